This design comes from an exercise in tuning for small area on the open sky130 flow, not from production work. Where RTL was checked, it was by simulation tests only, not by an equivalence proof against the original. The runs stand in the order in which they began. Some may have run side by side, so a run need not build on the results above it, and the first need not be the original design. The series may have gaps, and a smaller design here may also do less where the tests do not look. The RTL of run 1 was laid out without a check of its function. Power figures rest on the tool's default switching activity, not on a simulated workload.

### config.mk
export PLATFORM = sky130hd
export DESIGN_NAME = snitch
export DESIGN_NICKNAME = snitch
export VERILOG_FILES = /design/flow/design.v
export SDC_FILE = /design/flow/constraint.sdc
export NUM_CORES = 4
export LEC_CHECK = 0
export CAP_MARGIN = 20
export CORE_MARGIN = 2
export CORE_UTILIZATION = 40
export GPL_TIMING_DRIVEN = 0
export SETUP_SLACK_MARGIN = 0.2
export SLEW_MARGIN = 20
export SYNTH_HIERARCHICAL = 1
### constraint.sdc
create_clock -name core_clock -period 16.0 [get_ports {clk_i}]
set_input_delay 3.2000 -clock core_clock [delete_from_list [all_inputs] [get_ports {clk_i}]]
set_output_delay 3.2000 -clock core_clock [all_outputs]
set_load 0.01 [all_outputs]
### design.v
package riscv_instr;
  localparam [31:0] BEQ                = 32'b?????????????????000?????1100011;
  localparam [31:0] BEQ_MASK = 32'b00000000000000000111000001111111;
  localparam [31:0] BEQ_MATCH = 32'b00000000000000000000000001100011;
  localparam [31:0] BNE                = 32'b?????????????????001?????1100011;
  localparam [31:0] BNE_MASK = 32'b00000000000000000111000001111111;
  localparam [31:0] BNE_MATCH = 32'b00000000000000000001000001100011;
  localparam [31:0] BLT                = 32'b?????????????????100?????1100011;
  localparam [31:0] BLT_MASK = 32'b00000000000000000111000001111111;
  localparam [31:0] BLT_MATCH = 32'b00000000000000000100000001100011;
  localparam [31:0] BGE                = 32'b?????????????????101?????1100011;
  localparam [31:0] BGE_MASK = 32'b00000000000000000111000001111111;
  localparam [31:0] BGE_MATCH = 32'b00000000000000000101000001100011;
  localparam [31:0] BLTU               = 32'b?????????????????110?????1100011;
  localparam [31:0] BLTU_MASK = 32'b00000000000000000111000001111111;
  localparam [31:0] BLTU_MATCH = 32'b00000000000000000110000001100011;
  localparam [31:0] BGEU               = 32'b?????????????????111?????1100011;
  localparam [31:0] BGEU_MASK = 32'b00000000000000000111000001111111;
  localparam [31:0] BGEU_MATCH = 32'b00000000000000000111000001100011;
  localparam [31:0] JALR               = 32'b?????????????????000?????1100111;
  localparam [31:0] JALR_MASK = 32'b00000000000000000111000001111111;
  localparam [31:0] JALR_MATCH = 32'b00000000000000000000000001100111;
  localparam [31:0] JAL                = 32'b?????????????????????????1101111;
  localparam [31:0] JAL_MASK = 32'b00000000000000000000000001111111;
  localparam [31:0] JAL_MATCH = 32'b00000000000000000000000001101111;
  localparam [31:0] LUI                = 32'b?????????????????????????0110111;
  localparam [31:0] LUI_MASK = 32'b00000000000000000000000001111111;
  localparam [31:0] LUI_MATCH = 32'b00000000000000000000000000110111;
  localparam [31:0] AUIPC              = 32'b?????????????????????????0010111;
  localparam [31:0] AUIPC_MASK = 32'b00000000000000000000000001111111;
  localparam [31:0] AUIPC_MATCH = 32'b00000000000000000000000000010111;
  localparam [31:0] ADDI               = 32'b?????????????????000?????0010011;
  localparam [31:0] ADDI_MASK = 32'b00000000000000000111000001111111;
  localparam [31:0] ADDI_MATCH = 32'b00000000000000000000000000010011;
  localparam [31:0] SLLI               = 32'b000000???????????001?????0010011;
  localparam [31:0] SLLI_MASK = 32'b11111100000000000111000001111111;
  localparam [31:0] SLLI_MATCH = 32'b00000000000000000001000000010011;
  localparam [31:0] SLTI               = 32'b?????????????????010?????0010011;
  localparam [31:0] SLTI_MASK = 32'b00000000000000000111000001111111;
  localparam [31:0] SLTI_MATCH = 32'b00000000000000000010000000010011;
  localparam [31:0] SLTIU              = 32'b?????????????????011?????0010011;
  localparam [31:0] SLTIU_MASK = 32'b00000000000000000111000001111111;
  localparam [31:0] SLTIU_MATCH = 32'b00000000000000000011000000010011;
  localparam [31:0] XORI               = 32'b?????????????????100?????0010011;
  localparam [31:0] XORI_MASK = 32'b00000000000000000111000001111111;
  localparam [31:0] XORI_MATCH = 32'b00000000000000000100000000010011;
  localparam [31:0] SRLI               = 32'b000000???????????101?????0010011;
  localparam [31:0] SRLI_MASK = 32'b11111100000000000111000001111111;
  localparam [31:0] SRLI_MATCH = 32'b00000000000000000101000000010011;
  localparam [31:0] SRAI               = 32'b010000???????????101?????0010011;
  localparam [31:0] SRAI_MASK = 32'b11111100000000000111000001111111;
  localparam [31:0] SRAI_MATCH = 32'b01000000000000000101000000010011;
  localparam [31:0] ORI                = 32'b?????????????????110?????0010011;
  localparam [31:0] ORI_MASK = 32'b00000000000000000111000001111111;
  localparam [31:0] ORI_MATCH = 32'b00000000000000000110000000010011;
  localparam [31:0] ANDI               = 32'b?????????????????111?????0010011;
  localparam [31:0] ANDI_MASK = 32'b00000000000000000111000001111111;
  localparam [31:0] ANDI_MATCH = 32'b00000000000000000111000000010011;
  localparam [31:0] ADD                = 32'b0000000??????????000?????0110011;
  localparam [31:0] ADD_MASK = 32'b11111110000000000111000001111111;
  localparam [31:0] ADD_MATCH = 32'b00000000000000000000000000110011;
  localparam [31:0] SUB                = 32'b0100000??????????000?????0110011;
  localparam [31:0] SUB_MASK = 32'b11111110000000000111000001111111;
  localparam [31:0] SUB_MATCH = 32'b01000000000000000000000000110011;
  localparam [31:0] SLL                = 32'b0000000??????????001?????0110011;
  localparam [31:0] SLL_MASK = 32'b11111110000000000111000001111111;
  localparam [31:0] SLL_MATCH = 32'b00000000000000000001000000110011;
  localparam [31:0] SLT                = 32'b0000000??????????010?????0110011;
  localparam [31:0] SLT_MASK = 32'b11111110000000000111000001111111;
  localparam [31:0] SLT_MATCH = 32'b00000000000000000010000000110011;
  localparam [31:0] SLTU               = 32'b0000000??????????011?????0110011;
  localparam [31:0] SLTU_MASK = 32'b11111110000000000111000001111111;
  localparam [31:0] SLTU_MATCH = 32'b00000000000000000011000000110011;
  localparam [31:0] XOR                = 32'b0000000??????????100?????0110011;
  localparam [31:0] XOR_MASK = 32'b11111110000000000111000001111111;
  localparam [31:0] XOR_MATCH = 32'b00000000000000000100000000110011;
  localparam [31:0] SRL                = 32'b0000000??????????101?????0110011;
  localparam [31:0] SRL_MASK = 32'b11111110000000000111000001111111;
  localparam [31:0] SRL_MATCH = 32'b00000000000000000101000000110011;
  localparam [31:0] SRA                = 32'b0100000??????????101?????0110011;
  localparam [31:0] SRA_MASK = 32'b11111110000000000111000001111111;
  localparam [31:0] SRA_MATCH = 32'b01000000000000000101000000110011;
  localparam [31:0] OR                 = 32'b0000000??????????110?????0110011;
  localparam [31:0] OR_MASK = 32'b11111110000000000111000001111111;
  localparam [31:0] OR_MATCH = 32'b00000000000000000110000000110011;
  localparam [31:0] AND                = 32'b0000000??????????111?????0110011;
  localparam [31:0] AND_MASK = 32'b11111110000000000111000001111111;
  localparam [31:0] AND_MATCH = 32'b00000000000000000111000000110011;
  localparam [31:0] ADDIW              = 32'b?????????????????000?????0011011;
  localparam [31:0] ADDIW_MASK = 32'b00000000000000000111000001111111;
  localparam [31:0] ADDIW_MATCH = 32'b00000000000000000000000000011011;
  localparam [31:0] SLLIW              = 32'b0000000??????????001?????0011011;
  localparam [31:0] SLLIW_MASK = 32'b11111110000000000111000001111111;
  localparam [31:0] SLLIW_MATCH = 32'b00000000000000000001000000011011;
  localparam [31:0] SRLIW              = 32'b0000000??????????101?????0011011;
  localparam [31:0] SRLIW_MASK = 32'b11111110000000000111000001111111;
  localparam [31:0] SRLIW_MATCH = 32'b00000000000000000101000000011011;
  localparam [31:0] SRAIW              = 32'b0100000??????????101?????0011011;
  localparam [31:0] SRAIW_MASK = 32'b11111110000000000111000001111111;
  localparam [31:0] SRAIW_MATCH = 32'b01000000000000000101000000011011;
  localparam [31:0] ADDW               = 32'b0000000??????????000?????0111011;
  localparam [31:0] ADDW_MASK = 32'b11111110000000000111000001111111;
  localparam [31:0] ADDW_MATCH = 32'b00000000000000000000000000111011;
  localparam [31:0] SUBW               = 32'b0100000??????????000?????0111011;
  localparam [31:0] SUBW_MASK = 32'b11111110000000000111000001111111;
  localparam [31:0] SUBW_MATCH = 32'b01000000000000000000000000111011;
  localparam [31:0] SLLW               = 32'b0000000??????????001?????0111011;
  localparam [31:0] SLLW_MASK = 32'b11111110000000000111000001111111;
  localparam [31:0] SLLW_MATCH = 32'b00000000000000000001000000111011;
  localparam [31:0] SRLW               = 32'b0000000??????????101?????0111011;
  localparam [31:0] SRLW_MASK = 32'b11111110000000000111000001111111;
  localparam [31:0] SRLW_MATCH = 32'b00000000000000000101000000111011;
  localparam [31:0] SRAW               = 32'b0100000??????????101?????0111011;
  localparam [31:0] SRAW_MASK = 32'b11111110000000000111000001111111;
  localparam [31:0] SRAW_MATCH = 32'b01000000000000000101000000111011;
  localparam [31:0] LB                 = 32'b?????????????????000?????0000011;
  localparam [31:0] LB_MASK = 32'b00000000000000000111000001111111;
  localparam [31:0] LB_MATCH = 32'b00000000000000000000000000000011;
  localparam [31:0] LH                 = 32'b?????????????????001?????0000011;
  localparam [31:0] LH_MASK = 32'b00000000000000000111000001111111;
  localparam [31:0] LH_MATCH = 32'b00000000000000000001000000000011;
  localparam [31:0] LW                 = 32'b?????????????????010?????0000011;
  localparam [31:0] LW_MASK = 32'b00000000000000000111000001111111;
  localparam [31:0] LW_MATCH = 32'b00000000000000000010000000000011;
  localparam [31:0] LD                 = 32'b?????????????????011?????0000011;
  localparam [31:0] LD_MASK = 32'b00000000000000000111000001111111;
  localparam [31:0] LD_MATCH = 32'b00000000000000000011000000000011;
  localparam [31:0] LBU                = 32'b?????????????????100?????0000011;
  localparam [31:0] LBU_MASK = 32'b00000000000000000111000001111111;
  localparam [31:0] LBU_MATCH = 32'b00000000000000000100000000000011;
  localparam [31:0] LHU                = 32'b?????????????????101?????0000011;
  localparam [31:0] LHU_MASK = 32'b00000000000000000111000001111111;
  localparam [31:0] LHU_MATCH = 32'b00000000000000000101000000000011;
  localparam [31:0] LWU                = 32'b?????????????????110?????0000011;
  localparam [31:0] LWU_MASK = 32'b00000000000000000111000001111111;
  localparam [31:0] LWU_MATCH = 32'b00000000000000000110000000000011;
  localparam [31:0] SB                 = 32'b?????????????????000?????0100011;
  localparam [31:0] SB_MASK = 32'b00000000000000000111000001111111;
  localparam [31:0] SB_MATCH = 32'b00000000000000000000000000100011;
  localparam [31:0] SH                 = 32'b?????????????????001?????0100011;
  localparam [31:0] SH_MASK = 32'b00000000000000000111000001111111;
  localparam [31:0] SH_MATCH = 32'b00000000000000000001000000100011;
  localparam [31:0] SW                 = 32'b?????????????????010?????0100011;
  localparam [31:0] SW_MASK = 32'b00000000000000000111000001111111;
  localparam [31:0] SW_MATCH = 32'b00000000000000000010000000100011;
  localparam [31:0] SD                 = 32'b?????????????????011?????0100011;
  localparam [31:0] SD_MASK = 32'b00000000000000000111000001111111;
  localparam [31:0] SD_MATCH = 32'b00000000000000000011000000100011;
  localparam [31:0] FENCE              = 32'b?????????????????000?????0001111;
  localparam [31:0] FENCE_MASK = 32'b00000000000000000111000001111111;
  localparam [31:0] FENCE_MATCH = 32'b00000000000000000000000000001111;
  localparam [31:0] FENCE_I            = 32'b?????????????????001?????0001111;
  localparam [31:0] FENCE_I_MASK = 32'b00000000000000000111000001111111;
  localparam [31:0] FENCE_I_MATCH = 32'b00000000000000000001000000001111;
  localparam [31:0] MUL                = 32'b0000001??????????000?????0110011;
  localparam [31:0] MUL_MASK = 32'b11111110000000000111000001111111;
  localparam [31:0] MUL_MATCH = 32'b00000010000000000000000000110011;
  localparam [31:0] MULH               = 32'b0000001??????????001?????0110011;
  localparam [31:0] MULH_MASK = 32'b11111110000000000111000001111111;
  localparam [31:0] MULH_MATCH = 32'b00000010000000000001000000110011;
  localparam [31:0] MULHSU             = 32'b0000001??????????010?????0110011;
  localparam [31:0] MULHSU_MASK = 32'b11111110000000000111000001111111;
  localparam [31:0] MULHSU_MATCH = 32'b00000010000000000010000000110011;
  localparam [31:0] MULHU              = 32'b0000001??????????011?????0110011;
  localparam [31:0] MULHU_MASK = 32'b11111110000000000111000001111111;
  localparam [31:0] MULHU_MATCH = 32'b00000010000000000011000000110011;
  localparam [31:0] DIV                = 32'b0000001??????????100?????0110011;
  localparam [31:0] DIV_MASK = 32'b11111110000000000111000001111111;
  localparam [31:0] DIV_MATCH = 32'b00000010000000000100000000110011;
  localparam [31:0] DIVU               = 32'b0000001??????????101?????0110011;
  localparam [31:0] DIVU_MASK = 32'b11111110000000000111000001111111;
  localparam [31:0] DIVU_MATCH = 32'b00000010000000000101000000110011;
  localparam [31:0] REM                = 32'b0000001??????????110?????0110011;
  localparam [31:0] REM_MASK = 32'b11111110000000000111000001111111;
  localparam [31:0] REM_MATCH = 32'b00000010000000000110000000110011;
  localparam [31:0] REMU               = 32'b0000001??????????111?????0110011;
  localparam [31:0] REMU_MASK = 32'b11111110000000000111000001111111;
  localparam [31:0] REMU_MATCH = 32'b00000010000000000111000000110011;
  localparam [31:0] MULW               = 32'b0000001??????????000?????0111011;
  localparam [31:0] MULW_MASK = 32'b11111110000000000111000001111111;
  localparam [31:0] MULW_MATCH = 32'b00000010000000000000000000111011;
  localparam [31:0] DIVW               = 32'b0000001??????????100?????0111011;
  localparam [31:0] DIVW_MASK = 32'b11111110000000000111000001111111;
  localparam [31:0] DIVW_MATCH = 32'b00000010000000000100000000111011;
  localparam [31:0] DIVUW              = 32'b0000001??????????101?????0111011;
  localparam [31:0] DIVUW_MASK = 32'b11111110000000000111000001111111;
  localparam [31:0] DIVUW_MATCH = 32'b00000010000000000101000000111011;
  localparam [31:0] REMW               = 32'b0000001??????????110?????0111011;
  localparam [31:0] REMW_MASK = 32'b11111110000000000111000001111111;
  localparam [31:0] REMW_MATCH = 32'b00000010000000000110000000111011;
  localparam [31:0] REMUW              = 32'b0000001??????????111?????0111011;
  localparam [31:0] REMUW_MASK = 32'b11111110000000000111000001111111;
  localparam [31:0] REMUW_MATCH = 32'b00000010000000000111000000111011;
  localparam [31:0] ANDN               = 32'b0100000??????????111?????0110011;
  localparam [31:0] ANDN_MASK = 32'b11111110000000000111000001111111;
  localparam [31:0] ANDN_MATCH = 32'b01000000000000000111000000110011;
  localparam [31:0] ORN                = 32'b0100000??????????110?????0110011;
  localparam [31:0] ORN_MASK = 32'b11111110000000000111000001111111;
  localparam [31:0] ORN_MATCH = 32'b01000000000000000110000000110011;
  localparam [31:0] XNOR               = 32'b0100000??????????100?????0110011;
  localparam [31:0] XNOR_MASK = 32'b11111110000000000111000001111111;
  localparam [31:0] XNOR_MATCH = 32'b01000000000000000100000000110011;
  localparam [31:0] GREV               = 32'b0100000??????????001?????0110011;
  localparam [31:0] GREV_MASK = 32'b11111110000000000111000001111111;
  localparam [31:0] GREV_MATCH = 32'b01000000000000000001000000110011;
  localparam [31:0] SLO                = 32'b0010000??????????001?????0110011;
  localparam [31:0] SLO_MASK = 32'b11111110000000000111000001111111;
  localparam [31:0] SLO_MATCH = 32'b00100000000000000001000000110011;
  localparam [31:0] SRO                = 32'b0010000??????????101?????0110011;
  localparam [31:0] SRO_MASK = 32'b11111110000000000111000001111111;
  localparam [31:0] SRO_MATCH = 32'b00100000000000000101000000110011;
  localparam [31:0] ROL                = 32'b0110000??????????001?????0110011;
  localparam [31:0] ROL_MASK = 32'b11111110000000000111000001111111;
  localparam [31:0] ROL_MATCH = 32'b01100000000000000001000000110011;
  localparam [31:0] ROR                = 32'b0110000??????????101?????0110011;
  localparam [31:0] ROR_MASK = 32'b11111110000000000111000001111111;
  localparam [31:0] ROR_MATCH = 32'b01100000000000000101000000110011;
  localparam [31:0] SBSET              = 32'b0010100??????????001?????0110011;
  localparam [31:0] SBSET_MASK = 32'b11111110000000000111000001111111;
  localparam [31:0] SBSET_MATCH = 32'b00101000000000000001000000110011;
  localparam [31:0] SBCLR              = 32'b0100100??????????001?????0110011;
  localparam [31:0] SBCLR_MASK = 32'b11111110000000000111000001111111;
  localparam [31:0] SBCLR_MATCH = 32'b01001000000000000001000000110011;
  localparam [31:0] SBINV              = 32'b0110100??????????001?????0110011;
  localparam [31:0] SBINV_MASK = 32'b11111110000000000111000001111111;
  localparam [31:0] SBINV_MATCH = 32'b01101000000000000001000000110011;
  localparam [31:0] SBEXT              = 32'b0100100??????????101?????0110011;
  localparam [31:0] SBEXT_MASK = 32'b11111110000000000111000001111111;
  localparam [31:0] SBEXT_MATCH = 32'b01001000000000000101000000110011;
  localparam [31:0] GREVI              = 32'b010000???????????001?????0010011;
  localparam [31:0] GREVI_MASK = 32'b11111100000000000111000001111111;
  localparam [31:0] GREVI_MATCH = 32'b01000000000000000001000000010011;
  localparam [31:0] SLOI               = 32'b001000???????????001?????0010011;
  localparam [31:0] SLOI_MASK = 32'b11111100000000000111000001111111;
  localparam [31:0] SLOI_MATCH = 32'b00100000000000000001000000010011;
  localparam [31:0] SROI               = 32'b001000???????????101?????0010011;
  localparam [31:0] SROI_MASK = 32'b11111100000000000111000001111111;
  localparam [31:0] SROI_MATCH = 32'b00100000000000000101000000010011;
  localparam [31:0] RORI               = 32'b011000???????????101?????0010011;
  localparam [31:0] RORI_MASK = 32'b11111100000000000111000001111111;
  localparam [31:0] RORI_MATCH = 32'b01100000000000000101000000010011;
  localparam [31:0] SBSETI             = 32'b001010???????????001?????0010011;
  localparam [31:0] SBSETI_MASK = 32'b11111100000000000111000001111111;
  localparam [31:0] SBSETI_MATCH = 32'b00101000000000000001000000010011;
  localparam [31:0] SBCLRI             = 32'b010010???????????001?????0010011;
  localparam [31:0] SBCLRI_MASK = 32'b11111100000000000111000001111111;
  localparam [31:0] SBCLRI_MATCH = 32'b01001000000000000001000000010011;
  localparam [31:0] SBINVI             = 32'b011010???????????001?????0010011;
  localparam [31:0] SBINVI_MASK = 32'b11111100000000000111000001111111;
  localparam [31:0] SBINVI_MATCH = 32'b01101000000000000001000000010011;
  localparam [31:0] SBEXTI             = 32'b010010???????????101?????0010011;
  localparam [31:0] SBEXTI_MASK = 32'b11111100000000000111000001111111;
  localparam [31:0] SBEXTI_MATCH = 32'b01001000000000000101000000010011;
  localparam [31:0] CMIX               = 32'b?????11??????????001?????0110011;
  localparam [31:0] CMIX_MASK = 32'b00000110000000000111000001111111;
  localparam [31:0] CMIX_MATCH = 32'b00000110000000000001000000110011;
  localparam [31:0] CMOV               = 32'b?????11??????????101?????0110011;
  localparam [31:0] CMOV_MASK = 32'b00000110000000000111000001111111;
  localparam [31:0] CMOV_MATCH = 32'b00000110000000000101000000110011;
  localparam [31:0] FSL                = 32'b?????10??????????001?????0110011;
  localparam [31:0] FSL_MASK = 32'b00000110000000000111000001111111;
  localparam [31:0] FSL_MATCH = 32'b00000100000000000001000000110011;
  localparam [31:0] FSR                = 32'b?????10??????????101?????0110011;
  localparam [31:0] FSR_MASK = 32'b00000110000000000111000001111111;
  localparam [31:0] FSR_MATCH = 32'b00000100000000000101000000110011;
  localparam [31:0] FSRI               = 32'b?????1???????????101?????0010011;
  localparam [31:0] FSRI_MASK = 32'b00000100000000000111000001111111;
  localparam [31:0] FSRI_MATCH = 32'b00000100000000000101000000010011;
  localparam [31:0] CLZ                = 32'b011000000000?????001?????0010011;
  localparam [31:0] CLZ_MASK = 32'b11111111111100000111000001111111;
  localparam [31:0] CLZ_MATCH = 32'b01100000000000000001000000010011;
  localparam [31:0] CTZ                = 32'b011000000001?????001?????0010011;
  localparam [31:0] CTZ_MASK = 32'b11111111111100000111000001111111;
  localparam [31:0] CTZ_MATCH = 32'b01100000000100000001000000010011;
  localparam [31:0] PCNT               = 32'b011000000010?????001?????0010011;
  localparam [31:0] PCNT_MASK = 32'b11111111111100000111000001111111;
  localparam [31:0] PCNT_MATCH = 32'b01100000001000000001000000010011;
  localparam [31:0] CRC32_B            = 32'b011000010000?????001?????0010011;
  localparam [31:0] CRC32_B_MASK = 32'b11111111111100000111000001111111;
  localparam [31:0] CRC32_B_MATCH = 32'b01100001000000000001000000010011;
  localparam [31:0] CRC32_H            = 32'b011000010001?????001?????0010011;
  localparam [31:0] CRC32_H_MASK = 32'b11111111111100000111000001111111;
  localparam [31:0] CRC32_H_MATCH = 32'b01100001000100000001000000010011;
  localparam [31:0] CRC32_W            = 32'b011000010010?????001?????0010011;
  localparam [31:0] CRC32_W_MASK = 32'b11111111111100000111000001111111;
  localparam [31:0] CRC32_W_MATCH = 32'b01100001001000000001000000010011;
  localparam [31:0] CRC32C_B           = 32'b011000011000?????001?????0010011;
  localparam [31:0] CRC32C_B_MASK = 32'b11111111111100000111000001111111;
  localparam [31:0] CRC32C_B_MATCH = 32'b01100001100000000001000000010011;
  localparam [31:0] CRC32C_H           = 32'b011000011001?????001?????0010011;
  localparam [31:0] CRC32C_H_MASK = 32'b11111111111100000111000001111111;
  localparam [31:0] CRC32C_H_MATCH = 32'b01100001100100000001000000010011;
  localparam [31:0] CRC32C_W           = 32'b011000011010?????001?????0010011;
  localparam [31:0] CRC32C_W_MASK = 32'b11111111111100000111000001111111;
  localparam [31:0] CRC32C_W_MATCH = 32'b01100001101000000001000000010011;
  localparam [31:0] CLMUL              = 32'b0000101??????????001?????0110011;
  localparam [31:0] CLMUL_MASK = 32'b11111110000000000111000001111111;
  localparam [31:0] CLMUL_MATCH = 32'b00001010000000000001000000110011;
  localparam [31:0] CLMULR             = 32'b0000101??????????010?????0110011;
  localparam [31:0] CLMULR_MASK = 32'b11111110000000000111000001111111;
  localparam [31:0] CLMULR_MATCH = 32'b00001010000000000010000000110011;
  localparam [31:0] CLMULH             = 32'b0000101??????????011?????0110011;
  localparam [31:0] CLMULH_MASK = 32'b11111110000000000111000001111111;
  localparam [31:0] CLMULH_MATCH = 32'b00001010000000000011000000110011;
  localparam [31:0] MIN                = 32'b0000101??????????100?????0110011;
  localparam [31:0] MIN_MASK = 32'b11111110000000000111000001111111;
  localparam [31:0] MIN_MATCH = 32'b00001010000000000100000000110011;
  localparam [31:0] MAX                = 32'b0000101??????????101?????0110011;
  localparam [31:0] MAX_MASK = 32'b11111110000000000111000001111111;
  localparam [31:0] MAX_MATCH = 32'b00001010000000000101000000110011;
  localparam [31:0] MINU               = 32'b0000101??????????110?????0110011;
  localparam [31:0] MINU_MASK = 32'b11111110000000000111000001111111;
  localparam [31:0] MINU_MATCH = 32'b00001010000000000110000000110011;
  localparam [31:0] MAXU               = 32'b0000101??????????111?????0110011;
  localparam [31:0] MAXU_MASK = 32'b11111110000000000111000001111111;
  localparam [31:0] MAXU_MATCH = 32'b00001010000000000111000000110011;
  localparam [31:0] SHFL               = 32'b0000100??????????001?????0110011;
  localparam [31:0] SHFL_MASK = 32'b11111110000000000111000001111111;
  localparam [31:0] SHFL_MATCH = 32'b00001000000000000001000000110011;
  localparam [31:0] UNSHFL             = 32'b0000100??????????101?????0110011;
  localparam [31:0] UNSHFL_MASK = 32'b11111110000000000111000001111111;
  localparam [31:0] UNSHFL_MATCH = 32'b00001000000000000101000000110011;
  localparam [31:0] BDEP               = 32'b0000100??????????010?????0110011;
  localparam [31:0] BDEP_MASK = 32'b11111110000000000111000001111111;
  localparam [31:0] BDEP_MATCH = 32'b00001000000000000010000000110011;
  localparam [31:0] BEXT               = 32'b0000100??????????110?????0110011;
  localparam [31:0] BEXT_MASK = 32'b11111110000000000111000001111111;
  localparam [31:0] BEXT_MATCH = 32'b00001000000000000110000000110011;
  localparam [31:0] PACK               = 32'b0000100??????????100?????0110011;
  localparam [31:0] PACK_MASK = 32'b11111110000000000111000001111111;
  localparam [31:0] PACK_MATCH = 32'b00001000000000000100000000110011;
  localparam [31:0] SHFLI              = 32'b000010???????????001?????0010011;
  localparam [31:0] SHFLI_MASK = 32'b11111100000000000111000001111111;
  localparam [31:0] SHFLI_MATCH = 32'b00001000000000000001000000010011;
  localparam [31:0] UNSHFLI            = 32'b000010???????????101?????0010011;
  localparam [31:0] UNSHFLI_MASK = 32'b11111100000000000111000001111111;
  localparam [31:0] UNSHFLI_MATCH = 32'b00001000000000000101000000010011;
  localparam [31:0] BMATFLIP           = 32'b011000000011?????001?????0010011;
  localparam [31:0] BMATFLIP_MASK = 32'b11111111111100000111000001111111;
  localparam [31:0] BMATFLIP_MATCH = 32'b01100000001100000001000000010011;
  localparam [31:0] CRC32_D            = 32'b011000010011?????001?????0010011;
  localparam [31:0] CRC32_D_MASK = 32'b11111111111100000111000001111111;
  localparam [31:0] CRC32_D_MATCH = 32'b01100001001100000001000000010011;
  localparam [31:0] CRC32C_D           = 32'b011000011011?????001?????0010011;
  localparam [31:0] CRC32C_D_MASK = 32'b11111111111100000111000001111111;
  localparam [31:0] CRC32C_D_MATCH = 32'b01100001101100000001000000010011;
  localparam [31:0] BMATOR             = 32'b0000100??????????011?????0110011;
  localparam [31:0] BMATOR_MASK = 32'b11111110000000000111000001111111;
  localparam [31:0] BMATOR_MATCH = 32'b00001000000000000011000000110011;
  localparam [31:0] BMATXOR            = 32'b0000100??????????111?????0110011;
  localparam [31:0] BMATXOR_MASK = 32'b11111110000000000111000001111111;
  localparam [31:0] BMATXOR_MATCH = 32'b00001000000000000111000000110011;
  localparam [31:0] ADDIWU             = 32'b?????????????????100?????0011011;
  localparam [31:0] ADDIWU_MASK = 32'b00000000000000000111000001111111;
  localparam [31:0] ADDIWU_MATCH = 32'b00000000000000000100000000011011;
  localparam [31:0] SLLIU_W            = 32'b000010???????????001?????0011011;
  localparam [31:0] SLLIU_W_MASK = 32'b11111100000000000111000001111111;
  localparam [31:0] SLLIU_W_MATCH = 32'b00001000000000000001000000011011;
  localparam [31:0] ADDWU              = 32'b0000101??????????000?????0111011;
  localparam [31:0] ADDWU_MASK = 32'b11111110000000000111000001111111;
  localparam [31:0] ADDWU_MATCH = 32'b00001010000000000000000000111011;
  localparam [31:0] SUBWU              = 32'b0100101??????????000?????0111011;
  localparam [31:0] SUBWU_MASK = 32'b11111110000000000111000001111111;
  localparam [31:0] SUBWU_MATCH = 32'b01001010000000000000000000111011;
  localparam [31:0] ADDU_W             = 32'b0000100??????????000?????0111011;
  localparam [31:0] ADDU_W_MASK = 32'b11111110000000000111000001111111;
  localparam [31:0] ADDU_W_MATCH = 32'b00001000000000000000000000111011;
  localparam [31:0] SUBU_W             = 32'b0100100??????????000?????0111011;
  localparam [31:0] SUBU_W_MASK = 32'b11111110000000000111000001111111;
  localparam [31:0] SUBU_W_MATCH = 32'b01001000000000000000000000111011;
  localparam [31:0] GREVW              = 32'b0100000??????????001?????0111011;
  localparam [31:0] GREVW_MASK = 32'b11111110000000000111000001111111;
  localparam [31:0] GREVW_MATCH = 32'b01000000000000000001000000111011;
  localparam [31:0] SLOW               = 32'b0010000??????????001?????0111011;
  localparam [31:0] SLOW_MASK = 32'b11111110000000000111000001111111;
  localparam [31:0] SLOW_MATCH = 32'b00100000000000000001000000111011;
  localparam [31:0] SROW               = 32'b0010000??????????101?????0111011;
  localparam [31:0] SROW_MASK = 32'b11111110000000000111000001111111;
  localparam [31:0] SROW_MATCH = 32'b00100000000000000101000000111011;
  localparam [31:0] ROLW               = 32'b0110000??????????001?????0111011;
  localparam [31:0] ROLW_MASK = 32'b11111110000000000111000001111111;
  localparam [31:0] ROLW_MATCH = 32'b01100000000000000001000000111011;
  localparam [31:0] RORW               = 32'b0110000??????????101?????0111011;
  localparam [31:0] RORW_MASK = 32'b11111110000000000111000001111111;
  localparam [31:0] RORW_MATCH = 32'b01100000000000000101000000111011;
  localparam [31:0] SBSETW             = 32'b0010100??????????001?????0111011;
  localparam [31:0] SBSETW_MASK = 32'b11111110000000000111000001111111;
  localparam [31:0] SBSETW_MATCH = 32'b00101000000000000001000000111011;
  localparam [31:0] SBCLRW             = 32'b0100100??????????001?????0111011;
  localparam [31:0] SBCLRW_MASK = 32'b11111110000000000111000001111111;
  localparam [31:0] SBCLRW_MATCH = 32'b01001000000000000001000000111011;
  localparam [31:0] SBINVW             = 32'b0110100??????????001?????0111011;
  localparam [31:0] SBINVW_MASK = 32'b11111110000000000111000001111111;
  localparam [31:0] SBINVW_MATCH = 32'b01101000000000000001000000111011;
  localparam [31:0] SBEXTW             = 32'b0100100??????????101?????0111011;
  localparam [31:0] SBEXTW_MASK = 32'b11111110000000000111000001111111;
  localparam [31:0] SBEXTW_MATCH = 32'b01001000000000000101000000111011;
  localparam [31:0] GREVIW             = 32'b0100000??????????001?????0011011;
  localparam [31:0] GREVIW_MASK = 32'b11111110000000000111000001111111;
  localparam [31:0] GREVIW_MATCH = 32'b01000000000000000001000000011011;
  localparam [31:0] SLOIW              = 32'b0010000??????????001?????0011011;
  localparam [31:0] SLOIW_MASK = 32'b11111110000000000111000001111111;
  localparam [31:0] SLOIW_MATCH = 32'b00100000000000000001000000011011;
  localparam [31:0] SROIW              = 32'b0010000??????????101?????0011011;
  localparam [31:0] SROIW_MASK = 32'b11111110000000000111000001111111;
  localparam [31:0] SROIW_MATCH = 32'b00100000000000000101000000011011;
  localparam [31:0] RORIW              = 32'b0110000??????????101?????0011011;
  localparam [31:0] RORIW_MASK = 32'b11111110000000000111000001111111;
  localparam [31:0] RORIW_MATCH = 32'b01100000000000000101000000011011;
  localparam [31:0] SBSETIW            = 32'b0010100??????????001?????0011011;
  localparam [31:0] SBSETIW_MASK = 32'b11111110000000000111000001111111;
  localparam [31:0] SBSETIW_MATCH = 32'b00101000000000000001000000011011;
  localparam [31:0] SBCLRIW            = 32'b0100100??????????001?????0011011;
  localparam [31:0] SBCLRIW_MASK = 32'b11111110000000000111000001111111;
  localparam [31:0] SBCLRIW_MATCH = 32'b01001000000000000001000000011011;
  localparam [31:0] SBINVIW            = 32'b0110100??????????001?????0011011;
  localparam [31:0] SBINVIW_MASK = 32'b11111110000000000111000001111111;
  localparam [31:0] SBINVIW_MATCH = 32'b01101000000000000001000000011011;
  localparam [31:0] FSLW               = 32'b?????10??????????001?????0111011;
  localparam [31:0] FSLW_MASK = 32'b00000110000000000111000001111111;
  localparam [31:0] FSLW_MATCH = 32'b00000100000000000001000000111011;
  localparam [31:0] FSRW               = 32'b?????10??????????101?????0111011;
  localparam [31:0] FSRW_MASK = 32'b00000110000000000111000001111111;
  localparam [31:0] FSRW_MATCH = 32'b00000100000000000101000000111011;
  localparam [31:0] FSRIW              = 32'b?????10??????????101?????0011011;
  localparam [31:0] FSRIW_MASK = 32'b00000110000000000111000001111111;
  localparam [31:0] FSRIW_MATCH = 32'b00000100000000000101000000011011;
  localparam [31:0] CLZW               = 32'b011000000000?????001?????0011011;
  localparam [31:0] CLZW_MASK = 32'b11111111111100000111000001111111;
  localparam [31:0] CLZW_MATCH = 32'b01100000000000000001000000011011;
  localparam [31:0] CTZW               = 32'b011000000001?????001?????0011011;
  localparam [31:0] CTZW_MASK = 32'b11111111111100000111000001111111;
  localparam [31:0] CTZW_MATCH = 32'b01100000000100000001000000011011;
  localparam [31:0] PCNTW              = 32'b011000000010?????001?????0011011;
  localparam [31:0] PCNTW_MASK = 32'b11111111111100000111000001111111;
  localparam [31:0] PCNTW_MATCH = 32'b01100000001000000001000000011011;
  localparam [31:0] CLMULW             = 32'b0000101??????????001?????0111011;
  localparam [31:0] CLMULW_MASK = 32'b11111110000000000111000001111111;
  localparam [31:0] CLMULW_MATCH = 32'b00001010000000000001000000111011;
  localparam [31:0] CLMULRW            = 32'b0000101??????????010?????0111011;
  localparam [31:0] CLMULRW_MASK = 32'b11111110000000000111000001111111;
  localparam [31:0] CLMULRW_MATCH = 32'b00001010000000000010000000111011;
  localparam [31:0] CLMULHW            = 32'b0000101??????????011?????0111011;
  localparam [31:0] CLMULHW_MASK = 32'b11111110000000000111000001111111;
  localparam [31:0] CLMULHW_MATCH = 32'b00001010000000000011000000111011;
  localparam [31:0] SHFLW              = 32'b0000100??????????001?????0111011;
  localparam [31:0] SHFLW_MASK = 32'b11111110000000000111000001111111;
  localparam [31:0] SHFLW_MATCH = 32'b00001000000000000001000000111011;
  localparam [31:0] UNSHFLW            = 32'b0000100??????????101?????0111011;
  localparam [31:0] UNSHFLW_MASK = 32'b11111110000000000111000001111111;
  localparam [31:0] UNSHFLW_MATCH = 32'b00001000000000000101000000111011;
  localparam [31:0] BDEPW              = 32'b0000100??????????010?????0111011;
  localparam [31:0] BDEPW_MASK = 32'b11111110000000000111000001111111;
  localparam [31:0] BDEPW_MATCH = 32'b00001000000000000010000000111011;
  localparam [31:0] BEXTW              = 32'b0000100??????????110?????0111011;
  localparam [31:0] BEXTW_MASK = 32'b11111110000000000111000001111111;
  localparam [31:0] BEXTW_MATCH = 32'b00001000000000000110000000111011;
  localparam [31:0] PACKW              = 32'b0000100??????????100?????0111011;
  localparam [31:0] PACKW_MASK = 32'b11111110000000000111000001111111;
  localparam [31:0] PACKW_MATCH = 32'b00001000000000000100000000111011;
  localparam [31:0] AMOADD_W           = 32'b00000????????????010?????0101111;
  localparam [31:0] AMOADD_W_MASK = 32'b11111000000000000111000001111111;
  localparam [31:0] AMOADD_W_MATCH = 32'b00000000000000000010000000101111;
  localparam [31:0] AMOXOR_W           = 32'b00100????????????010?????0101111;
  localparam [31:0] AMOXOR_W_MASK = 32'b11111000000000000111000001111111;
  localparam [31:0] AMOXOR_W_MATCH = 32'b00100000000000000010000000101111;
  localparam [31:0] AMOOR_W            = 32'b01000????????????010?????0101111;
  localparam [31:0] AMOOR_W_MASK = 32'b11111000000000000111000001111111;
  localparam [31:0] AMOOR_W_MATCH = 32'b01000000000000000010000000101111;
  localparam [31:0] AMOAND_W           = 32'b01100????????????010?????0101111;
  localparam [31:0] AMOAND_W_MASK = 32'b11111000000000000111000001111111;
  localparam [31:0] AMOAND_W_MATCH = 32'b01100000000000000010000000101111;
  localparam [31:0] AMOMIN_W           = 32'b10000????????????010?????0101111;
  localparam [31:0] AMOMIN_W_MASK = 32'b11111000000000000111000001111111;
  localparam [31:0] AMOMIN_W_MATCH = 32'b10000000000000000010000000101111;
  localparam [31:0] AMOMAX_W           = 32'b10100????????????010?????0101111;
  localparam [31:0] AMOMAX_W_MASK = 32'b11111000000000000111000001111111;
  localparam [31:0] AMOMAX_W_MATCH = 32'b10100000000000000010000000101111;
  localparam [31:0] AMOMINU_W          = 32'b11000????????????010?????0101111;
  localparam [31:0] AMOMINU_W_MASK = 32'b11111000000000000111000001111111;
  localparam [31:0] AMOMINU_W_MATCH = 32'b11000000000000000010000000101111;
  localparam [31:0] AMOMAXU_W          = 32'b11100????????????010?????0101111;
  localparam [31:0] AMOMAXU_W_MASK = 32'b11111000000000000111000001111111;
  localparam [31:0] AMOMAXU_W_MATCH = 32'b11100000000000000010000000101111;
  localparam [31:0] AMOSWAP_W          = 32'b00001????????????010?????0101111;
  localparam [31:0] AMOSWAP_W_MASK = 32'b11111000000000000111000001111111;
  localparam [31:0] AMOSWAP_W_MATCH = 32'b00001000000000000010000000101111;
  localparam [31:0] LR_W               = 32'b00010??00000?????010?????0101111;
  localparam [31:0] LR_W_MASK = 32'b11111001111100000111000001111111;
  localparam [31:0] LR_W_MATCH = 32'b00010000000000000010000000101111;
  localparam [31:0] SC_W               = 32'b00011????????????010?????0101111;
  localparam [31:0] SC_W_MASK = 32'b11111000000000000111000001111111;
  localparam [31:0] SC_W_MATCH = 32'b00011000000000000010000000101111;
  localparam [31:0] AMOADD_D           = 32'b00000????????????011?????0101111;
  localparam [31:0] AMOADD_D_MASK = 32'b11111000000000000111000001111111;
  localparam [31:0] AMOADD_D_MATCH = 32'b00000000000000000011000000101111;
  localparam [31:0] AMOXOR_D           = 32'b00100????????????011?????0101111;
  localparam [31:0] AMOXOR_D_MASK = 32'b11111000000000000111000001111111;
  localparam [31:0] AMOXOR_D_MATCH = 32'b00100000000000000011000000101111;
  localparam [31:0] AMOOR_D            = 32'b01000????????????011?????0101111;
  localparam [31:0] AMOOR_D_MASK = 32'b11111000000000000111000001111111;
  localparam [31:0] AMOOR_D_MATCH = 32'b01000000000000000011000000101111;
  localparam [31:0] AMOAND_D           = 32'b01100????????????011?????0101111;
  localparam [31:0] AMOAND_D_MASK = 32'b11111000000000000111000001111111;
  localparam [31:0] AMOAND_D_MATCH = 32'b01100000000000000011000000101111;
  localparam [31:0] AMOMIN_D           = 32'b10000????????????011?????0101111;
  localparam [31:0] AMOMIN_D_MASK = 32'b11111000000000000111000001111111;
  localparam [31:0] AMOMIN_D_MATCH = 32'b10000000000000000011000000101111;
  localparam [31:0] AMOMAX_D           = 32'b10100????????????011?????0101111;
  localparam [31:0] AMOMAX_D_MASK = 32'b11111000000000000111000001111111;
  localparam [31:0] AMOMAX_D_MATCH = 32'b10100000000000000011000000101111;
  localparam [31:0] AMOMINU_D          = 32'b11000????????????011?????0101111;
  localparam [31:0] AMOMINU_D_MASK = 32'b11111000000000000111000001111111;
  localparam [31:0] AMOMINU_D_MATCH = 32'b11000000000000000011000000101111;
  localparam [31:0] AMOMAXU_D          = 32'b11100????????????011?????0101111;
  localparam [31:0] AMOMAXU_D_MASK = 32'b11111000000000000111000001111111;
  localparam [31:0] AMOMAXU_D_MATCH = 32'b11100000000000000011000000101111;
  localparam [31:0] AMOSWAP_D          = 32'b00001????????????011?????0101111;
  localparam [31:0] AMOSWAP_D_MASK = 32'b11111000000000000111000001111111;
  localparam [31:0] AMOSWAP_D_MATCH = 32'b00001000000000000011000000101111;
  localparam [31:0] LR_D               = 32'b00010??00000?????011?????0101111;
  localparam [31:0] LR_D_MASK = 32'b11111001111100000111000001111111;
  localparam [31:0] LR_D_MATCH = 32'b00010000000000000011000000101111;
  localparam [31:0] SC_D               = 32'b00011????????????011?????0101111;
  localparam [31:0] SC_D_MASK = 32'b11111000000000000111000001111111;
  localparam [31:0] SC_D_MATCH = 32'b00011000000000000011000000101111;
  localparam [31:0] ECALL              = 32'b00000000000000000000000001110011;
  localparam [31:0] EBREAK             = 32'b00000000000100000000000001110011;
  localparam [31:0] URET               = 32'b00000000001000000000000001110011;
  localparam [31:0] SRET               = 32'b00010000001000000000000001110011;
  localparam [31:0] MRET               = 32'b00110000001000000000000001110011;
  localparam [31:0] DRET               = 32'b01111011001000000000000001110011;
  localparam [31:0] SFENCE_VMA         = 32'b0001001??????????000000001110011;
  localparam [31:0] SFENCE_VMA_MASK = 32'b11111110000000000111111111111111;
  localparam [31:0] SFENCE_VMA_MATCH = 32'b00010010000000000000000001110011;
  localparam [31:0] WFI                = 32'b00010000010100000000000001110011;
  localparam [31:0] CSRRW              = 32'b?????????????????001?????1110011;
  localparam [31:0] CSRRW_MASK = 32'b00000000000000000111000001111111;
  localparam [31:0] CSRRW_MATCH = 32'b00000000000000000001000001110011;
  localparam [31:0] CSRRS              = 32'b?????????????????010?????1110011;
  localparam [31:0] CSRRS_MASK = 32'b00000000000000000111000001111111;
  localparam [31:0] CSRRS_MATCH = 32'b00000000000000000010000001110011;
  localparam [31:0] CSRRC              = 32'b?????????????????011?????1110011;
  localparam [31:0] CSRRC_MASK = 32'b00000000000000000111000001111111;
  localparam [31:0] CSRRC_MATCH = 32'b00000000000000000011000001110011;
  localparam [31:0] CSRRWI             = 32'b?????????????????101?????1110011;
  localparam [31:0] CSRRWI_MASK = 32'b00000000000000000111000001111111;
  localparam [31:0] CSRRWI_MATCH = 32'b00000000000000000101000001110011;
  localparam [31:0] CSRRSI             = 32'b?????????????????110?????1110011;
  localparam [31:0] CSRRSI_MASK = 32'b00000000000000000111000001111111;
  localparam [31:0] CSRRSI_MATCH = 32'b00000000000000000110000001110011;
  localparam [31:0] CSRRCI             = 32'b?????????????????111?????1110011;
  localparam [31:0] CSRRCI_MASK = 32'b00000000000000000111000001111111;
  localparam [31:0] CSRRCI_MATCH = 32'b00000000000000000111000001110011;
  localparam [31:0] HFENCE_BVMA        = 32'b0010001??????????000000001110011;
  localparam [31:0] HFENCE_BVMA_MASK = 32'b11111110000000000111111111111111;
  localparam [31:0] HFENCE_BVMA_MATCH = 32'b00100010000000000000000001110011;
  localparam [31:0] HFENCE_GVMA        = 32'b1010001??????????000000001110011;
  localparam [31:0] HFENCE_GVMA_MASK = 32'b11111110000000000111111111111111;
  localparam [31:0] HFENCE_GVMA_MATCH = 32'b10100010000000000000000001110011;
  localparam [31:0] FADD_S             = 32'b0000000??????????????????1010011;
  localparam [31:0] FADD_S_MASK = 32'b11111110000000000000000001111111;
  localparam [31:0] FADD_S_MATCH = 32'b00000000000000000000000001010011;
  localparam [31:0] FSUB_S             = 32'b0000100??????????????????1010011;
  localparam [31:0] FSUB_S_MASK = 32'b11111110000000000000000001111111;
  localparam [31:0] FSUB_S_MATCH = 32'b00001000000000000000000001010011;
  localparam [31:0] FMUL_S             = 32'b0001000??????????????????1010011;
  localparam [31:0] FMUL_S_MASK = 32'b11111110000000000000000001111111;
  localparam [31:0] FMUL_S_MATCH = 32'b00010000000000000000000001010011;
  localparam [31:0] FDIV_S             = 32'b0001100??????????????????1010011;
  localparam [31:0] FDIV_S_MASK = 32'b11111110000000000000000001111111;
  localparam [31:0] FDIV_S_MATCH = 32'b00011000000000000000000001010011;
  localparam [31:0] FSGNJ_S            = 32'b0010000??????????000?????1010011;
  localparam [31:0] FSGNJ_S_MASK = 32'b11111110000000000111000001111111;
  localparam [31:0] FSGNJ_S_MATCH = 32'b00100000000000000000000001010011;
  localparam [31:0] FSGNJN_S           = 32'b0010000??????????001?????1010011;
  localparam [31:0] FSGNJN_S_MASK = 32'b11111110000000000111000001111111;
  localparam [31:0] FSGNJN_S_MATCH = 32'b00100000000000000001000001010011;
  localparam [31:0] FSGNJX_S           = 32'b0010000??????????010?????1010011;
  localparam [31:0] FSGNJX_S_MASK = 32'b11111110000000000111000001111111;
  localparam [31:0] FSGNJX_S_MATCH = 32'b00100000000000000010000001010011;
  localparam [31:0] FMIN_S             = 32'b0010100??????????000?????1010011;
  localparam [31:0] FMIN_S_MASK = 32'b11111110000000000111000001111111;
  localparam [31:0] FMIN_S_MATCH = 32'b00101000000000000000000001010011;
  localparam [31:0] FMAX_S             = 32'b0010100??????????001?????1010011;
  localparam [31:0] FMAX_S_MASK = 32'b11111110000000000111000001111111;
  localparam [31:0] FMAX_S_MATCH = 32'b00101000000000000001000001010011;
  localparam [31:0] FSQRT_S            = 32'b010110000000?????????????1010011;
  localparam [31:0] FSQRT_S_MASK = 32'b11111111111100000000000001111111;
  localparam [31:0] FSQRT_S_MATCH = 32'b01011000000000000000000001010011;
  localparam [31:0] FADD_D             = 32'b0000001??????????????????1010011;
  localparam [31:0] FADD_D_MASK = 32'b11111110000000000000000001111111;
  localparam [31:0] FADD_D_MATCH = 32'b00000010000000000000000001010011;
  localparam [31:0] FSUB_D             = 32'b0000101??????????????????1010011;
  localparam [31:0] FSUB_D_MASK = 32'b11111110000000000000000001111111;
  localparam [31:0] FSUB_D_MATCH = 32'b00001010000000000000000001010011;
  localparam [31:0] FMUL_D             = 32'b0001001??????????????????1010011;
  localparam [31:0] FMUL_D_MASK = 32'b11111110000000000000000001111111;
  localparam [31:0] FMUL_D_MATCH = 32'b00010010000000000000000001010011;
  localparam [31:0] FDIV_D             = 32'b0001101??????????????????1010011;
  localparam [31:0] FDIV_D_MASK = 32'b11111110000000000000000001111111;
  localparam [31:0] FDIV_D_MATCH = 32'b00011010000000000000000001010011;
  localparam [31:0] FSGNJ_D            = 32'b0010001??????????000?????1010011;
  localparam [31:0] FSGNJ_D_MASK = 32'b11111110000000000111000001111111;
  localparam [31:0] FSGNJ_D_MATCH = 32'b00100010000000000000000001010011;
  localparam [31:0] FSGNJN_D           = 32'b0010001??????????001?????1010011;
  localparam [31:0] FSGNJN_D_MASK = 32'b11111110000000000111000001111111;
  localparam [31:0] FSGNJN_D_MATCH = 32'b00100010000000000001000001010011;
  localparam [31:0] FSGNJX_D           = 32'b0010001??????????010?????1010011;
  localparam [31:0] FSGNJX_D_MASK = 32'b11111110000000000111000001111111;
  localparam [31:0] FSGNJX_D_MATCH = 32'b00100010000000000010000001010011;
  localparam [31:0] FMIN_D             = 32'b0010101??????????000?????1010011;
  localparam [31:0] FMIN_D_MASK = 32'b11111110000000000111000001111111;
  localparam [31:0] FMIN_D_MATCH = 32'b00101010000000000000000001010011;
  localparam [31:0] FMAX_D             = 32'b0010101??????????001?????1010011;
  localparam [31:0] FMAX_D_MASK = 32'b11111110000000000111000001111111;
  localparam [31:0] FMAX_D_MATCH = 32'b00101010000000000001000001010011;
  localparam [31:0] FCVT_S_D           = 32'b010000000001?????????????1010011;
  localparam [31:0] FCVT_S_D_MASK = 32'b11111111111100000000000001111111;
  localparam [31:0] FCVT_S_D_MATCH = 32'b01000000000100000000000001010011;
  localparam [31:0] FCVT_D_S           = 32'b010000100000?????????????1010011;
  localparam [31:0] FCVT_D_S_MASK = 32'b11111111111100000000000001111111;
  localparam [31:0] FCVT_D_S_MATCH = 32'b01000010000000000000000001010011;
  localparam [31:0] FSQRT_D            = 32'b010110100000?????????????1010011;
  localparam [31:0] FSQRT_D_MASK = 32'b11111111111100000000000001111111;
  localparam [31:0] FSQRT_D_MATCH = 32'b01011010000000000000000001010011;
  localparam [31:0] FADD_Q             = 32'b0000011??????????????????1010011;
  localparam [31:0] FADD_Q_MASK = 32'b11111110000000000000000001111111;
  localparam [31:0] FADD_Q_MATCH = 32'b00000110000000000000000001010011;
  localparam [31:0] FSUB_Q             = 32'b0000111??????????????????1010011;
  localparam [31:0] FSUB_Q_MASK = 32'b11111110000000000000000001111111;
  localparam [31:0] FSUB_Q_MATCH = 32'b00001110000000000000000001010011;
  localparam [31:0] FMUL_Q             = 32'b0001011??????????????????1010011;
  localparam [31:0] FMUL_Q_MASK = 32'b11111110000000000000000001111111;
  localparam [31:0] FMUL_Q_MATCH = 32'b00010110000000000000000001010011;
  localparam [31:0] FDIV_Q             = 32'b0001111??????????????????1010011;
  localparam [31:0] FDIV_Q_MASK = 32'b11111110000000000000000001111111;
  localparam [31:0] FDIV_Q_MATCH = 32'b00011110000000000000000001010011;
  localparam [31:0] FSGNJ_Q            = 32'b0010011??????????000?????1010011;
  localparam [31:0] FSGNJ_Q_MASK = 32'b11111110000000000111000001111111;
  localparam [31:0] FSGNJ_Q_MATCH = 32'b00100110000000000000000001010011;
  localparam [31:0] FSGNJN_Q           = 32'b0010011??????????001?????1010011;
  localparam [31:0] FSGNJN_Q_MASK = 32'b11111110000000000111000001111111;
  localparam [31:0] FSGNJN_Q_MATCH = 32'b00100110000000000001000001010011;
  localparam [31:0] FSGNJX_Q           = 32'b0010011??????????010?????1010011;
  localparam [31:0] FSGNJX_Q_MASK = 32'b11111110000000000111000001111111;
  localparam [31:0] FSGNJX_Q_MATCH = 32'b00100110000000000010000001010011;
  localparam [31:0] FMIN_Q             = 32'b0010111??????????000?????1010011;
  localparam [31:0] FMIN_Q_MASK = 32'b11111110000000000111000001111111;
  localparam [31:0] FMIN_Q_MATCH = 32'b00101110000000000000000001010011;
  localparam [31:0] FMAX_Q             = 32'b0010111??????????001?????1010011;
  localparam [31:0] FMAX_Q_MASK = 32'b11111110000000000111000001111111;
  localparam [31:0] FMAX_Q_MATCH = 32'b00101110000000000001000001010011;
  localparam [31:0] FCVT_S_Q           = 32'b010000000011?????????????1010011;
  localparam [31:0] FCVT_S_Q_MASK = 32'b11111111111100000000000001111111;
  localparam [31:0] FCVT_S_Q_MATCH = 32'b01000000001100000000000001010011;
  localparam [31:0] FCVT_Q_S           = 32'b010001100000?????????????1010011;
  localparam [31:0] FCVT_Q_S_MASK = 32'b11111111111100000000000001111111;
  localparam [31:0] FCVT_Q_S_MATCH = 32'b01000110000000000000000001010011;
  localparam [31:0] FCVT_D_Q           = 32'b010000100011?????????????1010011;
  localparam [31:0] FCVT_D_Q_MASK = 32'b11111111111100000000000001111111;
  localparam [31:0] FCVT_D_Q_MATCH = 32'b01000010001100000000000001010011;
  localparam [31:0] FCVT_Q_D           = 32'b010001100001?????????????1010011;
  localparam [31:0] FCVT_Q_D_MASK = 32'b11111111111100000000000001111111;
  localparam [31:0] FCVT_Q_D_MATCH = 32'b01000110000100000000000001010011;
  localparam [31:0] FSQRT_Q            = 32'b010111100000?????????????1010011;
  localparam [31:0] FSQRT_Q_MASK = 32'b11111111111100000000000001111111;
  localparam [31:0] FSQRT_Q_MATCH = 32'b01011110000000000000000001010011;
  localparam [31:0] FLE_S              = 32'b1010000??????????000?????1010011;
  localparam [31:0] FLE_S_MASK = 32'b11111110000000000111000001111111;
  localparam [31:0] FLE_S_MATCH = 32'b10100000000000000000000001010011;
  localparam [31:0] FLT_S              = 32'b1010000??????????001?????1010011;
  localparam [31:0] FLT_S_MASK = 32'b11111110000000000111000001111111;
  localparam [31:0] FLT_S_MATCH = 32'b10100000000000000001000001010011;
  localparam [31:0] FEQ_S              = 32'b1010000??????????010?????1010011;
  localparam [31:0] FEQ_S_MASK = 32'b11111110000000000111000001111111;
  localparam [31:0] FEQ_S_MATCH = 32'b10100000000000000010000001010011;
  localparam [31:0] FLE_D              = 32'b1010001??????????000?????1010011;
  localparam [31:0] FLE_D_MASK = 32'b11111110000000000111000001111111;
  localparam [31:0] FLE_D_MATCH = 32'b10100010000000000000000001010011;
  localparam [31:0] FLT_D              = 32'b1010001??????????001?????1010011;
  localparam [31:0] FLT_D_MASK = 32'b11111110000000000111000001111111;
  localparam [31:0] FLT_D_MATCH = 32'b10100010000000000001000001010011;
  localparam [31:0] FEQ_D              = 32'b1010001??????????010?????1010011;
  localparam [31:0] FEQ_D_MASK = 32'b11111110000000000111000001111111;
  localparam [31:0] FEQ_D_MATCH = 32'b10100010000000000010000001010011;
  localparam [31:0] FLE_Q              = 32'b1010011??????????000?????1010011;
  localparam [31:0] FLE_Q_MASK = 32'b11111110000000000111000001111111;
  localparam [31:0] FLE_Q_MATCH = 32'b10100110000000000000000001010011;
  localparam [31:0] FLT_Q              = 32'b1010011??????????001?????1010011;
  localparam [31:0] FLT_Q_MASK = 32'b11111110000000000111000001111111;
  localparam [31:0] FLT_Q_MATCH = 32'b10100110000000000001000001010011;
  localparam [31:0] FEQ_Q              = 32'b1010011??????????010?????1010011;
  localparam [31:0] FEQ_Q_MASK = 32'b11111110000000000111000001111111;
  localparam [31:0] FEQ_Q_MATCH = 32'b10100110000000000010000001010011;
  localparam [31:0] FCVT_W_S           = 32'b110000000000?????????????1010011;
  localparam [31:0] FCVT_W_S_MASK = 32'b11111111111100000000000001111111;
  localparam [31:0] FCVT_W_S_MATCH = 32'b11000000000000000000000001010011;
  localparam [31:0] FCVT_WU_S          = 32'b110000000001?????????????1010011;
  localparam [31:0] FCVT_WU_S_MASK = 32'b11111111111100000000000001111111;
  localparam [31:0] FCVT_WU_S_MATCH = 32'b11000000000100000000000001010011;
  localparam [31:0] FCVT_L_S           = 32'b110000000010?????????????1010011;
  localparam [31:0] FCVT_L_S_MASK = 32'b11111111111100000000000001111111;
  localparam [31:0] FCVT_L_S_MATCH = 32'b11000000001000000000000001010011;
  localparam [31:0] FCVT_LU_S          = 32'b110000000011?????????????1010011;
  localparam [31:0] FCVT_LU_S_MASK = 32'b11111111111100000000000001111111;
  localparam [31:0] FCVT_LU_S_MATCH = 32'b11000000001100000000000001010011;
  localparam [31:0] FMV_X_W            = 32'b111000000000?????000?????1010011;
  localparam [31:0] FMV_X_W_MASK = 32'b11111111111100000111000001111111;
  localparam [31:0] FMV_X_W_MATCH = 32'b11100000000000000000000001010011;
  localparam [31:0] FCLASS_S           = 32'b111000000000?????001?????1010011;
  localparam [31:0] FCLASS_S_MASK = 32'b11111111111100000111000001111111;
  localparam [31:0] FCLASS_S_MATCH = 32'b11100000000000000001000001010011;
  localparam [31:0] FCVT_W_D           = 32'b110000100000?????????????1010011;
  localparam [31:0] FCVT_W_D_MASK = 32'b11111111111100000000000001111111;
  localparam [31:0] FCVT_W_D_MATCH = 32'b11000010000000000000000001010011;
  localparam [31:0] FCVT_WU_D          = 32'b110000100001?????????????1010011;
  localparam [31:0] FCVT_WU_D_MASK = 32'b11111111111100000000000001111111;
  localparam [31:0] FCVT_WU_D_MATCH = 32'b11000010000100000000000001010011;
  localparam [31:0] FCVT_L_D           = 32'b110000100010?????????????1010011;
  localparam [31:0] FCVT_L_D_MASK = 32'b11111111111100000000000001111111;
  localparam [31:0] FCVT_L_D_MATCH = 32'b11000010001000000000000001010011;
  localparam [31:0] FCVT_LU_D          = 32'b110000100011?????????????1010011;
  localparam [31:0] FCVT_LU_D_MASK = 32'b11111111111100000000000001111111;
  localparam [31:0] FCVT_LU_D_MATCH = 32'b11000010001100000000000001010011;
  localparam [31:0] FMV_X_D            = 32'b111000100000?????000?????1010011;
  localparam [31:0] FMV_X_D_MASK = 32'b11111111111100000111000001111111;
  localparam [31:0] FMV_X_D_MATCH = 32'b11100010000000000000000001010011;
  localparam [31:0] FCLASS_D           = 32'b111000100000?????001?????1010011;
  localparam [31:0] FCLASS_D_MASK = 32'b11111111111100000111000001111111;
  localparam [31:0] FCLASS_D_MATCH = 32'b11100010000000000001000001010011;
  localparam [31:0] FCVT_W_Q           = 32'b110001100000?????????????1010011;
  localparam [31:0] FCVT_W_Q_MASK = 32'b11111111111100000000000001111111;
  localparam [31:0] FCVT_W_Q_MATCH = 32'b11000110000000000000000001010011;
  localparam [31:0] FCVT_WU_Q          = 32'b110001100001?????????????1010011;
  localparam [31:0] FCVT_WU_Q_MASK = 32'b11111111111100000000000001111111;
  localparam [31:0] FCVT_WU_Q_MATCH = 32'b11000110000100000000000001010011;
  localparam [31:0] FCVT_L_Q           = 32'b110001100010?????????????1010011;
  localparam [31:0] FCVT_L_Q_MASK = 32'b11111111111100000000000001111111;
  localparam [31:0] FCVT_L_Q_MATCH = 32'b11000110001000000000000001010011;
  localparam [31:0] FCVT_LU_Q          = 32'b110001100011?????????????1010011;
  localparam [31:0] FCVT_LU_Q_MASK = 32'b11111111111100000000000001111111;
  localparam [31:0] FCVT_LU_Q_MATCH = 32'b11000110001100000000000001010011;
  localparam [31:0] FMV_X_Q            = 32'b111001100000?????000?????1010011;
  localparam [31:0] FMV_X_Q_MASK = 32'b11111111111100000111000001111111;
  localparam [31:0] FMV_X_Q_MATCH = 32'b11100110000000000000000001010011;
  localparam [31:0] FCLASS_Q           = 32'b111001100000?????001?????1010011;
  localparam [31:0] FCLASS_Q_MASK = 32'b11111111111100000111000001111111;
  localparam [31:0] FCLASS_Q_MATCH = 32'b11100110000000000001000001010011;
  localparam [31:0] FCVT_S_W           = 32'b110100000000?????????????1010011;
  localparam [31:0] FCVT_S_W_MASK = 32'b11111111111100000000000001111111;
  localparam [31:0] FCVT_S_W_MATCH = 32'b11010000000000000000000001010011;
  localparam [31:0] FCVT_S_WU          = 32'b110100000001?????????????1010011;
  localparam [31:0] FCVT_S_WU_MASK = 32'b11111111111100000000000001111111;
  localparam [31:0] FCVT_S_WU_MATCH = 32'b11010000000100000000000001010011;
  localparam [31:0] FCVT_S_L           = 32'b110100000010?????????????1010011;
  localparam [31:0] FCVT_S_L_MASK = 32'b11111111111100000000000001111111;
  localparam [31:0] FCVT_S_L_MATCH = 32'b11010000001000000000000001010011;
  localparam [31:0] FCVT_S_LU          = 32'b110100000011?????????????1010011;
  localparam [31:0] FCVT_S_LU_MASK = 32'b11111111111100000000000001111111;
  localparam [31:0] FCVT_S_LU_MATCH = 32'b11010000001100000000000001010011;
  localparam [31:0] FMV_W_X            = 32'b111100000000?????000?????1010011;
  localparam [31:0] FMV_W_X_MASK = 32'b11111111111100000111000001111111;
  localparam [31:0] FMV_W_X_MATCH = 32'b11110000000000000000000001010011;
  localparam [31:0] FCVT_D_W           = 32'b110100100000?????????????1010011;
  localparam [31:0] FCVT_D_W_MASK = 32'b11111111111100000000000001111111;
  localparam [31:0] FCVT_D_W_MATCH = 32'b11010010000000000000000001010011;
  localparam [31:0] FCVT_D_WU          = 32'b110100100001?????????????1010011;
  localparam [31:0] FCVT_D_WU_MASK = 32'b11111111111100000000000001111111;
  localparam [31:0] FCVT_D_WU_MATCH = 32'b11010010000100000000000001010011;
  localparam [31:0] FCVT_D_L           = 32'b110100100010?????????????1010011;
  localparam [31:0] FCVT_D_L_MASK = 32'b11111111111100000000000001111111;
  localparam [31:0] FCVT_D_L_MATCH = 32'b11010010001000000000000001010011;
  localparam [31:0] FCVT_D_LU          = 32'b110100100011?????????????1010011;
  localparam [31:0] FCVT_D_LU_MASK = 32'b11111111111100000000000001111111;
  localparam [31:0] FCVT_D_LU_MATCH = 32'b11010010001100000000000001010011;
  localparam [31:0] FMV_D_X            = 32'b111100100000?????000?????1010011;
  localparam [31:0] FMV_D_X_MASK = 32'b11111111111100000111000001111111;
  localparam [31:0] FMV_D_X_MATCH = 32'b11110010000000000000000001010011;
  localparam [31:0] FCVT_Q_W           = 32'b110101100000?????????????1010011;
  localparam [31:0] FCVT_Q_W_MASK = 32'b11111111111100000000000001111111;
  localparam [31:0] FCVT_Q_W_MATCH = 32'b11010110000000000000000001010011;
  localparam [31:0] FCVT_Q_WU          = 32'b110101100001?????????????1010011;
  localparam [31:0] FCVT_Q_WU_MASK = 32'b11111111111100000000000001111111;
  localparam [31:0] FCVT_Q_WU_MATCH = 32'b11010110000100000000000001010011;
  localparam [31:0] FCVT_Q_L           = 32'b110101100010?????????????1010011;
  localparam [31:0] FCVT_Q_L_MASK = 32'b11111111111100000000000001111111;
  localparam [31:0] FCVT_Q_L_MATCH = 32'b11010110001000000000000001010011;
  localparam [31:0] FCVT_Q_LU          = 32'b110101100011?????????????1010011;
  localparam [31:0] FCVT_Q_LU_MASK = 32'b11111111111100000000000001111111;
  localparam [31:0] FCVT_Q_LU_MATCH = 32'b11010110001100000000000001010011;
  localparam [31:0] FMV_Q_X            = 32'b111101100000?????000?????1010011;
  localparam [31:0] FMV_Q_X_MASK = 32'b11111111111100000111000001111111;
  localparam [31:0] FMV_Q_X_MATCH = 32'b11110110000000000000000001010011;
  localparam [31:0] FLW                = 32'b?????????????????010?????0000111;
  localparam [31:0] FLW_MASK = 32'b00000000000000000111000001111111;
  localparam [31:0] FLW_MATCH = 32'b00000000000000000010000000000111;
  localparam [31:0] FLD                = 32'b?????????????????011?????0000111;
  localparam [31:0] FLD_MASK = 32'b00000000000000000111000001111111;
  localparam [31:0] FLD_MATCH = 32'b00000000000000000011000000000111;
  localparam [31:0] FLQ                = 32'b?????????????????100?????0000111;
  localparam [31:0] FLQ_MASK = 32'b00000000000000000111000001111111;
  localparam [31:0] FLQ_MATCH = 32'b00000000000000000100000000000111;
  localparam [31:0] FSW                = 32'b?????????????????010?????0100111;
  localparam [31:0] FSW_MASK = 32'b00000000000000000111000001111111;
  localparam [31:0] FSW_MATCH = 32'b00000000000000000010000000100111;
  localparam [31:0] FSD                = 32'b?????????????????011?????0100111;
  localparam [31:0] FSD_MASK = 32'b00000000000000000111000001111111;
  localparam [31:0] FSD_MATCH = 32'b00000000000000000011000000100111;
  localparam [31:0] FSQ                = 32'b?????????????????100?????0100111;
  localparam [31:0] FSQ_MASK = 32'b00000000000000000111000001111111;
  localparam [31:0] FSQ_MATCH = 32'b00000000000000000100000000100111;
  localparam [31:0] FMADD_S            = 32'b?????00??????????????????1000011;
  localparam [31:0] FMADD_S_MASK = 32'b00000110000000000000000001111111;
  localparam [31:0] FMADD_S_MATCH = 32'b00000000000000000000000001000011;
  localparam [31:0] FMSUB_S            = 32'b?????00??????????????????1000111;
  localparam [31:0] FMSUB_S_MASK = 32'b00000110000000000000000001111111;
  localparam [31:0] FMSUB_S_MATCH = 32'b00000000000000000000000001000111;
  localparam [31:0] FNMSUB_S           = 32'b?????00??????????????????1001011;
  localparam [31:0] FNMSUB_S_MASK = 32'b00000110000000000000000001111111;
  localparam [31:0] FNMSUB_S_MATCH = 32'b00000000000000000000000001001011;
  localparam [31:0] FNMADD_S           = 32'b?????00??????????????????1001111;
  localparam [31:0] FNMADD_S_MASK = 32'b00000110000000000000000001111111;
  localparam [31:0] FNMADD_S_MATCH = 32'b00000000000000000000000001001111;
  localparam [31:0] FMADD_D            = 32'b?????01??????????????????1000011;
  localparam [31:0] FMADD_D_MASK = 32'b00000110000000000000000001111111;
  localparam [31:0] FMADD_D_MATCH = 32'b00000010000000000000000001000011;
  localparam [31:0] FMSUB_D            = 32'b?????01??????????????????1000111;
  localparam [31:0] FMSUB_D_MASK = 32'b00000110000000000000000001111111;
  localparam [31:0] FMSUB_D_MATCH = 32'b00000010000000000000000001000111;
  localparam [31:0] FNMSUB_D           = 32'b?????01??????????????????1001011;
  localparam [31:0] FNMSUB_D_MASK = 32'b00000110000000000000000001111111;
  localparam [31:0] FNMSUB_D_MATCH = 32'b00000010000000000000000001001011;
  localparam [31:0] FNMADD_D           = 32'b?????01??????????????????1001111;
  localparam [31:0] FNMADD_D_MASK = 32'b00000110000000000000000001111111;
  localparam [31:0] FNMADD_D_MATCH = 32'b00000010000000000000000001001111;
  localparam [31:0] FMADD_Q            = 32'b?????11??????????????????1000011;
  localparam [31:0] FMADD_Q_MASK = 32'b00000110000000000000000001111111;
  localparam [31:0] FMADD_Q_MATCH = 32'b00000110000000000000000001000011;
  localparam [31:0] FMSUB_Q            = 32'b?????11??????????????????1000111;
  localparam [31:0] FMSUB_Q_MASK = 32'b00000110000000000000000001111111;
  localparam [31:0] FMSUB_Q_MATCH = 32'b00000110000000000000000001000111;
  localparam [31:0] FNMSUB_Q           = 32'b?????11??????????????????1001011;
  localparam [31:0] FNMSUB_Q_MASK = 32'b00000110000000000000000001111111;
  localparam [31:0] FNMSUB_Q_MATCH = 32'b00000110000000000000000001001011;
  localparam [31:0] FNMADD_Q           = 32'b?????11??????????????????1001111;
  localparam [31:0] FNMADD_Q_MASK = 32'b00000110000000000000000001111111;
  localparam [31:0] FNMADD_Q_MATCH = 32'b00000110000000000000000001001111;
  localparam [31:0] C_ADDI4SPN         = 32'b????????????????000???????????00;
  localparam [31:0] C_ADDI4SPN_MASK = 32'b00000000000000001110000000000011;
  localparam [31:0] C_ADDI4SPN_MATCH = 32'b00000000000000000000000000000000;
  localparam [31:0] C_FLD              = 32'b????????????????001???????????00;
  localparam [31:0] C_FLD_MASK = 32'b00000000000000001110000000000011;
  localparam [31:0] C_FLD_MATCH = 32'b00000000000000000010000000000000;
  localparam [31:0] C_LW               = 32'b????????????????010???????????00;
  localparam [31:0] C_LW_MASK = 32'b00000000000000001110000000000011;
  localparam [31:0] C_LW_MATCH = 32'b00000000000000000100000000000000;
  localparam [31:0] C_FLW              = 32'b????????????????011???????????00;
  localparam [31:0] C_FLW_MASK = 32'b00000000000000001110000000000011;
  localparam [31:0] C_FLW_MATCH = 32'b00000000000000000110000000000000;
  localparam [31:0] C_FSD              = 32'b????????????????101???????????00;
  localparam [31:0] C_FSD_MASK = 32'b00000000000000001110000000000011;
  localparam [31:0] C_FSD_MATCH = 32'b00000000000000001010000000000000;
  localparam [31:0] C_SW               = 32'b????????????????110???????????00;
  localparam [31:0] C_SW_MASK = 32'b00000000000000001110000000000011;
  localparam [31:0] C_SW_MATCH = 32'b00000000000000001100000000000000;
  localparam [31:0] C_FSW              = 32'b????????????????111???????????00;
  localparam [31:0] C_FSW_MASK = 32'b00000000000000001110000000000011;
  localparam [31:0] C_FSW_MATCH = 32'b00000000000000001110000000000000;
  localparam [31:0] C_ADDI             = 32'b????????????????000???????????01;
  localparam [31:0] C_ADDI_MASK = 32'b00000000000000001110000000000011;
  localparam [31:0] C_ADDI_MATCH = 32'b00000000000000000000000000000001;
  localparam [31:0] C_JAL              = 32'b????????????????001???????????01;
  localparam [31:0] C_JAL_MASK = 32'b00000000000000001110000000000011;
  localparam [31:0] C_JAL_MATCH = 32'b00000000000000000010000000000001;
  localparam [31:0] C_LI               = 32'b????????????????010???????????01;
  localparam [31:0] C_LI_MASK = 32'b00000000000000001110000000000011;
  localparam [31:0] C_LI_MATCH = 32'b00000000000000000100000000000001;
  localparam [31:0] C_LUI              = 32'b????????????????011???????????01;
  localparam [31:0] C_LUI_MASK = 32'b00000000000000001110000000000011;
  localparam [31:0] C_LUI_MATCH = 32'b00000000000000000110000000000001;
  localparam [31:0] C_SRLI             = 32'b????????????????100?00????????01;
  localparam [31:0] C_SRLI_MASK = 32'b00000000000000001110110000000011;
  localparam [31:0] C_SRLI_MATCH = 32'b00000000000000001000000000000001;
  localparam [31:0] C_SRAI             = 32'b????????????????100?01????????01;
  localparam [31:0] C_SRAI_MASK = 32'b00000000000000001110110000000011;
  localparam [31:0] C_SRAI_MATCH = 32'b00000000000000001000010000000001;
  localparam [31:0] C_ANDI             = 32'b????????????????100?10????????01;
  localparam [31:0] C_ANDI_MASK = 32'b00000000000000001110110000000011;
  localparam [31:0] C_ANDI_MATCH = 32'b00000000000000001000100000000001;
  localparam [31:0] C_SUB              = 32'b????????????????100011???00???01;
  localparam [31:0] C_SUB_MASK = 32'b00000000000000001111110001100011;
  localparam [31:0] C_SUB_MATCH = 32'b00000000000000001000110000000001;
  localparam [31:0] C_XOR              = 32'b????????????????100011???01???01;
  localparam [31:0] C_XOR_MASK = 32'b00000000000000001111110001100011;
  localparam [31:0] C_XOR_MATCH = 32'b00000000000000001000110000100001;
  localparam [31:0] C_OR               = 32'b????????????????100011???10???01;
  localparam [31:0] C_OR_MASK = 32'b00000000000000001111110001100011;
  localparam [31:0] C_OR_MATCH = 32'b00000000000000001000110001000001;
  localparam [31:0] C_AND              = 32'b????????????????100011???11???01;
  localparam [31:0] C_AND_MASK = 32'b00000000000000001111110001100011;
  localparam [31:0] C_AND_MATCH = 32'b00000000000000001000110001100001;
  localparam [31:0] C_SUBW             = 32'b????????????????100111???00???01;
  localparam [31:0] C_SUBW_MASK = 32'b00000000000000001111110001100011;
  localparam [31:0] C_SUBW_MATCH = 32'b00000000000000001001110000000001;
  localparam [31:0] C_ADDW             = 32'b????????????????100111???01???01;
  localparam [31:0] C_ADDW_MASK = 32'b00000000000000001111110001100011;
  localparam [31:0] C_ADDW_MATCH = 32'b00000000000000001001110000100001;
  localparam [31:0] C_J                = 32'b????????????????101???????????01;
  localparam [31:0] C_J_MASK = 32'b00000000000000001110000000000011;
  localparam [31:0] C_J_MATCH = 32'b00000000000000001010000000000001;
  localparam [31:0] C_BEQZ             = 32'b????????????????110???????????01;
  localparam [31:0] C_BEQZ_MASK = 32'b00000000000000001110000000000011;
  localparam [31:0] C_BEQZ_MATCH = 32'b00000000000000001100000000000001;
  localparam [31:0] C_BNEZ             = 32'b????????????????111???????????01;
  localparam [31:0] C_BNEZ_MASK = 32'b00000000000000001110000000000011;
  localparam [31:0] C_BNEZ_MATCH = 32'b00000000000000001110000000000001;
  localparam [31:0] C_SLLI             = 32'b????????????????000???????????10;
  localparam [31:0] C_SLLI_MASK = 32'b00000000000000001110000000000011;
  localparam [31:0] C_SLLI_MATCH = 32'b00000000000000000000000000000010;
  localparam [31:0] C_FLDSP            = 32'b????????????????001???????????10;
  localparam [31:0] C_FLDSP_MASK = 32'b00000000000000001110000000000011;
  localparam [31:0] C_FLDSP_MATCH = 32'b00000000000000000010000000000010;
  localparam [31:0] C_LWSP             = 32'b????????????????010???????????10;
  localparam [31:0] C_LWSP_MASK = 32'b00000000000000001110000000000011;
  localparam [31:0] C_LWSP_MATCH = 32'b00000000000000000100000000000010;
  localparam [31:0] C_FLWSP            = 32'b????????????????011???????????10;
  localparam [31:0] C_FLWSP_MASK = 32'b00000000000000001110000000000011;
  localparam [31:0] C_FLWSP_MATCH = 32'b00000000000000000110000000000010;
  localparam [31:0] C_MV               = 32'b????????????????1000??????????10;
  localparam [31:0] C_MV_MASK = 32'b00000000000000001111000000000011;
  localparam [31:0] C_MV_MATCH = 32'b00000000000000001000000000000010;
  localparam [31:0] C_ADD              = 32'b????????????????1001??????????10;
  localparam [31:0] C_ADD_MASK = 32'b00000000000000001111000000000011;
  localparam [31:0] C_ADD_MATCH = 32'b00000000000000001001000000000010;
  localparam [31:0] C_FSDSP            = 32'b????????????????101???????????10;
  localparam [31:0] C_FSDSP_MASK = 32'b00000000000000001110000000000011;
  localparam [31:0] C_FSDSP_MATCH = 32'b00000000000000001010000000000010;
  localparam [31:0] C_SWSP             = 32'b????????????????110???????????10;
  localparam [31:0] C_SWSP_MASK = 32'b00000000000000001110000000000011;
  localparam [31:0] C_SWSP_MATCH = 32'b00000000000000001100000000000010;
  localparam [31:0] C_FSWSP            = 32'b????????????????111???????????10;
  localparam [31:0] C_FSWSP_MASK = 32'b00000000000000001110000000000011;
  localparam [31:0] C_FSWSP_MATCH = 32'b00000000000000001110000000000010;
  localparam [31:0] C_NOP              = 32'b????????????????0000000000000001;
  localparam [31:0] C_NOP_MASK = 32'b00000000000000001111111111111111;
  localparam [31:0] C_NOP_MATCH = 32'b00000000000000000000000000000001;
  localparam [31:0] C_ADDI16SP         = 32'b????????????????011?00010?????01;
  localparam [31:0] C_ADDI16SP_MASK = 32'b00000000000000001110111110000011;
  localparam [31:0] C_ADDI16SP_MATCH = 32'b00000000000000000110000100000001;
  localparam [31:0] C_JR               = 32'b????????????????1000?????0000010;
  localparam [31:0] C_JR_MASK = 32'b00000000000000001111000001111111;
  localparam [31:0] C_JR_MATCH = 32'b00000000000000001000000000000010;
  localparam [31:0] C_JALR             = 32'b????????????????1001?????0000010;
  localparam [31:0] C_JALR_MASK = 32'b00000000000000001111000001111111;
  localparam [31:0] C_JALR_MATCH = 32'b00000000000000001001000000000010;
  localparam [31:0] C_EBREAK           = 32'b????????????????1001000000000010;
  localparam [31:0] C_EBREAK_MASK = 32'b00000000000000001111111111111111;
  localparam [31:0] C_EBREAK_MATCH = 32'b00000000000000001001000000000010;
  localparam [31:0] C_LD               = 32'b????????????????011???????????00;
  localparam [31:0] C_LD_MASK = 32'b00000000000000001110000000000011;
  localparam [31:0] C_LD_MATCH = 32'b00000000000000000110000000000000;
  localparam [31:0] C_SD               = 32'b????????????????111???????????00;
  localparam [31:0] C_SD_MASK = 32'b00000000000000001110000000000011;
  localparam [31:0] C_SD_MATCH = 32'b00000000000000001110000000000000;
  localparam [31:0] C_ADDIW            = 32'b????????????????001???????????01;
  localparam [31:0] C_ADDIW_MASK = 32'b00000000000000001110000000000011;
  localparam [31:0] C_ADDIW_MATCH = 32'b00000000000000000010000000000001;
  localparam [31:0] C_LDSP             = 32'b????????????????011???????????10;
  localparam [31:0] C_LDSP_MASK = 32'b00000000000000001110000000000011;
  localparam [31:0] C_LDSP_MATCH = 32'b00000000000000000110000000000010;
  localparam [31:0] C_SDSP             = 32'b????????????????111???????????10;
  localparam [31:0] C_SDSP_MASK = 32'b00000000000000001110000000000011;
  localparam [31:0] C_SDSP_MATCH = 32'b00000000000000001110000000000010;
  localparam [31:0] FREP               = 32'b?????????????????????????0001011;
  localparam [31:0] FREP_MASK = 32'b00000000000000000000000001111111;
  localparam [31:0] FREP_MATCH = 32'b00000000000000000000000000001011;
  localparam [31:0] SLLI_RV32          = 32'b0000000??????????001?????0010011;
  localparam [31:0] SLLI_RV32_MASK = 32'b11111110000000000111000001111111;
  localparam [31:0] SLLI_RV32_MATCH = 32'b00000000000000000001000000010011;
  localparam [31:0] SRLI_RV32          = 32'b0000000??????????101?????0010011;
  localparam [31:0] SRLI_RV32_MASK = 32'b11111110000000000111000001111111;
  localparam [31:0] SRLI_RV32_MATCH = 32'b00000000000000000101000000010011;
  localparam [31:0] SRAI_RV32          = 32'b0100000??????????101?????0010011;
  localparam [31:0] SRAI_RV32_MASK = 32'b11111110000000000111000001111111;
  localparam [31:0] SRAI_RV32_MATCH = 32'b01000000000000000101000000010011;
  localparam [31:0] FRFLAGS            = 32'b00000000000100000010?????1110011;
  localparam [31:0] FRFLAGS_MASK = 32'b11111111111111111111000001111111;
  localparam [31:0] FRFLAGS_MATCH = 32'b00000000000100000010000001110011;
  localparam [31:0] FSFLAGS            = 32'b000000000001?????001?????1110011;
  localparam [31:0] FSFLAGS_MASK = 32'b11111111111100000111000001111111;
  localparam [31:0] FSFLAGS_MATCH = 32'b00000000000100000001000001110011;
  localparam [31:0] FSFLAGSI           = 32'b000000000001?????101?????1110011;
  localparam [31:0] FSFLAGSI_MASK = 32'b11111111111100000111000001111111;
  localparam [31:0] FSFLAGSI_MATCH = 32'b00000000000100000101000001110011;
  localparam [31:0] FRRM               = 32'b00000000001000000010?????1110011;
  localparam [31:0] FRRM_MASK = 32'b11111111111111111111000001111111;
  localparam [31:0] FRRM_MATCH = 32'b00000000001000000010000001110011;
  localparam [31:0] FSRM               = 32'b000000000010?????001?????1110011;
  localparam [31:0] FSRM_MASK = 32'b11111111111100000111000001111111;
  localparam [31:0] FSRM_MATCH = 32'b00000000001000000001000001110011;
  localparam [31:0] FSRMI              = 32'b000000000010?????101?????1110011;
  localparam [31:0] FSRMI_MASK = 32'b11111111111100000111000001111111;
  localparam [31:0] FSRMI_MATCH = 32'b00000000001000000101000001110011;
  localparam [31:0] FSCSR              = 32'b000000000011?????001?????1110011;
  localparam [31:0] FSCSR_MASK = 32'b11111111111100000111000001111111;
  localparam [31:0] FSCSR_MATCH = 32'b00000000001100000001000001110011;
  localparam [31:0] FRCSR              = 32'b00000000001100000010?????1110011;
  localparam [31:0] FRCSR_MASK = 32'b11111111111111111111000001111111;
  localparam [31:0] FRCSR_MATCH = 32'b00000000001100000010000001110011;
  localparam [31:0] RDCYCLE            = 32'b11000000000000000010?????1110011;
  localparam [31:0] RDCYCLE_MASK = 32'b11111111111111111111000001111111;
  localparam [31:0] RDCYCLE_MATCH = 32'b11000000000000000010000001110011;
  localparam [31:0] RDTIME             = 32'b11000000000100000010?????1110011;
  localparam [31:0] RDTIME_MASK = 32'b11111111111111111111000001111111;
  localparam [31:0] RDTIME_MATCH = 32'b11000000000100000010000001110011;
  localparam [31:0] RDINSTRET          = 32'b11000000001000000010?????1110011;
  localparam [31:0] RDINSTRET_MASK = 32'b11111111111111111111000001111111;
  localparam [31:0] RDINSTRET_MATCH = 32'b11000000001000000010000001110011;
  localparam [31:0] RDCYCLEH           = 32'b11001000000000000010?????1110011;
  localparam [31:0] RDCYCLEH_MASK = 32'b11111111111111111111000001111111;
  localparam [31:0] RDCYCLEH_MATCH = 32'b11001000000000000010000001110011;
  localparam [31:0] RDTIMEH            = 32'b11001000000100000010?????1110011;
  localparam [31:0] RDTIMEH_MASK = 32'b11111111111111111111000001111111;
  localparam [31:0] RDTIMEH_MATCH = 32'b11001000000100000010000001110011;
  localparam [31:0] RDINSTRETH         = 32'b11001000001000000010?????1110011;
  localparam [31:0] RDINSTRETH_MASK = 32'b11111111111111111111000001111111;
  localparam [31:0] RDINSTRETH_MATCH = 32'b11001000001000000010000001110011;
  localparam [31:0] SCALL              = 32'b00000000000000000000000001110011;
  localparam [31:0] SBREAK             = 32'b00000000000100000000000001110011;
  localparam [31:0] FMV_X_S            = 32'b111000000000?????000?????1010011;
  localparam [31:0] FMV_X_S_MASK = 32'b11111111111100000111000001111111;
  localparam [31:0] FMV_X_S_MATCH = 32'b11100000000000000000000001010011;
  localparam [31:0] FMV_S_X            = 32'b111100000000?????000?????1010011;
  localparam [31:0] FMV_S_X_MASK = 32'b11111111111100000111000001111111;
  localparam [31:0] FMV_S_X_MATCH = 32'b11110000000000000000000001010011;
  localparam [31:0] FENCE_TSO          = 32'b100000110011?????000?????0001111;
  localparam [31:0] FENCE_TSO_MASK = 32'b11111111111100000111000001111111;
  localparam [31:0] FENCE_TSO_MATCH = 32'b10000011001100000000000000001111;
  localparam [31:0] FLH                = 32'b?????????????????001?????0000111;
  localparam [31:0] FLH_MASK = 32'b00000000000000000111000001111111;
  localparam [31:0] FLH_MATCH = 32'b00000000000000000001000000000111;
  localparam [31:0] FSH                = 32'b?????????????????001?????0100111;
  localparam [31:0] FSH_MASK = 32'b00000000000000000111000001111111;
  localparam [31:0] FSH_MATCH = 32'b00000000000000000001000000100111;
  localparam [31:0] FMADD_H            = 32'b?????10??????????????????1000011;
  localparam [31:0] FMADD_H_MASK = 32'b00000110000000000000000001111111;
  localparam [31:0] FMADD_H_MATCH = 32'b00000100000000000000000001000011;
  localparam [31:0] FMSUB_H            = 32'b?????10??????????????????1000111;
  localparam [31:0] FMSUB_H_MASK = 32'b00000110000000000000000001111111;
  localparam [31:0] FMSUB_H_MATCH = 32'b00000100000000000000000001000111;
  localparam [31:0] FNMSUB_H           = 32'b?????10??????????????????1001011;
  localparam [31:0] FNMSUB_H_MASK = 32'b00000110000000000000000001111111;
  localparam [31:0] FNMSUB_H_MATCH = 32'b00000100000000000000000001001011;
  localparam [31:0] FNMADD_H           = 32'b?????10??????????????????1001111;
  localparam [31:0] FNMADD_H_MASK = 32'b00000110000000000000000001111111;
  localparam [31:0] FNMADD_H_MATCH = 32'b00000100000000000000000001001111;
  localparam [31:0] FADD_H             = 32'b0000010??????????????????1010011;
  localparam [31:0] FADD_H_MASK = 32'b11111110000000000000000001111111;
  localparam [31:0] FADD_H_MATCH = 32'b00000100000000000000000001010011;
  localparam [31:0] FSUB_H             = 32'b0000110??????????????????1010011;
  localparam [31:0] FSUB_H_MASK = 32'b11111110000000000000000001111111;
  localparam [31:0] FSUB_H_MATCH = 32'b00001100000000000000000001010011;
  localparam [31:0] FMUL_H             = 32'b0001010??????????????????1010011;
  localparam [31:0] FMUL_H_MASK = 32'b11111110000000000000000001111111;
  localparam [31:0] FMUL_H_MATCH = 32'b00010100000000000000000001010011;
  localparam [31:0] FDIV_H             = 32'b0001110??????????????????1010011;
  localparam [31:0] FDIV_H_MASK = 32'b11111110000000000000000001111111;
  localparam [31:0] FDIV_H_MATCH = 32'b00011100000000000000000001010011;
  localparam [31:0] FSQRT_H            = 32'b010111000000?????????????1010011;
  localparam [31:0] FSQRT_H_MASK = 32'b11111111111100000000000001111111;
  localparam [31:0] FSQRT_H_MATCH = 32'b01011100000000000000000001010011;
  localparam [31:0] FSGNJ_H            = 32'b0010010??????????000?????1010011;
  localparam [31:0] FSGNJ_H_MASK = 32'b11111110000000000111000001111111;
  localparam [31:0] FSGNJ_H_MATCH = 32'b00100100000000000000000001010011;
  localparam [31:0] FSGNJN_H           = 32'b0010010??????????001?????1010011;
  localparam [31:0] FSGNJN_H_MASK = 32'b11111110000000000111000001111111;
  localparam [31:0] FSGNJN_H_MATCH = 32'b00100100000000000001000001010011;
  localparam [31:0] FSGNJX_H           = 32'b0010010??????????010?????1010011;
  localparam [31:0] FSGNJX_H_MASK = 32'b11111110000000000111000001111111;
  localparam [31:0] FSGNJX_H_MATCH = 32'b00100100000000000010000001010011;
  localparam [31:0] FMIN_H             = 32'b0010110??????????000?????1010011;
  localparam [31:0] FMIN_H_MASK = 32'b11111110000000000111000001111111;
  localparam [31:0] FMIN_H_MATCH = 32'b00101100000000000000000001010011;
  localparam [31:0] FMAX_H             = 32'b0010110??????????001?????1010011;
  localparam [31:0] FMAX_H_MASK = 32'b11111110000000000111000001111111;
  localparam [31:0] FMAX_H_MATCH = 32'b00101100000000000001000001010011;
  localparam [31:0] FEQ_H              = 32'b1010010??????????010?????1010011;
  localparam [31:0] FEQ_H_MASK = 32'b11111110000000000111000001111111;
  localparam [31:0] FEQ_H_MATCH = 32'b10100100000000000010000001010011;
  localparam [31:0] FLT_H              = 32'b1010010??????????001?????1010011;
  localparam [31:0] FLT_H_MASK = 32'b11111110000000000111000001111111;
  localparam [31:0] FLT_H_MATCH = 32'b10100100000000000001000001010011;
  localparam [31:0] FLE_H              = 32'b1010010??????????000?????1010011;
  localparam [31:0] FLE_H_MASK = 32'b11111110000000000111000001111111;
  localparam [31:0] FLE_H_MATCH = 32'b10100100000000000000000001010011;
  localparam [31:0] FCVT_W_H           = 32'b110001000000?????????????1010011;
  localparam [31:0] FCVT_W_H_MASK = 32'b11111111111100000000000001111111;
  localparam [31:0] FCVT_W_H_MATCH = 32'b11000100000000000000000001010011;
  localparam [31:0] FCVT_WU_H          = 32'b110001000001?????????????1010011;
  localparam [31:0] FCVT_WU_H_MASK = 32'b11111111111100000000000001111111;
  localparam [31:0] FCVT_WU_H_MATCH = 32'b11000100000100000000000001010011;
  localparam [31:0] FCVT_H_W           = 32'b110101000000?????????????1010011;
  localparam [31:0] FCVT_H_W_MASK = 32'b11111111111100000000000001111111;
  localparam [31:0] FCVT_H_W_MATCH = 32'b11010100000000000000000001010011;
  localparam [31:0] FCVT_H_WU          = 32'b110101000001?????????????1010011;
  localparam [31:0] FCVT_H_WU_MASK = 32'b11111111111100000000000001111111;
  localparam [31:0] FCVT_H_WU_MATCH = 32'b11010100000100000000000001010011;
  localparam [31:0] FMV_X_H            = 32'b111001000000?????000?????1010011;
  localparam [31:0] FMV_X_H_MASK = 32'b11111111111100000111000001111111;
  localparam [31:0] FMV_X_H_MATCH = 32'b11100100000000000000000001010011;
  localparam [31:0] FCLASS_H           = 32'b111001000000?????001?????1010011;
  localparam [31:0] FCLASS_H_MASK = 32'b11111111111100000111000001111111;
  localparam [31:0] FCLASS_H_MATCH = 32'b11100100000000000001000001010011;
  localparam [31:0] FMV_H_X            = 32'b111101000000?????000?????1010011;
  localparam [31:0] FMV_H_X_MASK = 32'b11111111111100000111000001111111;
  localparam [31:0] FMV_H_X_MATCH = 32'b11110100000000000000000001010011;
  localparam [31:0] FCVT_L_H           = 32'b110001000010?????????????1010011;
  localparam [31:0] FCVT_L_H_MASK = 32'b11111111111100000000000001111111;
  localparam [31:0] FCVT_L_H_MATCH = 32'b11000100001000000000000001010011;
  localparam [31:0] FCVT_LU_H          = 32'b110001000011?????????????1010011;
  localparam [31:0] FCVT_LU_H_MASK = 32'b11111111111100000000000001111111;
  localparam [31:0] FCVT_LU_H_MATCH = 32'b11000100001100000000000001010011;
  localparam [31:0] FCVT_H_L           = 32'b110101000010?????????????1010011;
  localparam [31:0] FCVT_H_L_MASK = 32'b11111111111100000000000001111111;
  localparam [31:0] FCVT_H_L_MATCH = 32'b11010100001000000000000001010011;
  localparam [31:0] FCVT_H_LU          = 32'b110101000011?????????????1010011;
  localparam [31:0] FCVT_H_LU_MASK = 32'b11111111111100000000000001111111;
  localparam [31:0] FCVT_H_LU_MATCH = 32'b11010100001100000000000001010011;
  localparam [31:0] FCVT_S_H           = 32'b010000000010?????000?????1010011;
  localparam [31:0] FCVT_S_H_MASK = 32'b11111111111100000111000001111111;
  localparam [31:0] FCVT_S_H_MATCH = 32'b01000000001000000000000001010011;
  localparam [31:0] FCVT_H_S           = 32'b010001000000?????????????1010011;
  localparam [31:0] FCVT_H_S_MASK = 32'b11111111111100000000000001111111;
  localparam [31:0] FCVT_H_S_MATCH = 32'b01000100000000000000000001010011;
  localparam [31:0] FCVT_D_H           = 32'b010000100010?????000?????1010011;
  localparam [31:0] FCVT_D_H_MASK = 32'b11111111111100000111000001111111;
  localparam [31:0] FCVT_D_H_MATCH = 32'b01000010001000000000000001010011;
  localparam [31:0] FCVT_H_D           = 32'b010001000001?????????????1010011;
  localparam [31:0] FCVT_H_D_MASK = 32'b11111111111100000000000001111111;
  localparam [31:0] FCVT_H_D_MATCH = 32'b01000100000100000000000001010011;
  localparam [31:0] FLAH               = 32'b?????????????????001?????0000111;
  localparam [31:0] FLAH_MASK = 32'b00000000000000000111000001111111;
  localparam [31:0] FLAH_MATCH = 32'b00000000000000000001000000000111;
  localparam [31:0] FSAH               = 32'b?????????????????001?????0100111;
  localparam [31:0] FSAH_MASK = 32'b00000000000000000111000001111111;
  localparam [31:0] FSAH_MATCH = 32'b00000000000000000001000000100111;
  localparam [31:0] FMADD_AH           = 32'b?????10??????????101?????1000011;
  localparam [31:0] FMADD_AH_MASK = 32'b00000110000000000111000001111111;
  localparam [31:0] FMADD_AH_MATCH = 32'b00000100000000000101000001000011;
  localparam [31:0] FMSUB_AH           = 32'b?????10??????????101?????1000111;
  localparam [31:0] FMSUB_AH_MASK = 32'b00000110000000000111000001111111;
  localparam [31:0] FMSUB_AH_MATCH = 32'b00000100000000000101000001000111;
  localparam [31:0] FNMSUB_AH          = 32'b?????10??????????101?????1001011;
  localparam [31:0] FNMSUB_AH_MASK = 32'b00000110000000000111000001111111;
  localparam [31:0] FNMSUB_AH_MATCH = 32'b00000100000000000101000001001011;
  localparam [31:0] FNMADD_AH          = 32'b?????10??????????101?????1001111;
  localparam [31:0] FNMADD_AH_MASK = 32'b00000110000000000111000001111111;
  localparam [31:0] FNMADD_AH_MATCH = 32'b00000100000000000101000001001111;
  localparam [31:0] FADD_AH            = 32'b0000010??????????101?????1010011;
  localparam [31:0] FADD_AH_MASK = 32'b11111110000000000111000001111111;
  localparam [31:0] FADD_AH_MATCH = 32'b00000100000000000101000001010011;
  localparam [31:0] FSUB_AH            = 32'b0000110??????????101?????1010011;
  localparam [31:0] FSUB_AH_MASK = 32'b11111110000000000111000001111111;
  localparam [31:0] FSUB_AH_MATCH = 32'b00001100000000000101000001010011;
  localparam [31:0] FMUL_AH            = 32'b0001010??????????101?????1010011;
  localparam [31:0] FMUL_AH_MASK = 32'b11111110000000000111000001111111;
  localparam [31:0] FMUL_AH_MATCH = 32'b00010100000000000101000001010011;
  localparam [31:0] FDIV_AH            = 32'b0001110??????????101?????1010011;
  localparam [31:0] FDIV_AH_MASK = 32'b11111110000000000111000001111111;
  localparam [31:0] FDIV_AH_MATCH = 32'b00011100000000000101000001010011;
  localparam [31:0] FSQRT_AH           = 32'b010111000000?????101?????1010011;
  localparam [31:0] FSQRT_AH_MASK = 32'b11111111111100000111000001111111;
  localparam [31:0] FSQRT_AH_MATCH = 32'b01011100000000000101000001010011;
  localparam [31:0] FSGNJ_AH           = 32'b0010010??????????100?????1010011;
  localparam [31:0] FSGNJ_AH_MASK = 32'b11111110000000000111000001111111;
  localparam [31:0] FSGNJ_AH_MATCH = 32'b00100100000000000100000001010011;
  localparam [31:0] FSGNJN_AH          = 32'b0010010??????????101?????1010011;
  localparam [31:0] FSGNJN_AH_MASK = 32'b11111110000000000111000001111111;
  localparam [31:0] FSGNJN_AH_MATCH = 32'b00100100000000000101000001010011;
  localparam [31:0] FSGNJX_AH          = 32'b0010010??????????110?????1010011;
  localparam [31:0] FSGNJX_AH_MASK = 32'b11111110000000000111000001111111;
  localparam [31:0] FSGNJX_AH_MATCH = 32'b00100100000000000110000001010011;
  localparam [31:0] FMIN_AH            = 32'b0010110??????????100?????1010011;
  localparam [31:0] FMIN_AH_MASK = 32'b11111110000000000111000001111111;
  localparam [31:0] FMIN_AH_MATCH = 32'b00101100000000000100000001010011;
  localparam [31:0] FMAX_AH            = 32'b0010110??????????101?????1010011;
  localparam [31:0] FMAX_AH_MASK = 32'b11111110000000000111000001111111;
  localparam [31:0] FMAX_AH_MATCH = 32'b00101100000000000101000001010011;
  localparam [31:0] FEQ_AH             = 32'b1010010??????????110?????1010011;
  localparam [31:0] FEQ_AH_MASK = 32'b11111110000000000111000001111111;
  localparam [31:0] FEQ_AH_MATCH = 32'b10100100000000000110000001010011;
  localparam [31:0] FLT_AH             = 32'b1010010??????????101?????1010011;
  localparam [31:0] FLT_AH_MASK = 32'b11111110000000000111000001111111;
  localparam [31:0] FLT_AH_MATCH = 32'b10100100000000000101000001010011;
  localparam [31:0] FLE_AH             = 32'b1010010??????????100?????1010011;
  localparam [31:0] FLE_AH_MASK = 32'b11111110000000000111000001111111;
  localparam [31:0] FLE_AH_MATCH = 32'b10100100000000000100000001010011;
  localparam [31:0] FCVT_W_AH          = 32'b110001000000?????101?????1010011;
  localparam [31:0] FCVT_W_AH_MASK = 32'b11111111111100000111000001111111;
  localparam [31:0] FCVT_W_AH_MATCH = 32'b11000100000000000101000001010011;
  localparam [31:0] FCVT_WU_AH         = 32'b110001000001?????101?????1010011;
  localparam [31:0] FCVT_WU_AH_MASK = 32'b11111111111100000111000001111111;
  localparam [31:0] FCVT_WU_AH_MATCH = 32'b11000100000100000101000001010011;
  localparam [31:0] FCVT_AH_W          = 32'b110101000000?????101?????1010011;
  localparam [31:0] FCVT_AH_W_MASK = 32'b11111111111100000111000001111111;
  localparam [31:0] FCVT_AH_W_MATCH = 32'b11010100000000000101000001010011;
  localparam [31:0] FCVT_AH_WU         = 32'b110101000001?????101?????1010011;
  localparam [31:0] FCVT_AH_WU_MASK = 32'b11111111111100000111000001111111;
  localparam [31:0] FCVT_AH_WU_MATCH = 32'b11010100000100000101000001010011;
  localparam [31:0] FMV_X_AH           = 32'b111001000000?????100?????1010011;
  localparam [31:0] FMV_X_AH_MASK = 32'b11111111111100000111000001111111;
  localparam [31:0] FMV_X_AH_MATCH = 32'b11100100000000000100000001010011;
  localparam [31:0] FCLASS_AH          = 32'b111001000000?????101?????1010011;
  localparam [31:0] FCLASS_AH_MASK = 32'b11111111111100000111000001111111;
  localparam [31:0] FCLASS_AH_MATCH = 32'b11100100000000000101000001010011;
  localparam [31:0] FMV_AH_X           = 32'b111101000000?????100?????1010011;
  localparam [31:0] FMV_AH_X_MASK = 32'b11111111111100000111000001111111;
  localparam [31:0] FMV_AH_X_MATCH = 32'b11110100000000000100000001010011;
  localparam [31:0] FCVT_L_AH          = 32'b110001000010?????101?????1010011;
  localparam [31:0] FCVT_L_AH_MASK = 32'b11111111111100000111000001111111;
  localparam [31:0] FCVT_L_AH_MATCH = 32'b11000100001000000101000001010011;
  localparam [31:0] FCVT_LU_AH         = 32'b110001000011?????101?????1010011;
  localparam [31:0] FCVT_LU_AH_MASK = 32'b11111111111100000111000001111111;
  localparam [31:0] FCVT_LU_AH_MATCH = 32'b11000100001100000101000001010011;
  localparam [31:0] FCVT_AH_L          = 32'b110101000010?????101?????1010011;
  localparam [31:0] FCVT_AH_L_MASK = 32'b11111111111100000111000001111111;
  localparam [31:0] FCVT_AH_L_MATCH = 32'b11010100001000000101000001010011;
  localparam [31:0] FCVT_AH_LU         = 32'b110101000011?????101?????1010011;
  localparam [31:0] FCVT_AH_LU_MASK = 32'b11111111111100000111000001111111;
  localparam [31:0] FCVT_AH_LU_MATCH = 32'b11010100001100000101000001010011;
  localparam [31:0] FCVT_S_AH          = 32'b010000000110?????000?????1010011;
  localparam [31:0] FCVT_S_AH_MASK = 32'b11111111111100000111000001111111;
  localparam [31:0] FCVT_S_AH_MATCH = 32'b01000000011000000000000001010011;
  localparam [31:0] FCVT_AH_S          = 32'b010001000000?????101?????1010011;
  localparam [31:0] FCVT_AH_S_MASK = 32'b11111111111100000111000001111111;
  localparam [31:0] FCVT_AH_S_MATCH = 32'b01000100000000000101000001010011;
  localparam [31:0] FCVT_D_AH          = 32'b010000100110?????000?????1010011;
  localparam [31:0] FCVT_D_AH_MASK = 32'b11111111111100000111000001111111;
  localparam [31:0] FCVT_D_AH_MATCH = 32'b01000010011000000000000001010011;
  localparam [31:0] FCVT_AH_D          = 32'b010001000001?????101?????1010011;
  localparam [31:0] FCVT_AH_D_MASK = 32'b11111111111100000111000001111111;
  localparam [31:0] FCVT_AH_D_MATCH = 32'b01000100000100000101000001010011;
  localparam [31:0] FCVT_H_AH          = 32'b010001000110?????????????1010011;
  localparam [31:0] FCVT_H_AH_MASK = 32'b11111111111100000000000001111111;
  localparam [31:0] FCVT_H_AH_MATCH = 32'b01000100011000000000000001010011;
  localparam [31:0] FCVT_AH_H          = 32'b010001000010?????101?????1010011;
  localparam [31:0] FCVT_AH_H_MASK = 32'b11111111111100000111000001111111;
  localparam [31:0] FCVT_AH_H_MATCH = 32'b01000100001000000101000001010011;
  localparam [31:0] FLB                = 32'b?????????????????000?????0000111;
  localparam [31:0] FLB_MASK = 32'b00000000000000000111000001111111;
  localparam [31:0] FLB_MATCH = 32'b00000000000000000000000000000111;
  localparam [31:0] FSB                = 32'b?????????????????000?????0100111;
  localparam [31:0] FSB_MASK = 32'b00000000000000000111000001111111;
  localparam [31:0] FSB_MATCH = 32'b00000000000000000000000000100111;
  localparam [31:0] FMADD_B            = 32'b?????11??????????????????1000011;
  localparam [31:0] FMADD_B_MASK = 32'b00000110000000000000000001111111;
  localparam [31:0] FMADD_B_MATCH = 32'b00000110000000000000000001000011;
  localparam [31:0] FMSUB_B            = 32'b?????11??????????????????1000111;
  localparam [31:0] FMSUB_B_MASK = 32'b00000110000000000000000001111111;
  localparam [31:0] FMSUB_B_MATCH = 32'b00000110000000000000000001000111;
  localparam [31:0] FNMSUB_B           = 32'b?????11??????????????????1001011;
  localparam [31:0] FNMSUB_B_MASK = 32'b00000110000000000000000001111111;
  localparam [31:0] FNMSUB_B_MATCH = 32'b00000110000000000000000001001011;
  localparam [31:0] FNMADD_B           = 32'b?????11??????????????????1001111;
  localparam [31:0] FNMADD_B_MASK = 32'b00000110000000000000000001111111;
  localparam [31:0] FNMADD_B_MATCH = 32'b00000110000000000000000001001111;
  localparam [31:0] FADD_B             = 32'b0000011??????????????????1010011;
  localparam [31:0] FADD_B_MASK = 32'b11111110000000000000000001111111;
  localparam [31:0] FADD_B_MATCH = 32'b00000110000000000000000001010011;
  localparam [31:0] FSUB_B             = 32'b0000111??????????????????1010011;
  localparam [31:0] FSUB_B_MASK = 32'b11111110000000000000000001111111;
  localparam [31:0] FSUB_B_MATCH = 32'b00001110000000000000000001010011;
  localparam [31:0] FMUL_B             = 32'b0001011??????????????????1010011;
  localparam [31:0] FMUL_B_MASK = 32'b11111110000000000000000001111111;
  localparam [31:0] FMUL_B_MATCH = 32'b00010110000000000000000001010011;
  localparam [31:0] FDIV_B             = 32'b0001111??????????????????1010011;
  localparam [31:0] FDIV_B_MASK = 32'b11111110000000000000000001111111;
  localparam [31:0] FDIV_B_MATCH = 32'b00011110000000000000000001010011;
  localparam [31:0] FSQRT_B            = 32'b010111100000?????????????1010011;
  localparam [31:0] FSQRT_B_MASK = 32'b11111111111100000000000001111111;
  localparam [31:0] FSQRT_B_MATCH = 32'b01011110000000000000000001010011;
  localparam [31:0] FSGNJ_B            = 32'b0010011??????????000?????1010011;
  localparam [31:0] FSGNJ_B_MASK = 32'b11111110000000000111000001111111;
  localparam [31:0] FSGNJ_B_MATCH = 32'b00100110000000000000000001010011;
  localparam [31:0] FSGNJN_B           = 32'b0010011??????????001?????1010011;
  localparam [31:0] FSGNJN_B_MASK = 32'b11111110000000000111000001111111;
  localparam [31:0] FSGNJN_B_MATCH = 32'b00100110000000000001000001010011;
  localparam [31:0] FSGNJX_B           = 32'b0010011??????????010?????1010011;
  localparam [31:0] FSGNJX_B_MASK = 32'b11111110000000000111000001111111;
  localparam [31:0] FSGNJX_B_MATCH = 32'b00100110000000000010000001010011;
  localparam [31:0] FMIN_B             = 32'b0010111??????????000?????1010011;
  localparam [31:0] FMIN_B_MASK = 32'b11111110000000000111000001111111;
  localparam [31:0] FMIN_B_MATCH = 32'b00101110000000000000000001010011;
  localparam [31:0] FMAX_B             = 32'b0010111??????????001?????1010011;
  localparam [31:0] FMAX_B_MASK = 32'b11111110000000000111000001111111;
  localparam [31:0] FMAX_B_MATCH = 32'b00101110000000000001000001010011;
  localparam [31:0] FEQ_B              = 32'b1010011??????????010?????1010011;
  localparam [31:0] FEQ_B_MASK = 32'b11111110000000000111000001111111;
  localparam [31:0] FEQ_B_MATCH = 32'b10100110000000000010000001010011;
  localparam [31:0] FLT_B              = 32'b1010011??????????001?????1010011;
  localparam [31:0] FLT_B_MASK = 32'b11111110000000000111000001111111;
  localparam [31:0] FLT_B_MATCH = 32'b10100110000000000001000001010011;
  localparam [31:0] FLE_B              = 32'b1010011??????????000?????1010011;
  localparam [31:0] FLE_B_MASK = 32'b11111110000000000111000001111111;
  localparam [31:0] FLE_B_MATCH = 32'b10100110000000000000000001010011;
  localparam [31:0] FCVT_W_B           = 32'b110001100000?????????????1010011;
  localparam [31:0] FCVT_W_B_MASK = 32'b11111111111100000000000001111111;
  localparam [31:0] FCVT_W_B_MATCH = 32'b11000110000000000000000001010011;
  localparam [31:0] FCVT_WU_B          = 32'b110001100001?????????????1010011;
  localparam [31:0] FCVT_WU_B_MASK = 32'b11111111111100000000000001111111;
  localparam [31:0] FCVT_WU_B_MATCH = 32'b11000110000100000000000001010011;
  localparam [31:0] FCVT_B_W           = 32'b110101100000?????????????1010011;
  localparam [31:0] FCVT_B_W_MASK = 32'b11111111111100000000000001111111;
  localparam [31:0] FCVT_B_W_MATCH = 32'b11010110000000000000000001010011;
  localparam [31:0] FCVT_B_WU          = 32'b110101100001?????????????1010011;
  localparam [31:0] FCVT_B_WU_MASK = 32'b11111111111100000000000001111111;
  localparam [31:0] FCVT_B_WU_MATCH = 32'b11010110000100000000000001010011;
  localparam [31:0] FMV_X_B            = 32'b111001100000?????000?????1010011;
  localparam [31:0] FMV_X_B_MASK = 32'b11111111111100000111000001111111;
  localparam [31:0] FMV_X_B_MATCH = 32'b11100110000000000000000001010011;
  localparam [31:0] FCLASS_B           = 32'b111001100000?????001?????1010011;
  localparam [31:0] FCLASS_B_MASK = 32'b11111111111100000111000001111111;
  localparam [31:0] FCLASS_B_MATCH = 32'b11100110000000000001000001010011;
  localparam [31:0] FMV_B_X            = 32'b111101100000?????000?????1010011;
  localparam [31:0] FMV_B_X_MASK = 32'b11111111111100000111000001111111;
  localparam [31:0] FMV_B_X_MATCH = 32'b11110110000000000000000001010011;
  localparam [31:0] FCVT_L_B           = 32'b110001100010?????????????1010011;
  localparam [31:0] FCVT_L_B_MASK = 32'b11111111111100000000000001111111;
  localparam [31:0] FCVT_L_B_MATCH = 32'b11000110001000000000000001010011;
  localparam [31:0] FCVT_LU_B          = 32'b110001100011?????????????1010011;
  localparam [31:0] FCVT_LU_B_MASK = 32'b11111111111100000000000001111111;
  localparam [31:0] FCVT_LU_B_MATCH = 32'b11000110001100000000000001010011;
  localparam [31:0] FCVT_B_L           = 32'b110101100010?????????????1010011;
  localparam [31:0] FCVT_B_L_MASK = 32'b11111111111100000000000001111111;
  localparam [31:0] FCVT_B_L_MATCH = 32'b11010110001000000000000001010011;
  localparam [31:0] FCVT_B_LU          = 32'b110101100011?????????????1010011;
  localparam [31:0] FCVT_B_LU_MASK = 32'b11111111111100000000000001111111;
  localparam [31:0] FCVT_B_LU_MATCH = 32'b11010110001100000000000001010011;
  localparam [31:0] FCVT_S_B           = 32'b010000000011?????000?????1010011;
  localparam [31:0] FCVT_S_B_MASK = 32'b11111111111100000111000001111111;
  localparam [31:0] FCVT_S_B_MATCH = 32'b01000000001100000000000001010011;
  localparam [31:0] FCVT_B_S           = 32'b010001100000?????????????1010011;
  localparam [31:0] FCVT_B_S_MASK = 32'b11111111111100000000000001111111;
  localparam [31:0] FCVT_B_S_MATCH = 32'b01000110000000000000000001010011;
  localparam [31:0] FCVT_D_B           = 32'b010000100011?????000?????1010011;
  localparam [31:0] FCVT_D_B_MASK = 32'b11111111111100000111000001111111;
  localparam [31:0] FCVT_D_B_MATCH = 32'b01000010001100000000000001010011;
  localparam [31:0] FCVT_B_D           = 32'b010001100001?????????????1010011;
  localparam [31:0] FCVT_B_D_MASK = 32'b11111111111100000000000001111111;
  localparam [31:0] FCVT_B_D_MATCH = 32'b01000110000100000000000001010011;
  localparam [31:0] FCVT_H_B           = 32'b010001000011?????000?????1010011;
  localparam [31:0] FCVT_H_B_MASK = 32'b11111111111100000111000001111111;
  localparam [31:0] FCVT_H_B_MATCH = 32'b01000100001100000000000001010011;
  localparam [31:0] FCVT_B_H           = 32'b010001100010?????????????1010011;
  localparam [31:0] FCVT_B_H_MASK = 32'b11111111111100000000000001111111;
  localparam [31:0] FCVT_B_H_MATCH = 32'b01000110001000000000000001010011;
  localparam [31:0] FCVT_AH_B          = 32'b010001000011?????101?????1010011;
  localparam [31:0] FCVT_AH_B_MASK = 32'b11111111111100000111000001111111;
  localparam [31:0] FCVT_AH_B_MATCH = 32'b01000100001100000101000001010011;
  localparam [31:0] FCVT_B_AH          = 32'b010001100110?????????????1010011;
  localparam [31:0] FCVT_B_AH_MASK = 32'b11111111111100000000000001111111;
  localparam [31:0] FCVT_B_AH_MATCH = 32'b01000110011000000000000001010011;
  localparam [31:0] VFADD_S            = 32'b1000001??????????000?????0110011;
  localparam [31:0] VFADD_S_MASK = 32'b11111110000000000111000001111111;
  localparam [31:0] VFADD_S_MATCH = 32'b10000010000000000000000000110011;
  localparam [31:0] VFADD_R_S          = 32'b1000001??????????100?????0110011;
  localparam [31:0] VFADD_R_S_MASK = 32'b11111110000000000111000001111111;
  localparam [31:0] VFADD_R_S_MATCH = 32'b10000010000000000100000000110011;
  localparam [31:0] VFSUB_S            = 32'b1000010??????????000?????0110011;
  localparam [31:0] VFSUB_S_MASK = 32'b11111110000000000111000001111111;
  localparam [31:0] VFSUB_S_MATCH = 32'b10000100000000000000000000110011;
  localparam [31:0] VFSUB_R_S          = 32'b1000010??????????100?????0110011;
  localparam [31:0] VFSUB_R_S_MASK = 32'b11111110000000000111000001111111;
  localparam [31:0] VFSUB_R_S_MATCH = 32'b10000100000000000100000000110011;
  localparam [31:0] VFMUL_S            = 32'b1000011??????????000?????0110011;
  localparam [31:0] VFMUL_S_MASK = 32'b11111110000000000111000001111111;
  localparam [31:0] VFMUL_S_MATCH = 32'b10000110000000000000000000110011;
  localparam [31:0] VFMUL_R_S          = 32'b1000011??????????100?????0110011;
  localparam [31:0] VFMUL_R_S_MASK = 32'b11111110000000000111000001111111;
  localparam [31:0] VFMUL_R_S_MATCH = 32'b10000110000000000100000000110011;
  localparam [31:0] VFDIV_S            = 32'b1000100??????????000?????0110011;
  localparam [31:0] VFDIV_S_MASK = 32'b11111110000000000111000001111111;
  localparam [31:0] VFDIV_S_MATCH = 32'b10001000000000000000000000110011;
  localparam [31:0] VFDIV_R_S          = 32'b1000100??????????100?????0110011;
  localparam [31:0] VFDIV_R_S_MASK = 32'b11111110000000000111000001111111;
  localparam [31:0] VFDIV_R_S_MATCH = 32'b10001000000000000100000000110011;
  localparam [31:0] VFMIN_S            = 32'b1000101??????????000?????0110011;
  localparam [31:0] VFMIN_S_MASK = 32'b11111110000000000111000001111111;
  localparam [31:0] VFMIN_S_MATCH = 32'b10001010000000000000000000110011;
  localparam [31:0] VFMIN_R_S          = 32'b1000101??????????100?????0110011;
  localparam [31:0] VFMIN_R_S_MASK = 32'b11111110000000000111000001111111;
  localparam [31:0] VFMIN_R_S_MATCH = 32'b10001010000000000100000000110011;
  localparam [31:0] VFMAX_S            = 32'b1000110??????????000?????0110011;
  localparam [31:0] VFMAX_S_MASK = 32'b11111110000000000111000001111111;
  localparam [31:0] VFMAX_S_MATCH = 32'b10001100000000000000000000110011;
  localparam [31:0] VFMAX_R_S          = 32'b1000110??????????100?????0110011;
  localparam [31:0] VFMAX_R_S_MASK = 32'b11111110000000000111000001111111;
  localparam [31:0] VFMAX_R_S_MATCH = 32'b10001100000000000100000000110011;
  localparam [31:0] VFSQRT_S           = 32'b100011100000?????000?????0110011;
  localparam [31:0] VFSQRT_S_MASK = 32'b11111111111100000111000001111111;
  localparam [31:0] VFSQRT_S_MATCH = 32'b10001110000000000000000000110011;
  localparam [31:0] VFMAC_S            = 32'b1001000??????????000?????0110011;
  localparam [31:0] VFMAC_S_MASK = 32'b11111110000000000111000001111111;
  localparam [31:0] VFMAC_S_MATCH = 32'b10010000000000000000000000110011;
  localparam [31:0] VFMAC_R_S          = 32'b1001000??????????100?????0110011;
  localparam [31:0] VFMAC_R_S_MASK = 32'b11111110000000000111000001111111;
  localparam [31:0] VFMAC_R_S_MATCH = 32'b10010000000000000100000000110011;
  localparam [31:0] VFMRE_S            = 32'b1001001??????????000?????0110011;
  localparam [31:0] VFMRE_S_MASK = 32'b11111110000000000111000001111111;
  localparam [31:0] VFMRE_S_MATCH = 32'b10010010000000000000000000110011;
  localparam [31:0] VFMRE_R_S          = 32'b1001001??????????100?????0110011;
  localparam [31:0] VFMRE_R_S_MASK = 32'b11111110000000000111000001111111;
  localparam [31:0] VFMRE_R_S_MATCH = 32'b10010010000000000100000000110011;
  localparam [31:0] VFCLASS_S          = 32'b100110000001?????000?????0110011;
  localparam [31:0] VFCLASS_S_MASK = 32'b11111111111100000111000001111111;
  localparam [31:0] VFCLASS_S_MATCH = 32'b10011000000100000000000000110011;
  localparam [31:0] VFSGNJ_S           = 32'b1001101??????????000?????0110011;
  localparam [31:0] VFSGNJ_S_MASK = 32'b11111110000000000111000001111111;
  localparam [31:0] VFSGNJ_S_MATCH = 32'b10011010000000000000000000110011;
  localparam [31:0] VFSGNJ_R_S         = 32'b1001101??????????100?????0110011;
  localparam [31:0] VFSGNJ_R_S_MASK = 32'b11111110000000000111000001111111;
  localparam [31:0] VFSGNJ_R_S_MATCH = 32'b10011010000000000100000000110011;
  localparam [31:0] VFSGNJN_S          = 32'b1001110??????????000?????0110011;
  localparam [31:0] VFSGNJN_S_MASK = 32'b11111110000000000111000001111111;
  localparam [31:0] VFSGNJN_S_MATCH = 32'b10011100000000000000000000110011;
  localparam [31:0] VFSGNJN_R_S        = 32'b1001110??????????100?????0110011;
  localparam [31:0] VFSGNJN_R_S_MASK = 32'b11111110000000000111000001111111;
  localparam [31:0] VFSGNJN_R_S_MATCH = 32'b10011100000000000100000000110011;
  localparam [31:0] VFSGNJX_S          = 32'b1001111??????????000?????0110011;
  localparam [31:0] VFSGNJX_S_MASK = 32'b11111110000000000111000001111111;
  localparam [31:0] VFSGNJX_S_MATCH = 32'b10011110000000000000000000110011;
  localparam [31:0] VFSGNJX_R_S        = 32'b1001111??????????100?????0110011;
  localparam [31:0] VFSGNJX_R_S_MASK = 32'b11111110000000000111000001111111;
  localparam [31:0] VFSGNJX_R_S_MATCH = 32'b10011110000000000100000000110011;
  localparam [31:0] VFEQ_S             = 32'b1010000??????????000?????0110011;
  localparam [31:0] VFEQ_S_MASK = 32'b11111110000000000111000001111111;
  localparam [31:0] VFEQ_S_MATCH = 32'b10100000000000000000000000110011;
  localparam [31:0] VFEQ_R_S           = 32'b1010000??????????100?????0110011;
  localparam [31:0] VFEQ_R_S_MASK = 32'b11111110000000000111000001111111;
  localparam [31:0] VFEQ_R_S_MATCH = 32'b10100000000000000100000000110011;
  localparam [31:0] VFNE_S             = 32'b1010001??????????000?????0110011;
  localparam [31:0] VFNE_S_MASK = 32'b11111110000000000111000001111111;
  localparam [31:0] VFNE_S_MATCH = 32'b10100010000000000000000000110011;
  localparam [31:0] VFNE_R_S           = 32'b1010001??????????100?????0110011;
  localparam [31:0] VFNE_R_S_MASK = 32'b11111110000000000111000001111111;
  localparam [31:0] VFNE_R_S_MATCH = 32'b10100010000000000100000000110011;
  localparam [31:0] VFLT_S             = 32'b1010010??????????000?????0110011;
  localparam [31:0] VFLT_S_MASK = 32'b11111110000000000111000001111111;
  localparam [31:0] VFLT_S_MATCH = 32'b10100100000000000000000000110011;
  localparam [31:0] VFLT_R_S           = 32'b1010010??????????100?????0110011;
  localparam [31:0] VFLT_R_S_MASK = 32'b11111110000000000111000001111111;
  localparam [31:0] VFLT_R_S_MATCH = 32'b10100100000000000100000000110011;
  localparam [31:0] VFGE_S             = 32'b1010011??????????000?????0110011;
  localparam [31:0] VFGE_S_MASK = 32'b11111110000000000111000001111111;
  localparam [31:0] VFGE_S_MATCH = 32'b10100110000000000000000000110011;
  localparam [31:0] VFGE_R_S           = 32'b1010011??????????100?????0110011;
  localparam [31:0] VFGE_R_S_MASK = 32'b11111110000000000111000001111111;
  localparam [31:0] VFGE_R_S_MATCH = 32'b10100110000000000100000000110011;
  localparam [31:0] VFLE_S             = 32'b1010100??????????000?????0110011;
  localparam [31:0] VFLE_S_MASK = 32'b11111110000000000111000001111111;
  localparam [31:0] VFLE_S_MATCH = 32'b10101000000000000000000000110011;
  localparam [31:0] VFLE_R_S           = 32'b1010100??????????100?????0110011;
  localparam [31:0] VFLE_R_S_MASK = 32'b11111110000000000111000001111111;
  localparam [31:0] VFLE_R_S_MATCH = 32'b10101000000000000100000000110011;
  localparam [31:0] VFGT_S             = 32'b1010101??????????000?????0110011;
  localparam [31:0] VFGT_S_MASK = 32'b11111110000000000111000001111111;
  localparam [31:0] VFGT_S_MATCH = 32'b10101010000000000000000000110011;
  localparam [31:0] VFGT_R_S           = 32'b1010101??????????100?????0110011;
  localparam [31:0] VFGT_R_S_MASK = 32'b11111110000000000111000001111111;
  localparam [31:0] VFGT_R_S_MATCH = 32'b10101010000000000100000000110011;
  localparam [31:0] VFMV_X_S           = 32'b100110000000?????000?????0110011;
  localparam [31:0] VFMV_X_S_MASK = 32'b11111111111100000111000001111111;
  localparam [31:0] VFMV_X_S_MATCH = 32'b10011000000000000000000000110011;
  localparam [31:0] VFMV_S_X           = 32'b100110000000?????100?????0110011;
  localparam [31:0] VFMV_S_X_MASK = 32'b11111111111100000111000001111111;
  localparam [31:0] VFMV_S_X_MATCH = 32'b10011000000000000100000000110011;
  localparam [31:0] VFCVT_X_S          = 32'b100110000010?????000?????0110011;
  localparam [31:0] VFCVT_X_S_MASK = 32'b11111111111100000111000001111111;
  localparam [31:0] VFCVT_X_S_MATCH = 32'b10011000001000000000000000110011;
  localparam [31:0] VFCVT_XU_S         = 32'b100110000010?????100?????0110011;
  localparam [31:0] VFCVT_XU_S_MASK = 32'b11111111111100000111000001111111;
  localparam [31:0] VFCVT_XU_S_MATCH = 32'b10011000001000000100000000110011;
  localparam [31:0] VFCVT_S_X          = 32'b100110000011?????000?????0110011;
  localparam [31:0] VFCVT_S_X_MASK = 32'b11111111111100000111000001111111;
  localparam [31:0] VFCVT_S_X_MATCH = 32'b10011000001100000000000000110011;
  localparam [31:0] VFCVT_S_XU         = 32'b100110000011?????100?????0110011;
  localparam [31:0] VFCVT_S_XU_MASK = 32'b11111111111100000111000001111111;
  localparam [31:0] VFCVT_S_XU_MATCH = 32'b10011000001100000100000000110011;
  localparam [31:0] VFCPKA_S_S         = 32'b1011000??????????000?????0110011;
  localparam [31:0] VFCPKA_S_S_MASK = 32'b11111110000000000111000001111111;
  localparam [31:0] VFCPKA_S_S_MATCH = 32'b10110000000000000000000000110011;
  localparam [31:0] VFCPKB_S_S         = 32'b1011000??????????100?????0110011;
  localparam [31:0] VFCPKB_S_S_MASK = 32'b11111110000000000111000001111111;
  localparam [31:0] VFCPKB_S_S_MATCH = 32'b10110000000000000100000000110011;
  localparam [31:0] VFCPKC_S_S         = 32'b1011001??????????000?????0110011;
  localparam [31:0] VFCPKC_S_S_MASK = 32'b11111110000000000111000001111111;
  localparam [31:0] VFCPKC_S_S_MATCH = 32'b10110010000000000000000000110011;
  localparam [31:0] VFCPKD_S_S         = 32'b1011001??????????100?????0110011;
  localparam [31:0] VFCPKD_S_S_MASK = 32'b11111110000000000111000001111111;
  localparam [31:0] VFCPKD_S_S_MATCH = 32'b10110010000000000100000000110011;
  localparam [31:0] VFCPKA_S_D         = 32'b1011010??????????000?????0110011;
  localparam [31:0] VFCPKA_S_D_MASK = 32'b11111110000000000111000001111111;
  localparam [31:0] VFCPKA_S_D_MATCH = 32'b10110100000000000000000000110011;
  localparam [31:0] VFCPKB_S_D         = 32'b1011010??????????100?????0110011;
  localparam [31:0] VFCPKB_S_D_MASK = 32'b11111110000000000111000001111111;
  localparam [31:0] VFCPKB_S_D_MATCH = 32'b10110100000000000100000000110011;
  localparam [31:0] VFCPKC_S_D         = 32'b1011011??????????000?????0110011;
  localparam [31:0] VFCPKC_S_D_MASK = 32'b11111110000000000111000001111111;
  localparam [31:0] VFCPKC_S_D_MATCH = 32'b10110110000000000000000000110011;
  localparam [31:0] VFCPKD_S_D         = 32'b1011011??????????100?????0110011;
  localparam [31:0] VFCPKD_S_D_MASK = 32'b11111110000000000111000001111111;
  localparam [31:0] VFCPKD_S_D_MATCH = 32'b10110110000000000100000000110011;
  localparam [31:0] VFADD_H            = 32'b1000001??????????010?????0110011;
  localparam [31:0] VFADD_H_MASK = 32'b11111110000000000111000001111111;
  localparam [31:0] VFADD_H_MATCH = 32'b10000010000000000010000000110011;
  localparam [31:0] VFADD_R_H          = 32'b1000001??????????110?????0110011;
  localparam [31:0] VFADD_R_H_MASK = 32'b11111110000000000111000001111111;
  localparam [31:0] VFADD_R_H_MATCH = 32'b10000010000000000110000000110011;
  localparam [31:0] VFSUB_H            = 32'b1000010??????????010?????0110011;
  localparam [31:0] VFSUB_H_MASK = 32'b11111110000000000111000001111111;
  localparam [31:0] VFSUB_H_MATCH = 32'b10000100000000000010000000110011;
  localparam [31:0] VFSUB_R_H          = 32'b1000010??????????110?????0110011;
  localparam [31:0] VFSUB_R_H_MASK = 32'b11111110000000000111000001111111;
  localparam [31:0] VFSUB_R_H_MATCH = 32'b10000100000000000110000000110011;
  localparam [31:0] VFMUL_H            = 32'b1000011??????????010?????0110011;
  localparam [31:0] VFMUL_H_MASK = 32'b11111110000000000111000001111111;
  localparam [31:0] VFMUL_H_MATCH = 32'b10000110000000000010000000110011;
  localparam [31:0] VFMUL_R_H          = 32'b1000011??????????110?????0110011;
  localparam [31:0] VFMUL_R_H_MASK = 32'b11111110000000000111000001111111;
  localparam [31:0] VFMUL_R_H_MATCH = 32'b10000110000000000110000000110011;
  localparam [31:0] VFDIV_H            = 32'b1000100??????????010?????0110011;
  localparam [31:0] VFDIV_H_MASK = 32'b11111110000000000111000001111111;
  localparam [31:0] VFDIV_H_MATCH = 32'b10001000000000000010000000110011;
  localparam [31:0] VFDIV_R_H          = 32'b1000100??????????110?????0110011;
  localparam [31:0] VFDIV_R_H_MASK = 32'b11111110000000000111000001111111;
  localparam [31:0] VFDIV_R_H_MATCH = 32'b10001000000000000110000000110011;
  localparam [31:0] VFMIN_H            = 32'b1000101??????????010?????0110011;
  localparam [31:0] VFMIN_H_MASK = 32'b11111110000000000111000001111111;
  localparam [31:0] VFMIN_H_MATCH = 32'b10001010000000000010000000110011;
  localparam [31:0] VFMIN_R_H          = 32'b1000101??????????110?????0110011;
  localparam [31:0] VFMIN_R_H_MASK = 32'b11111110000000000111000001111111;
  localparam [31:0] VFMIN_R_H_MATCH = 32'b10001010000000000110000000110011;
  localparam [31:0] VFMAX_H            = 32'b1000110??????????010?????0110011;
  localparam [31:0] VFMAX_H_MASK = 32'b11111110000000000111000001111111;
  localparam [31:0] VFMAX_H_MATCH = 32'b10001100000000000010000000110011;
  localparam [31:0] VFMAX_R_H          = 32'b1000110??????????110?????0110011;
  localparam [31:0] VFMAX_R_H_MASK = 32'b11111110000000000111000001111111;
  localparam [31:0] VFMAX_R_H_MATCH = 32'b10001100000000000110000000110011;
  localparam [31:0] VFSQRT_H           = 32'b100011100000?????010?????0110011;
  localparam [31:0] VFSQRT_H_MASK = 32'b11111111111100000111000001111111;
  localparam [31:0] VFSQRT_H_MATCH = 32'b10001110000000000010000000110011;
  localparam [31:0] VFMAC_H            = 32'b1001000??????????010?????0110011;
  localparam [31:0] VFMAC_H_MASK = 32'b11111110000000000111000001111111;
  localparam [31:0] VFMAC_H_MATCH = 32'b10010000000000000010000000110011;
  localparam [31:0] VFMAC_R_H          = 32'b1001000??????????110?????0110011;
  localparam [31:0] VFMAC_R_H_MASK = 32'b11111110000000000111000001111111;
  localparam [31:0] VFMAC_R_H_MATCH = 32'b10010000000000000110000000110011;
  localparam [31:0] VFMRE_H            = 32'b1001001??????????010?????0110011;
  localparam [31:0] VFMRE_H_MASK = 32'b11111110000000000111000001111111;
  localparam [31:0] VFMRE_H_MATCH = 32'b10010010000000000010000000110011;
  localparam [31:0] VFMRE_R_H          = 32'b1001001??????????110?????0110011;
  localparam [31:0] VFMRE_R_H_MASK = 32'b11111110000000000111000001111111;
  localparam [31:0] VFMRE_R_H_MATCH = 32'b10010010000000000110000000110011;
  localparam [31:0] VFCLASS_H          = 32'b100110000001?????010?????0110011;
  localparam [31:0] VFCLASS_H_MASK = 32'b11111111111100000111000001111111;
  localparam [31:0] VFCLASS_H_MATCH = 32'b10011000000100000010000000110011;
  localparam [31:0] VFSGNJ_H           = 32'b1001101??????????010?????0110011;
  localparam [31:0] VFSGNJ_H_MASK = 32'b11111110000000000111000001111111;
  localparam [31:0] VFSGNJ_H_MATCH = 32'b10011010000000000010000000110011;
  localparam [31:0] VFSGNJ_R_H         = 32'b1001101??????????110?????0110011;
  localparam [31:0] VFSGNJ_R_H_MASK = 32'b11111110000000000111000001111111;
  localparam [31:0] VFSGNJ_R_H_MATCH = 32'b10011010000000000110000000110011;
  localparam [31:0] VFSGNJN_H          = 32'b1001110??????????010?????0110011;
  localparam [31:0] VFSGNJN_H_MASK = 32'b11111110000000000111000001111111;
  localparam [31:0] VFSGNJN_H_MATCH = 32'b10011100000000000010000000110011;
  localparam [31:0] VFSGNJN_R_H        = 32'b1001110??????????110?????0110011;
  localparam [31:0] VFSGNJN_R_H_MASK = 32'b11111110000000000111000001111111;
  localparam [31:0] VFSGNJN_R_H_MATCH = 32'b10011100000000000110000000110011;
  localparam [31:0] VFSGNJX_H          = 32'b1001111??????????010?????0110011;
  localparam [31:0] VFSGNJX_H_MASK = 32'b11111110000000000111000001111111;
  localparam [31:0] VFSGNJX_H_MATCH = 32'b10011110000000000010000000110011;
  localparam [31:0] VFSGNJX_R_H        = 32'b1001111??????????110?????0110011;
  localparam [31:0] VFSGNJX_R_H_MASK = 32'b11111110000000000111000001111111;
  localparam [31:0] VFSGNJX_R_H_MATCH = 32'b10011110000000000110000000110011;
  localparam [31:0] VFEQ_H             = 32'b1010000??????????010?????0110011;
  localparam [31:0] VFEQ_H_MASK = 32'b11111110000000000111000001111111;
  localparam [31:0] VFEQ_H_MATCH = 32'b10100000000000000010000000110011;
  localparam [31:0] VFEQ_R_H           = 32'b1010000??????????110?????0110011;
  localparam [31:0] VFEQ_R_H_MASK = 32'b11111110000000000111000001111111;
  localparam [31:0] VFEQ_R_H_MATCH = 32'b10100000000000000110000000110011;
  localparam [31:0] VFNE_H             = 32'b1010001??????????010?????0110011;
  localparam [31:0] VFNE_H_MASK = 32'b11111110000000000111000001111111;
  localparam [31:0] VFNE_H_MATCH = 32'b10100010000000000010000000110011;
  localparam [31:0] VFNE_R_H           = 32'b1010001??????????110?????0110011;
  localparam [31:0] VFNE_R_H_MASK = 32'b11111110000000000111000001111111;
  localparam [31:0] VFNE_R_H_MATCH = 32'b10100010000000000110000000110011;
  localparam [31:0] VFLT_H             = 32'b1010010??????????010?????0110011;
  localparam [31:0] VFLT_H_MASK = 32'b11111110000000000111000001111111;
  localparam [31:0] VFLT_H_MATCH = 32'b10100100000000000010000000110011;
  localparam [31:0] VFLT_R_H           = 32'b1010010??????????110?????0110011;
  localparam [31:0] VFLT_R_H_MASK = 32'b11111110000000000111000001111111;
  localparam [31:0] VFLT_R_H_MATCH = 32'b10100100000000000110000000110011;
  localparam [31:0] VFGE_H             = 32'b1010011??????????010?????0110011;
  localparam [31:0] VFGE_H_MASK = 32'b11111110000000000111000001111111;
  localparam [31:0] VFGE_H_MATCH = 32'b10100110000000000010000000110011;
  localparam [31:0] VFGE_R_H           = 32'b1010011??????????110?????0110011;
  localparam [31:0] VFGE_R_H_MASK = 32'b11111110000000000111000001111111;
  localparam [31:0] VFGE_R_H_MATCH = 32'b10100110000000000110000000110011;
  localparam [31:0] VFLE_H             = 32'b1010100??????????010?????0110011;
  localparam [31:0] VFLE_H_MASK = 32'b11111110000000000111000001111111;
  localparam [31:0] VFLE_H_MATCH = 32'b10101000000000000010000000110011;
  localparam [31:0] VFLE_R_H           = 32'b1010100??????????110?????0110011;
  localparam [31:0] VFLE_R_H_MASK = 32'b11111110000000000111000001111111;
  localparam [31:0] VFLE_R_H_MATCH = 32'b10101000000000000110000000110011;
  localparam [31:0] VFGT_H             = 32'b1010101??????????010?????0110011;
  localparam [31:0] VFGT_H_MASK = 32'b11111110000000000111000001111111;
  localparam [31:0] VFGT_H_MATCH = 32'b10101010000000000010000000110011;
  localparam [31:0] VFGT_R_H           = 32'b1010101??????????110?????0110011;
  localparam [31:0] VFGT_R_H_MASK = 32'b11111110000000000111000001111111;
  localparam [31:0] VFGT_R_H_MATCH = 32'b10101010000000000110000000110011;
  localparam [31:0] VFMV_X_H           = 32'b100110000000?????010?????0110011;
  localparam [31:0] VFMV_X_H_MASK = 32'b11111111111100000111000001111111;
  localparam [31:0] VFMV_X_H_MATCH = 32'b10011000000000000010000000110011;
  localparam [31:0] VFMV_H_X           = 32'b100110000000?????110?????0110011;
  localparam [31:0] VFMV_H_X_MASK = 32'b11111111111100000111000001111111;
  localparam [31:0] VFMV_H_X_MATCH = 32'b10011000000000000110000000110011;
  localparam [31:0] VFCVT_X_H          = 32'b100110000010?????010?????0110011;
  localparam [31:0] VFCVT_X_H_MASK = 32'b11111111111100000111000001111111;
  localparam [31:0] VFCVT_X_H_MATCH = 32'b10011000001000000010000000110011;
  localparam [31:0] VFCVT_XU_H         = 32'b100110000010?????110?????0110011;
  localparam [31:0] VFCVT_XU_H_MASK = 32'b11111111111100000111000001111111;
  localparam [31:0] VFCVT_XU_H_MATCH = 32'b10011000001000000110000000110011;
  localparam [31:0] VFCVT_H_X          = 32'b100110000011?????010?????0110011;
  localparam [31:0] VFCVT_H_X_MASK = 32'b11111111111100000111000001111111;
  localparam [31:0] VFCVT_H_X_MATCH = 32'b10011000001100000010000000110011;
  localparam [31:0] VFCVT_H_XU         = 32'b100110000011?????110?????0110011;
  localparam [31:0] VFCVT_H_XU_MASK = 32'b11111111111100000111000001111111;
  localparam [31:0] VFCVT_H_XU_MATCH = 32'b10011000001100000110000000110011;
  localparam [31:0] VFCPKA_H_S         = 32'b1011000??????????010?????0110011;
  localparam [31:0] VFCPKA_H_S_MASK = 32'b11111110000000000111000001111111;
  localparam [31:0] VFCPKA_H_S_MATCH = 32'b10110000000000000010000000110011;
  localparam [31:0] VFCPKB_H_S         = 32'b1011000??????????110?????0110011;
  localparam [31:0] VFCPKB_H_S_MASK = 32'b11111110000000000111000001111111;
  localparam [31:0] VFCPKB_H_S_MATCH = 32'b10110000000000000110000000110011;
  localparam [31:0] VFCPKC_H_S         = 32'b1011001??????????010?????0110011;
  localparam [31:0] VFCPKC_H_S_MASK = 32'b11111110000000000111000001111111;
  localparam [31:0] VFCPKC_H_S_MATCH = 32'b10110010000000000010000000110011;
  localparam [31:0] VFCPKD_H_S         = 32'b1011001??????????110?????0110011;
  localparam [31:0] VFCPKD_H_S_MASK = 32'b11111110000000000111000001111111;
  localparam [31:0] VFCPKD_H_S_MATCH = 32'b10110010000000000110000000110011;
  localparam [31:0] VFCPKA_H_D         = 32'b1011010??????????010?????0110011;
  localparam [31:0] VFCPKA_H_D_MASK = 32'b11111110000000000111000001111111;
  localparam [31:0] VFCPKA_H_D_MATCH = 32'b10110100000000000010000000110011;
  localparam [31:0] VFCPKB_H_D         = 32'b1011010??????????110?????0110011;
  localparam [31:0] VFCPKB_H_D_MASK = 32'b11111110000000000111000001111111;
  localparam [31:0] VFCPKB_H_D_MATCH = 32'b10110100000000000110000000110011;
  localparam [31:0] VFCPKC_H_D         = 32'b1011011??????????010?????0110011;
  localparam [31:0] VFCPKC_H_D_MASK = 32'b11111110000000000111000001111111;
  localparam [31:0] VFCPKC_H_D_MATCH = 32'b10110110000000000010000000110011;
  localparam [31:0] VFCPKD_H_D         = 32'b1011011??????????110?????0110011;
  localparam [31:0] VFCPKD_H_D_MASK = 32'b11111110000000000111000001111111;
  localparam [31:0] VFCPKD_H_D_MATCH = 32'b10110110000000000110000000110011;
  localparam [31:0] VFCVT_S_H          = 32'b100110000110?????000?????0110011;
  localparam [31:0] VFCVT_S_H_MASK = 32'b11111111111100000111000001111111;
  localparam [31:0] VFCVT_S_H_MATCH = 32'b10011000011000000000000000110011;
  localparam [31:0] VFCVTU_S_H         = 32'b100110000110?????100?????0110011;
  localparam [31:0] VFCVTU_S_H_MASK = 32'b11111111111100000111000001111111;
  localparam [31:0] VFCVTU_S_H_MATCH = 32'b10011000011000000100000000110011;
  localparam [31:0] VFCVT_H_S          = 32'b100110000100?????010?????0110011;
  localparam [31:0] VFCVT_H_S_MASK = 32'b11111111111100000111000001111111;
  localparam [31:0] VFCVT_H_S_MATCH = 32'b10011000010000000010000000110011;
  localparam [31:0] VFCVTU_H_S         = 32'b100110000100?????110?????0110011;
  localparam [31:0] VFCVTU_H_S_MASK = 32'b11111111111100000111000001111111;
  localparam [31:0] VFCVTU_H_S_MATCH = 32'b10011000010000000110000000110011;
  localparam [31:0] VFADD_AH           = 32'b1000001??????????001?????0110011;
  localparam [31:0] VFADD_AH_MASK = 32'b11111110000000000111000001111111;
  localparam [31:0] VFADD_AH_MATCH = 32'b10000010000000000001000000110011;
  localparam [31:0] VFADD_R_AH         = 32'b1000001??????????101?????0110011;
  localparam [31:0] VFADD_R_AH_MASK = 32'b11111110000000000111000001111111;
  localparam [31:0] VFADD_R_AH_MATCH = 32'b10000010000000000101000000110011;
  localparam [31:0] VFSUB_AH           = 32'b1000010??????????001?????0110011;
  localparam [31:0] VFSUB_AH_MASK = 32'b11111110000000000111000001111111;
  localparam [31:0] VFSUB_AH_MATCH = 32'b10000100000000000001000000110011;
  localparam [31:0] VFSUB_R_AH         = 32'b1000010??????????101?????0110011;
  localparam [31:0] VFSUB_R_AH_MASK = 32'b11111110000000000111000001111111;
  localparam [31:0] VFSUB_R_AH_MATCH = 32'b10000100000000000101000000110011;
  localparam [31:0] VFMUL_AH           = 32'b1000011??????????001?????0110011;
  localparam [31:0] VFMUL_AH_MASK = 32'b11111110000000000111000001111111;
  localparam [31:0] VFMUL_AH_MATCH = 32'b10000110000000000001000000110011;
  localparam [31:0] VFMUL_R_AH         = 32'b1000011??????????101?????0110011;
  localparam [31:0] VFMUL_R_AH_MASK = 32'b11111110000000000111000001111111;
  localparam [31:0] VFMUL_R_AH_MATCH = 32'b10000110000000000101000000110011;
  localparam [31:0] VFDIV_AH           = 32'b1000100??????????001?????0110011;
  localparam [31:0] VFDIV_AH_MASK = 32'b11111110000000000111000001111111;
  localparam [31:0] VFDIV_AH_MATCH = 32'b10001000000000000001000000110011;
  localparam [31:0] VFDIV_R_AH         = 32'b1000100??????????101?????0110011;
  localparam [31:0] VFDIV_R_AH_MASK = 32'b11111110000000000111000001111111;
  localparam [31:0] VFDIV_R_AH_MATCH = 32'b10001000000000000101000000110011;
  localparam [31:0] VFMIN_AH           = 32'b1000101??????????001?????0110011;
  localparam [31:0] VFMIN_AH_MASK = 32'b11111110000000000111000001111111;
  localparam [31:0] VFMIN_AH_MATCH = 32'b10001010000000000001000000110011;
  localparam [31:0] VFMIN_R_AH         = 32'b1000101??????????101?????0110011;
  localparam [31:0] VFMIN_R_AH_MASK = 32'b11111110000000000111000001111111;
  localparam [31:0] VFMIN_R_AH_MATCH = 32'b10001010000000000101000000110011;
  localparam [31:0] VFMAX_AH           = 32'b1000110??????????001?????0110011;
  localparam [31:0] VFMAX_AH_MASK = 32'b11111110000000000111000001111111;
  localparam [31:0] VFMAX_AH_MATCH = 32'b10001100000000000001000000110011;
  localparam [31:0] VFMAX_R_AH         = 32'b1000110??????????101?????0110011;
  localparam [31:0] VFMAX_R_AH_MASK = 32'b11111110000000000111000001111111;
  localparam [31:0] VFMAX_R_AH_MATCH = 32'b10001100000000000101000000110011;
  localparam [31:0] VFSQRT_AH          = 32'b100011100000?????001?????0110011;
  localparam [31:0] VFSQRT_AH_MASK = 32'b11111111111100000111000001111111;
  localparam [31:0] VFSQRT_AH_MATCH = 32'b10001110000000000001000000110011;
  localparam [31:0] VFMAC_AH           = 32'b1001000??????????001?????0110011;
  localparam [31:0] VFMAC_AH_MASK = 32'b11111110000000000111000001111111;
  localparam [31:0] VFMAC_AH_MATCH = 32'b10010000000000000001000000110011;
  localparam [31:0] VFMAC_R_AH         = 32'b1001000??????????101?????0110011;
  localparam [31:0] VFMAC_R_AH_MASK = 32'b11111110000000000111000001111111;
  localparam [31:0] VFMAC_R_AH_MATCH = 32'b10010000000000000101000000110011;
  localparam [31:0] VFMRE_AH           = 32'b1001001??????????001?????0110011;
  localparam [31:0] VFMRE_AH_MASK = 32'b11111110000000000111000001111111;
  localparam [31:0] VFMRE_AH_MATCH = 32'b10010010000000000001000000110011;
  localparam [31:0] VFMRE_R_AH         = 32'b1001001??????????101?????0110011;
  localparam [31:0] VFMRE_R_AH_MASK = 32'b11111110000000000111000001111111;
  localparam [31:0] VFMRE_R_AH_MATCH = 32'b10010010000000000101000000110011;
  localparam [31:0] VFCLASS_AH         = 32'b100110000001?????001?????0110011;
  localparam [31:0] VFCLASS_AH_MASK = 32'b11111111111100000111000001111111;
  localparam [31:0] VFCLASS_AH_MATCH = 32'b10011000000100000001000000110011;
  localparam [31:0] VFSGNJ_AH          = 32'b1001101??????????001?????0110011;
  localparam [31:0] VFSGNJ_AH_MASK = 32'b11111110000000000111000001111111;
  localparam [31:0] VFSGNJ_AH_MATCH = 32'b10011010000000000001000000110011;
  localparam [31:0] VFSGNJ_R_AH        = 32'b1001101??????????101?????0110011;
  localparam [31:0] VFSGNJ_R_AH_MASK = 32'b11111110000000000111000001111111;
  localparam [31:0] VFSGNJ_R_AH_MATCH = 32'b10011010000000000101000000110011;
  localparam [31:0] VFSGNJN_AH         = 32'b1001110??????????001?????0110011;
  localparam [31:0] VFSGNJN_AH_MASK = 32'b11111110000000000111000001111111;
  localparam [31:0] VFSGNJN_AH_MATCH = 32'b10011100000000000001000000110011;
  localparam [31:0] VFSGNJN_R_AH       = 32'b1001110??????????101?????0110011;
  localparam [31:0] VFSGNJN_R_AH_MASK = 32'b11111110000000000111000001111111;
  localparam [31:0] VFSGNJN_R_AH_MATCH = 32'b10011100000000000101000000110011;
  localparam [31:0] VFSGNJX_AH         = 32'b1001111??????????001?????0110011;
  localparam [31:0] VFSGNJX_AH_MASK = 32'b11111110000000000111000001111111;
  localparam [31:0] VFSGNJX_AH_MATCH = 32'b10011110000000000001000000110011;
  localparam [31:0] VFSGNJX_R_AH       = 32'b1001111??????????101?????0110011;
  localparam [31:0] VFSGNJX_R_AH_MASK = 32'b11111110000000000111000001111111;
  localparam [31:0] VFSGNJX_R_AH_MATCH = 32'b10011110000000000101000000110011;
  localparam [31:0] VFEQ_AH            = 32'b1010000??????????001?????0110011;
  localparam [31:0] VFEQ_AH_MASK = 32'b11111110000000000111000001111111;
  localparam [31:0] VFEQ_AH_MATCH = 32'b10100000000000000001000000110011;
  localparam [31:0] VFEQ_R_AH          = 32'b1010000??????????101?????0110011;
  localparam [31:0] VFEQ_R_AH_MASK = 32'b11111110000000000111000001111111;
  localparam [31:0] VFEQ_R_AH_MATCH = 32'b10100000000000000101000000110011;
  localparam [31:0] VFNE_AH            = 32'b1010001??????????001?????0110011;
  localparam [31:0] VFNE_AH_MASK = 32'b11111110000000000111000001111111;
  localparam [31:0] VFNE_AH_MATCH = 32'b10100010000000000001000000110011;
  localparam [31:0] VFNE_R_AH          = 32'b1010001??????????101?????0110011;
  localparam [31:0] VFNE_R_AH_MASK = 32'b11111110000000000111000001111111;
  localparam [31:0] VFNE_R_AH_MATCH = 32'b10100010000000000101000000110011;
  localparam [31:0] VFLT_AH            = 32'b1010010??????????001?????0110011;
  localparam [31:0] VFLT_AH_MASK = 32'b11111110000000000111000001111111;
  localparam [31:0] VFLT_AH_MATCH = 32'b10100100000000000001000000110011;
  localparam [31:0] VFLT_R_AH          = 32'b1010010??????????101?????0110011;
  localparam [31:0] VFLT_R_AH_MASK = 32'b11111110000000000111000001111111;
  localparam [31:0] VFLT_R_AH_MATCH = 32'b10100100000000000101000000110011;
  localparam [31:0] VFGE_AH            = 32'b1010011??????????001?????0110011;
  localparam [31:0] VFGE_AH_MASK = 32'b11111110000000000111000001111111;
  localparam [31:0] VFGE_AH_MATCH = 32'b10100110000000000001000000110011;
  localparam [31:0] VFGE_R_AH          = 32'b1010011??????????101?????0110011;
  localparam [31:0] VFGE_R_AH_MASK = 32'b11111110000000000111000001111111;
  localparam [31:0] VFGE_R_AH_MATCH = 32'b10100110000000000101000000110011;
  localparam [31:0] VFLE_AH            = 32'b1010100??????????001?????0110011;
  localparam [31:0] VFLE_AH_MASK = 32'b11111110000000000111000001111111;
  localparam [31:0] VFLE_AH_MATCH = 32'b10101000000000000001000000110011;
  localparam [31:0] VFLE_R_AH          = 32'b1010100??????????101?????0110011;
  localparam [31:0] VFLE_R_AH_MASK = 32'b11111110000000000111000001111111;
  localparam [31:0] VFLE_R_AH_MATCH = 32'b10101000000000000101000000110011;
  localparam [31:0] VFGT_AH            = 32'b1010101??????????001?????0110011;
  localparam [31:0] VFGT_AH_MASK = 32'b11111110000000000111000001111111;
  localparam [31:0] VFGT_AH_MATCH = 32'b10101010000000000001000000110011;
  localparam [31:0] VFGT_R_AH          = 32'b1010101??????????101?????0110011;
  localparam [31:0] VFGT_R_AH_MASK = 32'b11111110000000000111000001111111;
  localparam [31:0] VFGT_R_AH_MATCH = 32'b10101010000000000101000000110011;
  localparam [31:0] VFMV_X_AH          = 32'b100110000000?????001?????0110011;
  localparam [31:0] VFMV_X_AH_MASK = 32'b11111111111100000111000001111111;
  localparam [31:0] VFMV_X_AH_MATCH = 32'b10011000000000000001000000110011;
  localparam [31:0] VFMV_AH_X          = 32'b100110000000?????101?????0110011;
  localparam [31:0] VFMV_AH_X_MASK = 32'b11111111111100000111000001111111;
  localparam [31:0] VFMV_AH_X_MATCH = 32'b10011000000000000101000000110011;
  localparam [31:0] VFCVT_X_AH         = 32'b100110000010?????001?????0110011;
  localparam [31:0] VFCVT_X_AH_MASK = 32'b11111111111100000111000001111111;
  localparam [31:0] VFCVT_X_AH_MATCH = 32'b10011000001000000001000000110011;
  localparam [31:0] VFCVT_XU_AH        = 32'b100110000010?????101?????0110011;
  localparam [31:0] VFCVT_XU_AH_MASK = 32'b11111111111100000111000001111111;
  localparam [31:0] VFCVT_XU_AH_MATCH = 32'b10011000001000000101000000110011;
  localparam [31:0] VFCVT_AH_X         = 32'b100110000011?????001?????0110011;
  localparam [31:0] VFCVT_AH_X_MASK = 32'b11111111111100000111000001111111;
  localparam [31:0] VFCVT_AH_X_MATCH = 32'b10011000001100000001000000110011;
  localparam [31:0] VFCVT_AH_XU        = 32'b100110000011?????101?????0110011;
  localparam [31:0] VFCVT_AH_XU_MASK = 32'b11111111111100000111000001111111;
  localparam [31:0] VFCVT_AH_XU_MATCH = 32'b10011000001100000101000000110011;
  localparam [31:0] VFCPKA_AH_S        = 32'b1011000??????????001?????0110011;
  localparam [31:0] VFCPKA_AH_S_MASK = 32'b11111110000000000111000001111111;
  localparam [31:0] VFCPKA_AH_S_MATCH = 32'b10110000000000000001000000110011;
  localparam [31:0] VFCPKB_AH_S        = 32'b1011000??????????101?????0110011;
  localparam [31:0] VFCPKB_AH_S_MASK = 32'b11111110000000000111000001111111;
  localparam [31:0] VFCPKB_AH_S_MATCH = 32'b10110000000000000101000000110011;
  localparam [31:0] VFCPKC_AH_S        = 32'b1011001??????????001?????0110011;
  localparam [31:0] VFCPKC_AH_S_MASK = 32'b11111110000000000111000001111111;
  localparam [31:0] VFCPKC_AH_S_MATCH = 32'b10110010000000000001000000110011;
  localparam [31:0] VFCPKD_AH_S        = 32'b1011001??????????101?????0110011;
  localparam [31:0] VFCPKD_AH_S_MASK = 32'b11111110000000000111000001111111;
  localparam [31:0] VFCPKD_AH_S_MATCH = 32'b10110010000000000101000000110011;
  localparam [31:0] VFCPKA_AH_D        = 32'b1011010??????????001?????0110011;
  localparam [31:0] VFCPKA_AH_D_MASK = 32'b11111110000000000111000001111111;
  localparam [31:0] VFCPKA_AH_D_MATCH = 32'b10110100000000000001000000110011;
  localparam [31:0] VFCPKB_AH_D        = 32'b1011010??????????101?????0110011;
  localparam [31:0] VFCPKB_AH_D_MASK = 32'b11111110000000000111000001111111;
  localparam [31:0] VFCPKB_AH_D_MATCH = 32'b10110100000000000101000000110011;
  localparam [31:0] VFCPKC_AH_D        = 32'b1011011??????????001?????0110011;
  localparam [31:0] VFCPKC_AH_D_MASK = 32'b11111110000000000111000001111111;
  localparam [31:0] VFCPKC_AH_D_MATCH = 32'b10110110000000000001000000110011;
  localparam [31:0] VFCPKD_AH_D        = 32'b1011011??????????101?????0110011;
  localparam [31:0] VFCPKD_AH_D_MASK = 32'b11111110000000000111000001111111;
  localparam [31:0] VFCPKD_AH_D_MATCH = 32'b10110110000000000101000000110011;
  localparam [31:0] VFCVT_S_AH         = 32'b100110000101?????000?????0110011;
  localparam [31:0] VFCVT_S_AH_MASK = 32'b11111111111100000111000001111111;
  localparam [31:0] VFCVT_S_AH_MATCH = 32'b10011000010100000000000000110011;
  localparam [31:0] VFCVTU_S_AH        = 32'b100110000101?????100?????0110011;
  localparam [31:0] VFCVTU_S_AH_MASK = 32'b11111111111100000111000001111111;
  localparam [31:0] VFCVTU_S_AH_MATCH = 32'b10011000010100000100000000110011;
  localparam [31:0] VFCVT_AH_S         = 32'b100110000100?????001?????0110011;
  localparam [31:0] VFCVT_AH_S_MASK = 32'b11111111111100000111000001111111;
  localparam [31:0] VFCVT_AH_S_MATCH = 32'b10011000010000000001000000110011;
  localparam [31:0] VFCVTU_AH_S        = 32'b100110000100?????101?????0110011;
  localparam [31:0] VFCVTU_AH_S_MASK = 32'b11111111111100000111000001111111;
  localparam [31:0] VFCVTU_AH_S_MATCH = 32'b10011000010000000101000000110011;
  localparam [31:0] VFCVT_H_AH         = 32'b100110000101?????010?????0110011;
  localparam [31:0] VFCVT_H_AH_MASK = 32'b11111111111100000111000001111111;
  localparam [31:0] VFCVT_H_AH_MATCH = 32'b10011000010100000010000000110011;
  localparam [31:0] VFCVTU_H_AH        = 32'b100110000101?????110?????0110011;
  localparam [31:0] VFCVTU_H_AH_MASK = 32'b11111111111100000111000001111111;
  localparam [31:0] VFCVTU_H_AH_MATCH = 32'b10011000010100000110000000110011;
  localparam [31:0] VFCVT_AH_H         = 32'b100110000110?????001?????0110011;
  localparam [31:0] VFCVT_AH_H_MASK = 32'b11111111111100000111000001111111;
  localparam [31:0] VFCVT_AH_H_MATCH = 32'b10011000011000000001000000110011;
  localparam [31:0] VFCVTU_AH_H        = 32'b100110000110?????101?????0110011;
  localparam [31:0] VFCVTU_AH_H_MASK = 32'b11111111111100000111000001111111;
  localparam [31:0] VFCVTU_AH_H_MATCH = 32'b10011000011000000101000000110011;
  localparam [31:0] VFADD_B            = 32'b1000001??????????011?????0110011;
  localparam [31:0] VFADD_B_MASK = 32'b11111110000000000111000001111111;
  localparam [31:0] VFADD_B_MATCH = 32'b10000010000000000011000000110011;
  localparam [31:0] VFADD_R_B          = 32'b1000001??????????111?????0110011;
  localparam [31:0] VFADD_R_B_MASK = 32'b11111110000000000111000001111111;
  localparam [31:0] VFADD_R_B_MATCH = 32'b10000010000000000111000000110011;
  localparam [31:0] VFSUB_B            = 32'b1000010??????????011?????0110011;
  localparam [31:0] VFSUB_B_MASK = 32'b11111110000000000111000001111111;
  localparam [31:0] VFSUB_B_MATCH = 32'b10000100000000000011000000110011;
  localparam [31:0] VFSUB_R_B          = 32'b1000010??????????111?????0110011;
  localparam [31:0] VFSUB_R_B_MASK = 32'b11111110000000000111000001111111;
  localparam [31:0] VFSUB_R_B_MATCH = 32'b10000100000000000111000000110011;
  localparam [31:0] VFMUL_B            = 32'b1000011??????????011?????0110011;
  localparam [31:0] VFMUL_B_MASK = 32'b11111110000000000111000001111111;
  localparam [31:0] VFMUL_B_MATCH = 32'b10000110000000000011000000110011;
  localparam [31:0] VFMUL_R_B          = 32'b1000011??????????111?????0110011;
  localparam [31:0] VFMUL_R_B_MASK = 32'b11111110000000000111000001111111;
  localparam [31:0] VFMUL_R_B_MATCH = 32'b10000110000000000111000000110011;
  localparam [31:0] VFDIV_B            = 32'b1000100??????????011?????0110011;
  localparam [31:0] VFDIV_B_MASK = 32'b11111110000000000111000001111111;
  localparam [31:0] VFDIV_B_MATCH = 32'b10001000000000000011000000110011;
  localparam [31:0] VFDIV_R_B          = 32'b1000100??????????111?????0110011;
  localparam [31:0] VFDIV_R_B_MASK = 32'b11111110000000000111000001111111;
  localparam [31:0] VFDIV_R_B_MATCH = 32'b10001000000000000111000000110011;
  localparam [31:0] VFMIN_B            = 32'b1000101??????????011?????0110011;
  localparam [31:0] VFMIN_B_MASK = 32'b11111110000000000111000001111111;
  localparam [31:0] VFMIN_B_MATCH = 32'b10001010000000000011000000110011;
  localparam [31:0] VFMIN_R_B          = 32'b1000101??????????111?????0110011;
  localparam [31:0] VFMIN_R_B_MASK = 32'b11111110000000000111000001111111;
  localparam [31:0] VFMIN_R_B_MATCH = 32'b10001010000000000111000000110011;
  localparam [31:0] VFMAX_B            = 32'b1000110??????????011?????0110011;
  localparam [31:0] VFMAX_B_MASK = 32'b11111110000000000111000001111111;
  localparam [31:0] VFMAX_B_MATCH = 32'b10001100000000000011000000110011;
  localparam [31:0] VFMAX_R_B          = 32'b1000110??????????111?????0110011;
  localparam [31:0] VFMAX_R_B_MASK = 32'b11111110000000000111000001111111;
  localparam [31:0] VFMAX_R_B_MATCH = 32'b10001100000000000111000000110011;
  localparam [31:0] VFSQRT_B           = 32'b100011100000?????011?????0110011;
  localparam [31:0] VFSQRT_B_MASK = 32'b11111111111100000111000001111111;
  localparam [31:0] VFSQRT_B_MATCH = 32'b10001110000000000011000000110011;
  localparam [31:0] VFMAC_B            = 32'b1001000??????????011?????0110011;
  localparam [31:0] VFMAC_B_MASK = 32'b11111110000000000111000001111111;
  localparam [31:0] VFMAC_B_MATCH = 32'b10010000000000000011000000110011;
  localparam [31:0] VFMAC_R_B          = 32'b1001000??????????111?????0110011;
  localparam [31:0] VFMAC_R_B_MASK = 32'b11111110000000000111000001111111;
  localparam [31:0] VFMAC_R_B_MATCH = 32'b10010000000000000111000000110011;
  localparam [31:0] VFMRE_B            = 32'b1001001??????????011?????0110011;
  localparam [31:0] VFMRE_B_MASK = 32'b11111110000000000111000001111111;
  localparam [31:0] VFMRE_B_MATCH = 32'b10010010000000000011000000110011;
  localparam [31:0] VFMRE_R_B          = 32'b1001001??????????111?????0110011;
  localparam [31:0] VFMRE_R_B_MASK = 32'b11111110000000000111000001111111;
  localparam [31:0] VFMRE_R_B_MATCH = 32'b10010010000000000111000000110011;
  localparam [31:0] VFSGNJ_B           = 32'b1001101??????????011?????0110011;
  localparam [31:0] VFSGNJ_B_MASK = 32'b11111110000000000111000001111111;
  localparam [31:0] VFSGNJ_B_MATCH = 32'b10011010000000000011000000110011;
  localparam [31:0] VFSGNJ_R_B         = 32'b1001101??????????111?????0110011;
  localparam [31:0] VFSGNJ_R_B_MASK = 32'b11111110000000000111000001111111;
  localparam [31:0] VFSGNJ_R_B_MATCH = 32'b10011010000000000111000000110011;
  localparam [31:0] VFSGNJN_B          = 32'b1001110??????????011?????0110011;
  localparam [31:0] VFSGNJN_B_MASK = 32'b11111110000000000111000001111111;
  localparam [31:0] VFSGNJN_B_MATCH = 32'b10011100000000000011000000110011;
  localparam [31:0] VFSGNJN_R_B        = 32'b1001110??????????111?????0110011;
  localparam [31:0] VFSGNJN_R_B_MASK = 32'b11111110000000000111000001111111;
  localparam [31:0] VFSGNJN_R_B_MATCH = 32'b10011100000000000111000000110011;
  localparam [31:0] VFSGNJX_B          = 32'b1001111??????????011?????0110011;
  localparam [31:0] VFSGNJX_B_MASK = 32'b11111110000000000111000001111111;
  localparam [31:0] VFSGNJX_B_MATCH = 32'b10011110000000000011000000110011;
  localparam [31:0] VFSGNJX_R_B        = 32'b1001111??????????111?????0110011;
  localparam [31:0] VFSGNJX_R_B_MASK = 32'b11111110000000000111000001111111;
  localparam [31:0] VFSGNJX_R_B_MATCH = 32'b10011110000000000111000000110011;
  localparam [31:0] VFEQ_B             = 32'b1010000??????????011?????0110011;
  localparam [31:0] VFEQ_B_MASK = 32'b11111110000000000111000001111111;
  localparam [31:0] VFEQ_B_MATCH = 32'b10100000000000000011000000110011;
  localparam [31:0] VFEQ_R_B           = 32'b1010000??????????111?????0110011;
  localparam [31:0] VFEQ_R_B_MASK = 32'b11111110000000000111000001111111;
  localparam [31:0] VFEQ_R_B_MATCH = 32'b10100000000000000111000000110011;
  localparam [31:0] VFNE_B             = 32'b1010001??????????011?????0110011;
  localparam [31:0] VFNE_B_MASK = 32'b11111110000000000111000001111111;
  localparam [31:0] VFNE_B_MATCH = 32'b10100010000000000011000000110011;
  localparam [31:0] VFNE_R_B           = 32'b1010001??????????111?????0110011;
  localparam [31:0] VFNE_R_B_MASK = 32'b11111110000000000111000001111111;
  localparam [31:0] VFNE_R_B_MATCH = 32'b10100010000000000111000000110011;
  localparam [31:0] VFLT_B             = 32'b1010010??????????011?????0110011;
  localparam [31:0] VFLT_B_MASK = 32'b11111110000000000111000001111111;
  localparam [31:0] VFLT_B_MATCH = 32'b10100100000000000011000000110011;
  localparam [31:0] VFLT_R_B           = 32'b1010010??????????111?????0110011;
  localparam [31:0] VFLT_R_B_MASK = 32'b11111110000000000111000001111111;
  localparam [31:0] VFLT_R_B_MATCH = 32'b10100100000000000111000000110011;
  localparam [31:0] VFGE_B             = 32'b1010011??????????011?????0110011;
  localparam [31:0] VFGE_B_MASK = 32'b11111110000000000111000001111111;
  localparam [31:0] VFGE_B_MATCH = 32'b10100110000000000011000000110011;
  localparam [31:0] VFGE_R_B           = 32'b1010011??????????111?????0110011;
  localparam [31:0] VFGE_R_B_MASK = 32'b11111110000000000111000001111111;
  localparam [31:0] VFGE_R_B_MATCH = 32'b10100110000000000111000000110011;
  localparam [31:0] VFLE_B             = 32'b1010100??????????011?????0110011;
  localparam [31:0] VFLE_B_MASK = 32'b11111110000000000111000001111111;
  localparam [31:0] VFLE_B_MATCH = 32'b10101000000000000011000000110011;
  localparam [31:0] VFLE_R_B           = 32'b1010100??????????111?????0110011;
  localparam [31:0] VFLE_R_B_MASK = 32'b11111110000000000111000001111111;
  localparam [31:0] VFLE_R_B_MATCH = 32'b10101000000000000111000000110011;
  localparam [31:0] VFGT_B             = 32'b1010101??????????011?????0110011;
  localparam [31:0] VFGT_B_MASK = 32'b11111110000000000111000001111111;
  localparam [31:0] VFGT_B_MATCH = 32'b10101010000000000011000000110011;
  localparam [31:0] VFGT_R_B           = 32'b1010101??????????111?????0110011;
  localparam [31:0] VFGT_R_B_MASK = 32'b11111110000000000111000001111111;
  localparam [31:0] VFGT_R_B_MATCH = 32'b10101010000000000111000000110011;
  localparam [31:0] VFMV_X_B           = 32'b100110000000?????011?????0110011;
  localparam [31:0] VFMV_X_B_MASK = 32'b11111111111100000111000001111111;
  localparam [31:0] VFMV_X_B_MATCH = 32'b10011000000000000011000000110011;
  localparam [31:0] VFMV_B_X           = 32'b100110000000?????111?????0110011;
  localparam [31:0] VFMV_B_X_MASK = 32'b11111111111100000111000001111111;
  localparam [31:0] VFMV_B_X_MATCH = 32'b10011000000000000111000000110011;
  localparam [31:0] VFCLASS_B          = 32'b100110000001?????011?????0110011;
  localparam [31:0] VFCLASS_B_MASK = 32'b11111111111100000111000001111111;
  localparam [31:0] VFCLASS_B_MATCH = 32'b10011000000100000011000000110011;
  localparam [31:0] VFCVT_X_B          = 32'b100110000010?????011?????0110011;
  localparam [31:0] VFCVT_X_B_MASK = 32'b11111111111100000111000001111111;
  localparam [31:0] VFCVT_X_B_MATCH = 32'b10011000001000000011000000110011;
  localparam [31:0] VFCVT_XU_B         = 32'b100110000010?????111?????0110011;
  localparam [31:0] VFCVT_XU_B_MASK = 32'b11111111111100000111000001111111;
  localparam [31:0] VFCVT_XU_B_MATCH = 32'b10011000001000000111000000110011;
  localparam [31:0] VFCVT_B_X          = 32'b100110000011?????011?????0110011;
  localparam [31:0] VFCVT_B_X_MASK = 32'b11111111111100000111000001111111;
  localparam [31:0] VFCVT_B_X_MATCH = 32'b10011000001100000011000000110011;
  localparam [31:0] VFCVT_B_XU         = 32'b100110000011?????111?????0110011;
  localparam [31:0] VFCVT_B_XU_MASK = 32'b11111111111100000111000001111111;
  localparam [31:0] VFCVT_B_XU_MATCH = 32'b10011000001100000111000000110011;
  localparam [31:0] VFCPKA_B_S         = 32'b1011000??????????011?????0110011;
  localparam [31:0] VFCPKA_B_S_MASK = 32'b11111110000000000111000001111111;
  localparam [31:0] VFCPKA_B_S_MATCH = 32'b10110000000000000011000000110011;
  localparam [31:0] VFCPKB_B_S         = 32'b1011000??????????111?????0110011;
  localparam [31:0] VFCPKB_B_S_MASK = 32'b11111110000000000111000001111111;
  localparam [31:0] VFCPKB_B_S_MATCH = 32'b10110000000000000111000000110011;
  localparam [31:0] VFCPKC_B_S         = 32'b1011001??????????011?????0110011;
  localparam [31:0] VFCPKC_B_S_MASK = 32'b11111110000000000111000001111111;
  localparam [31:0] VFCPKC_B_S_MATCH = 32'b10110010000000000011000000110011;
  localparam [31:0] VFCPKD_B_S         = 32'b1011001??????????111?????0110011;
  localparam [31:0] VFCPKD_B_S_MASK = 32'b11111110000000000111000001111111;
  localparam [31:0] VFCPKD_B_S_MATCH = 32'b10110010000000000111000000110011;
  localparam [31:0] VFCPKA_B_D         = 32'b1011010??????????011?????0110011;
  localparam [31:0] VFCPKA_B_D_MASK = 32'b11111110000000000111000001111111;
  localparam [31:0] VFCPKA_B_D_MATCH = 32'b10110100000000000011000000110011;
  localparam [31:0] VFCPKB_B_D         = 32'b1011010??????????111?????0110011;
  localparam [31:0] VFCPKB_B_D_MASK = 32'b11111110000000000111000001111111;
  localparam [31:0] VFCPKB_B_D_MATCH = 32'b10110100000000000111000000110011;
  localparam [31:0] VFCPKC_B_D         = 32'b1011011??????????011?????0110011;
  localparam [31:0] VFCPKC_B_D_MASK = 32'b11111110000000000111000001111111;
  localparam [31:0] VFCPKC_B_D_MATCH = 32'b10110110000000000011000000110011;
  localparam [31:0] VFCPKD_B_D         = 32'b1011011??????????111?????0110011;
  localparam [31:0] VFCPKD_B_D_MASK = 32'b11111110000000000111000001111111;
  localparam [31:0] VFCPKD_B_D_MATCH = 32'b10110110000000000111000000110011;
  localparam [31:0] VFCVT_S_B          = 32'b100110000111?????000?????0110011;
  localparam [31:0] VFCVT_S_B_MASK = 32'b11111111111100000111000001111111;
  localparam [31:0] VFCVT_S_B_MATCH = 32'b10011000011100000000000000110011;
  localparam [31:0] VFCVTU_S_B         = 32'b100110000111?????100?????0110011;
  localparam [31:0] VFCVTU_S_B_MASK = 32'b11111111111100000111000001111111;
  localparam [31:0] VFCVTU_S_B_MATCH = 32'b10011000011100000100000000110011;
  localparam [31:0] VFCVT_B_S          = 32'b100110000100?????011?????0110011;
  localparam [31:0] VFCVT_B_S_MASK = 32'b11111111111100000111000001111111;
  localparam [31:0] VFCVT_B_S_MATCH = 32'b10011000010000000011000000110011;
  localparam [31:0] VFCVTU_B_S         = 32'b100110000100?????111?????0110011;
  localparam [31:0] VFCVTU_B_S_MASK = 32'b11111111111100000111000001111111;
  localparam [31:0] VFCVTU_B_S_MATCH = 32'b10011000010000000111000000110011;
  localparam [31:0] VFCVT_H_B          = 32'b100110000111?????010?????0110011;
  localparam [31:0] VFCVT_H_B_MASK = 32'b11111111111100000111000001111111;
  localparam [31:0] VFCVT_H_B_MATCH = 32'b10011000011100000010000000110011;
  localparam [31:0] VFCVTU_H_B         = 32'b100110000111?????110?????0110011;
  localparam [31:0] VFCVTU_H_B_MASK = 32'b11111111111100000111000001111111;
  localparam [31:0] VFCVTU_H_B_MATCH = 32'b10011000011100000110000000110011;
  localparam [31:0] VFCVT_B_H          = 32'b100110000110?????011?????0110011;
  localparam [31:0] VFCVT_B_H_MASK = 32'b11111111111100000111000001111111;
  localparam [31:0] VFCVT_B_H_MATCH = 32'b10011000011000000011000000110011;
  localparam [31:0] VFCVTU_B_H         = 32'b100110000110?????111?????0110011;
  localparam [31:0] VFCVTU_B_H_MASK = 32'b11111111111100000111000001111111;
  localparam [31:0] VFCVTU_B_H_MATCH = 32'b10011000011000000111000000110011;
  localparam [31:0] VFCVT_AH_B         = 32'b100110000111?????001?????0110011;
  localparam [31:0] VFCVT_AH_B_MASK = 32'b11111111111100000111000001111111;
  localparam [31:0] VFCVT_AH_B_MATCH = 32'b10011000011100000001000000110011;
  localparam [31:0] VFCVTU_AH_B        = 32'b100110000111?????101?????0110011;
  localparam [31:0] VFCVTU_AH_B_MASK = 32'b11111111111100000111000001111111;
  localparam [31:0] VFCVTU_AH_B_MATCH = 32'b10011000011100000101000000110011;
  localparam [31:0] VFCVT_B_AH         = 32'b100110000101?????011?????0110011;
  localparam [31:0] VFCVT_B_AH_MASK = 32'b11111111111100000111000001111111;
  localparam [31:0] VFCVT_B_AH_MATCH = 32'b10011000010100000011000000110011;
  localparam [31:0] VFCVTU_B_AH        = 32'b100110000101?????111?????0110011;
  localparam [31:0] VFCVTU_B_AH_MASK = 32'b11111111111100000111000001111111;
  localparam [31:0] VFCVTU_B_AH_MATCH = 32'b10011000010100000111000000110011;
  localparam [31:0] VFDOTP_S           = 32'b1001010??????????000?????0110011;
  localparam [31:0] VFDOTP_S_MASK = 32'b11111110000000000111000001111111;
  localparam [31:0] VFDOTP_S_MATCH = 32'b10010100000000000000000000110011;
  localparam [31:0] VFDOTP_R_S         = 32'b1001010??????????100?????0110011;
  localparam [31:0] VFDOTP_R_S_MASK = 32'b11111110000000000111000001111111;
  localparam [31:0] VFDOTP_R_S_MATCH = 32'b10010100000000000100000000110011;
  localparam [31:0] VFAVG_S            = 32'b1010110??????????000?????0110011;
  localparam [31:0] VFAVG_S_MASK = 32'b11111110000000000111000001111111;
  localparam [31:0] VFAVG_S_MATCH = 32'b10101100000000000000000000110011;
  localparam [31:0] VFAVG_R_S          = 32'b1010110??????????100?????0110011;
  localparam [31:0] VFAVG_R_S_MASK = 32'b11111110000000000111000001111111;
  localparam [31:0] VFAVG_R_S_MATCH = 32'b10101100000000000100000000110011;
  localparam [31:0] FMULEX_S_H         = 32'b0100110??????????????????1010011;
  localparam [31:0] FMULEX_S_H_MASK = 32'b11111110000000000000000001111111;
  localparam [31:0] FMULEX_S_H_MATCH = 32'b01001100000000000000000001010011;
  localparam [31:0] FMACEX_S_H         = 32'b0101010??????????????????1010011;
  localparam [31:0] FMACEX_S_H_MASK = 32'b11111110000000000000000001111111;
  localparam [31:0] FMACEX_S_H_MATCH = 32'b01010100000000000000000001010011;
  localparam [31:0] VFDOTP_H           = 32'b1001010??????????010?????0110011;
  localparam [31:0] VFDOTP_H_MASK = 32'b11111110000000000111000001111111;
  localparam [31:0] VFDOTP_H_MATCH = 32'b10010100000000000010000000110011;
  localparam [31:0] VFDOTP_R_H         = 32'b1001010??????????110?????0110011;
  localparam [31:0] VFDOTP_R_H_MASK = 32'b11111110000000000111000001111111;
  localparam [31:0] VFDOTP_R_H_MATCH = 32'b10010100000000000110000000110011;
  localparam [31:0] VFDOTPEX_S_H       = 32'b1001011??????????010?????0110011;
  localparam [31:0] VFDOTPEX_S_H_MASK = 32'b11111110000000000111000001111111;
  localparam [31:0] VFDOTPEX_S_H_MATCH = 32'b10010110000000000010000000110011;
  localparam [31:0] VFDOTPEX_S_R_H     = 32'b1001011??????????110?????0110011;
  localparam [31:0] VFDOTPEX_S_R_H_MASK = 32'b11111110000000000111000001111111;
  localparam [31:0] VFDOTPEX_S_R_H_MATCH = 32'b10010110000000000110000000110011;
  localparam [31:0] VFAVG_H            = 32'b1010110??????????010?????0110011;
  localparam [31:0] VFAVG_H_MASK = 32'b11111110000000000111000001111111;
  localparam [31:0] VFAVG_H_MATCH = 32'b10101100000000000010000000110011;
  localparam [31:0] VFAVG_R_H          = 32'b1010110??????????110?????0110011;
  localparam [31:0] VFAVG_R_H_MASK = 32'b11111110000000000111000001111111;
  localparam [31:0] VFAVG_R_H_MATCH = 32'b10101100000000000110000000110011;
  localparam [31:0] FMULEX_S_AH        = 32'b0100110??????????101?????1010011;
  localparam [31:0] FMULEX_S_AH_MASK = 32'b11111110000000000111000001111111;
  localparam [31:0] FMULEX_S_AH_MATCH = 32'b01001100000000000101000001010011;
  localparam [31:0] FMACEX_S_AH        = 32'b0101010??????????101?????1010011;
  localparam [31:0] FMACEX_S_AH_MASK = 32'b11111110000000000111000001111111;
  localparam [31:0] FMACEX_S_AH_MATCH = 32'b01010100000000000101000001010011;
  localparam [31:0] VFDOTP_AH          = 32'b1001010??????????001?????0110011;
  localparam [31:0] VFDOTP_AH_MASK = 32'b11111110000000000111000001111111;
  localparam [31:0] VFDOTP_AH_MATCH = 32'b10010100000000000001000000110011;
  localparam [31:0] VFDOTP_R_AH        = 32'b1001010??????????101?????0110011;
  localparam [31:0] VFDOTP_R_AH_MASK = 32'b11111110000000000111000001111111;
  localparam [31:0] VFDOTP_R_AH_MATCH = 32'b10010100000000000101000000110011;
  localparam [31:0] VFDOTPEX_S_AH      = 32'b1001011??????????001?????0110011;
  localparam [31:0] VFDOTPEX_S_AH_MASK = 32'b11111110000000000111000001111111;
  localparam [31:0] VFDOTPEX_S_AH_MATCH = 32'b10010110000000000001000000110011;
  localparam [31:0] VFDOTPEX_S_R_AH    = 32'b1001011??????????101?????0110011;
  localparam [31:0] VFDOTPEX_S_R_AH_MASK = 32'b11111110000000000111000001111111;
  localparam [31:0] VFDOTPEX_S_R_AH_MATCH = 32'b10010110000000000101000000110011;
  localparam [31:0] VFAVG_AH           = 32'b1010110??????????001?????0110011;
  localparam [31:0] VFAVG_AH_MASK = 32'b11111110000000000111000001111111;
  localparam [31:0] VFAVG_AH_MATCH = 32'b10101100000000000001000000110011;
  localparam [31:0] VFAVG_R_AH         = 32'b1010110??????????101?????0110011;
  localparam [31:0] VFAVG_R_AH_MASK = 32'b11111110000000000111000001111111;
  localparam [31:0] VFAVG_R_AH_MATCH = 32'b10101100000000000101000000110011;
  localparam [31:0] FMULEX_S_B         = 32'b0100111??????????????????1010011;
  localparam [31:0] FMULEX_S_B_MASK = 32'b11111110000000000000000001111111;
  localparam [31:0] FMULEX_S_B_MATCH = 32'b01001110000000000000000001010011;
  localparam [31:0] FMACEX_S_B         = 32'b0101011??????????????????1010011;
  localparam [31:0] FMACEX_S_B_MASK = 32'b11111110000000000000000001111111;
  localparam [31:0] FMACEX_S_B_MATCH = 32'b01010110000000000000000001010011;
  localparam [31:0] VFDOTP_B           = 32'b1001010??????????011?????0110011;
  localparam [31:0] VFDOTP_B_MASK = 32'b11111110000000000111000001111111;
  localparam [31:0] VFDOTP_B_MATCH = 32'b10010100000000000011000000110011;
  localparam [31:0] VFDOTP_R_B         = 32'b1001010??????????111?????0110011;
  localparam [31:0] VFDOTP_R_B_MASK = 32'b11111110000000000111000001111111;
  localparam [31:0] VFDOTP_R_B_MATCH = 32'b10010100000000000111000000110011;
  localparam [31:0] VFDOTPEX_S_B       = 32'b1001011??????????011?????0110011;
  localparam [31:0] VFDOTPEX_S_B_MASK = 32'b11111110000000000111000001111111;
  localparam [31:0] VFDOTPEX_S_B_MATCH = 32'b10010110000000000011000000110011;
  localparam [31:0] VFDOTPEX_S_R_B     = 32'b1001011??????????111?????0110011;
  localparam [31:0] VFDOTPEX_S_R_B_MASK = 32'b11111110000000000111000001111111;
  localparam [31:0] VFDOTPEX_S_R_B_MATCH = 32'b10010110000000000111000000110011;
  localparam [31:0] VFAVG_B            = 32'b1010110??????????011?????0110011;
  localparam [31:0] VFAVG_B_MASK = 32'b11111110000000000111000001111111;
  localparam [31:0] VFAVG_B_MATCH = 32'b10101100000000000011000000110011;
  localparam [31:0] VFAVG_R_B          = 32'b1010110??????????111?????0110011;
  localparam [31:0] VFAVG_R_B_MASK = 32'b11111110000000000111000001111111;
  localparam [31:0] VFAVG_R_B_MATCH = 32'b10101100000000000111000000110011;
  localparam logic [11:0] CSR_FFLAGS = 12'h1;
  localparam logic [11:0] CSR_FRM = 12'h2;
  localparam logic [11:0] CSR_FCSR = 12'h3;
  localparam logic [11:0] CSR_CYCLE = 12'hc00;
  localparam logic [11:0] CSR_TIME = 12'hc01;
  localparam logic [11:0] CSR_INSTRET = 12'hc02;
  localparam logic [11:0] CSR_HPMCOUNTER3 = 12'hc03;
  localparam logic [11:0] CSR_HPMCOUNTER4 = 12'hc04;
  localparam logic [11:0] CSR_HPMCOUNTER5 = 12'hc05;
  localparam logic [11:0] CSR_HPMCOUNTER6 = 12'hc06;
  localparam logic [11:0] CSR_HPMCOUNTER7 = 12'hc07;
  localparam logic [11:0] CSR_HPMCOUNTER8 = 12'hc08;
  localparam logic [11:0] CSR_HPMCOUNTER9 = 12'hc09;
  localparam logic [11:0] CSR_HPMCOUNTER10 = 12'hc0a;
  localparam logic [11:0] CSR_HPMCOUNTER11 = 12'hc0b;
  localparam logic [11:0] CSR_HPMCOUNTER12 = 12'hc0c;
  localparam logic [11:0] CSR_HPMCOUNTER13 = 12'hc0d;
  localparam logic [11:0] CSR_HPMCOUNTER14 = 12'hc0e;
  localparam logic [11:0] CSR_HPMCOUNTER15 = 12'hc0f;
  localparam logic [11:0] CSR_HPMCOUNTER16 = 12'hc10;
  localparam logic [11:0] CSR_HPMCOUNTER17 = 12'hc11;
  localparam logic [11:0] CSR_HPMCOUNTER18 = 12'hc12;
  localparam logic [11:0] CSR_HPMCOUNTER19 = 12'hc13;
  localparam logic [11:0] CSR_HPMCOUNTER20 = 12'hc14;
  localparam logic [11:0] CSR_HPMCOUNTER21 = 12'hc15;
  localparam logic [11:0] CSR_HPMCOUNTER22 = 12'hc16;
  localparam logic [11:0] CSR_HPMCOUNTER23 = 12'hc17;
  localparam logic [11:0] CSR_HPMCOUNTER24 = 12'hc18;
  localparam logic [11:0] CSR_HPMCOUNTER25 = 12'hc19;
  localparam logic [11:0] CSR_HPMCOUNTER26 = 12'hc1a;
  localparam logic [11:0] CSR_HPMCOUNTER27 = 12'hc1b;
  localparam logic [11:0] CSR_HPMCOUNTER28 = 12'hc1c;
  localparam logic [11:0] CSR_HPMCOUNTER29 = 12'hc1d;
  localparam logic [11:0] CSR_HPMCOUNTER30 = 12'hc1e;
  localparam logic [11:0] CSR_HPMCOUNTER31 = 12'hc1f;
  localparam logic [11:0] CSR_SSTATUS = 12'h100;
  localparam logic [11:0] CSR_SIE = 12'h104;
  localparam logic [11:0] CSR_STVEC = 12'h105;
  localparam logic [11:0] CSR_SCOUNTEREN = 12'h106;
  localparam logic [11:0] CSR_SSCRATCH = 12'h140;
  localparam logic [11:0] CSR_SEPC = 12'h141;
  localparam logic [11:0] CSR_SCAUSE = 12'h142;
  localparam logic [11:0] CSR_STVAL = 12'h143;
  localparam logic [11:0] CSR_SIP = 12'h144;
  localparam logic [11:0] CSR_SATP = 12'h180;
  localparam logic [11:0] CSR_BSSTATUS = 12'h200;
  localparam logic [11:0] CSR_BSIE = 12'h204;
  localparam logic [11:0] CSR_BSTVEC = 12'h205;
  localparam logic [11:0] CSR_BSSCRATCH = 12'h240;
  localparam logic [11:0] CSR_BSEPC = 12'h241;
  localparam logic [11:0] CSR_BSCAUSE = 12'h242;
  localparam logic [11:0] CSR_BSTVAL = 12'h243;
  localparam logic [11:0] CSR_BSIP = 12'h244;
  localparam logic [11:0] CSR_BSATP = 12'h280;
  localparam logic [11:0] CSR_HSTATUS = 12'ha00;
  localparam logic [11:0] CSR_HEDELEG = 12'ha02;
  localparam logic [11:0] CSR_HIDELEG = 12'ha03;
  localparam logic [11:0] CSR_HGATP = 12'ha80;
  localparam logic [11:0] CSR_UTVT = 12'h7;
  localparam logic [11:0] CSR_UNXTI = 12'h45;
  localparam logic [11:0] CSR_UINTSTATUS = 12'h46;
  localparam logic [11:0] CSR_USCRATCHCSW = 12'h48;
  localparam logic [11:0] CSR_USCRATCHCSWL = 12'h49;
  localparam logic [11:0] CSR_STVT = 12'h107;
  localparam logic [11:0] CSR_SNXTI = 12'h145;
  localparam logic [11:0] CSR_SINTSTATUS = 12'h146;
  localparam logic [11:0] CSR_SSCRATCHCSW = 12'h148;
  localparam logic [11:0] CSR_SSCRATCHCSWL = 12'h149;
  localparam logic [11:0] CSR_MTVT = 12'h307;
  localparam logic [11:0] CSR_MNXTI = 12'h345;
  localparam logic [11:0] CSR_MINTSTATUS = 12'h346;
  localparam logic [11:0] CSR_MSCRATCHCSW = 12'h348;
  localparam logic [11:0] CSR_MSCRATCHCSWL = 12'h349;
  localparam logic [11:0] CSR_MSTATUS = 12'h300;
  localparam logic [11:0] CSR_MISA = 12'h301;
  localparam logic [11:0] CSR_MEDELEG = 12'h302;
  localparam logic [11:0] CSR_MIDELEG = 12'h303;
  localparam logic [11:0] CSR_MIE = 12'h304;
  localparam logic [11:0] CSR_MTVEC = 12'h305;
  localparam logic [11:0] CSR_MCOUNTEREN = 12'h306;
  localparam logic [11:0] CSR_MSCRATCH = 12'h340;
  localparam logic [11:0] CSR_MEPC = 12'h341;
  localparam logic [11:0] CSR_MCAUSE = 12'h342;
  localparam logic [11:0] CSR_MTVAL = 12'h343;
  localparam logic [11:0] CSR_MIP = 12'h344;
  localparam logic [11:0] CSR_PMPCFG0 = 12'h3a0;
  localparam logic [11:0] CSR_PMPCFG1 = 12'h3a1;
  localparam logic [11:0] CSR_PMPCFG2 = 12'h3a2;
  localparam logic [11:0] CSR_PMPCFG3 = 12'h3a3;
  localparam logic [11:0] CSR_PMPADDR0 = 12'h3b0;
  localparam logic [11:0] CSR_PMPADDR1 = 12'h3b1;
  localparam logic [11:0] CSR_PMPADDR2 = 12'h3b2;
  localparam logic [11:0] CSR_PMPADDR3 = 12'h3b3;
  localparam logic [11:0] CSR_PMPADDR4 = 12'h3b4;
  localparam logic [11:0] CSR_PMPADDR5 = 12'h3b5;
  localparam logic [11:0] CSR_PMPADDR6 = 12'h3b6;
  localparam logic [11:0] CSR_PMPADDR7 = 12'h3b7;
  localparam logic [11:0] CSR_PMPADDR8 = 12'h3b8;
  localparam logic [11:0] CSR_PMPADDR9 = 12'h3b9;
  localparam logic [11:0] CSR_PMPADDR10 = 12'h3ba;
  localparam logic [11:0] CSR_PMPADDR11 = 12'h3bb;
  localparam logic [11:0] CSR_PMPADDR12 = 12'h3bc;
  localparam logic [11:0] CSR_PMPADDR13 = 12'h3bd;
  localparam logic [11:0] CSR_PMPADDR14 = 12'h3be;
  localparam logic [11:0] CSR_PMPADDR15 = 12'h3bf;
  localparam logic [11:0] CSR_TSELECT = 12'h7a0;
  localparam logic [11:0] CSR_TDATA1 = 12'h7a1;
  localparam logic [11:0] CSR_TDATA2 = 12'h7a2;
  localparam logic [11:0] CSR_TDATA3 = 12'h7a3;
  localparam logic [11:0] CSR_DCSR = 12'h7b0;
  localparam logic [11:0] CSR_DPC = 12'h7b1;
  localparam logic [11:0] CSR_DSCRATCH = 12'h7b2;
  localparam logic [11:0] CSR_MCYCLE = 12'hb00;
  localparam logic [11:0] CSR_MINSTRET = 12'hb02;
  localparam logic [11:0] CSR_MHPMCOUNTER3 = 12'hb03;
  localparam logic [11:0] CSR_MHPMCOUNTER4 = 12'hb04;
  localparam logic [11:0] CSR_MHPMCOUNTER5 = 12'hb05;
  localparam logic [11:0] CSR_MHPMCOUNTER6 = 12'hb06;
  localparam logic [11:0] CSR_MHPMCOUNTER7 = 12'hb07;
  localparam logic [11:0] CSR_MHPMCOUNTER8 = 12'hb08;
  localparam logic [11:0] CSR_MHPMCOUNTER9 = 12'hb09;
  localparam logic [11:0] CSR_MHPMCOUNTER10 = 12'hb0a;
  localparam logic [11:0] CSR_MHPMCOUNTER11 = 12'hb0b;
  localparam logic [11:0] CSR_MHPMCOUNTER12 = 12'hb0c;
  localparam logic [11:0] CSR_MHPMCOUNTER13 = 12'hb0d;
  localparam logic [11:0] CSR_MHPMCOUNTER14 = 12'hb0e;
  localparam logic [11:0] CSR_MHPMCOUNTER15 = 12'hb0f;
  localparam logic [11:0] CSR_MHPMCOUNTER16 = 12'hb10;
  localparam logic [11:0] CSR_MHPMCOUNTER17 = 12'hb11;
  localparam logic [11:0] CSR_MHPMCOUNTER18 = 12'hb12;
  localparam logic [11:0] CSR_MHPMCOUNTER19 = 12'hb13;
  localparam logic [11:0] CSR_MHPMCOUNTER20 = 12'hb14;
  localparam logic [11:0] CSR_MHPMCOUNTER21 = 12'hb15;
  localparam logic [11:0] CSR_MHPMCOUNTER22 = 12'hb16;
  localparam logic [11:0] CSR_MHPMCOUNTER23 = 12'hb17;
  localparam logic [11:0] CSR_MHPMCOUNTER24 = 12'hb18;
  localparam logic [11:0] CSR_MHPMCOUNTER25 = 12'hb19;
  localparam logic [11:0] CSR_MHPMCOUNTER26 = 12'hb1a;
  localparam logic [11:0] CSR_MHPMCOUNTER27 = 12'hb1b;
  localparam logic [11:0] CSR_MHPMCOUNTER28 = 12'hb1c;
  localparam logic [11:0] CSR_MHPMCOUNTER29 = 12'hb1d;
  localparam logic [11:0] CSR_MHPMCOUNTER30 = 12'hb1e;
  localparam logic [11:0] CSR_MHPMCOUNTER31 = 12'hb1f;
  localparam logic [11:0] CSR_MHPMEVENT3 = 12'h323;
  localparam logic [11:0] CSR_MHPMEVENT4 = 12'h324;
  localparam logic [11:0] CSR_MHPMEVENT5 = 12'h325;
  localparam logic [11:0] CSR_MHPMEVENT6 = 12'h326;
  localparam logic [11:0] CSR_MHPMEVENT7 = 12'h327;
  localparam logic [11:0] CSR_MHPMEVENT8 = 12'h328;
  localparam logic [11:0] CSR_MHPMEVENT9 = 12'h329;
  localparam logic [11:0] CSR_MHPMEVENT10 = 12'h32a;
  localparam logic [11:0] CSR_MHPMEVENT11 = 12'h32b;
  localparam logic [11:0] CSR_MHPMEVENT12 = 12'h32c;
  localparam logic [11:0] CSR_MHPMEVENT13 = 12'h32d;
  localparam logic [11:0] CSR_MHPMEVENT14 = 12'h32e;
  localparam logic [11:0] CSR_MHPMEVENT15 = 12'h32f;
  localparam logic [11:0] CSR_MHPMEVENT16 = 12'h330;
  localparam logic [11:0] CSR_MHPMEVENT17 = 12'h331;
  localparam logic [11:0] CSR_MHPMEVENT18 = 12'h332;
  localparam logic [11:0] CSR_MHPMEVENT19 = 12'h333;
  localparam logic [11:0] CSR_MHPMEVENT20 = 12'h334;
  localparam logic [11:0] CSR_MHPMEVENT21 = 12'h335;
  localparam logic [11:0] CSR_MHPMEVENT22 = 12'h336;
  localparam logic [11:0] CSR_MHPMEVENT23 = 12'h337;
  localparam logic [11:0] CSR_MHPMEVENT24 = 12'h338;
  localparam logic [11:0] CSR_MHPMEVENT25 = 12'h339;
  localparam logic [11:0] CSR_MHPMEVENT26 = 12'h33a;
  localparam logic [11:0] CSR_MHPMEVENT27 = 12'h33b;
  localparam logic [11:0] CSR_MHPMEVENT28 = 12'h33c;
  localparam logic [11:0] CSR_MHPMEVENT29 = 12'h33d;
  localparam logic [11:0] CSR_MHPMEVENT30 = 12'h33e;
  localparam logic [11:0] CSR_MHPMEVENT31 = 12'h33f;
  localparam logic [11:0] CSR_MVENDORID = 12'hf11;
  localparam logic [11:0] CSR_MARCHID = 12'hf12;
  localparam logic [11:0] CSR_MIMPID = 12'hf13;
  localparam logic [11:0] CSR_MHARTID = 12'hf14;
  localparam logic [11:0] CSR_CYCLEH = 12'hc80;
  localparam logic [11:0] CSR_TIMEH = 12'hc81;
  localparam logic [11:0] CSR_INSTRETH = 12'hc82;
  localparam logic [11:0] CSR_HPMCOUNTER3H = 12'hc83;
  localparam logic [11:0] CSR_HPMCOUNTER4H = 12'hc84;
  localparam logic [11:0] CSR_HPMCOUNTER5H = 12'hc85;
  localparam logic [11:0] CSR_HPMCOUNTER6H = 12'hc86;
  localparam logic [11:0] CSR_HPMCOUNTER7H = 12'hc87;
  localparam logic [11:0] CSR_HPMCOUNTER8H = 12'hc88;
  localparam logic [11:0] CSR_HPMCOUNTER9H = 12'hc89;
  localparam logic [11:0] CSR_HPMCOUNTER10H = 12'hc8a;
  localparam logic [11:0] CSR_HPMCOUNTER11H = 12'hc8b;
  localparam logic [11:0] CSR_HPMCOUNTER12H = 12'hc8c;
  localparam logic [11:0] CSR_HPMCOUNTER13H = 12'hc8d;
  localparam logic [11:0] CSR_HPMCOUNTER14H = 12'hc8e;
  localparam logic [11:0] CSR_HPMCOUNTER15H = 12'hc8f;
  localparam logic [11:0] CSR_HPMCOUNTER16H = 12'hc90;
  localparam logic [11:0] CSR_HPMCOUNTER17H = 12'hc91;
  localparam logic [11:0] CSR_HPMCOUNTER18H = 12'hc92;
  localparam logic [11:0] CSR_HPMCOUNTER19H = 12'hc93;
  localparam logic [11:0] CSR_HPMCOUNTER20H = 12'hc94;
  localparam logic [11:0] CSR_HPMCOUNTER21H = 12'hc95;
  localparam logic [11:0] CSR_HPMCOUNTER22H = 12'hc96;
  localparam logic [11:0] CSR_HPMCOUNTER23H = 12'hc97;
  localparam logic [11:0] CSR_HPMCOUNTER24H = 12'hc98;
  localparam logic [11:0] CSR_HPMCOUNTER25H = 12'hc99;
  localparam logic [11:0] CSR_HPMCOUNTER26H = 12'hc9a;
  localparam logic [11:0] CSR_HPMCOUNTER27H = 12'hc9b;
  localparam logic [11:0] CSR_HPMCOUNTER28H = 12'hc9c;
  localparam logic [11:0] CSR_HPMCOUNTER29H = 12'hc9d;
  localparam logic [11:0] CSR_HPMCOUNTER30H = 12'hc9e;
  localparam logic [11:0] CSR_HPMCOUNTER31H = 12'hc9f;
  localparam logic [11:0] CSR_MCYCLEH = 12'hb80;
  localparam logic [11:0] CSR_MINSTRETH = 12'hb82;
  localparam logic [11:0] CSR_MHPMCOUNTER3H = 12'hb83;
  localparam logic [11:0] CSR_MHPMCOUNTER4H = 12'hb84;
  localparam logic [11:0] CSR_MHPMCOUNTER5H = 12'hb85;
  localparam logic [11:0] CSR_MHPMCOUNTER6H = 12'hb86;
  localparam logic [11:0] CSR_MHPMCOUNTER7H = 12'hb87;
  localparam logic [11:0] CSR_MHPMCOUNTER8H = 12'hb88;
  localparam logic [11:0] CSR_MHPMCOUNTER9H = 12'hb89;
  localparam logic [11:0] CSR_MHPMCOUNTER10H = 12'hb8a;
  localparam logic [11:0] CSR_MHPMCOUNTER11H = 12'hb8b;
  localparam logic [11:0] CSR_MHPMCOUNTER12H = 12'hb8c;
  localparam logic [11:0] CSR_MHPMCOUNTER13H = 12'hb8d;
  localparam logic [11:0] CSR_MHPMCOUNTER14H = 12'hb8e;
  localparam logic [11:0] CSR_MHPMCOUNTER15H = 12'hb8f;
  localparam logic [11:0] CSR_MHPMCOUNTER16H = 12'hb90;
  localparam logic [11:0] CSR_MHPMCOUNTER17H = 12'hb91;
  localparam logic [11:0] CSR_MHPMCOUNTER18H = 12'hb92;
  localparam logic [11:0] CSR_MHPMCOUNTER19H = 12'hb93;
  localparam logic [11:0] CSR_MHPMCOUNTER20H = 12'hb94;
  localparam logic [11:0] CSR_MHPMCOUNTER21H = 12'hb95;
  localparam logic [11:0] CSR_MHPMCOUNTER22H = 12'hb96;
  localparam logic [11:0] CSR_MHPMCOUNTER23H = 12'hb97;
  localparam logic [11:0] CSR_MHPMCOUNTER24H = 12'hb98;
  localparam logic [11:0] CSR_MHPMCOUNTER25H = 12'hb99;
  localparam logic [11:0] CSR_MHPMCOUNTER26H = 12'hb9a;
  localparam logic [11:0] CSR_MHPMCOUNTER27H = 12'hb9b;
  localparam logic [11:0] CSR_MHPMCOUNTER28H = 12'hb9c;
  localparam logic [11:0] CSR_MHPMCOUNTER29H = 12'hb9d;
  localparam logic [11:0] CSR_MHPMCOUNTER30H = 12'hb9e;
  localparam logic [11:0] CSR_MHPMCOUNTER31H = 12'hb9f;
endpackage
package fpnew_pkg;
  typedef enum logic [2:0] {
    RNE = 3'b000,
    RTZ = 3'b001,
    RDN = 3'b010,
    RUP = 3'b011,
    RMM = 3'b100,
    DYN = 3'b111
  } roundmode_e;
  typedef struct packed {
    logic NV;  
    logic DZ;  
    logic OF;  
    logic UF;  
    logic NX;  
  } status_t;
endpackage
package snitch_pkg;
  localparam int NumIntOutstandingLoads = 1;
  localparam logic [11:0] CSR_SSR = 12'h7C0;
  localparam bit RVF = 1'b1;  
  localparam bit RVD = 1'b1;  
  localparam bit XF16    = 1'b0;  
  localparam bit XF16ALT = 1'b0;  
  localparam bit XF8     = 1'b0;  
  localparam bit XFVEC   = 1'b1;  
  localparam bit FP_PRESENT = RVF | RVD | XF16 | XF16ALT | XF8;
  localparam FLEN = RVD     ? 64 :  
                    RVF     ? 32 :  
                    XF16    ? 16 :  
                    XF16ALT ? 16 :  
                    XF8     ? 8 :   
                    0;              
  typedef struct packed {
    logic issue_fpu;           
    logic issue_fpu_seq;       
    logic issue_core_to_fpu;   
    logic retired_insts;       
  } core_events_t;
endpackage
module snitch #(
  parameter logic [31:0] BootAddr  = 32'h0000_1000,
  parameter logic [31:0] MTVEC     = BootAddr,  
  parameter bit          RVE       = 0,    
  parameter bit          RVFD      = 0     
) (
  input  logic          clk_i,
  input  logic          rst_i,
  input  logic [31:0]   hart_id_i,
  output logic [31:0]   inst_addr_o,
  input  logic [31:0]   inst_data_i,
  output logic          inst_valid_o,
  input  logic          inst_ready_i,
  output logic [31:0]   acc_qaddr_o,
  output logic [4:0]    acc_qid_o,
  output logic [31:0]   acc_qdata_op_o,
  output logic [63:0]   acc_qdata_arga_o,
  output logic [63:0]   acc_qdata_argb_o,
  output logic [63:0]   acc_qdata_argc_o,
  output logic          acc_qvalid_o,
  input  logic          acc_qready_i,
  input  logic [63:0]   acc_pdata_i,
  input  logic [4:0]    acc_pid_i,
  input  logic          acc_perror_i,
  input  logic          acc_pvalid_i,
  output logic          acc_pready_o,
  output logic [31:0]   data_qaddr_o,
  output logic          data_qwrite_o,
  output logic [3:0]    data_qamo_o,
  output logic [63:0]   data_qdata_o,
  output logic [7:0]    data_qstrb_o,
  output logic          data_qvalid_o,
  input  logic          data_qready_i,
  input  logic [63:0]   data_pdata_i,
  input  logic          data_perror_i,
  input  logic          data_pvalid_i,
  output logic          data_pready_o,
  input  logic          wake_up_sync_i,  
  output logic [2:0]    fpu_rnd_mode_o,
  input  logic [4:0]    fpu_status_i,
  output logic [3:0]    core_events_o
);
  localparam logic [3:0] Add = 4'd0, Sub = 4'd1, Slt = 4'd2, Sltu = 4'd3, Sll = 4'd4,
                         Srl = 4'd5, Sra = 4'd6, LXor = 4'd7, LOr = 4'd8, LAnd = 4'd9,
                         LNAnd = 4'd10, Eq = 4'd11, Neq = 4'd12, Ge = 4'd13, Geu = 4'd14,
                         BypassA = 4'd15;
  localparam logic [3:0] None = 4'd0, Reg = 4'd1, IImmediate = 4'd2, UImmediate = 4'd3,
                         JImmediate = 4'd4, SImmediate = 4'd5, SFImmediate = 4'd6, PC = 4'd7,
                         CSR = 4'd8, CSRImmmediate = 4'd9;
  localparam logic [1:0] Consec = 2'd0, Alu = 2'd1, Exception = 2'd2;
  localparam logic [1:0] RdAlu = 2'd0, RdConsecPC = 2'd1, RdBypass = 2'd2;
  localparam logic [1:0] Byte = 2'b00, HalfWord = 2'b01, Word = 2'b10;
  localparam logic [3:0] AMONone = 4'h0, AMOSwap = 4'h1, AMOAdd = 4'h2, AMOAnd = 4'h3,
                         AMOOr = 4'h4, AMOXor = 4'h5, AMOMax = 4'h6, AMOMaxu = 4'h7,
                         AMOMin = 4'h8, AMOMinu = 4'h9, AMOLR = 4'hA, AMOSC = 4'hB;
  logic [31:0] pc_q, pc_d;
  logic        wfi_q, wfi_d;
  logic [31:1] sb_q, sb_d;
  logic [2:0]  frm_q, frm_d;
  logic [4:0]  fflags_q, fflags_d;
  logic        laq_full_q, laq_full_d;
  logic [4:0]  laq_tag_q;
  logic        laq_sext_q;
  logic [2:0]  laq_off_q;
  logic [1:0]  laq_size_q;
  logic [31:0] mem_q [1:31];
  logic illegal_inst;
  logic [3:0] alu_op, opa_select, opb_select;
  logic [1:0] next_pc, rd_select, ls_size;
  logic [3:0] ls_amo;
  logic write_rd, uses_rd, zero_lsb, is_branch, is_load, is_store, is_signed;
  logic acc_off, acc_register_rd, csr_en, is_wfi, byp_lui;
  always_comb begin
    illegal_inst = 1'b0;
    alu_op = Add;
    opa_select = None;
    opb_select = None;
    next_pc = Consec;
    rd_select = RdAlu;
    write_rd = 1'b1;
    uses_rd = write_rd;
    byp_lui = 1'b0;
    zero_lsb = 1'b0;
    is_branch = 1'b0;
    is_load = 1'b0;
    is_store = 1'b0;
    is_signed = 1'b0;
    ls_size = Byte;
    ls_amo = AMONone;
    acc_off = 1'b0;
    acc_register_rd = 1'b0;
    csr_en = 1'b0;
    is_wfi = 1'b0;
    unique case (1'b1)
      ((inst_data_i & riscv_instr::ADD_MASK) == riscv_instr::ADD_MATCH): begin
        opa_select = Reg;
        opb_select = Reg;
      end
      ((inst_data_i & riscv_instr::ADDI_MASK) == riscv_instr::ADDI_MATCH): begin
        opa_select = Reg;
        opb_select = IImmediate;
      end
      ((inst_data_i & riscv_instr::SUB_MASK) == riscv_instr::SUB_MATCH): begin
        alu_op = Sub;
        opa_select = Reg;
        opb_select = Reg;
      end
      ((inst_data_i & riscv_instr::XOR_MASK) == riscv_instr::XOR_MATCH): begin
        opa_select = Reg;
        opb_select = Reg;
        alu_op = LXor;
      end
      ((inst_data_i & riscv_instr::XORI_MASK) == riscv_instr::XORI_MATCH): begin
        alu_op = LXor;
        opa_select = Reg;
        opb_select = IImmediate;
      end
      ((inst_data_i & riscv_instr::OR_MASK) == riscv_instr::OR_MATCH): begin
        opa_select = Reg;
        opb_select = Reg;
        alu_op = LOr;
      end
      ((inst_data_i & riscv_instr::ORI_MASK) == riscv_instr::ORI_MATCH): begin
        alu_op = LOr;
        opa_select = Reg;
        opb_select = IImmediate;
      end
      ((inst_data_i & riscv_instr::AND_MASK) == riscv_instr::AND_MATCH): begin
        alu_op = LAnd;
        opa_select = Reg;
        opb_select = Reg;
      end
      ((inst_data_i & riscv_instr::ANDI_MASK) == riscv_instr::ANDI_MATCH): begin
        alu_op = LAnd;
        opa_select = Reg;
        opb_select = IImmediate;
      end
      ((inst_data_i & riscv_instr::SLT_MASK) == riscv_instr::SLT_MATCH): begin
        alu_op = Slt;
        opa_select = Reg;
        opb_select = Reg;
      end
      ((inst_data_i & riscv_instr::SLTI_MASK) == riscv_instr::SLTI_MATCH): begin
        alu_op = Slt;
        opa_select = Reg;
        opb_select = IImmediate;
      end
      ((inst_data_i & riscv_instr::SLTU_MASK) == riscv_instr::SLTU_MATCH): begin
        alu_op = Sltu;
        opa_select = Reg;
        opb_select = Reg;
      end
      ((inst_data_i & riscv_instr::SLTIU_MASK) == riscv_instr::SLTIU_MATCH): begin
        alu_op = Sltu;
        opa_select = Reg;
        opb_select = IImmediate;
      end
      ((inst_data_i & riscv_instr::SLL_MASK) == riscv_instr::SLL_MATCH): begin
        alu_op = Sll;
        opa_select = Reg;
        opb_select = Reg;
      end
      ((inst_data_i & riscv_instr::SRL_MASK) == riscv_instr::SRL_MATCH): begin
        alu_op = Srl;
        opa_select = Reg;
        opb_select = Reg;
      end
      ((inst_data_i & riscv_instr::SRA_MASK) == riscv_instr::SRA_MATCH): begin
        alu_op = Sra;
        opa_select = Reg;
        opb_select = Reg;
      end
      ((inst_data_i & riscv_instr::SLLI_MASK) == riscv_instr::SLLI_MATCH): begin
        alu_op = Sll;
        opa_select = Reg;
        opb_select = IImmediate;
      end
      ((inst_data_i & riscv_instr::SRLI_MASK) == riscv_instr::SRLI_MATCH): begin
        alu_op = Srl;
        opa_select = Reg;
        opb_select = IImmediate;
      end
      ((inst_data_i & riscv_instr::SRAI_MASK) == riscv_instr::SRAI_MATCH): begin
        alu_op = Sra;
        opa_select = Reg;
        opb_select = IImmediate;
      end
      ((inst_data_i & riscv_instr::LUI_MASK) == riscv_instr::LUI_MATCH): begin
        opa_select = None;
        opb_select = None;
        rd_select = RdBypass;
        byp_lui = 1'b1;
      end
      ((inst_data_i & riscv_instr::AUIPC_MASK) == riscv_instr::AUIPC_MATCH): begin
        opa_select = UImmediate;
        opb_select = PC;
      end
      ((inst_data_i & riscv_instr::JAL_MASK) == riscv_instr::JAL_MATCH): begin
        rd_select = RdConsecPC;
        opa_select = JImmediate;
        opb_select = PC;
        next_pc = Alu;
      end
      ((inst_data_i & riscv_instr::JALR_MASK) == riscv_instr::JALR_MATCH): begin
        rd_select = RdConsecPC;
        opa_select = Reg;
        opb_select = IImmediate;
        next_pc = Alu;
        zero_lsb = 1'b1;
      end
      ((inst_data_i & riscv_instr::BEQ_MASK) == riscv_instr::BEQ_MATCH): begin
        is_branch = 1'b1;
        write_rd = 1'b0;
        alu_op = Eq;
        opa_select = Reg;
        opb_select = Reg;
      end
      ((inst_data_i & riscv_instr::BNE_MASK) == riscv_instr::BNE_MATCH): begin
        is_branch = 1'b1;
        write_rd = 1'b0;
        alu_op = Neq;
        opa_select = Reg;
        opb_select = Reg;
      end
      ((inst_data_i & riscv_instr::BLT_MASK) == riscv_instr::BLT_MATCH): begin
        is_branch = 1'b1;
        write_rd = 1'b0;
        alu_op = Slt;
        opa_select = Reg;
        opb_select = Reg;
      end
      ((inst_data_i & riscv_instr::BLTU_MASK) == riscv_instr::BLTU_MATCH): begin
        is_branch = 1'b1;
        write_rd = 1'b0;
        alu_op = Sltu;
        opa_select = Reg;
        opb_select = Reg;
      end
      ((inst_data_i & riscv_instr::BGE_MASK) == riscv_instr::BGE_MATCH): begin
        is_branch = 1'b1;
        write_rd = 1'b0;
        alu_op = Ge;
        opa_select = Reg;
        opb_select = Reg;
      end
      ((inst_data_i & riscv_instr::BGEU_MASK) == riscv_instr::BGEU_MATCH): begin
        is_branch = 1'b1;
        write_rd = 1'b0;
        alu_op = Geu;
        opa_select = Reg;
        opb_select = Reg;
      end
      ((inst_data_i & riscv_instr::SB_MASK) == riscv_instr::SB_MATCH): begin
        write_rd = 1'b0;
        is_store = 1'b1;
        opa_select = Reg;
        opb_select = SImmediate;
      end
      ((inst_data_i & riscv_instr::SH_MASK) == riscv_instr::SH_MATCH): begin
        write_rd = 1'b0;
        is_store = 1'b1;
        ls_size = HalfWord;
        opa_select = Reg;
        opb_select = SImmediate;
      end
      ((inst_data_i & riscv_instr::SW_MASK) == riscv_instr::SW_MATCH): begin
        write_rd = 1'b0;
        is_store = 1'b1;
        ls_size = Word;
        opa_select = Reg;
        opb_select = SImmediate;
      end
      ((inst_data_i & riscv_instr::LB_MASK) == riscv_instr::LB_MATCH): begin
        write_rd = 1'b0;
        uses_rd = 1'b1;
        is_load = 1'b1;
        is_signed = 1'b1;
        opa_select = Reg;
        opb_select = IImmediate;
      end
      ((inst_data_i & riscv_instr::LH_MASK) == riscv_instr::LH_MATCH): begin
        write_rd = 1'b0;
        uses_rd = 1'b1;
        is_load = 1'b1;
        is_signed = 1'b1;
        ls_size = HalfWord;
        opa_select = Reg;
        opb_select = IImmediate;
      end
      ((inst_data_i & riscv_instr::LW_MASK) == riscv_instr::LW_MATCH): begin
        write_rd = 1'b0;
        uses_rd = 1'b1;
        is_load = 1'b1;
        is_signed = 1'b1;
        ls_size = Word;
        opa_select = Reg;
        opb_select = IImmediate;
      end
      ((inst_data_i & riscv_instr::LBU_MASK) == riscv_instr::LBU_MATCH): begin
        write_rd = 1'b0;
        uses_rd = 1'b1;
        is_load = 1'b1;
        opa_select = Reg;
        opb_select = IImmediate;
      end
      ((inst_data_i & riscv_instr::LHU_MASK) == riscv_instr::LHU_MATCH): begin
        write_rd = 1'b0;
        uses_rd = 1'b1;
        is_load = 1'b1;
        ls_size = HalfWord;
        opa_select = Reg;
        opb_select = IImmediate;
      end
      ((inst_data_i & riscv_instr::CSRRW_MASK) == riscv_instr::CSRRW_MATCH): begin  
        opa_select = Reg;
        opb_select = None;
        rd_select = RdBypass;
        csr_en = 1'b1;
      end
      ((inst_data_i & riscv_instr::CSRRWI_MASK) == riscv_instr::CSRRWI_MATCH): begin
        opa_select = CSRImmmediate;
        opb_select = None;
        rd_select = RdBypass;
        csr_en = 1'b1;
      end
      ((inst_data_i & riscv_instr::CSRRS_MASK) == riscv_instr::CSRRS_MATCH): begin   
          alu_op = LOr;
          opa_select = Reg;
          opb_select = CSR;
          rd_select = RdBypass;
          csr_en = 1'b1;
      end
      ((inst_data_i & riscv_instr::CSRRSI_MASK) == riscv_instr::CSRRSI_MATCH): begin
        if (inst_data_i[31:20] != snitch_pkg::CSR_SSR) begin
          alu_op = LOr;
          opa_select = CSRImmmediate;
          opb_select = CSR;
          rd_select = RdBypass;
          csr_en = 1'b1;
        end else begin
          write_rd = 1'b0;
          acc_off = 1'b1;
        end
      end
      ((inst_data_i & riscv_instr::CSRRC_MASK) == riscv_instr::CSRRC_MATCH): begin  
        alu_op = LNAnd;
        opa_select = Reg;
        opb_select = CSR;
        rd_select = RdBypass;
        csr_en = 1'b1;
      end
      ((inst_data_i & riscv_instr::CSRRCI_MASK) == riscv_instr::CSRRCI_MATCH): begin
        if (inst_data_i[31:20] != snitch_pkg::CSR_SSR) begin
          alu_op = LNAnd;
          opa_select = CSRImmmediate;
          opb_select = CSR;
          rd_select = RdBypass;
          csr_en = 1'b1;
        end else begin
          write_rd = 1'b0;
          acc_off = 1'b1;
        end
      end
      (inst_data_i == riscv_instr::ECALL),
      (inst_data_i == riscv_instr::EBREAK): begin
        write_rd = 1'b0;
      end
      ((inst_data_i & riscv_instr::FENCE_MASK) == riscv_instr::FENCE_MATCH): begin
        write_rd = 1'b0;
      end
      (inst_data_i == riscv_instr::WFI): begin
        is_wfi = 1'b1;
      end
      ((inst_data_i & riscv_instr::AMOADD_W_MASK) == riscv_instr::AMOADD_W_MATCH): begin
        alu_op = BypassA;
        write_rd = 1'b0;
        uses_rd = 1'b1;
        is_load = 1'b1;
        is_signed = 1'b1;
        ls_size = Word;
        ls_amo = AMOAdd;
        opa_select = Reg;
        opb_select = Reg;
      end
      ((inst_data_i & riscv_instr::AMOXOR_W_MASK) == riscv_instr::AMOXOR_W_MATCH): begin
        alu_op = BypassA;
        write_rd = 1'b0;
        uses_rd = 1'b1;
        is_load = 1'b1;
        is_signed = 1'b1;
        ls_size = Word;
        ls_amo = AMOXor;
        opa_select = Reg;
        opb_select = Reg;
      end
      ((inst_data_i & riscv_instr::AMOOR_W_MASK) == riscv_instr::AMOOR_W_MATCH): begin
        alu_op = BypassA;
        write_rd = 1'b0;
        uses_rd = 1'b1;
        is_load = 1'b1;
        is_signed = 1'b1;
        ls_size = Word;
        ls_amo = AMOOr;
        opa_select = Reg;
        opb_select = Reg;
      end
      ((inst_data_i & riscv_instr::AMOAND_W_MASK) == riscv_instr::AMOAND_W_MATCH): begin
        alu_op = BypassA;
        write_rd = 1'b0;
        uses_rd = 1'b1;
        is_load = 1'b1;
        is_signed = 1'b1;
        ls_size = Word;
        ls_amo = AMOAnd;
        opa_select = Reg;
        opb_select = Reg;
      end
      ((inst_data_i & riscv_instr::AMOMIN_W_MASK) == riscv_instr::AMOMIN_W_MATCH): begin
        alu_op = BypassA;
        write_rd = 1'b0;
        uses_rd = 1'b1;
        is_load = 1'b1;
        is_signed = 1'b1;
        ls_size = Word;
        ls_amo = AMOMinu;
        opa_select = Reg;
        opb_select = Reg;
      end
      ((inst_data_i & riscv_instr::AMOMAX_W_MASK) == riscv_instr::AMOMAX_W_MATCH): begin
        alu_op = BypassA;
        write_rd = 1'b0;
        uses_rd = 1'b1;
        is_load = 1'b1;
        is_signed = 1'b1;
        ls_size = Word;
        ls_amo = AMOMax;
        opa_select = Reg;
        opb_select = Reg;
      end
      ((inst_data_i & riscv_instr::AMOMINU_W_MASK) == riscv_instr::AMOMINU_W_MATCH): begin
        alu_op = BypassA;
        write_rd = 1'b0;
        uses_rd = 1'b1;
        is_load = 1'b1;
        is_signed = 1'b1;
        ls_size = Word;
        ls_amo = AMOMinu;
        opa_select = Reg;
        opb_select = Reg;
      end
      ((inst_data_i & riscv_instr::AMOMAXU_W_MASK) == riscv_instr::AMOMAXU_W_MATCH): begin
        alu_op = BypassA;
        write_rd = 1'b0;
        uses_rd = 1'b1;
        is_load = 1'b1;
        is_signed = 1'b1;
        ls_size = Word;
        ls_amo = AMOMaxu;
        opa_select = Reg;
        opb_select = Reg;
      end
      ((inst_data_i & riscv_instr::AMOSWAP_W_MASK) == riscv_instr::AMOSWAP_W_MATCH): begin
        alu_op = BypassA;
        write_rd = 1'b0;
        uses_rd = 1'b1;
        is_load = 1'b1;
        is_signed = 1'b1;
        ls_size = Word;
        ls_amo = AMOSwap;
        opa_select = Reg;
        opb_select = Reg;
      end
      ((inst_data_i & riscv_instr::LR_W_MASK) == riscv_instr::LR_W_MATCH): begin
        alu_op = BypassA;
        write_rd = 1'b0;
        uses_rd = 1'b1;
        is_load = 1'b1;
        is_signed = 1'b1;
        ls_size = Word;
        ls_amo = AMOLR;
        opa_select = Reg;
        opb_select = Reg;
      end
      ((inst_data_i & riscv_instr::SC_W_MASK) == riscv_instr::SC_W_MATCH): begin
        alu_op = BypassA;
        write_rd = 1'b0;
        uses_rd = 1'b1;
        is_load = 1'b1;
        is_signed = 1'b1;
        ls_size = Word;
        ls_amo = AMOSC;
        opa_select = Reg;
        opb_select = Reg;
      end
      ((inst_data_i & riscv_instr::MUL_MASK) == riscv_instr::MUL_MATCH),
      ((inst_data_i & riscv_instr::MULH_MASK) == riscv_instr::MULH_MATCH),
      ((inst_data_i & riscv_instr::MULHSU_MASK) == riscv_instr::MULHSU_MATCH),
      ((inst_data_i & riscv_instr::MULHU_MASK) == riscv_instr::MULHU_MATCH),
      ((inst_data_i & riscv_instr::DIV_MASK) == riscv_instr::DIV_MATCH),
      ((inst_data_i & riscv_instr::DIVU_MASK) == riscv_instr::DIVU_MATCH),
      ((inst_data_i & riscv_instr::REM_MASK) == riscv_instr::REM_MATCH),
      ((inst_data_i & riscv_instr::REMU_MASK) == riscv_instr::REMU_MATCH),
      ((inst_data_i & riscv_instr::MULW_MASK) == riscv_instr::MULW_MATCH),
      ((inst_data_i & riscv_instr::DIVW_MASK) == riscv_instr::DIVW_MATCH),
      ((inst_data_i & riscv_instr::DIVUW_MASK) == riscv_instr::DIVUW_MATCH),
      ((inst_data_i & riscv_instr::REMW_MASK) == riscv_instr::REMW_MATCH),
      ((inst_data_i & riscv_instr::REMUW_MASK) == riscv_instr::REMUW_MATCH): begin
        write_rd = 1'b0;
        uses_rd = 1'b1;
        acc_off = 1'b1;
        opa_select = Reg;
        opb_select = Reg;
        acc_register_rd = 1'b1;
      end
      ((inst_data_i & riscv_instr::FADD_S_MASK) == riscv_instr::FADD_S_MATCH),
      ((inst_data_i & riscv_instr::FSUB_S_MASK) == riscv_instr::FSUB_S_MATCH),
      ((inst_data_i & riscv_instr::FMUL_S_MASK) == riscv_instr::FMUL_S_MATCH),
      ((inst_data_i & riscv_instr::FDIV_S_MASK) == riscv_instr::FDIV_S_MATCH),
      ((inst_data_i & riscv_instr::FSGNJ_S_MASK) == riscv_instr::FSGNJ_S_MATCH),
      ((inst_data_i & riscv_instr::FSGNJN_S_MASK) == riscv_instr::FSGNJN_S_MATCH),
      ((inst_data_i & riscv_instr::FSGNJX_S_MASK) == riscv_instr::FSGNJX_S_MATCH),
      ((inst_data_i & riscv_instr::FMIN_S_MASK) == riscv_instr::FMIN_S_MATCH),
      ((inst_data_i & riscv_instr::FMAX_S_MASK) == riscv_instr::FMAX_S_MATCH),
      ((inst_data_i & riscv_instr::FSQRT_S_MASK) == riscv_instr::FSQRT_S_MATCH),
      ((inst_data_i & riscv_instr::FMADD_S_MASK) == riscv_instr::FMADD_S_MATCH),
      ((inst_data_i & riscv_instr::FMSUB_S_MASK) == riscv_instr::FMSUB_S_MATCH),
      ((inst_data_i & riscv_instr::FNMSUB_S_MASK) == riscv_instr::FNMSUB_S_MATCH),
      ((inst_data_i & riscv_instr::FNMADD_S_MASK) == riscv_instr::FNMADD_S_MATCH): begin
        if (snitch_pkg::RVF) begin
          write_rd = 1'b0;
          acc_off = 1'b1;
        end else begin
          illegal_inst = 1'b1;
        end
      end
      ((inst_data_i & riscv_instr::VFADD_S_MASK) == riscv_instr::VFADD_S_MATCH),
      ((inst_data_i & riscv_instr::VFADD_R_S_MASK) == riscv_instr::VFADD_R_S_MATCH),
      ((inst_data_i & riscv_instr::VFSUB_S_MASK) == riscv_instr::VFSUB_S_MATCH),
      ((inst_data_i & riscv_instr::VFSUB_R_S_MASK) == riscv_instr::VFSUB_R_S_MATCH),
      ((inst_data_i & riscv_instr::VFMUL_S_MASK) == riscv_instr::VFMUL_S_MATCH),
      ((inst_data_i & riscv_instr::VFMUL_R_S_MASK) == riscv_instr::VFMUL_R_S_MATCH),
      ((inst_data_i & riscv_instr::VFDIV_S_MASK) == riscv_instr::VFDIV_S_MATCH),
      ((inst_data_i & riscv_instr::VFDIV_R_S_MASK) == riscv_instr::VFDIV_R_S_MATCH),
      ((inst_data_i & riscv_instr::VFMIN_S_MASK) == riscv_instr::VFMIN_S_MATCH),
      ((inst_data_i & riscv_instr::VFMIN_R_S_MASK) == riscv_instr::VFMIN_R_S_MATCH),
      ((inst_data_i & riscv_instr::VFMAX_S_MASK) == riscv_instr::VFMAX_S_MATCH),
      ((inst_data_i & riscv_instr::VFMAX_R_S_MASK) == riscv_instr::VFMAX_R_S_MATCH),
      ((inst_data_i & riscv_instr::VFSQRT_S_MASK) == riscv_instr::VFSQRT_S_MATCH),
      ((inst_data_i & riscv_instr::VFMAC_S_MASK) == riscv_instr::VFMAC_S_MATCH),
      ((inst_data_i & riscv_instr::VFMAC_R_S_MASK) == riscv_instr::VFMAC_R_S_MATCH),
      ((inst_data_i & riscv_instr::VFMRE_S_MASK) == riscv_instr::VFMRE_S_MATCH),
      ((inst_data_i & riscv_instr::VFMRE_R_S_MASK) == riscv_instr::VFMRE_R_S_MATCH),
      ((inst_data_i & riscv_instr::VFSGNJ_S_MASK) == riscv_instr::VFSGNJ_S_MATCH),
      ((inst_data_i & riscv_instr::VFSGNJ_R_S_MASK) == riscv_instr::VFSGNJ_R_S_MATCH),
      ((inst_data_i & riscv_instr::VFSGNJN_S_MASK) == riscv_instr::VFSGNJN_S_MATCH),
      ((inst_data_i & riscv_instr::VFSGNJN_R_S_MASK) == riscv_instr::VFSGNJN_R_S_MATCH),
      ((inst_data_i & riscv_instr::VFSGNJX_S_MASK) == riscv_instr::VFSGNJX_S_MATCH),
      ((inst_data_i & riscv_instr::VFSGNJX_R_S_MASK) == riscv_instr::VFSGNJX_R_S_MATCH),
      ((inst_data_i & riscv_instr::VFCPKA_S_S_MASK) == riscv_instr::VFCPKA_S_S_MATCH),
      ((inst_data_i & riscv_instr::VFCPKA_S_D_MASK) == riscv_instr::VFCPKA_S_D_MATCH): begin
        if (snitch_pkg::XFVEC && snitch_pkg::RVF && snitch_pkg::RVD) begin
          write_rd = 1'b0;
          acc_off = 1'b1;
        end else begin
          illegal_inst = 1'b1;
        end
      end
      ((inst_data_i & riscv_instr::FADD_D_MASK) == riscv_instr::FADD_D_MATCH),
      ((inst_data_i & riscv_instr::FSUB_D_MASK) == riscv_instr::FSUB_D_MATCH),
      ((inst_data_i & riscv_instr::FMUL_D_MASK) == riscv_instr::FMUL_D_MATCH),
      ((inst_data_i & riscv_instr::FDIV_D_MASK) == riscv_instr::FDIV_D_MATCH),
      ((inst_data_i & riscv_instr::FSGNJ_D_MASK) == riscv_instr::FSGNJ_D_MATCH),
      ((inst_data_i & riscv_instr::FSGNJN_D_MASK) == riscv_instr::FSGNJN_D_MATCH),
      ((inst_data_i & riscv_instr::FSGNJX_D_MASK) == riscv_instr::FSGNJX_D_MATCH),
      ((inst_data_i & riscv_instr::FMIN_D_MASK) == riscv_instr::FMIN_D_MATCH),
      ((inst_data_i & riscv_instr::FMAX_D_MASK) == riscv_instr::FMAX_D_MATCH),
      ((inst_data_i & riscv_instr::FSQRT_D_MASK) == riscv_instr::FSQRT_D_MATCH),
      ((inst_data_i & riscv_instr::FMADD_D_MASK) == riscv_instr::FMADD_D_MATCH),
      ((inst_data_i & riscv_instr::FMSUB_D_MASK) == riscv_instr::FMSUB_D_MATCH),
      ((inst_data_i & riscv_instr::FNMSUB_D_MASK) == riscv_instr::FNMSUB_D_MATCH),
      ((inst_data_i & riscv_instr::FNMADD_D_MASK) == riscv_instr::FNMADD_D_MATCH): begin
        if (snitch_pkg::RVD) begin
          write_rd = 1'b0;
          acc_off = 1'b1;
        end else begin
          illegal_inst = 1'b1;
        end
      end
      ((inst_data_i & riscv_instr::FCVT_S_D_MASK) == riscv_instr::FCVT_S_D_MATCH),
      ((inst_data_i & riscv_instr::FCVT_D_S_MASK) == riscv_instr::FCVT_D_S_MATCH): begin
        if (snitch_pkg::RVF && snitch_pkg::RVD) begin
          write_rd = 1'b0;
          acc_off = 1'b1;
        end else begin
          illegal_inst = 1'b1;
        end
      end
      ((inst_data_i & riscv_instr::FADD_H_MASK) == riscv_instr::FADD_H_MATCH),
      ((inst_data_i & riscv_instr::FSUB_H_MASK) == riscv_instr::FSUB_H_MATCH),
      ((inst_data_i & riscv_instr::FMUL_H_MASK) == riscv_instr::FMUL_H_MATCH),
      ((inst_data_i & riscv_instr::FDIV_H_MASK) == riscv_instr::FDIV_H_MATCH),
      ((inst_data_i & riscv_instr::FSQRT_H_MASK) == riscv_instr::FSQRT_H_MATCH),
      ((inst_data_i & riscv_instr::FMADD_H_MASK) == riscv_instr::FMADD_H_MATCH),
      ((inst_data_i & riscv_instr::FMSUB_H_MASK) == riscv_instr::FMSUB_H_MATCH),
      ((inst_data_i & riscv_instr::FNMSUB_H_MASK) == riscv_instr::FNMSUB_H_MATCH),
      ((inst_data_i & riscv_instr::FNMADD_H_MASK) == riscv_instr::FNMADD_H_MATCH): begin
        if ((snitch_pkg::XF16 && (inst_data_i[14:12] <= 3'b100 || inst_data_i[14:12] == 3'b111)) ||
            (snitch_pkg::XF16ALT && inst_data_i[14:12] == 3'b101)) begin
          write_rd = 1'b0;
          acc_off = 1'b1;
        end else begin
          illegal_inst = 1'b1;
        end
      end
      ((inst_data_i & riscv_instr::FSGNJ_H_MASK) == riscv_instr::FSGNJ_H_MATCH),
      ((inst_data_i & riscv_instr::FSGNJN_H_MASK) == riscv_instr::FSGNJN_H_MATCH),
      ((inst_data_i & riscv_instr::FSGNJX_H_MASK) == riscv_instr::FSGNJX_H_MATCH),
      ((inst_data_i & riscv_instr::FMIN_H_MASK) == riscv_instr::FMIN_H_MATCH),
      ((inst_data_i & riscv_instr::FMAX_H_MASK) == riscv_instr::FMAX_H_MATCH): begin
        if (snitch_pkg::XF16) begin
          write_rd = 1'b0;
          acc_off = 1'b1;
        end else begin
          illegal_inst = 1'b1;
        end
      end
      ((inst_data_i & riscv_instr::FCVT_S_H_MASK) == riscv_instr::FCVT_S_H_MATCH),
      ((inst_data_i & riscv_instr::FCVT_H_S_MASK) == riscv_instr::FCVT_H_S_MATCH): begin
        if (snitch_pkg::RVF) begin
          if ((snitch_pkg::XF16 && (inst_data_i[14:12] <= 3'b100 || inst_data_i[14:12] == 3'b111)) ||
              (snitch_pkg::XF16ALT && inst_data_i[14:12] == 3'b101)) begin
            write_rd = 1'b0;
            acc_off = 1'b1;
          end else begin
            illegal_inst = 1'b1;
          end
        end else begin
          illegal_inst = 1'b1;
        end
      end
      ((inst_data_i & riscv_instr::FCVT_D_H_MASK) == riscv_instr::FCVT_D_H_MATCH),
      ((inst_data_i & riscv_instr::FCVT_H_D_MASK) == riscv_instr::FCVT_H_D_MATCH): begin
        if (snitch_pkg::RVD) begin
          if ((snitch_pkg::XF16 && (inst_data_i[14:12] <= 3'b100 || inst_data_i[14:12] == 3'b111)) ||
              (snitch_pkg::XF16ALT && inst_data_i[14:12] == 3'b101)) begin
            write_rd = 1'b0;
            acc_off = 1'b1;
          end else begin
            illegal_inst = 1'b1;
          end
        end else begin
          illegal_inst = 1'b1;
        end
      end
      ((inst_data_i & riscv_instr::VFADD_H_MASK) == riscv_instr::VFADD_H_MATCH),
      ((inst_data_i & riscv_instr::VFADD_R_H_MASK) == riscv_instr::VFADD_R_H_MATCH),
      ((inst_data_i & riscv_instr::VFSUB_H_MASK) == riscv_instr::VFSUB_H_MATCH),
      ((inst_data_i & riscv_instr::VFSUB_R_H_MASK) == riscv_instr::VFSUB_R_H_MATCH),
      ((inst_data_i & riscv_instr::VFMUL_H_MASK) == riscv_instr::VFMUL_H_MATCH),
      ((inst_data_i & riscv_instr::VFMUL_R_H_MASK) == riscv_instr::VFMUL_R_H_MATCH),
      ((inst_data_i & riscv_instr::VFDIV_H_MASK) == riscv_instr::VFDIV_H_MATCH),
      ((inst_data_i & riscv_instr::VFDIV_R_H_MASK) == riscv_instr::VFDIV_R_H_MATCH),
      ((inst_data_i & riscv_instr::VFMIN_H_MASK) == riscv_instr::VFMIN_H_MATCH),
      ((inst_data_i & riscv_instr::VFMIN_R_H_MASK) == riscv_instr::VFMIN_R_H_MATCH),
      ((inst_data_i & riscv_instr::VFMAX_H_MASK) == riscv_instr::VFMAX_H_MATCH),
      ((inst_data_i & riscv_instr::VFMAX_R_H_MASK) == riscv_instr::VFMAX_R_H_MATCH),
      ((inst_data_i & riscv_instr::VFSQRT_H_MASK) == riscv_instr::VFSQRT_H_MATCH),
      ((inst_data_i & riscv_instr::VFMAC_H_MASK) == riscv_instr::VFMAC_H_MATCH),
      ((inst_data_i & riscv_instr::VFMAC_R_H_MASK) == riscv_instr::VFMAC_R_H_MATCH),
      ((inst_data_i & riscv_instr::VFMRE_H_MASK) == riscv_instr::VFMRE_H_MATCH),
      ((inst_data_i & riscv_instr::VFMRE_R_H_MASK) == riscv_instr::VFMRE_R_H_MATCH),
      ((inst_data_i & riscv_instr::VFSGNJ_H_MASK) == riscv_instr::VFSGNJ_H_MATCH),
      ((inst_data_i & riscv_instr::VFSGNJ_R_H_MASK) == riscv_instr::VFSGNJ_R_H_MATCH),
      ((inst_data_i & riscv_instr::VFSGNJN_H_MASK) == riscv_instr::VFSGNJN_H_MATCH),
      ((inst_data_i & riscv_instr::VFSGNJN_R_H_MASK) == riscv_instr::VFSGNJN_R_H_MATCH),
      ((inst_data_i & riscv_instr::VFSGNJX_H_MASK) == riscv_instr::VFSGNJX_H_MATCH),
      ((inst_data_i & riscv_instr::VFSGNJX_R_H_MASK) == riscv_instr::VFSGNJX_R_H_MATCH),
      ((inst_data_i & riscv_instr::VFCPKA_H_S_MASK) == riscv_instr::VFCPKA_H_S_MATCH): begin
        if (snitch_pkg::XFVEC && snitch_pkg::XF16 && snitch_pkg::RVF) begin
          write_rd = 1'b0;
          acc_off = 1'b1;
        end else begin
          illegal_inst = 1'b1;
        end
      end
      ((inst_data_i & riscv_instr::VFCVT_S_H_MASK) == riscv_instr::VFCVT_S_H_MATCH),
      ((inst_data_i & riscv_instr::VFCVTU_S_H_MASK) == riscv_instr::VFCVTU_S_H_MATCH),
      ((inst_data_i & riscv_instr::VFCVT_H_S_MASK) == riscv_instr::VFCVT_H_S_MATCH),
      ((inst_data_i & riscv_instr::VFCVTU_H_S_MASK) == riscv_instr::VFCVTU_H_S_MATCH),
      ((inst_data_i & riscv_instr::VFCPKB_H_S_MASK) == riscv_instr::VFCPKB_H_S_MATCH),
      ((inst_data_i & riscv_instr::VFCPKA_H_D_MASK) == riscv_instr::VFCPKA_H_D_MATCH),
      ((inst_data_i & riscv_instr::VFCPKB_H_D_MASK) == riscv_instr::VFCPKB_H_D_MATCH): begin
        if (snitch_pkg::XFVEC && snitch_pkg::XF16 && snitch_pkg::RVF && snitch_pkg::RVD) begin
          write_rd = 1'b0;
          acc_off = 1'b1;
        end else begin
          illegal_inst = 1'b1;
        end
      end
      ((inst_data_i & riscv_instr::FSGNJ_AH_MASK) == riscv_instr::FSGNJ_AH_MATCH),
      ((inst_data_i & riscv_instr::FSGNJN_AH_MASK) == riscv_instr::FSGNJN_AH_MATCH),
      ((inst_data_i & riscv_instr::FSGNJX_AH_MASK) == riscv_instr::FSGNJX_AH_MATCH),
      ((inst_data_i & riscv_instr::FMIN_AH_MASK) == riscv_instr::FMIN_AH_MATCH),
      ((inst_data_i & riscv_instr::FMAX_AH_MASK) == riscv_instr::FMAX_AH_MATCH): begin
        if (snitch_pkg::XF16ALT) begin
          write_rd = 1'b0;
          acc_off = 1'b1;
        end else begin
          illegal_inst = 1'b1;
        end
      end
      ((inst_data_i & riscv_instr::FCVT_S_AH_MASK) == riscv_instr::FCVT_S_AH_MATCH): begin
        if (snitch_pkg::RVF && snitch_pkg::XF16ALT) begin
          write_rd = 1'b0;
          acc_off = 1'b1;
        end else begin
          illegal_inst = 1'b1;
        end
      end
      ((inst_data_i & riscv_instr::FCVT_D_AH_MASK) == riscv_instr::FCVT_D_AH_MATCH): begin
        if (snitch_pkg::RVD && snitch_pkg::XF16ALT) begin
          write_rd = 1'b0;
          acc_off = 1'b1;
        end else begin
          illegal_inst = 1'b1;
        end
      end
      ((inst_data_i & riscv_instr::FCVT_H_AH_MASK) == riscv_instr::FCVT_H_AH_MATCH),
      ((inst_data_i & riscv_instr::FCVT_AH_H_MASK) == riscv_instr::FCVT_AH_H_MATCH): begin
        if (snitch_pkg::XF16 && snitch_pkg::XF16ALT) begin
          write_rd = 1'b0;
          acc_off = 1'b1;
        end else begin
          illegal_inst = 1'b1;
        end
      end
      ((inst_data_i & riscv_instr::VFADD_AH_MASK) == riscv_instr::VFADD_AH_MATCH),
      ((inst_data_i & riscv_instr::VFADD_R_AH_MASK) == riscv_instr::VFADD_R_AH_MATCH),
      ((inst_data_i & riscv_instr::VFSUB_AH_MASK) == riscv_instr::VFSUB_AH_MATCH),
      ((inst_data_i & riscv_instr::VFSUB_R_AH_MASK) == riscv_instr::VFSUB_R_AH_MATCH),
      ((inst_data_i & riscv_instr::VFMUL_AH_MASK) == riscv_instr::VFMUL_AH_MATCH),
      ((inst_data_i & riscv_instr::VFMUL_R_AH_MASK) == riscv_instr::VFMUL_R_AH_MATCH),
      ((inst_data_i & riscv_instr::VFDIV_AH_MASK) == riscv_instr::VFDIV_AH_MATCH),
      ((inst_data_i & riscv_instr::VFDIV_R_AH_MASK) == riscv_instr::VFDIV_R_AH_MATCH),
      ((inst_data_i & riscv_instr::VFMIN_AH_MASK) == riscv_instr::VFMIN_AH_MATCH),
      ((inst_data_i & riscv_instr::VFMIN_R_AH_MASK) == riscv_instr::VFMIN_R_AH_MATCH),
      ((inst_data_i & riscv_instr::VFMAX_AH_MASK) == riscv_instr::VFMAX_AH_MATCH),
      ((inst_data_i & riscv_instr::VFMAX_R_AH_MASK) == riscv_instr::VFMAX_R_AH_MATCH),
      ((inst_data_i & riscv_instr::VFSQRT_AH_MASK) == riscv_instr::VFSQRT_AH_MATCH),
      ((inst_data_i & riscv_instr::VFMAC_AH_MASK) == riscv_instr::VFMAC_AH_MATCH),
      ((inst_data_i & riscv_instr::VFMAC_R_AH_MASK) == riscv_instr::VFMAC_R_AH_MATCH),
      ((inst_data_i & riscv_instr::VFMRE_AH_MASK) == riscv_instr::VFMRE_AH_MATCH),
      ((inst_data_i & riscv_instr::VFMRE_R_AH_MASK) == riscv_instr::VFMRE_R_AH_MATCH),
      ((inst_data_i & riscv_instr::VFSGNJ_AH_MASK) == riscv_instr::VFSGNJ_AH_MATCH),
      ((inst_data_i & riscv_instr::VFSGNJ_R_AH_MASK) == riscv_instr::VFSGNJ_R_AH_MATCH),
      ((inst_data_i & riscv_instr::VFSGNJN_AH_MASK) == riscv_instr::VFSGNJN_AH_MATCH),
      ((inst_data_i & riscv_instr::VFSGNJN_R_AH_MASK) == riscv_instr::VFSGNJN_R_AH_MATCH),
      ((inst_data_i & riscv_instr::VFSGNJX_AH_MASK) == riscv_instr::VFSGNJX_AH_MATCH),
      ((inst_data_i & riscv_instr::VFSGNJX_R_AH_MASK) == riscv_instr::VFSGNJX_R_AH_MATCH),
      ((inst_data_i & riscv_instr::VFCPKA_AH_S_MASK) == riscv_instr::VFCPKA_AH_S_MATCH): begin
        if (snitch_pkg::XFVEC && snitch_pkg::XF16ALT && snitch_pkg::RVF) begin
          write_rd = 1'b0;
          acc_off = 1'b1;
        end else begin
          illegal_inst = 1'b1;
        end
      end
      ((inst_data_i & riscv_instr::VFCVT_S_AH_MASK) == riscv_instr::VFCVT_S_AH_MATCH),
      ((inst_data_i & riscv_instr::VFCVTU_S_AH_MASK) == riscv_instr::VFCVTU_S_AH_MATCH),
      ((inst_data_i & riscv_instr::VFCVT_AH_S_MASK) == riscv_instr::VFCVT_AH_S_MATCH),
      ((inst_data_i & riscv_instr::VFCVTU_AH_S_MASK) == riscv_instr::VFCVTU_AH_S_MATCH),
      ((inst_data_i & riscv_instr::VFCPKB_AH_S_MASK) == riscv_instr::VFCPKB_AH_S_MATCH),
      ((inst_data_i & riscv_instr::VFCPKA_AH_D_MASK) == riscv_instr::VFCPKA_AH_D_MATCH),
      ((inst_data_i & riscv_instr::VFCPKB_AH_D_MASK) == riscv_instr::VFCPKB_AH_D_MATCH): begin
        if (snitch_pkg::XFVEC && snitch_pkg::XF16ALT && snitch_pkg::RVF && snitch_pkg::RVD) begin
          write_rd = 1'b0;
          acc_off = 1'b1;
        end else begin
          illegal_inst = 1'b1;
        end
      end
      ((inst_data_i & riscv_instr::VFCVT_H_AH_MASK) == riscv_instr::VFCVT_H_AH_MATCH),
      ((inst_data_i & riscv_instr::VFCVTU_H_AH_MASK) == riscv_instr::VFCVTU_H_AH_MATCH),
      ((inst_data_i & riscv_instr::VFCVT_AH_H_MASK) == riscv_instr::VFCVT_AH_H_MATCH),
      ((inst_data_i & riscv_instr::VFCVTU_AH_H_MASK) == riscv_instr::VFCVTU_AH_H_MATCH): begin
        if (snitch_pkg::XFVEC && snitch_pkg::XF16ALT && snitch_pkg::XF16 && snitch_pkg::RVF) begin
          write_rd = 1'b0;
          acc_off = 1'b1;
        end else begin
          illegal_inst = 1'b1;
        end
      end
      ((inst_data_i & riscv_instr::FADD_B_MASK) == riscv_instr::FADD_B_MATCH),
      ((inst_data_i & riscv_instr::FSUB_B_MASK) == riscv_instr::FSUB_B_MATCH),
      ((inst_data_i & riscv_instr::FMUL_B_MASK) == riscv_instr::FMUL_B_MATCH),
      ((inst_data_i & riscv_instr::FDIV_B_MASK) == riscv_instr::FDIV_B_MATCH),
      ((inst_data_i & riscv_instr::FSGNJ_B_MASK) == riscv_instr::FSGNJ_B_MATCH),
      ((inst_data_i & riscv_instr::FSGNJN_B_MASK) == riscv_instr::FSGNJN_B_MATCH),
      ((inst_data_i & riscv_instr::FSGNJX_B_MASK) == riscv_instr::FSGNJX_B_MATCH),
      ((inst_data_i & riscv_instr::FMIN_B_MASK) == riscv_instr::FMIN_B_MATCH),
      ((inst_data_i & riscv_instr::FMAX_B_MASK) == riscv_instr::FMAX_B_MATCH),
      ((inst_data_i & riscv_instr::FSQRT_B_MASK) == riscv_instr::FSQRT_B_MATCH),
      ((inst_data_i & riscv_instr::FMADD_B_MASK) == riscv_instr::FMADD_B_MATCH),
      ((inst_data_i & riscv_instr::FMSUB_B_MASK) == riscv_instr::FMSUB_B_MATCH),
      ((inst_data_i & riscv_instr::FNMSUB_B_MASK) == riscv_instr::FNMSUB_B_MATCH),
      ((inst_data_i & riscv_instr::FNMADD_B_MASK) == riscv_instr::FNMADD_B_MATCH): begin
        if (snitch_pkg::XF8) begin
          write_rd = 1'b0;
          acc_off = 1'b1;
        end else begin
          illegal_inst = 1'b1;
        end
      end
      ((inst_data_i & riscv_instr::FCVT_S_B_MASK) == riscv_instr::FCVT_S_B_MATCH),
      ((inst_data_i & riscv_instr::FCVT_B_S_MASK) == riscv_instr::FCVT_B_S_MATCH): begin
        if (snitch_pkg::RVF && snitch_pkg::XF8) begin
          write_rd = 1'b0;
          acc_off = 1'b1;
        end else begin
          illegal_inst = 1'b1;
        end
      end
      ((inst_data_i & riscv_instr::FCVT_D_B_MASK) == riscv_instr::FCVT_D_B_MATCH),
      ((inst_data_i & riscv_instr::FCVT_B_D_MASK) == riscv_instr::FCVT_B_D_MATCH): begin
        if (snitch_pkg::RVD && snitch_pkg::XF8) begin
          write_rd = 1'b0;
          acc_off = 1'b1;
        end else begin
          illegal_inst = 1'b1;
        end
      end
      ((inst_data_i & riscv_instr::FCVT_H_B_MASK) == riscv_instr::FCVT_H_B_MATCH),
      ((inst_data_i & riscv_instr::FCVT_B_H_MASK) == riscv_instr::FCVT_B_H_MATCH): begin
        if (snitch_pkg::XF16 && snitch_pkg::XF8) begin
          write_rd = 1'b0;
          acc_off = 1'b1;
        end else begin
          illegal_inst = 1'b1;
        end
      end
      ((inst_data_i & riscv_instr::FCVT_AH_B_MASK) == riscv_instr::FCVT_AH_B_MATCH),
      ((inst_data_i & riscv_instr::FCVT_B_AH_MASK) == riscv_instr::FCVT_B_AH_MATCH): begin
        if (snitch_pkg::RVF && snitch_pkg::RVD) begin
          write_rd = 1'b0;
          acc_off = 1'b1;
        end else begin
          illegal_inst = 1'b1;
        end
      end
      ((inst_data_i & riscv_instr::VFADD_B_MASK) == riscv_instr::VFADD_B_MATCH),
      ((inst_data_i & riscv_instr::VFADD_R_B_MASK) == riscv_instr::VFADD_R_B_MATCH),
      ((inst_data_i & riscv_instr::VFSUB_B_MASK) == riscv_instr::VFSUB_B_MATCH),
      ((inst_data_i & riscv_instr::VFSUB_R_B_MASK) == riscv_instr::VFSUB_R_B_MATCH),
      ((inst_data_i & riscv_instr::VFMUL_B_MASK) == riscv_instr::VFMUL_B_MATCH),
      ((inst_data_i & riscv_instr::VFMUL_R_B_MASK) == riscv_instr::VFMUL_R_B_MATCH),
      ((inst_data_i & riscv_instr::VFDIV_B_MASK) == riscv_instr::VFDIV_B_MATCH),
      ((inst_data_i & riscv_instr::VFDIV_R_B_MASK) == riscv_instr::VFDIV_R_B_MATCH),
      ((inst_data_i & riscv_instr::VFMIN_B_MASK) == riscv_instr::VFMIN_B_MATCH),
      ((inst_data_i & riscv_instr::VFMIN_R_B_MASK) == riscv_instr::VFMIN_R_B_MATCH),
      ((inst_data_i & riscv_instr::VFMAX_B_MASK) == riscv_instr::VFMAX_B_MATCH),
      ((inst_data_i & riscv_instr::VFMAX_R_B_MASK) == riscv_instr::VFMAX_R_B_MATCH),
      ((inst_data_i & riscv_instr::VFSQRT_B_MASK) == riscv_instr::VFSQRT_B_MATCH),
      ((inst_data_i & riscv_instr::VFMAC_B_MASK) == riscv_instr::VFMAC_B_MATCH),
      ((inst_data_i & riscv_instr::VFMAC_R_B_MASK) == riscv_instr::VFMAC_R_B_MATCH),
      ((inst_data_i & riscv_instr::VFMRE_B_MASK) == riscv_instr::VFMRE_B_MATCH),
      ((inst_data_i & riscv_instr::VFMRE_R_B_MASK) == riscv_instr::VFMRE_R_B_MATCH),
      ((inst_data_i & riscv_instr::VFSGNJ_B_MASK) == riscv_instr::VFSGNJ_B_MATCH),
      ((inst_data_i & riscv_instr::VFSGNJ_R_B_MASK) == riscv_instr::VFSGNJ_R_B_MATCH),
      ((inst_data_i & riscv_instr::VFSGNJN_B_MASK) == riscv_instr::VFSGNJN_B_MATCH),
      ((inst_data_i & riscv_instr::VFSGNJN_R_B_MASK) == riscv_instr::VFSGNJN_R_B_MATCH),
      ((inst_data_i & riscv_instr::VFSGNJX_B_MASK) == riscv_instr::VFSGNJX_B_MATCH),
      ((inst_data_i & riscv_instr::VFSGNJX_R_B_MASK) == riscv_instr::VFSGNJX_R_B_MATCH): begin
        if (snitch_pkg::XFVEC && snitch_pkg::XF8 && snitch_pkg::FLEN >= 16) begin
          write_rd = 1'b0;
          acc_off = 1'b1;
        end else begin
          illegal_inst = 1'b1;
        end
      end
      ((inst_data_i & riscv_instr::VFCPKA_B_S_MASK) == riscv_instr::VFCPKA_B_S_MATCH),
      ((inst_data_i & riscv_instr::VFCPKB_B_S_MASK) == riscv_instr::VFCPKB_B_S_MATCH): begin
        if (snitch_pkg::XFVEC && snitch_pkg::XF8 && snitch_pkg::RVF) begin
          write_rd = 1'b0;
          acc_off = 1'b1;
        end else begin
          illegal_inst = 1'b1;
        end
      end
      ((inst_data_i & riscv_instr::VFCVT_S_B_MASK) == riscv_instr::VFCVT_S_B_MATCH),
      ((inst_data_i & riscv_instr::VFCVTU_S_B_MASK) == riscv_instr::VFCVTU_S_B_MATCH),
      ((inst_data_i & riscv_instr::VFCVT_B_S_MASK) == riscv_instr::VFCVT_B_S_MATCH),
      ((inst_data_i & riscv_instr::VFCVTU_B_S_MASK) == riscv_instr::VFCVTU_B_S_MATCH): begin
        if (snitch_pkg::XFVEC && snitch_pkg::XF8 && snitch_pkg::RVF && snitch_pkg::FLEN >= 64) begin
          write_rd = 1'b0;
          acc_off = 1'b1;
        end else begin
          illegal_inst = 1'b1;
        end
      end
      ((inst_data_i & riscv_instr::VFCPKC_B_S_MASK) == riscv_instr::VFCPKC_B_S_MATCH),
      ((inst_data_i & riscv_instr::VFCPKD_B_S_MASK) == riscv_instr::VFCPKD_B_S_MATCH),
      ((inst_data_i & riscv_instr::VFCPKA_B_D_MASK) == riscv_instr::VFCPKA_B_D_MATCH),
      ((inst_data_i & riscv_instr::VFCPKB_B_D_MASK) == riscv_instr::VFCPKB_B_D_MATCH),
      ((inst_data_i & riscv_instr::VFCPKC_B_D_MASK) == riscv_instr::VFCPKC_B_D_MATCH),
      ((inst_data_i & riscv_instr::VFCPKD_B_D_MASK) == riscv_instr::VFCPKD_B_D_MATCH): begin
        if (snitch_pkg::XFVEC && snitch_pkg::XF8 && snitch_pkg::RVD) begin
          write_rd = 1'b0;
          acc_off = 1'b1;
        end else begin
          illegal_inst = 1'b1;
        end
      end
      ((inst_data_i & riscv_instr::VFCVT_H_B_MASK) == riscv_instr::VFCVT_H_B_MATCH),
      ((inst_data_i & riscv_instr::VFCVTU_H_B_MASK) == riscv_instr::VFCVTU_H_B_MATCH),
      ((inst_data_i & riscv_instr::VFCVT_B_H_MASK) == riscv_instr::VFCVT_B_H_MATCH),
      ((inst_data_i & riscv_instr::VFCVTU_B_H_MASK) == riscv_instr::VFCVTU_B_H_MATCH): begin
        if (snitch_pkg::XFVEC && snitch_pkg::XF8 && snitch_pkg::XF16 && snitch_pkg::FLEN >= 32) begin
          write_rd = 1'b0;
          acc_off = 1'b1;
        end else begin
          illegal_inst = 1'b1;
        end
      end
      ((inst_data_i & riscv_instr::VFCVT_AH_B_MASK) == riscv_instr::VFCVT_AH_B_MATCH),
      ((inst_data_i & riscv_instr::VFCVTU_AH_B_MASK) == riscv_instr::VFCVTU_AH_B_MATCH),
      ((inst_data_i & riscv_instr::VFCVT_B_AH_MASK) == riscv_instr::VFCVT_B_AH_MATCH),
      ((inst_data_i & riscv_instr::VFCVTU_B_AH_MASK) == riscv_instr::VFCVTU_B_AH_MATCH): begin
        if (snitch_pkg::XFVEC && snitch_pkg::XF8 && snitch_pkg::XF16ALT && snitch_pkg::FLEN >= 32) begin
          write_rd = 1'b0;
          acc_off = 1'b1;
        end else begin
          illegal_inst = 1'b1;
        end
      end
      ((inst_data_i & riscv_instr::FLE_S_MASK) == riscv_instr::FLE_S_MATCH),
      ((inst_data_i & riscv_instr::FLT_S_MASK) == riscv_instr::FLT_S_MATCH),
      ((inst_data_i & riscv_instr::FEQ_S_MASK) == riscv_instr::FEQ_S_MATCH),
      ((inst_data_i & riscv_instr::FCLASS_S_MASK) == riscv_instr::FCLASS_S_MATCH),
      ((inst_data_i & riscv_instr::FCVT_W_S_MASK) == riscv_instr::FCVT_W_S_MATCH),
      ((inst_data_i & riscv_instr::FCVT_WU_S_MASK) == riscv_instr::FCVT_WU_S_MATCH),
      ((inst_data_i & riscv_instr::FMV_X_W_MASK) == riscv_instr::FMV_X_W_MATCH): begin
        if (snitch_pkg::RVF) begin
          write_rd = 1'b0;
          uses_rd = 1'b1;
          acc_off = 1'b1;
          acc_register_rd = 1'b1;  
        end else begin
          illegal_inst = 1'b1;
        end
      end
      ((inst_data_i & riscv_instr::VFEQ_S_MASK) == riscv_instr::VFEQ_S_MATCH),
      ((inst_data_i & riscv_instr::VFEQ_R_S_MASK) == riscv_instr::VFEQ_R_S_MATCH),
      ((inst_data_i & riscv_instr::VFNE_S_MASK) == riscv_instr::VFNE_S_MATCH),
      ((inst_data_i & riscv_instr::VFNE_R_S_MASK) == riscv_instr::VFNE_R_S_MATCH),
      ((inst_data_i & riscv_instr::VFLT_S_MASK) == riscv_instr::VFLT_S_MATCH),
      ((inst_data_i & riscv_instr::VFLT_R_S_MASK) == riscv_instr::VFLT_R_S_MATCH),
      ((inst_data_i & riscv_instr::VFGE_S_MASK) == riscv_instr::VFGE_S_MATCH),
      ((inst_data_i & riscv_instr::VFGE_R_S_MASK) == riscv_instr::VFGE_R_S_MATCH),
      ((inst_data_i & riscv_instr::VFLE_S_MASK) == riscv_instr::VFLE_S_MATCH),
      ((inst_data_i & riscv_instr::VFLE_R_S_MASK) == riscv_instr::VFLE_R_S_MATCH),
      ((inst_data_i & riscv_instr::VFGT_S_MASK) == riscv_instr::VFGT_S_MATCH),
      ((inst_data_i & riscv_instr::VFGT_R_S_MASK) == riscv_instr::VFGT_R_S_MATCH),
      ((inst_data_i & riscv_instr::VFCLASS_S_MASK) == riscv_instr::VFCLASS_S_MATCH): begin
        if (snitch_pkg::XFVEC && snitch_pkg::RVF && snitch_pkg::FLEN >= 64) begin
          write_rd = 1'b0;
          acc_off = 1'b1;
        end else begin
          illegal_inst = 1'b1;
        end
      end
      ((inst_data_i & riscv_instr::FLE_D_MASK) == riscv_instr::FLE_D_MATCH),
      ((inst_data_i & riscv_instr::FLT_D_MASK) == riscv_instr::FLT_D_MATCH),
      ((inst_data_i & riscv_instr::FEQ_D_MASK) == riscv_instr::FEQ_D_MATCH),
      ((inst_data_i & riscv_instr::FCLASS_D_MASK) == riscv_instr::FCLASS_D_MATCH),
      ((inst_data_i & riscv_instr::FCVT_W_D_MASK) == riscv_instr::FCVT_W_D_MATCH),
      ((inst_data_i & riscv_instr::FCVT_WU_D_MASK) == riscv_instr::FCVT_WU_D_MATCH): begin
        if (snitch_pkg::RVD) begin
          write_rd = 1'b0;
          uses_rd = 1'b1;
          acc_off = 1'b1;
          acc_register_rd = 1'b1;  
        end else begin
          illegal_inst = 1'b1;
        end
      end
      ((inst_data_i & riscv_instr::FLE_H_MASK) == riscv_instr::FLE_H_MATCH),
      ((inst_data_i & riscv_instr::FLT_H_MASK) == riscv_instr::FLT_H_MATCH),
      ((inst_data_i & riscv_instr::FEQ_H_MASK) == riscv_instr::FEQ_H_MATCH),
      ((inst_data_i & riscv_instr::FCLASS_H_MASK) == riscv_instr::FCLASS_H_MATCH),
      ((inst_data_i & riscv_instr::FCVT_W_H_MASK) == riscv_instr::FCVT_W_H_MATCH),
      ((inst_data_i & riscv_instr::FCVT_WU_H_MASK) == riscv_instr::FCVT_WU_H_MATCH),
      ((inst_data_i & riscv_instr::FMV_X_H_MASK) == riscv_instr::FMV_X_H_MATCH): begin
        if ((snitch_pkg::XF16 && (inst_data_i[14:12] <= 3'b100 || inst_data_i[14:12] == 3'b111)) ||
              (snitch_pkg::XF16ALT && inst_data_i[14:12] == 3'b101)) begin
          write_rd = 1'b0;
          uses_rd = 1'b1;
          acc_off = 1'b1;
          acc_register_rd = 1'b1;  
        end else begin
          illegal_inst = 1'b1;
        end
      end
      ((inst_data_i & riscv_instr::VFEQ_H_MASK) == riscv_instr::VFEQ_H_MATCH),
      ((inst_data_i & riscv_instr::VFEQ_R_H_MASK) == riscv_instr::VFEQ_R_H_MATCH),
      ((inst_data_i & riscv_instr::VFNE_H_MASK) == riscv_instr::VFNE_H_MATCH),
      ((inst_data_i & riscv_instr::VFNE_R_H_MASK) == riscv_instr::VFNE_R_H_MATCH),
      ((inst_data_i & riscv_instr::VFLT_H_MASK) == riscv_instr::VFLT_H_MATCH),
      ((inst_data_i & riscv_instr::VFLT_R_H_MASK) == riscv_instr::VFLT_R_H_MATCH),
      ((inst_data_i & riscv_instr::VFGE_H_MASK) == riscv_instr::VFGE_H_MATCH),
      ((inst_data_i & riscv_instr::VFGE_R_H_MASK) == riscv_instr::VFGE_R_H_MATCH),
      ((inst_data_i & riscv_instr::VFLE_H_MASK) == riscv_instr::VFLE_H_MATCH),
      ((inst_data_i & riscv_instr::VFLE_R_H_MASK) == riscv_instr::VFLE_R_H_MATCH),
      ((inst_data_i & riscv_instr::VFGT_H_MASK) == riscv_instr::VFGT_H_MATCH),
      ((inst_data_i & riscv_instr::VFGT_R_H_MASK) == riscv_instr::VFGT_R_H_MATCH),
      ((inst_data_i & riscv_instr::VFCLASS_H_MASK) == riscv_instr::VFCLASS_H_MATCH): begin
        if (snitch_pkg::XFVEC && snitch_pkg::XF16 && snitch_pkg::FLEN >= 32) begin
          write_rd = 1'b0;
          acc_off = 1'b1;
        end else begin
          illegal_inst = 1'b1;
        end
      end
      ((inst_data_i & riscv_instr::VFMV_X_H_MASK) == riscv_instr::VFMV_X_H_MATCH),
      ((inst_data_i & riscv_instr::VFCVT_X_H_MASK) == riscv_instr::VFCVT_X_H_MATCH),
      ((inst_data_i & riscv_instr::VFCVT_XU_H_MASK) == riscv_instr::VFCVT_XU_H_MATCH): begin
        if (snitch_pkg::XFVEC && snitch_pkg::XF16 && snitch_pkg::FLEN >= 32 && ~snitch_pkg::RVD) begin
          write_rd = 1'b0;
          acc_off = 1'b1;
        end else begin
          illegal_inst = 1'b1;
        end
      end
      ((inst_data_i & riscv_instr::FLE_AH_MASK) == riscv_instr::FLE_AH_MATCH),
      ((inst_data_i & riscv_instr::FLT_AH_MASK) == riscv_instr::FLT_AH_MATCH),
      ((inst_data_i & riscv_instr::FEQ_AH_MASK) == riscv_instr::FEQ_AH_MATCH),
      ((inst_data_i & riscv_instr::FCLASS_AH_MASK) == riscv_instr::FCLASS_AH_MATCH),
      ((inst_data_i & riscv_instr::FMV_X_AH_MASK) == riscv_instr::FMV_X_AH_MATCH): begin
        if (snitch_pkg::XF16ALT) begin
          write_rd = 1'b0;
          uses_rd = 1'b1;
          acc_off = 1'b1;
          acc_register_rd = 1'b1;  
        end else begin
          illegal_inst = 1'b1;
        end
      end
      ((inst_data_i & riscv_instr::VFEQ_AH_MASK) == riscv_instr::VFEQ_AH_MATCH),
      ((inst_data_i & riscv_instr::VFEQ_R_AH_MASK) == riscv_instr::VFEQ_R_AH_MATCH),
      ((inst_data_i & riscv_instr::VFNE_AH_MASK) == riscv_instr::VFNE_AH_MATCH),
      ((inst_data_i & riscv_instr::VFNE_R_AH_MASK) == riscv_instr::VFNE_R_AH_MATCH),
      ((inst_data_i & riscv_instr::VFLT_AH_MASK) == riscv_instr::VFLT_AH_MATCH),
      ((inst_data_i & riscv_instr::VFLT_R_AH_MASK) == riscv_instr::VFLT_R_AH_MATCH),
      ((inst_data_i & riscv_instr::VFGE_AH_MASK) == riscv_instr::VFGE_AH_MATCH),
      ((inst_data_i & riscv_instr::VFGE_R_AH_MASK) == riscv_instr::VFGE_R_AH_MATCH),
      ((inst_data_i & riscv_instr::VFLE_AH_MASK) == riscv_instr::VFLE_AH_MATCH),
      ((inst_data_i & riscv_instr::VFLE_R_AH_MASK) == riscv_instr::VFLE_R_AH_MATCH),
      ((inst_data_i & riscv_instr::VFGT_AH_MASK) == riscv_instr::VFGT_AH_MATCH),
      ((inst_data_i & riscv_instr::VFGT_R_AH_MASK) == riscv_instr::VFGT_R_AH_MATCH),
      ((inst_data_i & riscv_instr::VFCLASS_AH_MASK) == riscv_instr::VFCLASS_AH_MATCH): begin
        if (snitch_pkg::XFVEC && snitch_pkg::XF16ALT && snitch_pkg::FLEN >= 32) begin
          write_rd = 1'b0;
          acc_off = 1'b1;
        end else begin
          illegal_inst = 1'b1;
        end
      end
      ((inst_data_i & riscv_instr::VFMV_X_AH_MASK) == riscv_instr::VFMV_X_AH_MATCH),
      ((inst_data_i & riscv_instr::VFCVT_X_AH_MASK) == riscv_instr::VFCVT_X_AH_MATCH),
      ((inst_data_i & riscv_instr::VFCVT_XU_AH_MASK) == riscv_instr::VFCVT_XU_AH_MATCH): begin
        if (snitch_pkg::XFVEC && snitch_pkg::XF16ALT && snitch_pkg::FLEN >= 32 && ~snitch_pkg::RVD) begin
          write_rd = 1'b0;
          acc_off = 1'b1;
        end else begin
          illegal_inst = 1'b1;
        end
      end
      ((inst_data_i & riscv_instr::FLE_B_MASK) == riscv_instr::FLE_B_MATCH),
      ((inst_data_i & riscv_instr::FLT_B_MASK) == riscv_instr::FLT_B_MATCH),
      ((inst_data_i & riscv_instr::FEQ_B_MASK) == riscv_instr::FEQ_B_MATCH),
      ((inst_data_i & riscv_instr::FCLASS_B_MASK) == riscv_instr::FCLASS_B_MATCH),
      ((inst_data_i & riscv_instr::FCVT_W_B_MASK) == riscv_instr::FCVT_W_B_MATCH),
      ((inst_data_i & riscv_instr::FCVT_WU_B_MASK) == riscv_instr::FCVT_WU_B_MATCH),
      ((inst_data_i & riscv_instr::FMV_X_B_MASK) == riscv_instr::FMV_X_B_MATCH): begin
        if (snitch_pkg::XF8) begin
          write_rd = 1'b0;
          uses_rd = 1'b1;
          acc_off = 1'b1;
          acc_register_rd = 1'b1;  
        end else begin
          illegal_inst = 1'b1;
        end
      end
      ((inst_data_i & riscv_instr::VFEQ_B_MASK) == riscv_instr::VFEQ_B_MATCH),
      ((inst_data_i & riscv_instr::VFEQ_R_B_MASK) == riscv_instr::VFEQ_R_B_MATCH),
      ((inst_data_i & riscv_instr::VFNE_B_MASK) == riscv_instr::VFNE_B_MATCH),
      ((inst_data_i & riscv_instr::VFNE_R_B_MASK) == riscv_instr::VFNE_R_B_MATCH),
      ((inst_data_i & riscv_instr::VFLT_B_MASK) == riscv_instr::VFLT_B_MATCH),
      ((inst_data_i & riscv_instr::VFLT_R_B_MASK) == riscv_instr::VFLT_R_B_MATCH),
      ((inst_data_i & riscv_instr::VFGE_B_MASK) == riscv_instr::VFGE_B_MATCH),
      ((inst_data_i & riscv_instr::VFGE_R_B_MASK) == riscv_instr::VFGE_R_B_MATCH),
      ((inst_data_i & riscv_instr::VFLE_B_MASK) == riscv_instr::VFLE_B_MATCH),
      ((inst_data_i & riscv_instr::VFLE_R_B_MASK) == riscv_instr::VFLE_R_B_MATCH),
      ((inst_data_i & riscv_instr::VFGT_B_MASK) == riscv_instr::VFGT_B_MATCH),
      ((inst_data_i & riscv_instr::VFGT_R_B_MASK) == riscv_instr::VFGT_R_B_MATCH): begin
        if (snitch_pkg::XFVEC && snitch_pkg::XF8 && snitch_pkg::FLEN >= 16) begin
          write_rd = 1'b0;
          acc_off = 1'b1;
        end else begin
          illegal_inst = 1'b1;
        end
      end
      ((inst_data_i & riscv_instr::VFMV_X_B_MASK) == riscv_instr::VFMV_X_B_MATCH),
      ((inst_data_i & riscv_instr::VFCLASS_B_MASK) == riscv_instr::VFCLASS_B_MATCH),
      ((inst_data_i & riscv_instr::VFCVT_X_B_MASK) == riscv_instr::VFCVT_X_B_MATCH),
      ((inst_data_i & riscv_instr::VFCVT_XU_B_MASK) == riscv_instr::VFCVT_XU_B_MATCH): begin
        if (snitch_pkg::XFVEC && snitch_pkg::XF8 && snitch_pkg::FLEN >= 16 && ~snitch_pkg::RVD) begin
          write_rd = 1'b0;
          acc_off = 1'b1;
        end else begin
          illegal_inst = 1'b1;
        end
      end
      ((inst_data_i & riscv_instr::FMV_W_X_MASK) == riscv_instr::FMV_W_X_MATCH),
      ((inst_data_i & riscv_instr::FCVT_S_W_MASK) == riscv_instr::FCVT_S_W_MATCH),
      ((inst_data_i & riscv_instr::FCVT_S_WU_MASK) == riscv_instr::FCVT_S_WU_MATCH): begin
        if (snitch_pkg::RVF) begin
          opa_select = Reg;
          write_rd = 1'b0;
          acc_off = 1'b1;
        end else begin
          illegal_inst = 1'b1;
        end
      end
      ((inst_data_i & riscv_instr::FCVT_D_W_MASK) == riscv_instr::FCVT_D_W_MATCH),
      ((inst_data_i & riscv_instr::FCVT_D_WU_MASK) == riscv_instr::FCVT_D_WU_MATCH): begin
        if (snitch_pkg::RVD) begin
          opa_select = Reg;
          write_rd = 1'b0;
          acc_off = 1'b1;
        end else begin
          illegal_inst = 1'b1;
        end
      end
      ((inst_data_i & riscv_instr::FMV_H_X_MASK) == riscv_instr::FMV_H_X_MATCH),
      ((inst_data_i & riscv_instr::FCVT_H_W_MASK) == riscv_instr::FCVT_H_W_MATCH),
      ((inst_data_i & riscv_instr::FCVT_H_WU_MASK) == riscv_instr::FCVT_H_WU_MATCH): begin
        if (snitch_pkg::XF16) begin
          opa_select = Reg;
          write_rd = 1'b0;
          acc_off = 1'b1;
        end else begin
          illegal_inst = 1'b1;
        end
      end
      ((inst_data_i & riscv_instr::VFMV_H_X_MASK) == riscv_instr::VFMV_H_X_MATCH),
      ((inst_data_i & riscv_instr::VFCVT_H_X_MASK) == riscv_instr::VFCVT_H_X_MATCH),
      ((inst_data_i & riscv_instr::VFCVT_H_XU_MASK) == riscv_instr::VFCVT_H_XU_MATCH): begin
        if (snitch_pkg::XFVEC && snitch_pkg::XF16 && snitch_pkg::FLEN >= 32 && ~snitch_pkg::RVD) begin
          write_rd = 1'b0;
          acc_off = 1'b1;
        end else begin
          illegal_inst = 1'b1;
        end
      end
      ((inst_data_i & riscv_instr::FMV_AH_X_MASK) == riscv_instr::FMV_AH_X_MATCH): begin
        if (snitch_pkg::XF16ALT) begin
          opa_select = Reg;
          write_rd = 1'b0;
          acc_off = 1'b1;
        end else begin
          illegal_inst = 1'b1;
        end
      end
      ((inst_data_i & riscv_instr::VFMV_AH_X_MASK) == riscv_instr::VFMV_AH_X_MATCH),
      ((inst_data_i & riscv_instr::VFCVT_AH_X_MASK) == riscv_instr::VFCVT_AH_X_MATCH),
      ((inst_data_i & riscv_instr::VFCVT_AH_XU_MASK) == riscv_instr::VFCVT_AH_XU_MATCH): begin
        if (snitch_pkg::XFVEC && snitch_pkg::XF16ALT && snitch_pkg::FLEN >= 32 && ~snitch_pkg::RVD) begin
          write_rd = 1'b0;
          acc_off = 1'b1;
        end else begin
          illegal_inst = 1'b1;
        end
      end
      ((inst_data_i & riscv_instr::FMV_B_X_MASK) == riscv_instr::FMV_B_X_MATCH),
      ((inst_data_i & riscv_instr::FCVT_B_W_MASK) == riscv_instr::FCVT_B_W_MATCH),
      ((inst_data_i & riscv_instr::FCVT_B_WU_MASK) == riscv_instr::FCVT_B_WU_MATCH): begin
        if (snitch_pkg::XF8) begin
          opa_select = Reg;
          write_rd = 1'b0;
          acc_off = 1'b1;
        end else begin
          illegal_inst = 1'b1;
        end
      end
      ((inst_data_i & riscv_instr::VFMV_B_X_MASK) == riscv_instr::VFMV_B_X_MATCH),
      ((inst_data_i & riscv_instr::VFCVT_B_X_MASK) == riscv_instr::VFCVT_B_X_MATCH),
      ((inst_data_i & riscv_instr::VFCVT_B_XU_MASK) == riscv_instr::VFCVT_B_XU_MATCH): begin
        if (snitch_pkg::XFVEC && snitch_pkg::XF8 && snitch_pkg::FLEN >= 16 && ~snitch_pkg::RVD) begin
          write_rd = 1'b0;
          acc_off = 1'b1;
        end else begin
          illegal_inst = 1'b1;
        end
      end
      ((inst_data_i & riscv_instr::FREP_MASK) == riscv_instr::FREP_MATCH): begin
        if (snitch_pkg::FP_PRESENT)
          opa_select = Reg;
          write_rd = 1'b0;
          acc_off = 1'b1;
      end
      ((inst_data_i & riscv_instr::FLW_MASK) == riscv_instr::FLW_MATCH): begin
        if (snitch_pkg::RVF) begin
          opa_select = Reg;
          opb_select = IImmediate;
          write_rd = 1'b0;
          acc_off = 1'b1;
        end else begin
          illegal_inst = 1'b1;
        end
      end
      ((inst_data_i & riscv_instr::FSW_MASK) == riscv_instr::FSW_MATCH): begin
        if (snitch_pkg::RVF) begin
          opa_select = Reg;
          opb_select = SFImmediate;
          write_rd = 1'b0;
          acc_off = 1'b1;
        end else begin
          illegal_inst = 1'b1;
        end
      end
      ((inst_data_i & riscv_instr::FLD_MASK) == riscv_instr::FLD_MATCH): begin
        if (snitch_pkg::RVD || snitch_pkg::XFVEC) begin
          opa_select = Reg;
          opb_select = IImmediate;
          write_rd = 1'b0;
          acc_off = 1'b1;
        end else begin
          illegal_inst = 1'b1;
        end
      end
      ((inst_data_i & riscv_instr::FSD_MASK) == riscv_instr::FSD_MATCH): begin
        if (snitch_pkg::RVD || snitch_pkg::XFVEC) begin
          opa_select = Reg;
          opb_select = SFImmediate;
          write_rd = 1'b0;
          acc_off = 1'b1;
        end else begin
          illegal_inst = 1'b1;
        end
      end
      ((inst_data_i & riscv_instr::FLH_MASK) == riscv_instr::FLH_MATCH): begin
        if (snitch_pkg::XF16 || snitch_pkg::XF16ALT) begin
          opa_select = Reg;
          opb_select = IImmediate;
          write_rd = 1'b0;
          acc_off = 1'b1;
        end else begin
          illegal_inst = 1'b1;
        end
      end
      ((inst_data_i & riscv_instr::FSH_MASK) == riscv_instr::FSH_MATCH): begin
        if (snitch_pkg::XF16 || snitch_pkg::XF16ALT) begin
          opa_select = Reg;
          opb_select = SFImmediate;
          write_rd = 1'b0;
          acc_off = 1'b1;
        end else begin
          illegal_inst = 1'b1;
        end
      end
      ((inst_data_i & riscv_instr::FLB_MASK) == riscv_instr::FLB_MATCH): begin
        if (snitch_pkg::XF8) begin
          opa_select = Reg;
          opb_select = IImmediate;
          write_rd = 1'b0;
          acc_off = 1'b1;
        end else begin
          illegal_inst = 1'b1;
        end
      end
      ((inst_data_i & riscv_instr::FSB_MASK) == riscv_instr::FSB_MATCH): begin
        if (snitch_pkg::XF8) begin
          opa_select = Reg;
          opb_select = SFImmediate;
          write_rd = 1'b0;
          acc_off = 1'b1;
        end else begin
          illegal_inst = 1'b1;
        end
      end
      default: begin
        illegal_inst = 1'b1;
      end
    endcase
    if (illegal_inst) begin
      write_rd = 1'b0;
      uses_rd = 1'b0;
      next_pc = Exception;
    end
  end
  logic [4:0] rd, rs1, rs2;
  assign rd  = inst_data_i[11:7];
  assign rs1 = inst_data_i[19:15];
  assign rs2 = inst_data_i[24:20];
  logic [31:1] rsel_a, rsel_b;
  logic [31:0] rdata_a, rdata_b;
  always_comb begin
    for (int unsigned k = 1; k < 32; k++) begin
      rsel_a[k] = (rs1 == k);
      rsel_b[k] = (rs2 == k);
    end
  end
  for (genvar b = 0; b < 32; b++) begin : gen_rf_rd
    logic [31:1] col;
    for (genvar k = 1; k < 32; k++) begin : gen_col
      assign col[k] = mem_q[k][b];
    end
    snitch_rf_bit i_rd_a (.d_i(col), .sel_i(rsel_a), .q_o(rdata_a[b]));
    snitch_rf_bit i_rd_b (.d_i(col), .sel_i(rsel_b), .q_o(rdata_b[b]));
  end
  logic valid_instr, stall, lsu_stall, acc_stall;
  logic opa_ready, opb_ready, dst_ready;
  logic lsu_qvalid, lsu_qready;
  logic [31:0] alu_result;
  logic [32:0] adder_result;
  logic [31:0] csr_rvalue;
  assign opa_ready = (opa_select != Reg) | ~sb_q[rs1];
  assign opb_ready = (opb_select != Reg & opb_select != SImmediate) | ~sb_q[rs2];
  assign dst_ready = uses_rd & ~sb_q[rd];
  assign valid_instr = inst_ready_i & ~wfi_q & opa_ready & opb_ready & dst_ready;
  assign acc_qvalid_o = acc_off & valid_instr;
  assign acc_stall = acc_qvalid_o & ~acc_qready_i;
  assign lsu_stall = lsu_qvalid & ~lsu_qready;
  assign stall = ~valid_instr | lsu_stall | acc_stall;
  assign core_events_o = {3'b000, ~stall};
  assign inst_addr_o = pc_q;
  assign inst_valid_o = ~wfi_q;
  assign fpu_rnd_mode_o = frm_q;
  logic [31:0] iimm, uimm, jimm, bimm, simm;
  assign iimm = {{20{inst_data_i[31]}}, inst_data_i[31:20]};
  assign uimm = {inst_data_i[31:12], 12'b0};
  assign jimm = {{12{inst_data_i[31]}}, inst_data_i[19:12], inst_data_i[20], inst_data_i[30:21], 1'b0};
  assign bimm = {{20{inst_data_i[31]}}, inst_data_i[7], inst_data_i[30:25], inst_data_i[11:8], 1'b0};
  assign simm = {{21{inst_data_i[31]}}, inst_data_i[30:25], inst_data_i[11:7]};
  logic [31:0] opa, opb;
  always_comb begin
    unique case (opa_select)
      Reg: opa = rdata_a;
      UImmediate: opa = uimm;
      JImmediate: opa = jimm;
      CSRImmmediate: opa = {27'b0, rs1};
      default: opa = '0;
    endcase
  end
  always_comb begin
    unique case (opb_select)
      Reg: opb = rdata_b;
      IImmediate: opb = iimm;
      SFImmediate, SImmediate: opb = simm;
      PC: opb = pc_q;
      CSR: opb = csr_rvalue;
      default: opb = '0;
    endcase
  end
  logic alu_sub, alu_sext;
  assign alu_sub = (alu_op == Sub) | (alu_op == Slt) | (alu_op == Ge) | (alu_op == Sltu) |
                   (alu_op == Geu) | (alu_op == Eq) | (alu_op == Neq);
  assign alu_sext = ~((alu_op == Sltu) | (alu_op == Geu));
  logic [32:0] alu_opa, alu_opb;
  assign alu_opa = {alu_sext & opa[31], opa};
  assign alu_opb = {alu_sext & opb[31], opb} ^ {33{alu_sub}};
  assign adder_result = alu_opa + alu_opb + {32'b0, alu_sub};
  logic shift_left, shift_arith;
  logic [31:0] shift_opa, shift_rres, shift_lres;
  assign shift_left = (alu_op == Sll);
  assign shift_arith = (alu_op == Sra);
  for (genvar i = 0; i < 32; i++) begin : gen_rev
    assign shift_opa[i] = shift_left ? opa[31-i] : opa[i];
    assign shift_lres[i] = shift_rres[31-i];
  end
  logic [32:0] shift_ext;
  assign shift_ext = $unsigned($signed({shift_opa[31] & shift_arith, shift_opa}) >>> opb[4:0]);
  assign shift_rres = shift_ext[31:0];
  always_comb begin
    unique case (alu_op)
      Slt, Sltu: alu_result = {31'b0, adder_result[32]};
      Ge, Geu:   alu_result = {31'b0, ~adder_result[32]};
      Sll:       alu_result = shift_lres;
      Srl, Sra:  alu_result = shift_rres;
      LXor:      alu_result = opa ^ opb;
      LAnd:      alu_result = opa & opb;
      LNAnd:     alu_result = (~opa) & opb;
      LOr:       alu_result = opa | opb;
      Eq:        alu_result = {31'b0, ~|adder_result[31:0]};
      Neq:       alu_result = {31'b0, |adder_result[31:0]};
      BypassA:   alu_result = opa;
      default:   alu_result = adder_result[31:0];
    endcase
  end
  logic csr_hartid, csr_fflags, csr_frm, csr_fcsr;
  assign csr_hartid = csr_en & (inst_data_i[31:20] == 12'hf14);
  assign csr_fflags = csr_en & (inst_data_i[31:20] == 12'h001);
  assign csr_frm    = csr_en & (inst_data_i[31:20] == 12'h002);
  assign csr_fcsr   = csr_en & (inst_data_i[31:20] == 12'h003);
  always_comb begin
    csr_rvalue = '0;
    if (csr_hartid) csr_rvalue = hart_id_i;
    if (csr_fflags) csr_rvalue = {27'b0, fflags_q};
    if (csr_frm)    csr_rvalue = {29'b0, frm_q};
    if (csr_fcsr)   csr_rvalue = {24'b0, frm_q, fflags_q};
  end
  always_comb begin
    frm_d = frm_q;
    fflags_d = fflags_q | fpu_status_i;
    if (valid_instr) begin
      if (csr_fflags) fflags_d = alu_result[4:0];
      if (csr_frm) frm_d = alu_result[2:0];
      if (csr_fcsr) {frm_d, fflags_d} = alu_result[7:0];
    end
  end
  logic [31:0] consec_pc;
  assign consec_pc = pc_q + ((is_branch & alu_result[0]) ? bimm : 32'd4);
  always_comb begin
    pc_d = pc_q;
    if (!stall) begin
      unique case (next_pc)
        Consec: pc_d = consec_pc;
        Alu: pc_d = {alu_result[31:1], alu_result[0] & ~zero_lsb};
        default: pc_d = MTVEC;
      endcase
    end
  end
  always_comb begin
    wfi_d = wake_up_sync_i ? 1'b0 : wfi_q;
    if (is_wfi & valid_instr) wfi_d = 1'b1;
  end
  assign lsu_qvalid = valid_instr & (is_load | is_store);
  assign data_qvalid_o = lsu_qvalid & (is_store | ~laq_full_q);
  assign data_qwrite_o = is_store;
  assign data_qaddr_o = {alu_result[31:3], 3'b0};
  assign data_qamo_o = ls_amo;
  always_comb begin
    unique case (ls_size)
      2'b00: data_qstrb_o = (8'b1 << alu_result[2:0]);
      2'b01: data_qstrb_o = (8'b11 << alu_result[2:0]);
      2'b10: data_qstrb_o = (8'b1111 << alu_result[2:0]);
      default: data_qstrb_o = '1;
    endcase
  end
  logic [31:0] st_rot;
  always_comb begin
    unique case (alu_result[1:0])
      2'b00: st_rot = rdata_b;
      2'b01: st_rot = {rdata_b[23:0], rdata_b[31:24]};
      2'b10: st_rot = {rdata_b[15:0], rdata_b[31:16]};
      default: st_rot = {rdata_b[7:0], rdata_b[31:8]};
    endcase
  end
  assign data_qdata_o = {st_rot, st_rot};
  assign lsu_qready = ~(data_qvalid_o & ~data_qready_i) & (is_store | ~laq_full_q);
  logic laq_push, laq_pop;
  assign laq_push = ~is_store & data_qready_i & data_qvalid_o & ~laq_full_q;
  assign laq_pop = data_pvalid_i & data_pready_o;
  always_comb begin
    laq_full_d = laq_full_q;
    if (laq_push) laq_full_d = 1'b1;
    else if (laq_pop) laq_full_d = 1'b0;
  end
  logic [55:0] ld_s1;
  logic [39:0] ld_s2;
  logic [31:0] ld_s3, ld_result;
  assign ld_s1 = laq_off_q[2] ? {24'b0, data_pdata_i[63:32]} : data_pdata_i[55:0];
  assign ld_s2 = laq_off_q[1] ? ld_s1[55:16] : ld_s1[39:0];
  assign ld_s3 = laq_off_q[0] ? ld_s2[39:8] : ld_s2[31:0];
  always_comb begin
    unique case (laq_size_q)
      2'b00: ld_result = {{24{ld_s3[7] & laq_sext_q}}, ld_s3[7:0]};
      2'b01: ld_result = {{16{ld_s3[15] & laq_sext_q}}, ld_s3[15:0]};
      default: ld_result = ld_s3;
    endcase
  end
  assign acc_qaddr_o = hart_id_i;
  assign acc_qid_o = rd;
  assign acc_qdata_op_o = inst_data_i;
  assign acc_qdata_arga_o = {{32{rdata_a[31]}}, rdata_a};
  assign acc_qdata_argb_o = {{32{rdata_b[31]}}, rdata_b};
  assign acc_qdata_argc_o = {32'b0, alu_result};
  logic retire_i, retire_load, retire_acc;
  assign retire_i = write_rd & valid_instr & (rd != 5'd0);
  assign retire_load = ~retire_i & data_pvalid_i;
  assign retire_acc = ~retire_i & ~data_pvalid_i & acc_pvalid_i;
  assign data_pready_o = retire_load;
  assign acc_pready_o = retire_acc;
  logic [31:0] alu_writeback;
  always_comb begin
    unique case (rd_select)
      RdConsecPC: alu_writeback = consec_pc;
      RdBypass: alu_writeback = byp_lui ? uimm : csr_rvalue;
      default: alu_writeback = alu_result;
    endcase
  end
  logic gpr_we;
  logic [4:0] gpr_waddr;
  logic [31:0] gpr_wdata;
  assign gpr_we = retire_i | data_pvalid_i | acc_pvalid_i;
  always_comb begin
    if (retire_i) begin
      gpr_waddr = rd;
      gpr_wdata = alu_writeback;
    end else if (data_pvalid_i) begin
      gpr_waddr = laq_tag_q;
      gpr_wdata = ld_result;
    end else begin
      gpr_waddr = acc_pid_i;
      gpr_wdata = acc_pdata_i[31:0];
    end
  end
  always_comb begin
    sb_d = sb_q;
    for (int unsigned k = 1; k < 32; k++) begin
      if (retire_load && laq_tag_q == k) sb_d[k] = 1'b0;
      if ((is_load | acc_register_rd) && !stall && rd == k) sb_d[k] = 1'b1;
      if (retire_acc && acc_pid_i == k) sb_d[k] = 1'b0;
    end
  end
  always_ff @(posedge clk_i) begin
    if (rst_i) begin
      pc_q <= BootAddr;
      wfi_q <= 1'b0;
      sb_q <= '0;
      frm_q <= '0;
      fflags_q <= '0;
      laq_full_q <= 1'b0;
    end else begin
      pc_q <= pc_d;
      wfi_q <= wfi_d;
      sb_q <= sb_d;
      frm_q <= frm_d;
      fflags_q <= fflags_d;
      laq_full_q <= laq_full_d;
    end
  end
  always_ff @(posedge clk_i) begin
    if (laq_push) begin
      laq_tag_q <= rd;
      laq_sext_q <= is_signed;
      laq_off_q <= alu_result[2:0];
      laq_size_q <= ls_size;
    end
  end
  for (genvar k = 1; k < 32; k++) begin : gen_rf
    always_ff @(posedge clk_i) begin
      if (gpr_we && gpr_waddr == k) mem_q[k] <= gpr_wdata;
    end
  end
endmodule
module snitch_rf_bit (
  input  logic [31:1] d_i,
  input  logic [31:1] sel_i,
  output logic        q_o
);
  assign q_o = |(d_i & sel_i);
endmodule
### run.sh
#!/bin/bash
# synth_recipe.tcl (not shown) runs the flow's synth.tcl, then flattens the netlist and writes it again
# the make line also repeats each setting of config.mk as NAME=value (left out here)
make -C /OpenROAD-flow-scripts/flow DESIGN_CONFIG=/design/flow/config.mk WORK_HOME=/design/flow/orfs CLKGATE_MAP_FILE= SYNTH_SCRIPT=/design/flow/synth_recipe.tcl finish
==> impl_metrics.yaml, run 1 <==
placement:
  gp_routability_congestion: 1.08
  placed_area_um2: 75500
  dp_cells: 8293
  io_buffers: 547
  dp_slack_ns: -5.77
  hpwl_um: 260000
logic_synthesis:
  synth_edf_count: 1003
  synthArstFlopShare_pct: 0
  yosys_warnings: 711
  synth_area_um2: 61900
  yosysTopAreaCell: "edfxtp_1"
  yosys_register_bits: 1076
  yosysTopAreaCellShare_pct: 48.6
  synth_area_leaders: "edfxtp_1, a22oi_1, mux2i_1"
  avgSynthCellArea_um2: 11.3
  synth-main-ff-cell: "edfxtp_1"
  syn_inst: 5476
  ys_seq_area_share_pct: 51.0
  synth.distinct_cells: 101
route:
  drc: 0
  drtIter0Drc: 9576
  dr_wl_met3_um: 48100
  via_per_inst: 7.06
  highest_layer: "met5"
  dr_total_vias: 60500
  totalWireLength_um: 346000
  drtAntennaViolNets: 0
  met2WireLength_um: 146000
  drtPass1Iterations: 12
  wl_met1_um: 118000
  wl_per_cell_um: 40.3
cts:
  holdBufCountCts: 0
  insertion_delay_ns: 0.80
  root_buffer: "clkbuf_16"
  cts.path.max_buffers: 3
  numCtsBuffers: 113
  cts.sinks: 1076
  cts_htree_levels: 3
  clkSlewWorstSetupHoldPaths_ns: 0.06
  tritoncts: "yes"
critical_path:
  cp.required_ns: 12.80
  slowest_delay_ns: 0.72
  cp_max_fo: 16
  crit_family: "compound AO/OA/AOI/OAI gates"
  r2r_end: "mem_q[17][31]$_DFFE_PP_"
  cp-end-kind: "primary output"
  cp-start-kind: "input pin"
  worstRegToRegCells: 50
  critPathBufInv: 11
  r2r_setup_slack_ns: 3.89
  r2r_start: "mem_q[14][0]$_DFFE_PP_"
  path_class: "input pin to primary output"
  critPathArrivalTime_ns: 12.51
  cp_num_cells: 35
  crit_slowest_cell: "nor2_4"
floorplanning:
  io_pins: 626
  die_w_um: 398
  die_area_um2: 158000
  start_util_pct: 40.3
  coreArea_um2: 154000
  row_count: 144
  die_h_um: 398
sta:
  slew_violations: 0
  rsz0062_at_grt: "false"
  fmax_mhz: 63.6
  clock_skew_ns: 0.0857
  tightest_slew_ns: 1.25
  hold_viol: 0
  finalCritPeriodShare_pct: 98.2
  finalCriticalPeriod_ns: 15.71
  setup_viol: 0
  slew_headroom_pct: 16.2
  setup_ws_ns: 0.285
grt:
  grt_usage_pct: 42.2
  antenna_found_initial: 45
  grt_pass1_wl_um: 463000
  grt_pass1_vias: 56600
  grt_overflow: 0
  grt_max_degree: 35
min_path:
  holdPathEnd: "sb_q[11]$_SDFFE_PP0P_"
  hp-start: "sb_q[11]$_SDFFE_PP0P_"
  hold_depth: 2
  min_path_type: "flop to flop"
pwr:
  cellLeakagePower_uw: 0.0270
  power_uw: 7210
  powerDensity_nw_per_um2: 89.3
  peakVddDrop_mv: 0.132
final_layout:
  drive_gt1_share_pct: 17.3
  area_delta_synth_final_pct: 30.3
  nFillCells: 13300
  finalNonFillerCells: 8572
  fin_area_um2: 80700
  fin_nets: 6744
  final_util_pct: 52.4
outcome:
  status: "timing/DRC/antenna clean"
job:
  max_cap_viol_count: 0
-- modules after synthesis (local to each module, per instance) --
module         area (µm²)  times used  cells inside
snitch              52100           1          4196
snitch_rf_bit         154          64            20
-- cell usage after synthesis, drive strengths merged (10+ instances only) --
master     n
a221o     30
mux2      36
xor2      24
nor4      19
a31oi     35
a222oi    66
nor3b     14
nor3      84
o21ai    228
nand2b    38
ha       113
nand2    252
o22ai     32
o221ai    17
inv      119
mux4      31
o31ai     37
a21o      52
nor2b     31
a221oi   138
and2      26
nand4    150
o211ai    58
a22o     120
or2       14
a211oi    68
or4       71
a21boi    10
a21oi    265
dfxtp     73
buf      301
xnor2     70
nor2     322
nand3    175
o21a      11
clkbuf   173
mux2i    190
a22oi    809
and3      26
edfxtp  1003
or3       12
-- repair_timing --
action | CTS | global route
pin swaps | 22 | 20
setup endpoints to repair | 1159 | 640
buffers inserted | 41 | 12
resized for setup | 210 | 88
-- through the flow --
step           hold WS (ns)   TNS, ns
2_1_floorplan         0.487         0
3_3_place_gp          0.506  -8648.68
3_5_place_dp          0.518  -4742.06
4_1_cts               0.530         0
5_1_grt               0.565         0
6_report              0.535         0
-- how the worst max path moves through the flow --
stage                          startpoint                       to
after floorplan           inst_data_i[20]  mem_q[10][18]$_DFFE_PP_
after global placement    inst_data_i[20]  mem_q[17][18]$_DFFE_PP_
after detailed placement  inst_data_i[20]  mem_q[15][27]$_DFFE_PP_
after CTS                 inst_data_i[20]         data_qdata_o[44]
after global routing      inst_data_i[21]         data_qdata_o[44]
final                     inst_data_i[23]         data_qdata_o[37]
-- metal layers --
metal | track usage (%) | vias up
li1 | - | 24200
met1 | 50.1 | 29600
met2 | 62.7 | 5185
met3 | 14.7 | 1480
met4 | 32.6 | 43
met5 | 0.0908 | -
-- worst register-to-register path: cells and delay by family (launching register included) --
family / cells / cell delay [ns]
AOI/OAI and AO/OA: 25 / 5.66
xor gates and xnor gates: 1 / 0.17
adders and majority gates: 3 / 1.03
buffers and inverters: 9 / 1.80
DFF: 1 / 0.42
muxes: 1 / 0.38
and+or+nand+nor: 11 / 2.46
-- logic make-up after synthesis --
family | after synthesis | share of synthesized area (%)
DFF | 1076 | 51.0
AOI/OAI and AO/OA | 2067 | 24.8
muxes | 257 | 4.85
other | 1 | 0.00605
buffers and inverters | 593 | 5.13
and+or+nand+nor | 1273 | 10.5
xor gates and xnor gates | 94 | 1.33
adders and majority gates | 115 | 2.35
-- cells in the final DEF (no fill, tap or decap), drive strengths merged, types with 17 or more instances in the layout --
master,n
a211oi,68
a21o,52
a21oi,265
a221o,30
a221oi,138
a222oi,66
a22o,120
a22oi,809
a31oi,35
and2,26
and3,26
buf,547
clkbuf,312
clkdlybuf4s50,527
clkinv,48
conb,38
dfxtp,73
diode,19
edfxtp,1003
ha,113
inv,123
mux2,36
mux2i,190
mux4,31
nand2,252
nand2b,38
nand3,175
nand4,150
nor2,322
nor2b,31
nor3,84
nor4,19
o211ai,58
o21ai,228
o221ai,17
o22ai,32
o31ai,37
or4,71
xnor2,70
xor2,24
-- cell type report --
type | count | area, µm² | share of cell area, %
buffer | 473 | 3010 | 3.73
antenna | 19 | 47.5 | 0.0589
multi-input combinational | 3844 | 29100 | 36.1
clock buffer | 138 | 2920 | 3.62
inverter | 119 | 459 | 0.569
clock inverter | 69 | 743 | 0.921
timing repair buffer | 790 | 10300 | 12.7
sequential | 1076 | 31600 | 39.1
tap | 2044 | 2560 | 3.17
-- sequential cells by signal (all words and copies together), names as in the netlist, 2 cells and up --
| name | flops |
|---|---|
| frm_q | 3 |
| mem_q | 992 |
| sb_q | 31 |
| laq_size_q | 2 |
| laq_tag_q | 5 |
| pc_q | 32 |
| laq_off_q | 3 |
| fflags_q | 5 |
-- where the power goes --
group | internal [µW] | switching [µW] | total [µW]
logic | 531 | 858 | 1390
registers | 3140 | 25.9 | 3170
clock network | 1480 | 1170 | 2650
==> run 2, diff against run 1 <==
==> design.v (replaced) <==
module snitch #(
  parameter logic [31:0] BootAddr  = 32'h0000_1000,
  parameter logic [31:0] MTVEC     = BootAddr,  
  parameter bit          RVE       = 0,    
  parameter bit          RVFD      = 0     
) (
  input  logic          clk_i,
  input  logic          rst_i,
  input  logic [31:0]   hart_id_i,
  output logic [31:0]   inst_addr_o,
  input  logic [31:0]   inst_data_i,
  output logic          inst_valid_o,
  input  logic          inst_ready_i,
  output logic [31:0]   acc_qaddr_o,
  output logic [4:0]    acc_qid_o,
  output logic [31:0]   acc_qdata_op_o,
  output logic [63:0]   acc_qdata_arga_o,
  output logic [63:0]   acc_qdata_argb_o,
  output logic [63:0]   acc_qdata_argc_o,
  output logic          acc_qvalid_o,
  input  logic          acc_qready_i,
  input  logic [63:0]   acc_pdata_i,
  input  logic [4:0]    acc_pid_i,
  input  logic          acc_perror_i,
  input  logic          acc_pvalid_i,
  output logic          acc_pready_o,
  output logic [31:0]   data_qaddr_o,
  output logic          data_qwrite_o,
  output logic [3:0]    data_qamo_o,
  output logic [63:0]   data_qdata_o,
  output logic [7:0]    data_qstrb_o,
  output logic          data_qvalid_o,
  input  logic          data_qready_i,
  input  logic [63:0]   data_pdata_i,
  input  logic          data_perror_i,
  input  logic          data_pvalid_i,
  output logic          data_pready_o,
  input  logic          wake_up_sync_i,  
  output logic [2:0]    fpu_rnd_mode_o,
  input  logic [4:0]    fpu_status_i,
  output logic [3:0]    core_events_o
);
  localparam logic [3:0] Add = 4'd0, Sub = 4'd1, Slt = 4'd2, Sltu = 4'd3, Sll = 4'd4,
                         Srl = 4'd5, Sra = 4'd6, LXor = 4'd7, LOr = 4'd8, LAnd = 4'd9,
                         LNAnd = 4'd10, Eq = 4'd11, Neq = 4'd12, Ge = 4'd13, Geu = 4'd14,
                         BypassA = 4'd15;
  localparam logic [3:0] None = 4'd0, Reg = 4'd1, IImmediate = 4'd2, UImmediate = 4'd3,
                         JImmediate = 4'd4, SImmediate = 4'd5, SFImmediate = 4'd6, PC = 4'd7,
                         CSR = 4'd8, CSRImmmediate = 4'd9;
  localparam logic [1:0] Consec = 2'd0, Alu = 2'd1, Exception = 2'd2;
  localparam logic [1:0] RdAlu = 2'd0, RdConsecPC = 2'd1, RdBypass = 2'd2;
  localparam logic [1:0] Byte = 2'b00, HalfWord = 2'b01, Word = 2'b10;
  localparam logic [3:0] AMONone = 4'h0, AMOSwap = 4'h1, AMOAdd = 4'h2, AMOAnd = 4'h3,
                         AMOOr = 4'h4, AMOXor = 4'h5, AMOMax = 4'h6, AMOMaxu = 4'h7,
                         AMOMin = 4'h8, AMOMinu = 4'h9, AMOLR = 4'hA, AMOSC = 4'hB;
  logic [31:0] pc_q, pc_d;
  logic [31:1] pc_hi_q;
  assign pc_q = {pc_hi_q, 1'b0};
  logic        wfi_q, wfi_d;
  logic [31:1] sb_q, sb_d;
  logic [2:0]  frm_q, frm_d;
  logic [4:0]  fflags_q, fflags_d;
  logic        laq_full_q, laq_full_d;
  logic [4:0]  laq_tag_q;
  logic        laq_sext_q;
  logic [2:0]  laq_off_q;
  logic [1:0]  laq_size_q;
  logic [31:0] mem_q [1:31];
  logic legal;
  logic d_opa_reg, d_opa_csri, d_opa_pc, d_opb_rdy, d_opb_reg, d_opb_csr, d_imm_i, d_imm_s, d_imm_u, d_imm_j, d_alu_sub, d_alu_uns, d_shift_left, d_shift_arith, d_cmp_ge, d_cmp_eq, d_cmp_inv, d_lu_tt0, d_lu_tt1, d_lu_tt2, d_lu_tt3, d_wb_pc, d_wb_csr, d_wb_add, d_wb_shr, d_wb_shl, d_wb_lu, d_wb_cmp, d_next_pc_alu, d_zero_lsb, d_is_branch, d_write_rd, d_is_load, d_is_store, d_is_signed, d_ls_size0, d_ls_size1, d_ls_amo0, d_ls_amo1, d_ls_amo2, d_ls_amo3, d_acc_off, d_acc_register_rd, d_csr_en, d_is_wfi;
  assign legal = ((inst_data_i & 32'h0000005f) == 32'h00000017) |
      ((inst_data_i & 32'h0000007f) == 32'h0000000b) |
      ((inst_data_i & 32'h0000007f) == 32'h0000006f) |
      ((inst_data_i & 32'h0000107f) == 32'h00000013) |
      ((inst_data_i & 32'h0000207f) == 32'h00000003) |
      ((inst_data_i & 32'h0000207f) == 32'h00000063) |
      ((inst_data_i & 32'h0000207f) == 32'h00002013) |
      ((inst_data_i & 32'h0000207f) == 32'h00002073) |
      ((inst_data_i & 32'h0000306f) == 32'h00000003) |
      ((inst_data_i & 32'h0000306f) == 32'h00001063) |
      ((inst_data_i & 32'h0000407f) == 32'h00004063) |
      ((inst_data_i & 32'h0000505f) == 32'h00000003) |
      ((inst_data_i & 32'h0000506f) == 32'h00000003) |
      ((inst_data_i & 32'h0000507f) == 32'h00001073) |
      ((inst_data_i & 32'h0000603f) == 32'h00000023) |
      ((inst_data_i & 32'h0000605f) == 32'h00000003) |
      ((inst_data_i & 32'h0000605f) == 32'h00002007) |
      ((inst_data_i & 32'h0000705b) == 32'h00002003) |
      ((inst_data_i & 32'h0000707b) == 32'h00000063) |
      ((inst_data_i & 32'h0000707f) == 32'h0000000f) |
      ((inst_data_i & 32'h04000073) == 32'h00000043) |
      ((inst_data_i & 32'h1800707f) == 32'h0000202f) |
      ((inst_data_i & 32'h7c00507f) == 32'h20000053) |
      ((inst_data_i & 32'h7c00607f) == 32'h20000053) |
      ((inst_data_i & 32'h7e00307f) == 32'h02000033) |
      ((inst_data_i & 32'h7ff0007f) == 32'h40100053) |
      ((inst_data_i & 32'h7ff0007f) == 32'h42000053) |
      ((inst_data_i & 32'hbc00707f) == 32'h00005013) |
      ((inst_data_i & 32'hbe00707f) == 32'h00000033) |
      ((inst_data_i & 32'hbe00707f) == 32'h00005033) |
      ((inst_data_i & 32'hd600307f) == 32'h82000033) |
      ((inst_data_i & 32'hda00307f) == 32'h82000033) |
      ((inst_data_i & 32'hdc00307f) == 32'h84000033) |
      ((inst_data_i & 32'hdc00307f) == 32'h88000033) |
      ((inst_data_i & 32'hde00707f) == 32'h90000033) |
      ((inst_data_i & 32'he400007f) == 32'h00000053) |
      ((inst_data_i & 32'he600307f) == 32'h82000033) |
      ((inst_data_i & 32'he800707f) == 32'h0800202f) |
      ((inst_data_i & 32'hea00707f) == 32'ha0000033) |
      ((inst_data_i & 32'hede0007f) == 32'hc0000053) |
      ((inst_data_i & 32'hee00307f) == 32'h8c000033) |
      ((inst_data_i & 32'heff0707f) == 32'he0000053) |
      ((inst_data_i & 32'hf000707f) == 32'h0000202f) |
      ((inst_data_i & 32'hf400307f) == 32'ha0000033) |
      ((inst_data_i & 32'hf400607f) == 32'h20000053) |
      ((inst_data_i & 32'hf600307f) == 32'h84000033) |
      ((inst_data_i & 32'hf800307f) == 32'ha0000033) |
      ((inst_data_i & 32'hf9f0707f) == 32'h1000202f) |
      ((inst_data_i & 32'hfa00307f) == 32'h88000033) |
      ((inst_data_i & 32'hfa00307f) == 32'h9a000033) |
      ((inst_data_i & 32'hfc00007f) == 32'h00000033) |
      ((inst_data_i & 32'hfc00305f) == 32'h00001013) |
      ((inst_data_i & 32'hfc00307f) == 32'h90000033) |
      ((inst_data_i & 32'hfc00307f) == 32'h9c000033) |
      ((inst_data_i & 32'hfdf0007f) == 32'h58000053) |
      ((inst_data_i & 32'hfdf0707f) == 32'he0001053) |
      ((inst_data_i & 32'hfe003077) == 32'h02000033) |
      ((inst_data_i & 32'hfe004077) == 32'h02004033) |
      ((inst_data_i & 32'hffefffff) == 32'h00000073) |
      ((inst_data_i & 32'hfff0007f) == 32'h46600053) |
      ((inst_data_i & 32'hfff0607f) == 32'he0000053) |
      ((inst_data_i & 32'hfff0707f) == 32'h44305053) |
      ((inst_data_i & 32'hfff0707f) == 32'h8e000033) |
      ((inst_data_i & 32'hfff0707f) == 32'h98100033) |
      ((inst_data_i & 32'hffffffff) == 32'h10500073);
  assign d_opa_reg = ((inst_data_i & 32'h00000038) == 32'h00000020) |
      ((inst_data_i & 32'h00000058) == 32'h00000000) |
      ((inst_data_i & 32'h00000064) == 32'h00000000) |
      ((inst_data_i & 32'h00002044) == 32'h00002000) |
      ((inst_data_i & 32'h00002050) == 32'h00002000) |
      ((inst_data_i & 32'h00005068) == 32'h00001060) |
      ((inst_data_i & 32'h00005070) == 32'h00001070) |
      ((inst_data_i & 32'h00006070) == 32'h00002070) |
      ((inst_data_i & 32'h80000044) == 32'h00000000) |
      ((inst_data_i & 32'h90000070) == 32'h90000050) |
      ((inst_data_i & 32'h90004050) == 32'h90000050);
  assign d_opa_csri = ((inst_data_i & 32'h00006070) == 32'h00004070) |
      ((inst_data_i & 32'h00104070) == 32'h00104070) |
      ((inst_data_i & 32'h00204070) == 32'h00204070) |
      ((inst_data_i & 32'h00404070) == 32'h00404070) |
      ((inst_data_i & 32'h00804070) == 32'h00804070) |
      ((inst_data_i & 32'h01004070) == 32'h01004070) |
      ((inst_data_i & 32'h02004070) == 32'h02004070) |
      ((inst_data_i & 32'h04004070) == 32'h00004070) |
      ((inst_data_i & 32'h0c204050) == 32'h04004050) |
      ((inst_data_i & 32'h1c004050) == 32'h0c004050) |
      ((inst_data_i & 32'h34004050) == 32'h14004050) |
      ((inst_data_i & 32'h60004050) == 32'h20004050) |
      ((inst_data_i & 32'ha0004050) == 32'ha0004050);
  assign d_opa_pc = ((inst_data_i & 32'h00000034) == 32'h00000014) |
      ((inst_data_i & 32'h00000068) == 32'h00000068);
  assign d_opb_rdy = ((inst_data_i & 32'h00000034) == 32'h00000020) |
      ((inst_data_i & 32'h00000068) == 32'h00000028) |
      ((inst_data_i & 32'h00004038) == 32'h00004020) |
      ((inst_data_i & 32'h80000064) == 32'h00000020) |
      ((inst_data_i & 32'h82003024) == 32'h02000020);
  assign d_opb_reg = ((inst_data_i & 32'h00000074) == 32'h00000060) |
      ((inst_data_i & 32'h00004038) == 32'h00004020) |
      ((inst_data_i & 32'h80000074) == 32'h00000030) |
      ((inst_data_i & 32'h80004064) == 32'h00004020) |
      ((inst_data_i & 32'h82003034) == 32'h02000030);
  assign d_opb_csr = ((inst_data_i & 32'h00006070) == 32'h00002070) |
      ((inst_data_i & 32'h00102070) == 32'h00102070) |
      ((inst_data_i & 32'h00202070) == 32'h00202070) |
      ((inst_data_i & 32'h00402070) == 32'h00402070) |
      ((inst_data_i & 32'h00802070) == 32'h00802070) |
      ((inst_data_i & 32'h01002070) == 32'h01002070) |
      ((inst_data_i & 32'h02002070) == 32'h02002070) |
      ((inst_data_i & 32'h04002070) == 32'h00002070) |
      ((inst_data_i & 32'h0e002050) == 32'h04002050) |
      ((inst_data_i & 32'h1c002050) == 32'h0c002050) |
      ((inst_data_i & 32'h34002050) == 32'h14002050) |
      ((inst_data_i & 32'h70002050) == 32'h30002050) |
      ((inst_data_i & 32'he0002050) == 32'he0002050);
  assign d_imm_i = ((inst_data_i & 32'h0000006c) == 32'h00000000) |
      ((inst_data_i & 32'h0000006c) == 32'h00000064) |
      ((inst_data_i & 32'h00000074) == 32'h00000010) |
      ((inst_data_i & 32'h00000078) == 32'h00000000);
  assign d_imm_s = ((inst_data_i & 32'h00000078) == 32'h00000020) |
      ((inst_data_i & 32'h00002070) == 32'h00000020) |
      ((inst_data_i & 32'h00006038) == 32'h00002020);
  assign d_imm_u = ((inst_data_i & 32'h00000014) == 32'h00000014);
  assign d_imm_j = ((inst_data_i & 32'h00000068) == 32'h00000068);
  assign d_alu_sub = ((inst_data_i & 32'h00000074) == 32'h00000060) |
      ((inst_data_i & 32'h00004038) == 32'h00004020) |
      ((inst_data_i & 32'h00006074) == 32'h00002010) |
      ((inst_data_i & 32'h02006054) == 32'h00002010) |
      ((inst_data_i & 32'h40003034) == 32'h40000030);
  assign d_alu_uns = ((inst_data_i & 32'h00006038) == 32'h00006020) |
      ((inst_data_i & 32'h00007074) == 32'h00003010) |
      ((inst_data_i & 32'h02007064) == 32'h00003020);
  assign d_shift_left = ((inst_data_i & 32'h00007074) == 32'h00001010) |
      ((inst_data_i & 32'h02007054) == 32'h00001010);
  assign d_shift_arith = ((inst_data_i & 32'h40003054) == 32'h40001010) |
      ((inst_data_i & 32'h40004064) == 32'h40004020);
  assign d_cmp_ge = ((inst_data_i & 32'h00005038) == 32'h00005020);
  assign d_cmp_eq = ((inst_data_i & 32'h00004074) == 32'h00000060);
  assign d_cmp_inv = ((inst_data_i & 32'h00005038) == 32'h00005020) |
      ((inst_data_i & 32'h00005074) == 32'h00000060);
  assign d_lu_tt0 = 1'b0;
  assign d_lu_tt1 = ((inst_data_i & 32'h00005074) == 32'h00004010) |
      ((inst_data_i & 32'h00006070) == 32'h00002070) |
      ((inst_data_i & 32'h00102070) == 32'h00102070) |
      ((inst_data_i & 32'h00202070) == 32'h00202070) |
      ((inst_data_i & 32'h00402070) == 32'h00402070) |
      ((inst_data_i & 32'h00802070) == 32'h00802070) |
      ((inst_data_i & 32'h01002070) == 32'h01002070) |
      ((inst_data_i & 32'h02002070) == 32'h02002070) |
      ((inst_data_i & 32'h04002070) == 32'h00002070) |
      ((inst_data_i & 32'h0e002050) == 32'h04002050) |
      ((inst_data_i & 32'h1c002050) == 32'h0c002050) |
      ((inst_data_i & 32'h34002050) == 32'h14002050) |
      ((inst_data_i & 32'h70002050) == 32'h30002050) |
      ((inst_data_i & 32'h82005064) == 32'h00004020) |
      ((inst_data_i & 32'he0002050) == 32'he0002050);
  assign d_lu_tt2 = ((inst_data_i & 32'h00000004) == 32'h00000004) |
      ((inst_data_i & 32'h00000010) == 32'h00000000) |
      ((inst_data_i & 32'h00000060) == 32'h00000040) |
      ((inst_data_i & 32'h00001000) == 32'h00000000) |
      ((inst_data_i & 32'h00002000) == 32'h00000000) |
      ((inst_data_i & 32'h00004040) == 32'h00000000) |
      ((inst_data_i & 32'h02000060) == 32'h02000020) |
      ((inst_data_i & 32'hfff04040) == 32'h7c004040);
  assign d_lu_tt3 = ((inst_data_i & 32'h00000004) == 32'h00000004) |
      ((inst_data_i & 32'h00000010) == 32'h00000000) |
      ((inst_data_i & 32'h00000060) == 32'h00000040) |
      ((inst_data_i & 32'h00001040) == 32'h00001000) |
      ((inst_data_i & 32'h00002040) == 32'h00000040) |
      ((inst_data_i & 32'h00002040) == 32'h00002000) |
      ((inst_data_i & 32'h00003000) == 32'h00001000) |
      ((inst_data_i & 32'h00003000) == 32'h00002000) |
      ((inst_data_i & 32'h00004040) == 32'h00000000) |
      ((inst_data_i & 32'h00005000) == 32'h00000000) |
      ((inst_data_i & 32'h00006000) == 32'h00000000) |
      ((inst_data_i & 32'h02000060) == 32'h02000020) |
      ((inst_data_i & 32'h02002020) == 32'h02000020) |
      ((inst_data_i & 32'h80002020) == 32'h80000020) |
      ((inst_data_i & 32'hfff06000) == 32'h7c006000);
  assign d_wb_pc = ((inst_data_i & 32'h00000064) == 32'h00000064) |
      ((inst_data_i & 32'h00000068) == 32'h00000068);
  assign d_wb_csr = ((inst_data_i & 32'h00003070) == 32'h00001070) |
      ((inst_data_i & 32'h00005070) == 32'h00001070) |
      ((inst_data_i & 32'h00006070) == 32'h00002070) |
      ((inst_data_i & 32'h00104070) == 32'h00104070) |
      ((inst_data_i & 32'h00200070) == 32'h00200070) |
      ((inst_data_i & 32'h00500070) == 32'h00400070) |
      ((inst_data_i & 32'h00800070) == 32'h00800070) |
      ((inst_data_i & 32'h01000070) == 32'h01000070) |
      ((inst_data_i & 32'h02000070) == 32'h02000070) |
      ((inst_data_i & 32'h04004070) == 32'h00004070) |
      ((inst_data_i & 32'h0c200050) == 32'h04000050) |
      ((inst_data_i & 32'h1c000050) == 32'h0c000050) |
      ((inst_data_i & 32'h34000050) == 32'h14000050) |
      ((inst_data_i & 32'h70000050) == 32'h30000050) |
      ((inst_data_i & 32'h88000050) == 32'h88000050);
  assign d_wb_add = ((inst_data_i & 32'h00000014) == 32'h00000014) |
      ((inst_data_i & 32'h00000030) == 32'h00000000) |
      ((inst_data_i & 32'h00000058) == 32'h00000000) |
      ((inst_data_i & 32'h00000060) == 32'h00000040) |
      ((inst_data_i & 32'h00002050) == 32'h00000000) |
      ((inst_data_i & 32'h00006018) == 32'h00002000) |
      ((inst_data_i & 32'h00007010) == 32'h00000010) |
      ((inst_data_i & 32'h00007040) == 32'h00000000) |
      ((inst_data_i & 32'h02000070) == 32'h02000030) |
      ((inst_data_i & 32'h02002060) == 32'h02000020) |
      ((inst_data_i & 32'h02004060) == 32'h02004020) |
      ((inst_data_i & 32'h04003020) == 32'h04001000) |
      ((inst_data_i & 32'h20006020) == 32'h20000000) |
      ((inst_data_i & 32'h80002060) == 32'h80000020) |
      ((inst_data_i & 32'h80006020) == 32'h80000000) |
      ((inst_data_i & 32'h80006040) == 32'h80000000) |
      ((inst_data_i & 32'h88000060) == 32'h88000020) |
      ((inst_data_i & 32'h90000060) == 32'h90000020) |
      ((inst_data_i & 32'hfff06050) == 32'h7c006050);
  assign d_wb_shr = ((inst_data_i & 32'h00007074) == 32'h00005010) |
      ((inst_data_i & 32'h02007064) == 32'h00005020);
  assign d_wb_shl = ((inst_data_i & 32'h00007074) == 32'h00001010) |
      ((inst_data_i & 32'h02007054) == 32'h00001010);
  assign d_wb_lu = ((inst_data_i & 32'h00005074) == 32'h00004010) |
      ((inst_data_i & 32'h00006068) == 32'h00002028) |
      ((inst_data_i & 32'h00006074) == 32'h00006010) |
      ((inst_data_i & 32'h02006064) == 32'h00006020) |
      ((inst_data_i & 32'h08000068) == 32'h08000028) |
      ((inst_data_i & 32'h10000068) == 32'h10000028) |
      ((inst_data_i & 32'h82005064) == 32'h00004020);
  assign d_wb_cmp = ((inst_data_i & 32'h00000074) == 32'h00000060) |
      ((inst_data_i & 32'h00004038) == 32'h00004020) |
      ((inst_data_i & 32'h00006074) == 32'h00002010) |
      ((inst_data_i & 32'h02006054) == 32'h00002010);
  assign d_next_pc_alu = ((inst_data_i & 32'h00000064) == 32'h00000064) |
      ((inst_data_i & 32'h00000068) == 32'h00000068);
  assign d_zero_lsb = ((inst_data_i & 32'h0000006c) == 32'h00000064);
  assign d_is_branch = ((inst_data_i & 32'h00000074) == 32'h00000060) |
      ((inst_data_i & 32'h00004038) == 32'h00004020);
  assign d_write_rd = ((inst_data_i & 32'h00000014) == 32'h00000014) |
      ((inst_data_i & 32'h00000068) == 32'h00000068) |
      ((inst_data_i & 32'h00000070) == 32'h00000010) |
      ((inst_data_i & 32'h00002024) == 32'h00000024) |
      ((inst_data_i & 32'h00003070) == 32'h00001070) |
      ((inst_data_i & 32'h00005070) == 32'h00001070) |
      ((inst_data_i & 32'h00006060) == 32'h00002060) |
      ((inst_data_i & 32'h00104070) == 32'h00104070) |
      ((inst_data_i & 32'h00200070) == 32'h00200070) |
      ((inst_data_i & 32'h00400070) == 32'h00400070) |
      ((inst_data_i & 32'h00800070) == 32'h00800070) |
      ((inst_data_i & 32'h01000070) == 32'h01000070) |
      ((inst_data_i & 32'h02000070) == 32'h02000070) |
      ((inst_data_i & 32'h06002030) == 32'h00002030) |
      ((inst_data_i & 32'h0e002010) == 32'h04002010) |
      ((inst_data_i & 32'h1c002010) == 32'h0c002010) |
      ((inst_data_i & 32'h34002010) == 32'h14002010) |
      ((inst_data_i & 32'h78000010) == 32'h38000010) |
      ((inst_data_i & 32'h82000050) == 32'h00000010) |
      ((inst_data_i & 32'h82004060) == 32'h00004020) |
      ((inst_data_i & 32'hc8000010) == 32'hc8000010) |
      ((inst_data_i & 32'hd0000030) == 32'h10000030);
  assign d_is_load = ((inst_data_i & 32'h0000007c) == 32'h00000000) |
      ((inst_data_i & 32'h00002078) == 32'h00000000) |
      ((inst_data_i & 32'h00006068) == 32'h00002028) |
      ((inst_data_i & 32'h08000068) == 32'h08000028) |
      ((inst_data_i & 32'h10000068) == 32'h10000028);
  assign d_is_store = ((inst_data_i & 32'h00000074) == 32'h00000020) |
      ((inst_data_i & 32'h00002070) == 32'h00000020);
  assign d_is_signed = ((inst_data_i & 32'h0000407c) == 32'h00000000) |
      ((inst_data_i & 32'h00006068) == 32'h00002028) |
      ((inst_data_i & 32'h00006078) == 32'h00000000) |
      ((inst_data_i & 32'h08000068) == 32'h08000028) |
      ((inst_data_i & 32'h10000068) == 32'h10000028);
  assign d_ls_size0 = ((inst_data_i & 32'h00003058) == 32'h00001000);
  assign d_ls_size1 = ((inst_data_i & 32'h0000205c) == 32'h00002000) |
      ((inst_data_i & 32'h00006068) == 32'h00002028) |
      ((inst_data_i & 32'h08000068) == 32'h08000028) |
      ((inst_data_i & 32'h10000068) == 32'h10000028);
  assign d_ls_amo0 = ((inst_data_i & 32'h08000068) == 32'h08000028) |
      ((inst_data_i & 32'h60000068) == 32'h60000028) |
      ((inst_data_i & 32'ha0000068) == 32'h20000028) |
      ((inst_data_i & 32'ha0000068) == 32'h80000028) |
      ((inst_data_i & 32'hc0000068) == 32'hc0000028);
  assign d_ls_amo1 = ((inst_data_i & 32'h10000068) == 32'h10000028) |
      ((inst_data_i & 32'h60000068) == 32'h60000028) |
      ((inst_data_i & 32'ha0000068) == 32'ha0000028) |
      ((inst_data_i & 32'he8006068) == 32'h00002028);
  assign d_ls_amo2 = ((inst_data_i & 32'h60000068) == 32'h20000028) |
      ((inst_data_i & 32'ha0000068) == 32'ha0000028) |
      ((inst_data_i & 32'he0000068) == 32'h40000028);
  assign d_ls_amo3 = ((inst_data_i & 32'h10000068) == 32'h10000028) |
      ((inst_data_i & 32'ha0000068) == 32'h80000028);
  assign d_acc_off = ((inst_data_i & 32'h0000000c) == 32'h00000008) |
      ((inst_data_i & 32'h00000060) == 32'h00000040) |
      ((inst_data_i & 32'h0000201c) == 32'h00002004) |
      ((inst_data_i & 32'h02000074) == 32'h02000030) |
      ((inst_data_i & 32'h02003034) == 32'h02000030) |
      ((inst_data_i & 32'h02004064) == 32'h02004020) |
      ((inst_data_i & 32'h80003034) == 32'h80000030) |
      ((inst_data_i & 32'hfff06050) == 32'h7c006050);
  assign d_acc_register_rd = ((inst_data_i & 32'h82000074) == 32'h02000030) |
      ((inst_data_i & 32'h82003034) == 32'h02000030) |
      ((inst_data_i & 32'h82004064) == 32'h02004020) |
      ((inst_data_i & 32'h90000070) == 32'h80000050) |
      ((inst_data_i & 32'hc0000070) == 32'h80000050);
  assign d_csr_en = ((inst_data_i & 32'h00003070) == 32'h00001070) |
      ((inst_data_i & 32'h00005070) == 32'h00001070) |
      ((inst_data_i & 32'h00006070) == 32'h00002070) |
      ((inst_data_i & 32'h00104070) == 32'h00104070) |
      ((inst_data_i & 32'h00200070) == 32'h00200070) |
      ((inst_data_i & 32'h00500070) == 32'h00400070) |
      ((inst_data_i & 32'h00800070) == 32'h00800070) |
      ((inst_data_i & 32'h01000070) == 32'h01000070) |
      ((inst_data_i & 32'h02000070) == 32'h02000070) |
      ((inst_data_i & 32'h04004070) == 32'h00004070) |
      ((inst_data_i & 32'h0c200050) == 32'h04000050) |
      ((inst_data_i & 32'h1c000050) == 32'h0c000050) |
      ((inst_data_i & 32'h34000050) == 32'h14000050) |
      ((inst_data_i & 32'h70000050) == 32'h30000050) |
      ((inst_data_i & 32'h88000050) == 32'h88000050);
  assign d_is_wfi = ((inst_data_i & 32'h10003070) == 32'h10000070);
  logic uses_rd, write_rd, is_load, is_store, is_signed, acc_off, acc_register_rd, csr_en, is_wfi;
  logic is_branch, zero_lsb;
  logic [1:0] ls_size;
  logic [3:0] ls_amo;
  assign uses_rd = legal;
  assign write_rd = d_write_rd;
  assign is_load = d_is_load;
  assign is_store = d_is_store;
  assign is_signed = d_is_signed;
  assign acc_off = d_acc_off;
  assign acc_register_rd = d_acc_register_rd;
  assign csr_en = d_csr_en;
  assign is_wfi = d_is_wfi;
  assign is_branch = d_is_branch;
  assign zero_lsb = d_zero_lsb;
  assign ls_size = {d_ls_size1, d_ls_size0};
  assign ls_amo = {d_ls_amo3, d_ls_amo2, d_ls_amo1, d_ls_amo0};
  logic [4:0] rd, rs1, rs2;
  assign rd  = inst_data_i[11:7];
  assign rs1 = inst_data_i[19:15];
  assign rs2 = inst_data_i[24:20];
  logic [31:1] rsel_a, rsel_b;
  logic [31:0] rdata_a, rdata_b;
  always_comb begin
    for (int unsigned k = 1; k < 32; k++) begin
      rsel_a[k] = (rs1 == k);
      rsel_b[k] = (rs2 == k);
    end
  end
  for (genvar b = 0; b < 32; b++) begin : gen_rf_rd
    logic [31:1] col;
    for (genvar k = 1; k < 32; k++) begin : gen_col
      assign col[k] = mem_q[k][b];
    end
    snitch_rf_bit i_rd_a (.d_i(col), .sel_i(rsel_a), .q_o(rdata_a[b]));
    snitch_rf_bit i_rd_b (.d_i(col), .sel_i(rsel_b), .q_o(rdata_b[b]));
  end
  logic [31:1] rdsel;
  always_comb begin
    for (int unsigned k = 1; k < 32; k++) rdsel[k] = (rd == k);
  end
  logic valid_instr, stall, lsu_stall, acc_stall;
  logic opa_ready, opb_ready, dst_ready;
  logic lsu_qvalid, lsu_qready;
  logic [32:0] adder_result;
  logic [31:0] csr_rvalue;
  assign opa_ready = ~d_opa_reg | ~|(sb_q & rsel_a);
  assign opb_ready = ~d_opb_rdy | ~|(sb_q & rsel_b);
  assign dst_ready = uses_rd & ~|(sb_q & rdsel);
  assign valid_instr = inst_ready_i & ~wfi_q & opa_ready & opb_ready & dst_ready;
  assign acc_qvalid_o = acc_off & valid_instr;
  assign acc_stall = acc_qvalid_o & ~acc_qready_i;
  assign lsu_stall = lsu_qvalid & ~lsu_qready;
  assign stall = ~valid_instr | lsu_stall | acc_stall;
  assign core_events_o = {3'b000, ~stall};
  assign inst_addr_o = pc_q;
  assign inst_valid_o = ~wfi_q;
  assign fpu_rnd_mode_o = frm_q;
  logic opa_is_reg, opa_is_pc, opa_is_csri;
  logic opb_is_reg, opb_is_imm, opb_is_csr;
  logic imm_i, imm_s, imm_u, imm_j;
  assign opa_is_reg  = d_opa_reg;
  assign opa_is_pc   = d_opa_pc;
  assign opa_is_csri = d_opa_csri;
  assign opb_is_reg  = d_opb_reg;
  assign opb_is_csr  = d_opb_csr;
  assign imm_i = d_imm_i;
  assign imm_s = d_imm_s;
  assign imm_u = d_imm_u;
  assign imm_j = d_imm_j;
  assign opb_is_imm = imm_i | imm_s | imm_u | imm_j;
  logic [31:0] bimm;
  assign bimm = {{20{inst_data_i[31]}}, inst_data_i[7], inst_data_i[30:25], inst_data_i[11:8], 1'b0};
  logic [31:0] imm;
  always_comb begin
    imm[31:20] = imm_u ? inst_data_i[31:20] : {12{inst_data_i[31]}};
    imm[19:12] = (imm_u | imm_j) ? inst_data_i[19:12] : {8{inst_data_i[31]}};
    imm[11] = imm_j ? inst_data_i[20] : (imm_u ? 1'b0 : inst_data_i[31]);
    imm[10:5] = imm_u ? 6'b0 : inst_data_i[30:25];
    imm[4:1] = imm_s ? inst_data_i[11:8] : (imm_u ? 4'b0 : inst_data_i[24:21]);
    imm[0] = imm_s ? inst_data_i[7] : (imm_i ? inst_data_i[20] : 1'b0);
  end
  logic [31:0] opa, opb;
  assign opa = ({32{opa_is_reg}} & rdata_a) | ({32{opa_is_pc}} & pc_q) |
               ({32{opa_is_csri}} & {27'b0, rs1});
  assign opb = ({32{opb_is_reg}} & rdata_b) | ({32{opb_is_imm}} & imm) |
               ({32{opb_is_csr}} & csr_rvalue);
  logic alu_sub, alu_sext;
  assign alu_sub = d_alu_sub;
  assign alu_sext = ~d_alu_uns;
  logic [32:0] alu_opa, alu_opb;
  assign alu_opa = {alu_sext & opa[31], opa};
  assign alu_opb = {alu_sext & opb[31], opb} ^ {33{alu_sub}};
  assign adder_result = alu_opa + alu_opb + {32'b0, alu_sub};
  logic shift_left, shift_arith;
  logic [31:0] shift_opa, shift_rres, shift_lres;
  assign shift_left = d_shift_left;
  assign shift_arith = d_shift_arith;
  for (genvar i = 0; i < 32; i++) begin : gen_rev
    assign shift_opa[i] = shift_left ? opa[31-i] : opa[i];
    assign shift_lres[i] = shift_rres[31-i];
  end
  logic [32:0] shift_ext;
  assign shift_ext = $unsigned($signed({shift_opa[31] & shift_arith, shift_opa}) >>> opb[4:0]);
  assign shift_rres = shift_ext[31:0];
  logic [3:0] lu_tt;
  assign lu_tt = {d_lu_tt3, d_lu_tt2, d_lu_tt1, d_lu_tt0};
  logic [31:0] lu;
  for (genvar i = 0; i < 32; i++) begin : gen_lu
    assign lu[i] = lu_tt[{opa[i], opb[i]}];
  end
  logic cmp_res;
  assign cmp_res = (d_cmp_eq ? |adder_result[31:0] : adder_result[32]) ^ d_cmp_inv;
  logic csr_hartid, csr_fflags, csr_frm, csr_fcsr;
  assign csr_hartid = csr_en & (inst_data_i[31:20] == 12'hf14);
  assign csr_fflags = csr_en & (inst_data_i[31:20] == 12'h001);
  assign csr_frm    = csr_en & (inst_data_i[31:20] == 12'h002);
  assign csr_fcsr   = csr_en & (inst_data_i[31:20] == 12'h003);
  assign csr_rvalue = ({32{csr_hartid}} & hart_id_i) |
                      ({32{csr_fflags}} & {27'b0, fflags_q}) |
                      ({32{csr_frm}} & {29'b0, frm_q}) |
                      ({32{csr_fcsr}} & {24'b0, frm_q, fflags_q});
  logic [7:0] csr_wdata;
  assign csr_wdata = lu[7:0];
  always_comb begin
    frm_d = frm_q;
    fflags_d = fflags_q | fpu_status_i;
    if (valid_instr) begin
      if (csr_fflags) fflags_d = csr_wdata[4:0];
      if (csr_frm) frm_d = csr_wdata[2:0];
      if (csr_fcsr) {frm_d, fflags_d} = csr_wdata[7:0];
    end
  end
  logic [31:0] consec_pc;
  assign consec_pc = pc_q + ((is_branch & cmp_res) ? bimm : 32'd4);
  always_comb begin
    pc_d = pc_q;
    if (!stall) begin
      if (d_next_pc_alu) pc_d = {adder_result[31:1], adder_result[0] & ~zero_lsb};
      else pc_d = consec_pc;
    end
  end
  always_comb begin
    wfi_d = wake_up_sync_i ? 1'b0 : wfi_q;
    if (is_wfi & valid_instr) wfi_d = 1'b1;
  end
  logic [31:0] lsu_addr;
  assign lsu_addr = adder_result[31:0];
  assign lsu_qvalid = valid_instr & (is_load | is_store);
  assign data_qvalid_o = lsu_qvalid & (is_store | ~laq_full_q);
  assign data_qwrite_o = is_store;
  assign data_qaddr_o = {lsu_addr[31:3], 3'b0};
  assign data_qamo_o = ls_amo;
  always_comb begin
    unique case (ls_size)
      2'b00: data_qstrb_o = (8'b1 << lsu_addr[2:0]);
      2'b01: data_qstrb_o = (8'b11 << lsu_addr[2:0]);
      2'b10: data_qstrb_o = (8'b1111 << lsu_addr[2:0]);
      default: data_qstrb_o = '1;
    endcase
  end
  logic [31:0] st_rot;
  always_comb begin
    unique case (lsu_addr[1:0])
      2'b00: st_rot = rdata_b;
      2'b01: st_rot = {rdata_b[23:0], rdata_b[31:24]};
      2'b10: st_rot = {rdata_b[15:0], rdata_b[31:16]};
      default: st_rot = {rdata_b[7:0], rdata_b[31:8]};
    endcase
  end
  assign data_qdata_o = {st_rot, st_rot};
  assign lsu_qready = ~(data_qvalid_o & ~data_qready_i) & (is_store | ~laq_full_q);
  logic laq_push, laq_pop;
  assign laq_push = ~is_store & data_qready_i & data_qvalid_o & ~laq_full_q;
  assign laq_pop = data_pvalid_i & data_pready_o;
  always_comb begin
    laq_full_d = laq_full_q;
    if (laq_push) laq_full_d = 1'b1;
    else if (laq_pop) laq_full_d = 1'b0;
  end
  logic [55:0] ld_s1;
  logic [39:0] ld_s2;
  logic [31:0] ld_s3, ld_result;
  assign ld_s1 = laq_off_q[2] ? {24'b0, data_pdata_i[63:32]} : data_pdata_i[55:0];
  assign ld_s2 = laq_off_q[1] ? ld_s1[55:16] : ld_s1[39:0];
  assign ld_s3 = laq_off_q[0] ? ld_s2[39:8] : ld_s2[31:0];
  always_comb begin
    unique case (laq_size_q)
      2'b00: ld_result = {{24{ld_s3[7] & laq_sext_q}}, ld_s3[7:0]};
      2'b01: ld_result = {{16{ld_s3[15] & laq_sext_q}}, ld_s3[15:0]};
      default: ld_result = ld_s3;
    endcase
  end
  assign acc_qaddr_o = hart_id_i;
  assign acc_qid_o = rd;
  assign acc_qdata_op_o = inst_data_i;
  assign acc_qdata_arga_o = {{32{rdata_a[31]}}, rdata_a};
  assign acc_qdata_argb_o = {{32{rdata_b[31]}}, rdata_b};
  assign acc_qdata_argc_o = {32'b0, adder_result[31:0]};
  logic retire_i, retire_load, retire_acc;
  assign retire_i = write_rd & valid_instr & (rd != 5'd0);
  assign retire_load = ~retire_i & data_pvalid_i;
  assign retire_acc = ~retire_i & ~data_pvalid_i & acc_pvalid_i;
  assign data_pready_o = retire_load;
  assign acc_pready_o = retire_acc;
  logic wb_add, wb_shr, wb_shl, wb_lu, wb_cmp, wb_pc, wb_csr;
  assign wb_pc  = d_wb_pc;
  assign wb_csr = d_wb_csr;
  assign wb_add = d_wb_add;
  assign wb_shr = d_wb_shr;
  assign wb_shl = d_wb_shl;
  assign wb_lu  = d_wb_lu;
  assign wb_cmp = d_wb_cmp;
  logic [31:0] alu_writeback;
  assign alu_writeback = ({32{wb_add}} & adder_result[31:0]) | ({32{wb_shr}} & shift_rres) |
                         ({32{wb_shl}} & shift_lres) | ({32{wb_lu}} & lu) |
                         ({32{wb_pc}} & consec_pc) | ({32{wb_csr}} & csr_rvalue) |
                         {31'b0, wb_cmp & cmp_res};
  logic gpr_we;
  logic [4:0] gpr_waddr;
  logic [31:0] gpr_wdata;
  assign gpr_we = retire_i | data_pvalid_i | acc_pvalid_i;
  always_comb begin
    if (retire_i) begin
      gpr_waddr = rd;
      gpr_wdata = alu_writeback;
    end else if (data_pvalid_i) begin
      gpr_waddr = laq_tag_q;
      gpr_wdata = ld_result;
    end else begin
      gpr_waddr = acc_pid_i;
      gpr_wdata = acc_pdata_i[31:0];
    end
  end
  always_comb begin
    sb_d = sb_q;
    for (int unsigned k = 1; k < 32; k++) begin
      if (retire_load && laq_tag_q == k) sb_d[k] = 1'b0;
      if ((is_load | acc_register_rd) && !stall && rdsel[k]) sb_d[k] = 1'b1;
      if (retire_acc && acc_pid_i == k) sb_d[k] = 1'b0;
    end
  end
  always_ff @(posedge clk_i) begin
    if (rst_i) begin
      pc_hi_q <= BootAddr[31:1];
      wfi_q <= 1'b0;
      sb_q <= '0;
      frm_q <= '0;
      fflags_q <= '0;
      laq_full_q <= 1'b0;
    end else begin
      pc_hi_q <= pc_d[31:1];
      wfi_q <= wfi_d;
      sb_q <= sb_d;
      frm_q <= frm_d;
      fflags_q <= fflags_d;
      laq_full_q <= laq_full_d;
    end
  end
  always_ff @(posedge clk_i) begin
    if (laq_push) begin
      laq_tag_q <= rd;
      laq_sext_q <= is_signed;
      laq_off_q <= lsu_addr[2:0];
      laq_size_q <= ls_size;
    end
  end
  logic [31:1] rf_we, rf_hold;
  always_comb begin
    for (int unsigned k = 1; k < 32; k++) begin
      rf_we[k] = gpr_we & (gpr_waddr == k);
      rf_hold[k] = ~rf_we[k];
    end
  end
  for (genvar k = 1; k < 32; k++) begin : gen_rf
    logic [31:0] mem_d;
    for (genvar b = 0; b < 32; b++) begin : gen_bit
      snitch_rf_wr i_wr (.we_i(rf_we[k]), .hold_i(rf_hold[k]), .d_i(gpr_wdata[b]),
                         .q_i(mem_q[k][b]), .q_o(mem_d[b]));
    end
    always_ff @(posedge clk_i) begin
      mem_q[k] <= mem_d;
    end
  end
endmodule
module snitch_rf_bit (
  input  logic [31:1] d_i,
  input  logic [31:1] sel_i,
  output logic        q_o
);
  logic [10:0] n;
  for (genvar g = 0; g < 10; g++) begin : gen_aoi
    snitch_rf_aoi3 i_aoi (.d_i(d_i[3*g+3:3*g+1]), .sel_i(sel_i[3*g+3:3*g+1]), .q_no(n[g]));
  end
  snitch_rf_nand2 i_nand (.a_i(d_i[31]), .b_i(sel_i[31]), .q_no(n[10]));
  snitch_rf_or11 i_or (.n_i(n), .q_o(q_o));
endmodule
module snitch_rf_aoi3 (
  input  logic [2:0] d_i,
  input  logic [2:0] sel_i,
  output logic       q_no
);
  assign q_no = ~|(d_i & sel_i);
endmodule
module snitch_rf_nand2 (
  input  logic a_i,
  input  logic b_i,
  output logic q_no
);
  assign q_no = ~(a_i & b_i);
endmodule
module snitch_rf_or11 (
  input  logic [10:0] n_i,
  output logic        q_o
);
  assign q_o = ~&n_i;
endmodule
module snitch_rf_wr (
  input  logic we_i,
  input  logic hold_i,
  input  logic d_i,
  input  logic q_i,
  output logic q_o
);
  assign q_o = (we_i & d_i) | (hold_i & q_i);
endmodule
==> flow/run.sh (new file) <==
#!/bin/bash
# Layout: the standard ORFS flow (standard.sh). Synthesis runs unchanged; the
# later steps change a few ORFS settings:
#  - port buffers use the smallest buffer cell;
#  - the buffers ABC inserted are removed before placement (repair_design
#    re-buffers what needs it);
#  - the largest buffers and inverters are kept out of repair (added to the
#    platform's don't-use list), so high-fanout nets get moderate buffers;
#  - clock tree synthesis with small clock buffers and no dummy loads.
# make's output goes to synth.log and standard.log; each tool's log is in orfs/logs.
set -euo pipefail
bash standard.sh synth > synth.log 2>&1
bash standard.sh \
  "DONT_USE_CELLS=sky130_fd_sc_hd__probe_p_8 sky130_fd_sc_hd__probec_p_8 sky130_fd_sc_hd__lpflow_bleeder_1 sky130_fd_sc_hd__lpflow_clkbufkapwr_1 sky130_fd_sc_hd__lpflow_clkbufkapwr_16 sky130_fd_sc_hd__lpflow_clkbufkapwr_2 sky130_fd_sc_hd__lpflow_clkbufkapwr_4 sky130_fd_sc_hd__lpflow_clkbufkapwr_8 sky130_fd_sc_hd__lpflow_clkinvkapwr_1 sky130_fd_sc_hd__lpflow_clkinvkapwr_16 sky130_fd_sc_hd__lpflow_clkinvkapwr_2 sky130_fd_sc_hd__lpflow_clkinvkapwr_4 sky130_fd_sc_hd__lpflow_clkinvkapwr_8 sky130_fd_sc_hd__lpflow_decapkapwr_12 sky130_fd_sc_hd__lpflow_decapkapwr_3 sky130_fd_sc_hd__lpflow_decapkapwr_4 sky130_fd_sc_hd__lpflow_decapkapwr_6 sky130_fd_sc_hd__lpflow_decapkapwr_8 sky130_fd_sc_hd__lpflow_inputiso0n_1 sky130_fd_sc_hd__lpflow_inputiso0p_1 sky130_fd_sc_hd__lpflow_inputiso1n_1 sky130_fd_sc_hd__lpflow_inputiso1p_1 sky130_fd_sc_hd__lpflow_inputisolatch_1 sky130_fd_sc_hd__lpflow_isobufsrc_1 sky130_fd_sc_hd__lpflow_isobufsrc_16 sky130_fd_sc_hd__lpflow_isobufsrc_2 sky130_fd_sc_hd__lpflow_isobufsrc_4 sky130_fd_sc_hd__lpflow_isobufsrc_8 sky130_fd_sc_hd__lpflow_isobufsrckapwr_16 sky130_fd_sc_hd__lpflow_lsbuf_lh_hl_isowell_tap_1 sky130_fd_sc_hd__lpflow_lsbuf_lh_hl_isowell_tap_2 sky130_fd_sc_hd__lpflow_lsbuf_lh_hl_isowell_tap_4 sky130_fd_sc_hd__lpflow_lsbuf_lh_isowell_4 sky130_fd_sc_hd__lpflow_lsbuf_lh_isowell_tap_1 sky130_fd_sc_hd__lpflow_lsbuf_lh_isowell_tap_2 sky130_fd_sc_hd__lpflow_lsbuf_lh_isowell_tap_4 sky130_fd_sc_hd__buf_12 sky130_fd_sc_hd__buf_16 sky130_fd_sc_hd__bufinv_16 sky130_fd_sc_hd__inv_12 sky130_fd_sc_hd__inv_16" \
  "BUFFER_PORTS_ARGS=-buffer_cell sky130_fd_sc_hd__buf_1" \
  "REMOVE_ABC_BUFFERS=1" \
  "CTS_ARGS=-sink_clustering_enable -repair_clock_nets -dont_use_dummy_load -buf_list {sky130_fd_sc_hd__clkbuf_4 sky130_fd_sc_hd__clkbuf_8}" \
  finish > standard.log 2>&1
==> standard.sh (new file) <==
#!/bin/bash
# synth_recipe.tcl (not shown) runs the flow's synth.tcl, then flattens the netlist and writes it again
# the make line also repeats each setting of config.mk as NAME=value (left out here)
make -C /OpenROAD-flow-scripts/flow DESIGN_CONFIG=/design/flow/config.mk WORK_HOME=/design/flow/orfs CLKGATE_MAP_FILE= SYNTH_SCRIPT=/design/flow/synth_recipe.tcl "${@:-finish}"
--- a/config.mk
+++ b/config.mk
@@ -6,9 +6,9 @@
 export NUM_CORES = 4
 export LEC_CHECK = 0
-export CAP_MARGIN = 20
+export CAP_MARGIN = 5
 export CORE_MARGIN = 2
 export CORE_UTILIZATION = 40
 export GPL_TIMING_DRIVEN = 0
-export SETUP_SLACK_MARGIN = 0.2
-export SLEW_MARGIN = 20
+export SETUP_SLACK_MARGIN = 0.3
+export SLEW_MARGIN = 5
 export SYNTH_HIERARCHICAL = 1
removed: run.sh
==> run 2 against run 1 <==
Against the previous run:
- the layout now fails its checks (max-capacitance violations)
- synthesized cell count up 8.4%
- wire length down 6.5%
- register-to-register slack worse by 0.11 ns
- clock power down 22%
- cell count down 2.2%
- critical path depth up 9
- non-clock buffer count down 497
- utilization down 6.0 points
- via count up 4.5%
- critical endpoint is now mem_q[12][30]$_DFF_P_
- largest power group unchanged
==> impl_metrics.yaml, run 2 <==
grt:
  grt_busiest_layer: "met2"
  antenna_found_initial: 40
  grt_pass1_vias: 57300
  grt_max_degree: 44
  met2_usage_pct: 58.9
  grt_use_met1_pct: 51.2
  use_met3_pct: 15.2
  grt_overflow: 0
  grt_pass1_wl_um: 444000
  grt_usage_pct: 42.1
final_layout:
  top_register: "mem_q"
  fin_area_um2: 65400
  nFillCells: 13400
  top_regs: "mem_q x992, pc_hi_q x31, sb_q x31"
  drive_gt1_share_pct: 11.0
  largest_register_ffs: 992
  layout_common_cells: "dfxtp_1, a22o_1, a222oi_1, buf_1, nand2_1"
  fin_nets: 6744
  area_delta_synth_final_pct: 15.5
  layout_commonest_cell: "dfxtp_1"
placement:
  placed_area_um2: 62300
  dp_slack_ns: -4.19
  io_buffers: 552
  gp_routability_congestion: 1.01
  hpwl_um: 225000
sta:
  setup_ws_ns: 0.328
  fmax_mhz: 63.8
  slew_headroom_pct: 1.57
  finalCritPeriodShare_pct: 97.9
  setup_viol: 0
  clock_skew_ns: 0.120
  hold_viol: 0
  whs_ns: 0.494
  finalCriticalPeriod_ns: 15.67
  slew_violations: 0
  rsz0062_at_grt: "false"
  tightest_slew_ns: 1.46
route:
  via_per_inst: 7.54
  totalWireLength_um: 323000
  drc: 0
  wl_per_cell_um: 38.5
  drtPass1Iterations: 12
  dr_total_vias: 63200
  drtAntennaViolNets: 0
  drtIter0Drc: 13900
cts:
  tritoncts: "yes"
  numCtsBuffers: 181
  cts.path.max_buffers: 3
  cts_htree_levels: 4
  insertion_delay_ns: 0.93
  root_buffer: "clkbuf_8"
  cts.sinks: 1075
  clkSlewWorstSetupHoldPaths_ns: 0.06
logic_synthesis:
  avgSynthCellArea_um2: 9.54
  yosysTopAreaCell: "dfxtp_1"
  synth_edf_count: 11
  synth_area_um2: 56600
  ys_top_cells_by_count: "dfxtp_1, a22o_1, a222oi_1, nand2_1, nor2_1"
  ys_seq_area_share_pct: 38.2
  synth.distinct_cells: 87
  yosys_warnings: 9
  synth-main-ff-cell: "dfxtp_1"
  yosysMostFrequentCell: "dfxtp_1"
  yosys_register_bits: 1075
  synth_area_leaders: "dfxtp_1, a22o_1, a222oi_1"
  syn_inst: 5936
  synthArstFlopShare_pct: 0
  yosysTopAreaCellShare_pct: 37.6
pwr:
  powerDensity_nw_per_um2: 129
  peakVddDrop_mv: 0.0843
  cellLeakagePower_uw: 0.0257
job:
  max_cap_viol_count: 1
critical_path:
  slowest_delay_ns: 0.71
  crit_slowest_cell: "or3_1"
  cp_max_fo: 17
  cp-end-kind: "flop"
  critPathArrivalTime_ns: 16.41
  cpMostUsedCell: "a21oi_1"
  cp.required_ns: 16.74
  path_class: "input pin to flop"
  cp-start-kind: "input pin"
floorplanning:
  die_area_um2: 145000
  row_count: 138
  io_pins: 626
  start_util_pct: 40.2
  die_h_um: 380
  die_w_um: 380
  coreArea_um2: 141000
outcome:
  failed_checks: "max-capacitance violations"
  status: "complete, but fails checks"
min_path:
  min_path_type: "flop to flop"
## run 2: cell count changes after synthesis, sizes merged, moves of 42 or more
| cell | before | now |
|---|---|---|
| edfxtp | 1003 | 11 |
| dfxtp | 73 | 1064 |
| a22o | 120 | 1019 |
| a22oi | 809 | 44 |
| a222oi | 66 | 661 |
| nand2 | 252 | 397 |
| a221oi | 138 | 54 |
| or3 | 12 | 83 |
| or4 | 71 | 7 |
| ha | 113 | 63 |
| mux2i | 190 | 232 |
## run 2: path summary, 6_finish.rpt
check / cells past startpoint / startpoint / endpoint / slack (ns)
worst min register to register: 1 / mem_q[31][21]$_DFF_P_ / mem_q[31][21]$_DFF_P_ / 0.49
worst max-delay path: 44 / inst_data_i[24] / mem_q[12][30]$_DFF_P_ / 0.33
worst max register to register: 40 / mem_q[16][3]$_DFF_P_ / mem_q[12][30]$_DFF_P_ / 3.78
worst min-delay path: 1 / mem_q[31][21]$_DFF_P_ / mem_q[31][21]$_DFF_P_ / 0.49
## run 2: logic make-up (layout without fill, tap and decap cells)
group           after synthesis  count (layout)  synth area share (%)
flops                      1075            1075                  38.2
fa+ha+maj                    65              65                  1.46
other cells                   1              69               0.00662
compound gates             2572            2575                  37.6
simple gates               1296            1296                  11.0
mux                         270             270                  5.03
buf+inv                     569            1057                  5.37
xor+xnor                     88              88                  1.38
## run 2: cell type report
type                            instances  area, µm²  area share (%)
Multi-Input combinational cell       4333      33500            51.2
Clock buffer                          181       2490            3.81
Antenna cell                           30       75.1           0.115
Timing Repair Buffer                  766       4950            7.56
Inverter                              110        415           0.635
Tap cell                             1890       2360            3.61
Sequential cell                      1075      21600            33.1
## run 2: what timing repair did
item	in CTS	in global routing
setup buffers	17	15
hold buffers	0	0
endpoints found under the setup margin	1005	324
gates resized for setup	48	35
gates cloned	1	2
pin swaps	10	8
## run 2: metrics by stage
step           cells  setup TNS (ns)  total power [µW]  utilization [%]
2_1_floorplan   5515         -483.37              5090                -
4_1_cts         8336               0              8280             46.1
5_1_grt         8367               0              8700             46.4
3_5_place_dp    8137        -2419.45              6240             44.2
6_report        8385               0              8460             46.4
3_3_place_gp    7957               -              6130             41.5
## run 2: worst max-delay path: cells and delay by family
family	cells	cell delay [ns]
buffers and inverters	3	0.87
adder cells (fa/ha/maj)	2	0.65
AND/OR/NAND/NOR	12	4.98
AO/OA/AOI/OAI	24	5.90
XOR/XNOR	3	0.72
## run 2: layer usage
metal	vias to the layer above	part of all wire, %
met3	1367	15
li1	25600	-
met5	-	0.044
met2	5811	40
met4	22	10
met1	30400	35
## run 2: Yosys stat by module, one instance, submodules excluded, a selection
module           copies in the design  cells inside
snitch_rf_aoi3                    640             1
snitch_rf_wr                      992             1
snitch                              1          3984
snitch_rf_nand2                    64             1
snitch_rf_or11                     64             4
## run 2: where the power goes
group	leakage, µW	internal, µW	switching [µW]	total (µW)
clock	0.00130	990	1070	2060
combinational	0.0155	901	1660	2560
sequential	0.00896	3330	503	3830
total	0.0257	5220	3240	8460
==> run 3, diff against run 2 <==
--- a/flow/run.sh
+++ b/flow/run.sh
@@ -7,5 +7,4 @@
 #  - the largest buffers and inverters are kept out of repair (added to the
 #    platform's don't-use list), so high-fanout nets get moderate buffers;
-#  - clock tree synthesis with small clock buffers and no dummy loads.
 # make's output goes to synth.log and standard.log; each tool's log is in orfs/logs.
 set -euo pipefail
@@ -15,4 +14,3 @@
   "BUFFER_PORTS_ARGS=-buffer_cell sky130_fd_sc_hd__buf_1" \
   "REMOVE_ABC_BUFFERS=1" \
-  "CTS_ARGS=-sink_clustering_enable -repair_clock_nets -dont_use_dummy_load -buf_list {sky130_fd_sc_hd__clkbuf_4 sky130_fd_sc_hd__clkbuf_8}" \
   finish > standard.log 2>&1
--- a/config.mk
+++ b/config.mk
@@ -10,5 +10,5 @@
 export CORE_UTILIZATION = 40
 export GPL_TIMING_DRIVEN = 0
-export SETUP_SLACK_MARGIN = 0.3
+export SETUP_SLACK_MARGIN = 0.5
 export SLEW_MARGIN = 5
 export SYNTH_HIERARCHICAL = 1
==> run 3 against run 2 <==
Against the previous run:
- the layout fails its checks (max-capacitance violations, max-slew violations)
- clock skew shrank 0.061 ns
- first-iteration DRC count is 3.6% lower
- worst setup slack better by 0.27 ns
- non-clock buffer count grew 1
- sequential share of layout area down 0.72 points
- worst hold slack is essentially flat
- utilization increased by 1.0 points
- sequential cell count stayed put
- die area did not move
- maximum frequency up 1.7%
- critical path type unchanged
- critical endpoint is now mem_q[3][31]$_DFF_P_
- largest cell class unchanged
- largest power group unchanged
==> impl_metrics.yaml, run 3 <==
outcome:
  failed_checks: "max-capacitance violations, max-slew violations"
  status: "complete, but fails checks"
min_path:
  hp-start: "mem_q[31][15]$_DFF_P_"
  min_path_type: "flop to flop"
logic_synthesis:
  avgSynthCellArea_um2: 9.54
  synth-main-ff-cell: "dfxtp_1"
  synth_area_um2: 56600
  yosysTopAreaCellShare_pct: 37.6
  yosys_warnings: 9
  yosysMostFrequentCell: "dfxtp_1"
  synth_area_leaders: "dfxtp_1, a22o_1, a222oi_1"
  ys_top_cells_by_count: "dfxtp_1, a22o_1, a222oi_1, nand2_1, nor2_1"
  yosysTopAreaCell: "dfxtp_1"
  syn_inst: 5936
  yosys_register_bits: 1075
  synthArstFlopShare_pct: 0
  synth.distinct_cells: 87
  synth_edf_count: 11
  ys_seq_area_share_pct: 38.2
floorplanning:
  die_area_um2: 145000
  io_pins: 626
  coreArea_um2: 141000
  start_util_pct: 40.2
  row_count: 138
  die_w_um: 380
  die_h_um: 380
route:
  via_per_inst: 7.48
  drtPass1Iterations: 17
  drc: 0
  drtIter0Drc: 13400
  totalWireLength_um: 322000
  wl_per_cell_um: 38.4
  drtAntennaViolNets: 0
  dr_total_vias: 62800
cts:
  cts.sinks: 1075
  cts.path.max_buffers: 3
  holdBufCountCts: 0
  tritoncts: "yes"
  cts_htree_levels: 3
  numCtsBuffers: 114
  clkSlewWorstSetupHoldPaths_ns: 0.06
  root_buffer: "clkbuf_16"
  insertion_delay_ns: 0.78
grt:
  grt_max_degree: 44
  grt_pass1_wl_um: 442000
  grt_usage_pct: 41.9
  grt_pass1_vias: 56700
  antenna_found_initial: 26
  grt_overflow: 0
sta:
  finalCritPeriodShare_pct: 96.3
  finalCriticalPeriod_ns: 15.40
  fmax_mhz: 64.9
  clock_skew_ns: 0.0591
  rsz0062_at_grt: "false"
  setup_tns_ns: 0
  setup_ws_ns: 0.595
  slew_violations: 5
  tightest_slew_ns: 1.56
  setup_viol: 0
  slew_headroom_pct: -4.97
  hold_viol: 0
final_layout:
  nFillCells: 13300
  multi_input_area_um2: 33600
  layout_common_cells: "dfxtp_1, a22o_1, a222oi_1, buf_1, nand2_1"
  ff_latch_area_um2: 21600
  top_register: "mem_q"
  layout_commonest_cell: "dfxtp_1"
  fin_nets: 6677
  largest_register_ffs: 992
  top_regs: "mem_q x992, pc_hi_q x31, sb_q x31"
  drive_gt1_share_pct: 11.3
  area_delta_synth_final_pct: 18.1
placement:
  dp_slack_ns: -4.19
  io_buffers: 552
  hpwl_um: 225000
  gp_routability_congestion: 1.01
critical_path:
  cpMostUsedCell: "a21oi_1"
  cp_max_fo: 29
  startpoint: "inst_data_i[24]"
  cp-end-kind: "flop"
  slowest_delay_ns: 0.69
  cp.required_ns: 16.67
  crit_slowest_cell: "nor2_4"
  r2r_start: "mem_q[7][2]$_DFF_P_"
  critPathArrivalTime_ns: 16.07
  path_class: "input pin to flop"
  cp-start-kind: "input pin"
job:
  max_cap_viol_count: 2
pwr:
  power_uw: 9120
  peakVddDrop_mv: 0.116
  powerDensity_nw_per_um2: 136
  cellLeakagePower_uw: 0.0263
## run 3: layer usage
metal  vias to the layer above  track usage [%]  share of wire [%]
met1                     30200             51.2                 35
met5                         -           0.0661              0.033
met2                      5687             59.3                 40
met3                      1333             14.3                 15
li1                      25600                -                  -
met4                        16             34.6                 10
## run 3: final timing paths
check	end	slack, ns	cells after the start
max	mem_q[3][31]$_DFF_P_	0.60	48
min	mem_q[31][15]$_DFF_P_	0.49	1
max reg2reg	mem_q[3][31]$_DFF_P_	3.94	44
min reg2reg	mem_q[31][15]$_DFF_P_	0.49	1
## run 3: per-module statistics from Yosys, one instance, submodules excluded, excerpt
module           cells inside  flip-flops and latches  area [µm²]  copies in the design
snitch_rf_wr                1                       0        8.76                   992
snitch_rf_aoi3              1                       0        10.0                   640
snitch_rf_or11              4                       0        23.8                    64
snitch_rf_nand2             1                       0        3.75                    64
snitch                   3984                    1075       39800                     1
## run 3: cells by family (layout without fill, tap and decap cells)
logic type,Yosys count,in the layout,synth area share (%)
fa+ha+maj,65,65,1.46
xor+xnor,88,88,1.38
compound gates,2572,2574,37.6
simple gates,1296,1296,11.0
other cells,1,61,0.00662
flops,1075,1075,38.2
buf+inv,569,1083,5.37
mux,270,270,5.03
## run 3: worst max-delay path: cells and delay by family
kind,cells,cell delay (ns)
AND/OR/NAND/NOR,13,4.78
adder cells (fa/ha/maj),3,0.83
XOR/XNOR,2,0.40
buffers and inverters,6,1.34
AO/OA/AOI/OAI,24,5.41
## run 3: through the flow
stage	cell area [µm²]	cells	hold slack (ns)	util, %
after detailed placement	62300	8137	0.477	44.2
after floorplan	54200	5515	0.461	-
after global routing	66800	8386	0.508	47.4
after global placement	58600	7957	0.474	41.5
after CTS	66600	8369	0.497	47.2
final	66900	8402	0.494	47.4
## run 3: layout make-up
cell class,count,area share [%]
Inverter,110,0.636
Clock buffer,167,5.25
Tap cell,1890,3.54
Timing Repair Buffer,767,7.45
Multi-Input combinational cell,4332,50.2
Clock inverter,39,0.498
Sequential cell,1075,32.3
Antenna cell,22,0.0823
## run 3: repair_timing
item,CTS,global route
buffers inserted,25,9
pin swaps,17,9
gates cloned,1,1
endpoints found under the setup margin,1033,323
gates resized for setup,72,40
## run 3: power breakdown
group          internal, µW  switching [µW]
sequential             3330             505
clock                  1520            1210
combinational           905            1660
==> run 4, diff against run 3 <==
==> run.sh (new file) <==
#!/bin/bash
# synth_recipe.tcl (not shown) runs the flow's synth.tcl, then flattens the netlist and writes it again
# the make line also repeats each setting of config.mk as NAME=value (left out here)
make -C /OpenROAD-flow-scripts/flow DESIGN_CONFIG=/design/flow/config.mk WORK_HOME=/design/flow/orfs CLKGATE_MAP_FILE= SYNTH_SCRIPT=/design/flow/synth_recipe.tcl finish
--- a/config.mk
+++ b/config.mk
@@ -6,9 +6,9 @@
 export NUM_CORES = 4
 export LEC_CHECK = 0
-export CAP_MARGIN = 5
+export CAP_MARGIN = 20
 export CORE_MARGIN = 2
 export CORE_UTILIZATION = 40
 export GPL_TIMING_DRIVEN = 0
-export SETUP_SLACK_MARGIN = 0.5
-export SLEW_MARGIN = 5
+export SETUP_SLACK_MARGIN = 0.3
+export SLEW_MARGIN = 20
 export SYNTH_HIERARCHICAL = 1
removed: flow/run.sh
removed: standard.sh
==> run 4 against run 3 <==
Against the previous run:
- now clean on timing, DRC and antenna
- register-to-register slack got worse by 0.37 ns
- critical path depth is 5 lower
- worst setup slack got worse by 0.32 ns
- via count is 4.2% higher
- power grew 9.0%
- clock skew fell by 0.0046 ns
- synthesized area unchanged
- sequential power about the same
- sequential cell count unchanged
- sequential share of layout area shrank 3.4 points
- largest cell class unchanged
==> impl_metrics.yaml, run 4 <==
min_path:
  hold_depth: 1
  hp-start: "mem_q[17][18]$_DFF_P_"
  holdPathEnd: "mem_q[17][18]$_DFF_P_"
  min_path_type: "flop to flop"
critical_path:
  r2r_start: "mem_q[1][2]$_DFF_P_"
  crit_family: "compound AO/OA/AOI/OAI gates"
  cp-start-kind: "input pin"
  cp_max_fo: 17
  critPathArrivalTime_ns: 16.37
  slowest_delay_ns: 0.69
  critPathBufInv: 5
  cp.required_ns: 16.65
  path_class: "input pin to flop"
  r2r_end: "mem_q[7][22]$_DFF_P_"
  worstRegToRegCells: 42
  crit_slowest_cell: "or3_4"
  cp-end-kind: "flop"
  r2r_setup_slack_ns: 3.57
pwr:
  p_sw_uw: 3580
  switching_share_pct: 36.0
  p_comb_share_pct: 33.3
  cellLeakagePower_uw: 0.0301
  seqPwrFrac_pct: 38.5
  p_clk_share_pct: 28.1
  powerDensity_nw_per_um2: 133
  peakVddDrop_mv: 0.0987
  p_int_uw: 6360
floorplanning:
  start_util_pct: 40.2
  die_w_um: 380
  die_area_um2: 145000
  die_h_um: 380
  coreArea_um2: 141000
  io_pins: 626
  row_count: 138
sta:
  finalCritPeriodShare_pct: 98.3
  setup_tns_ns: 0
  setup_viol: 0
  tightest_slew_ns: 1.26
  rsz0062_at_grt: "false"
  clock_skew_ns: 0.0545
  hold_viol: 0
  slew_headroom_pct: 15.9
  fmax_mhz: 63.6
  slew_violations: 0
  finalCriticalPeriod_ns: 15.72
logic_synthesis:
  synth-main-ff-cell: "dfxtp_1"
  synthArstFlopShare_pct: 0
  synth.distinct_cells: 87
  synth_area_um2: 56600
  yosys_warnings: 9
  yosysMostFrequentCell: "dfxtp_1"
  yosysTopAreaCell: "dfxtp_1"
  avgSynthCellArea_um2: 9.54
  yosysTopAreaCellShare_pct: 37.6
  yosys_register_bits: 1075
  ys_seq_area_share_pct: 38.2
  ys_top_cells_by_count: "dfxtp_1, a22o_1, a222oi_1, nand2_1, nor2_1"
  synth_area_leaders: "dfxtp_1, a22o_1, a222oi_1"
  syn_inst: 5936
  synth_edf_count: 11
final_layout:
  drive_gt1_share_pct: 15.0
  top_register: "mem_q"
  multi_input_area_um2: 33600
  largest_register_ffs: 992
  area_delta_synth_final_pct: 31.9
  nFillCells: 12800
  fin_nets: 7167
  final_util_pct: 53.0
  ff_latch_area_um2: 21600
  layout_common_cells: "dfxtp_1, a22o_1, a222oi_1, clkdlybuf4s50_1, nand2_1"
  layout_commonest_cell: "dfxtp_1"
  top_regs: "mem_q x992, pc_hi_q x31, sb_q x31"
cts:
  numCtsBuffers: 111
  cts.path.max_buffers: 3
  cts_htree_levels: 3
  insertion_delay_ns: 0.77
  clkSlewWorstSetupHoldPaths_ns: 0.06
  tritoncts: "yes"
  cts.sinks: 1075
  root_buffer: "clkbuf_16"
grt:
  grt_usage_pct: 46.7
  grt_max_degree: 36
  grt_pass1_wl_um: 487000
  grt_overflow: 0
  antenna_found_initial: 29
  grt_pass1_vias: 60800
route:
  wl_per_cell_um: 40.1
  dr_total_vias: 65500
  via_per_inst: 7.37
  drtPass1Iterations: 14
  drc: 0
  drtAntennaViolNets: 0
  totalWireLength_um: 357000
  drtIter0Drc: 13200
job:
  max_cap_viol_count: 0
outcome:
  status: "timing/DRC/antenna clean"
placement:
  gp_routability_congestion: 1.07
  hpwl_um: 258000
  io_buffers: 543
run 4: cell counts after synthesis:
Identical to the previous run, type by type.
run 4: logic make-up (layout without fill, tap and decap cells):
kind of cell / count (synthesis) / count (layout) / synth area share [%]
buf+inv: 569 / 1575 / 5.37
compound gates: 2572 / 2573 / 37.6
xor+xnor: 88 / 88 / 1.38
fa+ha+maj: 65 / 65 / 1.46
simple gates: 1296 / 1297 / 11.0
mux: 270 / 270 / 5.03
flops: 1075 / 1075 / 38.2
other cells: 1 / 53 / 0.00662
run 4: per-module statistics from Yosys, one instance, submodules excluded, excerpt:
module	cell area, µm²	cells
snitch_rf_aoi3	10.0	1
snitch_rf_or11	23.8	4
snitch	39800	3984
snitch_rf_nand2	3.75	1
snitch_rf_wr	8.76	1
run 4: power groups by stage:
| stage | Combinational [µW] | Clock [µW] | Sequential [µW] |
|---|---|---|---|
| after floorplan | 1550 | 0 | 3730 |
| after global placement | 2950 | 0 | 3820 |
| after detailed placement | 3080 | 0 | 3850 |
| after CTS | 3140 | 2790 | 3800 |
| after global routing | 3360 | 2900 | 3900 |
| final | 3310 | 2800 | 3830 |
run 4: per-layer routing:
metal  global-route usage, %  wire length, µm
met5                    2.18              537
met2                    67.2           144000
met4                    41.6            39700
met3                    15.3            48400
met1                    55.0           123000
run 4: how the worst max path moves through the flow:
stage | from | to | slack, ns | cells after the start
after floorplan | inst_data_i[24] | mem_q[10][31]$_DFF_P_ | 0.78 | 49
after global placement | inst_data_i[20] | mem_q[10][31]$_DFF_P_ | -9.54 | 43
after detailed placement | inst_data_i[20] | mem_q[18][31]$_DFF_P_ | -3.95 | 51
after CTS | inst_data_i[23] | mem_q[19][30]$_DFF_P_ | 0.31 | 49
after global routing | inst_data_i[19] | mem_q[10][31]$_DFF_P_ | 0.29 | 49
final | inst_data_i[19] | mem_q[7][22]$_DFF_P_ | 0.28 | 43
run 4: layout make-up:
type / instances / area share [%]
Antenna cell: 14 / 0.0469
Tap cell: 1890 / 3.17
Clock buffer: 162 / 4.49
Inverter: 110 / 0.574
Clock inverter: 43 / 0.784
Multi-Input combinational cell: 4332 / 45.0
Buffer: 457 / 3.62
Sequential cell: 1075 / 29.0
Timing Repair Buffer: 803 / 13.4
run 4: timing repair:
| action | in CTS | in global routing |
|---|---|---|
| gates cloned | 1 | 1 |
| gates resized for setup | 105 | 75 |
| pin swaps | 36 | 12 |
| hold buffers | 0 | 0 |
| buffers inserted | 67 | 12 |
| endpoints found under the setup margin | 1112 | 516 |
run 4: through the flow:
stage / cell area (µm²) / std cells / power (µW) / hold slack [ns] / setup slack, ns
floorplan: 56800 / 5974 / 5280 / 0.461 / 0.784
global placement: 64600 / 8407 / 6770 / 0.474 / -9.54
detailed placement: 69400 / 8587 / 6930 / 0.476 / -3.95
CTS: 74400 / 8858 / 9740 / 0.498 / 0.312
global route: 74700 / 8875 / 10200 / 0.509 / 0.289
finish: 74700 / 8886 / 9940 / 0.497 / 0.275

## afterwards: timing with drivers on the ports
The flow's constraints put no driver on any port. The routed layouts listed below were extracted and timed again, unchanged, in two steps. Step 1 assumes that a clkbuf_16 drives the clock port and a buf_2 every other input. Step 2, shift: input delay + t, output delay - t, t = (earliest + latest rising clock arrival at the registers) / 2. This alone moves slack from input paths to output paths. Slacks: no drivers / after step 1 / after step 2; pairs: no drivers / after step 1.
run	shift t [ns]	setup slack, ns	worst setup path after step 2	cell pins on the clock port's net
run 1	0.829	0.285 / 0.117 / -0.393	input to register	1
run 2	0.952	0.328 / 0.303 / -0.649	input to register	1
run 3	0.843	0.595 / 0.516 / -0.326	input to register	1
run 4	0.827	0.275 / 0.321 / -0.505	input to register	1
The setup slack of run 2, which loses most, moves by -0.025 ns with the drivers and by -0.977 ns with both steps.
